From an optimization exercise on the open Yosys and OpenROAD flow, aimed at small area, a short achievable clock period and few clock cycles per item; shortcuts taken in it are not production practice. RTL that was checked went through simulation tests only; none was proved equivalent to the original. The runs stand in the order in which they began. Some may have run side by side, so a run need not build on the results above it, and the first need not be the original design. Some runs may be left out. An edit can pass the tests and still lose a function that they never use. The RTL of runs 5 to 7, 11 to 13, 15, 17, 19 to 21, 23 and 24 was laid out without a check of its function.

### design/flow/design.v
module counter (
	input clk, rst, enable,
	output reg [2:0] count_val
);
	always @(posedge clk) begin
		if (rst) begin
			count_val <= 3'b000;
		end
		else if (enable) begin
			count_val <= count_val + 1;
		end
	end
endmodule
module rotator
(
	input enable,
	input signed [16:0] x, y,
	input signed [15:0] initial_angle,
	input [2:0] count_val,
	output signed [16:0] xp, yp,
	output signed [15:0] updated_angle,
	output is_done
);
	reg signed [15:0] angle_table [0:7];
	initial begin
		$readmemh("scaled_angles.hex", angle_table);
	end
	wire [16:0] x_shifted, y_shifted;
	reg signed [15:0] update_angle;
	reg signed [16:0] xnew, ynew;
	reg signed [15:0] new_angle;
	reg d;
	assign x_shifted = x >> count_val;
	assign y_shifted = y >>> count_val;
	assign updated_angle = new_angle;
	assign xp = xnew;
	assign yp = ynew;
	assign is_done = d;
	always @(*) begin
		if (y[16]) begin
			xnew = x - y_shifted;
			ynew = x_shifted + y;
			update_angle = -angle_table[count_val];
		end
		else begin
			xnew = x + y_shifted;
			ynew = y - x_shifted;
			update_angle = angle_table[count_val];
		end
		new_angle = initial_angle + update_angle;
		d = (~|ynew) | (&count_val);
	end
endmodule
module cordic_mod(
	input clk, rst,
	input signed [15:0] inp_x, inp_y,
	output reg signed [15:0] arctan,
	output reg valid
);
	localparam [2:0] stStart = 0, stWait = 1, stRotate = 2, stFinal = 3, stHold = 4;
	reg [2:0] state;
	reg signed [16:0] x, y;
	wire signed [16:0] xp, yp;
	wire is_x_negative = inp_x[15];
	wire is_y_negative = inp_y[15];
	wire is_x_zero = ~|inp_x;
	wire is_y_zero = ~|inp_y;
	reg enable;
	wire [2:0] count_val;
	counter cntr(clk, rst, enable, count_val);
	reg signed [15:0] initial_angle;
	wire signed [15:0] updated_angle;
	wire is_done;
	rotator rttr(enable, x, y, initial_angle, count_val, xp, yp, updated_angle, is_done);
	always @(posedge clk) begin
		if (rst) begin
			initial_angle <= 0;
			x <= 0;
			y <= 0;
			state <= stStart;
		end
		else begin
			case (state)
				stStart		:	begin
					if (is_x_zero | is_y_zero) begin
						state <= stFinal;
					end
					else begin
						x <= (is_x_negative) ? -inp_x : inp_x;
						y <= (is_y_negative) ? -inp_y : inp_y;
						state <= stWait;
					end
				end
				stWait		:	begin
					state <= stRotate;
				end
				stRotate	:	begin
					if (is_done) begin
						initial_angle <= updated_angle;
						state <= stFinal;
						end
					else begin
						x <= xp;
						y <= yp;
						initial_angle <= updated_angle;
						state <= stRotate;
					end
				end
				stFinal		:	begin
					state <= stHold;
				end
				default		:	begin
					state <= stHold;
				end
			endcase
		end
	end
	always @(posedge clk) begin
		if (rst) begin
			valid <= 0;
			enable <= 0;
		end
		else begin
			case (state)
				stStart		:	begin
				end
				stWait		:	begin
					enable <= 1;
				end
				stRotate	:	begin
					if (is_done) begin
						enable <= 0;
					end
				end
				stFinal		:	begin
					if (is_x_zero) begin
						arctan <= {is_y_negative, {15{~is_y_negative}}};
					end
					else if (is_y_zero) begin
						arctan <= 0;
					end
					else begin
						case ({is_x_negative, is_y_negative})
							2'b00	:	arctan <= initial_angle; 
							2'b01	:	arctan <= -initial_angle;
							2'b10	:	arctan <= 16'h7fff - initial_angle;
							2'b11	:	arctan <= initial_angle - 16'h7fff;
						endcase
					end
					valid <= 1;
				end
				default		:	begin
				end
			endcase
		end
	end
endmodule
### design/flow/constraint.sdc
create_clock -name core_clock -period 8.0 [get_ports {clk}]
set_input_delay 1.6000 -clock core_clock [delete_from_list [all_inputs] [get_ports {clk}]]
set_output_delay 1.6000 -clock core_clock [all_outputs]
set_load 0.01 [all_outputs]
### design/flow/run.sh
#!/bin/bash
# synth_recipe.tcl (not shown) runs the flow's synth.tcl, then flattens the netlist and writes it again
# the make line also repeats each setting of config.mk as NAME=value (left out here)
make -C /OpenROAD-flow-scripts/flow DESIGN_CONFIG=/design/flow/config.mk WORK_HOME=/design/flow/orfs CLKGATE_MAP_FILE= SYNTH_SCRIPT=/design/flow/synth_recipe.tcl finish
### design/flow/config.mk
export PLATFORM = sky130hd
export DESIGN_NAME = cordic_mod
export DESIGN_NICKNAME = cordic_mod
export VERILOG_FILES = /design/flow/design.v
export SDC_FILE = /design/flow/constraint.sdc
export NUM_CORES = 4
export LEC_CHECK = 0
export CAP_MARGIN = 20
export CORE_MARGIN = 2
export CORE_UTILIZATION = 40
export SLEW_MARGIN = 20
### design/flow/scaled_angles.hex
2000
12e4
09fb
0511
028b
0146
00a3
0051
==> results of run 1 <==
[cell usage after synthesis (10+ instances only)]
master	n
sky130_fd_sc_hd__a31oi_1	17
sky130_fd_sc_hd__and2_1	11
sky130_fd_sc_hd__o21ai_0	68
sky130_fd_sc_hd__mux2i_1	47
sky130_fd_sc_hd__or3_1	24
sky130_fd_sc_hd__o31ai_1	16
sky130_fd_sc_hd__ha_1	61
sky130_fd_sc_hd__a21o_1	21
sky130_fd_sc_hd__nor4_1	20
sky130_fd_sc_hd__xnor2_1	71
sky130_fd_sc_hd__o211ai_1	23
sky130_fd_sc_hd__nor2_1	88
sky130_fd_sc_hd__nand3_1	25
sky130_fd_sc_hd__a211oi_1	19
sky130_fd_sc_hd__edfxtp_1	16
sky130_fd_sc_hd__or2_2	10
sky130_fd_sc_hd__xor2_1	36
sky130_fd_sc_hd__mux4_2	13
sky130_fd_sc_hd__inv_1	42
sky130_fd_sc_hd__nor3_1	29
sky130_fd_sc_hd__nand2_1	133
sky130_fd_sc_hd__dfxtp_1	72
sky130_fd_sc_hd__and3_1	10
sky130_fd_sc_hd__a21oi_1	98
sky130_fd_sc_hd__clkbuf_1	35
[worst max-delay path: cells and delay by family, from the launching register on]
family / cells / cell delay [ns]
compound gates: 7 / 2.21
simple gates: 5 / 1.02
flops: 1 / 0.79
xor+xnor: 2 / 0.68
mux: 1 / 0.61
buf+inv: 1 / 0.47
fa+ha+maj: 1 / 0.40
[final cells by class]
cell class / instances / area (µm²)
timing repair buffer: 61 / 578
sequential: 88 / 1930
multi-input combinational: 1004 / 7260
clock inverter: 5 / 65.1
tap: 324 / 405
fill: 2448 / 13600
clock buffer: 11 / 264
inverter: 47 / 178
[routing by layer]
metal	up-vias	track usage	share of wire	routed length, µm
met5	-	0	0	0
met4	0	0.0556	0.022	612
met3	42	0.0393	0.059	1670
met2	282	0.335	0.44	12500
met1	4295	0.311	0.48	13400
li1	4487	-	-	-
[power groups by stage]
stage	combinational [W]	clock, W	sequential [W]
final	0.00214	0.000470	0.000655
after global routing	0.00236	0.000495	0.000661
after CTS	0.00211	0.000475	0.000649
after detailed placement	0.00210	0	0.000659
after global placement	0.00209	0	0.000660
after floorplan	0.00171	0	0.000583
[stage by stage]
step	area (µm²)	std cells	setup WS, ns
after floorplan	9840	1211	2.54
after global placement	10400	1524	1.88
after detailed placement	10400	1524	1.75
after CTS	10700	1540	1.73
after global routing	10700	1540	1.30
final	10700	1540	1.66
[logic make-up after synthesis]
group                    count (synthesis)
XOR/XNOR                               108
flip-flops                              88
multiplexers                            81
AO/OA/AOI/OAI                          349
adder cells (fa/ha/maj)                 64
buffers and inverters                  119
AND/OR/NAND/NOR                        402
[worst paths after layout]
kind                                        start  slack, ns    end
worst max-delay path            cntr.count_val[1]       1.66  x[12]
worst min-delay path                        valid       0.46  valid
worst max register to register  cntr.count_val[1]       1.66  x[12]
worst min register to register              valid       0.46  valid
==> metrics.csv, run 1 <==
metric;value;unit
synth_sequential_area_ratio;0.195;
path_clk_slew;0.08;ns
holdCritPathClass;flop to flop;
vias_in_the_first_global_route;8433;
routed_via_density;5.91;
holdWs;0.456;ns
postRouteAntennaNets;0;
netlist_top_cells_area;sky130_fd_sc_hd__dfxtp_1 (15%), sky130_fd_sc_hd__ha_1 (7.8%), sky130_fd_sc_hd__xnor2_1 (6.3%);
crit_chain;buf_4, mux4_2, a21oi_1, nand2_1, nor2_1, a21oi_1, xnor2_1, ha_1, a21o_1, a2111o_1, and2_1, a2111o_1, a41oi_1, xor3_2, nand4_4, nand3_4, o311a_1;
post-dp-hpwl;21200;µm
maxCapViolCount;0;
syn-instance-count;1211;
drv_slew;0;
worstPathArrival;6.59;ns
synth.top_cell.area_share;0.146;
power_per_cell_area;306;nW/µm²
die_area;25900;µm²
combinational_family_with_the_most_area_after_synthesis;compound AO/OA/AOI/OAI gates;
setup.worst_path.start_class;flop;
start_util;0.406;
synth.distinct_cells;99;
min_path_cells;1;
gpl.final_weighted_congestion;0.897;
postCtsResizedCells;0;
synth_largest_area_cell;sky130_fd_sc_hd__dfxtp_1;
sequentialPowerShare;0.201;
cpPeakStageDelay;0.79;ns
fp.dieW;161;µm
num_antenna_cells;0;
area_delta_synth_final;8.52;%
finalCritPeriodShare;0.793;
outcome;timing/DRC/antenna clean;
grt_overflow;0;
synth.area.mux_share;0.115;
layout.nets;1309;
synth_simple_gate_area_share;0.205;
totalPowerFinal;0.00326;W
postSynthRegisterBits;88;
switching_power;0.00157;W
timing_worst_slew_pin_value;1.00;ns
finalWorstPathRequiredPeriod;6.34;ns
asyncSetResetFlopFracSynth;0;
dr.pass1.iters;5;
postLayoutCoreUtil;0.440;
power.combinational.fraction;0.655;
synth_adder_area_share;0.0837;
timing.max_slew.rel_slack;0.316;
grt_setup_unrepaired;no;
cts_tree;done;
fin_worst_skew;0.0115;ns
grtUsageTotal;0.217;
placement_rows;57;
crit_fanout;30;
post_drt_wl_per_cell;18.3;µm
share_of_cells_above_drive_strength_1;0.0781;
crit_path_kind;flop to flop;
layout_common_cells;sky130_fd_sc_hd__nand2_1 (133), sky130_fd_sc_hd__a21oi_1 (98), sky130_fd_sc_hd__nor2_1 (88);
post_cts_buffers;0;
synth_enable_flop_cells;16;
worst_reg2reg_path_length_in_cells;17;
detail_route.drc_violations;0;
design.portCount;51;
root_buffer;sky130_fd_sc_hd__clkbuf_16;
finalWirelength;28200;µm
clock_sinks;88;
drt_first_iter_violations;831;
mostFrequentLayoutCell;sky130_fd_sc_hd__nand2_1;
p_int;0.00169;W
avgSynthCellArea;8.13;µm²
grt_max_degree;54;
cts_made_buffers;9;
clock_tree.buffer_depth;2;
worstSkewPairLatency;0.35;ns
switching_share;0.482;
hold_violations;0;
critical-path-slowest-cell;sky130_fd_sc_hd__dfxtp_2;
synth_warnings;3;
core;24200;µm²
antenna_found_initial;0;
placement.io_buffers;50;
cellLeakagePower;4.22;nW
post_synth_instance_area;9840;µm²
maxClockFrequency;158;MHz
peakVddDrop;0.159;mV
synthesized_area_fraction_occupied_by_ao_oa_aoi_and_oai_cells;0.236;
critPathCaptureType;flop;
setup_tns;0;ns
critPathRequiredTime;8.25;ns
proportion_of_power_drawn_by_the_clock_network;0.144;
synth-main-ff-cell;sky130_fd_sc_hd__dfxtp_1;
num_vias;9106;
h-tree-depth;3;
die_boundary_height;161;µm
ctsHoldBuffers;0;
post_synth_xor_area_fraction;0.0978;
timing.final.setup_violations;0;
syn-num-nets;1309;
grt_pass1_wl;45400;µm
Testbench counts, summed over its fixed seeds: cycles 143,912, items 12,000.
==> inputs of run 2 (changes only) <==
==> design/flow/design.v (replaced) <==
module counter (
	input clk, rst,
	output reg [2:0] count_val
);
	always @(posedge clk) begin
		if (rst)
			count_val <= 3'b000;
		else
			count_val <= count_val + 3'd1;
	end
endmodule
module rotator
(
	input [16:0] x, y,
	input [2:0] count_val,
	output reg [16:0] xp, yp,
	output reg [15:0] angle_step,
	output y_is_zero
);
	wire [16:0] x_shifted = x >> count_val;
	wire signed [16:0] y_signed = y;
	wire [16:0] y_shifted = y_signed >>> count_val;
	always @(*) begin
		if (y[16]) begin
			xp = x - y_shifted;
			yp = x_shifted + y;
		end
		else begin
			xp = x + y_shifted;
			yp = y - x_shifted;
		end
		case (count_val)
			3'd0: angle_step = 16'h2000;
			3'd1: angle_step = 16'h12e4;
			3'd2: angle_step = 16'h09fb;
			3'd3: angle_step = 16'h0511;
			3'd4: angle_step = 16'h028b;
			3'd5: angle_step = 16'h0146;
			3'd6: angle_step = 16'h00a3;
			3'd7: angle_step = 16'h0051;
		endcase
	end
	assign y_is_zero = ~|y;
endmodule
module cordic_mod(
	input clk, rst,
	input signed [15:0] inp_x, inp_y,
	output [15:0] arctan,
	output reg valid
);
	reg [16:0] x, y;
	reg [15:0] angle;
	wire [2:0] count_val;
	reg neg_dir;	 
	reg stop;	 
	wire is_x_negative = inp_x[15];
	wire is_y_negative = inp_y[15];
	wire is_x_zero = ~|inp_x;
	wire is_y_zero = ~|inp_y;
	wire [16:0] abs_x = is_x_negative ? -{inp_x[15], inp_x} : {1'b0, inp_x};
	wire [16:0] abs_y = is_y_negative ? -{inp_y[15], inp_y} : {1'b0, inp_y};
	reg [15:0] start_angle;
	always @(*) begin
		if (is_x_zero)
			start_angle = {is_y_negative, {15{~is_y_negative}}};
		else if (is_y_zero)
			start_angle = 16'h0000;
		else case ({is_x_negative, is_y_negative})
			2'b00: start_angle = 16'h0000;
			2'b01: start_angle = 16'h0000;
			2'b10: start_angle = 16'h7fff;
			2'b11: start_angle = 16'h8001;
		endcase
	end
	wire [16:0] xp, yp;
	wire [15:0] angle_step;
	wire y_is_zero;
	rotator rttr(x, y, count_val, xp, yp, angle_step, y_is_zero);
	wire sub = y[16] ^ neg_dir;
	wire [15:0] angle_next = sub ? angle - angle_step : angle + angle_step;
	wire step_en = ~valid & ~stop & ~y_is_zero;
	always @(posedge clk) begin
		if (rst) begin
			x <= abs_x;
			y <= abs_y;
			angle <= start_angle;
			neg_dir <= is_x_negative ^ is_y_negative;
			stop <= is_x_zero;
		end
		else begin
			x <= xp;
			y <= yp;
			if (step_en)
				angle <= angle_next;
			stop <= stop | y_is_zero;
		end
	end
	counter cntr(clk, rst, count_val);
	always @(posedge clk) begin
		if (rst)
			valid <= 1'b0;
		else if (&count_val)
			valid <= 1'b1;
	end
	assign arctan = angle;
endmodule
removed: design/flow/scaled_angles.hex
==> run 2 against run 1 <==
Compared with the run above:
- still clean
- critical path depth shrank 2
- register-to-register slack gained 1.5 ns
- non-clock buffer count shrank 6
- maximum frequency grew 31%
==> metrics.csv, run 2 <==
metric;value;unit;change
placement_rows;49;;-14%
post_cts_buffers;0;;unchanged
postSynthRegisterBits;70;;-20%
crit_path_kind;flop to flop;;
num_vias;6487;;-29%
met3_usage;0.0274;;-0.0119
syn-instance-count;910;;-25%
post-dp-hpwl;13800;µm;-35%
postCtsResizedCells;0;;unchanged
fp.dieW;140;µm;-13%
holdWs;0.535;ns;+0.0792 ns
maxClockFrequency;206;MHz;+31%
die_boundary_height;140;µm;-13%
yosysMostFrequentCell;sky130_fd_sc_hd__nand2_1;;
postRouteAntennaNets;0;;unchanged
holdCritStartpoint;valid;;
core;18100;µm²;-25%
holdCritPathClass;flop to flop;;
root_buffer;sky130_fd_sc_hd__clkbuf_16;;
critPathRequiredTime;8.20;ns;-0.05 ns
path_clk_slew;0.06;ns;-0.02 ns
asyncSetResetFlopFracSynth;0;;unchanged
dr.pass1.iters;5;;unchanged
dpl_worst_slack;3.19;ns;+1.44 ns
min_path_cells;2;;+1
gpl.final_weighted_congestion;0.857;;-4.5%
placement.io_buffers;50;;unchanged
place_area;8070;µm²;-22%
hold_end;valid;;
setup_tns;0;ns;unchanged
top_usage_layer;met1;;
r2r_setup_slack;3.15;ns;+1.49 ns
finalWorstPathRequiredPeriod;4.85;ns;-1.49 ns
cts_made_buffers;9;;unchanged
fin_worst_skew;0.00409;ns;-0.00742 ns
maxCapViolCount;0;;unchanged
synth_sequential_area_ratio;0.211;;+0.0159
design.portCount;51;;unchanged
synth.distinct_cells;75;;-24%
outcome;timing/DRC/antenna clean;;
reg_top3;x x17, y x17, angle x16;;
synth_enable_flop_cells;17;;+1
grtUsageTotal;0.186;;-0.0312
top_cell_types_by_occurrence_after_synthesis;sky130_fd_sc_hd__nand2_1 (89), sky130_fd_sc_hd__nor2_1 (82), sky130_fd_sc_hd__a21oi_1 (66);;
drv_slew;0;;unchanged
post_drt_wl_per_cell;15.4;µm;-16%
synth_warnings;3;;unchanged
worstPathArrival;5.05;ns;-1.54 ns
timing_worst_slew_pin_value;1.06;ns;+0.0582 ns
grt_max_degree;55;;+1.9%
r2r-end;y[15];;
worstSkewPairLatency;0.35;ns;about the same
detail_route.drc_violations;0;;unchanged
fin_ws;3.15;ns;+1.49 ns
crit_fanout;53;;+77%
layout.nets;1036;;-21%
finalWirelength;18100;µm;-36%
hold_violations;0;;unchanged
layout_common_cells;sky130_fd_sc_hd__nand2_1 (89), sky130_fd_sc_hd__nor2_1 (82), sky130_fd_sc_hd__a21oi_1 (66);;
synth-main-ff-cell;sky130_fd_sc_hd__dfxtp_1;;
area_delta_synth_final;12.6;%;
critPathCaptureType;flop;;
drt_first_iter_violations;385;;-54%
finalCritPeriodShare;0.606;;-0.187
cts_tree;done;;
timing.max_slew.rel_slack;0.295;;-0.0216
share_of_cells_above_drive_strength_1;0.0796;;+0.00149
post_synth_instance_area;7440;µm²;-24%
grt_overflow;0;;unchanged
use_met1;0.278;;-0.0330
worst_reg2reg_path_length_in_cells;15;;-2
vias_in_the_first_global_route;5927;;-30%
num_antenna_cells;0;;unchanged
start_util;0.411;;+0.00553
mostFrequentLayoutCell;sky130_fd_sc_hd__nand2_1;;
use_met2;0.276;;-0.0594
worstReg2RegStart;cntr.count_val[0];;
synth.top_cell.area_share;0.143;;-0.00386
netlist_top_cells_area;sky130_fd_sc_hd__dfxtp_1 (14%), sky130_fd_sc_hd__ha_1 (10%), sky130_fd_sc_hd__edfxtp_1 (6.9%);;
grt_setup_unrepaired;no;;
grt_pass1_wl;29700;µm;-35%
syn-num-nets;1009;;-23%
postLayoutCellArea;8380;µm²;-22%
clock_tree.buffer_depth;2;;unchanged
ctsHoldBuffers;0;;unchanged
h-tree-depth;3;;unchanged
clock_sinks;70;;-20%
synth_largest_area_cell;sky130_fd_sc_hd__dfxtp_1;;
setup.worst_path.start_class;flop;;
timing.final.setup_violations;0;;unchanged
avgSynthCellArea;8.18;µm²;+0.61%
die_area;19700;µm²;-24%
antenna_found_initial;0;;unchanged
routed_via_density;5.54;;-6.3%
==> run 2: changes by cell type after synthesis, moves of 16 or more <==
cell                       change
sky130_fd_sc_hd__dfxtp_1      -19
sky130_fd_sc_hd__clkbuf_1     -17
sky130_fd_sc_hd__o211ai_1     -18
sky130_fd_sc_hd__nand3_1      -16
sky130_fd_sc_hd__nand2_1      -44
sky130_fd_sc_hd__xnor2_1      -16
sky130_fd_sc_hd__a21oi_1      -32
==> run 2: cell families (layout without fill, tap and decap cells) <==
kind of cell             Yosys count  after routing  synth area share
AO/OA/AOI/OAI                    244            244             0.207
XOR/XNOR                         104            104             0.122
adder cells (fa/ha/maj)           65             65             0.112
buffers and inverters             77            109            0.0451
flip-flops                        70             70             0.211
multiplexers                      64             64             0.114
AND/OR/NAND/NOR                  286            286             0.188
==> run 2: stage by stage <==
stage | util | instances
CTS | 0.463 | 1171
floorplan | - | 910
detailed placement | 0.446 | 1155
global placement | 0.446 | 1155
global route | 0.463 | 1171
finish | 0.463 | 1171
==> run 2: routing by layer <==
metal  routed length, µm  part of all wire
met4                 217             0.012
met3                 701             0.039
met2                7490              0.41
met5                   0                 0
met1                9640              0.53
==> run 2: layout make-up <==
cell class	instances	area (µm²)
clock buffer	12	258
clock inverter	4	53.8
multi-input combinational	763	5530
fill	1808	9700
timing repair buffer	55	533
inverter	38	143
tap	229	287
sequential	70	1570
==> run 2: how the worst max path moves through the flow <==
stage                           start    end  slack [ns]  depth (start not counted)
floorplan           cntr.count_val[2]  y[16]        3.65                         19
global placement    cntr.count_val[0]  y[15]        3.26                         15
detailed placement  cntr.count_val[0]  y[15]        3.19                         15
CTS                 cntr.count_val[0]  y[15]        3.17                         15
global route        cntr.count_val[2]  y[16]        2.74                         14
finish              cntr.count_val[0]  y[15]        3.15                         15
==> run 2: critical path, cell delays in order (launching register included) <==
cell and delay (ns):
sky130_fd_sc_hd__dfxtp_2 1.02, sky130_fd_sc_hd__mux4_2 0.63, sky130_fd_sc_hd__or3_1 0.36, sky130_fd_sc_hd__o31ai_1 0.10, sky130_fd_sc_hd__nand4_1 0.20, sky130_fd_sc_hd__nor3_1 0.40
sky130_fd_sc_hd__a21oi_1 0.15, sky130_fd_sc_hd__xor2_1 0.16, sky130_fd_sc_hd__ha_1 0.32, sky130_fd_sc_hd__or2_2 0.28, sky130_fd_sc_hd__a21oi_1 0.20, sky130_fd_sc_hd__a311oi_1 0.10
sky130_fd_sc_hd__a311o_1 0.37, sky130_fd_sc_hd__a21oi_1 0.17, sky130_fd_sc_hd__xor2_1 0.16, sky130_fd_sc_hd__o21ai_0 0.08
Testbench counts for the RTL of run 2, summed over its fixed seeds: cycles 108,000, items 12,000.
Power of run 2 is not shown: the default activity estimate is doubtful for this run.
==> inputs of run 3 (changes only) <==
--- a/design/flow/config.mk
+++ b/design/flow/config.mk
@@ -6,6 +6,8 @@
 export NUM_CORES = 4
 export LEC_CHECK = 0
+export ABC_CLOCK_PERIOD_IN_PS = 3500
 export CAP_MARGIN = 20
 export CORE_MARGIN = 2
 export CORE_UTILIZATION = 40
+export SETUP_SLACK_MARGIN = 4
 export SLEW_MARGIN = 20
==> run 3 against run 2 <==
Compared with the run above:
- die area is the same
- hold slack got worse by 0.0018 ns
- synthesized cell count unchanged
- still clean on timing, DRC and antenna
- critical path type unchanged
- sequential share of layout area is 1.3 points lower
- critical path depth down 1
- first-iteration DRC count increased by 16%
- final cell count rose by 2.4%
- core utilization grew 3.7 points
- non-clock buffer count rose by 28
- clock skew rose by 0.0070 ns
==> metrics.csv, run 3 <==
metric;value;unit;change
outcome;timing/DRC/antenna clean;;
placement.io_buffers;50;;unchanged
crit_chain;bufbuf_16, mux2_2, mux4_2, nor3_2, a21oi_2, xor2_1, ha_1, or2_2, a21oi_4, a311oi_4, a311o_1, a21oi_2, xor2_1, o21ai_0;;
grt_pass1_wl;31100;µm;+4.8%
detail_route.drc_violations;0;;unchanged
netlist_top_cells_area;sky130_fd_sc_hd__dfxtp_1 (14%), sky130_fd_sc_hd__ha_1 (10%), sky130_fd_sc_hd__edfxtp_1 (6.9%);;
maxClockFrequency;255;MHz;+24%
h-tree-depth;3;;unchanged
worstPathArrival;4.13;ns;-0.92 ns
avgSynthCellArea;8.18;µm²;unchanged
crit_path_kind;flop to flop;;
postRouteAntennaNets;0;;unchanged
critPathCaptureType;flop;;
ctsHoldBuffers;0;;unchanged
holdWs;0.534;ns;-0.00179 ns
worstSkewPairLatency;0.35;ns;about the same
top_cell_types_by_occurrence_after_synthesis;sky130_fd_sc_hd__nand2_1 (89), sky130_fd_sc_hd__nor2_1 (82), sky130_fd_sc_hd__a21oi_1 (66);;
core;18100;µm²;unchanged
syn-instance-count;910;;unchanged
timing.max_slew.rel_slack;0.398;;+0.103
post_drt_wl_per_cell;16.4;µm;+6.7%
layout_common_cells;sky130_fd_sc_hd__nand2_1 (89), sky130_fd_sc_hd__nor2_1 (82), sky130_fd_sc_hd__a21oi_1 (62);;
synth-main-ff-cell;sky130_fd_sc_hd__dfxtp_1;;
setup.worst_path.start_class;flop;;
drt_first_iter_violations;447;;+16%
maxCapViolCount;0;;unchanged
cpPeakStageDelay;0.55;ns;-0.47 ns
synth.top_cell.area_share;0.143;;unchanged
asyncSetResetFlopFracSynth;0;;unchanged
syn-num-nets;1009;;unchanged
fp.dieW;140;µm;unchanged
vias_in_the_first_global_route;6236;;+5.2%
yosysMostFrequentCell;sky130_fd_sc_hd__nand2_1;;
clock_sinks;70;;unchanged
grt_overflow;0;;unchanged
synth_warnings;3;;unchanged
finalCritPeriodShare;0.490;;-0.115
cts_made_buffers;9;;unchanged
die_area;19700;µm²;unchanged
timing_worst_slew_pin_value;0.903;ns;-0.155 ns
root_buffer;sky130_fd_sc_hd__clkbuf_16;;
num_vias;6766;;+4.3%
num_antenna_cells;0;;unchanged
grt_max_degree;83;;+51%
critical-path-slowest-cell;sky130_fd_sc_hd__mux4_2;;
post_synth_instance_area;7440;µm²;unchanged
dpl_worst_slack;3.28;ns;+0.0858 ns
finalWorstPathRequiredPeriod;3.92;ns;-0.923 ns
hold_violations;0;;unchanged
cts_tree;done;;
start_util;0.411;;unchanged
critPathRequiredTime;8.21;ns;about the same
grt_setup_unrepaired;yes;;
design.portCount;51;;unchanged
grtUsageTotal;0.195;;+0.00973
synth_largest_area_cell;sky130_fd_sc_hd__dfxtp_1;;
post-dp-hpwl;13600;µm;-1.7%
share_of_cells_above_drive_strength_1;0.148;;+0.0688
area_delta_synth_final;21.7;%;
clock_tree.buffer_depth;2;;unchanged
gpl.final_weighted_congestion;0.849;;-0.97%
antenna_found_initial;0;;unchanged
finalWirelength;19700;µm;+9.2%
layout.nets;1064;;+2.7%
placement_rows;49;;unchanged
reg_top3;x x17, y x17, angle x16;;
fin_worst_skew;0.0111;ns;+0.00698 ns
crit_fanout;13;;-75%
synth_sequential_area_ratio;0.211;;unchanged
mostFrequentLayoutCell;sky130_fd_sc_hd__nand2_1;;
postSynthRegisterBits;70;;unchanged
synth_enable_flop_cells;17;;unchanged
synth.distinct_cells;75;;unchanged
die_boundary_height;140;µm;unchanged
fin_ws;4.08;ns;+0.923 ns
path_clk_slew;0.07;ns;about the same
dr.pass1.iters;5;;unchanged
routed_via_density;5.64;;+1.9%
drv_slew;0;;unchanged
holdCritPathClass;flop to flop;;
setup_tns;0;ns;unchanged
timing.final.setup_violations;0;;unchanged
-- run 3: final timing paths --
| path | from | end | slack [ns] | cells past startpoint |
|---|---|---|---|---|
| min reg2reg | valid | valid | 0.53 | 2 |
| min | valid | valid | 0.53 | 2 |
| max reg2reg | cntr.count_val[1] | y[15] | 4.08 | 14 |
| max | cntr.count_val[1] | y[15] | 4.08 | 14 |
-- run 3: through the flow --
| stage | cell area [µm²] | utilization | cells |
|---|---|---|---|
| after global routing | 9050 | 0.501 | 1199 |
| final | 9050 | 0.501 | 1199 |
| after CTS | 8730 | 0.483 | 1189 |
| after global placement | 8090 | 0.447 | 1157 |
| after detailed placement | 8090 | 0.447 | 1157 |
| after floorplan | 7460 | - | 910 |
-- run 3: logic make-up (layout without fill, tap and decap cells) --
logic type / Yosys count / in the layout / share of synthesized area
AOI/OAI and AO/OA: 244 / 244 / 0.207
muxes: 64 / 64 / 0.114
buffers and inverters: 77 / 137 / 0.0451
xor gates and xnor gates: 104 / 104 / 0.122
adders and majority gates: 65 / 65 / 0.112
DFF: 70 / 70 / 0.211
and+or+nand+nor: 286 / 286 / 0.188
-- run 3: critical path: cells and delay by family, from the launching register on --
family | cells | cell delay (ns)
AOI/OAI and AO/OA | 6 | 0.88
xor gates and xnor gates | 2 | 0.32
adders and majority gates | 1 | 0.35
buffers and inverters | 1 | 0.32
DFF | 1 | 0.42
muxes | 2 | 0.92
and+or+nand+nor | 2 | 0.57
-- run 3: layout make-up --
cell class                      instances  area [µm²]
Fill cell                            1747        9030
Clock inverter                          6        67.6
Inverter                               38         146
Timing Repair Buffer                   83         956
Clock buffer                           10         239
Sequential cell                        70        1580
Tap cell                              229         287
Multi-Input combinational cell        763        5780
-- run 3: what timing repair did --
action                     CTS  global route
pin swaps                    7            20
buffers inserted            12             8
resized for setup           23            49
gates cloned                 4             2
setup endpoints to repair   31            30
-- run 3: routing by layer --
layer,global-route usage,share of wire
met5,0,0
met4,0.0420,0.014
met3,0.0356,0.055
met2,0.301,0.43
met1,0.285,0.50
Power of run 3 is not shown: the default activity estimate is doubtful for this run.
==> inputs of run 4 (changes only) <==
--- a/design/flow/config.mk
+++ b/design/flow/config.mk
@@ -6,8 +6,8 @@
 export NUM_CORES = 4
 export LEC_CHECK = 0
-export ABC_CLOCK_PERIOD_IN_PS = 3500
+export ABC_CLOCK_PERIOD_IN_PS = 2500
 export CAP_MARGIN = 20
 export CORE_MARGIN = 2
 export CORE_UTILIZATION = 40
-export SETUP_SLACK_MARGIN = 4
+export SETUP_SLACK_MARGIN = 5
 export SLEW_MARGIN = 20
==> run 4 against run 3 <==
Compared with the run above:
- critical path type unchanged
- still clean
- largest cell class unchanged
- core utilization is 4.0 points higher
- area after synthesis stayed put
- flip-flop and latch count stayed put
- clock skew is 0.0034 ns lower
==> metrics.csv, run 4 <==
metric;value;unit;change
timing_worst_slew_pin_value;0.961;ns;+0.0586 ns
vias_in_the_first_global_route;6558;;+5.2%
grtUsageTotal;0.209;;+0.0135
fin_worst_skew;0.00770;ns;-0.00337 ns
reg_top3;x x17, y x17, angle x16;;
crit_chain;buf_12, mux4_2, buf_4, mux2i_4, ha_4, nand4_1, buf_4, nor3_4, nor2_1, xnor2_1, ha_1, nor3_2, a311oi_2, a311o_1, a21oi_2, xor2_1, o21ai_1;;
grt_max_degree;46;;-45%
syn-num-nets;1009;;unchanged
cts_tree;done;;
die_area;19700;µm²;unchanged
maxCapViolCount;0;;unchanged
synth-main-ff-cell;sky130_fd_sc_hd__dfxtp_1;;
drv_slew;0;;unchanged
detail_route.drc_violations;0;;unchanged
crit_fanout;5;;-8
path_clk_slew;0.06;ns;about the same
yosysMostFrequentCell;sky130_fd_sc_hd__nand2_1;;
gpl.final_weighted_congestion;0.839;;-1.1%
fp.dieW;140;µm;unchanged
top_cell_types_by_occurrence_after_synthesis;sky130_fd_sc_hd__nand2_1 (89), sky130_fd_sc_hd__nor2_1 (82), sky130_fd_sc_hd__a21oi_1 (66);;
drt_first_iter_violations;491;;+9.8%
buf_inv_stages_crit_path;3;;+2
design.portCount;51;;unchanged
dpl_worst_slack;3.27;ns;-0.00890 ns
num_antenna_cells;0;;unchanged
place_area;8240;µm²;+1.8%
timing.final.setup_violations;0;;unchanged
maxClockFrequency;265;MHz;+4.0%
timing.max_slew.rel_slack;0.359;;-0.0391
syn-instance-count;910;;unchanged
postSynthRegisterBits;70;;unchanged
post_synth_instance_area;7440;µm²;unchanged
fillerInstances;1635;;-6.4%
holdCritPathClass;flop to flop;;
share_of_cells_above_drive_strength_1;0.253;;+0.104
critical-path-slowest-cell;sky130_fd_sc_hd__mux4_2;;
post-dp-hpwl;14000;µm;+2.9%
fin_ws;4.23;ns;+0.150 ns
setup.worst_path.start_class;flop;;
clock_sinks;70;;unchanged
num_vias;7069;;+4.5%
place.detailed.instances;1155;;-0.17%
synth_sequential_area_ratio;0.211;;unchanged
grt_setup_unrepaired;yes;;
cpPeakStageDelay;0.53;ns;-0.02 ns
synth.top_cell.area_share;0.143;;unchanged
asyncSetResetFlopFracSynth;0;;unchanged
finalCritPeriodShare;0.472;;-0.0187
critPathRequiredTime;8.22;ns;about the same
synth_largest_area_cell;sky130_fd_sc_hd__dfxtp_1;;
netlist_top_cells_area;sky130_fd_sc_hd__dfxtp_1 (14%), sky130_fd_sc_hd__ha_1 (10%), sky130_fd_sc_hd__edfxtp_1 (6.9%);;
finalWirelength;21100;µm;+7.0%
grt_overflow;0;;unchanged
synth_enable_flop_cells;17;;unchanged
h-tree-depth;3;;unchanged
start_util;0.411;;unchanged
synth.distinct_cells;75;;unchanged
clock_tree.buffer_depth;2;;unchanged
post_drt_wl_per_cell;16.9;µm;+3.1%
hold_violations;0;;unchanged
placement_rows;49;;unchanged
antenna_found_initial;0;;unchanged
synth_warnings;3;;unchanged
crit_path_kind;flop to flop;;
setup_tns;0;ns;unchanged
mostFrequentLayoutCell;sky130_fd_sc_hd__nand2_1;;
postLayoutCellArea;9770;µm²;+8.0%
layout.nets;1110;;+4.3%
critPathCaptureType;flop;;
root_buffer;sky130_fd_sc_hd__clkbuf_16;;
path_delay_family;simple AND/OR/NAND/NOR gates;;
critPathMostFrequentCell;sky130_fd_sc_hd__buf_4;;
avgSynthCellArea;8.18;µm²;unchanged
postRouteAntennaNets;0;;unchanged
worstSkewPairLatency;0.35;ns;about the same
cts_made_buffers;9;;unchanged
placement.io_buffers;50;;unchanged
outcome;timing/DRC/antenna clean;;
core;18100;µm²;unchanged
worstPathArrival;3.99;ns;-0.14 ns
layout_common_cells;sky130_fd_sc_hd__nand2_1 (86), sky130_fd_sc_hd__nor2_1 (74), sky130_fd_sc_hd__buf_4 (60);;
finish.cell_count_without_fillers;1245;;+3.8%
die_boundary_height;140;µm;unchanged
routed_via_density;5.68;;+0.62%
dr.pass1.iters;5;;unchanged
area_delta_synth_final;31.4;%;
grt_pass1_wl;33200;µm;+6.7%
finalWorstPathRequiredPeriod;3.77;ns;-0.150 ns
run 4: cell counts after synthesis:
No cell type changed its count.
run 4: worst reg2reg max path: cells and delay by family, from the launching register on:
family                   cells  cell delay, ns
AND/OR/NAND/NOR              4            0.71
multiplexers                 2            0.69
AO/OA/AOI/OAI                4            0.67
adder cells (fa/ha/maj)      2            0.47
buffers and inverters        3            0.44
flip-flops                   1            0.37
XOR/XNOR                     2            0.29
run 4: timing repair:
item                       CTS  global route
pin swaps                   49            37
setup buffers               52            16
gates resized for setup    109            42
setup endpoints to repair   76            47
gates cloned                 6             0
hold buffers                 0             0
run 4: area by class of cell:
type                            count  area (µm²)  share of cell area
Multi-Input combinational cell    763        6120               0.626
Sequential cell                    70        1580               0.162
Timing Repair Buffer              129        1340               0.137
Tap cell                          229         287              0.0293
Clock buffer                       12         267              0.0273
Inverter                           38         150              0.0154
Clock inverter                      4        28.8             0.00294
run 4: path summary, 6_finish.rpt:
kind,slack (ns),startpoint,depth (start not counted),endpoint
setup / recovery,4.23,cntr.count_val[0],17,y[15]
setup reg to reg,4.23,cntr.count_val[0],17,y[15]
hold reg to reg,0.57,valid,2,valid
hold / removal,0.57,valid,2,valid
run 4: per-stage QoR:
| step | hold WS [ns] | utilization |
|---|---|---|
| after floorplan | 0.528 | - |
| after global placement | 0.499 | 0.455 |
| after detailed placement | 0.539 | 0.455 |
| after CTS | 0.561 | 0.524 |
| after global routing | 0.587 | 0.540 |
| final | 0.571 | 0.540 |
run 4: cells by family after synthesis:
family	Yosys count	share of synthesized area
simple gates	286	0.188
compound gates	244	0.207
fa+ha+maj	65	0.112
xor+xnor	104	0.122
mux	64	0.114
buf+inv	77	0.0451
flops	70	0.211
run 4: metal layers:
metal	global-route usage	share of wire	routed length [µm]
met5	0	0	0
met4	0.0723	0.019	404
met3	0.0294	0.051	1090
met2	0.325	0.45	9430
met1	0.296	0.48	10200
Power of run 4 is not shown: the default activity estimate is doubtful for this run.
==> inputs of run 5 (changes only) <==
==> design/flow/design.v (replaced) <==
module counter #(parameter W = 3, parameter LAST = 7) (
	input clk, rst,
	output reg [W-1:0] count_val
);
	always @(posedge clk) begin
		if (rst)
			count_val <= {W{1'b0}};
		else if (LAST > 0)
			count_val <= count_val + 1'b1;
	end
endmodule
module rotator
(
	input [16:0] x, y,
	input [15:0] angle,
	input neg_dir,
	input [2:0] shift,
	output reg [16:0] xp, yp,
	output [15:0] angle_p,
	output y_is_zero
);
	wire signed [16:0] y_signed = y;
	wire [16:0] x_shifted = x >> shift;
	wire [16:0] y_shifted = y_signed >>> shift;
	reg [15:0] t;
	always @(*) begin
		if (y[16]) begin
			xp = x - y_shifted;
			yp = x_shifted + y;
		end
		else begin
			xp = x + y_shifted;
			yp = y - x_shifted;
		end
		case (shift)
			3'd0: t = 16'h2000;
			3'd1: t = 16'h12e4;
			3'd2: t = 16'h09fb;
			3'd3: t = 16'h0511;
			3'd4: t = 16'h028b;
			3'd5: t = 16'h0146;
			3'd6: t = 16'h00a3;
			3'd7: t = 16'h0051;
		endcase
	end
	assign angle_p = (y[16] ^ neg_dir) ? angle - t : angle + t;
	assign y_is_zero = ~|y;
endmodule
module cordic_mod #(parameter STEPS = 4) (
	input clk, rst,
	input signed [15:0] inp_x, inp_y,
	output [15:0] arctan,
	output reg valid
);
	localparam CYCLES = 8 / STEPS;
	localparam CW = (CYCLES > 1) ? $clog2(CYCLES) : 1;
	reg [16:0] x, y;
	reg [15:0] angle;
	reg neg_dir;	 
	reg stop;	 
	wire is_x_negative = inp_x[15];
	wire is_y_negative = inp_y[15];
	wire is_x_zero = ~|inp_x;
	wire is_y_zero = ~|inp_y;
	wire [16:0] abs_x = is_x_negative ? -{inp_x[15], inp_x} : {1'b0, inp_x};
	wire [16:0] abs_y = is_y_negative ? -{inp_y[15], inp_y} : {1'b0, inp_y};
	reg [15:0] start_angle;
	always @(*) begin
		if (is_x_zero)
			start_angle = {is_y_negative, {15{~is_y_negative}}};
		else if (is_y_zero)
			start_angle = 16'h0000;
		else case ({is_x_negative, is_y_negative})
			2'b00: start_angle = 16'h0000;
			2'b01: start_angle = 16'h0000;
			2'b10: start_angle = 16'h7fff;
			2'b11: start_angle = 16'h8001;
		endcase
	end
	wire [CW-1:0] count_val;
	counter #(.W(CW), .LAST(CYCLES - 1)) cntr(clk, rst, count_val);
	wire [16:0] xs [0:STEPS];
	wire [16:0] ys [0:STEPS];
	wire [15:0] as [0:STEPS];
	wire act [0:STEPS];
	assign xs[0] = x;
	assign ys[0] = y;
	assign as[0] = angle;
	assign act[0] = ~valid & ~stop;
	genvar s;
	generate for (s = 0; s < STEPS; s = s + 1) begin : step
		wire [2:0] shift;
		if (CYCLES > 1)
			assign shift = count_val * STEPS + s;
		else
			assign shift = s;
		wire [16:0] xn, yn;
		wire [15:0] an;
		wire y_is_zero;
		rotator rttr(xs[s], ys[s], as[s], neg_dir, shift, xn, yn, an, y_is_zero);
		assign act[s+1] = act[s] & ~y_is_zero;
		assign xs[s+1] = xn;
		assign ys[s+1] = yn;
		assign as[s+1] = act[s+1] ? an : as[s];
	end endgenerate
	always @(posedge clk) begin
		if (rst) begin
			x <= abs_x;
			y <= abs_y;
			angle <= start_angle;
			neg_dir <= is_x_negative ^ is_y_negative;
			stop <= is_x_zero;
		end
		else begin
			x <= xs[STEPS];
			y <= ys[STEPS];
			angle <= as[STEPS];
			stop <= stop | ~act[STEPS];
		end
	end
	always @(posedge clk) begin
		if (rst)
			valid <= 1'b0;
		else if (count_val == CYCLES - 1)
			valid <= 1'b1;
	end
	assign arctan = angle;
endmodule
--- a/design/flow/config.mk
+++ b/design/flow/config.mk
@@ -6,8 +6,8 @@
 export NUM_CORES = 4
 export LEC_CHECK = 0
-export ABC_CLOCK_PERIOD_IN_PS = 2500
+export ABC_CLOCK_PERIOD_IN_PS = 5500
 export CAP_MARGIN = 20
 export CORE_MARGIN = 2
 export CORE_UTILIZATION = 40
-export SETUP_SLACK_MARGIN = 5
+export SETUP_SLACK_MARGIN = 2
 export SLEW_MARGIN = 20
==> run 5 against run 4 <==
Compared with the run above:
- non-clock buffer count up 971
- via count rose to 3.3 times the previous value
- now fails the layout checks on setup timing
- final cell count rose to 3.1 times the previous value
- flip-flop and latch count down 14
==> metrics.csv, run 5 <==
metric;value;unit;change
num_vias;23285;;+230%
grt_max_degree;60;;+30%
die_area;43400;µm²;+120%
grt_setup_unrepaired;yes;;
worstSkewPairLatency;0.32;ns;-0.03 ns
synth_largest_area_cell;sky130_fd_sc_hd__ha_1;;
die_boundary_height;208;µm;+48%
finalWorstPathRequiredPeriod;12.44;ns;+8.67 ns
finalCritPeriodShare;1.56;;+1.08
cts_made_buffers;5;;-4
postSynthRegisterBits;56;;-20%
holdCritPathClass;flop to flop;;
placement_rows;74;;+51%
num_antenna_cells;0;;unchanged
synth_enable_flop_cells;1;;-16
worstPathArrival;12.63;ns;+8.64 ns
mostFrequentLayoutCell;sky130_fd_sc_hd__buf_4;;
area_delta_synth_final;69.6;%;
critical-path-slowest-cell;sky130_fd_sc_hd__nor2_1;;
layout.nets;3619;;+230%
dr.pass1.iters;8;;+3
critPathCaptureType;flop;;
clock_sinks;56;;-20%
syn-instance-count;2346;;+160%
synth_sequential_area_ratio;0.0677;;-0.143
hold_violations;0;;unchanged
critPathRequiredTime;8.19;ns;-0.03 ns
post_drt_wl_per_cell;22.1;µm;+31%
top_cell_types_by_occurrence_after_synthesis;sky130_fd_sc_hd__nor2_1 (230), sky130_fd_sc_hd__ha_1 (202), sky130_fd_sc_hd__nand2_1 (198);;
cts_tree;done;;
vias_in_the_first_global_route;22492;;+240%
check_fail_reasons;setup timing;;
timing.final.setup_violations;51;;+51
crit_path_kind;flop to flop;;
reg_top3;x x17, y x17, angle x16;;
h-tree-depth;2;;-1
post_synth_instance_area;16700;µm²;+120%
synth.top_cell.area_share;0.151;;+0.00868
maxClockFrequency;80.4;MHz;-70%
core;41000;µm²;+130%
maxCapViolCount;0;;unchanged
gpl.final_weighted_congestion;0.979;;+17%
antenna_found_initial;1;;+1
dpl_worst_slack;-3.98;ns;-7.25 ns
worst_setup_path_endpoint;y[15];;
worstReg2RegStart;cntr.count_val;;
drt_first_iter_violations;2203;;+350%
buf_inv_stages_crit_path;17;;+14
start_util;0.407;;-0.00409
outcome;complete, but fails checks;;
fp.dieW;208;µm;+48%
post-dp-hpwl;55300;µm;+300%
r2r_setup_slack;-4.44;ns;-8.67 ns
cpPeakStageDelay;0.56;ns;+0.03 ns
path_depth;67;;+50
synth-main-ff-cell;sky130_fd_sc_hd__dfxtp_1;;
drv_slew;0;;unchanged
fillerInstances;3130;;+91%
avgSynthCellArea;7.12;µm²;-13%
path_clk_slew;0.09;ns;+0.03 ns
design.portCount;51;;unchanged
detail_route.drc_violations;0;;unchanged
critPathMostFrequentCell;sky130_fd_sc_hd__buf_4;;
fin_worst_skew;0.0147;ns;+0.00701 ns
ctsHoldBuffers;0;;unchanged
worst_reg2reg_path_length_in_cells;67;;+50
share_of_cells_above_drive_strength_1;0.442;;+0.189
asyncSetResetFlopFracSynth;0;;unchanged
min_path_cells;2;;unchanged
layout_common_cells;sky130_fd_sc_hd__buf_4 (880), sky130_fd_sc_hd__nor2_1 (198), sky130_fd_sc_hd__nand2_1 (185), sky130_fd_sc_hd__ha_1 (185), sky130_fd_sc_hd__buf_6 (164);;
setup.worst_path.start_class;flop;;
placement.io_buffers;50;;unchanged
critical_path.startpoint;cntr.count_val;;
grtUsageTotal;0.340;;+0.131
synth_warnings;3;;unchanged
yosysMostFrequentCell;sky130_fd_sc_hd__nor2_1;;
postRouteAntennaNets;0;;unchanged
grt_overflow;0;;unchanged
r2r-end;y[15];;
clock_tree.buffer_depth;2;;unchanged
netlist_top_cells_area;sky130_fd_sc_hd__ha_1 (15%), sky130_fd_sc_hd__xnor2_1 (9.1%), sky130_fd_sc_hd__dfxtp_1 (6.6%);;
timing.max_slew.rel_slack;0.150;;-0.209
finalWirelength;86500;µm;+310%
path_delay_family;compound AO/OA/AOI/OAI gates;;
routed_via_density;5.96;;+5.0%
timing_worst_slew_pin_value;1.26;ns;+0.302 ns
syn-num-nets;2593;;+160%
crit_fanout;6;;+1
root_buffer;sky130_fd_sc_hd__clkbuf_16;;
fin_ws;-4.44;ns;-8.67 ns
grt_pass1_wl;119000;µm;+260%
synth.distinct_cells;115;;+53%
## run 5: cell count changes after synthesis, sizes merged, moves of 38 or more
cell   delta
xor2     +38
xnor2   +127
nor3     +41
nand2   +110
a21oi   +122
inv     +127
o21ai   +117
nor2    +150
nand3    +40
ha      +140
## run 5: layout make-up
class / count / area, µm² / area share
Tap cell: 532 / 666 / 0.0235
Timing Repair Buffer: 1100 / 9060 / 0.320
Inverter: 167 / 631 / 0.0222
Clock inverter: 3 / 28.8 / 0.00102
Sequential cell: 56 / 1130 / 0.0400
Clock buffer: 5 / 125 / 0.00441
Multi-Input combinational cell: 2042 / 16700 / 0.589
## run 5: per-stage QoR
| step | util | instance area [µm²] | hold slack [ns] | setup TNS (ns) | cells |
|---|---|---|---|---|---|
| 2_1_floorplan | - | 17000 | 0.515 | -161.37 | 2346 |
| 3_3_place_gp | 0.580 | 23800 | 0.526 | -130.83 | 3658 |
| 3_5_place_dp | 0.580 | 23800 | 0.523 | -138.26 | 3658 |
| 4_1_cts | 0.657 | 26900 | 0.535 | -117.72 | 3849 |
| 5_1_grt | 0.691 | 28300 | 0.574 | -179.64 | 3905 |
| 6_report | 0.691 | 28300 | 0.551 | -164.68 | 3905 |
## run 5: logic make-up (layout without fill, tap and decap cells)
family	count (synthesis)	count (layout)	synth area share
muxes	84	84	0.0525
xor gates and xnor gates	269	269	0.149
adders and majority gates	214	214	0.165
and+or+nand+nor	755	755	0.221
DFF	56	56	0.0677
buffers and inverters	248	1275	0.0602
AOI/OAI and AO/OA	720	720	0.285
## run 5: layer usage
metal,vias up,GRT usage,wire (µm)
met1,10850,0.396,31900
met4,2,0.181,8120
met3,578,0.0379,7200
met5,-,0,15
met2,1346,0.610,39300
li1,10509,-,-
## run 5: what timing repair did
item,in CTS,in global routing
resized for setup,393,204
setup buffers,183,56
pin swaps,179,150
setup endpoints to repair,51,51
## run 5: worst min-delay path by stage
stage	from	endpoint	slack [ns]
global route	valid	valid	0.57
finish	valid	valid	0.55
floorplan	valid	valid	0.52
global placement	valid	valid	0.53
CTS	valid	valid	0.54
detailed placement	valid	valid	0.52
## run 5: worst register-to-register path, delay by kind of cell (launching register included)
family / cells / cell delay, ns
AO/OA/AOI/OAI: 24 / 3.71
XOR/XNOR: 6 / 1.49
adder cells (fa/ha/maj): 5 / 1.49
buffers and inverters: 17 / 2.07
flip-flops: 1 / 0.39
multiplexers: 2 / 0.49
AND/OR/NAND/NOR: 13 / 2.70
Power of run 5 is left out: the tool's default activity adds up to more than one toggle a clock period on the data nets, which glitch-free logic cannot reach.
==> inputs of run 6 (changes only) <==
--- a/design/flow/design.v
+++ b/design/flow/design.v
@@ -47,5 +47,5 @@
 	assign y_is_zero = ~|y;
 endmodule
-module cordic_mod #(parameter STEPS = 4) (
+module cordic_mod #(parameter STEPS = 2) (
 	input clk, rst,
 	input signed [15:0] inp_x, inp_y,
--- a/design/flow/config.mk
+++ b/design/flow/config.mk
@@ -6,8 +6,8 @@
 export NUM_CORES = 4
 export LEC_CHECK = 0
-export ABC_CLOCK_PERIOD_IN_PS = 5500
+export ABC_CLOCK_PERIOD_IN_PS = 4000
 export CAP_MARGIN = 20
 export CORE_MARGIN = 2
 export CORE_UTILIZATION = 40
-export SETUP_SLACK_MARGIN = 2
+export SETUP_SLACK_MARGIN = 3
 export SLEW_MARGIN = 20
==> run 6 against run 5 <==
Compared with the run above:
- the run now finishes clean
- count of clock-buffer cells in the layout increased by 4
- highest routed layer is now met4
- die area decreased by 35%
- flip-flop and latch count increased by 5
- clock skew decreased by 0.0025 ns
- register-to-register slack improved by 5.4 ns
- hold slack got worse by 0.027 ns
- critical path depth decreased by 37
- worst setup slack improved by 5.4 ns
- routed wire length decreased by 54%
- critical endpoint is now y[16]
- design area decreased by 51%
==> metrics.csv, run 6 <==
metric;value;unit;change
fin_worst_skew;0.0122;ns;-0.00251 ns
placement_rows;60;;-19%
layout_common_cells;sky130_fd_sc_hd__nand2_1 (152), sky130_fd_sc_hd__buf_4 (148), sky130_fd_sc_hd__nor2_1 (112);;
maxClockFrequency;142;MHz;+77%
hold_violations;0;;unchanged
synth_warnings;3;;unchanged
finalWirelength;39700;µm;-54%
crit_path_kind;flop to flop;;
outcome;timing/DRC/antenna clean;;
fp.dieW;168;µm;-19%
finalWorstPathRequiredPeriod;7.04;ns;-5.40 ns
num_vias;11796;;-49%
ctsHoldBuffers;0;;unchanged
synth-main-ff-cell;sky130_fd_sc_hd__dfxtp_1;;
syn-instance-count;1460;;-38%
post-dp-hpwl;29800;µm;-46%
cts_tree;done;;
fin_ws;0.956;ns;+5.40 ns
critPathRequiredTime;8.24;ns;+0.05 ns
routed_via_density;6.00;;+0.57%
path_clk_slew;0.06;ns;-0.03 ns
h-tree-depth;3;;+1
yosysMostFrequentCell;sky130_fd_sc_hd__nand2_1;;
grt_pass1_wl;61600;µm;-48%
post_synth_xor_area_fraction;0.129;;-0.0204
synthesized_area_fraction_occupied_by_ao_oa_aoi_and_oai_cells;0.270;;-0.0143
clock_sinks;61;;+8.9%
top_cell_types_by_occurrence_after_synthesis;sky130_fd_sc_hd__nand2_1 (156), sky130_fd_sc_hd__nor2_1 (126), sky130_fd_sc_hd__o21ai_0 (125);;
dpl_worst_slack;0.369;ns;+4.35 ns
critPathCaptureType;flop;;
maxCapViolCount;0;;unchanged
antenna_found_initial;0;;-1
placement.io_buffers;50;;unchanged
drt_first_iter_violations;996;;-55%
share_of_cells_above_drive_strength_1;0.248;;-0.194
worstPathArrival;7.29;ns;-5.34 ns
syn-num-nets;1611;;-38%
grt_setup_unrepaired;yes;;
timing_worst_slew_pin_value;1.16;ns;-0.0995 ns
timing.max_slew.rel_slack;0.223;;+0.0724
avgSynthCellArea;7.37;µm²;+3.5%
post_drt_wl_per_cell;20.2;µm;-8.9%
synth.top_cell.area_share;0.129;;-0.0223
critPathMostFrequentCell;sky130_fd_sc_hd__a21o_1;;
postSynthRegisterBits;61;;+8.9%
clock_tree.buffer_depth;2;;unchanged
gpl.final_weighted_congestion;1.00;;+2.6%
worstSkewPairLatency;0.35;ns;+0.03 ns
setup.worst_path.start_class;flop;;
postRouteAntennaNets;0;;unchanged
synth_enable_flop_cells;1;;unchanged
synth_sequential_area_ratio;0.114;;+0.0467
post_synth_instance_area;10800;µm²;-36%
detail_route.drc_violations;0;;unchanged
crit_fanout;7;;+1
vias_in_the_first_global_route;11331;;-50%
root_buffer;sky130_fd_sc_hd__clkbuf_16;;
postLayoutCoreUtil;0.525;;-0.166
core;26700;µm²;-35%
die_boundary_height;168;µm;-19%
holdCritPathClass;flop to flop;;
timing.final.setup_violations;0;;-100%
mostFrequentLayoutCell;sky130_fd_sc_hd__nand2_1;;
critical-path-slowest-cell;sky130_fd_sc_hd__or4b_4;;
synth.area.mux_share;0.0740;;+0.0215
setup_tns;0;ns;+164.68 ns
finalCritPeriodShare;0.881;;-0.675
synth.distinct_cells;96;;-17%
combinational_family_with_the_most_area_after_synthesis;compound AO/OA/AOI/OAI gates;;
die_area;28200;µm²;-35%
grt_overflow;0;;unchanged
reg_top3;x x17, y x17, angle x16;;
cts_made_buffers;9;;+4
cpPeakStageDelay;0.57;ns;about the same
start_util;0.404;;-0.00338
layout.nets;1772;;-51%
drv_slew;0;;unchanged
asyncSetResetFlopFracSynth;0;;unchanged
synth_simple_gate_area_share;0.219;;-0.00162
synth_adder_area_share;0.142;;-0.0229
dr.pass1.iters;6;;-2
area_delta_synth_final;29.9;%;
netlist_top_cells_area;sky130_fd_sc_hd__ha_1 (13%), sky130_fd_sc_hd__dfxtp_1 (11%), sky130_fd_sc_hd__xnor2_1 (8.0%);;
num_antenna_cells;0;;unchanged
design.portCount;51;;unchanged
grtUsageTotal;0.276;;-0.0643
grt_max_degree;63;;+5.0%
synth_largest_area_cell;sky130_fd_sc_hd__ha_1;;
run 6: changes by cell type after synthesis, moves of 42 or more:
cell and change:
sky130_fd_sc_hd__nand2_1 -42, sky130_fd_sc_hd__ha_1 -91, sky130_fd_sc_hd__nor2_1 -104, sky130_fd_sc_hd__o21ai_0 -50, sky130_fd_sc_hd__a21oi_1 -86, sky130_fd_sc_hd__xnor2_1 -76
sky130_fd_sc_hd__inv_1 -87
run 6: what timing repair did:
item	4_1_cts	5_1_grt
endpoints found under the setup margin	49	49
cloned	1	0
buffers inserted	85	26
gates resized for setup	126	63
endpoints found under the hold margin	0	0
pin swaps	73	45
run 6: logic make-up (layout without fill, tap and decap cells):
logic type / count (synthesis) / count (layout)
compound gates: 441 / 441
xor+xnor: 156 / 156
fa+ha+maj: 119 / 119
buf+inv: 138 / 304
flops: 61 / 61
mux: 60 / 60
simple gates: 485 / 485
run 6: layout make-up:
cell class	instances	area, µm²
tap	341	427
clock inverter	7	73.8
timing repair buffer	210	1780
sequential	61	1240
fill	2525	12700
clock buffer	9	225
multi-input combinational	1261	9940
inverter	78	297
run 6: path summary, 6_finish.rpt:
path | startpoint | end | slack (ns) | cells past startpoint
hold / removal | valid | valid | 0.52 | 2
hold reg to reg | valid | valid | 0.52 | 2
setup / recovery | y[4] | y[16] | 0.96 | 30
setup reg to reg | y[4] | y[16] | 0.96 | 30
run 6: stage by stage:
step / cells / cell area [µm²] / hold slack, ns
6_report: 1967 / 14000 / 0.524
5_1_grt: 1967 / 14000 / 0.581
4_1_cts: 1941 / 13500 / 0.531
3_5_place_dp: 1839 / 12000 / 0.523
3_3_place_gp: 1839 / 12000 / 0.519
2_1_floorplan: 1460 / 11000 / 0.516
run 6: worst max-delay path, delay by kind of cell, from the launching register on:
kind,cells,cell delay [ns]
AO/OA/AOI/OAI,10,1.95
XOR/XNOR,2,0.31
adder cells (fa/ha/maj),4,1.07
buffers and inverters,5,0.56
flip-flops,1,0.42
multiplexers,2,0.84
AND/OR/NAND/NOR,7,1.75
run 6: per-layer routing:
| layer | global-route usage | part of all wire | up-vias | wire length [µm] |
|---|---|---|---|---|
| met5 | 0 | 0 | - | 0 |
| met4 | 0.148 | 0.057 | 0 | 2250 |
| met3 | 0.0353 | 0.060 | 126 | 2400 |
| met2 | 0.474 | 0.47 | 459 | 18800 |
| met1 | 0.336 | 0.41 | 5574 | 16300 |
| li1 | - | - | 5637 | - |
Power of run 6 is left out for the same reason.
==> inputs of run 7 (changes only) <==
--- a/design/flow/design.v
+++ b/design/flow/design.v
@@ -24,13 +24,8 @@
 	wire [16:0] y_shifted = y_signed >>> shift;
 	reg [15:0] t;
+	wire y_pos = ~y[16];
 	always @(*) begin
-		if (y[16]) begin
-			xp = x - y_shifted;
-			yp = x_shifted + y;
-		end
-		else begin
-			xp = x + y_shifted;
-			yp = y - x_shifted;
-		end
+		xp = x + (y_shifted ^ {17{y[16]}}) + y[16];
+		yp = y + (x_shifted ^ {17{y_pos}}) + y_pos;
 		case (shift)
 			3'd0: t = 16'h2000;
@@ -47,5 +42,5 @@
 	assign y_is_zero = ~|y;
 endmodule
-module cordic_mod #(parameter STEPS = 2) (
+module cordic_mod #(parameter STEPS = 1) (
 	input clk, rst,
 	input signed [15:0] inp_x, inp_y,
--- a/design/flow/config.mk
+++ b/design/flow/config.mk
@@ -6,8 +6,7 @@
 export NUM_CORES = 4
 export LEC_CHECK = 0
-export ABC_CLOCK_PERIOD_IN_PS = 4000
 export CAP_MARGIN = 20
 export CORE_MARGIN = 2
 export CORE_UTILIZATION = 40
-export SETUP_SLACK_MARGIN = 3
+export SETUP_SLACK_MARGIN = 4
 export SLEW_MARGIN = 20
==> run 7 against run 6 <==
Compared with the run above:
- still clean on timing, DRC and antenna
- maximum frequency increased by 81%
- hold slack improved by 0.047 ns
- synthesized cell count decreased by 43%
- count of clock-buffer cells in the layout increased by 2
- global-route usage shrank 7.7 points
- first-iteration DRC count decreased by 63%
- design area decreased by 42%
- sequential share of layout area is 11 points higher
- routed wire length fell by 55%
==> metrics.csv, run 7 <==
metric;value;unit;change
outcome;timing/DRC/antenna clean;;
area_delta_synth_final;16.5;%;
maxClockFrequency;256;MHz;+81%
placement_rows;48;;-20%
setup.worst_path.start_class;input pin;;
postSynthRegisterBits;70;;+15%
crit_path_kind;input pin to flop;;
timing.max_slew.rel_slack;0.439;;+0.216
holdCritStartpoint;valid;;
min_path_cells;2;;unchanged
holdCritPathClass;flop to flop;;
setup_tns;0;ns;unchanged
top_usage_layer;met2;;
use_met2;0.339;;-0.135
synth-main-ff-cell;sky130_fd_sc_hd__dfxtp_1;;
num_antenna_cells;0;;unchanged
drt_first_iter_violations;365;;-63%
path_clk_slew;0.06;ns;about the same
h-tree-depth;3;;unchanged
fillerInstances;1740;;-31%
met3_usage;0.0362;;+0.000906
crit_fanout;4;;-3
start_util;0.407;;+0.00282
fin_worst_skew;0.00737;ns;-0.00484 ns
share_of_cells_above_drive_strength_1;0.0973;;-0.151
grt_max_degree;58;;-7.9%
reg_top3;x x17, y x17, angle x16;;
clock_sinks;70;;+15%
post_synth_instance_area;6990;µm²;-35%
die_area;18500;µm²;-34%
detail_route.drc_violations;0;;unchanged
finalCritPeriodShare;0.488;;-0.393
clock_tree.buffer_depth;2;;unchanged
postLayoutCellArea;8140;µm²;-42%
layout.nets;973;;-45%
critPathCaptureType;flop;;
synth_largest_area_cell;sky130_fd_sc_hd__dfxtp_1;;
avgSynthCellArea;8.34;µm²;+13%
hold_violations;0;;unchanged
mostFrequentLayoutCell;sky130_fd_sc_hd__nand2_1;;
post-dp-hpwl;13200;µm;-56%
timing.final.setup_violations;0;;unchanged
finalWorstPathRequiredPeriod;3.90;ns;-3.14 ns
gpl.final_weighted_congestion;0.894;;-11%
critPathRequiredTime;8.11;ns;-0.13 ns
core;17200;µm²;-36%
fp.dieW;136;µm;-19%
synth.top_cell.area_share;0.152;;+0.0229
worstPathArrival;4.01;ns;-3.28 ns
post_drt_wl_per_cell;16.2;µm;-20%
design.portCount;51;;unchanged
root_buffer;sky130_fd_sc_hd__clkbuf_16;;
timing_worst_slew_pin_value;0.842;ns;-0.322 ns
use_met1;0.256;;-0.0804
cts_tree;done;;
ctsHoldBuffers;0;;unchanged
maxCapViolCount;0;;unchanged
ff_latch_area;1580;µm²;+27%
cts_made_buffers;9;;unchanged
grt_setup_unrepaired;yes;;
place_area;7630;µm²;-36%
num_vias;6172;;-48%
critical_path.startpoint;inp_x[9];;
worstSkewPairLatency;0.35;ns;about the same
synth_warnings;3;;unchanged
asyncSetResetFlopFracSynth;0;;unchanged
top_cell_types_by_occurrence_after_synthesis;sky130_fd_sc_hd__nand2_1 (76), sky130_fd_sc_hd__a21oi_1 (71), sky130_fd_sc_hd__xnor2_1 (68);;
finalWirelength;17900;µm;-55%
routed_via_density;5.57;;-7.2%
grt_pass1_wl;29200;µm;-53%
grtUsageTotal;0.199;;-0.0770
synth.distinct_cells;69;;-28%
postLayoutCoreUtil;0.474;;-0.0510
drv_slew;0;;unchanged
multi_input_area;5180;µm²;-48%
die_boundary_height;136;µm;-19%
synth_enable_flop_cells;17;;+16
yosysMostFrequentCell;sky130_fd_sc_hd__nand2_1;;
synth_sequential_area_ratio;0.225;;+0.111
worstReg2RegStart;cntr.count_val[0];;
r2r_setup_slack;4.18;ns;+3.22 ns
layout_common_cells;sky130_fd_sc_hd__nand2_1 (75), sky130_fd_sc_hd__a21oi_1 (71), sky130_fd_sc_hd__xnor2_1 (67);;
worst_reg2reg_path_length_in_cells;15;;-50%
antenna_found_initial;0;;unchanged
syn-num-nets;932;;-42%
dr.pass1.iters;5;;-1
syn-instance-count;838;;-43%
grt_overflow;0;;unchanged
placement.io_buffers;50;;unchanged
vias_in_the_first_global_route;5825;;-49%
postRouteAntennaNets;0;;unchanged
netlist_top_cells_area;sky130_fd_sc_hd__dfxtp_1 (15%), sky130_fd_sc_hd__ha_1 (10%), sky130_fd_sc_hd__xnor2_1 (8.5%);;
==> run 7: kinds of logic (layout without fill, tap and decap cells) <==
kind of cell | Yosys count | in the layout | share of synthesized area
AOI/OAI and AO/OA | 249 | 249 | 0.229
and+or+nand+nor | 228 | 229 | 0.162
xor gates and xnor gates | 105 | 105 | 0.132
buffers and inverters | 72 | 117 | 0.0428
DFF | 70 | 70 | 0.225
adders and majority gates | 60 | 60 | 0.111
muxes | 54 | 54 | 0.0989
==> run 7: final timing paths <==
path,to
min reg2reg,valid
max,angle[15]
min,valid
max reg2reg,y[10]
==> run 7: critical path, cell delays in order <==
cell and delay, ns:
sky130_fd_sc_hd__clkdlybuf4s50_1 0.45, sky130_fd_sc_hd__or4_1 0.62, sky130_fd_sc_hd__nor4_2 0.20, sky130_fd_sc_hd__nand2b_1 0.20, sky130_fd_sc_hd__or3_2 0.55, sky130_fd_sc_hd__a21oi_1 0.15, sky130_fd_sc_hd__o21ai_0 0.10, sky130_fd_sc_hd__o21a_1 0.13
==> run 7: what timing repair did <==
| action | in CTS | in global routing |
|---|---|---|
| pin swaps | 1 | 1 |
| setup buffers | 4 | 6 |
| gates cloned | 3 | 0 |
| endpoints found under the hold margin | 0 | 0 |
| endpoints found under the setup margin | 20 | 23 |
| resized for setup | 10 | 20 |
==> run 7: cell type report <==
cell class                      instances  share of cell area
Inverter                               36              0.0175
Tap cell                              225              0.0346
Multi-Input combinational cell        697               0.637
Timing Repair Buffer                   63              0.0786
Clock buffer                           11              0.0298
Sequential cell                        70               0.194
Clock inverter                          5             0.00723
Timing Repair inverter                  2             0.00123
==> run 7: layer usage <==
metal / wire [µm] / vias to the layer above
met5: 0 / -
met4: 374 / 0
met3: 559 / 20
met2: 8670 / 93
met1: 8310 / 2928
li1: - / 3131
==> run 7: stage by stage <==
stage | worst slack [ns] | cells | hold slack, ns
after global placement | 3.60 | 1080 | 0.584
final | 4.10 | 1109 | 0.570
after global routing | 3.93 | 1109 | 0.598
after CTS | 4.00 | 1103 | 0.596
after detailed placement | 3.53 | 1080 | 0.588
after floorplan | 4.20 | 838 | 0.516
Power of run 7 is not shown: the default activity estimate is doubtful for this run.
==> inputs of run 8 (changes only) <==
==> design/flow/design.v (replaced) <==
module counter (
	input clk, rst,
	output reg [7:0] step
);
	always @(posedge clk) begin
		if (rst)
			step <= 8'b0000_0001;
		else
			step <= {step[6:0], step[7]};
	end
endmodule
module rotator
(
	input [16:0] x, y,
	input [15:0] angle,
	input neg_dir,
	input [7:0] step,
	output [16:0] xp, yp,
	output [15:0] angle_p,
	output y_is_zero
);
	wire signed [16:0] y_signed = y;
	reg [16:0] x_shifted, y_shifted;
	reg [15:0] t;
	wire y_neg = y[16];
	wire y_pos = ~y[16];
	integer i;
	reg signed [16:0] y_sh;
	localparam [127:0] T = {16'h0051, 16'h00a3, 16'h0146, 16'h028b,
	                        16'h0511, 16'h09fb, 16'h12e4, 16'h2000};
	always @(*) begin
		x_shifted = 17'd0;
		y_shifted = 17'd0;
		t = 16'd0;
		for (i = 0; i < 8; i = i + 1) begin
			x_shifted = x_shifted | ((x >> i) & {17{step[i]}});
			y_sh = y_signed >>> i;
			y_shifted = y_shifted | (y_sh & {17{step[i]}});
			t = t | (T[16*i +: 16] & {16{step[i]}});
		end
	end
	assign xp = x + (y_shifted ^ {17{y_neg}}) + y_neg;
	assign yp = y + (x_shifted ^ {17{y_pos}}) + y_pos;
	wire sub = y_neg ^ neg_dir;
	assign angle_p = angle + (t ^ {16{sub}}) + sub;
	assign y_is_zero = ~|y;
endmodule
module cordic_mod(
	input clk, rst,
	input signed [15:0] inp_x, inp_y,
	output [15:0] arctan,
	output reg valid
);
	reg [16:0] x, y;
	reg [15:0] angle;
	reg neg_dir;	 
	reg stop;	 
	wire is_x_negative = inp_x[15];
	wire is_y_negative = inp_y[15];
	wire is_x_zero = ~|inp_x;
	wire is_y_zero = ~|inp_y;
	wire [16:0] abs_x = is_x_negative ? -{inp_x[15], inp_x} : {1'b0, inp_x};
	wire [16:0] abs_y = is_y_negative ? -{inp_y[15], inp_y} : {1'b0, inp_y};
	reg [15:0] start_angle;
	always @(*) begin
		if (is_x_zero)
			start_angle = {is_y_negative, {15{~is_y_negative}}};
		else if (is_y_zero)
			start_angle = 16'h0000;
		else case ({is_x_negative, is_y_negative})
			2'b00: start_angle = 16'h0000;
			2'b01: start_angle = 16'h0000;
			2'b10: start_angle = 16'h7fff;
			2'b11: start_angle = 16'h8001;
		endcase
	end
	wire [7:0] step;
	counter cntr(clk, rst, step);
	wire [16:0] xp, yp;
	wire [15:0] angle_p;
	wire y_is_zero;
	rotator rttr(x, y, angle, neg_dir, step, xp, yp, angle_p, y_is_zero);
	wire step_en = ~valid & ~stop & ~y_is_zero;
	always @(posedge clk) begin
		if (rst) begin
			x <= abs_x;
			y <= abs_y;
			angle <= start_angle;
			neg_dir <= is_x_negative ^ is_y_negative;
			stop <= is_x_zero;
		end
		else begin
			x <= xp;
			y <= yp;
			if (step_en)
				angle <= angle_p;
			stop <= stop | y_is_zero;
		end
	end
	always @(posedge clk) begin
		if (rst)
			valid <= 1'b0;
		else if (step[7])
			valid <= 1'b1;
	end
	assign arctan = angle;
endmodule
--- a/design/flow/config.mk
+++ b/design/flow/config.mk
@@ -9,4 +9,4 @@
 export CORE_MARGIN = 2
 export CORE_UTILIZATION = 40
-export SETUP_SLACK_MARGIN = 4
+export SETUP_SLACK_MARGIN = 4.5
 export SLEW_MARGIN = 20
==> run 8 against run 7 <==
Compared with the run above:
- still clean on timing, DRC and antenna
- design area decreased by 6.2%
- hold slack got worse by 0.044 ns
- flip-flop and latch count decreased by 9
- via count increased by 0.83%
- die area decreased by 8.0%
- first-iteration DRC count increased by 27%
- highest routed layer unchanged
==> metrics.csv, run 8 <==
metric;value;unit;change
holdCritPathClass;flop to flop;;
design.portCount;51;;unchanged
fp.dieW;131;µm;-4.1%
top_cell_types_by_occurrence_after_synthesis;sky130_fd_sc_hd__a22oi_1 (92), sky130_fd_sc_hd__xnor2_1 (76), sky130_fd_sc_hd__nand2_1 (55);;
placement.io_buffers;50;;unchanged
die_area;17100;µm²;-8.0%
antenna_found_initial;0;;unchanged
hold_end;valid;;
postRouteAntennaNets;0;;unchanged
post-dp-hpwl;12600;µm;-4.8%
critPathCaptureType;flop;;
finalWorstPathRequiredPeriod;3.39;ns;-0.514 ns
post_synth_instance_area;6410;µm²;-8.2%
grt_setup_unrepaired;no;;
clock_sinks;61;;-13%
postLayoutCoreUtil;0.484;;+0.0100
core;15800;µm²;-8.2%
synth_sequential_area_ratio;0.217;;-0.00795
netlist_top_cells_area;sky130_fd_sc_hd__dfxtp_1 (14%), sky130_fd_sc_hd__a22oi_1 (11%), sky130_fd_sc_hd__xnor2_1 (10%);;
worst_reg2reg_path_length_in_cells;13;;-2
drv_slew;0;;unchanged
grt_overflow;0;;unchanged
layout.nets;900;;-7.5%
path_clk_slew;0.06;ns;about the same
post_drt_wl_per_cell;17.8;µm;+10%
maxClockFrequency;295;MHz;+15%
start_util;0.407;;about the same
fin_worst_skew;0.00825;ns;+0.000876 ns
holdCritStartpoint;valid;;
root_buffer;sky130_fd_sc_hd__clkbuf_16;;
grtUsageTotal;0.215;;+0.0162
num_vias;6223;;+0.83%
asyncSetResetFlopFracSynth;0;;unchanged
timing.final.setup_violations;0;;unchanged
crit_path_kind;input pin to flop;;
layout_common_cells;sky130_fd_sc_hd__a22oi_1 (92), sky130_fd_sc_hd__xnor2_1 (76), sky130_fd_sc_hd__nand2_1 (51);;
timing_worst_slew_pin_value;0.876;ns;+0.0342 ns
r2r-end;angle[10];;
synth.distinct_cells;67;;-2.9%
vias_in_the_first_global_route;5960;;+2.3%
clock_tree.buffer_depth;2;;unchanged
worstReg2RegStart;cntr.step[4];;
h-tree-depth;3;;unchanged
syn-num-nets;887;;-4.8%
postSynthRegisterBits;61;;-13%
synth_largest_area_cell;sky130_fd_sc_hd__dfxtp_1;;
placement_rows;46;;-4.2%
post_synth_xor_area_fraction;0.143;;+0.0116
finalCritPeriodShare;0.424;;-0.0642
postLayoutCellArea;7630;µm²;-6.2%
area_delta_synth_final;19.0;%;
critPathRequiredTime;8.07;ns;-0.04 ns
num_antenna_cells;0;;unchanged
synth_adder_area_share;0.103;;-0.00765
timing.max_slew.rel_slack;0.416;;-0.0228
synthesized_area_fraction_occupied_by_ao_oa_aoi_and_oai_cells;0.283;;+0.0539
finalWirelength;18400;µm;+3.0%
synth_warnings;3;;unchanged
worstPathArrival;3.46;ns;-0.55 ns
grt_max_degree;61;;+5.2%
detail_route.drc_violations;0;;unchanged
dr.pass1.iters;6;;+1
setup.worst_path.start_class;input pin;;
die_boundary_height;131;µm;-4.1%
synth.area.mux_share;0.0261;;-0.0727
avgSynthCellArea;8.00;µm²;-4.1%
ctsHoldBuffers;0;;unchanged
reg_top3;x x17, y x17, angle x16;;
gpl.final_weighted_congestion;0.900;;+0.67%
synth-main-ff-cell;sky130_fd_sc_hd__dfxtp_1;;
mostFrequentLayoutCell;sky130_fd_sc_hd__a22oi_1;;
cts_made_buffers;9;;unchanged
share_of_cells_above_drive_strength_1;0.102;;+0.00515
min_path_cells;2;;unchanged
combinational_family_with_the_most_area_after_synthesis;compound AO/OA/AOI/OAI gates;;
synth.top_cell.area_share;0.137;;-0.0145
synth_simple_gate_area_share;0.173;;+0.0110
synth_enable_flop_cells;17;;unchanged
routed_via_density;6.01;;+7.9%
yosysMostFrequentCell;sky130_fd_sc_hd__a22oi_1;;
grt_pass1_wl;29300;µm;+0.21%
syn-instance-count;802;;-4.3%
place_area;6970;µm²;-8.6%
r2r_setup_slack;4.65;ns;+0.47 ns
drt_first_iter_violations;462;;+27%
cts_tree;done;;
maxCapViolCount;0;;unchanged
crit_fanout;3;;-1
setup_tns;0;ns;unchanged
worstSkewPairLatency;0.35;ns;about the same
fillerInstances;1562;;-10%
outcome;timing/DRC/antenna clean;;
hold_violations;0;;unchanged
run 8: cell count changes in the layout (fill, tap and decap cells not counted), moves of 9 or more:
cell	delta
sky130_fd_sc_hd__mux2i_1	-26
sky130_fd_sc_hd__ha_1	-11
sky130_fd_sc_hd__nand2_1	-24
sky130_fd_sc_hd__nand4_1	+22
sky130_fd_sc_hd__xor2_1	-9
sky130_fd_sc_hd__nor2_1	-10
sky130_fd_sc_hd__mux4_2	-11
sky130_fd_sc_hd__nand2b_1	-13
sky130_fd_sc_hd__xnor2_1	+9
sky130_fd_sc_hd__inv_1	-15
sky130_fd_sc_hd__a21oi_1	-37
sky130_fd_sc_hd__a31oi_1	-10
sky130_fd_sc_hd__o21a_1	-14
sky130_fd_sc_hd__a22oi_1	+92
run 8: cell families (layout without fill, tap and decap cells):
family,count (synthesis),in the layout
simple gates,213,214
fa+ha+maj,51,51
xor+xnor,104,104
compound gates,267,267
buf+inv,90,107
flops,61,61
mux,16,16
run 8: worst max-delay path by stage:
stage / slack, ns / to / startpoint / cells past startpoint
floorplan: 4.55 / angle[10] / y[16] / 13
global placement: 3.78 / angle[9] / inp_x[0] / 10
detailed placement: 3.67 / angle[9] / inp_x[0] / 10
CTS: 4.44 / angle[10] / cntr.step[2] / 13
global route: 4.46 / angle[10] / cntr.step[5] / 12
finish: 4.61 / angle[15] / inp_x[4] / 8
run 8: what timing repair did:
item / 4_1_cts / 5_1_grt
pin swaps: 6 / 11
gates resized for setup: 22 / 47
endpoints found under the setup margin: 29 / 21
cloned: 0 / 1
buffers inserted: 8 / 3
run 8: critical path, cell delays in order:
cell and delay, ns:
sky130_fd_sc_hd__clkdlybuf4s50_1 0.44, sky130_fd_sc_hd__nand3b_1 0.27, sky130_fd_sc_hd__nor4_4 0.20, sky130_fd_sc_hd__nand2_2 0.14
sky130_fd_sc_hd__or3_4 0.37, sky130_fd_sc_hd__a21o_1 0.19, sky130_fd_sc_hd__o211ai_1 0.11, sky130_fd_sc_hd__o211ai_1 0.12
run 8: routing by layer:
metal / part of all wire / global-route usage
met1: 0.42 / 0.256
met2: 0.51 / 0.380
met3: 0.044 / 0.0342
met4: 0.028 / 0.0989
met5: 0 / 0
run 8: final cells by class:
class	count	area [µm²]	share of cell area
multi-input cells	652	4860	0.637
well taps	216	270	0.0354
repair buffers	70	727	0.0953
flip-flops and latches	61	1400	0.183
inverters	21	83.8	0.0110
clock buffers	10	250	0.0328
clock inverters	6	43.8	0.00574
run 8: through the flow:
| stage | cells | hold slack, ns | worst slack [ns] |
|---|---|---|---|
| detailed placement | 1008 | 0.498 | 3.67 |
| floorplan | 802 | 0.475 | 4.55 |
| CTS | 1032 | 0.526 | 4.44 |
| global route | 1036 | 0.541 | 4.46 |
| finish | 1036 | 0.526 | 4.61 |
| global placement | 1008 | 0.519 | 3.78 |
Testbench counts for the RTL of run 8, summed over its fixed seeds: cycles 108,000, items 12,000.
Power of run 8 is not shown: the default activity estimate is doubtful for this run.
==> inputs of run 9 (changes only) <==
--- a/design/flow/config.mk
+++ b/design/flow/config.mk
@@ -9,4 +9,4 @@
 export CORE_MARGIN = 2
 export CORE_UTILIZATION = 40
-export SETUP_SLACK_MARGIN = 4.5
+export SETUP_SLACK_MARGIN = 4
 export SLEW_MARGIN = 20
==> run 9 against run 8 <==
Compared with the run above:
- area after synthesis unchanged
- design area fell by 2.9%
- synthesized cell count unchanged
- count of clock-buffer cells in the layout up 2
- first-iteration DRC count grew 21%
- final cell count is 0.39% lower
- critical endpoint is now angle[10]
- routed wire length down 2.6%
==> metrics.csv, run 9 <==
metric;value;unit;change
start_util;0.407;;unchanged
syn-num-nets;887;;unchanged
timing.max_slew.rel_slack;0.467;;+0.0509
num_antenna_cells;0;;unchanged
core;15800;µm²;unchanged
fin_ws;4.19;ns;-0.420 ns
worstPathArrival;3.88;ns;+0.42 ns
place_area;6980;µm²;+0.11%
antenna_found_initial;0;;unchanged
finalWirelength;18000;µm;-2.6%
synth_warnings;3;;unchanged
r2r_setup_slack;4.19;ns;-0.46 ns
grt_pass1_wl;28400;µm;-2.9%
maxCapViolCount;0;;unchanged
worst_reg2reg_path_length_in_cells;12;;-1
path_clk_slew;0.06;ns;about the same
crit_fanout;26;;+23
synth_sequential_area_ratio;0.217;;unchanged
post_synth_instance_area;6410;µm²;unchanged
critPathMostFrequentCell;sky130_fd_sc_hd__a21o_1;;
postRouteAntennaNets;0;;unchanged
min_path_cells;2;;unchanged
grtUsageTotal;0.209;;-0.00573
synth-main-ff-cell;sky130_fd_sc_hd__dfxtp_1;;
holdCritStartpoint;stop;;
critical-path-slowest-cell;sky130_fd_sc_hd__dfxtp_2;;
worstReg2RegStart;cntr.step[7];;
yosysMostFrequentCell;sky130_fd_sc_hd__a22oi_1;;
crit_path_kind;flop to flop;;
hold_violations;0;;unchanged
num_vias;6240;;+0.27%
netlist_top_cells_area;sky130_fd_sc_hd__dfxtp_1 (14%), sky130_fd_sc_hd__a22oi_1 (11%), sky130_fd_sc_hd__xnor2_1 (10%);;
asyncSetResetFlopFracSynth;0;;unchanged
top_cell_types_by_occurrence_after_synthesis;sky130_fd_sc_hd__a22oi_1 (92), sky130_fd_sc_hd__xnor2_1 (76), sky130_fd_sc_hd__nand2_1 (55);;
placement_rows;46;;unchanged
die_area;17100;µm²;unchanged
layout_common_cells;sky130_fd_sc_hd__a22oi_1 (92), sky130_fd_sc_hd__xnor2_1 (76), sky130_fd_sc_hd__nand2_1 (55);;
holdCritPathClass;flop to flop;;
fp.dieW;131;µm;unchanged
grt_max_degree;59;;-3.3%
layout.nets;896;;-0.44%
vias_in_the_first_global_route;5894;;-1.1%
hold_end;stop;;
drv_slew;0;;unchanged
root_buffer;sky130_fd_sc_hd__clkbuf_16;;
postSynthRegisterBits;61;;unchanged
synth_largest_area_cell;sky130_fd_sc_hd__dfxtp_1;;
clock_sinks;61;;unchanged
critPathRequiredTime;8.07;ns;about the same
cts_tree;done;;
post_drt_wl_per_cell;17.4;µm;-2.2%
worstSkewPairLatency;0.35;ns;about the same
post-dp-hpwl;12600;µm;+0.51%
routed_via_density;6.05;;+0.66%
grt_overflow;0;;unchanged
synth.distinct_cells;67;;unchanged
critPathCaptureType;flop;;
synth.top_cell.area_share;0.137;;unchanged
finalWorstPathRequiredPeriod;3.81;ns;+0.420 ns
maxClockFrequency;263;MHz;-11%
syn-instance-count;802;;unchanged
synth_enable_flop_cells;17;;unchanged
grt_setup_unrepaired;no;;
area_delta_synth_final;15.5;%;
die_boundary_height;131;µm;unchanged
clock_tree.buffer_depth;2;;unchanged
finish.cell_count_without_fillers;1032;;-0.39%
mostFrequentLayoutCell;sky130_fd_sc_hd__a22oi_1;;
placement.io_buffers;50;;unchanged
detail_route.drc_violations;0;;unchanged
cts_made_buffers;9;;unchanged
dr.pass1.iters;8;;+2
outcome;timing/DRC/antenna clean;;
postLayoutCellArea;7410;µm²;-2.9%
timing_worst_slew_pin_value;0.799;ns;-0.0764 ns
finalCritPeriodShare;0.476;;+0.0524
drt_first_iter_violations;561;;+21%
gpl.final_weighted_congestion;0.894;;-0.70%
crit_chain;nor2_1, nand2_1, mux2_2, fa_1, a21o_1, a21o_1, a21o_1, o31a_1, a21o_1, a311oi_1, xor2_1, o21ai_0;;
avgSynthCellArea;8.00;µm²;unchanged
share_of_cells_above_drive_strength_1;0.0662;;-0.0363
r2r-end;angle[10];;
design.portCount;51;;unchanged
fin_worst_skew;0.00873;ns;+0.000480 ns
dpl_worst_slack;3.70;ns;+0.0374 ns
ctsHoldBuffers;0;;unchanged
h-tree-depth;3;;unchanged
place.detailed.instances;1009;;+0.099%
timing.final.setup_violations;0;;unchanged
setup_tns;0;ns;unchanged
reg_top3;x x17, y x17, angle x16;;
cpPeakStageDelay;0.69;ns;+0.25 ns
setup.worst_path.start_class;flop;;
## run 9: cell type report
cell class / count / area, µm²
clock buffer: 12 / 300
clock inverter: 4 / 32.5
fill: 1523 / 8360
inverter: 21 / 82.6
multi-input combinational: 651 / 4700
sequential: 61 / 1390
tap: 216 / 270
timing repair buffer: 67 / 623
## run 9: stage by stage
step                utilization  hold slack, ns
floorplan                     -           0.475
global placement          0.443           0.517
detailed placement        0.443           0.528
CTS                       0.465           0.537
global route              0.470           0.558
finish                    0.470           0.530
## run 9: worst max path at each step
stage / from / to / slack (ns) / depth (start not counted)
floorplan: y[16] / angle[10] / 4.37 / 13
global placement: inp_x[0] / angle[9] / 3.78 / 10
detailed placement: inp_x[0] / angle[6] / 3.70 / 10
CTS: y[16] / x[16] / 4.05 / 12
global route: y[16] / x[16] / 4.01 / 12
finish: cntr.step[7] / angle[10] / 4.19 / 12
## run 9: cells by family (layout without fill, tap and decap cells)
family                     count (synthesis)  in the layout  synth area share
AOI/OAI and AO/OA                        267            267             0.283
xor gates and xnor gates                 104            104             0.143
adders and majority gates                 51             51             0.103
buffers and inverters                     90            104            0.0546
DFF                                       61             61             0.217
muxes                                     16             16            0.0261
and+or+nand+nor                          213            213             0.173
## run 9: worst max-delay path, delay by kind of cell (launching register included)
kind | cells | cell delay, ns
AO/OA/AOI/OAI | 7 | 1.52
flip-flops | 1 | 0.69
adder cells (fa/ha/maj) | 1 | 0.45
multiplexers | 1 | 0.36
AND/OR/NAND/NOR | 2 | 0.34
XOR/XNOR | 1 | 0.17
## run 9: layer usage
metal / GRT usage / wire length (µm)
met2: 0.366 / 9130
met5: 0 / 0
met4: 0.0845 / 401
met1: 0.253 / 7450
met3: 0.0383 / 977
## run 9: timing repair
item / in CTS / in global routing
buffers inserted: 0 / 7
resized for setup: 2 / 5
gates cloned: 0 / 0
endpoints found under the setup margin: 3 / 18
pin swaps: 0 / 1
Power of run 9 is not shown: the default activity estimate is doubtful for this run.
==> inputs of run 10 (changes only) <==
--- a/design/flow/config.mk
+++ b/design/flow/config.mk
@@ -9,4 +9,4 @@
 export CORE_MARGIN = 2
 export CORE_UTILIZATION = 40
-export SETUP_SLACK_MARGIN = 4
+export SETUP_SLACK_MARGIN = 5
 export SLEW_MARGIN = 20
==> run 10 against run 9 <==
Compared with the run above:
- die area stayed put
- synthesized cell count stayed put
- hold slack worse by 0.050 ns
- highest routed layer unchanged
- first-iteration DRC count is 0.89% higher
- flip-flop and latch count stayed put
- routed wire length is 15% higher
- critical path depth is 1 higher
- design area is 15% higher
- clock skew is 0.00083 ns lower
- still clean
==> metrics.csv, run 10 <==
metric;value;unit;change
holdCritPathClass;flop to flop;;
post_drt_wl_per_cell;18.9;µm;+8.8%
grt_overflow;0;;unchanged
worstSkewPairLatency;0.34;ns;about the same
top_cell_types_by_occurrence_after_synthesis;sky130_fd_sc_hd__a22oi_1 (92), sky130_fd_sc_hd__xnor2_1 (76), sky130_fd_sc_hd__nand2_1 (55);;
grtUsageTotal;0.230;;+0.0207
drv_slew;0;;unchanged
outcome;timing/DRC/antenna clean;;
synth-main-ff-cell;sky130_fd_sc_hd__dfxtp_1;;
postLayoutCellArea;8530;µm²;+15%
place_area;7070;µm²;+1.2%
post_synth_instance_area;6410;µm²;unchanged
antenna_found_initial;0;;unchanged
min_path_cells;1;;-1
hold_end;cntr.step[1];;
crit_path_kind;flop to flop;;
gpl.final_weighted_congestion;0.919;;+2.8%
syn-instance-count;802;;unchanged
postRouteAntennaNets;0;;unchanged
core;15800;µm²;unchanged
critical-path-slowest-cell;sky130_fd_sc_hd__fa_2;;
detail_route.drc_violations;0;;unchanged
dr.pass1.iters;9;;+1
hold_violations;0;;unchanged
share_of_cells_above_drive_strength_1;0.220;;+0.154
drt_first_iter_violations;566;;+0.89%
finalCritPeriodShare;0.408;;-0.0679
num_antenna_cells;0;;unchanged
grt_setup_unrepaired;yes;;
clock_sinks;61;;unchanged
cpPeakStageDelay;0.37;ns;-0.32 ns
placement.io_buffers;50;;unchanged
maxClockFrequency;306;MHz;+17%
reg_top3;x x17, y x17, angle x16;;
r2r_setup_slack;4.73;ns;+0.54 ns
vias_in_the_first_global_route;6295;;+6.8%
num_vias;6693;;+7.3%
cts_tree;done;;
r2r-end;angle[10];;
synth_sequential_area_ratio;0.217;;unchanged
critPathRequiredTime;8.07;ns;about the same
path_depth;13;;+1
synth_enable_flop_cells;17;;unchanged
fillerInstances;1485;;-2.5%
routed_via_density;6.15;;+1.6%
layout_common_cells;sky130_fd_sc_hd__a22oi_1 (88), sky130_fd_sc_hd__xnor2_1 (74), sky130_fd_sc_hd__buf_4 (52);;
setup_tns;0;ns;unchanged
postSynthRegisterBits;61;;unchanged
buf_inv_stages_crit_path;1;;+1
path_delay_family;compound AO/OA/AOI/OAI gates;;
mostFrequentLayoutCell;sky130_fd_sc_hd__a22oi_1;;
ctsHoldBuffers;0;;unchanged
start_util;0.407;;unchanged
maxCapViolCount;0;;unchanged
multi_input_area;5150;µm²;+9.5%
critPathMostFrequentCell;sky130_fd_sc_hd__a21o_1;;
syn-num-nets;887;;unchanged
design.portCount;51;;unchanged
synth_largest_area_cell;sky130_fd_sc_hd__dfxtp_1;;
netlist_top_cells_area;sky130_fd_sc_hd__dfxtp_1 (14%), sky130_fd_sc_hd__a22oi_1 (11%), sky130_fd_sc_hd__xnor2_1 (10%);;
holdCritStartpoint;cntr.step[0];;
fin_worst_skew;0.00790;ns;-0.000829 ns
timing.max_slew.rel_slack;0.353;;-0.114
finalWorstPathRequiredPeriod;3.27;ns;-0.543 ns
timing.final.setup_violations;0;;unchanged
placement_rows;46;;unchanged
asyncSetResetFlopFracSynth;0;;unchanged
synth.top_cell.area_share;0.137;;unchanged
area_delta_synth_final;33.1;%;
post-dp-hpwl;12700;µm;+0.72%
die_boundary_height;131;µm;unchanged
crit_chain;buf_12, nor3_4, nand2_2, mux2_4, fa_2, a21o_1, a21o_1, a21o_1, o31a_1, a21o_1, a311oi_2, xor2_1, o21ai_1;;
synth.distinct_cells;67;;unchanged
setup.worst_path.start_class;flop;;
crit_fanout;4;;-85%
cts_made_buffers;9;;unchanged
worstReg2RegStart;cntr.step[2];;
finalWirelength;20600;µm;+15%
path_clk_slew;0.06;ns;about the same
h-tree-depth;3;;unchanged
ff_latch_area;1400;µm²;+0.81%
die_area;17100;µm²;unchanged
clock_tree.buffer_depth;2;;unchanged
root_buffer;sky130_fd_sc_hd__clkbuf_16;;
critPathCaptureType;flop;;
grt_max_degree;59;;unchanged
synth_warnings;3;;unchanged
timing_worst_slew_pin_value;0.970;ns;+0.171 ns
avgSynthCellArea;8.00;µm²;unchanged
grt_pass1_wl;31200;µm;+9.6%
worstPathArrival;3.34;ns;-0.54 ns
worst_reg2reg_path_length_in_cells;13;;+1
yosysMostFrequentCell;sky130_fd_sc_hd__a22oi_1;;
fp.dieW;131;µm;unchanged
layout.nets;953;;+6.4%
run 10: cell counts after synthesis:
Identical to the previous run, type by type.
run 10: logic make-up (layout without fill, tap and decap cells):
group                    Yosys count  count (layout)  synth area share
XOR/XNOR                         104             104             0.143
multiplexers                      16              16            0.0261
buffers and inverters             90             160            0.0546
flip-flops                        61              61             0.217
AND/OR/NAND/NOR                  213             214             0.173
AO/OA/AOI/OAI                    267             267             0.283
adder cells (fa/ha/maj)           51              51             0.103
run 10: worst max-delay path by stage:
stage | start | to
2_1_floorplan | inp_x[2] | x[11]
3_3_place_gp | inp_x[0] | angle[9]
3_5_place_dp | inp_x[0] | angle[9]
4_1_cts | inp_x[1] | x[11]
5_1_grt | y[16] | angle[15]
6_report | cntr.step[2] | angle[10]
run 10: stage by stage:
stage	cells	hold WS (ns)	worst slack [ns]	utilization
floorplan	802	0.475	4.70	-
global placement	1009	0.463	3.78	0.448
detailed placement	1009	0.462	3.74	0.448
CTS	1068	0.483	4.69	0.517
global route	1089	0.504	4.62	0.541
finish	1089	0.480	4.73	0.541
run 10: layout make-up:
type	instances	share of cell area
Timing Repair Buffer	123	0.150
Inverter	21	0.0125
Clock buffer	10	0.0280
Multi-Input combinational cell	652	0.604
Tap cell	216	0.0317
Clock inverter	6	0.0101
Sequential cell	61	0.164
run 10: per-layer routing:
layer,routed length [µm],vias to the layer above,track usage
li1,-,3146,-
met1,8450,3210,0.278
met2,10300,272,0.404
met3,1080,65,0.0314
met4,813,0,0.109
met5,0,-,0
run 10: repair_timing:
| item | in CTS | in global routing |
|---|---|---|
| pin swaps | 55 | 36 |
| endpoints found under the setup margin | 42 | 35 |
| gates cloned | 3 | 3 |
| buffers inserted | 40 | 18 |
| resized for setup | 153 | 51 |
| endpoints found under the hold margin | 0 | 0 |
Power of run 10 is not shown: the default activity estimate is doubtful for this run.
==> inputs of run 11 (changes only) <==
--- a/design/flow/design.v
+++ b/design/flow/design.v
@@ -49,5 +49,5 @@
 	input clk, rst,
 	input signed [15:0] inp_x, inp_y,
-	output [15:0] arctan,
+	output reg [15:0] arctan,
 	output reg valid
 );
@@ -56,4 +56,5 @@
 	reg neg_dir;	 
 	reg stop;	 
+	reg done;	 
 	wire is_x_negative = inp_x[15];
 	wire is_y_negative = inp_y[15];
@@ -82,4 +83,5 @@
 	rotator rttr(x, y, angle, neg_dir, step, xp, yp, angle_p, y_is_zero);
 	wire step_en = ~valid & ~stop & ~y_is_zero;
+	wire last_en = valid & ~done & ~stop & ~y_is_zero;
 	always @(posedge clk) begin
 		if (rst) begin
@@ -93,5 +95,5 @@
 			x <= xp;
 			y <= yp;
-			if (step_en)
+			if (step_en | last_en)
 				angle <= angle_p;
 			stop <= stop | y_is_zero;
@@ -99,9 +101,26 @@
 	end
 	always @(posedge clk) begin
-		if (rst)
+		if (rst) begin
 			valid <= 1'b0;
-		else if (step[7])
-			valid <= 1'b1;
+			done <= 1'b0;
+		end
+		else begin
+			if (step[6])
+				valid <= 1'b1;
+			done <= valid;
+		end
 	end
-	assign arctan = angle;
+	wire last_sub = y[16] ^ neg_dir;
+	wire [7:0] lo_add = {1'b0, angle[6:0]} + 8'h51;	 
+	wire [7:0] lo_sub = {1'b0, angle[6:0]} - 8'h51;	 
+	wire [8:0] hi_inc = angle[15:7] + 9'd1;
+	wire [8:0] hi_dec = angle[15:7] - 9'd1;
+	always @(*) begin
+		if (!last_en)
+			arctan = angle;
+		else if (last_sub)
+			arctan = {lo_sub[7] ? hi_dec : angle[15:7], lo_sub[6:0]};
+		else
+			arctan = {lo_add[7] ? hi_inc : angle[15:7], lo_add[6:0]};
+	end
 endmodule
==> run 11 against run 10 <==
Compared with the run above:
- critical endpoint is now arctan[7]
- worst setup slack lost 0.75 ns
- area after synthesis grew 7.3%
- critical path depth shrank 3
- still clean
==> metrics.csv, run 11 <==
metric;value;unit;change
die_area;18300;µm²;+7.1%
asyncSetResetFlopFracSynth;0;;unchanged
fin_worst_skew;0.00757;ns;-0.000326 ns
path_clk_slew;0.06;ns;about the same
grt_max_degree;55;;-6.8%
post_drt_wl_per_cell;21.6;µm;+14%
outcome;timing/DRC/antenna clean;;
grt_overflow;0;;unchanged
fp.dieW;135;µm;+3.5%
share_of_cells_above_drive_strength_1;0.432;;+0.212
vias_in_the_first_global_route;7516;;+19%
antenna_found_initial;0;;unchanged
synth_adder_area_share;0.103;;+0.000248
placement.io_buffers;50;;unchanged
post-dp-hpwl;13900;µm;+9.1%
clock_tree.buffer_depth;2;;unchanged
holdCritStartpoint;valid;;
r2r_setup_slack;4.01;ns;-0.72 ns
syn-instance-count;892;;+11%
grtUsageTotal;0.279;;+0.0494
critical_path.startpoint;y[5];;
area_delta_synth_final;63.6;%;
timing_worst_slew_pin_value;0.737;ns;-0.233 ns
maxClockFrequency;249;MHz;-19%
crit_fanout;4;;unchanged
num_vias;8398;;+25%
synth_warnings;3;;unchanged
synth_largest_area_cell;sky130_fd_sc_hd__dfxtp_1;;
worstSkewPairLatency;0.35;ns;about the same
timing.max_slew.rel_slack;0.509;;+0.156
drv_slew;0;;unchanged
grt_setup_unrepaired;yes;;
yosysMostFrequentCell;sky130_fd_sc_hd__xnor2_1;;
synthesized_area_fraction_occupied_by_ao_oa_aoi_and_oai_cells;0.280;;-0.00276
mostFrequentLayoutCell;sky130_fd_sc_hd__buf_4;;
top_cell_types_by_occurrence_after_synthesis;sky130_fd_sc_hd__xnor2_1 (96), sky130_fd_sc_hd__a22oi_1 (92), sky130_fd_sc_hd__nand2_1 (73);;
postRouteAntennaNets;0;;unchanged
use_met2;0.431;;+0.0274
layout_common_cells;sky130_fd_sc_hd__buf_4 (130), sky130_fd_sc_hd__xnor2_1 (79), sky130_fd_sc_hd__a22oi_1 (76);;
synth.area.mux_share;0.0147;;-0.0114
die_boundary_height;135;µm;+3.5%
synth.top_cell.area_share;0.131;;-0.00646
top_usage_layer;met2;;
met3_usage;0.0692;;+0.0379
finalCritPeriodShare;0.502;;+0.0934
start_util;0.412;;+0.00543
clock_sinks;62;;+1.6%
routed_via_density;6.30;;+2.4%
worstReg2RegStart;y[5];;
synth_enable_flop_cells;17;;unchanged
post_synth_instance_area;6880;µm²;+7.3%
maxCapViolCount;0;;unchanged
worstPathArrival;2.41;ns;-0.93 ns
layout.nets;1198;;+26%
use_met1;0.381;;+0.104
synth_sequential_area_ratio;0.205;;-0.0119
design.portCount;51;;unchanged
post_synth_xor_area_fraction;0.153;;+0.00951
setup_tns;0;ns;unchanged
grt_pass1_wl;40400;µm;+30%
root_buffer;sky130_fd_sc_hd__clkbuf_16;;
finalWirelength;28900;µm;+40%
h-tree-depth;3;;unchanged
cts_made_buffers;9;;unchanged
combinational_family_with_the_most_area_after_synthesis;compound AO/OA/AOI/OAI gates;;
crit_path_kind;flop to output pin;;
finalWorstPathRequiredPeriod;4.01;ns;+0.747 ns
synth_simple_gate_area_share;0.185;;+0.0117
avgSynthCellArea;7.71;µm²;-3.5%
core;16700;µm²;+5.9%
detail_route.drc_violations;0;;unchanged
timing.final.setup_violations;0;;unchanged
synth-main-ff-cell;sky130_fd_sc_hd__dfxtp_1;;
critPathCaptureType;output pin;;
num_antenna_cells;0;;unchanged
netlist_top_cells_area;sky130_fd_sc_hd__dfxtp_1 (13%), sky130_fd_sc_hd__xnor2_1 (12%), sky130_fd_sc_hd__a22oi_1 (10%);;
dr.pass1.iters;9;;unchanged
ctsHoldBuffers;0;;unchanged
reg_top3;x x17, y x17, angle x16;;
holdCritPathClass;flop to flop;;
postSynthRegisterBits;62;;+1.6%
synth.distinct_cells;62;;-7.5%
setup.worst_path.start_class;flop;;
syn-num-nets;981;;+11%
hold_violations;0;;unchanged
drt_first_iter_violations;1147;;+100%
critPathRequiredTime;6.40;ns;-1.67 ns
placement_rows;47;;+2.2%
gpl.final_weighted_congestion;0.846;;-7.9%
cts_tree;done;;
[run 11: changes by cell type after synthesis, moves of 6 or more]
cell,delta
sky130_fd_sc_hd__o41ai_1,+6
sky130_fd_sc_hd__buf_2,-9
sky130_fd_sc_hd__clkbuf_1,+13
sky130_fd_sc_hd__xnor2_1,+20
sky130_fd_sc_hd__nand2_1,+18
sky130_fd_sc_hd__buf_1,-7
sky130_fd_sc_hd__a21o_1,-14
sky130_fd_sc_hd__nand2b_1,+10
sky130_fd_sc_hd__inv_1,+13
sky130_fd_sc_hd__nor2_1,+7
sky130_fd_sc_hd__o21ai_0,+21
[run 11: stage by stage]
stage	setup slack (ns)	instances	cell area, µm²	util	hold slack, ns
after floorplan	4.47	892	7130	-	0.485
after global placement	3.04	1103	7610	0.456	0.514
after detailed placement	2.94	1103	7610	0.456	0.526
after CTS	3.99	1279	10200	0.608	0.535
after global routing	3.88	1334	11300	0.674	0.570
final	3.99	1334	11300	0.674	0.545
[run 11: path summary, 6_finish.rpt]
kind / depth (start not counted) / endpoint
max: 10 / arctan[7]
min: 1 / done
min reg2reg: 1 / done
max reg2reg: 20 / x[16]
[run 11: cell type report]
class                           count  area [µm²]
Clock buffer                       11         243
Clock inverter                      5        48.8
Fill cell                        1203        5440
Inverter                           34         146
Multi-Input combinational cell    726        6250
Sequential cell                    62        1480
Tap cell                          220         275
Timing Repair Buffer              275        2800
Timing Repair inverter              1        7.51
[run 11: cells by family (layout without fill, tap and decap cells)]
logic type,count (synthesis),in the layout
multiplexers,10,10
flip-flops,62,62
adder cells (fa/ha/maj),55,55
buffers and inverters,105,326
AND/OR/NAND/NOR,253,254
AO/OA/AOI/OAI,287,287
XOR/XNOR,120,120
[run 11: what timing repair did]
| item | 4_1_cts | 5_1_grt |
|---|---|---|
| buffers inserted | 147 | 55 |
| setup endpoints to repair | 63 | 57 |
| pin swaps | 99 | 99 |
| resized for setup | 330 | 170 |
| cloned | 13 | 0 |
[run 11: critical path: stages (launching register included)]
cell and delay [ns]:
sky130_fd_sc_hd__dfxtp_4 0.37, sky130_fd_sc_hd__nor4_4 0.27, sky130_fd_sc_hd__nand4_1 0.18, sky130_fd_sc_hd__nor4_4 0.26
sky130_fd_sc_hd__nor2_2 0.09, sky130_fd_sc_hd__and3b_2 0.27, sky130_fd_sc_hd__buf_4 0.15, sky130_fd_sc_hd__buf_6 0.12
sky130_fd_sc_hd__o21ai_4 0.06, sky130_fd_sc_hd__xnor2_2 0.13, sky130_fd_sc_hd__buf_2 0.15
[run 11: metal layers]
metal	wire length (µm)	part of all wire
met5	0	0
met3	2750	0.095
met2	13100	0.45
met4	1430	0.049
met1	11600	0.40
Power of run 11 is not shown: the default activity estimate is doubtful for this run.
==> inputs of run 12 (changes only) <==
--- a/design/flow/config.mk
+++ b/design/flow/config.mk
@@ -9,4 +9,7 @@
 export CORE_MARGIN = 2
 export CORE_UTILIZATION = 40
-export SETUP_SLACK_MARGIN = 5
+export CTS_BUF_LIST = sky130_fd_sc_hd__clkbuf_4 sky130_fd_sc_hd__clkbuf_8
+export CTS_CLUSTER_DIAMETER = 100
+export CTS_CLUSTER_SIZE = 32
+export SETUP_SLACK_MARGIN = 4.5
 export SLEW_MARGIN = 20
==> run 12 against run 11 <==
Compared with the run above:
- count of clock-buffer cells in the layout did not move
- non-clock buffer count fell by 113
- area after synthesis did not move
- critical path depth did not move
- maximum frequency rose by 0.15%
- core utilization fell by 11 points
- worst setup slack improved by 0.0060 ns
- flip-flop and latch count did not move
- via count fell by 14%
- critical path type unchanged
- highest routed layer unchanged
- global-route usage fell by 4.9 points
- register-to-register slack improved by 0.31 ns
- design area fell by 17%
==> metrics.csv, run 12 <==
metric;value;unit;change
critPathCaptureType;output pin;;
outcome;timing/DRC/antenna clean;;
timing_worst_slew_pin_value;0.750;ns;+0.0134 ns
r2r-end;angle[14];;
syn-instance-count;892;;unchanged
fp.dieW;135;µm;unchanged
crit_fanout;3;;-1
num_antenna_cells;0;;unchanged
die_boundary_height;135;µm;unchanged
layout_common_cells;sky130_fd_sc_hd__xnor2_1 (87), sky130_fd_sc_hd__a22oi_1 (84), sky130_fd_sc_hd__buf_4 (80);;
synth.top_cell.area_share;0.131;;unchanged
critical_path.startpoint;angle[2];;
worst_setup_path_endpoint;arctan[15];;
crit_path_kind;flop to output pin;;
worstPathArrival;2.41;ns;about the same
detail_route.drc_violations;0;;unchanged
worst_reg2reg_path_length_in_cells;20;;unchanged
root_buffer;sky130_fd_sc_hd__clkbuf_8;;
placement_rows;47;;unchanged
postRouteAntennaNets;0;;unchanged
finalWorstPathRequiredPeriod;4.01;ns;-0.00601 ns
finalWirelength;22900;µm;-21%
cts_made_buffers;9;;unchanged
layout.nets;1085;;-9.4%
path_clk_slew;0.08;ns;+0.02 ns
post-dp-hpwl;13800;µm;-0.35%
maxClockFrequency;250;MHz;+0.15%
clock_tree.buffer_depth;2;;unchanged
clock_sinks;62;;unchanged
num_vias;7224;;-14%
gpl.final_weighted_congestion;0.839;;-0.86%
synth.distinct_cells;62;;unchanged
core;16700;µm²;unchanged
worstSkewPairLatency;0.38;ns;+0.03 ns
area_delta_synth_final;36.0;%;
netlist_top_cells_area;sky130_fd_sc_hd__dfxtp_1 (13%), sky130_fd_sc_hd__xnor2_1 (12%), sky130_fd_sc_hd__a22oi_1 (10%);;
grt_setup_unrepaired;yes;;
drt_first_iter_violations;877;;-24%
timing.final.setup_violations;0;;unchanged
synth_largest_area_cell;sky130_fd_sc_hd__dfxtp_1;;
drv_slew;0;;unchanged
synth_sequential_area_ratio;0.205;;unchanged
postSynthRegisterBits;62;;unchanged
post_drt_wl_per_cell;18.8;µm;-13%
synth_warnings;3;;unchanged
finalCritPeriodShare;0.501;;-0.000751
grt_max_degree;57;;+3.6%
top_cell_types_by_occurrence_after_synthesis;sky130_fd_sc_hd__xnor2_1 (96), sky130_fd_sc_hd__a22oi_1 (92), sky130_fd_sc_hd__nand2_1 (73);;
maxCapViolCount;0;;unchanged
worstReg2RegStart;y[16];;
grt_overflow;0;;unchanged
setup_tns;0;ns;unchanged
setup.worst_path.start_class;flop;;
mostFrequentLayoutCell;sky130_fd_sc_hd__xnor2_1;;
avgSynthCellArea;7.71;µm²;unchanged
h-tree-depth;3;;unchanged
dpl_worst_slack;3.52;ns;+0.576 ns
dr.pass1.iters;8;;-1
synth_enable_flop_cells;17;;unchanged
holdCritPathClass;flop to flop;;
share_of_cells_above_drive_strength_1;0.280;;-0.152
yosysMostFrequentCell;sky130_fd_sc_hd__xnor2_1;;
cts_tree;done;;
fin_worst_skew;0.0114;ns;+0.00384 ns
hold_violations;0;;unchanged
timing.max_slew.rel_slack;0.498;;-0.0105
asyncSetResetFlopFracSynth;0;;unchanged
holdCritStartpoint;valid;;
antenna_found_initial;0;;unchanged
post_synth_instance_area;6880;µm²;unchanged
die_area;18300;µm²;unchanged
start_util;0.412;;unchanged
grt_pass1_wl;33900;µm;-16%
syn-num-nets;981;;unchanged
vias_in_the_first_global_route;6510;;-13%
routed_via_density;5.92;;-6.0%
fin_ws;3.99;ns;+0.00601 ns
placement.io_buffers;50;;unchanged
grtUsageTotal;0.230;;-0.0491
design.portCount;51;;unchanged
critPathRequiredTime;6.40;ns;about the same
r2r_setup_slack;4.32;ns;+0.31 ns
reg_top3;x x17, y x17, angle x16;;
synth-main-ff-cell;sky130_fd_sc_hd__dfxtp_1;;
==> run 12: worst min-delay path by stage <==
stage           end  slack, ns  cells past startpoint
4_1_cts        done       0.56                      1
2_1_floorplan  stop       0.48                      2
5_1_grt        done       0.58                      1
3_5_place_dp   stop       0.53                      2
6_report       done       0.56                      1
3_3_place_gp   stop       0.52                      2
==> run 12: stage by stage <==
| step | instances | hold WS, ns | area [µm²] | utilization |
|---|---|---|---|---|
| 6_report | 1221 | 0.560 | 9360 | 0.560 |
| 5_1_grt | 1221 | 0.581 | 9360 | 0.560 |
| 4_1_cts | 1172 | 0.560 | 8380 | 0.502 |
| 3_5_place_dp | 1104 | 0.526 | 7500 | 0.449 |
| 3_3_place_gp | 1104 | 0.519 | 7500 | 0.449 |
| 2_1_floorplan | 892 | 0.485 | 6910 | - |
==> run 12: timing repair <==
item                                    CTS  global route
endpoints found under the setup margin   45            41
gates cloned                              4             8
hold buffers                              0             0
resized for setup                       169           122
buffers inserted                         48            41
hold endpoints to repair                  0             0
pin swaps                                29            59
==> run 12: critical path, cell delays in order (launching register included) <==
cell,delay [ns]
sky130_fd_sc_hd__edfxtp_1,0.46
sky130_fd_sc_hd__nor2_2,0.18
sky130_fd_sc_hd__a31oi_2,0.14
sky130_fd_sc_hd__o21ai_2,0.17
sky130_fd_sc_hd__nand2_1,0.09
sky130_fd_sc_hd__or3_1,0.32
sky130_fd_sc_hd__a21oi_2,0.15
sky130_fd_sc_hd__and2_4,0.16
sky130_fd_sc_hd__o21ai_1,0.07
sky130_fd_sc_hd__xnor2_1,0.14
sky130_fd_sc_hd__buf_2,0.14
==> run 12: routing by layer <==
metal	routed length [µm]	GRT usage
met4	507	0.0862
met2	10600	0.363
met1	10300	0.324
met3	1530	0.0251
met5	0	0
==> run 12: logic make-up after synthesis <==
group | synth area share
AO/OA/AOI/OAI | 0.280
AND/OR/NAND/NOR | 0.185
XOR/XNOR | 0.153
buffers and inverters | 0.0593
flip-flops | 0.205
adder cells (fa/ha/maj) | 0.103
multiplexers | 0.0147
==> run 12: layout make-up <==
type | instances | area, µm²
clock buffers | 11 | 139
clock inverters | 5 | 50.0
fillers | 1587 | 7340
inverters | 34 | 134
multi-input cells | 726 | 5650
flip-flops and latches | 62 | 1480
well taps | 220 | 275
repair buffers | 162 | 1630
repair inverters | 1 | 7.51
Power of run 12 is not shown: the default activity estimate is doubtful for this run.
==> inputs of run 13 (changes only) <==
--- a/design/flow/design.v
+++ b/design/flow/design.v
@@ -18,5 +18,5 @@
 	output [16:0] xp, yp,
 	output [15:0] angle_p,
-	output y_is_zero
+	output yp_is_zero
 );
 	wire signed [16:0] y_signed = y;
@@ -44,10 +44,10 @@
 	wire sub = y_neg ^ neg_dir;
 	assign angle_p = angle + (t ^ {16{sub}}) + sub;
-	assign y_is_zero = ~|y;
+	assign yp_is_zero = ~|yp;
 endmodule
 module cordic_mod(
 	input clk, rst,
 	input signed [15:0] inp_x, inp_y,
-	output reg [15:0] arctan,
+	output [15:0] arctan,
 	output reg valid
 );
@@ -56,5 +56,5 @@
 	reg neg_dir;	 
 	reg stop;	 
-	reg done;	 
+	reg y_is_zero;	 
 	wire is_x_negative = inp_x[15];
 	wire is_y_negative = inp_y[15];
@@ -80,8 +80,7 @@
 	wire [16:0] xp, yp;
 	wire [15:0] angle_p;
-	wire y_is_zero;
-	rotator rttr(x, y, angle, neg_dir, step, xp, yp, angle_p, y_is_zero);
+	wire yp_is_zero;
+	rotator rttr(x, y, angle, neg_dir, step, xp, yp, angle_p, yp_is_zero);
 	wire step_en = ~valid & ~stop & ~y_is_zero;
-	wire last_en = valid & ~done & ~stop & ~y_is_zero;
 	always @(posedge clk) begin
 		if (rst) begin
@@ -91,36 +90,21 @@
 			neg_dir <= is_x_negative ^ is_y_negative;
 			stop <= is_x_zero;
+			y_is_zero <= is_y_zero;
 		end
 		else begin
 			x <= xp;
 			y <= yp;
-			if (step_en | last_en)
+			if (step_en)
 				angle <= angle_p;
 			stop <= stop | y_is_zero;
+			y_is_zero <= yp_is_zero;
 		end
 	end
 	always @(posedge clk) begin
-		if (rst) begin
+		if (rst)
 			valid <= 1'b0;
-			done <= 1'b0;
-		end
-		else begin
-			if (step[6])
-				valid <= 1'b1;
-			done <= valid;
-		end
+		else if (step[7])
+			valid <= 1'b1;
 	end
-	wire last_sub = y[16] ^ neg_dir;
-	wire [7:0] lo_add = {1'b0, angle[6:0]} + 8'h51;	 
-	wire [7:0] lo_sub = {1'b0, angle[6:0]} - 8'h51;	 
-	wire [8:0] hi_inc = angle[15:7] + 9'd1;
-	wire [8:0] hi_dec = angle[15:7] - 9'd1;
-	always @(*) begin
-		if (!last_en)
-			arctan = angle;
-		else if (last_sub)
-			arctan = {lo_sub[7] ? hi_dec : angle[15:7], lo_sub[6:0]};
-		else
-			arctan = {lo_add[7] ? hi_inc : angle[15:7], lo_add[6:0]};
-	end
+	assign arctan = angle;
 endmodule
--- a/design/flow/config.mk
+++ b/design/flow/config.mk
@@ -9,7 +9,4 @@
 export CORE_MARGIN = 2
 export CORE_UTILIZATION = 40
-export CTS_BUF_LIST = sky130_fd_sc_hd__clkbuf_4 sky130_fd_sc_hd__clkbuf_8
-export CTS_CLUSTER_DIAMETER = 100
-export CTS_CLUSTER_SIZE = 32
 export SETUP_SLACK_MARGIN = 4.5
 export SLEW_MARGIN = 20
==> run 13 against run 12 <==
Compared with the run above:
- count of clock-buffer cells in the layout is 2 higher
- first-iteration DRC count is 31% lower
- core utilization is 7.1 points lower
- register-to-register slack worse by 0.03 ns
==> metrics.csv, run 13 <==
metric;value;unit;change
die_boundary_height;131;µm;-3.1%
finalWirelength;18400;µm;-20%
critPathCaptureType;flop;;
crit_path_kind;input pin to flop;;
postRouteAntennaNets;0;;unchanged
synth-main-ff-cell;sky130_fd_sc_hd__dfxtp_1;;
gpl.final_weighted_congestion;0.813;;-3.0%
synth_sequential_area_ratio;0.219;;+0.0137
avgSynthCellArea;8.01;µm²;+3.9%
fp.dieW;131;µm;-3.1%
postSynthRegisterBits;62;;unchanged
fin_worst_skew;0.00769;ns;-0.00372 ns
routed_via_density;5.96;;+0.77%
buf_inv_stages_crit_path;2;;+1
timing_worst_slew_pin_value;0.943;ns;+0.192 ns
cts_made_buffers;9;;unchanged
worstSkewPairLatency;0.34;ns;-0.04 ns
clock_tree.buffer_depth;2;;unchanged
worst_reg2reg_path_length_in_cells;14;;-30%
h-tree-depth;3;;unchanged
post-dp-hpwl;13000;µm;-6.4%
worstPathArrival;4.06;ns;+1.65 ns
r2r_setup_slack;4.29;ns;-0.03 ns
critPathMostFrequentCell;sky130_fd_sc_hd__or3_4;;
worstReg2RegStart;y[16];;
fillerInstances;1542;;-2.8%
num_vias;6254;;-13%
antenna_found_initial;0;;unchanged
grt_pass1_wl;29600;µm;-13%
dr.pass1.iters;6;;-2
timing.final.setup_violations;0;;unchanged
finalWorstPathRequiredPeriod;3.97;ns;-0.0341 ns
layout_common_cells;sky130_fd_sc_hd__a22oi_1 (90), sky130_fd_sc_hd__nand2_1 (67), sky130_fd_sc_hd__xnor2_1 (63);;
setup.worst_path.start_class;input pin;;
synth_warnings;3;;unchanged
design.portCount;51;;unchanged
synth.distinct_cells;72;;+16%
outcome;timing/DRC/antenna clean;;
critPathRequiredTime;8.08;ns;+1.68 ns
cts_tree;done;;
num_antenna_cells;0;;unchanged
grt_max_degree;82;;+44%
detail_route.drc_violations;0;;unchanged
grt_setup_unrepaired;yes;;
r2r-end;angle[12];;
crit_chain;clkdlybuf4s15_1, or3b_4, or3_4, or3_1, or3_4, nand2b_4, nor2_4, nor3b_4, o21ai_4, clkbuf_16, o21ai_2;;
mostFrequentLayoutCell;sky130_fd_sc_hd__a22oi_1;;
area_delta_synth_final;20.0;%;
netlist_top_cells_area;sky130_fd_sc_hd__dfxtp_1 (14%), sky130_fd_sc_hd__a22oi_1 (11%), sky130_fd_sc_hd__ha_1 (9.7%);;
syn-instance-count;805;;-9.8%
share_of_cells_above_drive_strength_1;0.133;;-0.146
holdCritPathClass;flop to flop;;
start_util;0.408;;-0.00454
grt_overflow;0;;unchanged
clock_sinks;62;;unchanged
cpPeakStageDelay;0.43;ns;-0.03 ns
vias_in_the_first_global_route;5980;;-8.1%
critical_path.startpoint;inp_y[3];;
worst_setup_path_endpoint;angle[9];;
asyncSetResetFlopFracSynth;0;;unchanged
reg_top3;x x17, y x17, angle x16;;
path_delay_family;simple AND/OR/NAND/NOR gates;;
placement.io_buffers;50;;unchanged
crit_fanout;7;;+4
synth_enable_flop_cells;17;;unchanged
grtUsageTotal;0.216;;-0.0137
core;15800;µm²;-5.2%
layout.nets;915;;-16%
path_depth;11;;+1
drt_first_iter_violations;609;;-31%
top_cell_types_by_occurrence_after_synthesis;sky130_fd_sc_hd__a22oi_1 (92), sky130_fd_sc_hd__nand2_1 (68), sky130_fd_sc_hd__xnor2_1 (64);;
maxClockFrequency;252;MHz;+0.86%
timing.max_slew.rel_slack;0.370;;-0.128
setup_tns;0;ns;unchanged
post_synth_instance_area;6450;µm²;-6.3%
drv_slew;0;;unchanged
synth.top_cell.area_share;0.140;;+0.00876
syn-num-nets;892;;-9.1%
critical-path-slowest-cell;sky130_fd_sc_hd__or3b_4;;
root_buffer;sky130_fd_sc_hd__clkbuf_16;;
yosysMostFrequentCell;sky130_fd_sc_hd__a22oi_1;;
die_area;17200;µm²;-6.1%
hold_violations;0;;unchanged
synth_largest_area_cell;sky130_fd_sc_hd__dfxtp_1;;
placement_rows;46;;-2.1%
finalCritPeriodShare;0.497;;-0.00427
path_clk_slew;0.06;ns;-0.02 ns
maxCapViolCount;0;;unchanged
post_drt_wl_per_cell;17.6;µm;-6.4%
==> run 13: changes by cell type in the layout (fill, tap and decap cells not counted), sizes merged, moves of 7 or more <==
cell,delta
clkdlybuf4s50,+16
a21oi,+12
xnor2,-32
o41ai,-7
buf,-87
xor2,+21
inv,-10
nand2b,-10
o21ai,-24
==> run 13: worst reg2reg max path: stages (launching register included) <==
cell and delay (ns):
sky130_fd_sc_hd__dfxtp_2 0.31, sky130_fd_sc_hd__clkbuf_8 0.26, sky130_fd_sc_hd__xor2_2 0.20, sky130_fd_sc_hd__buf_4 0.23, sky130_fd_sc_hd__mux2_2 0.31, sky130_fd_sc_hd__fa_1 0.44
sky130_fd_sc_hd__a21o_1 0.20, sky130_fd_sc_hd__a21oi_1 0.24, sky130_fd_sc_hd__o21bai_1 0.10, sky130_fd_sc_hd__a21oi_1 0.23, sky130_fd_sc_hd__o21ai_1 0.19, sky130_fd_sc_hd__a211o_1 0.29
sky130_fd_sc_hd__a21oi_1 0.17, sky130_fd_sc_hd__xor2_1 0.21, sky130_fd_sc_hd__o21ai_2 0.06
==> run 13: layout make-up <==
| cell class | count | area [µm²] | share of cell area |
|---|---|---|---|
| tap | 216 | 270 | 0.0349 |
| multi-input combinational | 652 | 4810 | 0.622 |
| sequential | 62 | 1410 | 0.183 |
| clock buffer | 13 | 260 | 0.0336 |
| timing repair buffer | 80 | 815 | 0.105 |
| inverter | 23 | 104 | 0.0134 |
| clock inverter | 3 | 67.6 | 0.00873 |
==> run 13: metal layers <==
metal / track usage / wire, µm / vias to the layer above
li1: - / - / 3022
met1: 0.305 / 8700 / 2981
met2: 0.340 / 8310 / 224
met3: 0.0314 / 1010 / 27
met4: 0.0738 / 380 / 0
met5: 0 / 0 / -
==> run 13: metrics by stage <==
step                      worst slack (ns)  instance area (µm²)  hold WS (ns)  utilization  instances
after detailed placement              2.92                 7050         0.503        0.445       1014
after global placement                3.02                 7050         0.495        0.445       1014
final                                 4.03                 7740         0.521        0.489       1049
after floorplan                       3.97                 6490         0.469            -        805
after CTS                             3.99                 7640         0.520        0.482       1045
after global routing                  3.97                 7740         0.558        0.489       1049
==> run 13: cells by family (layout without fill, tap and decap cells) <==
| kind of cell | after synthesis | count (layout) | synth area share |
|---|---|---|---|
| buffers and inverters | 91 | 119 | 0.0592 |
| AND/OR/NAND/NOR | 216 | 216 | 0.170 |
| XOR/XNOR | 109 | 109 | 0.149 |
| adder cells (fa/ha/maj) | 53 | 53 | 0.106 |
| multiplexers | 9 | 9 | 0.0147 |
| AO/OA/AOI/OAI | 265 | 265 | 0.282 |
| flip-flops | 62 | 62 | 0.219 |
==> run 13: how the worst min path moves through the flow <==
stage	from	end	slack, ns	cells past startpoint
floorplan	y_is_zero	stop	0.47	2
global placement	stop	stop	0.49	2
detailed placement	stop	stop	0.50	2
CTS	stop	stop	0.52	2
global route	stop	stop	0.56	2
finish	stop	stop	0.52	2
==> run 13: repair_timing <==
action | 4_1_cts | 5_1_grt
gates resized for setup | 61 | 29
cloned | 1 | 0
hold buffers | 0 | 0
setup endpoints to repair | 30 | 27
buffers inserted | 14 | 4
pin swaps | 18 | 13
Power of run 13 is not shown: the default activity estimate is doubtful for this run.
==> inputs of run 14 (changes only) <==
--- a/design/flow/design.v
+++ b/design/flow/design.v
@@ -18,5 +18,5 @@
 	output [16:0] xp, yp,
 	output [15:0] angle_p,
-	output yp_is_zero
+	output y_is_zero
 );
 	wire signed [16:0] y_signed = y;
@@ -44,5 +44,5 @@
 	wire sub = y_neg ^ neg_dir;
 	assign angle_p = angle + (t ^ {16{sub}}) + sub;
-	assign yp_is_zero = ~|yp;
+	assign y_is_zero = ~|y;
 endmodule
 module cordic_mod(
@@ -56,5 +56,4 @@
 	reg neg_dir;	 
 	reg stop;	 
-	reg y_is_zero;	 
 	wire is_x_negative = inp_x[15];
 	wire is_y_negative = inp_y[15];
@@ -80,6 +79,6 @@
 	wire [16:0] xp, yp;
 	wire [15:0] angle_p;
-	wire yp_is_zero;
-	rotator rttr(x, y, angle, neg_dir, step, xp, yp, angle_p, yp_is_zero);
+	wire y_is_zero;
+	rotator rttr(x, y, angle, neg_dir, step, xp, yp, angle_p, y_is_zero);
 	wire step_en = ~valid & ~stop & ~y_is_zero;
 	always @(posedge clk) begin
@@ -90,5 +89,4 @@
 			neg_dir <= is_x_negative ^ is_y_negative;
 			stop <= is_x_zero;
-			y_is_zero <= is_y_zero;
 		end
 		else begin
@@ -98,5 +96,4 @@
 				angle <= angle_p;
 			stop <= stop | y_is_zero;
-			y_is_zero <= yp_is_zero;
 		end
 	end
==> design/flow/flow/run.sh (new file) <==
#!/bin/bash
# The standard layout, except that the port buffers are the smallest buffer
# (buf_1) instead of the flow's default
# pick. Synthesis is the standard one, unchanged.
set -euo pipefail
bash standard.sh synth > synth.log 2>&1
bash standard.sh BUFFER_PORTS_ARGS="-buffer_cell sky130_fd_sc_hd__buf_1" finish > layout.log 2>&1
==> design/flow/standard.sh (new file) <==
#!/bin/bash
# synth_recipe.tcl (not shown) runs the flow's synth.tcl, then flattens the netlist and writes it again
# the make line also repeats each setting of config.mk as NAME=value (left out here)
make -C /OpenROAD-flow-scripts/flow DESIGN_CONFIG=/design/flow/config.mk WORK_HOME=/design/flow/orfs CLKGATE_MAP_FILE= SYNTH_SCRIPT=/design/flow/synth_recipe.tcl "${@:-finish}"
removed: design/flow/run.sh
==> run 14 against run 13 <==
Compared with the run above:
- flip-flop and latch count decreased by 1
- count of clock-buffer cells in the layout shrank 1
- critical path depth increased by 2
- global-route usage shrank 1.1 points
- via count fell by 1.8%
- critical endpoint is now angle[10]
==> metrics.csv, run 14 <==
metric;value;unit;change
outcome;timing/DRC/antenna clean;;
timing_worst_slew_pin_value;0.918;ns;-0.0244 ns
holdCritPathClass;flop to flop;;
share_of_cells_above_drive_strength_1;0.0723;;-0.0609
vias_in_the_first_global_route;5446;;-8.9%
start_util;0.407;;-0.000893
area_delta_synth_final;11.5;%;
fillerInstances;1619;;+5.0%
finalWorstPathRequiredPeriod;3.38;ns;-0.591 ns
mostFrequentLayoutCell;sky130_fd_sc_hd__a22oi_1;;
finalWirelength;17300;µm;-6.0%
synth_largest_area_cell;sky130_fd_sc_hd__dfxtp_1;;
ctsHoldBuffers;0;;unchanged
clock_tree.buffer_depth;2;;unchanged
synth_enable_flop_cells;17;;unchanged
die_boundary_height;131;µm;-0.28%
num_vias;6142;;-1.8%
design.portCount;51;;unchanged
timing.final.setup_violations;0;;unchanged
yosysMostFrequentCell;sky130_fd_sc_hd__a22oi_1;;
grt_pass1_wl;28000;µm;-5.5%
finalCritPeriodShare;0.423;;-0.0738
layout_common_cells;sky130_fd_sc_hd__a22oi_1 (92), sky130_fd_sc_hd__xnor2_1 (76), sky130_fd_sc_hd__nand2_1 (54);;
synth_warnings;3;;unchanged
fp.dieW;131;µm;-0.28%
placement.io_buffers;50;;unchanged
antenna_found_initial;0;;unchanged
avgSynthCellArea;8.00;µm²;-0.21%
placement_rows;46;;unchanged
grtUsageTotal;0.205;;-0.0111
post_synth_instance_area;6410;µm²;-0.58%
crit_path_kind;flop to flop;;
maxClockFrequency;296;MHz;+17%
netlist_top_cells_area;sky130_fd_sc_hd__dfxtp_1 (14%), sky130_fd_sc_hd__a22oi_1 (11%), sky130_fd_sc_hd__xnor2_1 (10%);;
critPathRequiredTime;8.07;ns;about the same
worstPathArrival;3.45;ns;-0.61 ns
synth_sequential_area_ratio;0.217;;-0.00184
syn-num-nets;887;;-0.56%
synth.top_cell.area_share;0.137;;-0.00230
grt_setup_unrepaired;no;;
grt_overflow;0;;unchanged
worstSkewPairLatency;0.34;ns;about the same
layout.nets;896;;-2.1%
dr.pass1.iters;7;;+1
synth-main-ff-cell;sky130_fd_sc_hd__dfxtp_1;;
post-dp-hpwl;12100;µm;-6.8%
setup.worst_path.start_class;flop;;
drt_first_iter_violations;638;;+4.8%
h-tree-depth;3;;unchanged
root_buffer;sky130_fd_sc_hd__clkbuf_16;;
top_cell_types_by_occurrence_after_synthesis;sky130_fd_sc_hd__a22oi_1 (92), sky130_fd_sc_hd__xnor2_1 (76), sky130_fd_sc_hd__nand2_1 (55);;
postLayoutCoreUtil;0.454;;-0.0357
postSynthRegisterBits;61;;-1.6%
synth.distinct_cells;67;;-6.9%
gpl.final_weighted_congestion;0.795;;-2.3%
detail_route.drc_violations;0;;unchanged
grt_max_degree;60;;-27%
reg_top3;x x17, y x17, angle x16;;
drv_slew;0;;unchanged
path_clk_slew;0.05;ns;about the same
timing.max_slew.rel_slack;0.388;;+0.0183
core;15800;µm²;-0.36%
syn-instance-count;802;;-0.37%
fin_worst_skew;0.00435;ns;-0.00333 ns
hold_violations;0;;unchanged
critPathCaptureType;flop;;
clock_sinks;61;;-1.6%
cts_tree;done;;
postRouteAntennaNets;0;;unchanged
asyncSetResetFlopFracSynth;0;;unchanged
num_antenna_cells;0;;unchanged
setup_tns;0;ns;unchanged
routed_via_density;5.95;;-0.17%
die_area;17100;µm²;-0.56%
crit_fanout;28;;+21
cts_made_buffers;9;;unchanged
post_drt_wl_per_cell;16.8;µm;-4.4%
maxCapViolCount;0;;unchanged
## run 14: changes by cell type in the layout (fill, tap and decap cells not counted), sizes merged, moves of 12 or more
cell and delta:
clkdlybuf4s50 -40, xor2 -17, buf +34, xnor2 +12
nand2 -13, a21o +15, a21oi -16
## run 14: cells by family after synthesis
| logic type | share of synthesized area |
|---|---|
| flops | 0.217 |
| buf+inv | 0.0546 |
| compound gates | 0.283 |
| xor+xnor | 0.143 |
| simple gates | 0.173 |
| mux | 0.0261 |
| fa+ha+maj | 0.103 |
## run 14: cell type report
type / instances / area [µm²] / area share
timing repair buffer: 67 / 368 / 0.0514
multi-input combinational: 651 / 4750 / 0.664
clock buffer: 12 / 246 / 0.0345
sequential: 61 / 1390 / 0.195
inverter: 21 / 80.1 / 0.0112
clock inverter: 4 / 47.5 / 0.00665
tap: 216 / 270 / 0.0378
## run 14: worst max-delay path, cell delays in order, from the launching register on
cell and delay, ns:
sky130_fd_sc_hd__dfxtp_1 0.31, sky130_fd_sc_hd__buf_8 0.17, sky130_fd_sc_hd__nor2_2 0.24, sky130_fd_sc_hd__nand2_2 0.10, sky130_fd_sc_hd__mux2_2 0.31, sky130_fd_sc_hd__fa_2 0.37, sky130_fd_sc_hd__a21o_1 0.18, sky130_fd_sc_hd__a21o_1 0.19
sky130_fd_sc_hd__a21o_1 0.19, sky130_fd_sc_hd__o31a_1 0.28, sky130_fd_sc_hd__a21o_1 0.21, sky130_fd_sc_hd__a311oi_2 0.31, sky130_fd_sc_hd__xor2_1 0.16, sky130_fd_sc_hd__o21ai_0 0.07
## run 14: through the flow
stage	hold WS, ns	cells	worst slack, ns	cell area, µm²
after floorplan	0.475	802	4.55	6410
after global placement	0.446	1009	4.01	6680
after detailed placement	0.456	1009	3.92	6680
after CTS	0.495	1031	4.48	7050
after global routing	0.519	1032	4.47	7150
final	0.502	1032	4.62	7150
## run 14: timing repair
| item | in CTS | in global routing |
|---|---|---|
| pin swaps | 1 | 2 |
| setup buffers | 6 | 1 |
| resized for setup | 9 | 21 |
| cloned | 0 | 0 |
| setup endpoints to repair | 24 | 20 |
## run 14: final timing paths
check | start | to | slack, ns | depth (start not counted)
min reg2reg | cntr.step[2] | cntr.step[3] | 0.50 | 1
max reg2reg | cntr.step[6] | angle[10] | 4.62 | 13
min | cntr.step[2] | cntr.step[3] | 0.50 | 1
max | cntr.step[6] | angle[10] | 4.62 | 13
## run 14: metal layers
metal,vias up,global-route usage,share of wire
met3,31,0.0322,0.041
met5,-,0,0
met1,2918,0.271,0.45
met4,0,0.0663,0.022
met2,168,0.345,0.49
li1,3025,-,-
Testbench counts for the RTL of run 14, summed over its fixed seeds: cycles 108,000, items 12,000.
Power of run 14 is not shown: the default activity estimate is doubtful for this run.
==> inputs of run 15 (changes only) <==
--- a/design/flow/design.v
+++ b/design/flow/design.v
@@ -40,9 +40,22 @@
 		end
 	end
-	assign xp = x + (y_shifted ^ {17{y_neg}}) + y_neg;
-	assign yp = y + (x_shifted ^ {17{y_pos}}) + y_pos;
+	adder #(17) add_x(x, y_shifted ^ {17{y_neg}}, y_neg, xp);
+	adder #(17) add_y(y, x_shifted ^ {17{y_pos}}, y_pos, yp);
 	wire sub = y_neg ^ neg_dir;
-	assign angle_p = angle + (t ^ {16{sub}}) + sub;
+	adder #(16) add_angle(angle, t ^ {16{sub}}, sub, angle_p);
 	assign y_is_zero = ~|y;
+endmodule
+module adder #(parameter W = 17) (
+	input [W-1:0] a, b,
+	input cin,
+	output [W-1:0] sum
+);
+	assign sum = a + b + cin;
+endmodule
+module abs17 (
+	input [15:0] a,
+	output [16:0] abs_a
+);
+	assign abs_a = a[15] ? 17'd0 - {1'b1, a} : {1'b0, a};
 endmodule
 module cordic_mod(
@@ -60,6 +73,7 @@
 	wire is_x_zero = ~|inp_x;
 	wire is_y_zero = ~|inp_y;
-	wire [16:0] abs_x = is_x_negative ? -{inp_x[15], inp_x} : {1'b0, inp_x};
-	wire [16:0] abs_y = is_y_negative ? -{inp_y[15], inp_y} : {1'b0, inp_y};
+	wire [16:0] abs_x, abs_y;
+	abs17 abs_x_unit(inp_x, abs_x);
+	abs17 abs_y_unit(inp_y, abs_y);
 	reg [15:0] start_angle;
 	always @(*) begin
==> design/flow/run.sh (new file) <==
#!/bin/bash
# synth_recipe.tcl (not shown) runs the flow's synth.tcl, then flattens the netlist and writes it again
# the make line also repeats each setting of config.mk as NAME=value (left out here)
make -C /OpenROAD-flow-scripts/flow DESIGN_CONFIG=/design/flow/config.mk WORK_HOME=/design/flow/orfs CLKGATE_MAP_FILE= SYNTH_SCRIPT=/design/flow/synth_recipe.tcl finish
--- a/design/flow/config.mk
+++ b/design/flow/config.mk
@@ -11,2 +11,4 @@
 export SETUP_SLACK_MARGIN = 4.5
 export SLEW_MARGIN = 20
+export SYNTH_HIERARCHICAL = 1
+export SYNTH_MINIMUM_KEEP_SIZE = 0
removed: design/flow/flow/run.sh
removed: design/flow/standard.sh
==> run 15 against run 14 <==
Compared with the run above:
- still clean
- first-iteration DRC count decreased by 13%
- area after synthesis increased by 11%
- final cell count increased by 3.5%
- non-clock buffer count decreased by 2
- synthesized cell count increased by 4.6%
- critical endpoint is now x[14]
==> metrics.csv, run 15 <==
metric;value;unit;change
outcome;timing/DRC/antenna clean;;
critical-path-slowest-cell;sky130_fd_sc_hd__fa_1;;
worstPathArrival;3.63;ns;+0.18 ns
die_area;18800;µm²;+10%
fillerInstances;1755;;+8.4%
clock_sinks;61;;unchanged
grtUsageTotal;0.208;;+0.00253
post_drt_wl_per_cell;18.0;µm;+7.5%
area_delta_synth_final;12.0;%;
multi_input_area;5260;µm²;+11%
crit_fanout;28;;unchanged
share_of_cells_above_drive_strength_1;0.126;;+0.0534
grt_overflow;0;;unchanged
place.detailed.instances;1048;;+3.9%
synth.top_cell.area_share;0.124;;-0.0132
timing_worst_slew_pin_value;0.893;ns;-0.0252 ns
cpPeakStageDelay;0.45;ns;+0.08 ns
post-dp-hpwl;13600;µm;+13%
finish.cell_count_without_fillers;1068;;+3.5%
drt_first_iter_violations;552;;-13%
syn-instance-count;839;;+4.6%
post_synth_instance_area;7090;µm²;+11%
postSynthRegisterBits;61;;unchanged
vias_in_the_first_global_route;6182;;+14%
timing.final.setup_violations;0;;unchanged
grt_setup_unrepaired;yes;;
critPathRequiredTime;8.22;ns;+0.15 ns
root_buffer;sky130_fd_sc_hd__clkbuf_16;;
synth_sequential_area_ratio;0.196;;-0.0209
grt_pass1_wl;31400;µm;+12%
finalWorstPathRequiredPeriod;3.41;ns;+0.0252 ns
drv_slew;0;;unchanged
start_util;0.410;;+0.00354
dr.pass1.iters;7;;unchanged
avgSynthCellArea;8.46;µm²;+5.8%
postLayoutCellArea;7940;µm²;+11%
ff_latch_area;1400;µm²;+0.45%
timing.max_slew.rel_slack;0.399;;+0.0113
hold_violations;0;;unchanged
synth_enable_flop_cells;17;;unchanged
fp.dieW;137;µm;+5.0%
buf_inv_stages_crit_path;2;;+1
setup.worst_path.start_class;flop;;
synth_largest_area_cell;sky130_fd_sc_hd__dfxtp_1;;
path_clk_slew;0.06;ns;about the same
crit_path_kind;flop to flop;;
detail_route.drc_violations;0;;unchanged
maxCapViolCount;0;;unchanged
die_boundary_height;137;µm;+5.0%
layout.nets;927;;+3.5%
placement_rows;48;;+4.3%
cts_made_buffers;9;;unchanged
asyncSetResetFlopFracSynth;0;;unchanged
holdCritPathClass;flop to flop;;
setup_tns;0;ns;unchanged
h-tree-depth;3;;unchanged
crit_chain;buf_6, inv_2, xnor2_1, fa_1, fa_2, a211oi_2, o211ai_1, a31oi_1, o21ai_1, xor2_1, mux2_2;;
syn-num-nets;928;;+4.6%
routed_via_density;6.12;;+2.8%
top_cell_types_by_occurrence_after_synthesis;sky130_fd_sc_hd__a22oi_1 (92), sky130_fd_sc_hd__xnor2_1 (76), sky130_fd_sc_hd__ha_1 (49);;
design.portCount;51;;unchanged
yosysMostFrequentCell;sky130_fd_sc_hd__a22oi_1;;
worstSkewPairLatency;0.34;ns;about the same
synth-main-ff-cell;sky130_fd_sc_hd__dfxtp_1;;
synth_warnings;9;;+6
num_antenna_cells;0;;unchanged
core;17300;µm²;+9.7%
synth.distinct_cells;71;;+6.0%
postRouteAntennaNets;0;;unchanged
critPathCaptureType;flop;;
fin_worst_skew;0.00925;ns;+0.00489 ns
maxClockFrequency;293;MHz;-0.74%
clock_tree.buffer_depth;2;;unchanged
netlist_top_cells_area;sky130_fd_sc_hd__dfxtp_1 (12%), sky130_fd_sc_hd__a22oi_1 (9.7%), sky130_fd_sc_hd__xnor2_1 (9.4%);;
layout_common_cells;sky130_fd_sc_hd__a22oi_1 (90), sky130_fd_sc_hd__xnor2_1 (76), sky130_fd_sc_hd__ha_1 (49);;
place_area;7540;µm²;+13%
path_delay_family;compound AO/OA/AOI/OAI gates;;
reg_top3;x x17, y x17, angle x16;;
num_vias;6535;;+6.4%
placement.io_buffers;50;;unchanged
cts_tree;done;;
finalWirelength;19300;µm;+11%
mostFrequentLayoutCell;sky130_fd_sc_hd__a22oi_1;;
gpl.final_weighted_congestion;0.828;;+4.1%
antenna_found_initial;0;;unchanged
grt_max_degree;69;;+15%
finalCritPeriodShare;0.426;;+0.00315
-- run 15: cell types whose count changed after synthesis, sizes merged, moves of 9 or more --
cell,before,now
mux2i,13,4
o21ai,62,31
nand2b,7,22
mux2,3,36
nand3,13,30
nand2,55,44
buf,31,45
-- run 15: final timing paths --
| path | startpoint | end | slack (ns) | cells after the start |
|---|---|---|---|---|
| hold / removal | cntr.step[3] | cntr.step[4] | 0.48 | 1 |
| setup reg to reg | y[16] | x[14] | 4.59 | 11 |
| setup / recovery | y[16] | x[14] | 4.59 | 11 |
| hold reg to reg | cntr.step[3] | cntr.step[4] | 0.48 | 1 |
-- run 15: Yosys stat by module (local to each module, per instance), excerpt --
module      cells  cell area, µm²
cordic_mod    156            2060
abs17          47             352
counter        16             210
rotator       259            1800
-- run 15: worst reg2reg max path, stage by stage, from the launching register on --
cell and delay [ns]:
sky130_fd_sc_hd__dfxtp_1 0.32, sky130_fd_sc_hd__buf_6 0.29, sky130_fd_sc_hd__inv_2 0.31, sky130_fd_sc_hd__xnor2_1 0.23, sky130_fd_sc_hd__fa_1 0.45, sky130_fd_sc_hd__fa_2 0.39
sky130_fd_sc_hd__a211oi_2 0.27, sky130_fd_sc_hd__o211ai_1 0.21, sky130_fd_sc_hd__a31oi_1 0.30, sky130_fd_sc_hd__o21ai_1 0.11, sky130_fd_sc_hd__xor2_1 0.16, sky130_fd_sc_hd__mux2_2 0.26
-- run 15: final cells by class --
class | instances | area share
clock buffers | 15 | 0.0362
clock inverters | 1 | 0.000630
inverters | 19 | 0.00898
multi-input cells | 682 | 0.662
flip-flops and latches | 61 | 0.176
well taps | 225 | 0.0354
repair buffers | 65 | 0.0806
-- run 15: metal layers --
| metal | vias up | wire length [µm] | track usage |
|---|---|---|---|
| li1 | 3179 | - | - |
| met5 | - | 0 | 0 |
| met1 | 3136 | 8650 | 0.270 |
| met4 | 0 | 420 | 0.0624 |
| met2 | 190 | 9300 | 0.351 |
| met3 | 30 | 873 | 0.0372 |
-- run 15: logic make-up (layout without fill, tap and decap cells) --
kind of cell,count (synthesis),in the layout,share of synthesized area
other cells,2,2,0.00106
mux,40,40,0.0638
flops,61,61,0.196
buf+inv,96,100,0.0677
simple gates,225,225,0.176
fa+ha+maj,55,55,0.103
xor+xnor,105,105,0.132
compound gates,255,255,0.260
-- run 15: through the flow --
step | hold slack (ns) | util | setup WS (ns)
after floorplan | 0.432 | - | 4.82
after global placement | 0.450 | 0.436 | 4.25
after detailed placement | 0.472 | 0.436 | 4.18
after CTS | 0.471 | 0.455 | 4.51
after global routing | 0.500 | 0.459 | 4.37
final | 0.480 | 0.459 | 4.59
-- run 15: repair_timing --
action,in CTS,in global routing
pin swaps,1,5
endpoints found under the setup margin,11,26
setup buffers,3,1
resized for setup,3,19
cloned,0,0
hold buffers,0,0
Power of run 15 is not shown: the default activity estimate is doubtful for this run.
==> inputs of run 16 (changes only) <==
--- a/design/flow/design.v
+++ b/design/flow/design.v
@@ -40,22 +40,9 @@
 		end
 	end
-	adder #(17) add_x(x, y_shifted ^ {17{y_neg}}, y_neg, xp);
-	adder #(17) add_y(y, x_shifted ^ {17{y_pos}}, y_pos, yp);
+	assign xp = x + (y_shifted ^ {17{y_neg}}) + y_neg;
+	assign yp = y + (x_shifted ^ {17{y_pos}}) + y_pos;
 	wire sub = y_neg ^ neg_dir;
-	adder #(16) add_angle(angle, t ^ {16{sub}}, sub, angle_p);
+	assign angle_p = angle + (t ^ {16{sub}}) + sub;
 	assign y_is_zero = ~|y;
-endmodule
-module adder #(parameter W = 17) (
-	input [W-1:0] a, b,
-	input cin,
-	output [W-1:0] sum
-);
-	assign sum = a + b + cin;
-endmodule
-module abs17 (
-	input [15:0] a,
-	output [16:0] abs_a
-);
-	assign abs_a = a[15] ? 17'd0 - {1'b1, a} : {1'b0, a};
 endmodule
 module cordic_mod(
@@ -73,7 +60,6 @@
 	wire is_x_zero = ~|inp_x;
 	wire is_y_zero = ~|inp_y;
-	wire [16:0] abs_x, abs_y;
-	abs17 abs_x_unit(inp_x, abs_x);
-	abs17 abs_y_unit(inp_y, abs_y);
+	wire [16:0] abs_x = is_x_negative ? -{inp_x[15], inp_x} : {1'b0, inp_x};
+	wire [16:0] abs_y = is_y_negative ? -{inp_y[15], inp_y} : {1'b0, inp_y};
 	reg [15:0] start_angle;
 	always @(*) begin
--- a/design/flow/config.mk
+++ b/design/flow/config.mk
@@ -9,6 +9,7 @@
 export CORE_MARGIN = 2
 export CORE_UTILIZATION = 40
+export CTS_BUF_LIST = sky130_fd_sc_hd__clkbuf_4 sky130_fd_sc_hd__clkbuf_8
+export CTS_CLUSTER_DIAMETER = 100
+export CTS_CLUSTER_SIZE = 32
 export SETUP_SLACK_MARGIN = 4.5
 export SLEW_MARGIN = 20
-export SYNTH_HIERARCHICAL = 1
-export SYNTH_MINIMUM_KEEP_SIZE = 0
==> run 16 against run 15 <==
Compared with the run above:
- die area is 9.3% lower
- highest routed layer unchanged
- clock skew rose by 0.0037 ns
- final cell count fell by 3.1%
- routed wire length shrank 4.7%
- first-iteration DRC count is 2.4% higher
==> metrics.csv, run 16 <==
metric;value;unit;change
r2r_setup_slack;4.65;ns;+0.06 ns
postRouteAntennaNets;0;;unchanged
netlist_top_cells_area;sky130_fd_sc_hd__dfxtp_1 (14%), sky130_fd_sc_hd__a22oi_1 (11%), sky130_fd_sc_hd__xnor2_1 (10%);;
synth-main-ff-cell;sky130_fd_sc_hd__dfxtp_1;;
asyncSetResetFlopFracSynth;0;;unchanged
clock_sinks;61;;unchanged
min_path_cells;2;;+1
layout_common_cells;sky130_fd_sc_hd__a22oi_1 (92), sky130_fd_sc_hd__xnor2_1 (76), sky130_fd_sc_hd__nand2_1 (51);;
finalWorstPathRequiredPeriod;3.41;ns;+0.00724 ns
use_met1;0.252;;-0.0176
cts_tree;done;;
met3_usage;0.0346;;-0.00255
start_util;0.407;;-0.00354
setup.worst_path.start_class;input pin;;
area_delta_synth_final;17.1;%;
post_synth_instance_area;6410;µm²;-9.6%
outcome;timing/DRC/antenna clean;;
top_cell_types_by_occurrence_after_synthesis;sky130_fd_sc_hd__a22oi_1 (92), sky130_fd_sc_hd__xnor2_1 (76), sky130_fd_sc_hd__nand2_1 (55);;
use_met2;0.381;;+0.0295
holdCritStartpoint;stop;;
routed_via_density;6.05;;-1.1%
timing.final.setup_violations;0;;unchanged
synth.top_cell.area_share;0.137;;+0.0132
finalCritPeriodShare;0.427;;+0.000905
core;15800;µm²;-8.8%
top_usage_layer;met2;;
crit_path_kind;input pin to flop;;
gpl.final_weighted_congestion;0.900;;+8.8%
maxClockFrequency;293;MHz;-0.21%
die_boundary_height;131;µm;-4.8%
reg_top3;x x17, y x17, angle x16;;
critPathCaptureType;flop;;
placement.io_buffers;50;;unchanged
maxCapViolCount;0;;unchanged
setup_tns;0;ns;unchanged
root_buffer;sky130_fd_sc_hd__clkbuf_8;;
worstPathArrival;3.51;ns;-0.12 ns
path_clk_slew;0.08;ns;+0.02 ns
antenna_found_initial;0;;unchanged
mostFrequentLayoutCell;sky130_fd_sc_hd__a22oi_1;;
postSynthRegisterBits;61;;unchanged
cts_made_buffers;9;;unchanged
fillerInstances;1583;;-9.8%
synth_sequential_area_ratio;0.217;;+0.0209
critPathRequiredTime;8.10;ns;-0.12 ns
layout.nets;899;;-3.0%
die_area;17100;µm²;-9.3%
num_vias;6261;;-4.2%
placement_rows;46;;-4.2%
post_drt_wl_per_cell;17.7;µm;-1.7%
share_of_cells_above_drive_strength_1;0.0952;;-0.0305
grt_max_degree;61;;-12%
crit_fanout;4;;-86%
fin_worst_skew;0.0130;ns;+0.00375 ns
worstSkewPairLatency;0.37;ns;+0.03 ns
grt_setup_unrepaired;yes;;
timing.max_slew.rel_slack;0.422;;+0.0230
grt_overflow;0;;unchanged
drv_slew;0;;unchanged
hold_end;stop;;
finalWirelength;18300;µm;-4.7%
synth_enable_flop_cells;17;;unchanged
r2r-end;angle[10];;
hold_violations;0;;unchanged
drt_first_iter_violations;565;;+2.4%
worstReg2RegStart;cntr.step[4];;
clock_tree.buffer_depth;2;;unchanged
avgSynthCellArea;8.00;µm²;-5.4%
num_antenna_cells;0;;unchanged
holdCritPathClass;flop to flop;;
grtUsageTotal;0.214;;+0.00582
detail_route.drc_violations;0;;unchanged
fp.dieW;131;µm;-4.8%
yosysMostFrequentCell;sky130_fd_sc_hd__a22oi_1;;
h-tree-depth;3;;unchanged
synth_warnings;3;;-6
worst_reg2reg_path_length_in_cells;13;;+2
vias_in_the_first_global_route;5945;;-3.8%
synth.distinct_cells;67;;-5.6%
design.portCount;51;;unchanged
synth_largest_area_cell;sky130_fd_sc_hd__dfxtp_1;;
dr.pass1.iters;7;;unchanged
grt_pass1_wl;29100;µm;-7.3%
syn-instance-count;802;;-4.4%
timing_worst_slew_pin_value;0.867;ns;-0.0263 ns
post-dp-hpwl;12600;µm;-7.6%
syn-num-nets;887;;-4.4%
ctsHoldBuffers;0;;unchanged
-- run 16: cell types whose count changed after synthesis, sizes merged, moves of 9 or more --
cell,delta
mux2,-33
buf,-14
mux2i,+9
o21ai,+31
nand3,-17
nand2b,-15
nand2,+11
-- run 16: repair_timing --
action                     CTS  global route
gates resized for setup     25            33
setup endpoints to repair   25            24
setup buffers                8             2
pin swaps                    6             6
gates cloned                 0             1
-- run 16: area by class of cell --
| cell class | instances | area (µm²) | area share |
|---|---|---|---|
| multi-input cells | 652 | 4860 | 0.647 |
| clock inverters | 7 | 73.8 | 0.00983 |
| repair buffers | 69 | 703 | 0.0937 |
| inverters | 21 | 83.8 | 0.0112 |
| clock buffers | 9 | 124 | 0.0165 |
| well taps | 216 | 270 | 0.0360 |
| flip-flops and latches | 61 | 1400 | 0.186 |
-- run 16: worst max path at each step --
stage / slack (ns) / cells after the start / start / endpoint
3_3_place_gp: 3.78 / 10 / inp_x[0] / angle[9]
4_1_cts: 4.50 / 13 / cntr.step[3] / angle[10]
5_1_grt: 4.48 / 13 / cntr.step[4] / angle[10]
2_1_floorplan: 4.55 / 13 / y[16] / angle[10]
6_report: 4.59 / 7 / inp_x[9] / angle[15]
3_5_place_dp: 3.67 / 10 / inp_x[0] / angle[9]
-- run 16: layer usage --
metal,wire length (µm),part of all wire
met5,0,0
met4,510,0.028
met3,756,0.041
met2,9320,0.51
met1,7760,0.42
-- run 16: metrics by stage --
| step | area [µm²] | utilization | hold slack [ns] | cells | worst slack, ns |
|---|---|---|---|---|---|
| 2_1_floorplan | 6410 | - | 0.475 | 802 | 4.55 |
| 3_3_place_gp | 6970 | 0.442 | 0.519 | 1008 | 3.78 |
| 3_5_place_dp | 6970 | 0.442 | 0.498 | 1008 | 3.67 |
| 4_1_cts | 7330 | 0.465 | 0.530 | 1032 | 4.50 |
| 5_1_grt | 7510 | 0.476 | 0.546 | 1035 | 4.48 |
| 6_report | 7510 | 0.476 | 0.530 | 1035 | 4.59 |
-- run 16: logic make-up (layout without fill, tap and decap cells) --
kind of cell               Yosys count  after routing  synth area share
AOI/OAI and AO/OA                  267            267             0.283
xor gates and xnor gates           104            104             0.143
adders and majority gates           51             51             0.103
buffers and inverters               90            106            0.0546
DFF                                 61             61             0.217
muxes                               16             16            0.0261
and+or+nand+nor                    213            214             0.173
-- run 16: worst max-delay path: stages --
cell and delay (ns):
sky130_fd_sc_hd__clkdlybuf4s50_1 0.56, sky130_fd_sc_hd__nor4_4 0.39, sky130_fd_sc_hd__nand2_2 0.15, sky130_fd_sc_hd__or3_4 0.37
sky130_fd_sc_hd__a21o_1 0.19, sky130_fd_sc_hd__o211ai_1 0.11, sky130_fd_sc_hd__o211ai_1 0.13
Testbench counts for the RTL of run 16, summed over its fixed seeds: cycles 108,000, items 12,000.
Power of run 16 is not shown: the default activity estimate is doubtful for this run.
==> inputs of run 17 (changes only) <==
--- a/design/flow/design.v
+++ b/design/flow/design.v
@@ -13,4 +13,5 @@
 (
 	input [16:0] x, y,
+	input y_pos,	 
 	input [15:0] angle,
 	input neg_dir,
@@ -24,5 +25,4 @@
 	reg [15:0] t;
 	wire y_neg = y[16];
-	wire y_pos = ~y[16];
 	integer i;
 	reg signed [16:0] y_sh;
@@ -42,5 +42,5 @@
 	assign xp = x + (y_shifted ^ {17{y_neg}}) + y_neg;
 	assign yp = y + (x_shifted ^ {17{y_pos}}) + y_pos;
-	wire sub = y_neg ^ neg_dir;
+	wire sub = ~(y_pos ^ neg_dir);
 	assign angle_p = angle + (t ^ {16{sub}}) + sub;
 	assign y_is_zero = ~|y;
@@ -53,4 +53,5 @@
 );
 	reg [16:0] x, y;
+	reg y_pos;	 
 	reg [15:0] angle;
 	reg neg_dir;	 
@@ -80,5 +81,5 @@
 	wire [15:0] angle_p;
 	wire y_is_zero;
-	rotator rttr(x, y, angle, neg_dir, step, xp, yp, angle_p, y_is_zero);
+	rotator rttr(x, y, y_pos, angle, neg_dir, step, xp, yp, angle_p, y_is_zero);
 	wire step_en = ~valid & ~stop & ~y_is_zero;
 	always @(posedge clk) begin
@@ -86,4 +87,5 @@
 			x <= abs_x;
 			y <= abs_y;
+			y_pos <= 1'b1;
 			angle <= start_angle;
 			neg_dir <= is_x_negative ^ is_y_negative;
@@ -93,4 +95,5 @@
 			x <= xp;
 			y <= yp;
+			y_pos <= ~yp[16];
 			if (step_en)
 				angle <= angle_p;
==> design/flow/flow/run.sh (new file) <==
#!/bin/bash
# The standard layout, except that the port buffers are the smallest buffer
# (buf_1) instead of the flow's default
# pick. Synthesis is the standard one, unchanged.
set -euo pipefail
bash standard.sh synth > synth.log 2>&1
bash standard.sh BUFFER_PORTS_ARGS="-buffer_cell sky130_fd_sc_hd__buf_1" finish > layout.log 2>&1
==> design/flow/standard.sh (new file) <==
#!/bin/bash
# synth_recipe.tcl (not shown) runs the flow's synth.tcl, then flattens the netlist and writes it again
# the make line also repeats each setting of config.mk as NAME=value (left out here)
make -C /OpenROAD-flow-scripts/flow DESIGN_CONFIG=/design/flow/config.mk WORK_HOME=/design/flow/orfs CLKGATE_MAP_FILE= SYNTH_SCRIPT=/design/flow/synth_recipe.tcl "${@:-finish}"
removed: design/flow/run.sh
==> run 17 against run 16 <==
Compared with the run above:
- area after synthesis about the same
- die area is essentially flat
- design area fell by 0.88%
- maximum frequency shrank 7.5%
- sequential share of layout area increased by 0.67 points
- routed wire length decreased by 0.76%
- global-route usage fell by 0.15 points
- synthesized cell count grew 0.12%
==> metrics.csv, run 17 <==
metric;value;unit;change
critPathRequiredTime;8.12;ns;+0.02 ns
layout.nets;919;;+2.2%
yosysMostFrequentCell;sky130_fd_sc_hd__a22oi_1;;
critical-path-slowest-cell;sky130_fd_sc_hd__or3_4;;
avgSynthCellArea;7.98;µm²;-0.16%
timing_worst_slew_pin_value;0.894;ns;+0.0271 ns
grt_pass1_wl;28900;µm;-0.81%
crit_chain;buf_4, inv_4, ha_4, nand2_2, or3_4, or2_4, or3_4, o311ai_4, o21ai_4, nand2_2, o311ai_1, a311o_1;;
holdWs;0.532;ns;+0.00272 ns
core;15800;µm²;unchanged
syn-num-nets;888;;+0.11%
worstSkewPairLatency;0.36;ns;about the same
clock_tree.buffer_depth;2;;unchanged
path_depth;12;;+5
synth.distinct_cells;69;;+3.0%
synth_sequential_area_ratio;0.220;;+0.00321
root_buffer;sky130_fd_sc_hd__clkbuf_8;;
worst_setup_path_endpoint;angle[14];;
fin_worst_skew;0.00810;ns;-0.00489 ns
die_area;17100;µm²;about the same
r2r_setup_slack;4.42;ns;-0.23 ns
num_antenna_cells;0;;unchanged
buf_inv_stages_crit_path;2;;+1
reg_top3;x x17, y x17, angle x16;;
share_of_cells_above_drive_strength_1;0.135;;+0.0396
grtUsageTotal;0.212;;-0.00154
worstPathArrival;3.81;ns;+0.30 ns
layout_common_cells;sky130_fd_sc_hd__a22oi_1 (85), sky130_fd_sc_hd__xnor2_1 (57), sky130_fd_sc_hd__nand2_1 (55);;
die_boundary_height;131;µm;about the same
antenna_found_initial;0;;unchanged
top_cell_types_by_occurrence_after_synthesis;sky130_fd_sc_hd__a22oi_1 (90), sky130_fd_sc_hd__xnor2_1 (57), sky130_fd_sc_hd__nand2_1 (56);;
critPathCaptureType;flop;;
finalWirelength;18200;µm;-0.76%
post-dp-hpwl;12100;µm;-3.7%
start_util;0.406;;about the same
timing.max_slew.rel_slack;0.404;;-0.0181
outcome;timing/DRC/antenna clean;;
post_drt_wl_per_cell;17.3;µm;-2.6%
grt_overflow;0;;unchanged
dr.pass1.iters;10;;+3
area_delta_synth_final;16.1;%;
postLayoutCellArea;7440;µm²;-0.88%
maxClockFrequency;271;MHz;-7.5%
design.portCount;51;;unchanged
post_synth_instance_area;6410;µm²;about the same
critical_path.startpoint;inp_y[0];;
placement.io_buffers;50;;unchanged
num_vias;6191;;-1.1%
h-tree-depth;3;;unchanged
routed_via_density;5.87;;-2.9%
gpl.final_weighted_congestion;0.842;;-6.4%
detail_route.drc_violations;0;;unchanged
maxCapViolCount;0;;unchanged
grt_setup_unrepaired;yes;;
r2r-end;angle[14];;
finalWorstPathRequiredPeriod;3.69;ns;+0.275 ns
drv_slew;0;;unchanged
worstReg2RegStart;neg_dir;;
setup.worst_path.start_class;input pin;;
crit_path_kind;input pin to flop;;
setup_tns;0;ns;unchanged
synth.top_cell.area_share;0.141;;+0.00318
finalCritPeriodShare;0.461;;+0.0344
postLayoutCoreUtil;0.472;;-0.00421
vias_in_the_first_global_route;5677;;-4.5%
crit_fanout;4;;unchanged
worst_reg2reg_path_length_in_cells;14;;+1
cts_tree;done;;
grt_max_degree;93;;+52%
timing.final.setup_violations;0;;unchanged
cts_made_buffers;9;;unchanged
placement_rows;46;;unchanged
mostFrequentLayoutCell;sky130_fd_sc_hd__a22oi_1;;
synth_largest_area_cell;sky130_fd_sc_hd__dfxtp_1;;
fp.dieW;131;µm;about the same
path_delay_family;simple AND/OR/NAND/NOR gates;;
asyncSetResetFlopFracSynth;0;;unchanged
synth-main-ff-cell;sky130_fd_sc_hd__dfxtp_1;;
drt_first_iter_violations;640;;+13%
synth_enable_flop_cells;17;;unchanged
postSynthRegisterBits;62;;+1.6%
ctsHoldBuffers;0;;unchanged
cpPeakStageDelay;0.37;ns;-0.19 ns
synth_warnings;3;;unchanged
clock_sinks;62;;+1.6%
syn-instance-count;803;;+0.12%
place_area;6720;µm²;-3.7%
postRouteAntennaNets;0;;unchanged
netlist_top_cells_area;sky130_fd_sc_hd__dfxtp_1 (14%), sky130_fd_sc_hd__a22oi_1 (11%), sky130_fd_sc_hd__ha_1 (9.4%);;
hold_violations;0;;unchanged
path_clk_slew;0.07;ns;about the same
holdCritPathClass;flop to flop;;
==> run 17: cell types whose count changed in the layout (fill, tap and decap cells not counted), moves of 10 or more <==
cell	previous run	this run
sky130_fd_sc_hd__buf_1	0	47
sky130_fd_sc_hd__buf_4	11	24
sky130_fd_sc_hd__xor2_1	27	39
sky130_fd_sc_hd__a21o_1	22	12
sky130_fd_sc_hd__clkdlybuf4s50_1	44	0
sky130_fd_sc_hd__xnor2_1	76	57
==> run 17: final cells by class <==
type | count | area [µm²]
Inverter | 30 | 128
Tap cell | 216 | 270
Timing Repair Buffer | 86 | 589
Fill cell | 1604 | 8330
Clock inverter | 6 | 77.6
Clock buffer | 9 | 124
Sequential cell | 62 | 1430
Multi-Input combinational cell | 645 | 4820
==> run 17: worst min-delay path by stage <==
stage	from	endpoint	slack, ns	cells after the start
floorplan	stop	stop	0.48	2
global placement	stop	stop	0.51	2
detailed placement	stop	stop	0.50	2
CTS	stop	stop	0.53	2
global route	stop	stop	0.53	2
finish	stop	stop	0.53	2
==> run 17: logic make-up after synthesis <==
| family | share of synthesized area |
|---|---|
| xor+xnor | 0.138 |
| compound gates | 0.293 |
| simple gates | 0.172 |
| mux | 0.0156 |
| buf+inv | 0.0586 |
| fa+ha+maj | 0.103 |
| flops | 0.220 |
==> run 17: layer usage <==
metal	global-route usage	wire (µm)	vias to the layer above
li1	-	-	3054
met1	0.285	7980	2902
met2	0.343	8660	196
met3	0.0379	1020	39
met4	0.0751	535	0
met5	0	0	-
==> run 17: through the flow <==
| stage | setup WS [ns] | std cells |
|---|---|---|
| after floorplan | 4.22 | 803 |
| after global placement | 3.61 | 1014 |
| after detailed placement | 3.59 | 1014 |
| after CTS | 4.36 | 1044 |
| after global routing | 4.21 | 1054 |
| final | 4.31 | 1054 |
==> run 17: what timing repair did <==
item,4_1_cts,5_1_grt
cloned,1,2
endpoints found under the hold margin,0,0
endpoints found under the setup margin,28,23
pin swaps,9,18
buffers inserted,14,8
resized for setup,41,41
==> run 17: worst register-to-register path: stages, from the launching register on <==
cell,delay (ns)
sky130_fd_sc_hd__edfxtp_1,0.49
sky130_fd_sc_hd__xnor2_4,0.22
sky130_fd_sc_hd__and3_1,0.17
sky130_fd_sc_hd__or2_2,0.31
sky130_fd_sc_hd__fa_1,0.44
sky130_fd_sc_hd__a21o_1,0.21
sky130_fd_sc_hd__a21oi_2,0.17
sky130_fd_sc_hd__o21bai_1,0.10
sky130_fd_sc_hd__a21oi_2,0.18
sky130_fd_sc_hd__o21ba_2,0.16
sky130_fd_sc_hd__o21ai_0,0.10
sky130_fd_sc_hd__a21o_1,0.23
sky130_fd_sc_hd__a21oi_2,0.16
sky130_fd_sc_hd__nor4b_1,0.07
sky130_fd_sc_hd__a311o_1,0.35
Power of run 17 is not shown: the default activity estimate is doubtful for this run.
==> inputs of run 18 (changes only) <==
--- a/design/flow/design.v
+++ b/design/flow/design.v
@@ -13,5 +13,4 @@
 (
 	input [16:0] x, y,
-	input y_pos,	 
 	input [15:0] angle,
 	input neg_dir,
@@ -25,4 +24,5 @@
 	reg [15:0] t;
 	wire y_neg = y[16];
+	wire y_pos = ~y[16];
 	integer i;
 	reg signed [16:0] y_sh;
@@ -42,5 +42,5 @@
 	assign xp = x + (y_shifted ^ {17{y_neg}}) + y_neg;
 	assign yp = y + (x_shifted ^ {17{y_pos}}) + y_pos;
-	wire sub = ~(y_pos ^ neg_dir);
+	wire sub = y_neg ^ neg_dir;
 	assign angle_p = angle + (t ^ {16{sub}}) + sub;
 	assign y_is_zero = ~|y;
@@ -53,5 +53,4 @@
 );
 	reg [16:0] x, y;
-	reg y_pos;	 
 	reg [15:0] angle;
 	reg neg_dir;	 
@@ -81,5 +80,5 @@
 	wire [15:0] angle_p;
 	wire y_is_zero;
-	rotator rttr(x, y, y_pos, angle, neg_dir, step, xp, yp, angle_p, y_is_zero);
+	rotator rttr(x, y, angle, neg_dir, step, xp, yp, angle_p, y_is_zero);
 	wire step_en = ~valid & ~stop & ~y_is_zero;
 	always @(posedge clk) begin
@@ -87,5 +86,4 @@
 			x <= abs_x;
 			y <= abs_y;
-			y_pos <= 1'b1;
 			angle <= start_angle;
 			neg_dir <= is_x_negative ^ is_y_negative;
@@ -95,5 +93,4 @@
 			x <= xp;
 			y <= yp;
-			y_pos <= ~yp[16];
 			if (step_en)
 				angle <= angle_p;
==> run 18 against run 17 <==
Compared with the run above:
- still clean on timing, DRC and antenna
- final cell count fell by 2.1%
- sequential share of layout area up 0.51 points
- flip-flop and latch count shrank 1
- via count down 0.97%
- register-to-register slack improved by 0.19 ns
- die area hardly changed
- clock skew is essentially flat
- worst setup slack better by 0.30 ns
- design area down 5.3%
- maximum frequency increased by 8.9%
- largest cell class unchanged
==> metrics.csv, run 18 <==
metric;value;unit;change
drv_slew;0;;unchanged
layout_common_cells;sky130_fd_sc_hd__a22oi_1 (92), sky130_fd_sc_hd__xnor2_1 (76), sky130_fd_sc_hd__nand2_1 (54);;
fin_ws;4.61;ns;+0.302 ns
root_buffer;sky130_fd_sc_hd__clkbuf_8;;
design.portCount;51;;unchanged
timing.max_slew.rel_slack;0.374;;-0.0303
finalWirelength;17500;µm;-4.0%
share_of_cells_above_drive_strength_1;0.0735;;-0.0613
cts_made_buffers;9;;unchanged
path_clk_slew;0.07;ns;about the same
synth_largest_area_cell;sky130_fd_sc_hd__dfxtp_1;;
postRouteAntennaNets;0;;unchanged
num_vias;6131;;-0.97%
worstSkewPairLatency;0.37;ns;about the same
maxCapViolCount;0;;unchanged
clock_sinks;61;;-1.6%
timing.final.setup_violations;0;;unchanged
ff_latch_area;1390;µm²;-2.8%
crit_fanout;28;;+24
crit_path_kind;flop to flop;;
detail_route.drc_violations;0;;unchanged
cts_tree;done;;
postSynthRegisterBits;61;;-1.6%
grt_max_degree;60;;-35%
place.detailed.instances;1009;;-0.49%
fillerInstances;1633;;+1.8%
grt_pass1_wl;27900;µm;-3.2%
timing_worst_slew_pin_value;0.939;ns;+0.0454 ns
dpl_worst_slack;3.92;ns;+0.326 ns
asyncSetResetFlopFracSynth;0;;unchanged
vias_in_the_first_global_route;5418;;-4.6%
dr.pass1.iters;7;;-3
num_antenna_cells;0;;unchanged
critPathCaptureType;flop;;
die_boundary_height;131;µm;about the same
grt_setup_unrepaired;yes;;
multi_input_area;4740;µm²;-1.6%
mostFrequentLayoutCell;sky130_fd_sc_hd__a22oi_1;;
synth.distinct_cells;67;;-2.9%
synth_warnings;3;;unchanged
synth_sequential_area_ratio;0.217;;-0.00321
yosysMostFrequentCell;sky130_fd_sc_hd__a22oi_1;;
synth_enable_flop_cells;17;;unchanged
area_delta_synth_final;9.91;%;
holdCritPathClass;flop to flop;;
placement_rows;46;;unchanged
grtUsageTotal;0.206;;-0.00638
synth.top_cell.area_share;0.137;;-0.00318
syn-num-nets;887;;-0.11%
cpPeakStageDelay;0.37;ns;about the same
critPathMostFrequentCell;sky130_fd_sc_hd__a21o_1;;
antenna_found_initial;0;;unchanged
critical-path-slowest-cell;sky130_fd_sc_hd__fa_2;;
fin_worst_skew;0.00820;ns;+0.000102 ns
post_synth_instance_area;6410;µm²;about the same
setup.worst_path.start_class;flop;;
start_util;0.407;;about the same
drt_first_iter_violations;679;;+6.1%
routed_via_density;5.94;;+1.1%
placement.io_buffers;50;;unchanged
clock_tree.buffer_depth;2;;unchanged
gpl.final_weighted_congestion;0.795;;-5.6%
critPathRequiredTime;8.10;ns;-0.02 ns
grt_overflow;0;;unchanged
top_cell_types_by_occurrence_after_synthesis;sky130_fd_sc_hd__a22oi_1 (92), sky130_fd_sc_hd__xnor2_1 (76), sky130_fd_sc_hd__nand2_1 (55);;
avgSynthCellArea;8.00;µm²;+0.16%
reg_top3;x x17, y x17, angle x16;;
worstPathArrival;3.49;ns;-0.32 ns
finish.cell_count_without_fillers;1032;;-2.1%
fp.dieW;131;µm;about the same
finalWorstPathRequiredPeriod;3.39;ns;-0.302 ns
h-tree-depth;3;;unchanged
die_area;17100;µm²;about the same
netlist_top_cells_area;sky130_fd_sc_hd__dfxtp_1 (14%), sky130_fd_sc_hd__a22oi_1 (11%), sky130_fd_sc_hd__xnor2_1 (10%);;
outcome;timing/DRC/antenna clean;;
post-dp-hpwl;12100;µm;-0.34%
synth-main-ff-cell;sky130_fd_sc_hd__dfxtp_1;;
core;15800;µm²;unchanged
layout.nets;896;;-2.5%
finalCritPeriodShare;0.424;;-0.0378
setup_tns;0;ns;unchanged
post_drt_wl_per_cell;16.9;µm;-2.0%
syn-instance-count;802;;-0.12%
maxClockFrequency;295;MHz;+8.9%
hold_violations;0;;unchanged
crit_chain;buf_8, nor2_2, nand2_2, mux2_2, fa_2, a21o_1, a21o_1, a21o_1, o31a_1, a21o_1, a311oi_2, xor2_1, o21ai_0;;
run 18: routing by layer:
metal / GRT usage / vias up / share of wire
li1: - / 3023 / -
met1: 0.272 / 2903 / 0.45
met2: 0.344 / 183 / 0.49
met3: 0.0391 / 22 / 0.049
met4: 0.0582 / 0 / 0.018
met5: 0 / - / 0
run 18: layout make-up:
type	count	area share
Timing Repair Buffer	67	0.0517
Clock inverter	4	0.00675
Sequential cell	61	0.198
Tap cell	216	0.0383
Clock buffer	12	0.0217
Inverter	21	0.0114
Multi-Input combinational cell	651	0.673
run 18: kinds of logic (layout without fill, tap and decap cells):
group | Yosys count | after routing | share of synthesized area
compound gates | 267 | 267 | 0.283
mux | 16 | 16 | 0.0261
buf+inv | 90 | 104 | 0.0546
fa+ha+maj | 51 | 51 | 0.103
simple gates | 213 | 213 | 0.173
xor+xnor | 104 | 104 | 0.143
flops | 61 | 61 | 0.217
run 18: final timing paths:
path,cells after the start,start,slack (ns),to
min reg2reg,1,cntr.step[2],0.51,cntr.step[3]
max reg2reg,13,cntr.step[6],4.61,angle[10]
max,13,cntr.step[6],4.61,angle[10]
min,1,cntr.step[2],0.51,cntr.step[3]
run 18: per-stage QoR:
stage          hold slack [ns]   util  cell area [µm²]
2_1_floorplan            0.475      -             6410
3_3_place_gp             0.446  0.423             6680
3_5_place_dp             0.456  0.423             6680
4_1_cts                  0.501  0.441             6960
5_1_grt                  0.526  0.447             7050
6_report                 0.512  0.447             7050
run 18: timing repair:
item                       CTS  global route
setup endpoints to repair   25            20
pin swaps                    1             3
gates resized for setup      9            19
hold buffers                 0             0
setup buffers                6             1
hold endpoints to repair     0             0
cloned                       0             0
run 18: worst max-delay path: cells and delay by family (launching register included):
kind / cells / cell delay (ns)
adder cells (fa/ha/maj): 1 / 0.37
multiplexers: 1 / 0.31
AND/OR/NAND/NOR: 2 / 0.34
XOR/XNOR: 1 / 0.15
flip-flops: 1 / 0.32
buffers and inverters: 1 / 0.17
AO/OA/AOI/OAI: 7 / 1.44
Testbench counts for the RTL of run 18, summed over its fixed seeds: cycles 108,000, items 12,000.
Power of run 18 is not shown: the default activity estimate is doubtful for this run.
==> inputs of run 19 (changes only) <==
--- a/design/flow/design.v
+++ b/design/flow/design.v
@@ -13,4 +13,5 @@
 (
 	input [16:0] x, y,
+	input y_pos,	 
 	input [15:0] angle,
 	input neg_dir,
@@ -24,5 +25,4 @@
 	reg [15:0] t;
 	wire y_neg = y[16];
-	wire y_pos = ~y[16];
 	integer i;
 	reg signed [16:0] y_sh;
@@ -40,9 +40,54 @@
 		end
 	end
-	assign xp = x + (y_shifted ^ {17{y_neg}}) + y_neg;
-	assign yp = y + (x_shifted ^ {17{y_pos}}) + y_pos;
-	wire sub = y_neg ^ neg_dir;
-	assign angle_p = angle + (t ^ {16{sub}}) + sub;
+	adder #(17) add_x(x, y_shifted ^ {17{y_neg}}, y_neg, xp);
+	adder #(17) add_y(y, x_shifted ^ {17{y_pos}}, y_pos, yp);
+	wire sub = ~(y_pos ^ neg_dir);
+	adder #(16) add_angle(angle, t ^ {16{sub}}, sub, angle_p);
 	assign y_is_zero = ~|y;
+endmodule
+module adder #(parameter W = 17) (
+	input [W-1:0] a, b,
+	input cin,
+	output [W-1:0] sum
+);
+	localparam N = W + 1;	 
+	localparam L = $clog2(N);
+	wire [N-1:0] g [0:L];
+	wire [N-1:0] p [0:L];
+	assign g[0] = {a & b, cin};
+	assign p[0] = {a ^ b, 1'b0};
+	genvar l, i;
+	generate for (l = 0; l < L; l = l + 1) begin : level
+		for (i = 0; i < N; i = i + 1) begin : node
+			if (((i >> l) & 1) == 1) begin : merge
+				localparam J = ((i >> l) << l) - 1;
+				if ((i >> l) == 1) begin : gray
+					prefix_gray pc(g[l][i], p[l][i], g[l][J], g[l+1][i]);
+					assign p[l+1][i] = 1'b0;
+				end
+				else begin : black
+					prefix_black pc(g[l][i], p[l][i], g[l][J], p[l][J], g[l+1][i], p[l+1][i]);
+				end
+			end
+			else begin : keep
+				assign g[l+1][i] = g[l][i];
+				assign p[l+1][i] = p[l][i];
+			end
+		end
+	end endgenerate
+	assign sum = p[0][N-1:1] ^ g[L][N-2:0];
+endmodule
+module prefix_black (
+	input gh, ph, gl, pl,
+	output g, p
+);
+	assign g = gh | (ph & gl);
+	assign p = ph & pl;
+endmodule
+module prefix_gray (
+	input gh, ph, gl,
+	output g
+);
+	assign g = gh | (ph & gl);
 endmodule
 module cordic_mod(
@@ -53,4 +98,5 @@
 );
 	reg [16:0] x, y;
+	reg y_pos;	 
 	reg [15:0] angle;
 	reg neg_dir;	 
@@ -60,6 +106,18 @@
 	wire is_x_zero = ~|inp_x;
 	wire is_y_zero = ~|inp_y;
-	wire [16:0] abs_x = is_x_negative ? -{inp_x[15], inp_x} : {1'b0, inp_x};
-	wire [16:0] abs_y = is_y_negative ? -{inp_y[15], inp_y} : {1'b0, inp_y};
+	wire [15:0] below_x, below_y;
+	genvar b;
+	generate for (b = 0; b < 16; b = b + 1) begin : abs_bits
+		if (b == 0) begin : lsb
+			assign below_x[b] = 1'b0;
+			assign below_y[b] = 1'b0;
+		end
+		else begin : other
+			assign below_x[b] = |inp_x[b-1:0];
+			assign below_y[b] = |inp_y[b-1:0];
+		end
+	end endgenerate
+	wire [16:0] abs_x = {1'b0, inp_x ^ (below_x & {16{is_x_negative}})};
+	wire [16:0] abs_y = {1'b0, inp_y ^ (below_y & {16{is_y_negative}})};
 	reg [15:0] start_angle;
 	always @(*) begin
@@ -80,5 +138,5 @@
 	wire [15:0] angle_p;
 	wire y_is_zero;
-	rotator rttr(x, y, angle, neg_dir, step, xp, yp, angle_p, y_is_zero);
+	rotator rttr(x, y, y_pos, angle, neg_dir, step, xp, yp, angle_p, y_is_zero);
 	wire step_en = ~valid & ~stop & ~y_is_zero;
 	always @(posedge clk) begin
@@ -86,4 +144,5 @@
 			x <= abs_x;
 			y <= abs_y;
+			y_pos <= 1'b1;
 			angle <= start_angle;
 			neg_dir <= is_x_negative ^ is_y_negative;
@@ -93,4 +152,5 @@
 			x <= xp;
 			y <= yp;
+			y_pos <= ~yp[16];
 			if (step_en)
 				angle <= angle_p;
--- a/design/flow/config.mk
+++ b/design/flow/config.mk
@@ -12,4 +12,6 @@
 export CTS_CLUSTER_DIAMETER = 100
 export CTS_CLUSTER_SIZE = 32
-export SETUP_SLACK_MARGIN = 4.5
+export SETUP_SLACK_MARGIN = 5.0
 export SLEW_MARGIN = 20
+export SYNTH_HIERARCHICAL = 1
+export SYNTH_MINIMUM_KEEP_SIZE = 0
==> run 19 against run 18 <==
Compared with the run above:
- largest cell class unchanged
- register-to-register slack improved by 0.50 ns
- critical endpoint is now angle[15]
- sequential share of layout area down 0.59 points
- clock skew grew 0.0096 ns
- non-clock buffer count is 6 higher
- flip-flop and latch count is 1 higher
==> metrics.csv, run 19 <==
metric;value;unit;change
area_delta_synth_final;11.7;%;
synth_sequential_area_ratio;0.213;;-0.00447
routed_via_density;5.79;;-2.5%
placement.io_buffers;50;;unchanged
grt_setup_unrepaired;yes;;
finalWirelength;17400;µm;-0.55%
worst_reg2reg_path_length_in_cells;11;;-2
yosysMostFrequentCell;sky130_fd_sc_hd__a21o_1;;
r2r-end;x[16];;
post_drt_wl_per_cell;17.2;µm;+1.4%
synth-main-ff-cell;sky130_fd_sc_hd__dfxtp_1;;
vias_in_the_first_global_route;5573;;+2.9%
layout_common_cells;sky130_fd_sc_hd__xor2_1 (97), sky130_fd_sc_hd__a21o_1 (94), sky130_fd_sc_hd__a22oi_1 (89);;
mostFrequentLayoutCell;sky130_fd_sc_hd__xor2_1;;
asyncSetResetFlopFracSynth;0;;unchanged
dpl_worst_slack;4.34;ns;+0.418 ns
detail_route.drc_violations;0;;unchanged
grt_overflow;0;;unchanged
clock_tree.buffer_depth;2;;unchanged
cts_tree;done;;
top_cell_types_by_occurrence_after_synthesis;sky130_fd_sc_hd__a21o_1 (98), sky130_fd_sc_hd__xor2_1 (97), sky130_fd_sc_hd__a22oi_1 (90);;
synth.top_cell.area_share;0.136;;-0.00172
hold_violations;0;;unchanged
multi_input_area;4990;µm²;+5.4%
start_util;0.405;;-0.00183
ff_latch_area;1420;µm²;+2.1%
die_boundary_height;133;µm;+1.7%
critical_path.startpoint;inp_y[3];;
grt_pass1_wl;28100;µm;+0.59%
antenna_found_initial;0;;unchanged
avgSynthCellArea;8.65;µm²;+8.2%
synth_warnings;11;;+8
setup_tns;0;ns;unchanged
hold_end;stop;;
postRouteAntennaNets;0;;unchanged
critPathCaptureType;flop;;
finalWorstPathRequiredPeriod;3.00;ns;-0.388 ns
synth_enable_flop_cells;17;;unchanged
placement_rows;47;;+2.2%
syn-instance-count;768;;-4.2%
share_of_cells_above_drive_strength_1;0.104;;+0.0300
clock_sinks;62;;+1.6%
design.portCount;51;;unchanged
postSynthRegisterBits;62;;+1.6%
post_synth_instance_area;6640;µm²;+3.6%
synth_largest_area_cell;sky130_fd_sc_hd__dfxtp_1;;
post-dp-hpwl;11700;µm;-2.8%
postLayoutCellArea;7420;µm²;+5.2%
worstPathArrival;3.11;ns;-0.38 ns
critPathRequiredTime;8.11;ns;about the same
fin_ws;5.00;ns;+0.388 ns
r2r_setup_slack;5.11;ns;+0.50 ns
fillerInstances;1631;;-0.12%
drt_first_iter_violations;477;;-30%
fp.dieW;133;µm;+1.7%
min_path_cells;2;;+1
num_antenna_cells;0;;unchanged
h-tree-depth;3;;unchanged
netlist_top_cells_area;sky130_fd_sc_hd__dfxtp_1 (14%), sky130_fd_sc_hd__xor2_1 (13%), sky130_fd_sc_hd__a21o_1 (11%);;
path_clk_slew;0.08;ns;about the same
layout.nets;872;;-2.7%
cts_made_buffers;9;;unchanged
core;16400;µm²;+4.0%
outcome;timing/DRC/antenna clean;;
timing_worst_slew_pin_value;0.690;ns;-0.249 ns
finalCritPeriodShare;0.375;;-0.0486
dr.pass1.iters;7;;unchanged
crit_path_kind;input pin to flop;;
maxCapViolCount;0;;unchanged
postLayoutCoreUtil;0.452;;+0.00507
grtUsageTotal;0.197;;-0.00906
timing.max_slew.rel_slack;0.536;;+0.162
grt_max_degree;52;;-13%
maxClockFrequency;333;MHz;+13%
setup.worst_path.start_class;input pin;;
crit_fanout;5;;-82%
syn-num-nets;852;;-3.9%
fin_worst_skew;0.0178;ns;+0.00956 ns
drv_slew;0;;unchanged
die_area;17700;µm²;+3.5%
root_buffer;sky130_fd_sc_hd__clkbuf_8;;
num_vias;5862;;-4.4%
gpl.final_weighted_congestion;0.818;;+2.9%
worstSkewPairLatency;0.38;ns;about the same
holdCritPathClass;flop to flop;;
timing.final.setup_violations;0;;unchanged
place_area;6860;µm²;+2.8%
reg_top3;x x17, y x17, angle x16;;
holdCritStartpoint;stop;;
synth.distinct_cells;56;;-16%
worstReg2RegStart;y[12];;
## run 19: cell count changes after synthesis, moves of 7 or more
| cell | previous run | this run |
|---|---|---|
| sky130_fd_sc_hd__nand2_1 | 55 | 21 |
| sky130_fd_sc_hd__xor2_1 | 27 | 97 |
| sky130_fd_sc_hd__o31ai_1 | 11 | 4 |
| sky130_fd_sc_hd__o21ai_1 | 11 | 1 |
| sky130_fd_sc_hd__nor3_1 | 19 | 10 |
| sky130_fd_sc_hd__inv_1 | 20 | 7 |
| sky130_fd_sc_hd__buf_1 | 22 | 4 |
| sky130_fd_sc_hd__xnor2_1 | 76 | 14 |
| sky130_fd_sc_hd__a21o_1 | 22 | 98 |
| sky130_fd_sc_hd__mux2i_1 | 12 | 4 |
| sky130_fd_sc_hd__and2_1 | 3 | 51 |
| sky130_fd_sc_hd__buf_2 | 9 | 20 |
| sky130_fd_sc_hd__o21ai_0 | 51 | 12 |
| sky130_fd_sc_hd__o21a_1 | 3 | 14 |
## run 19: cell families after synthesis
group | after synthesis | share of synthesized area
AOI/OAI and AO/OA | 272 | 0.297
and+or+nand+nor | 187 | 0.162
xor gates and xnor gates | 119 | 0.171
buffers and inverters | 72 | 0.0541
DFF | 62 | 0.213
adders and majority gates | 50 | 0.0942
muxes | 6 | 0.00942
## run 19: how the worst max path moves through the flow
stage	cells past startpoint	to
CTS	3	x[0]
floorplan	6	angle[10]
global placement	10	angle[15]
finish	6	angle[15]
detailed placement	6	angle[13]
global route	6	angle[15]
## run 19: cell type report
| class | count | share of cell area |
|---|---|---|
| clock buffer | 12 | 0.0206 |
| multi-input combinational | 635 | 0.674 |
| sequential | 62 | 0.192 |
| inverter | 7 | 0.00354 |
| clock inverter | 3 | 0.00928 |
| tap | 220 | 0.0371 |
| timing repair buffer | 73 | 0.0643 |
## run 19: critical path: stages
cell,delay [ns]
sky130_fd_sc_hd__buf_1,0.13
sky130_fd_sc_hd__nor4_1,0.43
sky130_fd_sc_hd__nand4_1,0.29
sky130_fd_sc_hd__or2_2,0.39
sky130_fd_sc_hd__a21oi_1,0.17
sky130_fd_sc_hd__o22ai_1,0.10
## run 19: metrics by stage
stage,hold WS [ns],std cells
after floorplan,0.432,768
after global placement,0.493,984
after detailed placement,0.503,984
after CTS,0.520,1006
after global routing,0.575,1012
final,0.521,1012
## run 19: timing repair
action                     in CTS  in global routing
setup buffers                   6                  6
pin swaps                       3                 10
setup endpoints to repair      32                 20
resized for setup              24                 36
hold buffers                    0                  0
cloned                          1                  0
## run 19: per-layer routing
metal	vias up	global-route usage	routed length [µm]
li1	2880	-	-
met1	2801	0.245	7620
met2	157	0.347	8640
met3	24	0.0379	825
met4	0	0.0526	290
met5	-	0	0
## run 19: Yosys stat by module (local to each module, per instance), excerpt
module	area [µm²]	times used	flip-flops and latches	cells inside
prefix_black	13.8	51	0	2
prefix_gray	7.51	47	0	1
counter	210	1	8	16
rotator	1860	1	0	254
cordic_mod	2440	1	54	252
Power of run 19 is not shown: the default activity estimate is doubtful for this run.
==> inputs of run 20 (changes only) <==
--- a/design/flow/design.v
+++ b/design/flow/design.v
@@ -13,5 +13,4 @@
 (
 	input [16:0] x, y,
-	input y_pos,	 
 	input [15:0] angle,
 	input neg_dir,
@@ -25,4 +24,5 @@
 	reg [15:0] t;
 	wire y_neg = y[16];
+	wire y_pos = ~y[16];
 	integer i;
 	reg signed [16:0] y_sh;
@@ -42,5 +42,5 @@
 	adder #(17) add_x(x, y_shifted ^ {17{y_neg}}, y_neg, xp);
 	adder #(17) add_y(y, x_shifted ^ {17{y_pos}}, y_pos, yp);
-	wire sub = ~(y_pos ^ neg_dir);
+	wire sub = y_neg ^ neg_dir;
 	adder #(16) add_angle(angle, t ^ {16{sub}}, sub, angle_p);
 	assign y_is_zero = ~|y;
@@ -98,5 +98,4 @@
 );
 	reg [16:0] x, y;
-	reg y_pos;	 
 	reg [15:0] angle;
 	reg neg_dir;	 
@@ -138,5 +137,5 @@
 	wire [15:0] angle_p;
 	wire y_is_zero;
-	rotator rttr(x, y, y_pos, angle, neg_dir, step, xp, yp, angle_p, y_is_zero);
+	rotator rttr(x, y, angle, neg_dir, step, xp, yp, angle_p, y_is_zero);
 	wire step_en = ~valid & ~stop & ~y_is_zero;
 	always @(posedge clk) begin
@@ -144,5 +143,4 @@
 			x <= abs_x;
 			y <= abs_y;
-			y_pos <= 1'b1;
 			angle <= start_angle;
 			neg_dir <= is_x_negative ^ is_y_negative;
@@ -152,5 +150,4 @@
 			x <= xp;
 			y <= yp;
-			y_pos <= ~yp[16];
 			if (step_en)
 				angle <= angle_p;
==> run 20 against run 19 <==
Compared with the run above:
- hold slack better by 0.0096 ns
- first-iteration DRC count up 51%
- count of clock-buffer cells in the layout down 3
- synthesized cell count up 0.39%
- critical path depth unchanged
- sequential share of layout area down 0.15 points
- flip-flop and latch count down 1
- non-clock buffer count up 4
- routed wire length up 6.8%
- maximum frequency down 1.1%
- critical path type unchanged
- largest cell class unchanged
==> metrics.csv, run 20 <==
metric;value;unit;change
combinational_family_with_the_most_area_after_synthesis;compound AO/OA/AOI/OAI gates;;
synth_adder_area_share;0.0955;;+0.00126
top_cell_types_by_occurrence_after_synthesis;sky130_fd_sc_hd__a21o_1 (98), sky130_fd_sc_hd__a22oi_1 (92), sky130_fd_sc_hd__xor2_1 (81);;
outcome;timing/DRC/antenna clean;;
critical-path-slowest-cell;sky130_fd_sc_hd__or4_4;;
worstSkewPairLatency;0.38;ns;about the same
yosysMostFrequentCell;sky130_fd_sc_hd__a21o_1;;
postRouteAntennaNets;0;;unchanged
die_boundary_height;132;µm;-0.64%
finalWorstPathRequiredPeriod;3.03;ns;+0.0338 ns
maxClockFrequency;330;MHz;-1.1%
share_of_cells_above_drive_strength_1;0.104;;+0.000344
timing.max_slew.rel_slack;0.609;;+0.0730
finalWirelength;18600;µm;+6.8%
synth_largest_area_cell;sky130_fd_sc_hd__dfxtp_1;;
clock_sinks;61;;-1.6%
ctsHoldBuffers;0;;unchanged
finalCritPeriodShare;0.379;;+0.00423
r2r_setup_slack;5.10;ns;about the same
synthesized_area_fraction_occupied_by_ao_oa_aoi_and_oai_cells;0.300;;+0.00244
clock_tree.buffer_depth;2;;unchanged
syn-num-nets;855;;+0.35%
num_vias;6092;;+3.9%
netlist_top_cells_area;sky130_fd_sc_hd__dfxtp_1 (13%), sky130_fd_sc_hd__a21o_1 (11%), sky130_fd_sc_hd__xor2_1 (11%);;
setup.worst_path.start_class;input pin;;
crit_fanout;7;;+2
holdCritPathClass;flop to flop;;
syn-instance-count;771;;+0.39%
timing.final.setup_violations;0;;unchanged
post_synth_xor_area_fraction;0.169;;-0.00230
synth.area.mux_share;0.00802;;-0.00140
mostFrequentLayoutCell;sky130_fd_sc_hd__a21o_1;;
cts_tree;done;;
design.portCount;51;;unchanged
r2r-end;x[16];;
synth.top_cell.area_share;0.134;;-0.00124
synth_sequential_area_ratio;0.212;;-0.000215
routed_via_density;6.00;;+3.6%
drv_slew;0;;unchanged
worstPathArrival;3.27;ns;+0.16 ns
post_synth_instance_area;6550;µm²;-1.3%
synth.distinct_cells;52;;-7.1%
crit_chain;buf_8, nor4_4, nand4_4, or4_4, o211ai_4, o21a_1;;
fp.dieW;132;µm;-0.64%
post-dp-hpwl;12500;µm;+6.2%
cts_made_buffers;9;;unchanged
detail_route.drc_violations;0;;unchanged
synth-main-ff-cell;sky130_fd_sc_hd__dfxtp_1;;
num_antenna_cells;0;;unchanged
worstReg2RegStart;cntr.step[1];;
vias_in_the_first_global_route;5864;;+5.2%
antenna_found_initial;0;;unchanged
grt_pass1_wl;29800;µm;+6.2%
synth_warnings;11;;unchanged
reg_top3;x x17, y x17, angle x16;;
synth_enable_flop_cells;17;;unchanged
layout.nets;878;;+0.69%
maxCapViolCount;0;;unchanged
hold_end;valid;;
grt_max_degree;72;;+38%
critPathRequiredTime;8.24;ns;+0.13 ns
die_area;17400;µm²;-1.3%
fin_worst_skew;0.0166;ns;-0.00121 ns
root_buffer;sky130_fd_sc_hd__clkbuf_8;;
start_util;0.411;;+0.00629
drt_first_iter_violations;721;;+51%
setup_tns;0;ns;unchanged
cpPeakStageDelay;0.65;ns;+0.22 ns
asyncSetResetFlopFracSynth;0;;unchanged
post_drt_wl_per_cell;18.3;µm;+6.5%
worst_reg2reg_path_length_in_cells;12;;+1
grt_setup_unrepaired;yes;;
placement.io_buffers;50;;unchanged
grtUsageTotal;0.208;;+0.0109
holdCritStartpoint;valid;;
min_path_cells;2;;unchanged
critPathCaptureType;flop;;
grt_overflow;0;;unchanged
area_delta_synth_final;12.4;%;
timing_worst_slew_pin_value;0.587;ns;-0.103 ns
dr.pass1.iters;10;;+3
layout_common_cells;sky130_fd_sc_hd__a21o_1 (94), sky130_fd_sc_hd__a22oi_1 (91), sky130_fd_sc_hd__xor2_1 (81);;
hold_violations;0;;unchanged
h-tree-depth;3;;unchanged
placement_rows;46;;-2.1%
gpl.final_weighted_congestion;0.796;;-2.7%
core;15900;µm²;-2.8%
crit_path_kind;input pin to flop;;
synth_simple_gate_area_share;0.161;;-0.000513
path_clk_slew;0.09;ns;about the same
postSynthRegisterBits;61;;-1.6%
avgSynthCellArea;8.50;µm²;-1.7%
## run 20: per-module statistics from Yosys (local to each module, per instance), excerpt
module	cells inside	cell area (µm²)
rotator	259	1800
counter	16	210
prefix_gray	1	7.51
cordic_mod	250	2420
prefix_black	2	13.8
## run 20: timing repair
item / CTS / global route
gates resized for setup: 24 / 42
setup buffers: 6 / 12
pin swaps: 6 / 14
setup endpoints to repair: 36 / 25
gates cloned: 1 / 1
## run 20: worst max-delay path: cells and delay by family
family | cells | cell delay [ns]
simple gates | 3 | 1.20
compound gates | 2 | 0.37
buf+inv | 1 | 0.10
## run 20: worst max-delay path by stage
stage	from	end	cells past startpoint
finish	inp_x[2]	angle[6]	6
detailed placement	inp_x[15]	angle[6]	5
global route	inp_x[2]	angle[6]	6
global placement	inp_x[15]	angle[8]	5
CTS	inp_y[12]	angle[6]	6
floorplan	inp_y[11]	angle[10]	6
## run 20: metrics by stage
stage | hold WS [ns] | utilization | instance area [µm²] | std cells | setup WS (ns)
after floorplan | 0.432 | - | 6560 | 771 | 4.93
after global placement | 0.515 | 0.423 | 6750 | 979 | 4.50
after detailed placement | 0.517 | 0.423 | 6750 | 979 | 4.41
after CTS | 0.534 | 0.447 | 7120 | 1002 | 5.01
after global routing | 0.547 | 0.462 | 7360 | 1015 | 4.92
final | 0.530 | 0.462 | 7360 | 1015 | 4.97
## run 20: cell families (layout without fill, tap and decap cells)
group / after synthesis / count (layout)
flip-flops: 61 / 61
AO/OA/AOI/OAI: 273 / 274
AND/OR/NAND/NOR: 190 / 190
multiplexers: 5 / 5
buffers and inverters: 73 / 100
XOR/XNOR: 119 / 119
adder cells (fa/ha/maj): 50 / 50
## run 20: final cells by class
type | instances | area (µm²)
clock buffers | 9 | 124
clock inverters | 7 | 75.1
fillers | 1575 | 8580
inverters | 7 | 31.3
multi-input cells | 638 | 4940
flip-flops and latches | 61 | 1400
well taps | 216 | 270
repair buffers | 77 | 523
## run 20: layer usage
metal	global-route usage	up-vias	part of all wire
li1	-	2892	-
met2	0.345	247	0.49
met4	0.0845	0	0.024
met3	0.0304	40	0.057
met1	0.270	2913	0.43
met5	0	-	0
Power of run 20 is not shown: the default activity estimate is doubtful for this run.
==> inputs of run 21 (changes only) <==
--- a/design/flow/design.v
+++ b/design/flow/design.v
@@ -13,4 +13,5 @@
 (
 	input [16:0] x, y,
+	input y_pos,	 
 	input [15:0] angle,
 	input neg_dir,
@@ -24,5 +25,4 @@
 	reg [15:0] t;
 	wire y_neg = y[16];
-	wire y_pos = ~y[16];
 	integer i;
 	reg signed [16:0] y_sh;
@@ -42,5 +42,5 @@
 	adder #(17) add_x(x, y_shifted ^ {17{y_neg}}, y_neg, xp);
 	adder #(17) add_y(y, x_shifted ^ {17{y_pos}}, y_pos, yp);
-	wire sub = y_neg ^ neg_dir;
+	wire sub = ~(y_pos ^ neg_dir);
 	adder #(16) add_angle(angle, t ^ {16{sub}}, sub, angle_p);
 	assign y_is_zero = ~|y;
@@ -98,4 +98,5 @@
 );
 	reg [16:0] x, y;
+	reg y_pos;	 
 	reg [15:0] angle;
 	reg neg_dir;	 
@@ -137,5 +138,5 @@
 	wire [15:0] angle_p;
 	wire y_is_zero;
-	rotator rttr(x, y, angle, neg_dir, step, xp, yp, angle_p, y_is_zero);
+	rotator rttr(x, y, y_pos, angle, neg_dir, step, xp, yp, angle_p, y_is_zero);
 	wire step_en = ~valid & ~stop & ~y_is_zero;
 	always @(posedge clk) begin
@@ -143,4 +144,5 @@
 			x <= abs_x;
 			y <= abs_y;
+			y_pos <= 1'b1;
 			angle <= start_angle;
 			neg_dir <= is_x_negative ^ is_y_negative;
@@ -150,4 +152,5 @@
 			x <= xp;
 			y <= yp;
+			y_pos <= ~yp[16];
 			if (step_en)
 				angle <= angle_p;
==> design/flow/flow/run.sh (replaced) <==
#!/bin/bash
set -euo pipefail
bash standard.sh synth > synth.log 2>&1
bash standard.sh BUFFER_PORTS_ARGS="-buffer_cell sky130_fd_sc_hd__buf_1" SETUP_SLACK_MARGIN=5.3 finish > layout.log 2>&1
==> run 21 against run 20 <==
Compared with the run above:
- still clean
- critical path depth grew 1
- via count grew 3.9%
- global-route usage grew 0.45 points
- sequential share of layout area shrank 1.7 points
- clock skew shrank 0.0019 ns
- non-clock buffer count grew 57
- critical path type unchanged
- highest routed layer unchanged
==> metrics.csv, run 21 <==
metric;value;unit;change
worst_setup_path_endpoint;angle[10];;
postSynthRegisterBits;62;;+1.6%
finalCritPeriodShare;0.377;;-0.00264
placement_rows;47;;+2.2%
clock_tree.buffer_depth;2;;unchanged
setup.worst_path.start_class;input pin;;
asyncSetResetFlopFracSynth;0;;unchanged
design.portCount;51;;unchanged
fin_ws;4.99;ns;+0.0211 ns
placement.io_buffers;50;;unchanged
share_of_cells_above_drive_strength_1;0.228;;+0.124
maxCapViolCount;0;;unchanged
cpPeakStageDelay;0.39;ns;-0.26 ns
cts_tree;done;;
finalWorstPathRequiredPeriod;3.01;ns;-0.0211 ns
crit_fanout;7;;unchanged
gpl.final_weighted_congestion;0.774;;-2.7%
grt_max_degree;50;;-31%
yosysMostFrequentCell;sky130_fd_sc_hd__a21o_1;;
start_util;0.405;;-0.00629
cts_made_buffers;9;;unchanged
crit_path_kind;input pin to flop;;
syn-num-nets;852;;-0.35%
dr.pass1.iters;6;;-4
r2r-end;angle[15];;
clock_sinks;62;;+1.6%
antenna_found_initial;0;;unchanged
netlist_top_cells_area;sky130_fd_sc_hd__dfxtp_1 (14%), sky130_fd_sc_hd__xor2_1 (13%), sky130_fd_sc_hd__a21o_1 (11%);;
synth_largest_area_cell;sky130_fd_sc_hd__dfxtp_1;;
min_path_cells;2;;unchanged
mostFrequentLayoutCell;sky130_fd_sc_hd__xor2_1;;
timing_worst_slew_pin_value;0.675;ns;+0.0875 ns
synth.area.mux_share;0.00942;;+0.00140
crit_chain;buf_8, nor4_4, nand4_4, buf_6, nor3_4, o211ai_4, o21a_1;;
num_vias;6328;;+3.9%
fillerInstances;1550;;-1.6%
hold_violations;0;;unchanged
combinational_family_with_the_most_area_after_synthesis;compound AO/OA/AOI/OAI gates;;
grt_overflow;0;;unchanged
syn-instance-count;768;;-0.39%
area_delta_synth_final;25.3;%;
h-tree-depth;3;;unchanged
finalWirelength;19300;µm;+4.0%
synth.distinct_cells;56;;+7.7%
grt_setup_unrepaired;yes;;
critical-path-slowest-cell;sky130_fd_sc_hd__nor4_4;;
avgSynthCellArea;8.65;µm²;+1.7%
core;16400;µm²;+2.9%
outcome;timing/DRC/antenna clean;;
critPathRequiredTime;8.13;ns;-0.11 ns
detail_route.drc_violations;0;;unchanged
timing.final.setup_violations;0;;unchanged
synth_enable_flop_cells;17;;unchanged
worstPathArrival;3.14;ns;-0.13 ns
vias_in_the_first_global_route;5932;;+1.2%
synth_adder_area_share;0.0942;;-0.00126
top_cell_types_by_occurrence_after_synthesis;sky130_fd_sc_hd__a21o_1 (98), sky130_fd_sc_hd__xor2_1 (97), sky130_fd_sc_hd__a22oi_1 (90);;
num_antenna_cells;0;;unchanged
synth-main-ff-cell;sky130_fd_sc_hd__dfxtp_1;;
multi_input_area;5180;µm²;+4.8%
setup_tns;0;ns;unchanged
layout_common_cells;sky130_fd_sc_hd__xor2_1 (96), sky130_fd_sc_hd__a21o_1 (93), sky130_fd_sc_hd__a22oi_1 (69);;
worstReg2RegStart;cntr.step[2];;
path_clk_slew;0.08;ns;about the same
synth.top_cell.area_share;0.136;;+0.00124
die_boundary_height;133;µm;+0.65%
fin_worst_skew;0.0147;ns;-0.00188 ns
grt_pass1_wl;30300;µm;+1.6%
synth_warnings;11;;unchanged
maxClockFrequency;332;MHz;+0.70%
postLayoutCoreUtil;0.507;;+0.0454
post_drt_wl_per_cell;18.0;µm;-1.7%
synth_simple_gate_area_share;0.162;;+0.000513
die_area;17700;µm²;+1.3%
routed_via_density;5.89;;-1.8%
timing.max_slew.rel_slack;0.546;;-0.0625
fp.dieW;133;µm;+0.65%
drt_first_iter_violations;490;;-32%
root_buffer;sky130_fd_sc_hd__clkbuf_8;;
worstSkewPairLatency;0.38;ns;about the same
post_synth_instance_area;6640;µm²;+1.3%
critical_path.startpoint;inp_x[3];;
worst_reg2reg_path_length_in_cells;12;;unchanged
critPathCaptureType;flop;;
synth_sequential_area_ratio;0.213;;+0.000215
grtUsageTotal;0.212;;+0.00451
postRouteAntennaNets;0;;unchanged
post_synth_xor_area_fraction;0.171;;+0.00230
drv_slew;0;;unchanged
post-dp-hpwl;11700;µm;-6.6%
dpl_worst_slack;4.37;ns;-0.0413 ns
reg_top3;x x17, y x17, angle x16;;
ff_latch_area;1440;µm²;+2.7%
synthesized_area_fraction_occupied_by_ao_oa_aoi_and_oai_cells;0.297;;-0.00244
r2r_setup_slack;5.09;ns;about the same
layout.nets;933;;+6.3%
holdCritPathClass;flop to flop;;
run 21: worst min-delay path by stage:
stage | endpoint | from | slack [ns]
final | stop | stop | 0.52
after global routing | stop | stop | 0.57
after CTS | stop | stop | 0.52
after detailed placement | stop | stop | 0.50
after global placement | stop | stop | 0.50
after floorplan | cntr.step[6] | cntr.step[5] | 0.45
run 21: modules after synthesis (local to each module, per instance), a selection:
module,flops+latches,copies in the design
cordic_mod,54,1
rotator,0,1
counter,8,1
prefix_black,0,51
prefix_gray,0,47
run 21: cells by family after synthesis:
| logic type | after synthesis |
|---|---|
| mux | 6 |
| fa+ha+maj | 50 |
| flops | 62 |
| compound gates | 272 |
| simple gates | 187 |
| buf+inv | 72 |
| xor+xnor | 119 |
run 21: cell type report:
cell class	count	share of cell area
Multi-Input combinational cell	635	0.622
Tap cell	220	0.0331
Timing Repair Buffer	134	0.144
Clock inverter	6	0.00812
Inverter	7	0.00316
Sequential cell	62	0.173
Clock buffer	10	0.0165
run 21: per-stage QoR:
stage / hold slack (ns) / area [µm²] / cells
after floorplan: 0.452 / 6720 / 768
after global placement: 0.504 / 6900 / 983
after detailed placement: 0.502 / 6900 / 983
after CTS: 0.521 / 7970 / 1053
after global routing: 0.567 / 8320 / 1074
final: 0.519 / 8320 / 1074
run 21: repair_timing:
item                       CTS  global route
pin swaps                   38            51
cloned                       8             1
buffers inserted            46            20
setup endpoints to repair   48            67
hold buffers                 0             0
gates resized for setup     87            49
run 21: per-layer routing:
metal	wire length, µm	GRT usage
met1	8140	0.270
met5	0	0
met2	9450	0.355
met4	608	0.0980
met3	1100	0.0318
run 21: critical path, delay by kind of cell:
kind | cells | cell delay, ns
buffers and inverters | 2 | 0.30
AOI/OAI and AO/OA | 2 | 0.34
and+or+nand+nor | 3 | 0.90
Power of run 21 is not shown: the default activity estimate is doubtful for this run.
==> inputs of run 22 (changes only) <==
--- a/design/flow/design.v
+++ b/design/flow/design.v
@@ -52,5 +52,5 @@
 );
 	localparam N = W + 1;	 
-	localparam L = $clog2(N);
+	localparam L = (N <= 2) ? 1 : (N <= 4) ? 2 : (N <= 8) ? 3 : (N <= 16) ? 4 : (N <= 32) ? 5 : 6;
 	wire [N-1:0] g [0:L];
 	wire [N-1:0] p [0:L];
==> design/flow/flow/run.sh (replaced) <==
#!/bin/bash
# The standard layout, except that the port buffers are the smallest buffer
# (buf_1) instead of the flow's default
# pick. Synthesis is the standard one, unchanged.
set -euo pipefail
bash standard.sh synth > synth.log 2>&1
bash standard.sh BUFFER_PORTS_ARGS="-buffer_cell sky130_fd_sc_hd__buf_1" finish > layout.log 2>&1
==> run 22 against run 21 <==
Compared with the run above:
- final cell count decreased by 5.8%
- maximum frequency up 0.42%
- hold slack improved by 0.0021 ns
- sequential share of layout area increased by 1.9 points
- count of clock-buffer cells in the layout is 2 higher
- critical endpoint is now angle[15]
==> metrics.csv, run 22 <==
metric;value;unit;change
maxCapViolCount;0;;unchanged
worst_reg2reg_path_length_in_cells;11;;-1
post-dp-hpwl;11700;µm;+0.79%
fin_ws;5.00;ns;+0.0127 ns
mostFrequentLayoutCell;sky130_fd_sc_hd__xor2_1;;
antenna_found_initial;0;;unchanged
top_cell_types_by_occurrence_after_synthesis;sky130_fd_sc_hd__a21o_1 (98), sky130_fd_sc_hd__xor2_1 (97), sky130_fd_sc_hd__a22oi_1 (90);;
met3_usage;0.0379;;+0.00613
use_met2;0.347;;-0.00748
syn-num-nets;852;;unchanged
avgSynthCellArea;8.65;µm²;unchanged
die_boundary_height;133;µm;unchanged
timing.final.setup_violations;0;;unchanged
hold_violations;0;;unchanged
fp.dieW;133;µm;unchanged
timing.max_slew.rel_slack;0.536;;-0.0105
worstSkewPairLatency;0.38;ns;about the same
worstReg2RegStart;y[12];;
die_area;17700;µm²;unchanged
synth.top_cell.area_share;0.136;;unchanged
dr.pass1.iters;7;;+1
worstPathArrival;3.11;ns;-0.03 ns
asyncSetResetFlopFracSynth;0;;unchanged
setup.worst_path.start_class;input pin;;
holdCritPathClass;flop to flop;;
finalCritPeriodShare;0.375;;-0.00159
drt_first_iter_violations;477;;-2.7%
post_synth_instance_area;6640;µm²;unchanged
path_clk_slew;0.08;ns;about the same
cts_tree;done;;
postRouteAntennaNets;0;;unchanged
critPathRequiredTime;8.11;ns;-0.02 ns
grt_overflow;0;;unchanged
drv_slew;0;;unchanged
synth_largest_area_cell;sky130_fd_sc_hd__dfxtp_1;;
design.portCount;51;;unchanged
root_buffer;sky130_fd_sc_hd__clkbuf_8;;
yosysMostFrequentCell;sky130_fd_sc_hd__a21o_1;;
maxClockFrequency;333;MHz;+0.42%
synth_enable_flop_cells;17;;unchanged
synth.distinct_cells;56;;unchanged
hold_end;stop;;
routed_via_density;5.79;;-1.7%
cts_made_buffers;9;;unchanged
clock_tree.buffer_depth;2;;unchanged
core;16400;µm²;unchanged
grt_max_degree;52;;+4.0%
r2r_setup_slack;5.11;ns;+0.02 ns
synth-main-ff-cell;sky130_fd_sc_hd__dfxtp_1;;
netlist_top_cells_area;sky130_fd_sc_hd__dfxtp_1 (14%), sky130_fd_sc_hd__xor2_1 (13%), sky130_fd_sc_hd__a21o_1 (11%);;
finalWorstPathRequiredPeriod;3.00;ns;-0.0127 ns
synth_warnings;11;;unchanged
post_drt_wl_per_cell;17.2;µm;-4.5%
vias_in_the_first_global_route;5573;;-6.1%
synth_sequential_area_ratio;0.213;;unchanged
num_antenna_cells;0;;unchanged
min_path_cells;2;;unchanged
share_of_cells_above_drive_strength_1;0.104;;-0.125
finalWirelength;17400;µm;-10%
dpl_worst_slack;4.34;ns;-0.0318 ns
placement_rows;47;;unchanged
postSynthRegisterBits;62;;unchanged
setup_tns;0;ns;unchanged
placement.io_buffers;50;;unchanged
layout.nets;872;;-6.5%
critPathCaptureType;flop;;
fillerInstances;1631;;+5.2%
detail_route.drc_violations;0;;unchanged
holdCritStartpoint;stop;;
grt_setup_unrepaired;yes;;
start_util;0.405;;unchanged
top_usage_layer;met2;;
h-tree-depth;3;;unchanged
outcome;timing/DRC/antenna clean;;
timing_worst_slew_pin_value;0.690;ns;+0.0156 ns
num_vias;5862;;-7.4%
r2r-end;x[16];;
syn-instance-count;768;;unchanged
reg_top3;x x17, y x17, angle x16;;
clock_sinks;62;;unchanged
layout_common_cells;sky130_fd_sc_hd__xor2_1 (97), sky130_fd_sc_hd__a21o_1 (94), sky130_fd_sc_hd__a22oi_1 (89);;
critical_path.startpoint;inp_y[3];;
grtUsageTotal;0.197;;-0.0154
grt_pass1_wl;28100;µm;-7.3%
crit_fanout;5;;-2
use_met1;0.245;;-0.0247
area_delta_synth_final;11.7;%;
gpl.final_weighted_congestion;0.818;;+5.7%
fin_worst_skew;0.0178;ns;+0.00309 ns
crit_path_kind;input pin to flop;;
## run 22: cell counts after synthesis
Identical to the previous run, type by type.
## run 22: modules after synthesis (local to each module, per instance), a selection
module / times used / flops+latches / cell area (µm²) / cells
cordic_mod: 1 / 54 / 2440 / 252
counter: 1 / 8 / 210 / 16
prefix_black: 51 / 0 / 13.8 / 2
prefix_gray: 47 / 0 / 7.51 / 1
rotator: 1 / 0 / 1860 / 254
## run 22: repair_timing
action / CTS / global route
gates resized for setup: 24 / 36
setup buffers: 6 / 6
pin swaps: 3 / 10
endpoints found under the setup margin: 32 / 20
gates cloned: 1 / 0
hold buffers: 0 / 0
## run 22: through the flow
stage               instance area, µm²  utilization  hold WS [ns]  std cells
floorplan                         6650            -         0.432        768
global placement                  6860        0.418         0.493        984
detailed placement                6860        0.418         0.503        984
CTS                               7270        0.443         0.520       1006
global route                      7420        0.452         0.575       1012
finish                            7420        0.452         0.521       1012
## run 22: final cells by class
type	instances	area [µm²]	area share
clock buffer	12	153	0.0206
clock inverter	3	68.8	0.00928
inverter	7	26.3	0.00354
multi-input combinational	635	4990	0.674
sequential	62	1420	0.192
tap	220	275	0.0371
timing repair buffer	73	477	0.0643
## run 22: layer usage
| metal | share of wire | vias to the layer above |
|---|---|---|
| li1 | - | 2880 |
| met1 | 0.44 | 2801 |
| met2 | 0.50 | 157 |
| met3 | 0.047 | 24 |
| met4 | 0.017 | 0 |
| met5 | 0 | - |
## run 22: worst max-delay path: stages
cell and delay (ns):
sky130_fd_sc_hd__buf_1 0.13, sky130_fd_sc_hd__nor4_1 0.43, sky130_fd_sc_hd__nand4_1 0.29, sky130_fd_sc_hd__or2_2 0.39, sky130_fd_sc_hd__a21oi_1 0.17, sky130_fd_sc_hd__o22ai_1 0.10
## run 22: how the worst max path moves through the flow
| stage | to | slack (ns) | cells after the start |
|---|---|---|---|
| after floorplan | angle[10] | 4.93 | 6 |
| after global placement | angle[15] | 4.39 | 10 |
| after detailed placement | angle[13] | 4.34 | 6 |
| after CTS | x[0] | 4.97 | 3 |
| after global routing | angle[15] | 4.89 | 6 |
| final | angle[15] | 5.00 | 6 |
## run 22: cells by family after synthesis
logic type	after synthesis	share of synthesized area
muxes	6	0.00942
xor gates and xnor gates	119	0.171
buffers and inverters	72	0.0541
AOI/OAI and AO/OA	272	0.297
and+or+nand+nor	187	0.162
DFF	62	0.213
adders and majority gates	50	0.0942
Testbench counts for the RTL of run 22, summed over its fixed seeds: cycles 108,000, items 12,000.
Power of run 22 is not shown: the default activity estimate is doubtful for this run.
==> inputs of run 23 (changes only) <==
--- a/design/flow/design.v
+++ b/design/flow/design.v
@@ -13,5 +13,4 @@
 (
 	input [16:0] x, y,
-	input y_pos,	 
 	input [15:0] angle,
 	input neg_dir,
@@ -25,4 +24,5 @@
 	reg [15:0] t;
 	wire y_neg = y[16];
+	wire y_pos = ~y[16];
 	integer i;
 	reg signed [16:0] y_sh;
@@ -42,5 +42,5 @@
 	adder #(17) add_x(x, y_shifted ^ {17{y_neg}}, y_neg, xp);
 	adder #(17) add_y(y, x_shifted ^ {17{y_pos}}, y_pos, yp);
-	wire sub = ~(y_pos ^ neg_dir);
+	wire sub = y_neg ^ neg_dir;
 	adder #(16) add_angle(angle, t ^ {16{sub}}, sub, angle_p);
 	assign y_is_zero = ~|y;
@@ -98,8 +98,8 @@
 );
 	reg [16:0] x, y;
-	reg y_pos;	 
 	reg [15:0] angle;
 	reg neg_dir;	 
 	reg stop;	 
+	reg x_zero;	 
 	wire is_x_negative = inp_x[15];
 	wire is_y_negative = inp_y[15];
@@ -122,9 +122,5 @@
 	reg [15:0] start_angle;
 	always @(*) begin
-		if (is_x_zero)
-			start_angle = {is_y_negative, {15{~is_y_negative}}};
-		else if (is_y_zero)
-			start_angle = 16'h0000;
-		else case ({is_x_negative, is_y_negative})
+		case ({is_x_negative, is_y_negative})
 			2'b00: start_angle = 16'h0000;
 			2'b01: start_angle = 16'h0000;
@@ -138,20 +134,23 @@
 	wire [15:0] angle_p;
 	wire y_is_zero;
-	rotator rttr(x, y, y_pos, angle, neg_dir, step, xp, yp, angle_p, y_is_zero);
+	rotator rttr(x, y, angle, neg_dir, step, xp, yp, angle_p, y_is_zero);
 	wire step_en = ~valid & ~stop & ~y_is_zero;
+	wire special = step[0] & ~valid & stop;
+	wire [15:0] special_angle = {16{x_zero}} & {neg_dir, {15{~neg_dir}}};
 	always @(posedge clk) begin
 		if (rst) begin
 			x <= abs_x;
 			y <= abs_y;
-			y_pos <= 1'b1;
 			angle <= start_angle;
 			neg_dir <= is_x_negative ^ is_y_negative;
-			stop <= is_x_zero;
+			stop <= is_x_zero | is_y_zero;
+			x_zero <= is_x_zero;
 		end
 		else begin
 			x <= xp;
 			y <= yp;
-			y_pos <= ~yp[16];
-			if (step_en)
+			if (special)
+				angle <= special_angle;
+			else if (step_en)
 				angle <= angle_p;
 			stop <= stop | y_is_zero;
==> design/flow/flow/run.sh (replaced) <==
#!/bin/bash
set -euo pipefail
bash standard.sh synth > synth.log 2>&1
bash standard.sh BUFFER_PORTS_ARGS="-buffer_cell sky130_fd_sc_hd__buf_1" SETUP_SLACK_MARGIN=5.3 finish > layout.log 2>&1
==> run 23 against run 22 <==
Compared with the run above:
- critical path type is now flop to flop
- highest routed layer unchanged
- maximum frequency is 3.6% higher
- critical path depth up 6
- critical endpoint is now x[14]
- hold slack better by 0.027 ns
- still clean
==> metrics.csv, run 23 <==
metric;value;unit;change
num_antenna_cells;0;;unchanged
grt_max_degree;78;;+50%
mostFrequentLayoutCell;sky130_fd_sc_hd__a21o_1;;
hold_violations;0;;unchanged
critPathRequiredTime;8.27;ns;+0.16 ns
synth_warnings;11;;unchanged
top_cell_types_by_occurrence_after_synthesis;sky130_fd_sc_hd__a21o_1 (112), sky130_fd_sc_hd__a22oi_1 (92), sky130_fd_sc_hd__xor2_1 (78);;
timing.final.setup_violations;0;;unchanged
dr.pass1.iters;6;;-1
postRouteAntennaNets;0;;unchanged
crit_fanout;5;;unchanged
grt_overflow;0;;unchanged
clock_tree.buffer_depth;2;;unchanged
syn-num-nets;862;;+1.2%
synth.top_cell.area_share;0.132;;-0.00321
cts_made_buffers;9;;unchanged
layout.nets;963;;+10%
start_util;0.405;;+0.000610
finalCritPeriodShare;0.362;;-0.0130
drv_slew;0;;unchanged
fp.dieW;133;µm;about the same
avgSynthCellArea;8.54;µm²;-1.3%
clock_sinks;62;;unchanged
finalWirelength;21500;µm;+24%
gpl.final_weighted_congestion;0.866;;+5.9%
share_of_cells_above_drive_strength_1;0.270;;+0.167
postSynthRegisterBits;62;;unchanged
place.detailed.instances;993;;+0.91%
grt_setup_unrepaired;yes;;
area_delta_synth_final;31.0;%;
vias_in_the_first_global_route;6085;;+9.2%
design.portCount;51;;unchanged
netlist_top_cells_area;sky130_fd_sc_hd__dfxtp_1 (13%), sky130_fd_sc_hd__a21o_1 (13%), sky130_fd_sc_hd__a22oi_1 (10%);;
path_clk_slew;0.08;ns;about the same
drt_first_iter_violations;628;;+32%
post_drt_wl_per_cell;19.5;µm;+13%
holdWs;0.548;ns;+0.0269 ns
routed_via_density;5.91;;+2.0%
fin_worst_skew;0.0113;ns;-0.00645 ns
fillerInstances;1489;;-8.7%
setup_tns;0;ns;unchanged
worstSkewPairLatency;0.38;ns;about the same
die_boundary_height;133;µm;about the same
yosysMostFrequentCell;sky130_fd_sc_hd__a21o_1;;
finalWorstPathRequiredPeriod;2.90;ns;-0.104 ns
maxCapViolCount;0;;unchanged
synth_largest_area_cell;sky130_fd_sc_hd__dfxtp_1;;
antenna_found_initial;0;;unchanged
placement.io_buffers;50;;unchanged
critPathCaptureType;flop;;
h-tree-depth;3;;unchanged
core;16400;µm²;unchanged
grt_pass1_wl;33200;µm;+18%
post_synth_instance_area;6650;µm²;+0.15%
cts_tree;done;;
holdCritPathClass;flop to flop;;
synth_sequential_area_ratio;0.214;;+0.00119
timing_worst_slew_pin_value;0.853;ns;+0.163 ns
postLayoutCoreUtil;0.531;;+0.0789
syn-instance-count;779;;+1.4%
placement_rows;47;;unchanged
synth.distinct_cells;53;;-5.4%
finish.cell_count_without_fillers;1105;;+9.2%
setup.worst_path.start_class;flop;;
maxClockFrequency;345;MHz;+3.6%
die_area;17700;µm²;+0.14%
detail_route.drc_violations;0;;unchanged
post-dp-hpwl;12700;µm;+7.9%
timing.max_slew.rel_slack;0.431;;-0.105
layout_common_cells;sky130_fd_sc_hd__a21o_1 (109), sky130_fd_sc_hd__a22oi_1 (74), sky130_fd_sc_hd__xor2_1 (71);;
reg_top3;x x17, y x17, angle x16;;
outcome;timing/DRC/antenna clean;;
synth_enable_flop_cells;18;;+1
crit_path_kind;flop to flop;;
num_vias;6527;;+11%
grtUsageTotal;0.235;;+0.0387
synth-main-ff-cell;sky130_fd_sc_hd__dfxtp_1;;
root_buffer;sky130_fd_sc_hd__clkbuf_8;;
asyncSetResetFlopFracSynth;0;;unchanged
worstPathArrival;3.16;ns;+0.05 ns
run 23: changes by cell type in the layout (fill, tap and decap cells not counted), moves of 13 or more:
cell                      change
sky130_fd_sc_hd__and2_4      +13
sky130_fd_sc_hd__xor2_1      -26
sky130_fd_sc_hd__o21a_1      -14
sky130_fd_sc_hd__and2_1      -13
sky130_fd_sc_hd__a22oi_1     -15
sky130_fd_sc_hd__buf_6       +14
sky130_fd_sc_hd__buf_4       +52
sky130_fd_sc_hd__a22oi_2     +17
sky130_fd_sc_hd__a21o_1      +15
run 23: timing repair:
action / in CTS / in global routing
setup buffers: 56 / 27
cloned: 7 / 6
pin swaps: 61 / 71
setup endpoints to repair: 60 / 38
hold buffers: 0 / 0
resized for setup: 70 / 77
run 23: area by class of cell:
cell class | count | area [µm²] | area share
Multi-Input combinational cell | 647 | 5430 | 0.623
Clock inverter | 5 | 26.3 | 0.00302
Tap cell | 220 | 275 | 0.0316
Inverter | 5 | 26.3 | 0.00302
Timing Repair Buffer | 155 | 1360 | 0.156
Sequential cell | 62 | 1460 | 0.167
Clock buffer | 11 | 139 | 0.0159
run 23: per-stage QoR:
step	cell area [µm²]	setup slack [ns]
after global routing	8710	4.98
after global placement	6980	4.46
final	8710	5.10
after CTS	7970	5.16
after detailed placement	6980	4.45
after floorplan	6870	5.04
run 23: layer usage:
layer	vias to the layer above	GRT usage	share of wire	wire (µm)
met5	-	0	0	0
met4	0	0.0818	0.028	612
met3	44	0.0494	0.068	1470
met2	247	0.357	0.45	9780
met1	3127	0.331	0.45	9640
li1	3109	-	-	-
run 23: critical path, cell delays in order (launching register included):
cell                       delay, ns
sky130_fd_sc_hd__dfxtp_4        0.41
sky130_fd_sc_hd__buf_12         0.15
sky130_fd_sc_hd__a222oi_1       0.32
sky130_fd_sc_hd__nand2_1        0.14
sky130_fd_sc_hd__mux2i_2        0.24
sky130_fd_sc_hd__ha_1           0.32
sky130_fd_sc_hd__and2_1         0.19
sky130_fd_sc_hd__and2_1         0.15
sky130_fd_sc_hd__a21o_1         0.17
sky130_fd_sc_hd__a21o_1         0.15
sky130_fd_sc_hd__xor2_1         0.14
sky130_fd_sc_hd__a222oi_1       0.32
sky130_fd_sc_hd__nand2_1        0.08
run 23: kinds of logic (layout without fill, tap and decap cells):
group / Yosys count / after routing / synth area share
AO/OA/AOI/OAI: 277 / 278 / 0.307
AND/OR/NAND/NOR: 198 / 199 / 0.163
XOR/XNOR: 115 / 115 / 0.161
buffers and inverters: 72 / 176 / 0.0538
flip-flops: 62 / 62 / 0.214
adder cells (fa/ha/maj): 49 / 49 / 0.0922
multiplexers: 6 / 6 / 0.00941
run 23: modules after synthesis, one instance, submodules excluded, excerpt:
module        times used  cell area, µm²  cells
cordic_mod             1            2520    258
counter                1             210     16
prefix_black          51            13.8      2
prefix_gray           47            7.51      1
rotator                1            1800    259
run 23: path summary, 6_finish.rpt:
path / cells past startpoint / endpoint / startpoint / slack, ns
worst min-delay path: 2 / valid / valid / 0.55
worst max register to register: 12 / x[14] / cntr.step[1] / 5.10
worst max-delay path: 12 / x[14] / cntr.step[1] / 5.10
worst min register to register: 2 / valid / valid / 0.55
Power of run 23 is not shown: the default activity estimate is doubtful for this run.
==> inputs of run 24 (changes only) <==
==> design/flow/flow/run.sh (replaced) <==
#!/bin/bash
# The standard layout, except that the port buffers are the smallest buffer
# (buf_1) instead of the flow's default
# pick. Synthesis is the standard one, unchanged.
set -euo pipefail
bash standard.sh synth > synth.log 2>&1
bash standard.sh BUFFER_PORTS_ARGS="-buffer_cell sky130_fd_sc_hd__buf_1" finish > layout.log 2>&1
==> run 24 against run 23 <==
Compared with the run above:
- worst setup slack worse by 0.045 ns
- critical endpoint unchanged
- largest cell class unchanged
- via count down 7.2%
- die area unchanged
- maximum frequency down 1.5%
- still clean
- area after synthesis unchanged
- flip-flop and latch count unchanged
==> metrics.csv, run 24 <==
metric;value;unit;change
clock_tree.buffer_depth;2;;unchanged
mostFrequentLayoutCell;sky130_fd_sc_hd__a21o_1;;
placement.io_buffers;50;;unchanged
hold_end;valid;;
synth-main-ff-cell;sky130_fd_sc_hd__dfxtp_1;;
share_of_cells_above_drive_strength_1;0.135;;-0.135
setup.worst_path.start_class;flop;;
die_area;17700;µm²;unchanged
start_util;0.405;;unchanged
clock_sinks;62;;unchanged
yosysMostFrequentCell;sky130_fd_sc_hd__a21o_1;;
fillerInstances;1605;;+7.8%
crit_fanout;17;;+12
postRouteAntennaNets;0;;unchanged
num_vias;6060;;-7.2%
post-dp-hpwl;12400;µm;-2.2%
top_cell_types_by_occurrence_after_synthesis;sky130_fd_sc_hd__a21o_1 (112), sky130_fd_sc_hd__a22oi_1 (92), sky130_fd_sc_hd__xor2_1 (78);;
synth.top_cell.area_share;0.132;;unchanged
grt_pass1_wl;29800;µm;-10%
avgSynthCellArea;8.54;µm²;unchanged
synth_sequential_area_ratio;0.214;;unchanged
postSynthRegisterBits;62;;unchanged
netlist_top_cells_area;sky130_fd_sc_hd__dfxtp_1 (13%), sky130_fd_sc_hd__a21o_1 (13%), sky130_fd_sc_hd__a22oi_1 (10%);;
synth.distinct_cells;53;;unchanged
finalWirelength;19000;µm;-12%
r2r_setup_slack;5.06;ns;-0.04 ns
design.portCount;51;;unchanged
r2r-end;x[14];;
timing.final.setup_violations;0;;unchanged
path_clk_slew;0.08;ns;about the same
layout.nets;892;;-7.4%
detail_route.drc_violations;0;;unchanged
worst_reg2reg_path_length_in_cells;12;;unchanged
ff_latch_area;1460;µm²;-0.17%
synth_warnings;11;;unchanged
fp.dieW;133;µm;unchanged
min_path_cells;2;;unchanged
outcome;timing/DRC/antenna clean;;
dr.pass1.iters;8;;+2
cts_tree;done;;
synth_enable_flop_cells;18;;unchanged
placement_rows;47;;unchanged
core;16400;µm²;unchanged
grtUsageTotal;0.210;;-0.0259
drt_first_iter_violations;604;;-3.8%
critPathCaptureType;flop;;
root_buffer;sky130_fd_sc_hd__clkbuf_8;;
timing_worst_slew_pin_value;1.03;ns;+0.180 ns
worstReg2RegStart;cntr.step[3];;
grt_overflow;0;;unchanged
finalWorstPathRequiredPeriod;2.94;ns;+0.0446 ns
worstSkewPairLatency;0.39;ns;about the same
maxClockFrequency;340;MHz;-1.5%
holdCritPathClass;flop to flop;;
gpl.final_weighted_congestion;0.787;;-9.2%
fin_worst_skew;0.0110;ns;-0.000278 ns
synth_largest_area_cell;sky130_fd_sc_hd__dfxtp_1;;
syn-instance-count;779;;unchanged
crit_path_kind;flop to flop;;
num_antenna_cells;0;;unchanged
grt_setup_unrepaired;yes;;
critical_path.startpoint;cntr.step[3];;
maxCapViolCount;0;;unchanged
critPathRequiredTime;8.27;ns;about the same
antenna_found_initial;0;;unchanged
cts_made_buffers;9;;unchanged
setup_tns;0;ns;unchanged
finalCritPeriodShare;0.368;;+0.00558
vias_in_the_first_global_route;5706;;-6.2%
die_boundary_height;133;µm;unchanged
postLayoutCoreUtil;0.465;;-0.0659
drv_slew;0;;unchanged
worstPathArrival;3.21;ns;+0.05 ns
timing.max_slew.rel_slack;0.304;;-0.127
layout_common_cells;sky130_fd_sc_hd__a21o_1 (108), sky130_fd_sc_hd__a22oi_1 (87), sky130_fd_sc_hd__xor2_1 (78);;
h-tree-depth;3;;unchanged
grt_max_degree;79;;+1.3%
post_synth_instance_area;6650;µm²;unchanged
multi_input_area;5030;µm²;-7.3%
holdCritStartpoint;valid;;
syn-num-nets;862;;unchanged
area_delta_synth_final;14.7;%;
reg_top3;x x17, y x17, angle x16;;
asyncSetResetFlopFracSynth;0;;unchanged
post_drt_wl_per_cell;18.3;µm;-5.7%
routed_via_density;5.86;;-0.78%
hold_violations;0;;unchanged
run 24: cell types whose count changed in the layout (fill, tap and decap cells not counted), moves of 5 or more:
cell and change:
sky130_fd_sc_hd__buf_4 -43, sky130_fd_sc_hd__buf_6 -17, sky130_fd_sc_hd__a22oi_1 +13, sky130_fd_sc_hd__a22oi_2 -13, sky130_fd_sc_hd__and2_1 +11, sky130_fd_sc_hd__and2_4 -11, sky130_fd_sc_hd__xor2_1 +7, sky130_fd_sc_hd__xor2_2 -7
sky130_fd_sc_hd__buf_16 -5
run 24: area by class of cell:
cell class	count	share of cell area
Clock buffer	10	0.0172
Clock inverter	6	0.0113
Inverter	5	0.00361
Multi-Input combinational cell	645	0.659
Sequential cell	62	0.191
Tap cell	220	0.0361
Timing Repair Buffer	86	0.0822
run 24: Yosys stat by module, one instance, submodules excluded, excerpt:
module        cells inside  copies in the design  area (µm²)
cordic_mod             258                     1        2520
rotator                259                     1        1800
counter                 16                     1         210
prefix_black             2                    51        13.8
prefix_gray              1                    47        7.51
run 24: timing repair:
item                                    CTS  global route
hold buffers                              0             0
pin swaps                                 1            28
endpoints found under the setup margin   54            31
gates cloned                              1             3
setup buffers                             4            17
resized for setup                        32            43
run 24: worst max-delay path, stage by stage (launching register included):
cell and delay [ns]:
sky130_fd_sc_hd__dfxtp_4 0.37, sky130_fd_sc_hd__buf_12 0.15, sky130_fd_sc_hd__a222oi_1 0.30, sky130_fd_sc_hd__nand3_1 0.16
sky130_fd_sc_hd__mux2i_2 0.28, sky130_fd_sc_hd__ha_1 0.31, sky130_fd_sc_hd__and2_4 0.15, sky130_fd_sc_hd__a21o_1 0.23
sky130_fd_sc_hd__a21o_1 0.18, sky130_fd_sc_hd__a21o_1 0.16, sky130_fd_sc_hd__xor2_1 0.14, sky130_fd_sc_hd__a222oi_1 0.31
sky130_fd_sc_hd__nand2_1 0.08
run 24: kinds of logic after synthesis:
group,after synthesis,share of synthesized area
compound gates,277,0.307
xor+xnor,115,0.161
fa+ha+maj,49,0.0922
buf+inv,72,0.0538
flops,62,0.214
mux,6,0.00941
simple gates,198,0.163
run 24: stage by stage:
| stage | setup slack [ns] | cell area, µm² | hold slack [ns] | cells |
|---|---|---|---|---|
| detailed placement | 3.87 | 6870 | 0.560 | 993 |
| global placement | 3.89 | 6870 | 0.556 | 993 |
| CTS | 5.00 | 7270 | 0.575 | 1014 |
| finish | 5.06 | 7630 | 0.567 | 1034 |
| global route | 4.91 | 7630 | 0.598 | 1034 |
| floorplan | 5.04 | 6660 | 0.432 | 779 |
run 24: worst max-delay path by stage:
stage,to,depth (start not counted)
after global placement,angle[6],6
after global routing,angle[15],11
final,x[14],12
after floorplan,y[12],5
after detailed placement,angle[5],6
after CTS,angle[15],12
run 24: layer usage:
metal	up-vias	wire length, µm	global-route usage
met1	2872	8960	0.294
met2	217	8550	0.325
met5	-	0	0
met3	16	1210	0.0425
li1	2955	-	-
met4	0	231	0.0621
Power of run 24 is not shown: the default activity estimate is doubtful for this run.
==> inputs of run 25 (changes only) <==
--- a/design/flow/design.v
+++ b/design/flow/design.v
@@ -101,5 +101,4 @@
 	reg neg_dir;	 
 	reg stop;	 
-	reg x_zero;	 
 	wire is_x_negative = inp_x[15];
 	wire is_y_negative = inp_y[15];
@@ -122,5 +121,9 @@
 	reg [15:0] start_angle;
 	always @(*) begin
-		case ({is_x_negative, is_y_negative})
+		if (is_x_zero)
+			start_angle = {is_y_negative, {15{~is_y_negative}}};
+		else if (is_y_zero)
+			start_angle = 16'h0000;
+		else case ({is_x_negative, is_y_negative})
 			2'b00: start_angle = 16'h0000;
 			2'b01: start_angle = 16'h0000;
@@ -136,6 +139,4 @@
 	rotator rttr(x, y, angle, neg_dir, step, xp, yp, angle_p, y_is_zero);
 	wire step_en = ~valid & ~stop & ~y_is_zero;
-	wire special = step[0] & ~valid & stop;
-	wire [15:0] special_angle = {16{x_zero}} & {neg_dir, {15{~neg_dir}}};
 	always @(posedge clk) begin
 		if (rst) begin
@@ -144,13 +145,10 @@
 			angle <= start_angle;
 			neg_dir <= is_x_negative ^ is_y_negative;
-			stop <= is_x_zero | is_y_zero;
-			x_zero <= is_x_zero;
+			stop <= is_x_zero;
 		end
 		else begin
 			x <= xp;
 			y <= yp;
-			if (special)
-				angle <= special_angle;
-			else if (step_en)
+			if (step_en)
 				angle <= angle_p;
 			stop <= stop | y_is_zero;
--- a/design/flow/config.mk
+++ b/design/flow/config.mk
@@ -8,5 +8,5 @@
 export CAP_MARGIN = 20
 export CORE_MARGIN = 2
-export CORE_UTILIZATION = 40
+export CORE_UTILIZATION = 55
 export CTS_BUF_LIST = sky130_fd_sc_hd__clkbuf_4 sky130_fd_sc_hd__clkbuf_8
 export CTS_CLUSTER_DIAMETER = 100
==> run 25 against run 24 <==
Compared with the run above:
- still clean
- sequential share of layout area rose by 0.12 points
- die area decreased by 28%
- final cell count is 8.9% lower
- critical path type is now input pin to flop
- critical endpoint is now angle[1]
- largest cell class unchanged
==> metrics.csv, run 25 <==
metric;value;unit;change
ctsHoldBuffers;0;;unchanged
synth_warnings;11;;unchanged
drv_slew;0;;unchanged
reg_top3;x x17, y x17, angle x16;;
yosysMostFrequentCell;sky130_fd_sc_hd__a21o_1;;
postSynthRegisterBits;61;;-1.6%
grt_overflow;0;;unchanged
synth.top_cell.area_share;0.134;;+0.00197
die_area;12800;µm²;-28%
h-tree-depth;3;;unchanged
holdCritPathClass;flop to flop;;
placement.io_buffers;50;;unchanged
synth_enable_flop_cells;17;;-1
crit_fanout;7;;-10
use_met1;0.383;;+0.0887
crit_chain;buf_8, nor4_4, nand4_4, buf_4, nor3_4, buf_4, o211ai_4, o21a_1;;
timing.final.setup_violations;0;;unchanged
use_met2;0.447;;+0.122
top_usage_layer;met2;;
finalCritPeriodShare;0.372;;+0.00415
buf_inv_stages_crit_path;3;;+2
cts_tree;done;;
cpPeakStageDelay;0.36;ns;about the same
finalWirelength;17900;µm;-5.7%
path_clk_slew;0.07;ns;about the same
path_delay_family;simple AND/OR/NAND/NOR gates;;
postLayoutCellArea;7310;µm²;-4.1%
synth_sequential_area_ratio;0.212;;-0.00140
setup_tns;0;ns;unchanged
fp.dieW;113;µm;-15%
r2r_setup_slack;5.05;ns;about the same
synth-main-ff-cell;sky130_fd_sc_hd__dfxtp_1;;
timing_worst_slew_pin_value;0.499;ns;-0.535 ns
synth_largest_area_cell;sky130_fd_sc_hd__dfxtp_1;;
design.portCount;51;;unchanged
antenna_found_initial;0;;unchanged
place.detailed.instances;905;;-8.9%
syn-instance-count;771;;-1.0%
outcome;timing/DRC/antenna clean;;
critPathCaptureType;flop;;
layout_common_cells;sky130_fd_sc_hd__a21o_1 (95), sky130_fd_sc_hd__a22oi_1 (91), sky130_fd_sc_hd__xor2_1 (81);;
detail_route.drc_violations;0;;unchanged
clock_tree.buffer_depth;2;;unchanged
postLayoutCoreUtil;0.635;;+0.170
worstSkewPairLatency;0.37;ns;-0.02 ns
grt_pass1_wl;28700;µm;-3.6%
num_vias;6044;;-0.26%
cts_made_buffers;9;;unchanged
post-dp-hpwl;12000;µm;-3.1%
area_delta_synth_final;11.6;%;
grt_max_degree;57;;-28%
drt_first_iter_violations;610;;+0.99%
syn-num-nets;855;;-0.81%
core;11500;µm²;-30%
maxCapViolCount;0;;unchanged
crit_path_kind;input pin to flop;;
postRouteAntennaNets;0;;unchanged
critical-path-slowest-cell;sky130_fd_sc_hd__nor4_4;;
finalWorstPathRequiredPeriod;2.97;ns;+0.0332 ns
num_antenna_cells;0;;unchanged
hold_violations;0;;unchanged
top_cell_types_by_occurrence_after_synthesis;sky130_fd_sc_hd__a21o_1 (98), sky130_fd_sc_hd__a22oi_1 (92), sky130_fd_sc_hd__xor2_1 (81);;
timing.max_slew.rel_slack;0.667;;+0.363
fin_worst_skew;0.0132;ns;+0.00213 ns
share_of_cells_above_drive_strength_1;0.109;;-0.0262
asyncSetResetFlopFracSynth;0;;unchanged
grtUsageTotal;0.277;;+0.0670
worstPathArrival;3.09;ns;-0.12 ns
avgSynthCellArea;8.50;µm²;-0.44%
grt_setup_unrepaired;yes;;
post_synth_instance_area;6550;µm²;-1.5%
vias_in_the_first_global_route;5734;;+0.49%
setup.worst_path.start_class;input pin;;
start_util;0.569;;+0.164
met3_usage;0.0300;;-0.0125
place_area;6650;µm²;-3.3%
clock_sinks;61;;-1.6%
critPathRequiredTime;8.12;ns;-0.15 ns
post_drt_wl_per_cell;19.0;µm;+3.5%
dr.pass1.iters;18;;+10
die_boundary_height;113;µm;-15%
fillerInstances;1064;;-34%
finish.cell_count_without_fillers;942;;-8.9%
root_buffer;sky130_fd_sc_hd__clkbuf_8;;
synth.distinct_cells;52;;-1.9%
gpl.final_weighted_congestion;0.863;;+9.6%
mostFrequentLayoutCell;sky130_fd_sc_hd__a21o_1;;
routed_via_density;6.42;;+9.5%
layout.nets;878;;-1.6%
critPathMostFrequentCell;sky130_fd_sc_hd__buf_4;;
netlist_top_cells_area;sky130_fd_sc_hd__dfxtp_1 (13%), sky130_fd_sc_hd__a21o_1 (11%), sky130_fd_sc_hd__xor2_1 (11%);;
maxClockFrequency;336;MHz;-1.1%
placement_rows;39;;-17%
-- run 25: worst paths after layout --
path,from,to,cells past startpoint
max,inp_x[10],angle[1],8
min,valid,valid,2
max reg2reg,cntr.step[1],x[16],12
min reg2reg,valid,valid,2
-- run 25: per-stage QoR --
step | hold WS, ns | setup WS, ns
5_1_grt | 0.534 | 4.86
3_3_place_gp | 0.492 | 4.33
4_1_cts | 0.512 | 4.98
2_1_floorplan | 0.432 | 4.93
3_5_place_dp | 0.501 | 4.27
6_report | 0.509 | 5.03
-- run 25: kinds of logic after synthesis --
logic type / count (synthesis) / synth area share
simple gates: 190 / 0.161
fa+ha+maj: 50 / 0.0955
buf+inv: 73 / 0.0548
flops: 61 / 0.212
compound gates: 273 / 0.300
xor+xnor: 119 / 0.169
mux: 5 / 0.00802
-- run 25: final cells by class --
cell class,count,area [µm²],share of cell area
clock buffers,13,160,0.0219
clock inverters,3,68.8,0.00941
inverters,7,28.8,0.00393
multi-input cells,638,4950,0.676
flip-flops and latches,61,1400,0.192
well taps,143,179,0.0245
repair buffers,77,526,0.0719
-- run 25: routing by layer --
metal	up-vias	wire [µm]
met3	24	1000
met4	0	311
met5	-	0
met1	2901	8160
li1	2897	-
met2	222	8410
-- run 25: tightest hold or removal path: stages (launching register included) --
cell                      delay, ns
sky130_fd_sc_hd__dfxtp_1       0.33
sky130_fd_sc_hd__nor2_1        0.10
sky130_fd_sc_hd__nor2_1        0.04
-- run 25: timing repair --
action | in CTS | in global routing
pin swaps | 4 | 10
gates resized for setup | 24 | 46
setup buffers | 6 | 13
endpoints found under the setup margin | 53 | 45
gates cloned | 1 | 1
-- run 25: modules after synthesis, one instance, submodules excluded, a selection --
| module | cells | copies in the design | area [µm²] | flops+latches |
|---|---|---|---|---|
| prefix_black | 2 | 51 | 13.8 | 0 |
| rotator | 259 | 1 | 1800 | 0 |
| counter | 16 | 1 | 210 | 8 |
| prefix_gray | 1 | 47 | 7.51 | 0 |
| cordic_mod | 250 | 1 | 2420 | 53 |
Testbench counts for the RTL of run 25, summed over its fixed seeds: cycles 108,000, items 12,000.
Power of run 25 is not shown: the default activity estimate is doubtful for this run.
==> inputs of run 26 (changes only) <==
--- a/design/flow/config.mk
+++ b/design/flow/config.mk
@@ -8,9 +8,9 @@
 export CAP_MARGIN = 20
 export CORE_MARGIN = 2
-export CORE_UTILIZATION = 55
+export CORE_UTILIZATION = 40
 export CTS_BUF_LIST = sky130_fd_sc_hd__clkbuf_4 sky130_fd_sc_hd__clkbuf_8
 export CTS_CLUSTER_DIAMETER = 100
 export CTS_CLUSTER_SIZE = 32
-export SETUP_SLACK_MARGIN = 5.0
+export SETUP_SLACK_MARGIN = 4.8
 export SLEW_MARGIN = 20
 export SYNTH_HIERARCHICAL = 1
==> run 26 against run 25 <==
Compared with the run above:
- still clean on timing, DRC and antenna
- maximum frequency shrank 4.4%
- synthesized cell count is the same
- sequential share of layout area grew 0.54 points
- critical endpoint is now angle[6]
- highest routed layer unchanged
==> metrics.csv, run 26 <==
metric;value;unit;change
path_clk_slew;0.08;ns;about the same
placement.io_buffers;50;;unchanged
finalWorstPathRequiredPeriod;3.11;ns;+0.137 ns
avgSynthCellArea;8.50;µm²;unchanged
postRouteAntennaNets;0;;unchanged
postSynthRegisterBits;61;;unchanged
layout_common_cells;sky130_fd_sc_hd__a21o_1 (98), sky130_fd_sc_hd__a22oi_1 (92), sky130_fd_sc_hd__xor2_1 (81);;
post_synth_xor_area_fraction;0.169;;unchanged
grt_max_degree;76;;+33%
postLayoutCoreUtil;0.443;;-0.192
finalCritPeriodShare;0.389;;+0.0172
share_of_cells_above_drive_strength_1;0.0625;;-0.0464
fillerInstances;1629;;+53%
grt_pass1_wl;28000;µm;-2.4%
holdWs;0.531;ns;+0.0222 ns
synthesized_area_fraction_occupied_by_ao_oa_aoi_and_oai_cells;0.300;;unchanged
area_delta_synth_final;7.66;%;
holdCritPathClass;flop to flop;;
synth.top_cell.area_share;0.134;;unchanged
num_vias;5724;;-5.3%
synth_warnings;11;;unchanged
worst_reg2reg_path_length_in_cells;11;;-1
mostFrequentLayoutCell;sky130_fd_sc_hd__a21o_1;;
grtUsageTotal;0.197;;-0.0792
timing_worst_slew_pin_value;0.731;ns;+0.233 ns
syn-num-nets;855;;unchanged
synth-main-ff-cell;sky130_fd_sc_hd__dfxtp_1;;
critPathCaptureType;flop;;
root_buffer;sky130_fd_sc_hd__clkbuf_8;;
crit_fanout;14;;+7
grt_setup_unrepaired;yes;;
synth_adder_area_share;0.0955;;unchanged
top_cell_types_by_occurrence_after_synthesis;sky130_fd_sc_hd__a21o_1 (98), sky130_fd_sc_hd__a22oi_1 (92), sky130_fd_sc_hd__xor2_1 (81);;
yosysMostFrequentCell;sky130_fd_sc_hd__a21o_1;;
routed_via_density;5.72;;-11%
min_path_cells;2;;unchanged
grt_overflow;0;;unchanged
maxCapViolCount;0;;unchanged
timing.final.setup_violations;0;;unchanged
drv_slew;0;;unchanged
outcome;timing/DRC/antenna clean;;
synth.area.mux_share;0.00802;;unchanged
synth_enable_flop_cells;17;;unchanged
start_util;0.411;;-0.158
combinational_family_with_the_most_area_after_synthesis;compound AO/OA/AOI/OAI gates;;
cts_tree;done;;
placement_rows;46;;+18%
syn-instance-count;771;;unchanged
post_drt_wl_per_cell;17.2;µm;-9.6%
fin_worst_skew;0.0129;ns;-0.000263 ns
gpl.final_weighted_congestion;0.851;;-1.4%
fp.dieW;132;µm;+17%
place.detailed.instances;980;;+8.3%
layout.nets;863;;-1.7%
synth_largest_area_cell;sky130_fd_sc_hd__dfxtp_1;;
buf_inv_stages_crit_path;1;;-2
path_depth;6;;-2
cpPeakStageDelay;0.36;ns;about the same
setup.worst_path.start_class;input pin;;
crit_chain;buf_1, nor4_4, nand4_2, nor3_1, o211ai_2, o21a_1;;
worstSkewPairLatency;0.38;ns;about the same
critical-path-slowest-cell;sky130_fd_sc_hd__nor4_4;;
path_delay_family;simple AND/OR/NAND/NOR gates;;
vias_in_the_first_global_route;5505;;-4.0%
asyncSetResetFlopFracSynth;0;;unchanged
post-dp-hpwl;11800;µm;-1.4%
antenna_found_initial;0;;unchanged
detail_route.drc_violations;0;;unchanged
finish.cell_count_without_fillers;1000;;+6.2%
finalWirelength;17200;µm;-4.0%
dr.pass1.iters;9;;-9
setup_tns;0;ns;unchanged
die_boundary_height;132;µm;+17%
hold_violations;0;;unchanged
netlist_top_cells_area;sky130_fd_sc_hd__dfxtp_1 (13%), sky130_fd_sc_hd__a21o_1 (11%), sky130_fd_sc_hd__xor2_1 (11%);;
post_synth_instance_area;6550;µm²;unchanged
core;15900;µm²;+38%
synth.distinct_cells;52;;unchanged
synth_sequential_area_ratio;0.212;;unchanged
cts_made_buffers;9;;unchanged
h-tree-depth;3;;unchanged
worstPathArrival;3.24;ns;+0.15 ns
synth_simple_gate_area_share;0.161;;unchanged
timing.max_slew.rel_slack;0.512;;-0.155
maxClockFrequency;321;MHz;-4.4%
clock_tree.buffer_depth;2;;unchanged
reg_top3;x x17, y x17, angle x16;;
clock_sinks;61;;unchanged
die_area;17400;µm²;+36%
drt_first_iter_violations;530;;-13%
crit_path_kind;input pin to flop;;
critPathRequiredTime;8.13;ns;about the same
num_antenna_cells;0;;unchanged
design.portCount;51;;unchanged
run 26: cell counts after synthesis:
No cell type changed its count.
run 26: tightest hold or removal path: stages, from the launching register on:
cell and delay [ns]:
sky130_fd_sc_hd__dfxtp_1 0.34, sky130_fd_sc_hd__nor3_1 0.06, sky130_fd_sc_hd__a21oi_1 0.10
run 26: layout make-up:
class                      instances  area [µm²]  area share
inverter                           7        28.8     0.00408
clock inverter                     7         104      0.0147
clock buffer                       9         124      0.0176
multi-input combinational        637        4810       0.682
sequential                        61        1390       0.197
tap                              216         270      0.0383
timing repair buffer              63         325      0.0461
run 26: modules after synthesis, one instance, submodules excluded, excerpt:
module | area [µm²] | flops+latches
counter | 210 | 8
rotator | 1800 | 0
cordic_mod | 2420 | 53
prefix_gray | 7.51 | 0
prefix_black | 13.8 | 0
run 26: path summary, 6_finish.rpt:
check,from,end,slack (ns)
worst max-delay path,inp_x[1],angle[6],4.89
worst min register to register,stop,stop,0.53
worst min-delay path,stop,stop,0.53
worst max register to register,cntr.step[7],y[16],4.97
run 26: timing repair:
item / 4_1_cts / 5_1_grt
gates resized for setup: 2 / 9
pin swaps: 1 / 0
hold buffers: 0 / 0
setup endpoints to repair: 11 / 17
buffers inserted: 4 / 0
run 26: cells by family (layout without fill, tap and decap cells):
| kind of cell | count (synthesis) | count (layout) |
|---|---|---|
| buffers and inverters | 73 | 86 |
| AO/OA/AOI/OAI | 273 | 273 |
| multiplexers | 5 | 5 |
| adder cells (fa/ha/maj) | 50 | 50 |
| XOR/XNOR | 119 | 119 |
| flip-flops | 61 | 61 |
| AND/OR/NAND/NOR | 190 | 190 |
run 26: metrics by stage:
| stage | instance area [µm²] | setup slack [ns] |
|---|---|---|
| floorplan | 6550 | 4.93 |
| global placement | 6750 | 4.50 |
| detailed placement | 6750 | 4.45 |
| CTS | 7040 | 4.85 |
| global route | 7060 | 4.72 |
| finish | 7060 | 4.89 |
run 26: per-layer routing:
metal,GRT usage,wire length [µm],vias to the layer above
li1,-,-,2867
met1,0.263,7960,2671
met2,0.325,8040,163
met3,0.0269,797,23
met4,0.0737,361,0
met5,0,0,-
Power of run 26 is not shown: the default activity estimate is doubtful for this run.
==> inputs of run 27 (changes only) <==
--- a/design/flow/config.mk
+++ b/design/flow/config.mk
@@ -12,5 +12,5 @@
 export CTS_CLUSTER_DIAMETER = 100
 export CTS_CLUSTER_SIZE = 32
-export SETUP_SLACK_MARGIN = 4.8
+export SETUP_SLACK_MARGIN = 4.6
 export SLEW_MARGIN = 20
 export SYNTH_HIERARCHICAL = 1
==> run 27 against run 26 <==
Compared with the run above:
- worst setup slack worse by 0.045 ns
- maximum frequency is 1.4% lower
- sequential share of layout area is 0.070 points higher
- routed wire length is 0.37% higher
- final cell count is 0.10% higher
- largest cell class unchanged
- design area is 0.35% lower
- highest routed layer unchanged
- first-iteration DRC count is 9.8% lower
- die area stayed put
- via count is 1.0% higher
- clock skew is 0.0012 ns higher
- non-clock buffer count is 1 higher
- area after synthesis stayed put
==> metrics.csv, run 27 <==
metric;value;unit;change
top_cell_types_by_occurrence_after_synthesis;sky130_fd_sc_hd__a21o_1 (98), sky130_fd_sc_hd__a22oi_1 (92), sky130_fd_sc_hd__xor2_1 (81);;
synth-main-ff-cell;sky130_fd_sc_hd__dfxtp_1;;
gpl.final_weighted_congestion;0.851;;unchanged
root_buffer;sky130_fd_sc_hd__clkbuf_8;;
synth_largest_area_cell;sky130_fd_sc_hd__dfxtp_1;;
area_delta_synth_final;7.27;%;
design.portCount;51;;unchanged
grt_max_degree;76;;unchanged
cts_tree;done;;
post_drt_wl_per_cell;17.2;µm;+0.27%
finalWorstPathRequiredPeriod;3.16;ns;+0.0447 ns
postLayoutCoreUtil;0.441;;-0.00157
maxCapViolCount;0;;unchanged
synth_sequential_area_ratio;0.212;;unchanged
path_clk_slew;0.08;ns;about the same
core;15900;µm²;unchanged
crit_path_kind;flop to flop;;
r2r_setup_slack;4.84;ns;-0.13 ns
vias_in_the_first_global_route;5489;;-0.29%
place.detailed.instances;980;;unchanged
mostFrequentLayoutCell;sky130_fd_sc_hd__a21o_1;;
fp.dieW;132;µm;unchanged
maxClockFrequency;317;MHz;-1.4%
avgSynthCellArea;8.50;µm²;unchanged
min_path_cells;2;;unchanged
asyncSetResetFlopFracSynth;0;;unchanged
fillerInstances;1630;;+0.061%
detail_route.drc_violations;0;;unchanged
finish.cell_count_without_fillers;1001;;+0.10%
die_area;17400;µm²;unchanged
setup_tns;0;ns;unchanged
reg_top3;x x17, y x17, angle x16;;
syn-num-nets;855;;unchanged
holdCritPathClass;flop to flop;;
synth_enable_flop_cells;17;;unchanged
met1_length;7900;µm;-0.83%
antenna_found_initial;0;;unchanged
timing.final.setup_violations;0;;unchanged
layout_common_cells;sky130_fd_sc_hd__a21o_1 (98), sky130_fd_sc_hd__a22oi_1 (92), sky130_fd_sc_hd__xor2_1 (81);;
drt_first_iter_violations;478;;-9.8%
num_antenna_cells;0;;unchanged
critPathRequiredTime;8.11;ns;-0.02 ns
layout.nets;864;;+0.12%
finalWirelength;17200;µm;+0.37%
worst_reg2reg_path_length_in_cells;12;;+1
post-dp-hpwl;11800;µm;unchanged
syn-instance-count;771;;unchanged
hold_violations;0;;unchanged
die_boundary_height;132;µm;unchanged
placement.io_buffers;50;;unchanged
post_synth_instance_area;6550;µm²;unchanged
grt_pass1_wl;28000;µm;-0.17%
share_of_cells_above_drive_strength_1;0.0586;;-0.00390
grt_setup_unrepaired;no;;
worstSkewPairLatency;0.38;ns;about the same
crit_fanout;38;;+24
setup.worst_path.start_class;flop;;
num_vias;5784;;+1.0%
route.met2.wl;8060;µm;+0.22%
synth.distinct_cells;52;;unchanged
yosysMostFrequentCell;sky130_fd_sc_hd__a21o_1;;
timing.max_slew.rel_slack;0.422;;-0.0899
outcome;timing/DRC/antenna clean;;
grtUsageTotal;0.197;;-0.000325
routed_via_density;5.78;;+0.95%
clock_sinks;61;;unchanged
placement_rows;46;;unchanged
synth_warnings;11;;unchanged
grt_overflow;0;;unchanged
holdWs;0.531;ns;+0.000185 ns
postRouteAntennaNets;0;;unchanged
netlist_top_cells_area;sky130_fd_sc_hd__dfxtp_1 (13%), sky130_fd_sc_hd__a21o_1 (11%), sky130_fd_sc_hd__xor2_1 (11%);;
h-tree-depth;3;;unchanged
maxUsedRoutingLayer;met4;;
fin_worst_skew;0.0141;ns;+0.00119 ns
cts_made_buffers;9;;unchanged
worstPathArrival;3.27;ns;+0.03 ns
synth.top_cell.area_share;0.134;;unchanged
timing_worst_slew_pin_value;0.866;ns;+0.135 ns
dr.pass1.iters;8;;-1
clock_tree.buffer_depth;2;;unchanged
start_util;0.411;;unchanged
met3WireLength;890;µm;+12%
drv_slew;0;;unchanged
critPathCaptureType;flop;;
finalCritPeriodShare;0.394;;+0.00558
postSynthRegisterBits;61;;unchanged
==> run 27: kinds of logic (layout without fill, tap and decap cells) <==
| logic type | after synthesis | count (layout) | share of synthesized area |
|---|---|---|---|
| AO/OA/AOI/OAI | 273 | 273 | 0.300 |
| XOR/XNOR | 119 | 119 | 0.169 |
| adder cells (fa/ha/maj) | 50 | 50 | 0.0955 |
| buffers and inverters | 73 | 87 | 0.0548 |
| flip-flops | 61 | 61 | 0.212 |
| multiplexers | 5 | 5 | 0.00802 |
| AND/OR/NAND/NOR | 190 | 190 | 0.161 |
==> run 27: worst max-delay path, stage by stage (launching register included) <==
cell and delay [ns]:
sky130_fd_sc_hd__dfxtp_1 0.30, sky130_fd_sc_hd__buf_4 0.27, sky130_fd_sc_hd__nor3_1 0.38, sky130_fd_sc_hd__nand2_1 0.13, sky130_fd_sc_hd__xor2_1 0.17, sky130_fd_sc_hd__ha_1 0.32
sky130_fd_sc_hd__a21o_1 0.18, sky130_fd_sc_hd__a21o_1 0.22, sky130_fd_sc_hd__a21o_1 0.35, sky130_fd_sc_hd__a21o_1 0.20, sky130_fd_sc_hd__xor3_1 0.23, sky130_fd_sc_hd__inv_1 0.06
sky130_fd_sc_hd__o22ai_1 0.06
==> run 27: layout make-up <==
class	instances	area, µm²	area share
Clock inverter	7	104	0.0148
Inverter	7	26.3	0.00374
Multi-Input combinational cell	637	4800	0.683
Sequential cell	61	1390	0.198
Tap cell	216	270	0.0384
Timing Repair Buffer	64	310	0.0441
Clock buffer	9	124	0.0176
==> run 27: path summary, 6_finish.rpt <==
check          startpoint        end
min                  stop       stop
min reg2reg          stop       stop
max          cntr.step[2]  angle[15]
max reg2reg  cntr.step[2]  angle[15]
==> run 27: per-layer routing <==
metal	vias up	global-route usage
met5	-	0
met4	0	0.0737
met3	25	0.0261
met2	186	0.324
met1	2705	0.263
li1	2868	-
==> run 27: timing repair <==
action                     in CTS  in global routing
setup endpoints to repair       0                 21
gates resized for setup         0                  2
setup buffers                   0                  5
hold buffers                    0                  0
==> run 27: metrics by stage <==
stage	setup WS (ns)	area (µm²)
2_1_floorplan	4.93	6550
3_5_place_dp	4.45	6750
5_1_grt	4.60	7030
3_3_place_gp	4.50	6750
6_report	4.84	7030
4_1_cts	4.61	6980
==> run 27: Yosys stat by module (local to each module, per instance), excerpt <==
module        times used  cell area, µm²  flops+latches  cells
cordic_mod             1            2420             53    250
rotator                1            1800              0    259
counter                1             210              8     16
prefix_black          51            13.8              0      2
prefix_gray           47            7.51              0      1
Power of run 27 is not shown: the default activity estimate is doubtful for this run.
==> inputs of run 28 (changes only) <==
--- a/design/flow/config.mk
+++ b/design/flow/config.mk
@@ -8,9 +8,9 @@
 export CAP_MARGIN = 20
 export CORE_MARGIN = 2
-export CORE_UTILIZATION = 40
+export CORE_UTILIZATION = 55
 export CTS_BUF_LIST = sky130_fd_sc_hd__clkbuf_4 sky130_fd_sc_hd__clkbuf_8
 export CTS_CLUSTER_DIAMETER = 100
 export CTS_CLUSTER_SIZE = 32
-export SETUP_SLACK_MARGIN = 4.6
+export SETUP_SLACK_MARGIN = 4.8
 export SLEW_MARGIN = 20
 export SYNTH_HIERARCHICAL = 1
==> run 28 against run 27 <==
Compared with the run above:
- largest cell class unchanged
- hold slack worse by 0.017 ns
- still clean on timing, DRC and antenna
- first-iteration DRC count is 20% higher
- global-route usage is 7.9 points higher
- flip-flop and latch count stayed put
- non-clock buffer count is 5 lower
- clock skew is 0.0051 ns lower
- count of clock-buffer cells in the layout is 2 higher
- highest routed layer unchanged
- maximum frequency is 1.1% higher
==> metrics.csv, run 28 <==
metric;value;unit;change
finalCritPeriodShare;0.390;;-0.00428
clock_sinks;61;;unchanged
die_boundary_height;113;µm;-14%
maxClockFrequency;320;MHz;+1.1%
cts_tree;done;;
critPathCaptureType;flop;;
drv_slew;0;;unchanged
core;11500;µm²;-28%
setup_tns;0;ns;unchanged
timing.max_slew.rel_slack;0.458;;+0.0357
postRouteAntennaNets;0;;unchanged
layout.nets;859;;-0.58%
num_antenna_cells;0;;unchanged
postSynthRegisterBits;61;;unchanged
grtUsageTotal;0.277;;+0.0794
timing_worst_slew_pin_value;0.813;ns;-0.0535 ns
routed_via_density;6.43;;+11%
placement_rows;39;;-15%
num_vias;5939;;+2.7%
die_area;12800;µm²;-27%
synth_simple_gate_area_share;0.161;;unchanged
fp.dieW;113;µm;-14%
met3_usage;0.0541;;+0.0280
synth.area.mux_share;0.00802;;unchanged
detail_route.drc_violations;0;;unchanged
placement.io_buffers;50;;unchanged
timing.final.setup_violations;0;;unchanged
top_cell_types_by_occurrence_after_synthesis;sky130_fd_sc_hd__a21o_1 (98), sky130_fd_sc_hd__a22oi_1 (92), sky130_fd_sc_hd__xor2_1 (81);;
top_usage_layer;met2;;
worstReg2RegStart;cntr.step[2];;
holdCritPathClass;flop to flop;;
area_delta_synth_final;5.78;%;
use_met1;0.375;;+0.111
yosysMostFrequentCell;sky130_fd_sc_hd__a21o_1;;
clock_tree.buffer_depth;2;;unchanged
r2r_setup_slack;4.94;ns;+0.10 ns
use_met2;0.443;;+0.119
outcome;timing/DRC/antenna clean;;
synth.top_cell.area_share;0.134;;unchanged
vias_in_the_first_global_route;5765;;+5.0%
reg_top3;x x17, y x17, angle x16;;
syn-num-nets;855;;unchanged
synthesized_area_fraction_occupied_by_ao_oa_aoi_and_oai_cells;0.300;;unchanged
grt_setup_unrepaired;yes;;
design.portCount;51;;unchanged
synth_enable_flop_cells;17;;unchanged
crit_fanout;21;;-45%
fin_worst_skew;0.00898;ns;-0.00511 ns
start_util;0.569;;+0.158
synth_adder_area_share;0.0955;;unchanged
critPathRequiredTime;8.23;ns;+0.12 ns
combinational_family_with_the_most_area_after_synthesis;compound AO/OA/AOI/OAI gates;;
cts_made_buffers;9;;unchanged
r2r-end;angle[15];;
synth.distinct_cells;52;;unchanged
asyncSetResetFlopFracSynth;0;;unchanged
synth-main-ff-cell;sky130_fd_sc_hd__dfxtp_1;;
setup.worst_path.start_class;input pin;;
antenna_found_initial;0;;unchanged
post_drt_wl_per_cell;18.8;µm;+9.4%
finalWorstPathRequiredPeriod;3.12;ns;-0.0343 ns
drt_first_iter_violations;574;;+20%
hold_end;stop;;
synth_sequential_area_ratio;0.212;;unchanged
grt_max_degree;55;;-28%
synth_largest_area_cell;sky130_fd_sc_hd__dfxtp_1;;
synth_warnings;11;;unchanged
min_path_cells;2;;unchanged
hold_violations;0;;unchanged
avgSynthCellArea;8.50;µm²;unchanged
worst_reg2reg_path_length_in_cells;12;;unchanged
crit_path_kind;input pin to flop;;
syn-instance-count;771;;unchanged
share_of_cells_above_drive_strength_1;0.0641;;+0.00550
grt_overflow;0;;unchanged
holdCritStartpoint;stop;;
ctsHoldBuffers;0;;unchanged
netlist_top_cells_area;sky130_fd_sc_hd__dfxtp_1 (13%), sky130_fd_sc_hd__a21o_1 (11%), sky130_fd_sc_hd__xor2_1 (11%);;
fillerInstances;1074;;-34%
mostFrequentLayoutCell;sky130_fd_sc_hd__a21o_1;;
layout_common_cells;sky130_fd_sc_hd__a21o_1 (96), sky130_fd_sc_hd__a22oi_1 (92), sky130_fd_sc_hd__xor2_1 (81);;
post_synth_xor_area_fraction;0.169;;unchanged
grt_pass1_wl;28800;µm;+2.8%
worstPathArrival;3.35;ns;+0.08 ns
worstSkewPairLatency;0.37;ns;about the same
path_clk_slew;0.07;ns;about the same
h-tree-depth;3;;unchanged
maxCapViolCount;0;;unchanged
root_buffer;sky130_fd_sc_hd__clkbuf_8;;
post_synth_instance_area;6550;µm²;unchanged
gpl.final_weighted_congestion;0.839;;-1.3%
finalWirelength;17400;µm;+0.91%
dr.pass1.iters;17;;+9
post-dp-hpwl;12100;µm;+2.0%
-- run 28: cell counts after synthesis --
Identical to the previous run, type by type.
-- run 28: Yosys stat by module, one instance, submodules excluded, a selection --
| module | times used | area, µm² | cells | flops+latches |
|---|---|---|---|---|
| cordic_mod | 1 | 2420 | 250 | 53 |
| rotator | 1 | 1800 | 259 | 0 |
| prefix_black | 51 | 13.8 | 2 | 0 |
| prefix_gray | 47 | 7.51 | 1 | 0 |
| counter | 1 | 210 | 16 | 8 |
-- run 28: stage by stage --
step	setup slack [ns]	hold WS, ns	std cells	util	cell area (µm²)
after detailed placement	4.27	0.501	905	0.577	6640
after CTS	4.82	0.515	923	0.597	6870
after global placement	4.34	0.493	905	0.577	6640
after floorplan	4.93	0.432	771	-	6550
final	4.88	0.515	923	0.602	6930
after global routing	4.79	0.533	923	0.602	6930
-- run 28: area by class of cell --
class | instances | area, µm² | area share
inverter | 7 | 28.8 | 0.00415
multi-input combinational | 637 | 4850 | 0.700
clock inverter | 5 | 51.3 | 0.00740
sequential | 61 | 1400 | 0.202
tap | 143 | 179 | 0.0258
clock buffer | 11 | 139 | 0.0200
timing repair buffer | 59 | 283 | 0.0408
-- run 28: worst max-delay path by stage --
stage,start,endpoint,depth (start not counted)
2_1_floorplan,inp_y[11],angle[10],6
3_3_place_gp,rst,angle[7],4
3_5_place_dp,rst,angle[1],4
4_1_cts,inp_x[15],angle[12],5
5_1_grt,cntr.step[2],angle[15],12
6_report,inp_x[15],angle[12],4
-- run 28: routing by layer --
metal  vias up  part of all wire
met5         -                 0
met4         0             0.017
met3        30             0.058
met2       197              0.48
met1      2859              0.45
li1       2853                 -
-- run 28: timing repair --
action | in CTS | in global routing
gates resized for setup | 6 | 15
endpoints found under the setup margin | 49 | 17
buffers inserted | 2 | 0
pin swaps | 1 | 0
-- run 28: critical path, stage by stage --
cell,delay (ns)
sky130_fd_sc_hd__clkdlybuf4s15_1,0.60
sky130_fd_sc_hd__or4_4,0.73
sky130_fd_sc_hd__o211ai_4,0.22
sky130_fd_sc_hd__o21a_1,0.19
-- run 28: kinds of logic (layout without fill, tap and decap cells) --
group,Yosys count,after routing
muxes,5,5
buffers and inverters,73,82
xor gates and xnor gates,119,119
DFF,61,61
adders and majority gates,50,50
AOI/OAI and AO/OA,273,273
and+or+nand+nor,190,190
Power of run 28 is not shown: the default activity estimate is doubtful for this run.
==> inputs of run 29 (changes only) <==
--- a/design/flow/config.mk
+++ b/design/flow/config.mk
@@ -8,10 +8,11 @@
 export CAP_MARGIN = 20
 export CORE_MARGIN = 2
-export CORE_UTILIZATION = 55
+export CORE_UTILIZATION = 40
 export CTS_BUF_LIST = sky130_fd_sc_hd__clkbuf_4 sky130_fd_sc_hd__clkbuf_8
 export CTS_CLUSTER_DIAMETER = 100
 export CTS_CLUSTER_SIZE = 32
-export SETUP_SLACK_MARGIN = 4.8
+export SETUP_SLACK_MARGIN = 5.0
 export SLEW_MARGIN = 20
 export SYNTH_HIERARCHICAL = 1
 export SYNTH_MINIMUM_KEEP_SIZE = 0
+export TNS_END_PERCENT = 0
==> run 29 against run 28 <==
Compared with the run above:
- non-clock buffer count increased by 8
- core utilization is 15 points lower
- clock skew is 0.0028 ns higher
- die area is 36% higher
- hold slack better by 0.0030 ns
- critical path depth rose by 2
- first-iteration DRC count grew 16%
- routed wire length grew 3.7%
- final cell count is 8.9% higher
==> metrics.csv, run 29 <==
metric;value;unit;change
fp.dieW;132;µm;+17%
num_antenna_cells;0;;unchanged
design.portCount;51;;unchanged
layout.nets;868;;+1.0%
synth.top_cell.area_share;0.134;;unchanged
setup_tns;0;ns;unchanged
cts_tree;done;;
path_clk_slew;0.08;ns;about the same
grt_overflow;0;;unchanged
post_drt_wl_per_cell;17.9;µm;-4.8%
placement.io_buffers;50;;unchanged
timing.final.setup_violations;0;;unchanged
finalWorstPathRequiredPeriod;3.05;ns;-0.0716 ns
synth_warnings;11;;unchanged
grt_max_degree;75;;+36%
finish.cell_count_without_fillers;1005;;+8.9%
post_synth_instance_area;6550;µm²;unchanged
netlist_top_cells_area;sky130_fd_sc_hd__dfxtp_1 (13%), sky130_fd_sc_hd__a21o_1 (11%), sky130_fd_sc_hd__xor2_1 (11%);;
worstSkewPairLatency;0.38;ns;about the same
vias_in_the_first_global_route;5588;;-3.1%
synth.area.mux_share;0.00802;;unchanged
critPathCaptureType;flop;;
synth_enable_flop_cells;17;;unchanged
fin_ws;4.95;ns;+0.0716 ns
top_usage_layer;met2;;
yosysMostFrequentCell;sky130_fd_sc_hd__a21o_1;;
clock_sinks;61;;unchanged
die_boundary_height;132;µm;+17%
crit_path_kind;input pin to flop;;
timing.max_slew.rel_slack;0.508;;+0.0502
synth_sequential_area_ratio;0.212;;unchanged
maxCapViolCount;0;;unchanged
mostFrequentLayoutCell;sky130_fd_sc_hd__a21o_1;;
finalWirelength;18000;µm;+3.7%
grtUsageTotal;0.199;;-0.0772
drt_first_iter_violations;665;;+16%
synth_largest_area_cell;sky130_fd_sc_hd__dfxtp_1;;
crit_fanout;7;;-67%
gpl.final_weighted_congestion;0.842;;+0.30%
synth_adder_area_share;0.0955;;unchanged
grt_setup_unrepaired;yes;;
timing_worst_slew_pin_value;0.737;ns;-0.0754 ns
asyncSetResetFlopFracSynth;0;;unchanged
area_delta_synth_final;10.8;%;
post_synth_xor_area_fraction;0.169;;unchanged
met3_usage;0.0281;;-0.0260
postRouteAntennaNets;0;;unchanged
finalCritPeriodShare;0.381;;-0.00895
antenna_found_initial;0;;unchanged
fillerInstances;1615;;+50%
avgSynthCellArea;8.50;µm²;unchanged
postSynthRegisterBits;61;;unchanged
maxClockFrequency;328;MHz;+2.3%
synthesized_area_fraction_occupied_by_ao_oa_aoi_and_oai_cells;0.300;;unchanged
use_met1;0.272;;-0.103
combinational_family_with_the_most_area_after_synthesis;compound AO/OA/AOI/OAI gates;;
dr.pass1.iters;6;;-11
share_of_cells_above_drive_strength_1;0.0862;;+0.0221
synth-main-ff-cell;sky130_fd_sc_hd__dfxtp_1;;
worstPathArrival;3.19;ns;-0.16 ns
clock_tree.buffer_depth;2;;unchanged
use_met2;0.314;;-0.129
setup.worst_path.start_class;input pin;;
syn-num-nets;855;;unchanged
outcome;timing/DRC/antenna clean;;
syn-instance-count;771;;unchanged
die_area;17400;µm²;+36%
hold_violations;0;;unchanged
top_cell_types_by_occurrence_after_synthesis;sky130_fd_sc_hd__a21o_1 (98), sky130_fd_sc_hd__a22oi_1 (92), sky130_fd_sc_hd__xor2_1 (81);;
fin_worst_skew;0.0117;ns;+0.00277 ns
detail_route.drc_violations;0;;unchanged
num_vias;5987;;+0.81%
layout_common_cells;sky130_fd_sc_hd__a21o_1 (94), sky130_fd_sc_hd__a22oi_1 (92), sky130_fd_sc_hd__xor2_1 (81);;
placement_rows;46;;+18%
holdCritPathClass;flop to flop;;
critPathRequiredTime;8.14;ns;-0.09 ns
drv_slew;0;;unchanged
start_util;0.411;;-0.158
core;15900;µm²;+38%
grt_pass1_wl;28500;µm;-0.94%
root_buffer;sky130_fd_sc_hd__clkbuf_8;;
h-tree-depth;3;;unchanged
routed_via_density;5.96;;-7.4%
post-dp-hpwl;11800;µm;-2.0%
synth_simple_gate_area_share;0.161;;unchanged
reg_top3;x x17, y x17, angle x16;;
dpl_worst_slack;4.39;ns;+0.123 ns
synth.distinct_cells;52;;unchanged
place.detailed.instances;981;;+8.4%
cts_made_buffers;9;;unchanged
[run 29: cell counts after synthesis]
No cell type changed its count.
[run 29: through the flow]
step	util	hold WS, ns	cell area (µm²)
after floorplan	-	0.432	6550
after global placement	0.424	0.487	6760
after detailed placement	0.424	0.500	6760
after CTS	0.446	0.519	7120
after global routing	0.456	0.559	7260
final	0.456	0.518	7260
[run 29: worst max-delay path, cell delays in order]
cell and delay, ns:
sky130_fd_sc_hd__clkbuf_2 0.12, sky130_fd_sc_hd__or4_4 0.55, sky130_fd_sc_hd__nand3b_1 0.25, sky130_fd_sc_hd__o21ai_4 0.29, sky130_fd_sc_hd__o211ai_4 0.20, sky130_fd_sc_hd__o21a_1 0.17
[run 29: layout make-up]
cell class                      count  area, µm²  area share
Clock inverter                      7        104      0.0143
Tap cell                          216        270      0.0372
Sequential cell                    61       1390       0.192
Multi-Input combinational cell    638       4930       0.679
Timing Repair Buffer               67        409      0.0563
Inverter                            7       28.8     0.00396
Clock buffer                        9        124      0.0171
[run 29: final timing paths]
path | startpoint | to | slack, ns | cells past startpoint
worst min register to register | stop | stop | 0.52 | 2
worst min-delay path | stop | stop | 0.52 | 2
worst max register to register | cntr.step[5] | y[16] | 5.05 | 12
worst max-delay path | inp_y[11] | angle[4] | 4.95 | 6
[run 29: per-module statistics from Yosys, one instance, submodules excluded, excerpt]
module        area [µm²]  times used  cells
cordic_mod          2420           1    250
rotator             1800           1    259
counter              210           1     16
prefix_black        13.8          51      2
prefix_gray         7.51          47      1
[run 29: what timing repair did]
action,4_1_cts,5_1_grt
cloned,0,2
pin swaps,3,6
gates resized for setup,16,22
setup buffers,5,1
endpoints found under the setup margin,22,29
hold buffers,0,0
[run 29: cells by family (layout without fill, tap and decap cells)]
family,after synthesis,in the layout
AO/OA/AOI/OAI,273,274
AND/OR/NAND/NOR,190,190
XOR/XNOR,119,119
buffers and inverters,73,90
flip-flops,61,61
adder cells (fa/ha/maj),50,50
multiplexers,5,5
[run 29: layer usage]
| layer | vias up | wire, µm |
|---|---|---|
| li1 | 2868 | - |
| met1 | 2830 | 7980 |
| met2 | 239 | 8370 |
| met3 | 50 | 1140 |
| met4 | 0 | 535 |
| met5 | - | 0 |
Power of run 29 is not shown: the default activity estimate is doubtful for this run.
==> inputs of run 30 (changes only) <==
--- a/design/flow/config.mk
+++ b/design/flow/config.mk
@@ -16,3 +16,3 @@
 export SYNTH_HIERARCHICAL = 1
 export SYNTH_MINIMUM_KEEP_SIZE = 0
-export TNS_END_PERCENT = 0
+export TNS_END_PERCENT = 20
==> run 30 against run 29 <==
Compared with the run above:
- global-route usage is essentially flat
- synthesized cell count is the same
- sequential share of layout area is 0.24 points lower
- design area grew 1.3%
- final cell count is 0.20% higher
- largest cell class unchanged
- core utilization is 0.61 points higher
- register-to-register slack better by 0.02 ns
- critical path depth did not move
- non-clock buffer count up 2
- count of clock-buffer cells in the layout stayed put
- maximum frequency grew 1.7%
==> metrics.csv, run 30 <==
metric;value;unit;change
outcome;timing/DRC/antenna clean;;
ctsHoldBuffers;0;;unchanged
drt_first_iter_violations;585;;-12%
routed_via_density;5.96;;about the same
num_vias;6003;;+0.27%
finalWorstPathRequiredPeriod;3.00;ns;-0.0513 ns
synth_warnings;11;;unchanged
share_of_cells_above_drive_strength_1;0.102;;+0.0162
worstSkewPairLatency;0.38;ns;about the same
setup.worst_path.start_class;input pin;;
grtUsageTotal;0.199;;about the same
synth_enable_flop_cells;17;;unchanged
mostFrequentLayoutCell;sky130_fd_sc_hd__a21o_1;;
crit_chain;buf_6, or4_4, nand3b_1, o21ai_4, o211ai_4, o21a_1;;
detail_route.drc_violations;0;;unchanged
synth.top_cell.area_share;0.134;;unchanged
post_drt_wl_per_cell;18.0;µm;+0.55%
drv_slew;0;;unchanged
critPathCaptureType;flop;;
postSynthRegisterBits;61;;unchanged
post-dp-hpwl;11800;µm;unchanged
synth_largest_area_cell;sky130_fd_sc_hd__dfxtp_1;;
h-tree-depth;3;;unchanged
die_area;17400;µm²;unchanged
synth.distinct_cells;52;;unchanged
place.detailed.instances;981;;unchanged
netlist_top_cells_area;sky130_fd_sc_hd__dfxtp_1 (13%), sky130_fd_sc_hd__a21o_1 (11%), sky130_fd_sc_hd__xor2_1 (11%);;
finalWirelength;18200;µm;+0.75%
layout.nets;870;;+0.23%
cts_made_buffers;9;;unchanged
holdCritPathClass;flop to flop;;
dr.pass1.iters;6;;unchanged
design.portCount;51;;unchanged
maxClockFrequency;334;MHz;+1.7%
critical-path-slowest-cell;sky130_fd_sc_hd__or4_4;;
hold_violations;0;;unchanged
gpl.final_weighted_congestion;0.842;;unchanged
core;15900;µm²;unchanged
grt_pass1_wl;28500;µm;about the same
finalCritPeriodShare;0.375;;-0.00642
synth-main-ff-cell;sky130_fd_sc_hd__dfxtp_1;;
clock_sinks;61;;unchanged
cpPeakStageDelay;0.53;ns;-0.02 ns
reg_top3;x x17, y x17, angle x16;;
clock_tree.buffer_depth;2;;unchanged
fin_worst_skew;0.0137;ns;+0.00198 ns
fp.dieW;132;µm;unchanged
synth_sequential_area_ratio;0.212;;unchanged
die_boundary_height;132;µm;unchanged
crit_fanout;7;;unchanged
holdWs;0.517;ns;-0.000994 ns
path_clk_slew;0.09;ns;about the same
layout_common_cells;sky130_fd_sc_hd__a21o_1 (94), sky130_fd_sc_hd__a22oi_1 (91), sky130_fd_sc_hd__xor2_1 (81);;
syn-instance-count;771;;unchanged
worstPathArrival;3.14;ns;-0.05 ns
timing.final.setup_violations;0;;unchanged
timing.max_slew.rel_slack;0.509;;about the same
timing_worst_slew_pin_value;0.737;ns;-0.000673 ns
maxCapViolCount;0;;unchanged
postRouteAntennaNets;0;;unchanged
area_delta_synth_final;12.3;%;
grt_overflow;0;;unchanged
num_antenna_cells;0;;unchanged
placement_rows;46;;unchanged
start_util;0.411;;unchanged
root_buffer;sky130_fd_sc_hd__clkbuf_8;;
syn-num-nets;855;;unchanged
yosysMostFrequentCell;sky130_fd_sc_hd__a21o_1;;
finish.cell_count_without_fillers;1007;;+0.20%
placement.io_buffers;50;;unchanged
grt_max_degree;75;;unchanged
cts_tree;done;;
grt_setup_unrepaired;yes;;
critPathRequiredTime;8.15;ns;about the same
antenna_found_initial;0;;unchanged
avgSynthCellArea;8.50;µm²;unchanged
post_synth_instance_area;6550;µm²;unchanged
crit_path_kind;input pin to flop;;
asyncSetResetFlopFracSynth;0;;unchanged
top_cell_types_by_occurrence_after_synthesis;sky130_fd_sc_hd__a21o_1 (98), sky130_fd_sc_hd__a22oi_1 (92), sky130_fd_sc_hd__xor2_1 (81);;
vias_in_the_first_global_route;5582;;-0.11%
setup_tns;0;ns;unchanged
run 30: final timing paths:
check / from / cells after the start / slack [ns] / endpoint
worst max-delay path: inp_y[14] / 6 / 5.00 / angle[10]
worst min-delay path: stop / 2 / 0.52 / stop
worst max register to register: y[16] / 12 / 5.07 / x[16]
worst min register to register: stop / 2 / 0.52 / stop
run 30: worst max-delay path, delay by kind of cell:
kind                   cells  cell delay (ns)
AOI/OAI and AO/OA          3             0.66
and+or+nand+nor            2             0.78
buffers and inverters      1             0.09
run 30: layer usage:
metal | up-vias | track usage | share of wire
met3 | 33 | 0.0281 | 0.053
met1 | 2862 | 0.272 | 0.45
met5 | - | 0 | 0
met4 | 0 | 0.0870 | 0.023
met2 | 233 | 0.313 | 0.47
li1 | 2875 | - | -
run 30: kinds of logic after synthesis:
group	share of synthesized area
XOR/XNOR	0.169
buffers and inverters	0.0548
AO/OA/AOI/OAI	0.300
multiplexers	0.00802
AND/OR/NAND/NOR	0.161
adder cells (fa/ha/maj)	0.0955
flip-flops	0.212
run 30: stage by stage:
step / area [µm²] / util / worst slack, ns
2_1_floorplan: 6550 / - / 4.93
3_3_place_gp: 6760 / 0.424 / 4.43
3_5_place_dp: 6760 / 0.424 / 4.39
4_1_cts: 7120 / 0.446 / 4.98
5_1_grt: 7360 / 0.462 / 4.91
6_report: 7360 / 0.462 / 5.00
run 30: cell type report:
cell class | count | area [µm²]
Inverter | 7 | 28.8
Clock inverter | 7 | 104
Tap cell | 216 | 270
Clock buffer | 9 | 124
Sequential cell | 61 | 1390
Fill cell | 1614 | 8580
Timing Repair Buffer | 69 | 485
Multi-Input combinational cell | 638 | 4950
run 30: timing repair:
| item | in CTS | in global routing |
|---|---|---|
| endpoints found under the setup margin | 22 | 29 |
| pin swaps | 3 | 10 |
| cloned | 0 | 2 |
| gates resized for setup | 16 | 55 |
| setup buffers | 5 | 3 |
run 30: per-module statistics from Yosys, one instance, submodules excluded, a selection:
| module | times used | area, µm² |
|---|---|---|
| prefix_gray | 47 | 7.51 |
| prefix_black | 51 | 13.8 |
| cordic_mod | 1 | 2420 |
| counter | 1 | 210 |
| rotator | 1 | 1800 |
Power of run 30 is not shown: the default activity estimate is doubtful for this run.
==> inputs of run 31 (changes only) <==
--- a/design/flow/config.mk
+++ b/design/flow/config.mk
@@ -12,7 +12,7 @@
 export CTS_CLUSTER_DIAMETER = 100
 export CTS_CLUSTER_SIZE = 32
-export SETUP_SLACK_MARGIN = 5.0
+export SETUP_SLACK_MARGIN = 4.9
 export SLEW_MARGIN = 20
 export SYNTH_HIERARCHICAL = 1
 export SYNTH_MINIMUM_KEEP_SIZE = 0
-export TNS_END_PERCENT = 20
+export TNS_END_PERCENT = 0
==> run 31 against run 30 <==
Compared with the run above:
- still clean
- routed wire length down 4.6%
- global-route usage decreased by 0.20 points
- count of clock-buffer cells in the layout stayed put
- design area fell by 3.2%
- non-clock buffer count is 6 lower
- synthesized cell count stayed put
- register-to-register slack lost 0.02 ns
- critical path depth stayed put
- core utilization fell by 1.5 points
- worst setup slack lost 0.067 ns
- clock skew about the same
- maximum frequency fell by 2.2%
- critical path type unchanged
- largest cell class unchanged
==> metrics.csv, run 31 <==
metric;value;unit;change
outcome;timing/DRC/antenna clean;;
critical_path.startpoint;inp_y[0];;
dpl_worst_slack;4.45;ns;+0.0622 ns
placement_rows;46;;unchanged
holdCritPathClass;flop to flop;;
syn-num-nets;855;;unchanged
syn-instance-count;771;;unchanged
cts_tree;done;;
hold_violations;0;;unchanged
synth_enable_flop_cells;17;;unchanged
gpl.final_weighted_congestion;0.851;;+1.1%
cts_made_buffers;9;;unchanged
setup.worst_path.start_class;input pin;;
fin_worst_skew;0.0136;ns;-0.000131 ns
die_area;17400;µm²;unchanged
timing.max_slew.rel_slack;0.507;;-0.00227
grt_max_degree;76;;+1.3%
postLayoutCellArea;7120;µm²;-3.2%
dr.pass1.iters;6;;unchanged
finish.cell_count_without_fillers;1000;;-0.70%
place_area;6750;µm²;-0.11%
maxClockFrequency;326;MHz;-2.2%
postSynthRegisterBits;61;;unchanged
num_vias;5777;;-3.8%
worstReg2RegStart;cntr.step[4];;
critical-path-slowest-cell;sky130_fd_sc_hd__nor3_1;;
worstSkewPairLatency;0.38;ns;about the same
routed_via_density;5.78;;-3.1%
worst_reg2reg_path_length_in_cells;12;;unchanged
use_met1;0.263;;-0.00944
finalWirelength;17300;µm;-4.6%
clock_tree.buffer_depth;2;;unchanged
synth-main-ff-cell;sky130_fd_sc_hd__dfxtp_1;;
top_usage_layer;met2;;
netlist_top_cells_area;sky130_fd_sc_hd__dfxtp_1 (13%), sky130_fd_sc_hd__a21o_1 (11%), sky130_fd_sc_hd__xor2_1 (11%);;
cpPeakStageDelay;0.44;ns;-0.09 ns
h-tree-depth;3;;unchanged
grt_overflow;0;;unchanged
finalWorstPathRequiredPeriod;3.07;ns;+0.0670 ns
mostFrequentLayoutCell;sky130_fd_sc_hd__a21o_1;;
setup_tns;0;ns;unchanged
drv_slew;0;;unchanged
finalCritPeriodShare;0.383;;+0.00838
avgSynthCellArea;8.50;µm²;unchanged
crit_path_kind;input pin to flop;;
antenna_found_initial;0;;unchanged
num_antenna_cells;0;;unchanged
critPathCaptureType;flop;;
post_drt_wl_per_cell;17.3;µm;-4.0%
worst_setup_path_endpoint;angle[15];;
synth.top_cell.area_share;0.134;;unchanged
synth_largest_area_cell;sky130_fd_sc_hd__dfxtp_1;;
path_clk_slew;0.08;ns;about the same
grt_setup_unrepaired;yes;;
r2r-end;angle[15];;
detail_route.drc_violations;0;;unchanged
fin_ws;4.93;ns;-0.0670 ns
core;15900;µm²;unchanged
synth.distinct_cells;52;;unchanged
post-dp-hpwl;11800;µm;about the same
area_delta_synth_final;8.69;%;
die_boundary_height;132;µm;unchanged
synth_sequential_area_ratio;0.212;;unchanged
timing_worst_slew_pin_value;0.740;ns;+0.00340 ns
clock_sinks;61;;unchanged
ctsHoldBuffers;0;;unchanged
worstPathArrival;3.18;ns;+0.04 ns
postRouteAntennaNets;0;;unchanged
start_util;0.411;;unchanged
synth_warnings;11;;unchanged
r2r_setup_slack;5.05;ns;-0.02 ns
share_of_cells_above_drive_strength_1;0.0689;;-0.0335
design.portCount;51;;unchanged
drt_first_iter_violations;511;;-13%
maxCapViolCount;0;;unchanged
grt_pass1_wl;28000;µm;-1.7%
grtUsageTotal;0.197;;-0.00200
asyncSetResetFlopFracSynth;0;;unchanged
layout.nets;863;;-0.80%
met3_usage;0.0269;;-0.00115
place.detailed.instances;980;;-0.10%
layout_common_cells;sky130_fd_sc_hd__a21o_1 (96), sky130_fd_sc_hd__a22oi_1 (92), sky130_fd_sc_hd__xor2_1 (81);;
top_cell_types_by_occurrence_after_synthesis;sky130_fd_sc_hd__a21o_1 (98), sky130_fd_sc_hd__a22oi_1 (92), sky130_fd_sc_hd__xor2_1 (81);;
reg_top3;x x17, y x17, angle x16;;
placement.io_buffers;50;;unchanged
crit_chain;buf_1, nor3_1, nand4_1, or2_2, a21oi_1, o22ai_1;;
yosysMostFrequentCell;sky130_fd_sc_hd__a21o_1;;
fp.dieW;132;µm;unchanged
crit_fanout;5;;-2
critPathRequiredTime;8.11;ns;-0.04 ns
use_met2;0.325;;+0.0119
vias_in_the_first_global_route;5505;;-1.4%
root_buffer;sky130_fd_sc_hd__clkbuf_8;;
timing.final.setup_violations;0;;unchanged
post_synth_instance_area;6550;µm²;unchanged
## run 31: cell counts after synthesis
No cell type changed its count.
## run 31: cells by family after synthesis
kind of cell	after synthesis	share of synthesized area
adders and majority gates	50	0.0955
DFF	61	0.212
buffers and inverters	73	0.0548
and+or+nand+nor	190	0.161
AOI/OAI and AO/OA	273	0.300
muxes	5	0.00802
xor gates and xnor gates	119	0.169
## run 31: modules after synthesis, one instance, submodules excluded, excerpt
module / flops+latches / cells / times used / cell area, µm²
counter: 8 / 16 / 1 / 210
cordic_mod: 53 / 250 / 1 / 2420
prefix_gray: 0 / 1 / 47 / 7.51
prefix_black: 0 / 2 / 51 / 13.8
rotator: 0 / 259 / 1 / 1800
## run 31: worst min-delay path by stage
stage / startpoint / endpoint / slack [ns] / cells after the start
after CTS: stop / stop / 0.53 / 2
after global placement: valid / valid / 0.52 / 2
final: stop / stop / 0.53 / 2
after global routing: stop / stop / 0.56 / 2
after floorplan: cntr.step[0] / cntr.step[1] / 0.43 / 1
after detailed placement: stop / stop / 0.50 / 2
## run 31: what timing repair did
action	CTS	global route
setup endpoints to repair	33	30
cloned	0	0
pin swaps	1	0
hold endpoints to repair	0	0
setup buffers	4	0
resized for setup	1	25
## run 31: per-layer routing
metal / part of all wire / vias to the layer above / wire length [µm]
met5: 0 / - / 0
li1: - / 2868 / -
met1: 0.46 / 2708 / 8030
met4: 0.019 / 0 / 323
met3: 0.046 / 20 / 792
met2: 0.47 / 181 / 8170
## run 31: stage by stage
step	hold WS [ns]	utilization
global route	0.559	0.447
finish	0.528	0.447
CTS	0.526	0.441
floorplan	0.432	-
global placement	0.519	0.423
detailed placement	0.504	0.423
## run 31: area by class of cell
type	count	area, µm²
Inverter	7	28.8
Sequential cell	61	1400
Clock inverter	7	104
Timing Repair Buffer	63	345
Fill cell	1629	8820
Clock buffer	9	124
Multi-Input combinational cell	637	4860
Tap cell	216	270
## run 31: worst max-delay path: cells and delay by family
family                 cells  cell delay (ns)
and+or+nand+nor            3             1.19
AOI/OAI and AO/OA          2             0.25
buffers and inverters      1             0.13
Power of run 31 is not shown: the default activity estimate is doubtful for this run.
==> inputs of run 32 (changes only) <==
--- a/design/flow/config.mk
+++ b/design/flow/config.mk
@@ -12,5 +12,5 @@
 export CTS_CLUSTER_DIAMETER = 100
 export CTS_CLUSTER_SIZE = 32
-export SETUP_SLACK_MARGIN = 4.9
+export SETUP_SLACK_MARGIN = 4.8
 export SLEW_MARGIN = 20
 export SYNTH_HIERARCHICAL = 1
==> run 32 against run 31 <==
Compared with the run above:
- register-to-register slack worse by 0.17 ns
- global-route usage stayed put
- first-iteration DRC count is 2.3% higher
==> metrics.csv, run 32 <==
metric;value;unit;change
outcome;timing/DRC/antenna clean;;
synth_sequential_area_ratio;0.212;;unchanged
grt_setup_unrepaired;yes;;
netlist_top_cells_area;sky130_fd_sc_hd__dfxtp_1 (13%), sky130_fd_sc_hd__a21o_1 (11%), sky130_fd_sc_hd__xor2_1 (11%);;
worstPathArrival;3.38;ns;+0.20 ns
path_clk_slew;0.09;ns;about the same
gpl.final_weighted_congestion;0.851;;unchanged
postSynthRegisterBits;61;;unchanged
top_cell_types_by_occurrence_after_synthesis;sky130_fd_sc_hd__a21o_1 (98), sky130_fd_sc_hd__a22oi_1 (92), sky130_fd_sc_hd__xor2_1 (81);;
yosysMostFrequentCell;sky130_fd_sc_hd__a21o_1;;
mostFrequentLayoutCell;sky130_fd_sc_hd__a21o_1;;
maxClockFrequency;321;MHz;-1.6%
routed_via_density;5.75;;-0.52%
design.portCount;51;;unchanged
syn-num-nets;855;;unchanged
h-tree-depth;3;;unchanged
num_antenna_cells;0;;unchanged
synth-main-ff-cell;sky130_fd_sc_hd__dfxtp_1;;
fp.dieW;132;µm;unchanged
path_delay_family;compound AO/OA/AOI/OAI gates;;
grt_pass1_wl;28000;µm;unchanged
placement_rows;46;;unchanged
setup_tns;0;ns;unchanged
num_vias;5747;;-0.52%
postRouteAntennaNets;0;;unchanged
critPathMostFrequentCell;sky130_fd_sc_hd__a21o_1;;
layout.nets;863;;unchanged
asyncSetResetFlopFracSynth;0;;unchanged
synth_enable_flop_cells;17;;unchanged
synth_warnings;11;;unchanged
finalWirelength;17200;µm;-0.46%
cts_tree;done;;
r2r-end;y[16];;
fin_worst_skew;0.0134;ns;-0.000220 ns
buf_inv_stages_crit_path;1;;unchanged
grtUsageTotal;0.197;;unchanged
cpPeakStageDelay;0.45;ns;about the same
cts_made_buffers;9;;unchanged
crit_fanout;32;;+27
clock_sinks;61;;unchanged
layout_common_cells;sky130_fd_sc_hd__a21o_1 (98), sky130_fd_sc_hd__a22oi_1 (92), sky130_fd_sc_hd__xor2_1 (81);;
timing_worst_slew_pin_value;0.732;ns;-0.00822 ns
timing.max_slew.rel_slack;0.512;;+0.00548
holdCritPathClass;flop to flop;;
crit_path_kind;flop to flop;;
worstSkewPairLatency;0.39;ns;about the same
worstReg2RegStart;cntr.step[0];;
setup.worst_path.start_class;flop;;
finalCritPeriodShare;0.390;;+0.00636
synth.top_cell.area_share;0.134;;unchanged
fillerInstances;1629;;unchanged
holdCritStartpoint;stop;;
reg_top3;x x17, y x17, angle x16;;
root_buffer;sky130_fd_sc_hd__clkbuf_8;;
synth_largest_area_cell;sky130_fd_sc_hd__dfxtp_1;;
timing.final.setup_violations;0;;unchanged
maxCapViolCount;0;;unchanged
hold_end;stop;;
grt_overflow;0;;unchanged
avgSynthCellArea;8.50;µm²;unchanged
r2r_setup_slack;4.88;ns;-0.17 ns
critPathRequiredTime;8.27;ns;+0.16 ns
clock_tree.buffer_depth;2;;unchanged
post_synth_instance_area;6550;µm²;unchanged
crit_chain;buf_4, a22oi_1, nand4_1, xnor2_1, ha_1, a21o_1, a21o_1, a21o_1, a21o_1, a21o_1, xor3_1, nor2b_1;;
synth.distinct_cells;52;;unchanged
drv_slew;0;;unchanged
core;15900;µm²;unchanged
drt_first_iter_violations;523;;+2.3%
worst_reg2reg_path_length_in_cells;12;;unchanged
share_of_cells_above_drive_strength_1;0.0625;;-0.00638
vias_in_the_first_global_route;5505;;unchanged
critical-path-slowest-cell;sky130_fd_sc_hd__dfxtp_1;;
grt_max_degree;76;;unchanged
post-dp-hpwl;11800;µm;unchanged
detail_route.drc_violations;0;;unchanged
min_path_cells;2;;unchanged
area_delta_synth_final;7.54;%;
place.detailed.instances;980;;unchanged
die_area;17400;µm²;unchanged
finalWorstPathRequiredPeriod;3.12;ns;+0.0509 ns
post_drt_wl_per_cell;17.2;µm;-0.46%
dr.pass1.iters;6;;unchanged
antenna_found_initial;0;;unchanged
placement.io_buffers;50;;unchanged
finish.cell_count_without_fillers;1000;;unchanged
start_util;0.411;;unchanged
hold_violations;0;;unchanged
die_boundary_height;132;µm;unchanged
critPathCaptureType;flop;;
syn-instance-count;771;;unchanged
==> run 32: worst max path at each step <==
stage / startpoint / end / slack [ns] / cells after the start
after floorplan: inp_y[11] / angle[10] / 4.93 / 6
after global placement: inp_x[15] / angle[8] / 4.50 / 5
after detailed placement: inp_x[15] / angle[7] / 4.45 / 5
after CTS: y[16] / x[16] / 4.74 / 12
after global routing: cntr.step[2] / angle[15] / 4.72 / 12
final: cntr.step[0] / y[16] / 4.88 / 12
==> run 32: cell families after synthesis <==
| kind of cell | after synthesis | share of synthesized area |
|---|---|---|
| buf+inv | 73 | 0.0548 |
| xor+xnor | 119 | 0.169 |
| mux | 5 | 0.00802 |
| compound gates | 273 | 0.300 |
| flops | 61 | 0.212 |
| simple gates | 190 | 0.161 |
| fa+ha+maj | 50 | 0.0955 |
==> run 32: through the flow <==
stage / cell area [µm²] / hold slack [ns] / setup WS (ns) / util
after floorplan: 6550 / 0.432 / 4.93 / -
after global placement: 6750 / 0.519 / 4.50 / 0.423
after detailed placement: 6750 / 0.504 / 4.45 / 0.423
after CTS: 7030 / 0.526 / 4.74 / 0.441
after global routing: 7050 / 0.559 / 4.72 / 0.442
final: 7050 / 0.532 / 4.88 / 0.442
==> run 32: what timing repair did <==
action	CTS	global route
endpoints found under the setup margin	11	21
hold buffers	0	0
setup buffers	4	0
resized for setup	1	8
pin swaps	1	0
==> run 32: area by class of cell <==
cell class | instances | area [µm²] | area share
multi-input cells | 637 | 4810 | 0.683
inverters | 7 | 28.8 | 0.00408
well taps | 216 | 270 | 0.0383
clock inverters | 7 | 104 | 0.0147
repair buffers | 63 | 318 | 0.0451
clock buffers | 9 | 124 | 0.0176
flip-flops and latches | 61 | 1390 | 0.198
==> run 32: modules after synthesis, one instance, submodules excluded, excerpt <==
module | cells inside | flip-flops and latches | cell area [µm²]
cordic_mod | 250 | 53 | 2420
rotator | 259 | 0 | 1800
counter | 16 | 8 | 210
prefix_black | 2 | 0 | 13.8
prefix_gray | 1 | 0 | 7.51
==> run 32: layer usage <==
metal  up-vias  GRT usage  wire length, µm
met4         0     0.0737              350
met2       157      0.325             8060
met1      2700      0.263             8010
li1       2867          -                -
met3        23     0.0269              811
met5         -          0                0
==> run 32: worst min-delay path, delay by kind of cell (launching register included) <==
kind | cells | cell delay [ns]
DFF | 1 | 0.34
AOI/OAI and AO/OA | 1 | 0.10
and+or+nand+nor | 1 | 0.06
Power of run 32 is not shown: the default activity estimate is doubtful for this run.

==> re-timing with driven ports <==
How much do the figures lean on ideal ports? The routed layouts below were timed once more, with nothing changed but the port constraints.
Step 1, drivers: a clkbuf_16 drives clk and a buf_2 each remaining input, both assumed.
Step 2 adds t to the input delays and takes it off the output delays; t is the mean of the earliest and latest rising clock arrival at the registers after step 1. Input paths then give back, and output paths get back, about the clock's delay inside the block.
Slacks: ideal ports / drivers / drivers and shift; pairs: ideal ports / drivers.
run	t, ns	setup WS [ns]	worst data-port slew with drivers (ns)	pins driven straight from the clock port
run 1	0.385	1.659 / 1.659 / 1.659	0.03	1
run 2	0.383	3.153 / 3.153 / 3.153	0.04	1
run 3	0.393	4.077 / 4.077 / 3.724	0.03	1
run 4	0.386	4.226 / 4.226 / 3.917	0.04	1
run 5	0.350	-4.443 / -4.443 / -4.443	0.08	1
run 6	0.389	0.956 / 0.956 / 0.956	0.04	1
run 7	0.392	4.097 / 4.121 / 3.729	0.03	1
run 8	0.385	4.611 / 4.628 / 4.243	0.04	1
run 9	0.389	4.191 / 4.191 / 3.958	0.04	1
run 10	0.378	4.734 / 4.734 / 4.475	0.05	1
run 11	0.390	3.987 / 3.942 / 4.009	0.07	1
run 12	0.410	3.993 / 3.961 / 4.181	0.04	1
run 13	0.373	4.027 / 4.026 / 3.653	0.06	1
run 14	0.377	4.618 / 4.618 / 4.382	0.03	1
run 15	0.378	4.592 / 4.592 / 4.254	0.03	1
run 16	0.405	4.585 / 4.594 / 4.188	0.04	1
run 17	0.398	4.310 / 4.324 / 3.926	0.04	1
run 18	0.402	4.612 / 4.612 / 4.281	0.03	1
run 19	0.407	5.000 / 5.017 / 4.610	0.05	1
run 20	0.407	4.967 / 4.966 / 4.559	0.05	1
run 21	0.408	4.988 / 4.987 / 4.579	0.05	1
run 22	0.407	5.000 / 5.017 / 4.610	0.05	1
run 23	0.412	5.105 / 5.105 / 4.892	0.04	1
run 24	0.422	5.060 / 5.060 / 4.710	0.03	1
run 25	0.396	5.027 / 5.024 / 4.628	0.07	1
run 26	0.413	4.889 / 4.905 / 4.492	0.04	1
run 27	0.414	4.845 / 4.845 / 4.468	0.04	1
run 28	0.402	4.879 / 4.895 / 4.494	0.03	1
run 29	0.412	4.951 / 4.967 / 4.555	0.04	1
run 30	0.413	5.002 / 5.007 / 4.594	0.05	1
run 31	0.413	4.935 / 4.951 / 4.537	0.04	1
run 32	0.417	4.884 / 4.884 / 4.491	0.04	1
For run 21, which loses most, drivers alone change the setup slack by -0.001 ns; drivers and shift together by -0.409 ns.
